Background: an optimization exercise with open tools, aiming at small area, a short achievable clock period and few clock cycles per item. Do not read the settings as production practice. Where RTL was checked, it was by simulation tests only, not by an equivalence proof against the original. The runs stand in the order in which they began. Some may have run side by side, so a run need not build on the results above it, and the first need not be the original design. Some runs may be left out. An edit can pass the tests and still lose a function that they never use. The RTL of runs 2, 19 to 21, 24, 30 and 31 was laid out without a check of its function.

[flow/design.v]
`default_nettype none
module chacha20_quarter(input wire [31:0] ai, bi, ci, di,
                        output reg [31:0] a, b, c, d);
    always @(*) begin a=ai; b=bi; c=ci; d=di;
        a = a + b; d = d ^ a; d = {d[31-16:0], d[31:32-16]};
        c = c + d; b = b ^ c; b = {b[31-12:0], b[31:32-12]};
        a = a + b; d = d ^ a; d = {d[31-8:0], d[31:32-8]};
        c = c + d; b = b ^ c; b = {b[31-7:0], b[31:32-7]};
    end
endmodule
module chacha20(input wire clock,
                input wire reset,  
                input wire start,
                input  wire [255:0] key,
                input  wire [63:0] index,  
                input  wire [63:0] nonce,
                output reg done,
                output wire [511:0] out);
    function automatic [31:0] LE32(input [31:0] a);
        LE32 = {a[7:0], a[15:8], a[23:16], a[31:24]};
    endfunction
    localparam CONST = 128'h657870616e642033322d62797465206b;  
    wire [511:0] init ={CONST, key, LE32(index[31:0]), LE32(index[63:32]), nonce};
    parameter ROUNDS=20;
    reg [4:0] i;  
    reg [31:0] x [0:15];
    wire [31:0] x_init [0:15];
    wire [31:0] x_final [0:15];
    genvar j; generate for (j = 0; j < 16; j = j + 1) begin: gen
        assign x_init [j] =      LE32(init[511 - 32*j -: 32]        );
        assign x_final[j] = LE32(LE32(init[511 - 32*j -: 32]) + x[j]);
    end endgenerate
    wire v = i[0] == 0;  
    wire [31:0] a1, a2, a3, a4, b1, b2, b3, b4, c1, c2, c3, c4, d1, d2, d3, d4;
    chacha20_quarter q1(.ai(x[0]), .bi(x[v?4:5]), .ci(x[v?8:10]), .di(x[v?12:15]),
                        .a(a1),    .b(b1),        .c(c1),         .d(d1));
    chacha20_quarter q2(.ai(x[1]), .bi(x[v?5:6]), .ci(x[v?9:11]), .di(x[v?13:12]),
                        .a(a2),    .b(b2),        .c(c2),         .d(d2));
    chacha20_quarter q3(.ai(x[2]), .bi(x[v?6:7]), .ci(x[v?10:8]), .di(x[v?14:13]),
                        .a(a3),    .b(b3),        .c(c3),         .d(d3));
    chacha20_quarter q4(.ai(x[3]), .bi(x[v?7:4]), .ci(x[v?11:9]), .di(x[v?15:14]),
                        .a(a4),    .b(b4),        .c(c4),         .d(d4));
    always @(posedge clock) begin
        if (i < ROUNDS) begin
            {x[0], x[4], x[ 8], x[12]} <= {a1, v?b1:b4, v?c1:c3, v?d1:d2};
            {x[1], x[5], x[ 9], x[13]} <= {a2, v?b2:b1, v?c2:c4, v?d2:d3};
            {x[2], x[6], x[10], x[14]} <= {a3, v?b3:b2, v?c3:c1, v?d3:d4};
            {x[3], x[7], x[11], x[15]} <= {a4, v?b4:b3, v?c4:c2, v?d4:d1};
        end
        if (start) begin
            i <= 0;
            {x[0],x[1],x[2],x[3],x[4],x[5],x[6],x[7],x[8],x[9],x[10],x[11],x[12],x[13],x[14],x[15]} <= {x_init[0],x_init[1],x_init[2],x_init[3],x_init[4],x_init[5],x_init[6],x_init[7],x_init[8],x_init[9],x_init[10],x_init[11],x_init[12],x_init[13],x_init[14],x_init[15]};
        end
        if (i < ROUNDS+1) i <= i + 1;
        if (i == ROUNDS) begin
            done <= 1;
            {x[0],x[1],x[2],x[3],x[4],x[5],x[6],x[7],x[8],x[9],x[10],x[11],x[12],x[13],x[14],x[15]} <= {x_final[0],x_final[1],x_final[2],x_final[3],x_final[4],x_final[5],x_final[6],x_final[7],x_final[8],x_final[9],x_final[10],x_final[11],x_final[12],x_final[13],x_final[14],x_final[15]};
        end
        if (done) done <= 0;
        if (reset) begin
            i <= ROUNDS+1;
            done <= 0;
        end
    end
    assign out = {x[0],x[1],x[2],x[3],x[4],x[5],x[6],x[7],x[8],x[9],x[10],x[11],x[12],x[13],x[14],x[15]};
endmodule
[flow/config.mk]
export PLATFORM = sky130hd
export DESIGN_NAME = chacha20
export DESIGN_NICKNAME = chacha20
export VERILOG_FILES = /design/flow/design.v
export SDC_FILE = /design/flow/constraint.sdc
export NUM_CORES = 8
export LEC_CHECK = 0
export CAP_MARGIN = 30
export CORE_MARGIN = 2
export CORE_UTILIZATION = 35
export SETUP_SLACK_MARGIN = 0.5
export SLEW_MARGIN = 20
[flow/run.sh]
#!/bin/bash
# synth_recipe.tcl (not shown) runs the flow's synth.tcl, then flattens the netlist and writes it again
# the make line also repeats each setting of config.mk as NAME=value (left out here)
make -C /OpenROAD-flow-scripts/flow DESIGN_CONFIG=/design/flow/config.mk WORK_HOME=/design/flow/orfs CLKGATE_MAP_FILE= SYNTH_SCRIPT=/design/flow/synth_recipe.tcl finish
[flow/constraint.sdc]
create_clock -name core_clock -period 14.0 [get_ports {clock}]
set_input_delay 2.8000 -clock core_clock [delete_from_list [all_inputs] [get_ports {clock}]]
set_output_delay 2.8000 -clock core_clock [all_outputs]
set_load 0.01 [all_outputs]
==> results of run 1 <==
metal layers:
metal  track usage [%]  vias to the layer above  wire length, µm
li1                  -                    41900                -
met1              62.4                    48900           234000
met2              70.4                     8793           246000
met3              21.5                     2222            92700
met4              44.6                       63            69700
met5             0.347                        -              507
cell type report:
cell class                      instances  area [µm²]  area share (%)
Antenna cell                           91         228           0.200
Clock buffer                           91        1980            1.74
Clock inverter                         43         463           0.407
Inverter                              452        1710            1.50
Multi-Input combinational cell       8697       66100            58.2
Sequential cell                       518       15500            13.6
Tap cell                             3026        3790            3.33
Timing Repair Buffer                 2770       23800            21.0
state kept, by name (all words and copies together) (netlist names):
| register | count |
|---|---|
| i | 5 |
| x | 512 |
| done | 1 |
cell usage after synthesis, types with 29 or more instances:
cell,instances,area [µm²]
xnor3_1,37,833
nand4_1,63,394
xor2_1,562,4920
and3_1,97,607
o211ai_1,136,1020
o22ai_1,41,257
a31o_2,29,254
a21oi_1,886,4430
and2_1,56,350
a31oi_1,109,682
nor2_1,828,3110
ha_1,842,10500
o21a_1,83,623
xnor2_1,834,7300
nor2b_1,86,538
nor3_1,268,1340
mux2i_1,324,3240
a21o_1,215,1610
or2_2,60,375
buf_1,59,221
nand2_1,803,3010
o21bai_1,93,698
a21boi_0,52,390
mux2_2,204,2300
o31ai_1,72,541
a211oi_1,211,1580
edfxtp_1,512,15400
buf_2,40,200
nand3_1,220,1100
inv_1,449,1690
o21ai_0,706,3530
nand2b_1,126,788
clkbuf_1,265,995
or3_1,97,607
kinds of logic after synthesis:
logic type,after synthesis
buffers and inverters,820
adders and majority gates,879
DFF,518
xor gates and xnor gates,1449
muxes,528
AOI/OAI and AO/OA,3011
and+or+nand+nor,2830
repair_timing:
item	4_1_cts	5_1_grt
endpoints found under the setup margin	120	149
cloned	1	4
pin swaps	88	279
buffers inserted	43	113
gates resized for setup	199	425
through the flow:
stage          instances  hold WS, ps  area, µm²  util [%]
2_1_floorplan      10000          467      81500         -
3_5_place_dp       15300          430     106000      46.1
4_1_cts            15500          438     110000      47.8
6_report           15700          442     114000      49.3
5_1_grt            15600          444     113000      49.2
3_3_place_gp       15300          423     106000      46.1
path summary, 6_finish.rpt:
path | start | end | slack (ps) | cells after the start
worst max register to register | i[0] | x[9][30] | 290 | 68
worst min-delay path | done | done | 440 | 1
worst max-delay path | i[0] | x[9][30] | 290 | 68
worst min register to register | done | done | 440 | 1
==> flow_summary.yaml, run 1 <==
logic_synthesis:
  async_flop_share_pct: 0
  synth_compound_area_share_pct: 23.7
  synth.cell_area_um2: 81200
  synth_edf_count: 512
  synth_cell_types: 124
  synth_warnings: 4
  synth_fa_ha_area_share_pct: 13.8
  synthesis.nets: 11300
  yosys.area_share.simple_pct: 16.3
  syn_area_per_cell_um2: 8.10
  ys_seq_area_share_pct: 19.1
  synth_top_family_by_area: "compound AO/OA/AOI/OAI gates"
  muxShareOfSynthArea_pct: 6.82
  syn_inst: 10000
  synth_ff_type: "edfxtp_1"
  ys_ff_latch: 518
  synth_xor_area_share_pct: 16.5
detailed_routing:
  via_count: 102000
  drt-pass1-iter-count: 9
  ant_nets: 0
  wl_um: 643000
  first_iter_violations: 16900
  routedWlPerCell_um: 41.0
  via_per_inst: 6.49
  drc_errors: 0
clocking:
  cts_max_level: 3
  insertion_delay_ps: 820
  clock_sinks: 518
  tritoncts: "yes"
  path_clk_slew_ps: 60
  numCtsBuffers: 76
  clk_path_buf_depth: 3
  clockRootBuffer: "clkbuf_16"
  postCtsHoldBufs: 0
floorplanning:
  die_area_um2: 236000
  row_count: 176
  core_um2: 230000
  die_h_um: 486
  io_pins: 900
  die_x_um: 486
  start_util_pct: 35.3
critical_path:
  crit_family: "compound AO/OA/AOI/OAI gates"
  critical_path_arrival_ps: 14300
  crit_buf_inv: 13
  critical-path-max-stage-delay_ps: 640
  start_kind: "flop"
  critPathKind: "flop to flop"
  crit_required_ps: 14600
  slowest_stage: "o211ai_1"
  critPathMostFrequentCell: "buf_4"
  worst-path-max-fanout: 6
  end_kind: "flop"
timing:
  rsz0062_at_grt: "true"
  skew_ps: 66.0
  tns_ps: 0
  fmax_mhz: 73.0
  setup-violations-final: 0
  max-slew-margin-rel_pct: 15.6
  slew_violations: 0
  fin_crit_sh_pct: 97.9
  fin_crit_ps: 13710
  finalHoldViolations: 0
  worstMarginPinSlew_ps: 1230
  layout_setup_ws_ps: 295
global_route:
  antenna_found_initial: 137
  grt_max_degree: 152
  grtUsageTotal_pct: 51.8
  grt_pass1_wl_um: 827000
  gr-total-overflow: 0
  grt_pass1_vias: 91300
layout:
  final_common_cell: "buf_4"
  final_cell_mix: "buf_4, clkdlybuf4s50_1, nor2_1, a21oi_1, nand2_1"
  fin_nets: 13800
  num-fill-cells: 22300
  syn_to_final_growth_pct: 39.9
  drive_gt1_share_pct: 22.7
job:
  max-cap-violations: 0
place:
  place_ws_ps: -1120
  post-dp-hpwl_um: 544000
  place_congestion: 1.17
  port_buffers: 899
min_path:
  min-delay-path-class: "flop to flop"
run_status:
  status: "timing/DRC/antenna clean"
Testbench counts, summed over its fixed seeds: cycles 5,632, blocks 256.
Power of run 1 is not shown: default switching activity piles up to over one toggle a cycle in this logic, so the estimate is an artifact.
==> inputs of run 2 (changes only) <==
==> flow/design.v (replaced) <==
`default_nettype none
module chacha20(input wire clock,
                input wire reset,
                input wire start,
                input  wire [255:0] key,
                input  wire [63:0] index,
                input  wire [63:0] nonce,
                output reg done,
                output wire [511:0] out);
    function automatic [31:0] LE32(input [31:0] a);
        LE32 = {a[7:0], a[15:8], a[23:16], a[31:24]};
    endfunction
    function automatic [31:0] ROTL(input [31:0] w, input integer n);
        ROTL = (w << n) | (w >> (32 - n));
    endfunction
function automatic [31:0] ADD(input [31:0] a, input [31:0] b);
    reg [31:0] p, g, pp, gg, c;
    begin
    p = a ^ b; g = a & b; pp = p; gg = g;
    gg[31] = gg[31] | (pp[31] & gg[30]); pp[31] = pp[31] & pp[30];
    gg[29] = gg[29] | (pp[29] & gg[28]); pp[29] = pp[29] & pp[28];
    gg[27] = gg[27] | (pp[27] & gg[26]); pp[27] = pp[27] & pp[26];
    gg[25] = gg[25] | (pp[25] & gg[24]); pp[25] = pp[25] & pp[24];
    gg[23] = gg[23] | (pp[23] & gg[22]); pp[23] = pp[23] & pp[22];
    gg[21] = gg[21] | (pp[21] & gg[20]); pp[21] = pp[21] & pp[20];
    gg[19] = gg[19] | (pp[19] & gg[18]); pp[19] = pp[19] & pp[18];
    gg[17] = gg[17] | (pp[17] & gg[16]); pp[17] = pp[17] & pp[16];
    gg[15] = gg[15] | (pp[15] & gg[14]); pp[15] = pp[15] & pp[14];
    gg[13] = gg[13] | (pp[13] & gg[12]); pp[13] = pp[13] & pp[12];
    gg[11] = gg[11] | (pp[11] & gg[10]); pp[11] = pp[11] & pp[10];
    gg[9] = gg[9] | (pp[9] & gg[8]); pp[9] = pp[9] & pp[8];
    gg[7] = gg[7] | (pp[7] & gg[6]); pp[7] = pp[7] & pp[6];
    gg[5] = gg[5] | (pp[5] & gg[4]); pp[5] = pp[5] & pp[4];
    gg[3] = gg[3] | (pp[3] & gg[2]); pp[3] = pp[3] & pp[2];
    gg[1] = gg[1] | (pp[1] & gg[0]); pp[1] = pp[1] & pp[0];
    gg[31] = gg[31] | (pp[31] & gg[29]); pp[31] = pp[31] & pp[29];
    gg[30] = gg[30] | (pp[30] & gg[29]); pp[30] = pp[30] & pp[29];
    gg[27] = gg[27] | (pp[27] & gg[25]); pp[27] = pp[27] & pp[25];
    gg[26] = gg[26] | (pp[26] & gg[25]); pp[26] = pp[26] & pp[25];
    gg[23] = gg[23] | (pp[23] & gg[21]); pp[23] = pp[23] & pp[21];
    gg[22] = gg[22] | (pp[22] & gg[21]); pp[22] = pp[22] & pp[21];
    gg[19] = gg[19] | (pp[19] & gg[17]); pp[19] = pp[19] & pp[17];
    gg[18] = gg[18] | (pp[18] & gg[17]); pp[18] = pp[18] & pp[17];
    gg[15] = gg[15] | (pp[15] & gg[13]); pp[15] = pp[15] & pp[13];
    gg[14] = gg[14] | (pp[14] & gg[13]); pp[14] = pp[14] & pp[13];
    gg[11] = gg[11] | (pp[11] & gg[9]); pp[11] = pp[11] & pp[9];
    gg[10] = gg[10] | (pp[10] & gg[9]); pp[10] = pp[10] & pp[9];
    gg[7] = gg[7] | (pp[7] & gg[5]); pp[7] = pp[7] & pp[5];
    gg[6] = gg[6] | (pp[6] & gg[5]); pp[6] = pp[6] & pp[5];
    gg[3] = gg[3] | (pp[3] & gg[1]); pp[3] = pp[3] & pp[1];
    gg[2] = gg[2] | (pp[2] & gg[1]); pp[2] = pp[2] & pp[1];
    gg[31] = gg[31] | (pp[31] & gg[27]); pp[31] = pp[31] & pp[27];
    gg[30] = gg[30] | (pp[30] & gg[27]); pp[30] = pp[30] & pp[27];
    gg[29] = gg[29] | (pp[29] & gg[27]); pp[29] = pp[29] & pp[27];
    gg[28] = gg[28] | (pp[28] & gg[27]); pp[28] = pp[28] & pp[27];
    gg[23] = gg[23] | (pp[23] & gg[19]); pp[23] = pp[23] & pp[19];
    gg[22] = gg[22] | (pp[22] & gg[19]); pp[22] = pp[22] & pp[19];
    gg[21] = gg[21] | (pp[21] & gg[19]); pp[21] = pp[21] & pp[19];
    gg[20] = gg[20] | (pp[20] & gg[19]); pp[20] = pp[20] & pp[19];
    gg[15] = gg[15] | (pp[15] & gg[11]); pp[15] = pp[15] & pp[11];
    gg[14] = gg[14] | (pp[14] & gg[11]); pp[14] = pp[14] & pp[11];
    gg[13] = gg[13] | (pp[13] & gg[11]); pp[13] = pp[13] & pp[11];
    gg[12] = gg[12] | (pp[12] & gg[11]); pp[12] = pp[12] & pp[11];
    gg[7] = gg[7] | (pp[7] & gg[3]); pp[7] = pp[7] & pp[3];
    gg[6] = gg[6] | (pp[6] & gg[3]); pp[6] = pp[6] & pp[3];
    gg[5] = gg[5] | (pp[5] & gg[3]); pp[5] = pp[5] & pp[3];
    gg[4] = gg[4] | (pp[4] & gg[3]); pp[4] = pp[4] & pp[3];
    gg[31] = gg[31] | (pp[31] & gg[23]); pp[31] = pp[31] & pp[23];
    gg[30] = gg[30] | (pp[30] & gg[23]); pp[30] = pp[30] & pp[23];
    gg[29] = gg[29] | (pp[29] & gg[23]); pp[29] = pp[29] & pp[23];
    gg[28] = gg[28] | (pp[28] & gg[23]); pp[28] = pp[28] & pp[23];
    gg[27] = gg[27] | (pp[27] & gg[23]); pp[27] = pp[27] & pp[23];
    gg[26] = gg[26] | (pp[26] & gg[23]); pp[26] = pp[26] & pp[23];
    gg[25] = gg[25] | (pp[25] & gg[23]); pp[25] = pp[25] & pp[23];
    gg[24] = gg[24] | (pp[24] & gg[23]); pp[24] = pp[24] & pp[23];
    gg[15] = gg[15] | (pp[15] & gg[7]); pp[15] = pp[15] & pp[7];
    gg[14] = gg[14] | (pp[14] & gg[7]); pp[14] = pp[14] & pp[7];
    gg[13] = gg[13] | (pp[13] & gg[7]); pp[13] = pp[13] & pp[7];
    gg[12] = gg[12] | (pp[12] & gg[7]); pp[12] = pp[12] & pp[7];
    gg[11] = gg[11] | (pp[11] & gg[7]); pp[11] = pp[11] & pp[7];
    gg[10] = gg[10] | (pp[10] & gg[7]); pp[10] = pp[10] & pp[7];
    gg[9] = gg[9] | (pp[9] & gg[7]); pp[9] = pp[9] & pp[7];
    gg[8] = gg[8] | (pp[8] & gg[7]); pp[8] = pp[8] & pp[7];
    gg[31] = gg[31] | (pp[31] & gg[15]); pp[31] = pp[31] & pp[15];
    gg[30] = gg[30] | (pp[30] & gg[15]); pp[30] = pp[30] & pp[15];
    gg[29] = gg[29] | (pp[29] & gg[15]); pp[29] = pp[29] & pp[15];
    gg[28] = gg[28] | (pp[28] & gg[15]); pp[28] = pp[28] & pp[15];
    gg[27] = gg[27] | (pp[27] & gg[15]); pp[27] = pp[27] & pp[15];
    gg[26] = gg[26] | (pp[26] & gg[15]); pp[26] = pp[26] & pp[15];
    gg[25] = gg[25] | (pp[25] & gg[15]); pp[25] = pp[25] & pp[15];
    gg[24] = gg[24] | (pp[24] & gg[15]); pp[24] = pp[24] & pp[15];
    gg[23] = gg[23] | (pp[23] & gg[15]); pp[23] = pp[23] & pp[15];
    gg[22] = gg[22] | (pp[22] & gg[15]); pp[22] = pp[22] & pp[15];
    gg[21] = gg[21] | (pp[21] & gg[15]); pp[21] = pp[21] & pp[15];
    gg[20] = gg[20] | (pp[20] & gg[15]); pp[20] = pp[20] & pp[15];
    gg[19] = gg[19] | (pp[19] & gg[15]); pp[19] = pp[19] & pp[15];
    gg[18] = gg[18] | (pp[18] & gg[15]); pp[18] = pp[18] & pp[15];
    gg[17] = gg[17] | (pp[17] & gg[15]); pp[17] = pp[17] & pp[15];
    gg[16] = gg[16] | (pp[16] & gg[15]); pp[16] = pp[16] & pp[15];
    c = {gg[30:0], 1'b0};
    ADD = p ^ c;
    end
endfunction
    localparam CONST = 128'h657870616e642033322d62797465206b;
    wire [511:0] init = {CONST, key, LE32(index[31:0]), LE32(index[63:32]), nonce};
    reg [4:0] i;
    reg [31:0] x [0:15];
    wire [31:0] xi [0:15];
    wire [31:0] xn [0:15];
    genvar j;
    generate for (j = 0; j < 16; j = j + 1) begin: g_init
        assign xi[j] = LE32(init[511 - 32*j -: 32]);
    end endgenerate
    generate for (j = 0; j < 4; j = j + 1) begin: g_qr
        wire [31:0] a1 = ADD(x[j], x[4+j]);
        wire [31:0] d1 = ROTL(x[12+j] ^ a1, 16);
        wire [31:0] c1 = ADD(x[8+j], d1);
        wire [31:0] b1 = ROTL(x[4+j] ^ c1, 12);
        wire [31:0] a2 = ADD(a1, b1);
        wire [31:0] d2 = ROTL(d1 ^ a2, 8);
        wire [31:0] c2 = ADD(c1, d2);
        wire [31:0] b2 = ROTL(b1 ^ c2, 7);
        assign xn[     ((4 - j) % 4)] = a2;
        assign xn[4 +  ((5 - j) % 4)] = b2;
        assign xn[8 +  ((6 - j) % 4)] = c2;
        assign xn[12 + ((7 - j) % 4)] = d2;
    end endgenerate
    integer k;
    always @(posedge clock) begin
        for (k = 0; k < 16; k = k + 1)
            x[k] <= start ? xi[k] : (i == 20) ? x[k] + xi[k] : xn[k];
        if (i != 21) i <= i + 1;
        if (start) i <= 0;
        done <= (i == 20) && !start;
        if (reset) begin
            i <= 21;
            done <= 0;
        end
    end
    generate for (j = 0; j < 16; j = j + 1) begin: g_out
        assign out[511 - 32*j -: 32] = LE32(x[j]);
    end endgenerate
endmodule
==> run 2 against run 1 <==
Net effect: synthesized area shrank 24%; cell count shrank 28%; design area shrank 31%; still clean on timing, DRC and antenna; flip-flop and latch count is the same; critical path type unchanged; maximum frequency grew 4.0%.
==> flow_summary.yaml, run 2 <==
run_status:
  status: "timing/DRC/antenna clean"
timing:
  finalHoldViolations: 0
  fin_hold_ws_ps: 479
  fmax_mhz: 75.9
  rsz0062_at_grt: "false"
  slew_violations: 0
  fin_crit_ps: 13170
  setup-violations-final: 0
  layout_setup_ws_ps: 828
  max-slew-margin-rel_pct: 22.3
  skew_ps: 46.8
  fin_crit_sh_pct: 94.1
  worstMarginPinSlew_ps: 1160
  tns_ps: 0
layout:
  syn_to_final_growth_pct: 26.7
  multiInputGateArea_um2: 50000
  regArea_um2: 10400
  postLayoutCellArea_um2: 78700
  fin_nets: 10300
  final_cell_mix: "clkdlybuf4s50_1, ha_1, a21oi_1, nor2_1, xor2_1"
  largest_register_ffs: 512
  final_cells: 11400
  final_common_cell: "clkdlybuf4s50_1"
  utilization_pct: 44.7
  drive_gt1_share_pct: 6.65
  num-fill-cells: 17900
logic_synthesis:
  synth_warnings: 2
  synth_cell_types: 101
  syn_area_per_cell_um2: 7.91
  async_flop_share_pct: 0
  yosysTopAreaCell: "ha_1"
  synth_top_area_share_pct: 17.3
  synth_most_common_cell: "ha_1"
  synth_edf_count: 0
  syn_inst: 7852
  synth_top_cells_by_count: "ha_1, a21oi_1, xor2_1"
  synthesis.nets: 9190
  ys_ff_latch: 518
  ys_seq_area_share_pct: 16.7
  synthTopCellsByArea: "ha_1, dfxtp_1, xor2_1"
  synth_ff_type: "dfxtp_1"
  synth.cell_area_um2: 62100
critical_path:
  critical-path-max-stage-delay_ps: 520
  reg2reg_from: "x[5][0]"
  slowest_stage: "dfxtp_1"
  rr_worst_depth: 51
  crit_required_ps: 14480
  ff2ff_setup_slack_ps: 830
  critPathKind: "flop to flop"
  critical_path_arrival_ps: 13650
  cp-startpoint: "x[5][0]"
  crit_end: "x[4][6]"
  end_kind: "flop"
  worst-path-max-fanout: 5
  start_kind: "flop"
  rr_endpoint: "x[4][6]"
floorplanning:
  row_count: 154
  die_area_um2: 181000
  io_pins: 900
  core_um2: 176000
  die_x_um: 425
  start_util_pct: 35.2
  die_h_um: 425
place:
  dp.cells: 11200
  post-dp-hpwl_um: 344000
  dpl_cell_area_um2: 75500
  port_buffers: 899
  place_congestion: 1.08
  place_ws_ps: -144
detailed_routing:
  routedWlPerCell_um: 35.3
  wl_um: 401000
  ant_nets: 0
  drc_errors: 0
  drt-pass1-iter-count: 8
  first_iter_violations: 6978
  via_count: 67400
  via_per_inst: 5.93
clocking:
  tritoncts: "yes"
  clockRootBuffer: "clkbuf_16"
  cts_max_level: 3
  path_clk_slew_ps: 60
  clock_sinks: 518
  numCtsBuffers: 74
  clk_path_buf_depth: 3
  insertion_delay_ps: 750
min_path:
  min_path_cells: 2
  min-delay-path-class: "flop to flop"
  hp-start: "x[2][0]"
  hold_end: "x[2][0]"
global_route:
  grt_max_degree: 156
  gr-total-overflow: 0
  grt_pass1_vias: 62900
  grt_pass1_wl_um: 529000
  grtUsageTotal_pct: 42.6
  antenna_found_initial: 75
job:
  max-cap-violations: 0
run 2: cell count changes after synthesis, sizes merged, moves of 81 or more:
cell    previous run  this run
nand3            221       106
mux2             204        20
dfxtp              6       518
mux2i            324        28
nor3             270       155
nand2            803       611
inv              450       366
edfxtp           512         0
a21oi            889       767
clkbuf           266       185
xnor2            841       608
xor2             563       663
nor2             829       652
o21ai            722       514
run 2: critical path: cells and delay by family, from the launching register on:
family / cells / cell delay [ps]
adder cells (fa/ha/maj): 5 / 1600
flip-flops: 1 / 520
AO/OA/AOI/OAI: 23 / 5680
buffers and inverters: 5 / 770
AND/OR/NAND/NOR: 12 / 2100
XOR/XNOR: 6 / 2220
run 2: cells by family (layout without fill, tap and decap cells):
| group | Yosys count | in the layout | share of synthesized area (%) |
|---|---|---|---|
| AOI/OAI and AO/OA | 2458 | 2458 | 25.3 |
| and+or+nand+nor | 2010 | 2010 | 14.9 |
| xor gates and xnor gates | 1288 | 1288 | 18.6 |
| adders and majority gates | 951 | 951 | 20.3 |
| buffers and inverters | 579 | 1710 | 3.54 |
| DFF | 518 | 518 | 16.7 |
| muxes | 48 | 48 | 0.814 |
| other | 0 | 33 | 0 |
run 2: cell type report:
cell class / instances / share of cell area (%)
inverters: 366 / 1.75
clock inverters: 27 / 0.497
well taps: 2340 / 3.72
repair buffers: 1210 / 14.5
flip-flops and latches: 518 / 13.2
multi-input cells: 6755 / 63.5
diodes: 33 / 0.105
clock buffers: 107 / 2.78
run 2: layer usage:
layer | share of wire, % | vias to the layer above | wire, µm | track usage [%]
met1 | 41 | 32900 | 164000 | 54.2
met5 | 0.030 | - | 119 | 0
li1 | - | 30300 | - | -
met3 | 7.9 | 794 | 31500 | 7.85
met4 | 7.5 | 18 | 29900 | 27.1
met2 | 44 | 3369 | 175000 | 66.0
run 2: repair_timing:
action	in CTS	in global routing
setup endpoints to repair	19	92
resized for setup	18	47
hold buffers	0	0
pin swaps	0	16
hold endpoints to repair	0	0
setup buffers	1	13
Power of run 2 is left out for the same reason.
==> inputs of run 3 (changes only) <==
--- a/flow/design.v
+++ b/flow/design.v
@@ -1,8 +1,8 @@
 `default_nettype none
 module chacha20(input wire clock,
-                input wire reset,
+                input wire reset,  
                 input wire start,
                 input  wire [255:0] key,
-                input  wire [63:0] index,
+                input  wire [63:0] index,  
                 input  wire [63:0] nonce,
                 output reg done,
@@ -10,7 +10,4 @@
     function automatic [31:0] LE32(input [31:0] a);
         LE32 = {a[7:0], a[15:8], a[23:16], a[31:24]};
-    endfunction
-    function automatic [31:0] ROTL(input [31:0] w, input integer n);
-        ROTL = (w << n) | (w >> (32 - n));
     endfunction
 function automatic [31:0] ADD(input [31:0] a, input [31:0] b);
@@ -104,40 +101,57 @@
     localparam CONST = 128'h657870616e642033322d62797465206b;
     wire [511:0] init = {CONST, key, LE32(index[31:0]), LE32(index[63:32]), nonce};
-    reg [4:0] i;
-    reg [31:0] x [0:15];
+    reg [4:0] i;  
+    reg [31:0] y [0:15];  
     wire [31:0] xi [0:15];
-    wire [31:0] xn [0:15];
+    wire [31:0] h [0:15];
+    wire ld = start;
+    wire fa = i == 5'd19;
     genvar j;
     generate for (j = 0; j < 16; j = j + 1) begin: g_init
         assign xi[j] = LE32(init[511 - 32*j -: 32]);
     end endgenerate
-    generate for (j = 0; j < 4; j = j + 1) begin: g_qr
-        wire [31:0] a1 = ADD(x[j], x[4+j]);
-        wire [31:0] d1 = ROTL(x[12+j] ^ a1, 16);
-        wire [31:0] c1 = ADD(x[8+j], d1);
-        wire [31:0] b1 = ROTL(x[4+j] ^ c1, 12);
-        wire [31:0] a2 = ADD(a1, b1);
-        wire [31:0] d2 = ROTL(d1 ^ a2, 8);
-        wire [31:0] c2 = ADD(c1, d2);
-        wire [31:0] b2 = ROTL(b1 ^ c2, 7);
-        assign xn[     ((4 - j) % 4)] = a2;
-        assign xn[4 +  ((5 - j) % 4)] = b2;
-        assign xn[8 +  ((6 - j) % 4)] = c2;
-        assign xn[12 + ((7 - j) % 4)] = d2;
+    generate for (j = 0; j < 4; j = j + 1) begin: g_h2
+        wire [31:0] a2 = ADD(y[j], y[4+j]);
+        wire [31:0] t2 = y[12+j] ^ a2;
+        wire [31:0] d2 = {t2[23:0], t2[31:24]};
+        wire [31:0] c2 = ADD(y[8+j], d2);
+        wire [31:0] t3 = y[4+j] ^ c2;
+        wire [31:0] b2 = {t3[24:0], t3[31:25]};
+        assign h[     (4-j)%4] = a2;
+        assign h[4 +  (5-j)%4] = b2;
+        assign h[8 +  (6-j)%4] = c2;
+        assign h[12 + (7-j)%4] = d2;
     end endgenerate
-    integer k;
+    generate for (j = 0; j < 4; j = j + 1) begin: g_h1
+        wire [31:0] ai = ld ? xi[j]    : h[j];
+        wire [31:0] bi = ld ? xi[4+j]  : fa ? xi[j] : h[4+j];
+        wire [31:0] ci = ld ? xi[8+j]  : h[8+j];
+        wire [31:0] di = ld ? xi[12+j] : h[12+j];
+        wire [31:0] s1 = ADD(ai, bi);
+        wire [31:0] t0 = di ^ s1;
+        wire [31:0] d1 = {t0[15:0], t0[31:16]};
+        wire [31:0] s2 = ADD(ci, (fa ? xi[8+j] : d1));
+        wire [31:0] t1 = bi ^ s2;
+        wire [31:0] b1 = {t1[19:0], t1[31:20]};
+        wire [31:0] fb = h[4+j] + xi[4+j];
+        wire [31:0] fd = h[12+j] + xi[12+j];
+        always @(posedge clock) begin
+            y[j]    <= s1;
+            y[4+j]  <= fa ? fb : b1;
+            y[8+j]  <= s2;
+            y[12+j] <= fa ? fd : d1;
+        end
+    end endgenerate
     always @(posedge clock) begin
-        for (k = 0; k < 16; k = k + 1)
-            x[k] <= start ? xi[k] : (i == 20) ? x[k] + xi[k] : xn[k];
-        if (i != 21) i <= i + 1;
-        if (start) i <= 0;
-        done <= (i == 20) && !start;
+        if (i != 5'd20) i <= i + 5'd1;
+        if (start) i <= 5'd0;
+        done <= fa;
         if (reset) begin
-            i <= 21;
-            done <= 0;
+            i <= 5'd20;
+            done <= 1'b0;
         end
     end
     generate for (j = 0; j < 16; j = j + 1) begin: g_out
-        assign out[511 - 32*j -: 32] = LE32(x[j]);
+        assign out[511 - 32*j -: 32] = LE32(y[j]);
     end endgenerate
 endmodule
--- a/flow/config.mk
+++ b/flow/config.mk
@@ -6,4 +6,5 @@
 export NUM_CORES = 8
 export LEC_CHECK = 0
+export ABC_AREA = 1
 export CAP_MARGIN = 30
 export CORE_MARGIN = 2
==> run 3 against run 2 <==
Net effect: flip-flop and latch count unchanged; synthesized cell count increased by 20%; clock skew rose by 4.7 ps; largest cell class unchanged; routed wire length grew 9.9%; via count grew 8.8%; sequential share of layout area increased by 0.62 points; highest routed layer unchanged; register-to-register slack improved by 590 ps; still clean.
==> flow_summary.yaml, run 3 <==
logic_synthesis:
  syn_area_per_cell_um2: 6.42
  syn_inst: 9387
  yosysTopAreaCell: "dfxtp_1"
  synth_edf_count: 0
  synth_ff_type: "dfxtp_1"
  synth_cell_types: 69
  synth_most_common_cell: "nand2_1"
  ys_ff_latch: 518
  ys_seq_area_share_pct: 17.2
  async_flop_share_pct: 0
  synthesis.nets: 10600
  synth_top_cells_by_count: "nand2_1, inv_1, ha_1"
  synth_warnings: 2
  synth_top_area_share_pct: 17.2
  synth.cell_area_um2: 60300
  synthTopCellsByArea: "dfxtp_1, nand2_1, ha_1"
clocking:
  insertion_delay_ps: 750
  cts_max_level: 3
  path_clk_slew_ps: 60
  clock_sinks: 518
  clk_path_buf_depth: 3
  numCtsBuffers: 78
  tritoncts: "yes"
  postCtsHoldBufs: 0
  cts.repair.resized: 0
  clockRootBuffer: "clkbuf_16"
  post_cts_buffers: 0
layout:
  largest_register_ffs: 512
  postLayoutCellArea_um2: 75200
  final_common_cell: "nand2_1"
  num-fill-cells: 18100
  drive_gt1_share_pct: 4.80
  fin_nets: 11500
  regArea_um2: 10400
  syn_to_final_growth_pct: 24.7
  multiInputGateArea_um2: 44200
  final_cell_mix: "nand2_1, inv_1, clkdlybuf4s50_1, ha_1, a21oi_1"
floorplanning:
  die_x_um: 419
  core_um2: 171000
  die_h_um: 419
  row_count: 152
  start_util_pct: 35.2
  die_area_um2: 176000
  io_pins: 900
global_route:
  grt_util_met1_pct: 60.3
  grt_max_degree: 121
  grt_pass1_wl_um: 569000
  grtUsageTotal_pct: 48.2
  grt.busiest_layer: "met2"
  gr-total-overflow: 0
  grt_use_met2_pct: 67.6
  grt_util_met3_pct: 12.2
  grt_pass1_vias: 65600
  antenna_found_initial: 68
timing:
  rsz0062_at_grt: "false"
  fin_crit_ps: 12580
  worstMarginPinSlew_ps: 1170
  skew_ps: 51.5
  fmax_mhz: 79.5
  finalHoldViolations: 0
  tns_ps: 0
  setup-violations-final: 0
  max-slew-margin-rel_pct: 21.4
  slew_violations: 0
  fin_crit_sh_pct: 89.9
critical_path:
  crit_required_ps: 14570
  critical-path-max-stage-delay_ps: 910
  critical_path_arrival_ps: 13150
  crit_buf_inv: 7
  worst-path-max-fanout: 13
  critPathKind: "flop to flop"
  start_kind: "flop"
  slowest_stage: "xor2_1"
  end_kind: "flop"
  critPathMostFrequentCell: "nand2_1"
  crit_family: "simple AND/OR/NAND/NOR gates"
detailed_routing:
  via_count: 73300
  drc_errors: 0
  first_iter_violations: 10700
  routedWlPerCell_um: 34.6
  via_per_inst: 5.77
  drt-pass1-iter-count: 8
  wl_um: 440000
  ant_nets: 0
place:
  post-dp-hpwl_um: 385000
  place_congestion: 1.15
  dpl_cell_area_um2: 72200
  port_buffers: 899
min_path:
  min-delay-path-class: "flop to flop"
run_status:
  status: "timing/DRC/antenna clean"
job:
  max-cap-violations: 0
run 3: cells by family (layout without fill, tap and decap cells):
family | Yosys count | after routing | share of synthesized area (%)
buffers and inverters | 1521 | 2495 | 9.56
flip-flops | 518 | 518 | 17.2
adder cells (fa/ha/maj) | 818 | 818 | 18.1
XOR/XNOR | 598 | 598 | 9.08
multiplexers | 28 | 28 | 0.465
AND/OR/NAND/NOR | 4077 | 4077 | 28.5
other | 0 | 36 | 0
AO/OA/AOI/OAI | 1827 | 1827 | 17.1
run 3: tightest hold or removal path, cell delays in order (launching register included):
cell and delay (ps):
dfxtp_1 310, inv_1 90, a21oi_1 70
run 3: final timing paths:
| kind | from | to | slack, ps | cells past startpoint |
|---|---|---|---|---|
| worst min-delay path | i[1] | i[1] | 520 | 2 |
| worst max-delay path | y[4][0] | y[5][3] | 1420 | 58 |
| worst max register to register | y[4][0] | y[5][3] | 1420 | 58 |
| worst min register to register | i[1] | i[1] | 520 | 2 |
run 3: metal layers:
layer  wire length, µm  vias to the layer above
met5               150                        -
met1            170000                    34700
li1                  -                    32500
met3             49000                     1094
met4             46100                       22
met2            175000                     5054
run 3: cell type report:
type	instances	share of cell area, %
antenna	36	0.120
clock inverter	42	0.696
inverter	1349	6.75
timing repair buffer	1002	13.0
clock buffer	102	2.99
tap	2310	3.84
multi-input combinational	7348	58.8
sequential	518	13.8
run 3: stage by stage:
stage | util (%) | setup WS, ps | cells | hold WS, ps
global placement | 42.0 | 1640 | 12500 | 481
global route | 43.8 | 1040 | 12700 | 552
finish | 43.9 | 1420 | 12700 | 521
floorplan | - | 4880 | 9387 | 471
detailed placement | 42.2 | 1920 | 12500 | 515
CTS | 43.8 | 1880 | 12700 | 522
Testbench counts for the RTL of run 3, summed over its fixed seeds: cycles 5,376, blocks 256.
Power of run 3 is left out for the same reason.
==> inputs of run 4 (changes only) <==
--- a/flow/config.mk
+++ b/flow/config.mk
@@ -6,5 +6,4 @@
 export NUM_CORES = 8
 export LEC_CHECK = 0
-export ABC_AREA = 1
 export CAP_MARGIN = 30
 export CORE_MARGIN = 2
==> run 4 against run 3 <==
Net effect: clock skew is 6.4 ps lower; highest routed layer unchanged; design area is 7.4% lower; register-to-register slack lost 450 ps; die area decreased by 9.2%; routed wire length fell by 17%; flip-flop and latch count did not move; first-iteration DRC count shrank 27%; worst setup slack lost 450 ps; critical endpoint is now y[5][6]; cell count down 24%; global-route usage fell by 4.5 points; maximum frequency down 3.5%; critical path depth is 11 lower.
==> flow_summary.yaml, run 4 <==
floorplanning:
  row_count: 145
  die_area_um2: 159000
  die_x_um: 399
  core_um2: 156000
  start_util_pct: 35.1
  die_h_um: 399
  io_pins: 900
clocking:
  cts_max_level: 3
  tritoncts: "yes"
  clock_sinks: 518
  clk_path_buf_depth: 3
  insertion_delay_ps: 730
  numCtsBuffers: 72
  clockRootBuffer: "clkbuf_16"
  path_clk_slew_ps: 60
layout:
  drive_gt1_share_pct: 6.03
  multiInputGateArea_um2: 43100
  final_common_cell: "clkdlybuf4s50_1"
  largest_register_ffs: 512
  final_cell_mix: "clkdlybuf4s50_1, ha_1, nor2_1, xnor2_1, nand2_1"
  syn_to_final_growth_pct: 27.3
  fin_nets: 8795
  utilization_pct: 44.7
  num-fill-cells: 15600
  regArea_um2: 10400
logic_synthesis:
  async_flop_share_pct: 0
  synth_edf_count: 0
  ys_ff_latch: 518
  syn_area_per_cell_um2: 8.22
  synth_cell_types: 94
  synthesis.nets: 7858
  synth_top_area_share_pct: 19.0
  synth.cell_area_um2: 54700
  synth_ff_type: "dfxtp_1"
  synth_most_common_cell: "ha_1"
  ys_seq_area_share_pct: 19.0
  syn_inst: 6653
  synth_top_cells_by_count: "ha_1, xnor2_1, nor2_1"
  yosysTopAreaCell: "dfxtp_1"
  synth_warnings: 2
  synthTopCellsByArea: "dfxtp_1, ha_1, xnor2_1"
critical_path:
  critPathMostFrequentCell: "a21oi_1"
  slowest_stage: "xnor2_1"
  critPathKind: "flop to flop"
  critical_path_arrival_ps: 13600
  end_kind: "flop"
  critical-path-max-stage-delay_ps: 550
  start_kind: "flop"
  worst-path-max-fanout: 5
  crit_required_ps: 14570
run_status:
  status: "timing/DRC/antenna clean"
detailed_routing:
  drt-pass1-iter-count: 6
  wl_um: 365000
  routedWlPerCell_um: 37.6
  drc_errors: 0
  via_per_inst: 6.08
  ant_nets: 0
  via_count: 59000
  first_iter_violations: 7829
place:
  place_ws_ps: 199
  port_buffers: 899
  post-dp-hpwl_um: 319000
  place_congestion: 1.07
job:
  max-cap-violations: 0
min_path:
  min-delay-path-class: "flop to flop"
global_route:
  grt_pass1_wl_um: 469000
  grtUsageTotal_pct: 43.6
  grt_max_degree: 100
  antenna_found_initial: 27
  gr-total-overflow: 0
  grt_pass1_vias: 54300
timing:
  tns_ps: 0
  layout_setup_ws_ps: 970
  fmax_mhz: 76.7
  max-slew-margin-rel_pct: 19.0
  rsz0062_at_grt: "true"
  slew_violations: 0
  skew_ps: 45.2
  fin_crit_ps: 13030
  finalHoldViolations: 0
  worstMarginPinSlew_ps: 1210
  fin_hold_ws_ps: 579
  fin_crit_sh_pct: 93.1
  setup-violations-final: 0
run 4: cell count changes after synthesis, sizes merged, moves of 67 or more:
cell / before / now
o21a: 50 / 117
nand2b: 1 / 111
xor2: 350 / 448
nand3: 635 / 104
nand2: 2588 / 532
inv: 1349 / 281
a21o: 54 / 232
or2: 135 / 53
xnor2: 243 / 620
nor2: 508 / 610
a21oi: 746 / 532
o21ai: 703 / 402
mux2i: 28 / 159
run 4: layout make-up:
cell class | instances | share of cell area (%)
repair buffers | 1027 | 14.4
flip-flops and latches | 518 | 14.9
inverters | 282 | 1.53
clock buffers | 93 | 2.88
diodes | 7 | 0.0252
clock inverters | 34 | 0.678
multi-input cells | 5689 | 61.9
well taps | 2058 | 3.70
run 4: metal layers:
metal  share of wire (%)  GRT usage [%]
met1                  39           55.5
met2                  41           63.1
met3                  11           11.0
met4                 9.2           33.0
met5               0.035              0
run 4: logic make-up (layout without fill, tap and decap cells):
logic type	Yosys count	in the layout	share of synthesized area (%)
AO/OA/AOI/OAI	1803	1803	21.4
AND/OR/NAND/NOR	1777	1777	14.8
XOR/XNOR	1093	1093	18.2
adder cells (fa/ha/maj)	818	818	19.9
flip-flops	518	518	19.0
buffers and inverters	446	1436	3.06
multiplexers	198	198	3.71
other	0	7	0
run 4: timing repair:
item | in CTS | in global routing
endpoints found under the setup margin | 8 | 75
setup buffers | 0 | 5
gates resized for setup | 7 | 60
hold buffers | 0 | 0
pin swaps | 0 | 6
run 4: worst paths after layout:
| check | startpoint | end | slack [ps] | cells after the start |
|---|---|---|---|---|
| max | y[4][5] | y[5][6] | 970 | 47 |
| min | i[4] | i[4] | 580 | 2 |
| max reg2reg | y[4][5] | y[5][6] | 970 | 47 |
| min reg2reg | i[4] | i[4] | 580 | 2 |
run 4: critical path: cells and delay by family, from the launching register on:
kind / cells / cell delay [ps]
flops: 1 / 470
simple gates: 8 / 1650
fa+ha+maj: 4 / 1230
xor+xnor: 7 / 2460
compound gates: 28 / 7040
run 4: metrics by stage:
step / cells / cell area, µm²
floorplan: 6653 / 54700
global placement: 9548 / 66500
detailed placement: 9561 / 66600
CTS: 9688 / 69100
global route: 9701 / 69600
finish: 9708 / 69600
Power of run 4 is left out for the same reason.
==> inputs of run 5 (changes only) <==
==> flow/flow/run.sh (new file) <==
#!/bin/bash
# The standard layout, with the port buffers made from the smallest buffer cell.
set -euo pipefail
export BUFFER_PORTS_ARGS="-buffer_cell sky130_fd_sc_hd__buf_1"
bash standard.sh > standard_flow.log 2>&1
==> flow/standard.sh (new file) <==
#!/bin/bash
# synth_recipe.tcl (not shown) runs the flow's synth.tcl, then flattens the netlist and writes it again
# the make line also repeats each setting of config.mk as NAME=value (left out here)
make -C /OpenROAD-flow-scripts/flow DESIGN_CONFIG=/design/flow/config.mk WORK_HOME=/design/flow/orfs CLKGATE_MAP_FILE= SYNTH_SCRIPT=/design/flow/synth_recipe.tcl "${@:-finish}"
removed: flow/run.sh
==> run 5 against run 4 <==
Net effect: cell count increased by 0.43%; count of clock-buffer cells in the layout is 11 higher; first-iteration DRC count grew 1.1%; design area decreased by 7.5%; utilization is 3.4 points lower; routed wire length grew 1.1%; critical endpoint is now y[4][11]; largest cell class unchanged; highest routed layer unchanged.
==> flow_summary.yaml, run 5 <==
clocking:
  clock_sinks: 518
  clk_path_buf_depth: 3
  path_clk_slew_ps: 60
  tritoncts: "yes"
  clockRootBuffer: "clkbuf_16"
  cts_max_level: 3
  insertion_delay_ps: 720
  numCtsBuffers: 75
global_route:
  grt_max_degree: 130
  grtUsageTotal_pct: 44.2
  grt_util_met3_pct: 13.0
  gr-total-overflow: 0
  grt_use_met2_pct: 63.9
  grt_util_met1_pct: 55.4
  grt_pass1_wl_um: 474000
  grt.busiest_layer: "met2"
  antenna_found_initial: 37
  grt_pass1_vias: 54600
place:
  port_buffers: 899
  place_congestion: 1.10
  dpl_cell_area_um2: 61200
  post-dp-hpwl_um: 321000
logic_synthesis:
  ys_seq_area_share_pct: 19.0
  synth_warnings: 2
  syn_inst: 6653
  synth_ff_type: "dfxtp_1"
  async_flop_share_pct: 0
  synth_edf_count: 0
  yosysTopAreaCell: "dfxtp_1"
  synth.cell_area_um2: 54700
  synth_top_area_share_pct: 19.0
  syn_area_per_cell_um2: 8.22
  synthTopCellsByArea: "dfxtp_1, ha_1, xnor2_1"
  synth_cell_types: 94
  ys_ff_latch: 518
  synthesis.nets: 7858
  synth_most_common_cell: "ha_1"
  synth_top_cells_by_count: "ha_1, xnor2_1, nor2_1"
detailed_routing:
  drc_errors: 0
  via_count: 59600
  via_per_inst: 6.11
  drt-pass1-iter-count: 9
  routedWlPerCell_um: 37.8
  first_iter_violations: 7918
  ant_nets: 0
  wl_um: 369000
timing:
  slew_violations: 0
  tns_ps: 0
  fin_crit_sh_pct: 94.6
  skew_ps: 32.9
  setup-violations-final: 0
  fmax_mhz: 75.5
  finalHoldViolations: 0
  max-slew-margin-rel_pct: 23.2
  fin_crit_ps: 13250
  worstMarginPinSlew_ps: 1140
  rsz0062_at_grt: "true"
critical_path:
  critical-path-max-stage-delay_ps: 660
  critPathKind: "flop to flop"
  slowest_stage: "dfxtp_1"
  end_kind: "flop"
  critical_path_arrival_ps: 13890
  start_kind: "flop"
  crit_required_ps: 14640
  critPathMostFrequentCell: "a21o_1"
  worst-path-max-fanout: 5
layout:
  largest_register_ffs: 512
  drive_gt1_share_pct: 6.49
  utilization_pct: 41.3
  syn_to_final_growth_pct: 17.7
  postLayoutCellArea_um2: 64400
  num-fill-cells: 16300
  fin_nets: 8820
  final_common_cell: "buf_1"
  final_cell_mix: "buf_1, ha_1, nor2_1, xnor2_1, nand2_1"
job:
  max-cap-violations: 0
floorplanning:
  die_x_um: 399
  row_count: 145
  start_util_pct: 35.1
  core_um2: 156000
  die_area_um2: 159000
  die_h_um: 399
  io_pins: 900
min_path:
  min-delay-path-class: "flop to flop"
run_status:
  status: "timing/DRC/antenna clean"
run 5: cell counts after synthesis:
Identical to the previous run, type by type.
run 5: critical path: cells and delay by family, from the launching register on:
family | cells | cell delay, ps
xor+xnor | 5 | 1480
compound gates | 33 | 7950
flops | 1 | 660
simple gates | 6 | 1480
fa+ha+maj | 5 | 1580
run 5: area by class of cell:
type	count	area (µm²)	share of cell area, %
Multi-Input combinational cell	5689	43100	67.0
Inverter	282	1070	1.66
Antenna cell	21	52.6	0.0817
Timing Repair Buffer	1049	4580	7.12
Clock inverter	29	383	0.595
Sequential cell	518	10400	16.1
Clock buffer	104	2230	3.46
Tap cell	2058	2570	4.00
run 5: repair_timing:
item | CTS | global route
endpoints found under the setup margin | 31 | 74
pin swaps | 1 | 11
hold buffers | 0 | 0
buffers inserted | 1 | 6
gates resized for setup | 19 | 48
run 5: final timing paths:
check | start | end | slack, ps | cells after the start
max reg2reg | y[5][17] | y[4][11] | 750 | 49
min | i[4] | i[4] | 580 | 2
max | y[5][17] | y[4][11] | 750 | 49
min reg2reg | i[4] | i[4] | 580 | 2
run 5: metrics by stage:
| stage | worst slack, ps | cells | hold WS (ps) |
|---|---|---|---|
| 2_1_floorplan | 2760 | 6653 | 545 |
| 3_3_place_gp | -327 | 9553 | 564 |
| 3_5_place_dp | -301 | 9585 | 564 |
| 4_1_cts | 518 | 9719 | 583 |
| 5_1_grt | 469 | 9732 | 604 |
| 6_report | 750 | 9750 | 582 |
run 5: cells by family after synthesis:
group	after synthesis	synth area share, %
buffers and inverters	446	3.06
adders and majority gates	818	19.9
AOI/OAI and AO/OA	1803	21.4
and+or+nand+nor	1777	14.8
DFF	518	19.0
muxes	198	3.71
xor gates and xnor gates	1093	18.2
run 5: metal layers:
metal,part of all wire [%],vias up
li1,-,25500
met1,39,28900
met2,41,4094
met3,12,1003
met4,9.0,26
met5,0.086,-
Power of run 5 is left out for the same reason.
==> inputs of run 6 (changes only) <==
==> flow/run.sh (new file) <==
#!/bin/bash
# synth_recipe.tcl (not shown) runs the flow's synth.tcl, then flattens the netlist and writes it again
# the make line also repeats each setting of config.mk as NAME=value (left out here)
make -C /OpenROAD-flow-scripts/flow DESIGN_CONFIG=/design/flow/config.mk WORK_HOME=/design/flow/orfs CLKGATE_MAP_FILE= SYNTH_SCRIPT=/design/flow/synth_recipe.tcl finish
--- a/flow/config.mk
+++ b/flow/config.mk
@@ -9,4 +9,4 @@
 export CORE_MARGIN = 2
 export CORE_UTILIZATION = 35
-export SETUP_SLACK_MARGIN = 0.5
+export SETUP_SLACK_MARGIN = 2.5
 export SLEW_MARGIN = 20
removed: flow/flow/run.sh
removed: flow/standard.sh
==> run 6 against run 5 <==
Net effect: global-route usage decreased by 0.29 points; synthesized cell count unchanged; worst setup slack improved by 1800 ps; largest cell class unchanged; clock skew increased by 7.4 ps; critical path depth increased by 1.
==> flow_summary.yaml, run 6 <==
timing:
  tns_ps: 0
  slew_violations: 0
  worstMarginPinSlew_ps: 1120
  setup-violations-final: 0
  rsz0062_at_grt: "true"
  skew_ps: 40.3
  finalHoldViolations: 0
  fmax_mhz: 87.4
  fin_hold_ws_ps: 579
  fin_crit_sh_pct: 81.8
  max-slew-margin-rel_pct: 24.7
  fin_crit_ps: 11450
place:
  post-dp-hpwl_um: 319000
  dp.cells: 9561
  place_congestion: 1.07
  port_buffers: 899
logic_synthesis:
  synth.cell_area_um2: 54700
  synth_top_area_share_pct: 19.0
  synthTopCellsByArea: "dfxtp_1, ha_1, xnor2_1"
  synth_most_common_cell: "ha_1"
  ys_ff_latch: 518
  yosysTopAreaCell: "dfxtp_1"
  synth_warnings: 2
  synth_ff_type: "dfxtp_1"
  synth_cell_types: 94
  syn_area_per_cell_um2: 8.22
  syn_inst: 6653
  synthesis.nets: 7858
  synth_top_cells_by_count: "ha_1, xnor2_1, nor2_1"
  async_flop_share_pct: 0
  synth_edf_count: 0
  ys_seq_area_share_pct: 19.0
global_route:
  grt_pass1_wl_um: 472000
  grtUsageTotal_pct: 43.9
  grt_pass1_vias: 55200
  gr-total-overflow: 0
  antenna_found_initial: 41
  grt_max_degree: 100
layout:
  syn_to_final_growth_pct: 34.3
  utilization_pct: 47.2
  regArea_um2: 10400
  drive_gt1_share_pct: 12.5
  final_common_cell: "clkdlybuf4s50_1"
  multiInputGateArea_um2: 45600
  largest_register_ffs: 512
  final_cell_mix: "clkdlybuf4s50_1, ha_1, nor2_1, xnor2_1, nand2_1"
  fin_nets: 8962
  num-fill-cells: 15300
  final_cells: 9884
floorplanning:
  die_area_um2: 159000
  io_pins: 900
  row_count: 145
  core_um2: 156000
  start_util_pct: 35.1
  die_h_um: 399
  die_x_um: 399
critical_path:
  critPathMostFrequentCell: "buf_4"
  crit_required_ps: 14550
  worst-path-max-fanout: 5
  start_kind: "flop"
  critical-path-max-stage-delay_ps: 920
  critPathKind: "flop to flop"
  end_kind: "flop"
  critical_path_arrival_ps: 12000
  slowest_stage: "fa_1"
  rr_endpoint: "y[4][10]"
  reg2reg_from: "y[5][0]"
  rr_worst_depth: 50
  ff2ff_setup_slack_ps: 2550
clocking:
  cts_max_level: 3
  insertion_delay_ps: 730
  postCtsHoldBufs: 0
  path_clk_slew_ps: 60
  numCtsBuffers: 72
  clockRootBuffer: "clkbuf_16"
  tritoncts: "yes"
  clock_sinks: 518
  clk_path_buf_depth: 3
detailed_routing:
  via_per_inst: 6.08
  drc_errors: 0
  first_iter_violations: 7746
  ant_nets: 0
  routedWlPerCell_um: 37.2
  drt-pass1-iter-count: 6
  via_count: 60000
  wl_um: 368000
job:
  max-cap-violations: 0
min_path:
  min_path_cells: 2
  hp-start: "i[4]"
  hold_end: "i[4]"
  min-delay-path-class: "flop to flop"
run_status:
  status: "timing/DRC/antenna clean"
==> run 6: metrics by stage <==
step,instance area [µm²],setup slack [ps]
after global placement,66500,516
after floorplan,54700,2760
after CTS,71100,2500
after detailed placement,66600,199
final,73500,2550
after global routing,73400,2350
==> run 6: cell type report <==
| cell class | count | share of cell area (%) |
|---|---|---|
| multi-input cells | 5689 | 62.1 |
| clock buffers | 93 | 2.73 |
| well taps | 2058 | 3.51 |
| flip-flops and latches | 518 | 14.2 |
| repair buffers | 1194 | 15.4 |
| inverters | 282 | 1.45 |
| clock inverters | 34 | 0.642 |
| diodes | 16 | 0.0545 |
==> run 6: kinds of logic (layout without fill, tap and decap cells) <==
logic type / after synthesis / count (layout) / synth area share, %
buffers and inverters: 446 / 1603 / 3.06
XOR/XNOR: 1093 / 1093 / 18.2
other: 0 / 16 / 0
AO/OA/AOI/OAI: 1803 / 1803 / 21.4
multiplexers: 198 / 198 / 3.71
adder cells (fa/ha/maj): 818 / 818 / 19.9
flip-flops: 518 / 518 / 19.0
AND/OR/NAND/NOR: 1777 / 1777 / 14.8
==> run 6: critical path, delay by kind of cell (launching register included) <==
family	cells	cell delay [ps]
compound gates	25	4960
xor+xnor	7	1350
fa+ha+maj	6	2210
buf+inv	6	830
flops	1	350
simple gates	6	1550
==> run 6: layer usage <==
layer	global-route usage (%)	routed length (µm)	up-vias
met4	34.0	35300	22
met5	0	154	-
li1	-	-	25800
met2	63.3	149000	4165
met3	11.6	41000	1050
met1	55.4	142000	29000
==> run 6: timing repair <==
| item | in CTS | in global routing |
|---|---|---|
| pin swaps | 98 | 226 |
| gates resized for setup | 256 | 288 |
| endpoints found under the hold margin | 0 | 0 |
| gates cloned | 0 | 0 |
| buffers inserted | 69 | 103 |
| setup endpoints to repair | 213 | 138 |
==> run 6: how the worst max path moves through the flow <==
stage | from | endpoint | slack (ps)
2_1_floorplan | y[6][0] | y[7][11] | 2760
4_1_cts | y[4][5] | y[5][11] | 2500
3_5_place_dp | y[4][0] | y[5][6] | 200
3_3_place_gp | y[4][0] | y[5][6] | 520
6_report | y[5][0] | y[4][10] | 2550
5_1_grt | y[5][0] | y[4][10] | 2350
Power of run 6 is left out for the same reason.
==> inputs of run 7 (changes only) <==
--- a/flow/config.mk
+++ b/flow/config.mk
@@ -9,4 +9,4 @@
 export CORE_MARGIN = 2
 export CORE_UTILIZATION = 35
-export SETUP_SLACK_MARGIN = 2.5
+export SETUP_SLACK_MARGIN = 4
 export SLEW_MARGIN = 20
==> run 7 against run 6 <==
Net effect: still clean; count of clock-buffer cells in the layout down 1; critical path depth shrank 9; synthesized cell count unchanged; largest cell class unchanged.
==> flow_summary.yaml, run 7 <==
critical_path:
  critical-path-max-stage-delay_ps: 820
  crit_end: "y[4][11]"
  rr_endpoint: "y[4][11]"
  ff2ff_setup_slack_ps: 2160
  worst-path-max-fanout: 4
  slowest_stage: "fa_1"
  rr_worst_depth: 41
  cp-startpoint: "y[5][9]"
  reg2reg_from: "y[5][9]"
  end_kind: "flop"
  critical_path_arrival_ps: 12400
  crit_required_ps: 14560
  start_kind: "flop"
  critPathKind: "flop to flop"
timing:
  skew_ps: 30.9
  setup-violations-final: 0
  fin_crit_ps: 11840
  tns_ps: 0
  fmax_mhz: 84.5
  fin_crit_sh_pct: 84.6
  layout_setup_ws_ps: 2160
  rsz0062_at_grt: "true"
  max-slew-margin-rel_pct: 19.5
  worstMarginPinSlew_ps: 1200
  finalHoldViolations: 0
  slew_violations: 0
global_route:
  grtUsageTotal_pct: 45.4
  grt.busiest_layer: "met2"
  grt_util_met3_pct: 10.9
  gr-total-overflow: 0
  grt_use_met2_pct: 66.4
  antenna_found_initial: 55
  grt_util_met1_pct: 58.4
  grt_pass1_wl_um: 489000
  grt_pass1_vias: 57000
  grt_max_degree: 171
detailed_routing:
  drt-pass1-iter-count: 8
  wl_um: 380000
  ant_nets: 0
  via_count: 61800
  dr_wl_met3_um: 42200
  routedWlPerCell_um: 37.3
  drc_errors: 0
  top_layer_used: "met5"
  via_per_inst: 6.07
  first_iter_violations: 7607
  drt-met1-wl_um: 148000
  route.met2.wl_um: 156000
clocking:
  clockRootBuffer: "clkbuf_16"
  cts_max_level: 3
  numCtsBuffers: 72
  path_clk_slew_ps: 60
  clock_sinks: 518
  clk_path_buf_depth: 3
  tritoncts: "yes"
  postCtsHoldBufs: 0
  insertion_delay_ps: 700
floorplanning:
  row_count: 145
  die_x_um: 399
  core_um2: 156000
  die_area_um2: 159000
  io_pins: 900
  die_h_um: 399
  start_util_pct: 35.1
logic_synthesis:
  yosysTopAreaCell: "dfxtp_1"
  synth_most_common_cell: "ha_1"
  synth_warnings: 2
  ys_seq_area_share_pct: 19.0
  synth.cell_area_um2: 54700
  async_flop_share_pct: 0
  synth_cell_types: 94
  synth_ff_type: "dfxtp_1"
  synthTopCellsByArea: "dfxtp_1, ha_1, xnor2_1"
  ys_ff_latch: 518
  synthesis.nets: 7858
  syn_area_per_cell_um2: 8.22
  synth_edf_count: 0
  synth_top_area_share_pct: 19.0
  synth_top_cells_by_count: "ha_1, xnor2_1, nor2_1"
  syn_inst: 6653
place:
  dpl_cell_area_um2: 67400
  post-dp-hpwl_um: 322000
  port_buffers: 899
  place_ws_ps: 193
  place_congestion: 1.08
layout:
  final_common_cell: "clkdlybuf4s50_1"
  syn_to_final_growth_pct: 45.2
  postLayoutCellArea_um2: 79400
  fin_nets: 9238
  final_cell_mix: "clkdlybuf4s50_1, ha_1, nand2_1, nor2_1, dfxtp_1"
  largest_register_ffs: 512
  drive_gt1_share_pct: 20.9
run_status:
  status: "timing/DRC/antenna clean"
job:
  max-cap-violations: 0
min_path:
  min_path_cells: 2
  hp-start: "i[4]"
  min-delay-path-class: "flop to flop"
-- run 7: cell count changes in the layout (fill, tap and decap cells not counted), sizes merged --
cell / before / now
buf: 293 / 572
clkbuf: 96 / 92
clkinv: 17 / 19
clkinvlp: 5 / 9
diode: 16 / 26
inv: 285 / 286
-- run 7: cell type report --
type                            instances  area, µm²
Antenna cell                           26       65.1
Inverter                              282       1070
Sequential cell                       518      10400
Clock buffer                           92       2020
Fill cell                           14700      76200
Timing Repair Buffer                 1470      13800
Tap cell                             2058       2570
Clock inverter                         41        502
Multi-Input combinational cell       5689      48900
-- run 7: worst max-delay path: cells and delay by family, from the launching register on --
kind                       cells  cell delay [ps]
AOI/OAI and AO/OA             24             5630
xor gates and xnor gates       6             2030
adders and majority gates      5             2200
buffers and inverters          2              330
DFF                            1              480
and+or+nand+nor                4             1010
-- run 7: kinds of logic after synthesis --
| kind of cell | Yosys count | share of synthesized area, % |
|---|---|---|
| mux | 198 | 3.71 |
| compound gates | 1803 | 21.4 |
| fa+ha+maj | 818 | 19.9 |
| flops | 518 | 19.0 |
| simple gates | 1777 | 14.8 |
| xor+xnor | 1093 | 18.2 |
| buf+inv | 446 | 3.06 |
-- run 7: how the worst min path moves through the flow --
| stage | endpoint | slack (ps) |
|---|---|---|
| 6_report | i[4] | 590 |
| 5_1_grt | i[4] | 620 |
| 4_1_cts | i[0] | 590 |
| 3_5_place_dp | i[4] | 570 |
| 3_3_place_gp | i[4] | 550 |
| 2_1_floorplan | i[4] | 550 |
-- run 7: what timing repair did --
| item | CTS | global route |
|---|---|---|
| resized for setup | 783 | 379 |
| gates cloned | 0 | 0 |
| endpoints found under the setup margin | 276 | 225 |
| pin swaps | 386 | 413 |
| buffers inserted | 273 | 156 |
-- run 7: stage by stage --
| stage | util [%] | cells | hold slack [ps] |
|---|---|---|---|
| after detailed placement | 43.3 | 9580 | 568 |
| after floorplan | - | 6653 | 545 |
| after CTS | 48.9 | 9986 | 591 |
| after global placement | 43.2 | 9556 | 555 |
| after global routing | 51.0 | 10200 | 621 |
| final | 51.0 | 10200 | 592 |
Power of run 7 is left out for the same reason.
==> inputs of run 8 (changes only) <==
--- a/flow/config.mk
+++ b/flow/config.mk
@@ -9,4 +9,4 @@
 export CORE_MARGIN = 2
 export CORE_UTILIZATION = 35
-export SETUP_SLACK_MARGIN = 4
+export SETUP_SLACK_MARGIN = 5
 export SLEW_MARGIN = 20
==> run 8 against run 7 <==
Net effect: still clean; worst setup slack improved by 6.8 ps; global-route usage fell by 0.21 points; critical path depth rose by 7; synthesized cell count did not move; utilization rose by 1.0 points; non-clock buffer count rose by 80; count of clock-buffer cells in the layout rose by 8; sequential share of layout area fell by 0.25 points; maximum frequency barely moved; design area rose by 2.0%; register-to-register slack barely moved; critical path type unchanged; critical endpoint is now y[7][2]; highest routed layer unchanged.
==> flow_summary.yaml, run 8 <==
logic_synthesis:
  synth_warnings: 2
  synth_cell_types: 94
  synth_top_area_share_pct: 19.0
  yosysTopAreaCell: "dfxtp_1"
  synthesis.nets: 7858
  ys_ff_latch: 518
  synth_edf_count: 0
  synth.cell_area_um2: 54700
  synth_most_common_cell: "ha_1"
  synth_top_cells_by_count: "ha_1, xnor2_1, nor2_1"
  syn_area_per_cell_um2: 8.22
  ys_seq_area_share_pct: 19.0
  synth_ff_type: "dfxtp_1"
  async_flop_share_pct: 0
  synthTopCellsByArea: "dfxtp_1, ha_1, xnor2_1"
  syn_inst: 6653
layout:
  fin_nets: 9320
  final_cell_mix: "clkdlybuf4s50_1, ha_1, nor2_1, nand2_1, dfxtp_1"
  syn_to_final_growth_pct: 48.1
  multiInputGateArea_um2: 49500
  largest_register_ffs: 512
  final_common_cell: "clkdlybuf4s50_1"
  utilization_pct: 52.0
  num-fill-cells: 14300
  drive_gt1_share_pct: 22.0
  regArea_um2: 10400
detailed_routing:
  via_per_inst: 6.12
  wl_um: 380000
  first_iter_violations: 8551
  via_count: 62700
  ant_nets: 0
  drt-pass1-iter-count: 8
  routedWlPerCell_um: 37.1
  drc_errors: 0
global_route:
  grt_util_met1_pct: 54.7
  grt.busiest_layer: "met2"
  grt_pass1_wl_um: 490000
  grt_max_degree: 126
  grtUsageTotal_pct: 45.2
  gr-total-overflow: 0
  grt_util_met3_pct: 14.0
  antenna_found_initial: 36
  grt_use_met2_pct: 65.1
  grt_pass1_vias: 58500
clocking:
  clock_sinks: 518
  insertion_delay_ps: 710
  numCtsBuffers: 74
  clockRootBuffer: "clkbuf_16"
  path_clk_slew_ps: 60
  tritoncts: "yes"
  cts_max_level: 3
  clk_path_buf_depth: 3
min_path:
  min-delay-path-class: "flop to flop"
timing:
  worstMarginPinSlew_ps: 1190
  max-slew-margin-rel_pct: 20.3
  fin_crit_ps: 11830
  setup-violations-final: 0
  rsz0062_at_grt: "true"
  skew_ps: 35.4
  slew_violations: 0
  fmax_mhz: 84.5
  fin_crit_sh_pct: 84.5
  finalHoldViolations: 0
job:
  max-cap-violations: 0
floorplanning:
  core_um2: 156000
  die_area_um2: 159000
  io_pins: 900
  start_util_pct: 35.1
  die_x_um: 399
  die_h_um: 399
  row_count: 145
critical_path:
  worst-path-max-fanout: 4
  crit_required_ps: 14530
  critPathKind: "flop to flop"
  critical-path-max-stage-delay_ps: 920
  ff2ff_setup_slack_ps: 2170
  start_kind: "flop"
  end_kind: "flop"
  critical_path_arrival_ps: 12370
  slowest_stage: "xnor2_1"
place:
  place_congestion: 1.10
  port_buffers: 899
  post-dp-hpwl_um: 318000
run_status:
  status: "timing/DRC/antenna clean"
## run 8: cell families after synthesis
logic type / share of synthesized area (%)
and+or+nand+nor: 14.8
adders and majority gates: 19.9
DFF: 19.0
AOI/OAI and AO/OA: 21.4
xor gates and xnor gates: 18.2
muxes: 3.71
buffers and inverters: 3.06
## run 8: repair_timing
item	CTS	global route
setup endpoints to repair	374	284
hold buffers	0	0
buffers inserted	350	189
gates resized for setup	851	446
pin swaps	443	370
## run 8: worst max-delay path: cells and delay by family, from the launching register on
| kind | cells | cell delay (ps) |
|---|---|---|
| AOI/OAI and AO/OA | 22 | 4540 |
| xor gates and xnor gates | 8 | 2830 |
| adders and majority gates | 5 | 1930 |
| and+or+nand+nor | 9 | 1270 |
| buffers and inverters | 4 | 560 |
| DFF | 1 | 480 |
## run 8: worst paths after layout
check	start	endpoint	cells past startpoint
worst max register to register	y[6][3]	y[7][2]	48
worst max-delay path	y[6][3]	y[7][2]	48
worst min-delay path	i[0]	i[0]	2
worst min register to register	i[0]	i[0]	2
## run 8: layout make-up
cell class,instances,share of cell area [%]
multi-input combinational,5689,61.1
timing repair buffer,1550,18.4
sequential,518,12.9
tap,2058,3.18
clock buffer,100,2.53
inverter,282,1.33
clock inverter,35,0.499
antenna,15,0.0463
## run 8: layer usage
layer	routed length, µm	vias to the layer above
li1	-	26400
met1	139000	30300
met2	153000	4671
met3	47100	1341
met4	40400	24
met5	258	-
## run 8: through the flow
stage	std cells	hold WS [ps]	worst slack, ps	setup TNS [ps]	area (µm²)
after floorplan	6653	545	3980	0	55500
after global placement	9537	557	-2.41	-2.41	67300
after detailed placement	9549	571	387	0	67400
after CTS	10000	580	2480	0	77300
after global routing	10200	610	1980	0	81000
final	10200	580	2170	0	81000
Power of run 8 is left out for the same reason.
==> inputs of run 9 (changes only) <==
==> flow/flow/run.sh (new file) <==
#!/bin/bash
# The standard layout, with the port buffers made from the smallest buffer cell.
set -euo pipefail
export BUFFER_PORTS_ARGS="-buffer_cell sky130_fd_sc_hd__buf_1"
bash standard.sh > standard_flow.log 2>&1
==> flow/standard.sh (new file) <==
#!/bin/bash
# synth_recipe.tcl (not shown) runs the flow's synth.tcl, then flattens the netlist and writes it again
# the make line also repeats each setting of config.mk as NAME=value (left out here)
make -C /OpenROAD-flow-scripts/flow DESIGN_CONFIG=/design/flow/config.mk WORK_HOME=/design/flow/orfs CLKGATE_MAP_FILE= SYNTH_SCRIPT=/design/flow/synth_recipe.tcl "${@:-finish}"
--- a/flow/config.mk
+++ b/flow/config.mk
@@ -9,4 +9,4 @@
 export CORE_MARGIN = 2
 export CORE_UTILIZATION = 35
-export SETUP_SLACK_MARGIN = 5
+export SETUP_SLACK_MARGIN = 3
 export SLEW_MARGIN = 20
removed: flow/run.sh
==> run 9 against run 8 <==
Net effect: still clean on timing, DRC and antenna; synthesized area is the same; die area is the same; hold slack gained 7.9 ps; critical path type unchanged; highest routed layer unchanged.
==> flow_summary.yaml, run 9 <==
critical_path:
  slowest_stage: "or4_4"
  crit_required_ps: 14570
  critPathMostFrequentCell: "a31oi_4"
  critical_path_arrival_ps: 12020
  end_kind: "flop"
  worst-path-max-fanout: 5
  critical-path-max-stage-delay_ps: 580
  start_kind: "flop"
  critPathKind: "flop to flop"
timing:
  finalHoldViolations: 0
  rsz0062_at_grt: "true"
  tns_ps: 0
  fin_crit_ps: 11450
  skew_ps: 45.9
  setup-violations-final: 0
  layout_setup_ws_ps: 2550
  worstMarginPinSlew_ps: 1150
  fin_crit_sh_pct: 81.8
  fmax_mhz: 87.4
  max-slew-margin-rel_pct: 22.6
  slew_violations: 0
  fin_hold_ws_ps: 588
clocking:
  clock_sinks: 518
  numCtsBuffers: 73
  insertion_delay_ps: 710
  clk_path_buf_depth: 3
  clockRootBuffer: "clkbuf_16"
  tritoncts: "yes"
  cts_max_level: 3
  path_clk_slew_ps: 60
layout:
  final_cell_mix: "buf_1, ha_1, nor2_1, nand2_1, xnor2_1"
  syn_to_final_growth_pct: 27.8
  final_common_cell: "buf_1"
  fin_nets: 9062
  num-fill-cells: 15800
  largest_register_ffs: 512
  drive_gt1_share_pct: 15.6
detailed_routing:
  via_count: 61000
  drt-pass1-iter-count: 8
  wl_um: 381000
  first_iter_violations: 7876
  via_per_inst: 6.10
  drc_errors: 0
  ant_nets: 0
  routedWlPerCell_um: 38.1
floorplanning:
  die_h_um: 399
  core_um2: 156000
  start_util_pct: 35.1
  io_pins: 900
  row_count: 145
  die_x_um: 399
  die_area_um2: 159000
logic_synthesis:
  async_flop_share_pct: 0
  ys_seq_area_share_pct: 19.0
  synthTopCellsByArea: "dfxtp_1, ha_1, xnor2_1"
  synth_cell_types: 94
  synthesis.nets: 7858
  yosysTopAreaCell: "dfxtp_1"
  synth_top_area_share_pct: 19.0
  synth.cell_area_um2: 54700
  ys_ff_latch: 518
  synth_warnings: 2
  synth_edf_count: 0
  syn_inst: 6653
  synth_top_cells_by_count: "ha_1, xnor2_1, nor2_1"
  syn_area_per_cell_um2: 8.22
  synth_ff_type: "dfxtp_1"
  synth_most_common_cell: "ha_1"
global_route:
  grtUsageTotal_pct: 45.5
  grt_pass1_wl_um: 487000
  gr-total-overflow: 0
  grt_max_degree: 114
  grt_pass1_vias: 56100
  antenna_found_initial: 42
place:
  place_ws_ps: 265
  place_congestion: 1.09
  port_buffers: 899
  post-dp-hpwl_um: 329000
job:
  max-cap-violations: 0
min_path:
  min-delay-path-class: "flop to flop"
run_status:
  status: "timing/DRC/antenna clean"
==> run 9: kinds of logic after synthesis <==
logic type                 Yosys count  synth area share, %
xor gates and xnor gates          1093                 18.2
AOI/OAI and AO/OA                 1803                 21.4
buffers and inverters              446                 3.06
adders and majority gates          818                 19.9
DFF                                518                 19.0
and+or+nand+nor                   1777                 14.8
muxes                              198                 3.71
==> run 9: path summary, 6_finish.rpt <==
kind | from | endpoint | slack (ps) | cells after the start
setup / recovery | y[5][5] | y[4][10] | 2550 | 50
hold / removal | i[3] | i[3] | 590 | 2
setup reg to reg | y[5][5] | y[4][10] | 2550 | 50
hold reg to reg | i[3] | i[3] | 590 | 2
==> run 9: cell type report <==
| cell class | instances | area, µm² | share of cell area (%) |
|---|---|---|---|
| Sequential cell | 518 | 10400 | 14.9 |
| Clock inverter | 24 | 430 | 0.616 |
| Multi-Input combinational cell | 5689 | 46700 | 66.9 |
| Clock buffer | 103 | 2090 | 2.99 |
| Timing Repair Buffer | 1293 | 6500 | 9.30 |
| Tap cell | 2058 | 2570 | 3.68 |
| Inverter | 282 | 1070 | 1.53 |
| Antenna cell | 27 | 67.6 | 0.0967 |
==> run 9: worst max-delay path: cells and delay by family (launching register included) <==
family | cells | cell delay [ps]
xor+xnor | 8 | 1620
flops | 1 | 370
simple gates | 4 | 840
fa+ha+maj | 5 | 1690
compound gates | 30 | 6300
buf+inv | 3 | 480
==> run 9: stage by stage <==
stage                     instances  instance area [µm²]  utilization (%)
after detailed placement       9574                61100             39.3
after global placement         9555                60900             39.1
final                          9994                69900             44.9
after CTS                      9841                67000             43.0
after global routing           9968                69800             44.9
after floorplan                6653                54700                -
==> run 9: repair_timing <==
item	in CTS	in global routing
buffers inserted	140	115
gates resized for setup	417	371
hold endpoints to repair	0	0
hold buffers	0	0
pin swaps	218	298
setup endpoints to repair	225	156
==> run 9: layer usage <==
metal | vias up | global-route usage, % | part of all wire [%]
met5 | - | 0 | 0.038
met4 | 22 | 32.1 | 8.5
met3 | 1004 | 12.8 | 11
met2 | 4125 | 65.6 | 41
met1 | 29800 | 58.1 | 39
li1 | 26000 | - | -
Power of run 9 is left out for the same reason.
==> inputs of run 10 (changes only) <==
--- a/flow/config.mk
+++ b/flow/config.mk
@@ -9,4 +9,4 @@
 export CORE_MARGIN = 2
 export CORE_UTILIZATION = 35
-export SETUP_SLACK_MARGIN = 3
+export SETUP_SLACK_MARGIN = 2
 export SLEW_MARGIN = 20
==> run 10 against run 9 <==
Net effect: critical path depth up 6; flip-flop and latch count stayed put; count of clock-buffer cells in the layout grew 1; maximum frequency is 3.4% lower; still clean on timing, DRC and antenna; non-clock buffer count down 143.
==> flow_summary.yaml, run 10 <==
floorplanning:
  die_area_um2: 159000
  io_pins: 900
  die_x_um: 399
  start_util_pct: 35.1
  die_h_um: 399
  core_um2: 156000
  n_tap_cell: 2058
  row_count: 145
logic_synthesis:
  synthesis.nets: 7858
  synth.cell_area_um2: 54700
  ys_ff_latch: 518
  yosysTopAreaCell: "dfxtp_1"
  synthTopCellsByArea: "dfxtp_1, ha_1, xnor2_1"
  syn_inst: 6653
  ys_seq_area_share_pct: 19.0
  synth_top_cells_by_count: "ha_1, xnor2_1, nor2_1"
  async_flop_share_pct: 0
  synth_most_common_cell: "ha_1"
  synth_cell_types: 94
  syn_area_per_cell_um2: 8.22
  synth_ff_type: "dfxtp_1"
  synth_top_area_share_pct: 19.0
  synth_edf_count: 0
  synth_warnings: 2
global_route:
  grt_max_degree: 130
  gr-total-overflow: 0
  grt.busiest_layer: "met2"
  grt_util_met1_pct: 55.3
  grt_util_met3_pct: 13.3
  antenna_found_initial: 36
  grt_pass1_wl_um: 475000
  grtUsageTotal_pct: 44.3
  grt_pass1_vias: 54900
  grt_use_met2_pct: 63.8
clocking:
  clockRootBuffer: "clkbuf_16"
  numCtsBuffers: 75
  cts_max_level: 3
  clk_path_buf_depth: 3
  clock_sinks: 518
  path_clk_slew_ps: 60
  tritoncts: "yes"
  postCtsHoldBufs: 0
  insertion_delay_ps: 720
detailed_routing:
  wl_um: 371000
  ant_nets: 0
  via_count: 60100
  routedWlPerCell_um: 37.6
  first_iter_violations: 7824
  drt-pass1-iter-count: 6
  via_per_inst: 6.10
  drc_errors: 0
layout:
  clk_share_pct: 3.92
  final_cell_mix: "buf_1, ha_1, nor2_1, xnor2_1, nand2_1"
  syn_to_final_growth_pct: 21.9
  n_all_buffers: 1150
  largest_cell_class: "multi-input combinational cells"
  regArea_um2: 10400
  num-fill-cells: 16100
  nMultiInputCombCells: 5689
  final_cells: 9854
  nonClkBufAreaFrac_pct: 8.03
  nFlopsAndLatches: 518
  drive_gt1_share_pct: 10.2
  clkbuf_count: 104
  multi_input_area_share_pct: 66.9
  final_common_cell: "buf_1"
  fin_nets: 8921
  sh_seq_area_pct: 15.6
  diodes: 24
  inverters: 282
  multiInputGateArea_um2: 44600
  largest_register_ffs: 512
timing:
  fmax_mhz: 84.4
  rsz0062_at_grt: "true"
  slew_violations: 0
  max-slew-margin-rel_pct: 23.3
  fin_crit_ps: 11850
  tns_ps: 0
  fin_crit_sh_pct: 84.7
  setup-violations-final: 0
  skew_ps: 32.2
  finalHoldViolations: 0
  worstMarginPinSlew_ps: 1140
place:
  post-dp-hpwl_um: 321000
  port_buffers: 899
  dp.cells: 9585
  place_congestion: 1.10
critical_path:
  crit_required_ps: 14630
  critPathKind: "flop to flop"
  slowest_stage: "fa_1"
  end_kind: "flop"
  critical_path_arrival_ps: 12480
  critical-path-max-stage-delay_ps: 540
  start_kind: "flop"
  worst-path-max-fanout: 5
job:
  max-cap-violations: 0
min_path:
  min-delay-path-class: "flop to flop"
run_status:
  status: "timing/DRC/antenna clean"
## run 10: cell types whose count changed in the layout (fill, tap and decap cells not counted), sizes merged
cell / delta
clkinv: +7
clkinvlp: +1
bufinv: -3
clkbuf: -2
buf: -139
diode: -3
dlymetal6s2s: -1
## run 10: critical path, delay by kind of cell, from the launching register on
family / cells / cell delay [ps]
AO/OA/AOI/OAI: 27 / 5330
XOR/XNOR: 7 / 1390
adder cells (fa/ha/maj): 7 / 2150
buffers and inverters: 7 / 890
flip-flops: 1 / 390
AND/OR/NAND/NOR: 8 / 1570
## run 10: layer usage
metal | vias to the layer above | share of wire (%) | wire (µm)
met3 | 1038 | 12 | 44400
met4 | 14 | 9.4 | 34800
met5 | - | 0.065 | 241
met1 | 29100 | 38 | 141000
li1 | 25700 | - | -
met2 | 4274 | 40 | 150000
## run 10: path summary, 6_finish.rpt
kind	endpoint	slack, ps	depth (start not counted)	startpoint
worst max register to register	y[4][9]	2150	56	y[5][0]
worst min-delay path	i[4]	580	2	i[4]
worst max-delay path	y[4][9]	2150	56	y[5][0]
worst min register to register	i[4]	580	2	i[4]
## run 10: repair_timing
item / 4_1_cts / 5_1_grt
endpoints found under the setup margin: 159 / 128
gates resized for setup: 141 / 201
pin swaps: 48 / 119
buffers inserted: 40 / 69
## run 10: logic make-up after synthesis
| kind of cell | after synthesis | synth area share [%] |
|---|---|---|
| xor+xnor | 1093 | 18.2 |
| flops | 518 | 19.0 |
| simple gates | 1777 | 14.8 |
| buf+inv | 446 | 3.06 |
| fa+ha+maj | 818 | 19.9 |
| mux | 198 | 3.71 |
| compound gates | 1803 | 21.4 |
## run 10: stage by stage
stage / utilization [%] / setup WS [ps] / hold slack (ps) / cell area [µm²]
after floorplan: - / 2760 / 545 / 54700
after global routing: 42.8 / 1800 / 604 / 66600
after detailed placement: 39.3 / -301 / 564 / 61200
after global placement: 39.1 / -327 / 564 / 60900
final: 42.8 / 2150 / 583 / 66600
after CTS: 41.7 / 1980 / 583 / 64900
Power of run 10 is left out for the same reason.
==> inputs of run 11 (changes only) <==
--- a/flow/design.v
+++ b/flow/design.v
@@ -134,6 +134,6 @@
         wire [31:0] t1 = bi ^ s2;
         wire [31:0] b1 = {t1[19:0], t1[31:20]};
-        wire [31:0] fb = h[4+j] + xi[4+j];
-        wire [31:0] fd = h[12+j] + xi[12+j];
+        wire [31:0] fb = ADD(h[4+j], xi[4+j]);
+        wire [31:0] fd = ADD(h[12+j], xi[12+j]);
         always @(posedge clock) begin
             y[j]    <= s1;
==> run 11 against run 10 <==
Net effect: sequential share of layout area increased by 0.46 points; synthesized cell count decreased by 6.0%; global-route usage down 0.74 points; register-to-register slack gained 20 ps; non-clock buffer count is 32 lower; worst setup slack better by 17 ps; die area is 2.9% lower; critical path depth shrank 12; maximum frequency is 0.15% higher; clock skew up 12 ps; critical path type unchanged; largest cell class unchanged; highest routed layer unchanged.
==> flow_summary.yaml, run 11 <==
logic_synthesis:
  synthTopCellsByArea: "dfxtp_1, ha_1, xnor2_1"
  synth_edf_count: 0
  ys_seq_area_share_pct: 19.5
  synth_most_common_cell: "ha_1"
  synth_warnings: 2
  yosysTopAreaCell: "dfxtp_1"
  synthesis.nets: 7483
  async_flop_share_pct: 0
  synth_top_area_share_pct: 19.5
  synth.cell_area_um2: 53100
  synth_top_cells_by_count: "ha_1, xnor2_1, nor2_1"
  synth_cell_types: 101
  ys_ff_latch: 518
  synth_ff_type: "dfxtp_1"
  syn_area_per_cell_um2: 8.49
  syn_inst: 6254
clocking:
  clock_sinks: 518
  insertion_delay_ps: 720
  tritoncts: "yes"
  cts_max_level: 3
  path_clk_slew_ps: 60
  clk_path_buf_depth: 3
  numCtsBuffers: 74
  clockRootBuffer: "clkbuf_16"
run_status:
  status: "timing/DRC/antenna clean"
floorplanning:
  core_um2: 150000
  die_h_um: 393
  start_util_pct: 35.4
  die_x_um: 393
  io_pins: 900
  die_area_um2: 155000
  row_count: 142
layout:
  fin_nets: 8517
  regArea_um2: 10400
  final_cell_mix: "buf_1, ha_1, xnor2_1, dfxtp_1, nor2_1"
  largest_register_ffs: 512
  multiInputGateArea_um2: 42900
  syn_to_final_growth_pct: 21.8
  drive_gt1_share_pct: 11.0
  final_common_cell: "buf_1"
  utilization_pct: 43.1
  final_cells: 9389
  num-fill-cells: 15500
critical_path:
  worst-path-max-fanout: 6
  end_kind: "flop"
  crit_required_ps: 14570
  crit_family: "compound AO/OA/AOI/OAI gates"
  slowest_stage: "xor2_1"
  ff2ff_setup_slack_ps: 2170
  crit_buf_inv: 2
  start_kind: "flop"
  critical-path-max-stage-delay_ps: 940
  critPathKind: "flop to flop"
  critical_path_arrival_ps: 12410
timing:
  rsz0062_at_grt: "false"
  fmax_mhz: 84.5
  setup-violations-final: 0
  max-slew-margin-rel_pct: 21.5
  fin_crit_ps: 11830
  finalHoldViolations: 0
  skew_ps: 44.0
  fin_crit_sh_pct: 84.5
  worstMarginPinSlew_ps: 1170
  slew_violations: 0
  fin_hold_ws_ps: 578
detailed_routing:
  wl_um: 354000
  drc_errors: 0
  via_per_inst: 6.03
  drt-pass1-iter-count: 8
  via_count: 56600
  ant_nets: 0
  first_iter_violations: 7277
  routedWlPerCell_um: 37.7
place:
  port_buffers: 899
  dp.cells: 9138
  post-dp-hpwl_um: 308000
  place_congestion: 1.10
global_route:
  antenna_found_initial: 58
  grt_max_degree: 117
  grt_pass1_wl_um: 459000
  grtUsageTotal_pct: 43.6
  gr-total-overflow: 0
  grt_pass1_vias: 52900
min_path:
  min-delay-path-class: "flop to flop"
job:
  max-cap-violations: 0
## run 11: cell count changes in the layout (fill, tap and decap cells not counted), moves of 32 or more
cell / previous run / this run
a21oi_1: 494 / 385
nor2_1: 593 / 506
o21ai_0: 369 / 304
nand2b_1: 107 / 58
nand3_1: 104 / 60
xnor2_1: 554 / 513
fa_1: 78 / 113
nand2_1: 530 / 498
## run 11: path summary, 6_finish.rpt
check        startpoint  endpoint  cells after the start
max             y[5][0]  y[4][11]                     44
min                i[4]      i[4]                      2
max reg2reg     y[5][0]  y[4][11]                     44
min reg2reg        i[4]      i[4]                      2
## run 11: per-layer routing
metal  share of wire [%]  GRT usage (%)  routed length (µm)  up-vias
li1                    -              -                   -    24100
met2                  42           64.2              147000     3846
met3                  11           10.4               38100      995
met4                 9.2           33.5               32500       30
met1                  39           54.7              136000    27700
met5               0.049              0                 173        -
## run 11: cells by family (layout without fill, tap and decap cells)
kind of cell,Yosys count,count (layout),share of synthesized area [%]
AOI/OAI and AO/OA,1602,1602,20.1
xor gates and xnor gates,1078,1078,18.5
adders and majority gates,842,842,21.5
buffers and inverters,472,1561,3.34
DFF,518,518,19.5
muxes,199,199,3.86
other,0,30,0
and+or+nand+nor,1543,1543,13.2
## run 11: stage by stage
step	setup TNS (ps)	setup WS [ps]	instance area, µm²
after floorplan	0	3420	53100
after global placement	-3800	-591	59400
after detailed placement	-1680	-483	59500
after CTS	0	1990	63000
after global routing	0	1960	64600
final	0	2170	64700
## run 11: layout make-up
type / instances / area share, %
Inverter: 312 / 1.82
Tap cell: 2016 / 3.90
Sequential cell: 518 / 16.1
Multi-Input combinational cell: 5264 / 66.4
Clock buffer: 103 / 3.30
Timing Repair Buffer: 1118 / 7.93
Clock inverter: 28 / 0.451
Antenna cell: 30 / 0.116
## run 11: repair_timing
item | 4_1_cts | 5_1_grt
setup buffers | 32 | 52
endpoints found under the hold margin | 0 | 0
pin swaps | 35 | 101
setup endpoints to repair | 168 | 132
hold buffers | 0 | 0
resized for setup | 158 | 195
Testbench counts for the RTL of run 11, summed over its fixed seeds: cycles 5,376, blocks 256.
Power of run 11 is left out for the same reason.
==> inputs of run 12 (changes only) <==
--- a/flow/design.v
+++ b/flow/design.v
@@ -134,6 +134,6 @@
         wire [31:0] t1 = bi ^ s2;
         wire [31:0] b1 = {t1[19:0], t1[31:20]};
-        wire [31:0] fb = ADD(h[4+j], xi[4+j]);
-        wire [31:0] fd = ADD(h[12+j], xi[12+j]);
+        wire [31:0] fb = h[4+j] + xi[4+j];
+        wire [31:0] fd = h[12+j] + xi[12+j];
         always @(posedge clock) begin
             y[j]    <= s1;
--- a/flow/config.mk
+++ b/flow/config.mk
@@ -6,4 +6,5 @@
 export NUM_CORES = 8
 export LEC_CHECK = 0
+export ABC_AREA = 1
 export CAP_MARGIN = 30
 export CORE_MARGIN = 2
==> run 12 against run 11 <==
Net effect: maximum frequency up 0.33%; register-to-register slack better by 40 ps; first-iteration DRC count up 43%; critical path depth up 9; die area up 13%; routed wire length up 20%; design area up 7.5%; non-clock buffer count down 134; via count up 29%; largest cell class unchanged.
==> flow_summary.yaml, run 12 <==
run_status:
  status: "timing/DRC/antenna clean"
detailed_routing:
  route.met2.wl_um: 170000
  drt-met1-wl_um: 159000
  via_count: 73300
  drt-pass1-iter-count: 7
  drc_errors: 0
  via_per_inst: 5.77
  wl_um: 423000
  top_layer_used: "met5"
  dr_wl_met3_um: 47700
  ant_nets: 0
  routedWlPerCell_um: 33.3
  first_iter_violations: 10400
layout:
  largest_register_ffs: 512
  fin_nets: 11500
  final_common_cell: "nand2_1"
  syn_to_final_growth_pct: 15.3
  num-fill-cells: 18700
  drive_gt1_share_pct: 4.72
  final_cell_mix: "nand2_1, inv_1, buf_1, ha_1, a21oi_1"
timing:
  tns_ps: 0
  setup-violations-final: 0
  fin_crit_ps: 11800
  slew_violations: 0
  rsz0062_at_grt: "true"
  skew_ps: 33.2
  max-slew-margin-rel_pct: 18.6
  finalHoldViolations: 0
  fmax_mhz: 84.8
  worstMarginPinSlew_ps: 1210
  fin_crit_sh_pct: 84.3
global_route:
  grt_util_met1_pct: 56.9
  grtUsageTotal_pct: 46.2
  grt_util_met3_pct: 10.9
  gr-total-overflow: 0
  grt_use_met2_pct: 66.0
  grt.busiest_layer: "met2"
  antenna_found_initial: 63
  grt_max_degree: 149
  grt_pass1_vias: 65300
  grt_pass1_wl_um: 549000
job:
  max-cap-violations: 0
min_path:
  min-delay-path-class: "flop to flop"
  min_path_cells: 2
clocking:
  numCtsBuffers: 77
  insertion_delay_ps: 750
  postCtsHoldBufs: 0
  cts_max_level: 3
  clock_sinks: 518
  tritoncts: "yes"
  clockRootBuffer: "clkbuf_16"
  clk_path_buf_depth: 3
  path_clk_slew_ps: 60
logic_synthesis:
  syn_area_per_cell_um2: 6.42
  synthesis.nets: 10600
  ys_ff_latch: 518
  synth_warnings: 2
  async_flop_share_pct: 0
  synth_top_area_share_pct: 17.2
  synth_edf_count: 0
  synth_top_cells_by_count: "nand2_1, inv_1, ha_1"
  synthTopCellsByArea: "dfxtp_1, nand2_1, ha_1"
  yosysTopAreaCell: "dfxtp_1"
  synth.cell_area_um2: 60300
  syn_inst: 9387
  ys_seq_area_share_pct: 17.2
  synth_most_common_cell: "nand2_1"
  synth_cell_types: 69
  synth_ff_type: "dfxtp_1"
critical_path:
  start_kind: "flop"
  rr_worst_depth: 53
  ff2ff_setup_slack_ps: 2200
  critPathMostFrequentCell: "nand2_1"
  critPathKind: "flop to flop"
  slowest_stage: "xor2_1"
  worst-path-max-fanout: 13
  critical_path_arrival_ps: 12350
  crit_required_ps: 14560
  end_kind: "flop"
  critical-path-max-stage-delay_ps: 820
place:
  post-dp-hpwl_um: 368000
  place_congestion: 1.13
  port_buffers: 899
floorplanning:
  io_pins: 900
  die_area_um2: 176000
  core_um2: 171000
  die_x_um: 419
  start_util_pct: 35.2
  row_count: 152
  die_h_um: 419
==> run 12: changes by cell type after synthesis, moves of 139 or more <==
| cell | change |
|---|---|
| xor2_1 | -139 |
| a21o_1 | -193 |
| xnor2_1 | -337 |
| a21oi_1 | +309 |
| nand2_1 | +2033 |
| o21ai_0 | +255 |
| nand3_1 | +568 |
| inv_1 | +1029 |
==> run 12: path summary, 6_finish.rpt <==
path,startpoint,end
max,y[4][0],y[5][10]
min,i[1],i[1]
max reg2reg,y[4][0],y[5][10]
min reg2reg,i[1],i[1]
==> run 12: repair_timing <==
item / CTS / global route
setup endpoints to repair: 19 / 55
setup buffers: 0 / 1
gates resized for setup: 4 / 23
pin swaps: 0 / 3
==> run 12: area by class of cell <==
type                    count  area (µm²)  share of cell area, %
multi-input cells        7348       44300                   63.8
repair buffers            984        4040                   5.81
flip-flops and latches    518       10400                   14.9
clock inverters            32         394                  0.567
diodes                     45         113                  0.162
clock buffers             111        2280                   3.28
inverters                1349        5080                   7.31
well taps                2310        2890                   4.16
==> run 12: critical path: cells and delay by family, from the launching register on <==
kind / cells / cell delay (ps)
AOI/OAI and AO/OA: 12 / 3360
xor gates and xnor gates: 3 / 1370
adders and majority gates: 6 / 2180
buffers and inverters: 7 / 830
DFF: 1 / 480
and+or+nand+nor: 25 / 3360
==> run 12: per-stage QoR <==
step	instances	hold WS, ps	instance area, µm²	setup WS (ps)	utilization, %
after floorplan	9387	471	60300	4880	-
after global placement	12500	483	66300	1360	38.7
after detailed placement	12500	502	66500	1510	38.8
after CTS	12600	510	69200	2000	40.4
after global routing	12700	547	69400	1910	40.5
final	12700	508	69500	2200	40.6
==> run 12: cells by family after synthesis <==
| family | after synthesis | synth area share [%] |
|---|---|---|
| and+or+nand+nor | 4077 | 28.5 |
| AOI/OAI and AO/OA | 1827 | 17.1 |
| buffers and inverters | 1521 | 9.56 |
| adders and majority gates | 818 | 18.1 |
| xor gates and xnor gates | 598 | 9.08 |
| DFF | 518 | 17.2 |
| muxes | 28 | 0.465 |
Testbench counts for the RTL of run 12, summed over its fixed seeds: cycles 5,376, blocks 256.
Power of run 12 is left out for the same reason.
==> inputs of run 13 (changes only) <==
--- a/flow/design.v
+++ b/flow/design.v
@@ -134,6 +134,6 @@
         wire [31:0] t1 = bi ^ s2;
         wire [31:0] b1 = {t1[19:0], t1[31:20]};
-        wire [31:0] fb = h[4+j] + xi[4+j];
-        wire [31:0] fd = h[12+j] + xi[12+j];
+        wire [31:0] fb = ADD(h[4+j], xi[4+j]);
+        wire [31:0] fd = ADD(h[12+j], xi[12+j]);
         always @(posedge clock) begin
             y[j]    <= s1;
--- a/flow/config.mk
+++ b/flow/config.mk
@@ -6,8 +6,9 @@
 export NUM_CORES = 8
 export LEC_CHECK = 0
-export ABC_AREA = 1
 export CAP_MARGIN = 30
 export CORE_MARGIN = 2
 export CORE_UTILIZATION = 35
+export CTS_BUF_LIST = sky130_fd_sc_hd__clkbuf_8
+export CTS_CLUSTER_SIZE = 20
 export SETUP_SLACK_MARGIN = 2
 export SLEW_MARGIN = 20
==> run 13 against run 12 <==
Net effect: die area down 12%; global-route usage is 2.5 points lower; non-clock buffer count is 131 higher; register-to-register slack improved by 30 ps; hold slack better by 68 ps; utilization increased by 2.6 points; count of clock-buffer cells in the layout grew 35; synthesized area fell by 12%; critical path type unchanged; critical endpoint is now y[4][11].
==> flow_summary.yaml, run 13 <==
critical_path:
  crit_family: "compound AO/OA/AOI/OAI gates"
  cp_num_cells: 45
  critPathMostFrequentCell: "ha_1"
  slowest_stage: "xor2_1"
  critical-path-max-stage-delay_ps: 770
  start_kind: "flop"
  rr_worst_depth: 45
  worst-path-max-fanout: 6
  end_kind: "flop"
  crit_required_ps: 14750
  critical_path_arrival_ps: 12510
  critPathKind: "flop to flop"
  crit_buf_inv: 4
logic_synthesis:
  synth_top_area_share_pct: 19.5
  synth.cell_area_um2: 53100
  synth_top_cells_by_count: "ha_1, xnor2_1, nor2_1"
  synth_edf_count: 0
  ys_ff_latch: 518
  ys_seq_area_share_pct: 19.5
  synthesis.nets: 7483
  yosysTopAreaCell: "dfxtp_1"
  syn_inst: 6254
  synth_ff_type: "dfxtp_1"
  syn_area_per_cell_um2: 8.49
  synth_cell_types: 101
  synth_warnings: 2
  synthTopCellsByArea: "dfxtp_1, ha_1, xnor2_1"
  synth_most_common_cell: "ha_1"
  async_flop_share_pct: 0
detailed_routing:
  wl_um: 355000
  first_iter_violations: 7250
  via_per_inst: 6.02
  routedWlPerCell_um: 37.5
  drc_errors: 0
  via_count: 56900
  ant_nets: 0
  drt-pass1-iter-count: 6
floorplanning:
  io_pins: 900
  row_count: 142
  die_area_um2: 155000
  start_util_pct: 35.4
  die_x_um: 393
  die_h_um: 393
  core_um2: 150000
timing:
  fin_crit_sh_pct: 84.0
  slew_violations: 0
  finalHoldViolations: 0
  skew_ps: 68.6
  tns_ps: 0
  fmax_mhz: 85.0
  fin_crit_ps: 11770
  max-slew-margin-rel_pct: 21.0
  setup-violations-final: 0
  rsz0062_at_grt: "true"
  worstMarginPinSlew_ps: 1180
place:
  port_buffers: 899
  dpl_cell_area_um2: 59500
  place_congestion: 1.10
  dp.cells: 9138
  post-dp-hpwl_um: 308000
global_route:
  grt_pass1_vias: 53100
  grt_pass1_wl_um: 460000
  grtUsageTotal_pct: 43.6
  antenna_found_initial: 62
  gr-total-overflow: 0
  grt_max_degree: 117
layout:
  final_cell_mix: "buf_1, ha_1, dfxtp_1, xnor2_1, nor2_1"
  largest_register_ffs: 512
  postLayoutCellArea_um2: 64800
  final_common_cell: "buf_1"
  syn_to_final_growth_pct: 22.1
  final_cells: 9459
  drive_gt1_share_pct: 11.8
  fin_nets: 8550
clocking:
  clk_path_buf_depth: 3
  clock_sinks: 518
  path_clk_slew_ps: 70
  tritoncts: "yes"
  cts_max_level: 3
  numCtsBuffers: 110
  insertion_delay_ps: 910
  clockRootBuffer: "clkbuf_8"
run_status:
  status: "timing/DRC/antenna clean"
min_path:
  min-delay-path-class: "flop to flop"
  min_path_cells: 2
job:
  max-cap-violations: 0
[run 13: cell types whose count changed after synthesis, moves of 139 or more]
cell and delta:
nand2_1 -2033, inv_1 -1029, nand3_1 -568, xnor2_1 +337
a21oi_1 -309, o21ai_0 -255, a21o_1 +193, xor2_1 +139
[run 13: logic make-up (layout without fill, tap and decap cells)]
logic type | count (synthesis) | in the layout | share of synthesized area [%]
DFF | 518 | 518 | 19.5
other | 0 | 30 | 0
muxes | 199 | 199 | 3.86
and+or+nand+nor | 1543 | 1543 | 13.2
adders and majority gates | 842 | 842 | 21.5
buffers and inverters | 472 | 1631 | 3.34
xor gates and xnor gates | 1078 | 1078 | 18.5
AOI/OAI and AO/OA | 1602 | 1602 | 20.1
[run 13: cell type report]
class	instances	area, µm²
tap	2016	2520
multi-input combinational	5264	43100
sequential	518	10400
antenna	30	75.1
clock buffer	146	2010
inverter	312	1180
clock inverter	58	455
fill	15500	85300
timing repair buffer	1115	5110
[run 13: path summary, 6_finish.rpt]
check / startpoint / end / slack [ps]
setup / recovery: y[5][8] / y[4][11] / 2230
hold / removal: i[4] / i[4] / 580
setup reg to reg: y[5][8] / y[4][11] / 2230
hold reg to reg: i[4] / i[4] / 580
[run 13: stage by stage]
| stage | utilization, % | worst slack (ps) | hold slack, ps |
|---|---|---|---|
| after floorplan | - | 3420 | 545 |
| after global placement | 39.5 | -591 | 556 |
| after detailed placement | 39.6 | -483 | 557 |
| after CTS | 42.0 | 1950 | 578 |
| after global routing | 43.1 | 1900 | 621 |
| final | 43.2 | 2230 | 576 |
[run 13: per-layer routing]
metal	up-vias	share of wire [%]	GRT usage, %
met1	27800	39	55.1
met5	-	0.077	0
met3	1024	11	9.95
met2	3887	41	64.6
met4	42	9.2	32.8
li1	24100	-	-
[run 13: tightest hold or removal path: stages, from the launching register on]
cell,delay (ps)
dfxtp_1,330
xnor2_1,120
a21o_1,100
[run 13: what timing repair did]
item | in CTS | in global routing
pin swaps | 36 | 99
gates resized for setup | 153 | 214
endpoints found under the hold margin | 0 | 0
setup buffers | 32 | 51
hold buffers | 0 | 0
setup endpoints to repair | 169 | 140
Testbench counts for the RTL of run 13, summed over its fixed seeds: cycles 5,376, blocks 256.
Power of run 13 is left out for the same reason.
==> inputs of run 14 (changes only) <==
--- a/flow/config.mk
+++ b/flow/config.mk
@@ -8,7 +8,5 @@
 export CAP_MARGIN = 30
 export CORE_MARGIN = 2
-export CORE_UTILIZATION = 35
-export CTS_BUF_LIST = sky130_fd_sc_hd__clkbuf_8
-export CTS_CLUSTER_SIZE = 20
+export CORE_UTILIZATION = 45
 export SETUP_SLACK_MARGIN = 2
 export SLEW_MARGIN = 20
==> run 14 against run 13 <==
Net effect: global-route usage up 8.7 points; still clean on timing, DRC and antenna; design area down 0.91%; critical path depth down 2; largest cell class unchanged.
==> flow_summary.yaml, run 14 <==
logic_synthesis:
  synth_edf_count: 0
  synth_top_cells_by_count: "ha_1, xnor2_1, nor2_1"
  synthTopCellsByArea: "dfxtp_1, ha_1, xnor2_1"
  async_flop_share_pct: 0
  yosysTopAreaCell: "dfxtp_1"
  synth_top_family_by_area: "adder cells"
  synth_compound_area_share_pct: 20.1
  synthesis.nets: 7483
  synth_cell_types: 101
  synth_most_common_cell: "ha_1"
  syn_area_per_cell_um2: 8.49
  synth.cell_area_um2: 53100
  yosys.area_share.simple_pct: 13.2
  ys_seq_area_share_pct: 19.5
  muxShareOfSynthArea_pct: 3.86
  ys_ff_latch: 518
  synth_top_area_share_pct: 19.5
  synth_warnings: 2
  synth_fa_ha_area_share_pct: 21.5
  synth_xor_area_share_pct: 18.5
  syn_inst: 6254
  synth_ff_type: "dfxtp_1"
critical_path:
  rr_endpoint: "y[5][3]"
  crit_required_ps: 14540
  worst-path-max-fanout: 5
  critical-path-max-stage-delay_ps: 770
  reg2reg_from: "y[4][0]"
  critPathKind: "flop to flop"
  ff2ff_setup_slack_ps: 2150
  end_kind: "flop"
  slowest_stage: "xor2_1"
  crit_buf_inv: 2
  rr_worst_depth: 43
  critical_path_arrival_ps: 12390
  start_kind: "flop"
  critPathMostFrequentCell: "ha_1"
  crit_family: "compound AO/OA/AOI/OAI gates"
layout:
  fin_nets: 8530
  utilization_pct: 54.6
  num-fill-cells: 11400
  largest_register_ffs: 512
  drive_gt1_share_pct: 11.0
  final_cells: 8924
  final_cell_mix: "buf_1, ha_1, dfxtp_1, xnor2_1, nor2_1"
  final_common_cell: "buf_1"
  syn_to_final_growth_pct: 21.0
  multiInputGateArea_um2: 42900
  regArea_um2: 10400
clocking:
  numCtsBuffers: 73
  tritoncts: "yes"
  clk_path_buf_depth: 3
  insertion_delay_ps: 680
  cts_max_level: 3
  path_clk_slew_ps: 60
  clockRootBuffer: "clkbuf_16"
  clock_sinks: 518
  postCtsHoldBufs: 0
detailed_routing:
  drc_errors: 0
  ant_nets: 0
  wl_um: 332000
  via_count: 57500
  routedWlPerCell_um: 37.2
  drt-pass1-iter-count: 6
  via_per_inst: 6.44
  first_iter_violations: 8445
timing:
  slew_violations: 0
  finalHoldViolations: 0
  fin_hold_ws_ps: 591
  fmax_mhz: 84.4
  setup-violations-final: 0
  rsz0062_at_grt: "true"
  skew_ps: 40.5
  worstMarginPinSlew_ps: 1250
  max-slew-margin-rel_pct: 15.5
  fin_crit_sh_pct: 84.6
  fin_crit_ps: 11850
  tns_ps: 0
place:
  dp.cells: 8669
  port_buffers: 899
  post-dp-hpwl_um: 286000
  place_congestion: 1.11
global_route:
  gr-total-overflow: 0
  grt.busiest_layer: "met2"
  grt_pass1_wl_um: 433000
  grt_pass1_vias: 53000
  antenna_found_initial: 51
  grtUsageTotal_pct: 52.4
  grt_max_degree: 103
  grt_use_met2_pct: 75.5
  grt_util_met3_pct: 14.3
  grt_util_met1_pct: 65.2
run_status:
  status: "timing/DRC/antenna clean"
floorplanning:
  die_x_um: 347
  io_pins: 900
  die_h_um: 347
  die_area_um2: 121000
  core_um2: 118000
  start_util_pct: 45.1
  row_count: 126
job:
  max-cap-violations: 0
min_path:
  hp-start: "i[4]"
  min-delay-path-class: "flop to flop"
  min_path_cells: 2
  hold_end: "i[4]"
run 14: cell count changes in the layout (fill, tap and decap cells not counted), sizes merged:
cell      previous run  this run
buf               1114      1126
inv                344       313
clkinv              16        15
bufinv               7         9
clkinvlp             3         4
diode               30        31
clkbuf             147       108
run 14: per-stage QoR:
stage,area (µm²),worst slack (ps)
after detailed placement,58900,-277
final,64200,2150
after global placement,58800,-269
after floorplan,53100,3420
after CTS,62400,1960
after global routing,64200,1820
run 14: area by class of cell:
type / count / share of cell area [%]
antenna: 31 / 0.121
clock buffer: 102 / 3.38
clock inverter: 29 / 0.621
inverter: 312 / 1.84
multi-input combinational: 5264 / 66.8
sequential: 518 / 16.2
tap: 1536 / 2.99
timing repair buffer: 1132 / 8.09
run 14: worst max path at each step:
stage | startpoint | slack, ps | cells after the start | end
after global routing | y[2][0] | 1820 | 53 | y[7][11]
after detailed placement | y[4][0] | -280 | 54 | y[5][11]
after global placement | y[4][0] | -270 | 52 | y[5][11]
after CTS | y[4][0] | 1960 | 52 | y[5][11]
final | y[4][0] | 2150 | 43 | y[5][3]
after floorplan | y[4][5] | 3420 | 53 | y[5][11]
run 14: routing by layer:
layer	vias to the layer above	wire length, µm
met3	1216	41000
met4	30	33400
met5	-	175
met1	27700	124000
met2	4448	133000
li1	24100	-
run 14: worst reg2reg max path, delay by kind of cell (launching register included):
kind / cells / cell delay [ps]
simple gates: 10 / 2450
buf+inv: 2 / 210
flops: 1 / 440
compound gates: 18 / 3830
xor+xnor: 6 / 2480
fa+ha+maj: 7 / 2350
run 14: repair_timing:
| item | CTS | global route |
|---|---|---|
| gates resized for setup | 128 | 201 |
| endpoints found under the setup margin | 155 | 147 |
| pin swaps | 30 | 86 |
| cloned | 0 | 0 |
| buffers inserted | 29 | 56 |
run 14: logic make-up (layout without fill, tap and decap cells):
kind of cell / after synthesis / count (layout)
and+or+nand+nor: 1543 / 1543
AOI/OAI and AO/OA: 1602 / 1602
DFF: 518 / 518
muxes: 199 / 199
adders and majority gates: 842 / 842
xor gates and xnor gates: 1078 / 1078
other: 0 / 31
buffers and inverters: 472 / 1575
Power of run 14 is left out for the same reason.
==> inputs of run 15 (changes only) <==
--- a/flow/config.mk
+++ b/flow/config.mk
@@ -8,5 +8,7 @@
 export CAP_MARGIN = 30
 export CORE_MARGIN = 2
-export CORE_UTILIZATION = 45
+export CORE_UTILIZATION = 35
+export CTS_CLUSTER_DIAMETER = 80
+export CTS_CLUSTER_SIZE = 30
 export SETUP_SLACK_MARGIN = 2
 export SLEW_MARGIN = 20
==> run 15 against run 14 <==
Net effect: routed wire length rose by 6.6%; hold slack got worse by 14 ps; cell count rose by 5.1%; design area barely moved; non-clock buffer count fell by 11; synthesized cell count did not move; flip-flop and latch count did not move; maximum frequency fell by 0.11%; register-to-register slack barely moved; critical path type unchanged; largest cell class unchanged; highest routed layer unchanged.
==> flow_summary.yaml, run 15 <==
clocking:
  postCtsHoldBufs: 0
  clk_path_buf_depth: 3
  path_clk_slew_ps: 90
  cts_max_level: 2
  numCtsBuffers: 56
  insertion_delay_ps: 740
  tritoncts: "yes"
  clockRootBuffer: "clkbuf_16"
  clock_sinks: 518
critical_path:
  critical_path_arrival_ps: 12520
  start_kind: "flop"
  critPathMostFrequentCell: "xor2_2"
  critical-path-max-stage-delay_ps: 940
  critPathKind: "flop to flop"
  worst-path-max-fanout: 6
  slowest_stage: "xor2_1"
  crit_required_ps: 14650
  rr_worst_depth: 47
  end_kind: "flop"
logic_synthesis:
  synth_ff_type: "dfxtp_1"
  ys_seq_area_share_pct: 19.5
  async_flop_share_pct: 0
  synthTopCellsByArea: "dfxtp_1, ha_1, xnor2_1"
  synthesis.nets: 7483
  ys_ff_latch: 518
  synth_edf_count: 0
  synth_top_area_share_pct: 19.5
  syn_inst: 6254
  synth_warnings: 2
  syn_area_per_cell_um2: 8.49
  yosysTopAreaCell: "dfxtp_1"
  synth_cell_types: 101
  synth_top_cells_by_count: "ha_1, xnor2_1, nor2_1"
  synth_most_common_cell: "ha_1"
  synth.cell_area_um2: 53100
global_route:
  gr-total-overflow: 0
  grtUsageTotal_pct: 43.4
  antenna_found_initial: 67
  grt_max_degree: 117
  grt_pass1_wl_um: 458000
  grt_pass1_vias: 52400
layout:
  final_cell_mix: "buf_1, ha_1, xnor2_1, dfxtp_1, nor2_1"
  syn_to_final_growth_pct: 21.1
  postLayoutCellArea_um2: 64300
  drive_gt1_share_pct: 10.9
  final_cells: 9375
  largest_register_ffs: 512
  fin_nets: 8502
  num-fill-cells: 15500
  final_common_cell: "buf_1"
timing:
  slew_violations: 0
  fin_crit_ps: 11860
  fin_crit_sh_pct: 84.7
  rsz0062_at_grt: "true"
  tns_ps: 0
  fmax_mhz: 84.3
  layout_setup_ws_ps: 2140
  skew_ps: 62.1
  setup-violations-final: 0
  max-slew-margin-rel_pct: 18.4
  worstMarginPinSlew_ps: 1210
  finalHoldViolations: 0
floorplanning:
  die_area_um2: 155000
  io_pins: 900
  row_count: 142
  core_um2: 150000
  start_util_pct: 35.4
  die_h_um: 393
  die_x_um: 393
min_path:
  min_path_cells: 2
  min-delay-path-class: "flop to flop"
place:
  place_ws_ps: -483
  dpl_cell_area_um2: 59500
  post-dp-hpwl_um: 308000
  port_buffers: 899
  dp.cells: 9138
  place_congestion: 1.10
detailed_routing:
  first_iter_violations: 7597
  drt-pass1-iter-count: 8
  ant_nets: 0
  routedWlPerCell_um: 37.7
  drc_errors: 0
  via_count: 56700
  wl_um: 354000
  via_per_inst: 6.05
job:
  max-cap-violations: 0
run_status:
  status: "timing/DRC/antenna clean"
## run 15: changes by cell type in the layout (fill, tap and decap cells not counted), sizes merged
cell / previous run / this run
clkbuf: 108 / 63
clkinv: 15 / 16
inv: 313 / 331
buf: 1126 / 1120
clkinvlp: 4 / 2
diode: 31 / 42
bufinv: 9 / 3
## run 15: metrics by stage
step | utilization [%] | hold WS (ps)
detailed placement | 39.6 | 557
floorplan | - | 545
global route | 42.8 | 621
global placement | 39.5 | 556
CTS | 41.7 | 578
finish | 42.8 | 577
## run 15: repair_timing
item	CTS	global route
buffers inserted	32	56
resized for setup	158	195
setup endpoints to repair	168	136
pin swaps	36	102
cloned	0	0
## run 15: cells by family after synthesis
kind of cell             after synthesis  share of synthesized area, %
AO/OA/AOI/OAI                       1602                          20.1
XOR/XNOR                            1078                          18.5
adder cells (fa/ha/maj)              842                          21.5
buffers and inverters                472                          3.34
flip-flops                           518                          19.5
multiplexers                         199                          3.86
AND/OR/NAND/NOR                     1543                          13.2
## run 15: worst max-delay path, delay by kind of cell, from the launching register on
family                     cells  cell delay [ps]
adders and majority gates      6             2210
DFF                            1              430
xor gates and xnor gates       8             3310
buffers and inverters          3              390
AOI/OAI and AO/OA             23             4190
and+or+nand+nor                7             1210
## run 15: area by class of cell
type / instances / area, µm² / share of cell area, %
Tap cell: 2016 / 2520 / 3.92
Clock inverter: 40 / 526 / 0.818
Timing Repair Buffer: 1121 / 5150 / 8.01
Multi-Input combinational cell: 5264 / 42900 / 66.8
Inverter: 312 / 1180 / 1.83
Antenna cell: 42 / 105 / 0.164
Sequential cell: 518 / 10400 / 16.2
Clock buffer: 62 / 1470 / 2.28
## run 15: final timing paths
kind	start	endpoint	slack (ps)
hold / removal	i[4]	i[4]	580
setup / recovery	y[5][0]	y[4][10]	2140
hold reg to reg	i[4]	i[4]	580
setup reg to reg	y[5][0]	y[4][10]	2140
## run 15: routing by layer
metal / vias to the layer above / part of all wire (%) / GRT usage [%] / wire, µm
met2: 3781 / 42 / 64.4 / 147000
met1: 27800 / 39 / 54.6 / 136000
met5: - / 0.072 / 0 / 255
li1: 24100 / - / - / -
met4: 40 / 9.0 / 31.8 / 32000
met3: 1046 / 11 / 10.5 / 38400
Power of run 15 is left out for the same reason.
==> inputs of run 16 (changes only) <==
--- a/flow/config.mk
+++ b/flow/config.mk
@@ -6,5 +6,5 @@
 export NUM_CORES = 8
 export LEC_CHECK = 0
-export CAP_MARGIN = 30
+export CAP_MARGIN = 10
 export CORE_MARGIN = 2
 export CORE_UTILIZATION = 35
@@ -12,3 +12,3 @@
 export CTS_CLUSTER_SIZE = 30
 export SETUP_SLACK_MARGIN = 2
-export SLEW_MARGIN = 20
+export SLEW_MARGIN = 10
==> run 16 against run 15 <==
Net effect: still clean; register-to-register slack improved by 60 ps; first-iteration DRC count decreased by 5.4%; design area hardly changed; synthesized area stayed put; utilization barely moved; largest cell class unchanged.
==> flow_summary.yaml, run 16 <==
detailed_routing:
  drt-pass1-iter-count: 6
  via_count: 56600
  dr_wl_met3_um: 37900
  top_layer_used: "met5"
  drc_errors: 0
  ant_nets: 0
  drt-met1-wl_um: 136000
  via_per_inst: 6.06
  route.met2.wl_um: 147000
  wl_um: 353000
  routedWlPerCell_um: 37.8
  first_iter_violations: 7186
timing:
  max-slew-margin-rel_pct: 5.70
  fin_crit_ps: 11810
  fmax_mhz: 84.7
  tns_ps: 0
  worstMarginPinSlew_ps: 1400
  fin_crit_sh_pct: 84.3
  slew_violations: 0
  finalHoldViolations: 0
  layout_setup_ws_ps: 2190
  skew_ps: 56.5
  setup-violations-final: 0
  rsz0062_at_grt: "false"
logic_synthesis:
  yosys.area_share.simple_pct: 13.2
  yosysTopAreaCell: "dfxtp_1"
  syn_inst: 6254
  synth_most_common_cell: "ha_1"
  muxShareOfSynthArea_pct: 3.86
  syn_area_per_cell_um2: 8.49
  ys_seq_area_share_pct: 19.5
  synth_fa_ha_area_share_pct: 21.5
  synth_top_family_by_area: "adder cells"
  ys_ff_latch: 518
  async_flop_share_pct: 0
  synthTopCellsByArea: "dfxtp_1, ha_1, xnor2_1"
  synth_ff_type: "dfxtp_1"
  synth_top_cells_by_count: "ha_1, xnor2_1, nor2_1"
  synth_xor_area_share_pct: 18.5
  synth_warnings: 2
  synth_edf_count: 0
  synthesis.nets: 7483
  synth_cell_types: 101
  synth_top_area_share_pct: 19.5
  synth.cell_area_um2: 53100
  synth_compound_area_share_pct: 20.1
clocking:
  path_clk_slew_ps: 90
  clock_sinks: 518
  insertion_delay_ps: 740
  postCtsHoldBufs: 0
  clockRootBuffer: "clkbuf_16"
  tritoncts: "yes"
  numCtsBuffers: 59
  clk_path_buf_depth: 3
  cts_max_level: 2
floorplanning:
  io_pins: 900
  start_util_pct: 35.4
  die_h_um: 393
  die_x_um: 393
  die_area_um2: 155000
  core_um2: 150000
  row_count: 142
critical_path:
  critical-path-max-stage-delay_ps: 970
  critical_path_arrival_ps: 12420
  crit_required_ps: 14610
  ff2ff_setup_slack_ps: 2190
  crit_buf_inv: 3
  start_kind: "flop"
  rr_endpoint: "y[5][2]"
  rr_worst_depth: 43
  slowest_stage: "fa_1"
  worst-path-max-fanout: 5
  reg2reg_from: "y[4][0]"
  crit_family: "compound AO/OA/AOI/OAI gates"
  end_kind: "flop"
  critPathKind: "flop to flop"
global_route:
  grt_max_degree: 117
  grt_pass1_wl_um: 459000
  grt_pass1_vias: 52600
  gr-total-overflow: 0
  antenna_found_initial: 63
  grtUsageTotal_pct: 43.4
min_path:
  hold_end: "i[4]"
  min_path_cells: 2
  hp-start: "i[4]"
  min-delay-path-class: "flop to flop"
layout:
  postLayoutCellArea_um2: 64200
  largest_register_ffs: 512
  final_cell_mix: "buf_1, ha_1, dfxtp_1, xnor2_1, nor2_1"
  fin_nets: 8479
  syn_to_final_growth_pct: 21.0
  final_common_cell: "buf_1"
  drive_gt1_share_pct: 10.6
  utilization_pct: 42.8
place:
  dpl_cell_area_um2: 59400
  place_congestion: 1.10
  port_buffers: 899
  place_ws_ps: -448
  post-dp-hpwl_um: 308000
run_status:
  status: "timing/DRC/antenna clean"
job:
  max-cap-violations: 0
-- run 16: cell count changes in the layout (fill, tap and decap cells not counted), sizes merged --
| cell | change |
|---|---|
| inv | +1 |
| buf | -26 |
| clkinvlp | +4 |
| clkinv | +5 |
| diode | -9 |
-- run 16: worst max path at each step --
| stage | from | endpoint | depth (start not counted) | slack (ps) |
|---|---|---|---|---|
| 2_1_floorplan | y[4][5] | y[5][11] | 53 | 3420 |
| 3_3_place_gp | y[5][0] | y[4][11] | 51 | -590 |
| 3_5_place_dp | y[5][0] | y[4][11] | 51 | -450 |
| 4_1_cts | y[5][0] | y[4][11] | 51 | 1980 |
| 5_1_grt | y[7][0] | y[6][10] | 57 | 1900 |
| 6_report | y[4][0] | y[5][2] | 43 | 2190 |
-- run 16: cell type report --
type | instances | area, µm²
Fill cell | 15500 | 85900
Multi-Input combinational cell | 5264 | 43000
Sequential cell | 518 | 10400
Timing Repair Buffer | 1095 | 4940
Tap cell | 2016 | 2520
Clock buffer | 62 | 1510
Inverter | 312 | 1180
Clock inverter | 50 | 614
Antenna cell | 33 | 82.6
-- run 16: metal layers --
layer / up-vias / GRT usage, %
met4: 26 / 32.6
met3: 981 / 9.88
met1: 27700 / 54.9
met5: - / 0
met2: 3874 / 64.3
li1: 24000 / -
-- run 16: worst min-delay path, stage by stage (launching register included) --
cell and delay [ps]:
dfxtp_1 340, xnor2_1 120, a21o_1 100
-- run 16: metrics by stage --
stage,hold slack [ps],std cells
after CTS,579,9265
after global routing,622,9331
after detailed placement,557,9121
after global placement,556,9121
after floorplan,545,6254
final,579,9350
-- run 16: logic make-up after synthesis --
group,count (synthesis)
AND/OR/NAND/NOR,1543
XOR/XNOR,1078
adder cells (fa/ha/maj),842
buffers and inverters,472
flip-flops,518
AO/OA/AOI/OAI,1602
multiplexers,199
-- run 16: repair_timing --
item                                    CTS  global route
resized for setup                       159           202
pin swaps                                43           107
endpoints found under the setup margin  169           138
setup buffers                            32            52
Power of run 16 is left out for the same reason.
==> inputs of run 17 (changes only) <==
--- a/flow/config.mk
+++ b/flow/config.mk
@@ -6,9 +6,10 @@
 export NUM_CORES = 8
 export LEC_CHECK = 0
-export CAP_MARGIN = 10
+export CAP_MARGIN = 30
 export CORE_MARGIN = 2
 export CORE_UTILIZATION = 35
 export CTS_CLUSTER_DIAMETER = 80
 export CTS_CLUSTER_SIZE = 30
+export PLACE_DENSITY = 0.8
 export SETUP_SLACK_MARGIN = 2
-export SLEW_MARGIN = 10
+export SLEW_MARGIN = 20
==> run 17 against run 16 <==
Net effect: largest cell class unchanged; critical path depth is 2 higher; hold slack gained 25 ps; critical path type unchanged; global-route usage increased by 0.77 points; die area stayed put; non-clock buffer count is 32 higher; maximum frequency is 0.58% higher; routed wire length is 2.1% higher.
==> flow_summary.yaml, run 17 <==
run_status:
  status: "timing/DRC/antenna clean"
job:
  max-cap-violations: 0
place:
  place_congestion: 1.15
  port_buffers: 899
  post-dp-hpwl_um: 314000
critical_path:
  slowest_stage: "a2111oi_4"
  crit_required_ps: 14590
  critical-path-max-stage-delay_ps: 500
  critPathMostFrequentCell: "a21o_1"
  critical_path_arrival_ps: 12330
  worst-path-max-fanout: 5
  critPathKind: "flop to flop"
  start_kind: "flop"
  end_kind: "flop"
timing:
  max-slew-margin-rel_pct: 20.6
  setup-violations-final: 0
  skew_ps: 51.7
  rsz0062_at_grt: "true"
  slew_violations: 0
  fin_crit_ps: 11740
  tns_ps: 0
  fin_crit_sh_pct: 83.8
  worstMarginPinSlew_ps: 1180
  fmax_mhz: 85.2
  finalHoldViolations: 0
logic_synthesis:
  syn_area_per_cell_um2: 8.49
  synth_top_area_share_pct: 19.5
  synth_cell_types: 101
  synthesis.nets: 7483
  ys_ff_latch: 518
  syn_inst: 6254
  synth_edf_count: 0
  synth_top_cells_by_count: "ha_1, xnor2_1, nor2_1"
  synth_warnings: 2
  yosysTopAreaCell: "dfxtp_1"
  synthTopCellsByArea: "dfxtp_1, ha_1, xnor2_1"
  synth.cell_area_um2: 53100
  synth_ff_type: "dfxtp_1"
  async_flop_share_pct: 0
  synth_most_common_cell: "ha_1"
  ys_seq_area_share_pct: 19.5
global_route:
  grtUsageTotal_pct: 44.2
  grt_pass1_wl_um: 466000
  grt_max_degree: 143
  grt_pass1_vias: 53000
  gr-total-overflow: 0
  antenna_found_initial: 67
floorplanning:
  die_h_um: 393
  start_util_pct: 35.4
  io_pins: 900
  die_area_um2: 155000
  row_count: 142
  core_um2: 150000
  die_x_um: 393
clocking:
  insertion_delay_ps: 750
  path_clk_slew_ps: 100
  clockRootBuffer: "clkbuf_16"
  tritoncts: "yes"
  numCtsBuffers: 53
  clock_sinks: 518
  cts_max_level: 2
  clk_path_buf_depth: 3
min_path:
  min-delay-path-class: "flop to flop"
layout:
  drive_gt1_share_pct: 10.8
  syn_to_final_growth_pct: 21.1
  fin_nets: 8505
  num-fill-cells: 15200
  largest_register_ffs: 512
  final_cell_mix: "buf_1, ha_1, xnor2_1, nor2_1, dfxtp_1"
  final_common_cell: "buf_1"
detailed_routing:
  via_count: 57400
  routedWlPerCell_um: 38.4
  ant_nets: 0
  wl_um: 360000
  drc_errors: 0
  drt-pass1-iter-count: 6
  first_iter_violations: 7649
  via_per_inst: 6.12
-- run 17: worst max-delay path: cells and delay by family (launching register included) --
kind,cells,cell delay (ps)
buffers and inverters,1,90
DFF,1,440
and+or+nand+nor,9,1880
xor gates and xnor gates,7,1750
adders and majority gates,5,1790
AOI/OAI and AO/OA,23,5610
-- run 17: final timing paths --
check	cells after the start	slack [ps]	start	end
setup reg to reg	45	2260	y[6][1]	y[7][1]
hold / removal	2	600	i[4]	i[4]
setup / recovery	45	2260	y[6][1]	y[7][1]
hold reg to reg	2	600	i[4]	i[4]
-- run 17: cells by family (layout without fill, tap and decap cells) --
kind of cell	Yosys count	after routing	synth area share, %
muxes	199	199	3.86
AOI/OAI and AO/OA	1602	1602	20.1
and+or+nand+nor	1543	1543	13.2
other	0	41	0
DFF	518	518	19.5
buffers and inverters	472	1539	3.34
xor gates and xnor gates	1078	1078	18.5
adders and majority gates	842	842	21.5
-- run 17: layout make-up --
class	instances	area, µm²	area share [%]
multi-input combinational	5264	42900	66.7
sequential	518	10400	16.1
timing repair buffer	1127	5140	7.99
tap	2016	2520	3.92
clock buffer	56	1380	2.14
inverter	312	1180	1.83
clock inverter	44	681	1.06
antenna	41	103	0.160
-- run 17: timing repair --
action | in CTS | in global routing
setup buffers | 29 | 61
hold buffers | 0 | 0
resized for setup | 142 | 206
pin swaps | 30 | 91
endpoints found under the setup margin | 187 | 145
-- run 17: metrics by stage --
stage / setup slack [ps] / util (%) / hold WS [ps] / std cells / area (µm²)
final: 2260 / 42.8 / 604 / 9378 / 64300
after detailed placement: 17.7 / 39.6 / 574 / 9143 / 59500
after CTS: 1900 / 41.7 / 600 / 9272 / 62600
after global routing: 1880 / 42.8 / 627 / 9354 / 64200
after global placement: 31.2 / 39.6 / 560 / 9128 / 59400
after floorplan: 3420 / - / 545 / 6254 / 53100
-- run 17: per-layer routing --
metal	GRT usage, %	wire [µm]	vias up
met3	11.7	41500	1126
met2	64.5	148000	4216
li1	-	-	24100
met5	0	176	-
met4	34.4	34800	28
met1	55.0	136000	28000
Power of run 17 is left out for the same reason.
==> inputs of run 18 (changes only) <==
==> flow/flow/run.sh (replaced) <==
#!/bin/bash
# The standard layout, with the port buffers made from the smallest buffer cell,
# and power recovery (downsizing of gates off the critical paths) after global routing.
set -euo pipefail
export BUFFER_PORTS_ARGS="-buffer_cell sky130_fd_sc_hd__buf_1"
export RECOVER_POWER=100
bash standard.sh > standard_flow.log 2>&1
--- a/flow/config.mk
+++ b/flow/config.mk
@@ -6,10 +6,9 @@
 export NUM_CORES = 8
 export LEC_CHECK = 0
-export CAP_MARGIN = 30
+export CAP_MARGIN = 10
 export CORE_MARGIN = 2
 export CORE_UTILIZATION = 35
 export CTS_CLUSTER_DIAMETER = 80
 export CTS_CLUSTER_SIZE = 30
-export PLACE_DENSITY = 0.8
 export SETUP_SLACK_MARGIN = 2
-export SLEW_MARGIN = 20
+export SLEW_MARGIN = 10
==> run 18 against run 17 <==
Net effect: now fails the layout checks on max-capacitance violations, max-slew violations; critical path depth up 5; global-route usage down 0.77 points; register-to-register slack worse by 1000 ps; worst setup slack worse by 1000 ps; routed wire length down 2.0%; via count down 1.3%; cell count down 0.30%.
==> flow_summary.yaml, run 18 <==
detailed_routing:
  drt-pass1-iter-count: 5
  wl_um: 353000
  first_iter_violations: 7201
  drc_errors: 0
  routedWlPerCell_um: 37.8
  via_per_inst: 6.06
  via_count: 56700
  ant_nets: 0
logic_synthesis:
  ys_seq_area_share_pct: 19.5
  synth_edf_count: 0
  async_flop_share_pct: 0
  synthesis.nets: 7483
  synth_warnings: 2
  yosysTopAreaCell: "dfxtp_1"
  synth_top_cells_by_count: "ha_1, xnor2_1, nor2_1"
  syn_area_per_cell_um2: 8.49
  synth_ff_type: "dfxtp_1"
  synth_top_area_share_pct: 19.5
  synth_most_common_cell: "ha_1"
  synthTopCellsByArea: "dfxtp_1, ha_1, xnor2_1"
  ys_ff_latch: 518
  syn_inst: 6254
  synth.cell_area_um2: 53100
  synth_cell_types: 101
global_route:
  grt_pass1_wl_um: 459000
  grt_max_degree: 117
  grt_pass1_vias: 52600
  antenna_found_initial: 63
  grtUsageTotal_pct: 43.4
  gr-total-overflow: 0
run_status:
  status: "complete, but fails checks"
  check-failures: "max-capacitance violations, max-slew violations"
place:
  place_congestion: 1.10
  port_buffers: 899
  post-dp-hpwl_um: 308000
job:
  max-cap-violations: 1
critical_path:
  critical_path_arrival_ps: 13350
  critPathMostFrequentCell: "ha_1"
  slowest_stage: "xor2_1"
  crit_required_ps: 14580
  end_kind: "flop"
  start_kind: "flop"
  worst-path-max-fanout: 5
  critical-path-max-stage-delay_ps: 750
  critPathKind: "flop to flop"
timing:
  max-slew-margin-rel_pct: -123
  setup-violations-final: 0
  slew_violations: 64
  fmax_mhz: 78.3
  finalHoldViolations: 0
  fin_hold_ws_ps: 578
  skew_ps: 55.1
  rsz0062_at_grt: "false"
  fin_crit_sh_pct: 91.2
  tns_ps: 0
  fin_crit_ps: 12770
  worstMarginPinSlew_ps: 3340
floorplanning:
  row_count: 142
  io_pins: 900
  die_x_um: 393
  core_um2: 150000
  die_area_um2: 155000
  start_util_pct: 35.4
  die_h_um: 393
clocking:
  clock_sinks: 518
  clk_path_buf_depth: 3
  numCtsBuffers: 59
  clockRootBuffer: "clkbuf_16"
  insertion_delay_ps: 740
  path_clk_slew_ps: 90
  postCtsHoldBufs: 0
  tritoncts: "yes"
  cts_max_level: 2
min_path:
  min-delay-path-class: "flop to flop"
layout:
  final_common_cell: "buf_1"
  final_cell_mix: "buf_1, ha_1, dfxtp_1, xnor2_1, nor2_1"
  fin_nets: 8479
  drive_gt1_share_pct: 10.0
  syn_to_final_growth_pct: 20.6
  largest_register_ffs: 512
[run 18: cells by family after synthesis]
| logic type | Yosys count | share of synthesized area [%] |
|---|---|---|
| AOI/OAI and AO/OA | 1602 | 20.1 |
| adders and majority gates | 842 | 21.5 |
| and+or+nand+nor | 1543 | 13.2 |
| muxes | 199 | 3.86 |
| xor gates and xnor gates | 1078 | 18.5 |
| buffers and inverters | 472 | 3.34 |
| DFF | 518 | 19.5 |
[run 18: per-stage QoR]
stage,setup WS (ps),instances,instance area [µm²],util (%)
after floorplan,3420,6254,53100,-
after global placement,-591,9121,59400,39.5
after detailed placement,-448,9121,59400,39.5
after CTS,1980,9265,62600,41.7
after global routing,915,9332,63900,42.6
final,1230,9350,64000,42.6
[run 18: area by class of cell]
cell class	count	area (µm²)
Clock buffer	62	1510
Sequential cell	518	10400
Multi-Input combinational cell	5264	42800
Antenna cell	33	82.6
Tap cell	2016	2520
Inverter	312	1180
Fill cell	15500	86100
Clock inverter	50	614
Timing Repair Buffer	1095	4880
[run 18: path summary, 6_finish.rpt]
kind / cells after the start / startpoint / slack (ps) / to
setup / recovery: 50 / y[5][0] / 1230 / y[4][11]
hold / removal: 2 / i[4] / 580 / i[4]
setup reg to reg: 50 / y[5][0] / 1230 / y[4][11]
hold reg to reg: 2 / i[4] / 580 / i[4]
[run 18: what timing repair did]
item / in CTS / in global routing
buffers inserted: 32 / 52
gates resized for setup: 159 / 202
pin swaps: 43 / 107
setup endpoints to repair: 169 / 138
cloned: 0 / 0
[run 18: critical path, delay by kind of cell (launching register included)]
family / cells / cell delay (ps)
buf+inv: 4 / 840
simple gates: 5 / 730
compound gates: 27 / 6020
fa+ha+maj: 6 / 2110
xor+xnor: 8 / 2310
flops: 1 / 590
[run 18: per-layer routing]
metal	vias to the layer above	global-route usage, %	wire [µm]
li1	24000	-	-
met1	27700	54.9	136000
met2	3914	64.3	147000
met3	992	9.88	37900
met4	24	32.6	32000
met5	-	0	152
Power of run 18 is left out for the same reason.
==> inputs of run 19 (changes only) <==
==> flow/design.v (replaced) <==
`default_nettype none
module chacha20(input wire clock,
                input wire reset,  
                input wire start,
                input  wire [255:0] key,
                input  wire [63:0] index,  
                input  wire [63:0] nonce,
                output reg done,
                output wire [511:0] out);
    function automatic [31:0] LE32(input [31:0] a);
        LE32 = {a[7:0], a[15:8], a[23:16], a[31:24]};
    endfunction
function automatic [31:0] ADD(input [31:0] a, input [31:0] b);
    reg [31:0] p, g, pp, gg, c;
    begin
    p = a ^ b; g = a & b; pp = p; gg = g;
    gg[1] = gg[1] | (pp[1] & gg[0]); pp[1] = pp[1] & pp[0];
    gg[3] = gg[3] | (pp[3] & gg[2]); pp[3] = pp[3] & pp[2];
    gg[5] = gg[5] | (pp[5] & gg[4]); pp[5] = pp[5] & pp[4];
    gg[7] = gg[7] | (pp[7] & gg[6]); pp[7] = pp[7] & pp[6];
    gg[9] = gg[9] | (pp[9] & gg[8]); pp[9] = pp[9] & pp[8];
    gg[11] = gg[11] | (pp[11] & gg[10]); pp[11] = pp[11] & pp[10];
    gg[13] = gg[13] | (pp[13] & gg[12]); pp[13] = pp[13] & pp[12];
    gg[15] = gg[15] | (pp[15] & gg[14]); pp[15] = pp[15] & pp[14];
    gg[17] = gg[17] | (pp[17] & gg[16]); pp[17] = pp[17] & pp[16];
    gg[19] = gg[19] | (pp[19] & gg[18]); pp[19] = pp[19] & pp[18];
    gg[21] = gg[21] | (pp[21] & gg[20]); pp[21] = pp[21] & pp[20];
    gg[23] = gg[23] | (pp[23] & gg[22]); pp[23] = pp[23] & pp[22];
    gg[25] = gg[25] | (pp[25] & gg[24]); pp[25] = pp[25] & pp[24];
    gg[27] = gg[27] | (pp[27] & gg[26]); pp[27] = pp[27] & pp[26];
    gg[29] = gg[29] | (pp[29] & gg[28]); pp[29] = pp[29] & pp[28];
    gg[31] = gg[31] | (pp[31] & gg[30]); pp[31] = pp[31] & pp[30];
    gg[3] = gg[3] | (pp[3] & gg[1]); pp[3] = pp[3] & pp[1];
    gg[7] = gg[7] | (pp[7] & gg[5]); pp[7] = pp[7] & pp[5];
    gg[11] = gg[11] | (pp[11] & gg[9]); pp[11] = pp[11] & pp[9];
    gg[15] = gg[15] | (pp[15] & gg[13]); pp[15] = pp[15] & pp[13];
    gg[19] = gg[19] | (pp[19] & gg[17]); pp[19] = pp[19] & pp[17];
    gg[23] = gg[23] | (pp[23] & gg[21]); pp[23] = pp[23] & pp[21];
    gg[27] = gg[27] | (pp[27] & gg[25]); pp[27] = pp[27] & pp[25];
    gg[31] = gg[31] | (pp[31] & gg[29]); pp[31] = pp[31] & pp[29];
    gg[7] = gg[7] | (pp[7] & gg[3]); pp[7] = pp[7] & pp[3];
    gg[15] = gg[15] | (pp[15] & gg[11]); pp[15] = pp[15] & pp[11];
    gg[23] = gg[23] | (pp[23] & gg[19]); pp[23] = pp[23] & pp[19];
    gg[31] = gg[31] | (pp[31] & gg[27]); pp[31] = pp[31] & pp[27];
    gg[15] = gg[15] | (pp[15] & gg[7]); pp[15] = pp[15] & pp[7];
    gg[31] = gg[31] | (pp[31] & gg[23]); pp[31] = pp[31] & pp[23];
    gg[31] = gg[31] | (pp[31] & gg[15]); pp[31] = pp[31] & pp[15];
    gg[23] = gg[23] | (pp[23] & gg[15]); pp[23] = pp[23] & pp[15];
    gg[11] = gg[11] | (pp[11] & gg[7]); pp[11] = pp[11] & pp[7];
    gg[19] = gg[19] | (pp[19] & gg[15]); pp[19] = pp[19] & pp[15];
    gg[27] = gg[27] | (pp[27] & gg[23]); pp[27] = pp[27] & pp[23];
    gg[5] = gg[5] | (pp[5] & gg[3]); pp[5] = pp[5] & pp[3];
    gg[9] = gg[9] | (pp[9] & gg[7]); pp[9] = pp[9] & pp[7];
    gg[13] = gg[13] | (pp[13] & gg[11]); pp[13] = pp[13] & pp[11];
    gg[17] = gg[17] | (pp[17] & gg[15]); pp[17] = pp[17] & pp[15];
    gg[21] = gg[21] | (pp[21] & gg[19]); pp[21] = pp[21] & pp[19];
    gg[25] = gg[25] | (pp[25] & gg[23]); pp[25] = pp[25] & pp[23];
    gg[29] = gg[29] | (pp[29] & gg[27]); pp[29] = pp[29] & pp[27];
    gg[2] = gg[2] | (pp[2] & gg[1]); pp[2] = pp[2] & pp[1];
    gg[4] = gg[4] | (pp[4] & gg[3]); pp[4] = pp[4] & pp[3];
    gg[6] = gg[6] | (pp[6] & gg[5]); pp[6] = pp[6] & pp[5];
    gg[8] = gg[8] | (pp[8] & gg[7]); pp[8] = pp[8] & pp[7];
    gg[10] = gg[10] | (pp[10] & gg[9]); pp[10] = pp[10] & pp[9];
    gg[12] = gg[12] | (pp[12] & gg[11]); pp[12] = pp[12] & pp[11];
    gg[14] = gg[14] | (pp[14] & gg[13]); pp[14] = pp[14] & pp[13];
    gg[16] = gg[16] | (pp[16] & gg[15]); pp[16] = pp[16] & pp[15];
    gg[18] = gg[18] | (pp[18] & gg[17]); pp[18] = pp[18] & pp[17];
    gg[20] = gg[20] | (pp[20] & gg[19]); pp[20] = pp[20] & pp[19];
    gg[22] = gg[22] | (pp[22] & gg[21]); pp[22] = pp[22] & pp[21];
    gg[24] = gg[24] | (pp[24] & gg[23]); pp[24] = pp[24] & pp[23];
    gg[26] = gg[26] | (pp[26] & gg[25]); pp[26] = pp[26] & pp[25];
    gg[28] = gg[28] | (pp[28] & gg[27]); pp[28] = pp[28] & pp[27];
    gg[30] = gg[30] | (pp[30] & gg[29]); pp[30] = pp[30] & pp[29];
    c = {gg[30:0], 1'b0};
    ADD = p ^ c;
    end
endfunction
    localparam CONST = 128'h657870616e642033322d62797465206b;
    wire [511:0] init = {CONST, key, LE32(index[31:0]), LE32(index[63:32]), nonce};
    reg [4:0] i;  
    reg [31:0] y [0:15];  
    wire [31:0] xi [0:15];
    wire [31:0] h [0:15];
    wire ld = start;
    wire fa = i == 5'd19;
    genvar j;
    generate for (j = 0; j < 16; j = j + 1) begin: g_init
        assign xi[j] = LE32(init[511 - 32*j -: 32]);
    end endgenerate
    generate for (j = 0; j < 4; j = j + 1) begin: g_h2
        wire [31:0] a2 = ADD(y[j], y[4+j]);
        wire [31:0] t2 = y[12+j] ^ a2;
        wire [31:0] d2 = {t2[23:0], t2[31:24]};
        wire [31:0] c2 = ADD(y[8+j], d2);
        wire [31:0] t3 = y[4+j] ^ c2;
        wire [31:0] b2 = {t3[24:0], t3[31:25]};
        assign h[     (4-j)%4] = a2;
        assign h[4 +  (5-j)%4] = b2;
        assign h[8 +  (6-j)%4] = c2;
        assign h[12 + (7-j)%4] = d2;
    end endgenerate
    generate for (j = 0; j < 4; j = j + 1) begin: g_h1
        wire [31:0] ai = ld ? xi[j]    : h[j];
        wire [31:0] bi = ld ? xi[4+j]  : fa ? xi[j] : h[4+j];
        wire [31:0] ci = ld ? xi[8+j]  : h[8+j];
        wire [31:0] di = ld ? xi[12+j] : h[12+j];
        wire [31:0] s1 = ADD(ai, bi);
        wire [31:0] t0 = di ^ s1;
        wire [31:0] d1 = {t0[15:0], t0[31:16]};
        wire [31:0] s2 = ADD(ci, (fa ? xi[8+j] : d1));
        wire [31:0] t1 = bi ^ s2;
        wire [31:0] b1 = {t1[19:0], t1[31:20]};
        wire [31:0] fb = ADD(h[4+j], xi[4+j]);
        wire [31:0] fd = ADD(h[12+j], xi[12+j]);
        always @(posedge clock) begin
            y[j]    <= s1;
            y[4+j]  <= fa ? fb : b1;
            y[8+j]  <= s2;
            y[12+j] <= fa ? fd : d1;
        end
    end endgenerate
    always @(posedge clock) begin
        if (i != 5'd20) i <= i + 5'd1;
        if (start) i <= 5'd0;
        done <= fa;
        if (reset) begin
            i <= 5'd20;
            done <= 1'b0;
        end
    end
    generate for (j = 0; j < 16; j = j + 1) begin: g_out
        assign out[511 - 32*j -: 32] = LE32(y[j]);
    end endgenerate
endmodule
==> flow/flow/run.sh (replaced) <==
#!/bin/bash
# The standard layout, with the port buffers made from the smallest buffer cell.
set -euo pipefail
export BUFFER_PORTS_ARGS="-buffer_cell sky130_fd_sc_hd__buf_1"
bash standard.sh > standard_flow.log 2>&1
==> run 19 against run 18 <==
Net effect: the run now finishes clean; hold slack better by 33 ps; routed wire length is 4.8% higher; global-route usage is 1.4 points higher; cell count is 4.7% higher; critical path type unchanged; largest cell class unchanged; highest routed layer unchanged.
==> flow_summary.yaml, run 19 <==
floorplanning:
  die_area_um2: 158000
  row_count: 144
  die_h_um: 398
  io_pins: 900
  start_util_pct: 35.3
  core_um2: 154000
  die_x_um: 398
logic_synthesis:
  synth_warnings: 2
  synthesis.nets: 7711
  synth_top_cells_by_count: "inv_1, ha_1, nand2_1"
  synth_fa_ha_area_share_pct: 30.2
  muxShareOfSynthArea_pct: 3.90
  synthTopCellsByArea: "dfxtp_1, ha_1, fa_1"
  synth_top_family_by_area: "adder cells"
  synth_edf_count: 0
  syn_inst: 6242
  synth_most_common_cell: "inv_1"
  async_flop_share_pct: 0
  ys_seq_area_share_pct: 19.1
  synth_xor_area_share_pct: 14.8
  yosysTopAreaCell: "dfxtp_1"
  synth.cell_area_um2: 54300
  syn_area_per_cell_um2: 8.70
  synth_cell_types: 75
  synth_compound_area_share_pct: 15.5
  yosys.area_share.simple_pct: 10.4
  synth_top_area_share_pct: 19.1
  synth_ff_type: "dfxtp_1"
  ys_ff_latch: 518
place:
  place_ws_ps: -1450
  port_buffers: 899
  dpl_cell_area_um2: 63000
  post-dp-hpwl_um: 323000
  place_congestion: 1.11
clocking:
  numCtsBuffers: 53
  postCtsHoldBufs: 0
  clk_path_buf_depth: 3
  insertion_delay_ps: 720
  cts_max_level: 2
  clock_sinks: 518
  tritoncts: "yes"
  clockRootBuffer: "clkbuf_16"
  path_clk_slew_ps: 110
min_path:
  hold_end: "i[0]"
  min-delay-path-class: "flop to flop"
  min_path_cells: 2
  hp-start: "i[0]"
critical_path:
  worst-path-max-fanout: 3
  end_kind: "flop"
  crit_buf_inv: 8
  reg2reg_from: "y[7][0]"
  critPathKind: "flop to flop"
  rr_worst_depth: 61
  crit_family: "compound AO/OA/AOI/OAI gates"
  crit_required_ps: 14630
  slowest_stage: "a2111o_1"
  rr_endpoint: "y[6][11]"
  ff2ff_setup_slack_ps: 710
  critical-path-max-stage-delay_ps: 420
  critical_path_arrival_ps: 13920
  critPathMostFrequentCell: "xnor2_2"
  cp_num_cells: 61
  start_kind: "flop"
layout:
  largest_register_ffs: 512
  drive_gt1_share_pct: 19.3
  final_common_cell: "buf_1"
  final_cell_mix: "buf_1, inv_1, ha_1, nand2_1, buf_4"
  postLayoutCellArea_um2: 70900
  multiInputGateArea_um2: 44500
  regArea_um2: 10400
  syn_to_final_growth_pct: 30.5
  num-fill-cells: 15500
  fin_nets: 9148
global_route:
  gr-total-overflow: 0
  grt_max_degree: 127
  antenna_found_initial: 54
  grtUsageTotal_pct: 44.9
  grt_pass1_vias: 53700
  grt_pass1_wl_um: 475000
detailed_routing:
  via_count: 57200
  via_per_inst: 5.85
  drc_errors: 0
  first_iter_violations: 6745
  drt-pass1-iter-count: 12
  ant_nets: 0
  routedWlPerCell_um: 37.8
  wl_um: 370000
timing:
  layout_setup_ws_ps: 707
  fin_crit_sh_pct: 95.0
  slew_violations: 0
  skew_ps: 45.0
  fin_crit_ps: 13290
  fmax_mhz: 75.2
  finalHoldViolations: 0
  worstMarginPinSlew_ps: 1320
  rsz0062_at_grt: "true"
  max-slew-margin-rel_pct: 11.4
  setup-violations-final: 0
run_status:
  status: "timing/DRC/antenna clean"
job:
  max-cap-violations: 0
-- run 19: cell types whose count changed after synthesis, moves of 40 or more --
| cell | before | now |
|---|---|---|
| nor2_1 | 525 | 349 |
| nor3_1 | 93 | 53 |
| mux2_2 | 46 | 110 |
| xnor2_1 | 572 | 494 |
| inv_1 | 311 | 724 |
| xor2_1 | 475 | 401 |
| nand2_1 | 506 | 629 |
| o21a_1 | 118 | 66 |
| or2_2 | 55 | 9 |
| o22a_1 | 44 | 3 |
| a21o_1 | 247 | 136 |
| fa_1 | 120 | 384 |
| a22o_1 | 49 | 5 |
| mux2i_1 | 153 | 88 |
-- run 19: timing repair --
item / CTS / global route
gates resized for setup: 415 / 453
setup endpoints to repair: 219 / 210
setup buffers: 140 / 86
pin swaps: 247 / 231
endpoints found under the hold margin: 0 / 0
-- run 19: worst max-delay path by stage --
stage | start | to | slack, ps
floorplan | y[7][0] | y[6][11] | 1960
global placement | y[5][0] | y[4][11] | -1510
detailed placement | y[5][0] | y[4][11] | -1450
CTS | y[7][0] | y[6][11] | 780
global route | y[3][0] | y[6][26] | 490
finish | y[7][0] | y[6][11] | 710
-- run 19: metrics by stage --
step | hold WS [ps] | TNS (ps) | instances | util [%]
2_1_floorplan | 548 | 0 | 6242 | -
3_3_place_gp | 574 | -31880 | 9442 | 40.9
3_5_place_dp | 578 | -29360 | 9442 | 40.9
4_1_cts | 602 | 0 | 9681 | 44.2
5_1_grt | 635 | 0 | 9775 | 46.0
6_report | 611 | 0 | 9791 | 46.0
-- run 19: cell type report --
| type | instances | area share, % |
|---|---|---|
| antenna | 24 | 0.0847 |
| clock buffer | 56 | 1.91 |
| clock inverter | 43 | 0.905 |
| inverter | 725 | 3.87 |
| multi-input combinational | 4843 | 62.7 |
| sequential | 518 | 14.7 |
| tap | 2044 | 3.61 |
| timing repair buffer | 1538 | 12.2 |
-- run 19: layer usage --
metal  routed length [µm]  vias up  global-route usage (%)
met5                  241        -                       0
met4                37300       36                    36.3
met3                40400     1055                    11.5
met2               152000     3939                    65.1
met1               140000    28300                    56.1
li1                     -    23900                       -
Power of run 19 is left out for the same reason.
==> inputs of run 20 (changes only) <==
--- a/flow/design.v
+++ b/flow/design.v
@@ -31,30 +31,53 @@
     gg[29] = gg[29] | (pp[29] & gg[28]); pp[29] = pp[29] & pp[28];
     gg[31] = gg[31] | (pp[31] & gg[30]); pp[31] = pp[31] & pp[30];
+    gg[31] = gg[31] | (pp[31] & gg[29]); pp[31] = pp[31] & pp[29];
+    gg[29] = gg[29] | (pp[29] & gg[27]); pp[29] = pp[29] & pp[27];
+    gg[27] = gg[27] | (pp[27] & gg[25]); pp[27] = pp[27] & pp[25];
+    gg[25] = gg[25] | (pp[25] & gg[23]); pp[25] = pp[25] & pp[23];
+    gg[23] = gg[23] | (pp[23] & gg[21]); pp[23] = pp[23] & pp[21];
+    gg[21] = gg[21] | (pp[21] & gg[19]); pp[21] = pp[21] & pp[19];
+    gg[19] = gg[19] | (pp[19] & gg[17]); pp[19] = pp[19] & pp[17];
+    gg[17] = gg[17] | (pp[17] & gg[15]); pp[17] = pp[17] & pp[15];
+    gg[15] = gg[15] | (pp[15] & gg[13]); pp[15] = pp[15] & pp[13];
+    gg[13] = gg[13] | (pp[13] & gg[11]); pp[13] = pp[13] & pp[11];
+    gg[11] = gg[11] | (pp[11] & gg[9]); pp[11] = pp[11] & pp[9];
+    gg[9] = gg[9] | (pp[9] & gg[7]); pp[9] = pp[9] & pp[7];
+    gg[7] = gg[7] | (pp[7] & gg[5]); pp[7] = pp[7] & pp[5];
+    gg[5] = gg[5] | (pp[5] & gg[3]); pp[5] = pp[5] & pp[3];
     gg[3] = gg[3] | (pp[3] & gg[1]); pp[3] = pp[3] & pp[1];
-    gg[7] = gg[7] | (pp[7] & gg[5]); pp[7] = pp[7] & pp[5];
-    gg[11] = gg[11] | (pp[11] & gg[9]); pp[11] = pp[11] & pp[9];
-    gg[15] = gg[15] | (pp[15] & gg[13]); pp[15] = pp[15] & pp[13];
-    gg[19] = gg[19] | (pp[19] & gg[17]); pp[19] = pp[19] & pp[17];
-    gg[23] = gg[23] | (pp[23] & gg[21]); pp[23] = pp[23] & pp[21];
-    gg[27] = gg[27] | (pp[27] & gg[25]); pp[27] = pp[27] & pp[25];
-    gg[31] = gg[31] | (pp[31] & gg[29]); pp[31] = pp[31] & pp[29];
+    gg[31] = gg[31] | (pp[31] & gg[27]); pp[31] = pp[31] & pp[27];
+    gg[29] = gg[29] | (pp[29] & gg[25]); pp[29] = pp[29] & pp[25];
+    gg[27] = gg[27] | (pp[27] & gg[23]); pp[27] = pp[27] & pp[23];
+    gg[25] = gg[25] | (pp[25] & gg[21]); pp[25] = pp[25] & pp[21];
+    gg[23] = gg[23] | (pp[23] & gg[19]); pp[23] = pp[23] & pp[19];
+    gg[21] = gg[21] | (pp[21] & gg[17]); pp[21] = pp[21] & pp[17];
+    gg[19] = gg[19] | (pp[19] & gg[15]); pp[19] = pp[19] & pp[15];
+    gg[17] = gg[17] | (pp[17] & gg[13]); pp[17] = pp[17] & pp[13];
+    gg[15] = gg[15] | (pp[15] & gg[11]); pp[15] = pp[15] & pp[11];
+    gg[13] = gg[13] | (pp[13] & gg[9]); pp[13] = pp[13] & pp[9];
+    gg[11] = gg[11] | (pp[11] & gg[7]); pp[11] = pp[11] & pp[7];
+    gg[9] = gg[9] | (pp[9] & gg[5]); pp[9] = pp[9] & pp[5];
     gg[7] = gg[7] | (pp[7] & gg[3]); pp[7] = pp[7] & pp[3];
-    gg[15] = gg[15] | (pp[15] & gg[11]); pp[15] = pp[15] & pp[11];
-    gg[23] = gg[23] | (pp[23] & gg[19]); pp[23] = pp[23] & pp[19];
-    gg[31] = gg[31] | (pp[31] & gg[27]); pp[31] = pp[31] & pp[27];
+    gg[5] = gg[5] | (pp[5] & gg[1]); pp[5] = pp[5] & pp[1];
+    gg[31] = gg[31] | (pp[31] & gg[23]); pp[31] = pp[31] & pp[23];
+    gg[29] = gg[29] | (pp[29] & gg[21]); pp[29] = pp[29] & pp[21];
+    gg[27] = gg[27] | (pp[27] & gg[19]); pp[27] = pp[27] & pp[19];
+    gg[25] = gg[25] | (pp[25] & gg[17]); pp[25] = pp[25] & pp[17];
+    gg[23] = gg[23] | (pp[23] & gg[15]); pp[23] = pp[23] & pp[15];
+    gg[21] = gg[21] | (pp[21] & gg[13]); pp[21] = pp[21] & pp[13];
+    gg[19] = gg[19] | (pp[19] & gg[11]); pp[19] = pp[19] & pp[11];
+    gg[17] = gg[17] | (pp[17] & gg[9]); pp[17] = pp[17] & pp[9];
     gg[15] = gg[15] | (pp[15] & gg[7]); pp[15] = pp[15] & pp[7];
-    gg[31] = gg[31] | (pp[31] & gg[23]); pp[31] = pp[31] & pp[23];
+    gg[13] = gg[13] | (pp[13] & gg[5]); pp[13] = pp[13] & pp[5];
+    gg[11] = gg[11] | (pp[11] & gg[3]); pp[11] = pp[11] & pp[3];
+    gg[9] = gg[9] | (pp[9] & gg[1]); pp[9] = pp[9] & pp[1];
     gg[31] = gg[31] | (pp[31] & gg[15]); pp[31] = pp[31] & pp[15];
-    gg[23] = gg[23] | (pp[23] & gg[15]); pp[23] = pp[23] & pp[15];
-    gg[11] = gg[11] | (pp[11] & gg[7]); pp[11] = pp[11] & pp[7];
-    gg[19] = gg[19] | (pp[19] & gg[15]); pp[19] = pp[19] & pp[15];
-    gg[27] = gg[27] | (pp[27] & gg[23]); pp[27] = pp[27] & pp[23];
-    gg[5] = gg[5] | (pp[5] & gg[3]); pp[5] = pp[5] & pp[3];
-    gg[9] = gg[9] | (pp[9] & gg[7]); pp[9] = pp[9] & pp[7];
-    gg[13] = gg[13] | (pp[13] & gg[11]); pp[13] = pp[13] & pp[11];
-    gg[17] = gg[17] | (pp[17] & gg[15]); pp[17] = pp[17] & pp[15];
-    gg[21] = gg[21] | (pp[21] & gg[19]); pp[21] = pp[21] & pp[19];
-    gg[25] = gg[25] | (pp[25] & gg[23]); pp[25] = pp[25] & pp[23];
-    gg[29] = gg[29] | (pp[29] & gg[27]); pp[29] = pp[29] & pp[27];
+    gg[29] = gg[29] | (pp[29] & gg[13]); pp[29] = pp[29] & pp[13];
+    gg[27] = gg[27] | (pp[27] & gg[11]); pp[27] = pp[27] & pp[11];
+    gg[25] = gg[25] | (pp[25] & gg[9]); pp[25] = pp[25] & pp[9];
+    gg[23] = gg[23] | (pp[23] & gg[7]); pp[23] = pp[23] & pp[7];
+    gg[21] = gg[21] | (pp[21] & gg[5]); pp[21] = pp[21] & pp[5];
+    gg[19] = gg[19] | (pp[19] & gg[3]); pp[19] = pp[19] & pp[3];
+    gg[17] = gg[17] | (pp[17] & gg[1]); pp[17] = pp[17] & pp[1];
     gg[2] = gg[2] | (pp[2] & gg[1]); pp[2] = pp[2] & pp[1];
     gg[4] = gg[4] | (pp[4] & gg[3]); pp[4] = pp[4] & pp[3];
@@ -76,4 +99,92 @@
     end
 endfunction
+function automatic [31:0] FADD(input [31:0] a, input [31:0] b);
+    reg [31:0] p, g, pp, gg, c;
+    begin
+    p = a ^ b; g = a & b; pp = p; gg = g;
+    gg[31] = gg[31] | (pp[31] & gg[30]); pp[31] = pp[31] & pp[30];
+    gg[29] = gg[29] | (pp[29] & gg[28]); pp[29] = pp[29] & pp[28];
+    gg[27] = gg[27] | (pp[27] & gg[26]); pp[27] = pp[27] & pp[26];
+    gg[25] = gg[25] | (pp[25] & gg[24]); pp[25] = pp[25] & pp[24];
+    gg[23] = gg[23] | (pp[23] & gg[22]); pp[23] = pp[23] & pp[22];
+    gg[21] = gg[21] | (pp[21] & gg[20]); pp[21] = pp[21] & pp[20];
+    gg[19] = gg[19] | (pp[19] & gg[18]); pp[19] = pp[19] & pp[18];
+    gg[17] = gg[17] | (pp[17] & gg[16]); pp[17] = pp[17] & pp[16];
+    gg[15] = gg[15] | (pp[15] & gg[14]); pp[15] = pp[15] & pp[14];
+    gg[13] = gg[13] | (pp[13] & gg[12]); pp[13] = pp[13] & pp[12];
+    gg[11] = gg[11] | (pp[11] & gg[10]); pp[11] = pp[11] & pp[10];
+    gg[9] = gg[9] | (pp[9] & gg[8]); pp[9] = pp[9] & pp[8];
+    gg[7] = gg[7] | (pp[7] & gg[6]); pp[7] = pp[7] & pp[6];
+    gg[5] = gg[5] | (pp[5] & gg[4]); pp[5] = pp[5] & pp[4];
+    gg[3] = gg[3] | (pp[3] & gg[2]); pp[3] = pp[3] & pp[2];
+    gg[1] = gg[1] | (pp[1] & gg[0]); pp[1] = pp[1] & pp[0];
+    gg[31] = gg[31] | (pp[31] & gg[29]); pp[31] = pp[31] & pp[29];
+    gg[30] = gg[30] | (pp[30] & gg[29]); pp[30] = pp[30] & pp[29];
+    gg[27] = gg[27] | (pp[27] & gg[25]); pp[27] = pp[27] & pp[25];
+    gg[26] = gg[26] | (pp[26] & gg[25]); pp[26] = pp[26] & pp[25];
+    gg[23] = gg[23] | (pp[23] & gg[21]); pp[23] = pp[23] & pp[21];
+    gg[22] = gg[22] | (pp[22] & gg[21]); pp[22] = pp[22] & pp[21];
+    gg[19] = gg[19] | (pp[19] & gg[17]); pp[19] = pp[19] & pp[17];
+    gg[18] = gg[18] | (pp[18] & gg[17]); pp[18] = pp[18] & pp[17];
+    gg[15] = gg[15] | (pp[15] & gg[13]); pp[15] = pp[15] & pp[13];
+    gg[14] = gg[14] | (pp[14] & gg[13]); pp[14] = pp[14] & pp[13];
+    gg[11] = gg[11] | (pp[11] & gg[9]); pp[11] = pp[11] & pp[9];
+    gg[10] = gg[10] | (pp[10] & gg[9]); pp[10] = pp[10] & pp[9];
+    gg[7] = gg[7] | (pp[7] & gg[5]); pp[7] = pp[7] & pp[5];
+    gg[6] = gg[6] | (pp[6] & gg[5]); pp[6] = pp[6] & pp[5];
+    gg[3] = gg[3] | (pp[3] & gg[1]); pp[3] = pp[3] & pp[1];
+    gg[2] = gg[2] | (pp[2] & gg[1]); pp[2] = pp[2] & pp[1];
+    gg[31] = gg[31] | (pp[31] & gg[27]); pp[31] = pp[31] & pp[27];
+    gg[30] = gg[30] | (pp[30] & gg[27]); pp[30] = pp[30] & pp[27];
+    gg[29] = gg[29] | (pp[29] & gg[27]); pp[29] = pp[29] & pp[27];
+    gg[28] = gg[28] | (pp[28] & gg[27]); pp[28] = pp[28] & pp[27];
+    gg[23] = gg[23] | (pp[23] & gg[19]); pp[23] = pp[23] & pp[19];
+    gg[22] = gg[22] | (pp[22] & gg[19]); pp[22] = pp[22] & pp[19];
+    gg[21] = gg[21] | (pp[21] & gg[19]); pp[21] = pp[21] & pp[19];
+    gg[20] = gg[20] | (pp[20] & gg[19]); pp[20] = pp[20] & pp[19];
+    gg[15] = gg[15] | (pp[15] & gg[11]); pp[15] = pp[15] & pp[11];
+    gg[14] = gg[14] | (pp[14] & gg[11]); pp[14] = pp[14] & pp[11];
+    gg[13] = gg[13] | (pp[13] & gg[11]); pp[13] = pp[13] & pp[11];
+    gg[12] = gg[12] | (pp[12] & gg[11]); pp[12] = pp[12] & pp[11];
+    gg[7] = gg[7] | (pp[7] & gg[3]); pp[7] = pp[7] & pp[3];
+    gg[6] = gg[6] | (pp[6] & gg[3]); pp[6] = pp[6] & pp[3];
+    gg[5] = gg[5] | (pp[5] & gg[3]); pp[5] = pp[5] & pp[3];
+    gg[4] = gg[4] | (pp[4] & gg[3]); pp[4] = pp[4] & pp[3];
+    gg[31] = gg[31] | (pp[31] & gg[23]); pp[31] = pp[31] & pp[23];
+    gg[30] = gg[30] | (pp[30] & gg[23]); pp[30] = pp[30] & pp[23];
+    gg[29] = gg[29] | (pp[29] & gg[23]); pp[29] = pp[29] & pp[23];
+    gg[28] = gg[28] | (pp[28] & gg[23]); pp[28] = pp[28] & pp[23];
+    gg[27] = gg[27] | (pp[27] & gg[23]); pp[27] = pp[27] & pp[23];
+    gg[26] = gg[26] | (pp[26] & gg[23]); pp[26] = pp[26] & pp[23];
+    gg[25] = gg[25] | (pp[25] & gg[23]); pp[25] = pp[25] & pp[23];
+    gg[24] = gg[24] | (pp[24] & gg[23]); pp[24] = pp[24] & pp[23];
+    gg[15] = gg[15] | (pp[15] & gg[7]); pp[15] = pp[15] & pp[7];
+    gg[14] = gg[14] | (pp[14] & gg[7]); pp[14] = pp[14] & pp[7];
+    gg[13] = gg[13] | (pp[13] & gg[7]); pp[13] = pp[13] & pp[7];
+    gg[12] = gg[12] | (pp[12] & gg[7]); pp[12] = pp[12] & pp[7];
+    gg[11] = gg[11] | (pp[11] & gg[7]); pp[11] = pp[11] & pp[7];
+    gg[10] = gg[10] | (pp[10] & gg[7]); pp[10] = pp[10] & pp[7];
+    gg[9] = gg[9] | (pp[9] & gg[7]); pp[9] = pp[9] & pp[7];
+    gg[8] = gg[8] | (pp[8] & gg[7]); pp[8] = pp[8] & pp[7];
+    gg[31] = gg[31] | (pp[31] & gg[15]); pp[31] = pp[31] & pp[15];
+    gg[30] = gg[30] | (pp[30] & gg[15]); pp[30] = pp[30] & pp[15];
+    gg[29] = gg[29] | (pp[29] & gg[15]); pp[29] = pp[29] & pp[15];
+    gg[28] = gg[28] | (pp[28] & gg[15]); pp[28] = pp[28] & pp[15];
+    gg[27] = gg[27] | (pp[27] & gg[15]); pp[27] = pp[27] & pp[15];
+    gg[26] = gg[26] | (pp[26] & gg[15]); pp[26] = pp[26] & pp[15];
+    gg[25] = gg[25] | (pp[25] & gg[15]); pp[25] = pp[25] & pp[15];
+    gg[24] = gg[24] | (pp[24] & gg[15]); pp[24] = pp[24] & pp[15];
+    gg[23] = gg[23] | (pp[23] & gg[15]); pp[23] = pp[23] & pp[15];
+    gg[22] = gg[22] | (pp[22] & gg[15]); pp[22] = pp[22] & pp[15];
+    gg[21] = gg[21] | (pp[21] & gg[15]); pp[21] = pp[21] & pp[15];
+    gg[20] = gg[20] | (pp[20] & gg[15]); pp[20] = pp[20] & pp[15];
+    gg[19] = gg[19] | (pp[19] & gg[15]); pp[19] = pp[19] & pp[15];
+    gg[18] = gg[18] | (pp[18] & gg[15]); pp[18] = pp[18] & pp[15];
+    gg[17] = gg[17] | (pp[17] & gg[15]); pp[17] = pp[17] & pp[15];
+    gg[16] = gg[16] | (pp[16] & gg[15]); pp[16] = pp[16] & pp[15];
+    c = {gg[30:0], 1'b0};
+    FADD = p ^ c;
+    end
+endfunction
     localparam CONST = 128'h657870616e642033322d62797465206b;
     wire [511:0] init = {CONST, key, LE32(index[31:0]), LE32(index[63:32]), nonce};
@@ -111,6 +222,6 @@
         wire [31:0] t1 = bi ^ s2;
         wire [31:0] b1 = {t1[19:0], t1[31:20]};
-        wire [31:0] fb = ADD(h[4+j], xi[4+j]);
-        wire [31:0] fd = ADD(h[12+j], xi[12+j]);
+        wire [31:0] fb = FADD(h[4+j], xi[4+j]);
+        wire [31:0] fd = FADD(h[12+j], xi[12+j]);
         always @(posedge clock) begin
             y[j]    <= s1;
==> run 20 against run 19 <==
Net effect: still clean on timing, DRC and antenna; maximum frequency is 1.4% lower; routed wire length shrank 4.2%; worst setup slack got worse by 190 ps; largest cell class unchanged; highest routed layer unchanged.
==> flow_summary.yaml, run 20 <==
logic_synthesis:
  synth_ff_type: "dfxtp_1"
  yosysTopAreaCell: "dfxtp_1"
  synth_most_common_cell: "ha_1"
  async_flop_share_pct: 0
  synth_warnings: 2
  ys_seq_area_share_pct: 19.5
  synth_top_cells_by_count: "ha_1, nand2_1, inv_1"
  synth.cell_area_um2: 53100
  synth_top_area_share_pct: 19.5
  ys_ff_latch: 518
  syn_inst: 6076
  syn_area_per_cell_um2: 8.74
  synth_cell_types: 91
  synthTopCellsByArea: "dfxtp_1, ha_1, fa_1"
  synth_edf_count: 0
  synthesis.nets: 7465
clocking:
  path_clk_slew_ps: 100
  cts_max_level: 2
  clock_sinks: 518
  numCtsBuffers: 54
  postCtsHoldBufs: 0
  clockRootBuffer: "clkbuf_16"
  insertion_delay_ps: 740
  clk_path_buf_depth: 3
  tritoncts: "yes"
critical_path:
  worst-path-max-fanout: 2
  cp-startpoint: "y[3][0]"
  critical-path-max-stage-delay_ps: 560
  end_kind: "flop"
  cp_num_cells: 64
  crit_family: "compound AO/OA/AOI/OAI gates"
  crit_required_ps: 14560
  crit_end: "y[6][11]"
  slowest_stage: "fa_2"
  ff2ff_setup_slack_ps: 520
  critPathMostFrequentCell: "fa_2"
  reg2reg_from: "y[3][0]"
  rr_endpoint: "y[6][11]"
  critPathKind: "flop to flop"
  start_kind: "flop"
  critical_path_arrival_ps: 14050
  rr_worst_depth: 64
  crit_buf_inv: 6
detailed_routing:
  via_per_inst: 5.88
  drc_errors: 0
  first_iter_violations: 6599
  wl_um: 355000
  routedWlPerCell_um: 37.2
  drt-pass1-iter-count: 6
  via_count: 56000
  ant_nets: 0
layout:
  multiInputGateArea_um2: 43000
  final_common_cell: "buf_1"
  fin_nets: 8848
  final_cells: 9533
  num-fill-cells: 15200
  final_cell_mix: "buf_1, ha_1, nand2_1, buf_4, inv_1"
  largest_register_ffs: 512
  drive_gt1_share_pct: 17.2
  regArea_um2: 10400
  postLayoutCellArea_um2: 68100
  syn_to_final_growth_pct: 28.2
  utilization_pct: 45.3
timing:
  setup-violations-final: 0
  fin_crit_ps: 13480
  finalHoldViolations: 0
  fin_hold_ws_ps: 581
  slew_violations: 0
  fin_crit_sh_pct: 96.3
  worstMarginPinSlew_ps: 1330
  skew_ps: 58.7
  fmax_mhz: 74.2
  max-slew-margin-rel_pct: 10.3
  tns_ps: 0
  rsz0062_at_grt: "true"
  layout_setup_ws_ps: 515
floorplanning:
  row_count: 142
  core_um2: 150000
  start_util_pct: 35.3
  die_area_um2: 155000
  die_h_um: 393
  io_pins: 900
  die_x_um: 393
global_route:
  grt_pass1_vias: 53100
  grt_pass1_wl_um: 461000
  grtUsageTotal_pct: 43.8
  antenna_found_initial: 47
  grt_max_degree: 94
  gr-total-overflow: 0
run_status:
  status: "timing/DRC/antenna clean"
place:
  dpl_cell_area_um2: 61700
  post-dp-hpwl_um: 312000
  place_ws_ps: -514
  place_congestion: 1.08
  dp.cells: 9234
  port_buffers: 899
min_path:
  min-delay-path-class: "flop to flop"
job:
  max-cap-violations: 0
==> run 20: cell types whose count changed after synthesis, sizes merged, moves of 32 or more <==
cell   before  now
nor3       53   85
inv       725  547
o21ai     372  297
mux2i      88  131
a21oi     417  368
xor2      401  436
nand2     629  595
fa        384  296
a21o      136  252
==> run 20: worst min-delay path by stage <==
stage	from	endpoint	slack (ps)	depth (start not counted)
6_report	i[4]	i[4]	580	2
3_5_place_dp	i[4]	i[4]	560	2
5_1_grt	i[4]	i[4]	590	2
2_1_floorplan	i[4]	i[4]	550	2
3_3_place_gp	i[4]	i[4]	560	2
4_1_cts	i[4]	i[4]	580	2
==> run 20: worst register-to-register path: cells and delay by family (launching register included) <==
family / cells / cell delay [ps]
compound gates: 31 / 6440
flops: 1 / 370
buf+inv: 6 / 790
fa+ha+maj: 10 / 3090
simple gates: 9 / 950
xor+xnor: 8 / 1660
==> run 20: kinds of logic after synthesis <==
logic type,count (synthesis),synth area share [%]
buffers and inverters,704,4.99
flip-flops,518,19.5
adder cells (fa/ha/maj),1002,27.8
multiplexers,227,4.51
AND/OR/NAND/NOR,1321,11.0
XOR/XNOR,951,15.7
AO/OA/AOI/OAI,1353,16.5
==> run 20: repair_timing <==
item | 4_1_cts | 5_1_grt
cloned | 0 | 0
pin swaps | 294 | 141
setup endpoints to repair | 225 | 218
hold endpoints to repair | 0 | 0
resized for setup | 383 | 167
setup buffers | 136 | 49
==> run 20: cell type report <==
| cell class | count | area share [%] |
|---|---|---|
| timing repair buffer | 1483 | 11.7 |
| multi-input combinational | 4854 | 63.2 |
| clock buffer | 56 | 2.03 |
| inverter | 548 | 3.04 |
| sequential | 518 | 15.3 |
| clock inverter | 45 | 1.05 |
| tap | 2016 | 3.70 |
| antenna | 13 | 0.0478 |
==> run 20: per-layer routing <==
layer	up-vias	share of wire, %	GRT usage (%)	routed length, µm
met5	-	0.082	0	291
met4	42	9.3	31.4	32900
met3	1041	11	10.7	38300
met2	3770	41	64.6	146000
met1	27600	39	55.8	137000
li1	23500	-	-	-
Power of run 20 is left out for the same reason.
==> inputs of run 21 (changes only) <==
--- a/flow/design.v
+++ b/flow/design.v
@@ -15,84 +15,133 @@
     begin
     p = a ^ b; g = a & b; pp = p; gg = g;
+    gg[31] = gg[31] | (pp[31] & gg[30]); pp[31] = pp[31] & pp[30];
+    gg[30] = gg[30] | (pp[30] & gg[29]); pp[30] = pp[30] & pp[29];
+    gg[29] = gg[29] | (pp[29] & gg[28]); pp[29] = pp[29] & pp[28];
+    gg[28] = gg[28] | (pp[28] & gg[27]); pp[28] = pp[28] & pp[27];
+    gg[27] = gg[27] | (pp[27] & gg[26]); pp[27] = pp[27] & pp[26];
+    gg[26] = gg[26] | (pp[26] & gg[25]); pp[26] = pp[26] & pp[25];
+    gg[25] = gg[25] | (pp[25] & gg[24]); pp[25] = pp[25] & pp[24];
+    gg[24] = gg[24] | (pp[24] & gg[23]); pp[24] = pp[24] & pp[23];
+    gg[23] = gg[23] | (pp[23] & gg[22]); pp[23] = pp[23] & pp[22];
+    gg[22] = gg[22] | (pp[22] & gg[21]); pp[22] = pp[22] & pp[21];
+    gg[21] = gg[21] | (pp[21] & gg[20]); pp[21] = pp[21] & pp[20];
+    gg[20] = gg[20] | (pp[20] & gg[19]); pp[20] = pp[20] & pp[19];
+    gg[19] = gg[19] | (pp[19] & gg[18]); pp[19] = pp[19] & pp[18];
+    gg[18] = gg[18] | (pp[18] & gg[17]); pp[18] = pp[18] & pp[17];
+    gg[17] = gg[17] | (pp[17] & gg[16]); pp[17] = pp[17] & pp[16];
+    gg[16] = gg[16] | (pp[16] & gg[15]); pp[16] = pp[16] & pp[15];
+    gg[15] = gg[15] | (pp[15] & gg[14]); pp[15] = pp[15] & pp[14];
+    gg[14] = gg[14] | (pp[14] & gg[13]); pp[14] = pp[14] & pp[13];
+    gg[13] = gg[13] | (pp[13] & gg[12]); pp[13] = pp[13] & pp[12];
+    gg[12] = gg[12] | (pp[12] & gg[11]); pp[12] = pp[12] & pp[11];
+    gg[11] = gg[11] | (pp[11] & gg[10]); pp[11] = pp[11] & pp[10];
+    gg[10] = gg[10] | (pp[10] & gg[9]); pp[10] = pp[10] & pp[9];
+    gg[9] = gg[9] | (pp[9] & gg[8]); pp[9] = pp[9] & pp[8];
+    gg[8] = gg[8] | (pp[8] & gg[7]); pp[8] = pp[8] & pp[7];
+    gg[7] = gg[7] | (pp[7] & gg[6]); pp[7] = pp[7] & pp[6];
+    gg[6] = gg[6] | (pp[6] & gg[5]); pp[6] = pp[6] & pp[5];
+    gg[5] = gg[5] | (pp[5] & gg[4]); pp[5] = pp[5] & pp[4];
+    gg[4] = gg[4] | (pp[4] & gg[3]); pp[4] = pp[4] & pp[3];
+    gg[3] = gg[3] | (pp[3] & gg[2]); pp[3] = pp[3] & pp[2];
+    gg[2] = gg[2] | (pp[2] & gg[1]); pp[2] = pp[2] & pp[1];
     gg[1] = gg[1] | (pp[1] & gg[0]); pp[1] = pp[1] & pp[0];
-    gg[3] = gg[3] | (pp[3] & gg[2]); pp[3] = pp[3] & pp[2];
-    gg[5] = gg[5] | (pp[5] & gg[4]); pp[5] = pp[5] & pp[4];
-    gg[7] = gg[7] | (pp[7] & gg[6]); pp[7] = pp[7] & pp[6];
-    gg[9] = gg[9] | (pp[9] & gg[8]); pp[9] = pp[9] & pp[8];
-    gg[11] = gg[11] | (pp[11] & gg[10]); pp[11] = pp[11] & pp[10];
-    gg[13] = gg[13] | (pp[13] & gg[12]); pp[13] = pp[13] & pp[12];
-    gg[15] = gg[15] | (pp[15] & gg[14]); pp[15] = pp[15] & pp[14];
-    gg[17] = gg[17] | (pp[17] & gg[16]); pp[17] = pp[17] & pp[16];
-    gg[19] = gg[19] | (pp[19] & gg[18]); pp[19] = pp[19] & pp[18];
-    gg[21] = gg[21] | (pp[21] & gg[20]); pp[21] = pp[21] & pp[20];
-    gg[23] = gg[23] | (pp[23] & gg[22]); pp[23] = pp[23] & pp[22];
-    gg[25] = gg[25] | (pp[25] & gg[24]); pp[25] = pp[25] & pp[24];
-    gg[27] = gg[27] | (pp[27] & gg[26]); pp[27] = pp[27] & pp[26];
-    gg[29] = gg[29] | (pp[29] & gg[28]); pp[29] = pp[29] & pp[28];
-    gg[31] = gg[31] | (pp[31] & gg[30]); pp[31] = pp[31] & pp[30];
     gg[31] = gg[31] | (pp[31] & gg[29]); pp[31] = pp[31] & pp[29];
+    gg[30] = gg[30] | (pp[30] & gg[28]); pp[30] = pp[30] & pp[28];
     gg[29] = gg[29] | (pp[29] & gg[27]); pp[29] = pp[29] & pp[27];
+    gg[28] = gg[28] | (pp[28] & gg[26]); pp[28] = pp[28] & pp[26];
     gg[27] = gg[27] | (pp[27] & gg[25]); pp[27] = pp[27] & pp[25];
+    gg[26] = gg[26] | (pp[26] & gg[24]); pp[26] = pp[26] & pp[24];
     gg[25] = gg[25] | (pp[25] & gg[23]); pp[25] = pp[25] & pp[23];
+    gg[24] = gg[24] | (pp[24] & gg[22]); pp[24] = pp[24] & pp[22];
     gg[23] = gg[23] | (pp[23] & gg[21]); pp[23] = pp[23] & pp[21];
+    gg[22] = gg[22] | (pp[22] & gg[20]); pp[22] = pp[22] & pp[20];
     gg[21] = gg[21] | (pp[21] & gg[19]); pp[21] = pp[21] & pp[19];
+    gg[20] = gg[20] | (pp[20] & gg[18]); pp[20] = pp[20] & pp[18];
     gg[19] = gg[19] | (pp[19] & gg[17]); pp[19] = pp[19] & pp[17];
+    gg[18] = gg[18] | (pp[18] & gg[16]); pp[18] = pp[18] & pp[16];
     gg[17] = gg[17] | (pp[17] & gg[15]); pp[17] = pp[17] & pp[15];
+    gg[16] = gg[16] | (pp[16] & gg[14]); pp[16] = pp[16] & pp[14];
     gg[15] = gg[15] | (pp[15] & gg[13]); pp[15] = pp[15] & pp[13];
+    gg[14] = gg[14] | (pp[14] & gg[12]); pp[14] = pp[14] & pp[12];
     gg[13] = gg[13] | (pp[13] & gg[11]); pp[13] = pp[13] & pp[11];
+    gg[12] = gg[12] | (pp[12] & gg[10]); pp[12] = pp[12] & pp[10];
     gg[11] = gg[11] | (pp[11] & gg[9]); pp[11] = pp[11] & pp[9];
+    gg[10] = gg[10] | (pp[10] & gg[8]); pp[10] = pp[10] & pp[8];
     gg[9] = gg[9] | (pp[9] & gg[7]); pp[9] = pp[9] & pp[7];
+    gg[8] = gg[8] | (pp[8] & gg[6]); pp[8] = pp[8] & pp[6];
     gg[7] = gg[7] | (pp[7] & gg[5]); pp[7] = pp[7] & pp[5];
+    gg[6] = gg[6] | (pp[6] & gg[4]); pp[6] = pp[6] & pp[4];
     gg[5] = gg[5] | (pp[5] & gg[3]); pp[5] = pp[5] & pp[3];
+    gg[4] = gg[4] | (pp[4] & gg[2]); pp[4] = pp[4] & pp[2];
     gg[3] = gg[3] | (pp[3] & gg[1]); pp[3] = pp[3] & pp[1];
+    gg[2] = gg[2] | (pp[2] & gg[0]); pp[2] = pp[2] & pp[0];
     gg[31] = gg[31] | (pp[31] & gg[27]); pp[31] = pp[31] & pp[27];
+    gg[30] = gg[30] | (pp[30] & gg[26]); pp[30] = pp[30] & pp[26];
     gg[29] = gg[29] | (pp[29] & gg[25]); pp[29] = pp[29] & pp[25];
+    gg[28] = gg[28] | (pp[28] & gg[24]); pp[28] = pp[28] & pp[24];
     gg[27] = gg[27] | (pp[27] & gg[23]); pp[27] = pp[27] & pp[23];
+    gg[26] = gg[26] | (pp[26] & gg[22]); pp[26] = pp[26] & pp[22];
     gg[25] = gg[25] | (pp[25] & gg[21]); pp[25] = pp[25] & pp[21];
+    gg[24] = gg[24] | (pp[24] & gg[20]); pp[24] = pp[24] & pp[20];
     gg[23] = gg[23] | (pp[23] & gg[19]); pp[23] = pp[23] & pp[19];
+    gg[22] = gg[22] | (pp[22] & gg[18]); pp[22] = pp[22] & pp[18];
     gg[21] = gg[21] | (pp[21] & gg[17]); pp[21] = pp[21] & pp[17];
+    gg[20] = gg[20] | (pp[20] & gg[16]); pp[20] = pp[20] & pp[16];
     gg[19] = gg[19] | (pp[19] & gg[15]); pp[19] = pp[19] & pp[15];
+    gg[18] = gg[18] | (pp[18] & gg[14]); pp[18] = pp[18] & pp[14];
     gg[17] = gg[17] | (pp[17] & gg[13]); pp[17] = pp[17] & pp[13];
+    gg[16] = gg[16] | (pp[16] & gg[12]); pp[16] = pp[16] & pp[12];
     gg[15] = gg[15] | (pp[15] & gg[11]); pp[15] = pp[15] & pp[11];
+    gg[14] = gg[14] | (pp[14] & gg[10]); pp[14] = pp[14] & pp[10];
     gg[13] = gg[13] | (pp[13] & gg[9]); pp[13] = pp[13] & pp[9];
+    gg[12] = gg[12] | (pp[12] & gg[8]); pp[12] = pp[12] & pp[8];
     gg[11] = gg[11] | (pp[11] & gg[7]); pp[11] = pp[11] & pp[7];
+    gg[10] = gg[10] | (pp[10] & gg[6]); pp[10] = pp[10] & pp[6];
     gg[9] = gg[9] | (pp[9] & gg[5]); pp[9] = pp[9] & pp[5];
+    gg[8] = gg[8] | (pp[8] & gg[4]); pp[8] = pp[8] & pp[4];
     gg[7] = gg[7] | (pp[7] & gg[3]); pp[7] = pp[7] & pp[3];
+    gg[6] = gg[6] | (pp[6] & gg[2]); pp[6] = pp[6] & pp[2];
     gg[5] = gg[5] | (pp[5] & gg[1]); pp[5] = pp[5] & pp[1];
+    gg[4] = gg[4] | (pp[4] & gg[0]); pp[4] = pp[4] & pp[0];
     gg[31] = gg[31] | (pp[31] & gg[23]); pp[31] = pp[31] & pp[23];
+    gg[30] = gg[30] | (pp[30] & gg[22]); pp[30] = pp[30] & pp[22];
     gg[29] = gg[29] | (pp[29] & gg[21]); pp[29] = pp[29] & pp[21];
+    gg[28] = gg[28] | (pp[28] & gg[20]); pp[28] = pp[28] & pp[20];
     gg[27] = gg[27] | (pp[27] & gg[19]); pp[27] = pp[27] & pp[19];
+    gg[26] = gg[26] | (pp[26] & gg[18]); pp[26] = pp[26] & pp[18];
     gg[25] = gg[25] | (pp[25] & gg[17]); pp[25] = pp[25] & pp[17];
+    gg[24] = gg[24] | (pp[24] & gg[16]); pp[24] = pp[24] & pp[16];
     gg[23] = gg[23] | (pp[23] & gg[15]); pp[23] = pp[23] & pp[15];
+    gg[22] = gg[22] | (pp[22] & gg[14]); pp[22] = pp[22] & pp[14];
     gg[21] = gg[21] | (pp[21] & gg[13]); pp[21] = pp[21] & pp[13];
+    gg[20] = gg[20] | (pp[20] & gg[12]); pp[20] = pp[20] & pp[12];
     gg[19] = gg[19] | (pp[19] & gg[11]); pp[19] = pp[19] & pp[11];
+    gg[18] = gg[18] | (pp[18] & gg[10]); pp[18] = pp[18] & pp[10];
     gg[17] = gg[17] | (pp[17] & gg[9]); pp[17] = pp[17] & pp[9];
+    gg[16] = gg[16] | (pp[16] & gg[8]); pp[16] = pp[16] & pp[8];
     gg[15] = gg[15] | (pp[15] & gg[7]); pp[15] = pp[15] & pp[7];
+    gg[14] = gg[14] | (pp[14] & gg[6]); pp[14] = pp[14] & pp[6];
     gg[13] = gg[13] | (pp[13] & gg[5]); pp[13] = pp[13] & pp[5];
+    gg[12] = gg[12] | (pp[12] & gg[4]); pp[12] = pp[12] & pp[4];
     gg[11] = gg[11] | (pp[11] & gg[3]); pp[11] = pp[11] & pp[3];
+    gg[10] = gg[10] | (pp[10] & gg[2]); pp[10] = pp[10] & pp[2];
     gg[9] = gg[9] | (pp[9] & gg[1]); pp[9] = pp[9] & pp[1];
+    gg[8] = gg[8] | (pp[8] & gg[0]); pp[8] = pp[8] & pp[0];
     gg[31] = gg[31] | (pp[31] & gg[15]); pp[31] = pp[31] & pp[15];
+    gg[30] = gg[30] | (pp[30] & gg[14]); pp[30] = pp[30] & pp[14];
     gg[29] = gg[29] | (pp[29] & gg[13]); pp[29] = pp[29] & pp[13];
+    gg[28] = gg[28] | (pp[28] & gg[12]); pp[28] = pp[28] & pp[12];
     gg[27] = gg[27] | (pp[27] & gg[11]); pp[27] = pp[27] & pp[11];
+    gg[26] = gg[26] | (pp[26] & gg[10]); pp[26] = pp[26] & pp[10];
     gg[25] = gg[25] | (pp[25] & gg[9]); pp[25] = pp[25] & pp[9];
+    gg[24] = gg[24] | (pp[24] & gg[8]); pp[24] = pp[24] & pp[8];
     gg[23] = gg[23] | (pp[23] & gg[7]); pp[23] = pp[23] & pp[7];
+    gg[22] = gg[22] | (pp[22] & gg[6]); pp[22] = pp[22] & pp[6];
     gg[21] = gg[21] | (pp[21] & gg[5]); pp[21] = pp[21] & pp[5];
+    gg[20] = gg[20] | (pp[20] & gg[4]); pp[20] = pp[20] & pp[4];
     gg[19] = gg[19] | (pp[19] & gg[3]); pp[19] = pp[19] & pp[3];
+    gg[18] = gg[18] | (pp[18] & gg[2]); pp[18] = pp[18] & pp[2];
     gg[17] = gg[17] | (pp[17] & gg[1]); pp[17] = pp[17] & pp[1];
-    gg[2] = gg[2] | (pp[2] & gg[1]); pp[2] = pp[2] & pp[1];
-    gg[4] = gg[4] | (pp[4] & gg[3]); pp[4] = pp[4] & pp[3];
-    gg[6] = gg[6] | (pp[6] & gg[5]); pp[6] = pp[6] & pp[5];
-    gg[8] = gg[8] | (pp[8] & gg[7]); pp[8] = pp[8] & pp[7];
-    gg[10] = gg[10] | (pp[10] & gg[9]); pp[10] = pp[10] & pp[9];
-    gg[12] = gg[12] | (pp[12] & gg[11]); pp[12] = pp[12] & pp[11];
-    gg[14] = gg[14] | (pp[14] & gg[13]); pp[14] = pp[14] & pp[13];
-    gg[16] = gg[16] | (pp[16] & gg[15]); pp[16] = pp[16] & pp[15];
-    gg[18] = gg[18] | (pp[18] & gg[17]); pp[18] = pp[18] & pp[17];
-    gg[20] = gg[20] | (pp[20] & gg[19]); pp[20] = pp[20] & pp[19];
-    gg[22] = gg[22] | (pp[22] & gg[21]); pp[22] = pp[22] & pp[21];
-    gg[24] = gg[24] | (pp[24] & gg[23]); pp[24] = pp[24] & pp[23];
-    gg[26] = gg[26] | (pp[26] & gg[25]); pp[26] = pp[26] & pp[25];
-    gg[28] = gg[28] | (pp[28] & gg[27]); pp[28] = pp[28] & pp[27];
-    gg[30] = gg[30] | (pp[30] & gg[29]); pp[30] = pp[30] & pp[29];
+    gg[16] = gg[16] | (pp[16] & gg[0]); pp[16] = pp[16] & pp[0];
     c = {gg[30:0], 1'b0};
     ADD = p ^ c;
==> run 21 against run 20 <==
Net effect: still clean; synthesized area increased by 8.6%; die area increased by 8.6%; clock skew decreased by 12 ps; maximum frequency increased by 14%; via count increased by 14%; register-to-register slack improved by 1700 ps; global-route usage increased by 0.13 points; count of clock-buffer cells in the layout increased by 3; sequential share of layout area decreased by 0.19 points; critical path type unchanged; largest cell class unchanged.
==> flow_summary.yaml, run 21 <==
run_status:
  status: "timing/DRC/antenna clean"
detailed_routing:
  routedWlPerCell_um: 37.5
  wl_um: 389000
  via_count: 64200
  drc_errors: 0
  ant_nets: 0
  first_iter_violations: 7981
  via_per_inst: 6.18
  drt-pass1-iter-count: 6
logic_synthesis:
  synth_fa_ha_area_share_pct: 18.0
  synth_compound_area_share_pct: 24.4
  syn_area_per_cell_um2: 8.06
  synth_edf_count: 0
  yosys.area_share.simple_pct: 15.2
  synth_top_family_by_area: "compound AO/OA/AOI/OAI gates"
  synth_cell_types: 98
  muxShareOfSynthArea_pct: 3.06
  yosysTopAreaCell: "dfxtp_1"
  synth_top_cells_by_count: "ha_1, a21oi_1, xnor2_1"
  async_flop_share_pct: 0
  synth_most_common_cell: "ha_1"
  synth_ff_type: "dfxtp_1"
  synth_warnings: 2
  syn_inst: 7159
  synthTopCellsByArea: "dfxtp_1, ha_1, xnor2_1"
  synth.cell_area_um2: 57700
  synth_top_area_share_pct: 18.0
  synth_xor_area_share_pct: 18.5
  ys_seq_area_share_pct: 18.0
  synthesis.nets: 8341
  ys_ff_latch: 518
clocking:
  clockRootBuffer: "clkbuf_16"
  insertion_delay_ps: 730
  path_clk_slew_ps: 90
  tritoncts: "yes"
  clock_sinks: 518
  postCtsHoldBufs: 0
  clk_path_buf_depth: 3
  numCtsBuffers: 56
  cts_max_level: 2
global_route:
  grt_pass1_wl_um: 505000
  grt_max_degree: 94
  antenna_found_initial: 63
  grt_pass1_vias: 59000
  grtUsageTotal_pct: 44.0
  gr-total-overflow: 0
layout:
  largest_register_ffs: 512
  drive_gt1_share_pct: 9.59
  num-fill-cells: 16900
  final_cell_mix: "buf_1, ha_1, nor2_1, a21oi_1, xnor2_1"
  syn_to_final_growth_pct: 19.8
  fin_nets: 9331
  final_common_cell: "buf_1"
timing:
  worstMarginPinSlew_ps: 1430
  skew_ps: 46.4
  fin_crit_ps: 11780
  max-slew-margin-rel_pct: 4.21
  slew_violations: 0
  setup-violations-final: 0
  rsz0062_at_grt: "true"
  fmax_mhz: 84.9
  fin_crit_sh_pct: 84.2
  tns_ps: 0
  finalHoldViolations: 0
critical_path:
  critical-path-max-stage-delay_ps: 950
  worst-path-max-fanout: 6
  critPathMostFrequentCell: "buf_4"
  crit_family: "compound AO/OA/AOI/OAI gates"
  start_kind: "flop"
  slowest_stage: "xor2_1"
  end_kind: "flop"
  crit_buf_inv: 5
  critPathKind: "flop to flop"
  critical_path_arrival_ps: 12410
  crit_required_ps: 14630
place:
  port_buffers: 899
  place_congestion: 1.09
  post-dp-hpwl_um: 338000
floorplanning:
  row_count: 148
  start_util_pct: 35.4
  core_um2: 163000
  die_area_um2: 168000
  die_h_um: 410
  die_x_um: 410
  io_pins: 900
min_path:
  min-delay-path-class: "flop to flop"
job:
  max-cap-violations: 0
-- run 21: worst paths after layout --
path / from / end / slack [ps] / cells past startpoint
setup / recovery: y[4][5] / y[5][11] / 2220 / 43
hold / removal: i[0] / i[0] / 590 / 2
setup reg to reg: y[4][5] / y[5][11] / 2220 / 43
hold reg to reg: i[0] / i[0] / 590 / 2
-- run 21: per-layer routing --
layer	vias up	GRT usage [%]	part of all wire, %
met5	-	0	0.063
met4	36	29.7	8.3
met3	952	10.5	11
met2	4119	64.8	41
met1	31300	56.7	40
li1	27800	-	-
-- run 21: cells by family after synthesis --
logic type      count (synthesis)
compound gates               2179
xor+xnor                     1148
fa+ha+maj                     795
buf+inv                       435
flops                         518
mux                           174
simple gates                 1910
-- run 21: per-stage QoR --
stage	instance area (µm²)	worst slack [ps]	instances	hold slack (ps)	utilization [%]
global route	69100	1910	10400	613	42.3
finish	69100	2220	10400	595	42.3
floorplan	57700	3060	7159	545	-
global placement	64300	115	10200	563	39.4
CTS	67500	2000	10300	591	41.4
detailed placement	64300	146	10200	574	39.4
-- run 21: final cells by class --
cell class | count | area [µm²] | share of cell area, %
multi-input combinational | 6206 | 47700 | 69.1
timing repair buffer | 1137 | 5200 | 7.53
inverter | 230 | 871 | 1.26
clock buffer | 59 | 1440 | 2.09
antenna | 15 | 37.5 | 0.0543
tap | 2175 | 2720 | 3.94
clock inverter | 45 | 663 | 0.960
sequential | 518 | 10400 | 15.1
-- run 21: what timing repair did --
action / 4_1_cts / 5_1_grt
endpoints found under the setup margin: 135 / 134
resized for setup: 157 / 240
pin swaps: 27 / 86
buffers inserted: 27 / 48
-- run 21: worst reg2reg max path, delay by kind of cell (launching register included) --
family,cells,cell delay (ps)
flops,1,470
simple gates,5,1320
xor+xnor,5,1960
compound gates,23,5390
fa+ha+maj,5,1720
buf+inv,5,850
Power of run 21 is left out for the same reason.
==> inputs of run 22 (changes only) <==
==> flow/design.v: back to that of run 11 <==
--- a/flow/config.mk
+++ b/flow/config.mk
@@ -11,4 +11,4 @@
 export CTS_CLUSTER_DIAMETER = 80
 export CTS_CLUSTER_SIZE = 30
-export SETUP_SLACK_MARGIN = 2
+export SETUP_SLACK_MARGIN = 3
 export SLEW_MARGIN = 10
==> run 22 against run 21 <==
Net effect: first-iteration DRC count shrank 14%; hold slack worse by 16 ps; flip-flop and latch count did not move; synthesized area shrank 8.0%; largest cell class unchanged.
==> flow_summary.yaml, run 22 <==
run_status:
  status: "timing/DRC/antenna clean"
clocking:
  numCtsBuffers: 59
  clock_sinks: 518
  insertion_delay_ps: 740
  clockRootBuffer: "clkbuf_16"
  tritoncts: "yes"
  cts_max_level: 2
  path_clk_slew_ps: 90
  clk_path_buf_depth: 3
floorplanning:
  die_area_um2: 155000
  io_pins: 900
  row_count: 142
  die_x_um: 393
  die_h_um: 393
  core_um2: 150000
  start_util_pct: 35.4
global_route:
  gr-total-overflow: 0
  grt_pass1_vias: 53700
  grt_pass1_wl_um: 464000
  grtUsageTotal_pct: 43.8
  grt_max_degree: 117
  antenna_found_initial: 60
job:
  max-cap-violations: 0
layout:
  postLayoutCellArea_um2: 67900
  final_common_cell: "buf_1"
  syn_to_final_growth_pct: 28.0
  fin_nets: 8683
  final_cells: 9553
  largest_register_ffs: 512
  final_cell_mix: "buf_1, ha_1, nand2_1, dfxtp_1, nor2_1"
  drive_gt1_share_pct: 17.1
  num-fill-cells: 15200
detailed_routing:
  ant_nets: 0
  routedWlPerCell_um: 37.4
  drc_errors: 0
  via_count: 57600
  drt-pass1-iter-count: 6
  via_per_inst: 6.03
  wl_um: 357000
  first_iter_violations: 6895
logic_synthesis:
  synth_cell_types: 101
  yosys.area_share.simple_pct: 13.2
  synth_xor_area_share_pct: 18.5
  synth_top_family_by_area: "adder cells"
  ys_seq_area_share_pct: 19.5
  synth_warnings: 2
  syn_inst: 6254
  muxShareOfSynthArea_pct: 3.86
  synth.cell_area_um2: 53100
  synth_fa_ha_area_share_pct: 21.5
  synth_ff_type: "dfxtp_1"
  synth_most_common_cell: "ha_1"
  yosysTopAreaCell: "dfxtp_1"
  syn_area_per_cell_um2: 8.49
  synth_compound_area_share_pct: 20.1
  synth_edf_count: 0
  synth_top_area_share_pct: 19.5
  synthTopCellsByArea: "dfxtp_1, ha_1, xnor2_1"
  synth_top_cells_by_count: "ha_1, xnor2_1, nor2_1"
  synthesis.nets: 7483
  async_flop_share_pct: 0
  ys_ff_latch: 518
critical_path:
  critical-path-max-stage-delay_ps: 450
  start_kind: "flop"
  crit_required_ps: 14640
  worst-path-max-fanout: 5
  critPathMostFrequentCell: "buf_4"
  critical_path_arrival_ps: 12050
  end_kind: "flop"
  critPathKind: "flop to flop"
  slowest_stage: "xor2_2"
  crit_buf_inv: 8
  ff2ff_setup_slack_ps: 2590
  crit_family: "compound AO/OA/AOI/OAI gates"
place:
  place_congestion: 1.10
  port_buffers: 899
  dpl_cell_area_um2: 59400
  dp.cells: 9121
  post-dp-hpwl_um: 308000
timing:
  skew_ps: 51.5
  worstMarginPinSlew_ps: 1440
  fmax_mhz: 87.7
  max-slew-margin-rel_pct: 3.20
  setup-violations-final: 0
  fin_crit_ps: 11410
  finalHoldViolations: 0
  rsz0062_at_grt: "true"
  slew_violations: 0
  fin_crit_sh_pct: 81.5
min_path:
  min-delay-path-class: "flop to flop"
## run 22: per-stage QoR
| step | utilization, % | setup TNS [ps] | worst slack (ps) | hold slack (ps) |
|---|---|---|---|---|
| finish | 45.2 | 0 | 2590 | 579 |
| detailed placement | 39.5 | -1560 | -448 | 557 |
| global route | 45.2 | 0 | 2400 | 622 |
| floorplan | - | 0 | 3420 | 545 |
| CTS | 43.5 | 0 | 2830 | 579 |
| global placement | 39.5 | -3800 | -591 | 556 |
## run 22: logic make-up (layout without fill, tap and decap cells)
group,count (synthesis),in the layout
AND/OR/NAND/NOR,1543,1543
multiplexers,199,199
XOR/XNOR,1078,1078
adder cells (fa/ha/maj),842,842
flip-flops,518,518
AO/OA/AOI/OAI,1602,1602
buffers and inverters,472,1723
other,0,32
## run 22: what timing repair did
| action | in CTS | in global routing |
|---|---|---|
| hold buffers | 0 | 0 |
| buffers inserted | 181 | 107 |
| setup endpoints to repair | 242 | 155 |
| gates cloned | 0 | 0 |
| pin swaps | 208 | 214 |
| resized for setup | 466 | 312 |
## run 22: path summary, 6_finish.rpt
check	startpoint	endpoint	depth (start not counted)
hold reg to reg	i[4]	i[4]	2
setup / recovery	y[5][0]	y[4][10]	54
setup reg to reg	y[5][0]	y[4][10]	54
hold / removal	i[4]	i[4]	2
## run 22: final cells by class
cell class | count | area [µm²] | area share [%]
Multi-Input combinational cell | 5264 | 45000 | 66.3
Timing Repair Buffer | 1299 | 6590 | 9.70
Clock inverter | 50 | 614 | 0.904
Clock buffer | 62 | 1510 | 2.22
Sequential cell | 518 | 10400 | 15.3
Inverter | 312 | 1180 | 1.74
Antenna cell | 32 | 80.1 | 0.118
Tap cell | 2016 | 2520 | 3.71
## run 22: worst min-delay path, stage by stage, from the launching register on
cell,delay (ps)
dfxtp_1,340
xnor2_1,120
a21o_1,100
## run 22: layer usage
layer | track usage, % | share of wire [%]
met5 | 0 | 0.072
met4 | 33.4 | 9.4
met3 | 10.4 | 11
met2 | 64.8 | 41
met1 | 55.0 | 38
Testbench counts for the RTL of run 22, summed over its fixed seeds: cycles 5,376, blocks 256.
Power of run 22 is left out for the same reason.
==> inputs of run 23 (changes only) <==
--- a/flow/config.mk
+++ b/flow/config.mk
@@ -11,4 +11,5 @@
 export CTS_CLUSTER_DIAMETER = 80
 export CTS_CLUSTER_SIZE = 30
-export SETUP_SLACK_MARGIN = 3
+export GPL_TIMING_DRIVEN = 0
+export SETUP_SLACK_MARGIN = 2.5
 export SLEW_MARGIN = 10
==> run 23 against run 22 <==
Net effect: count of clock-buffer cells in the layout unchanged; design area increased by 3.6%; utilization increased by 1.6 points; the layout now fails its checks (max-capacitance violations, max-slew violations); flip-flop and latch count unchanged; synthesized cell count unchanged; non-clock buffer count increased by 99; register-to-register slack got worse by 380 ps; critical path depth decreased by 6; synthesized area unchanged.
==> flow_summary.yaml, run 23 <==
floorplanning:
  io_pins: 900
  start_util_pct: 35.4
  die_x_um: 393
  die_h_um: 393
  core_um2: 150000
  die_area_um2: 155000
  row_count: 142
layout:
  final_common_cell: "buf_1"
  num-fill-cells: 15000
  utilization_pct: 46.9
  fin_nets: 8781
  largest_register_ffs: 512
  final_cell_mix: "buf_1, ha_1, nand2_1, nor2_1, dfxtp_1"
  drive_gt1_share_pct: 18.7
  postLayoutCellArea_um2: 70400
  syn_to_final_growth_pct: 32.5
logic_synthesis:
  synth_warnings: 2
  syn_area_per_cell_um2: 8.49
  synthesis.nets: 7483
  synth_top_area_share_pct: 19.5
  synth_ff_type: "dfxtp_1"
  synth.cell_area_um2: 53100
  synthTopCellsByArea: "dfxtp_1, ha_1, xnor2_1"
  ys_ff_latch: 518
  synth_most_common_cell: "ha_1"
  synth_top_cells_by_count: "ha_1, xnor2_1, nor2_1"
  ys_seq_area_share_pct: 19.5
  syn_inst: 6254
  synth_cell_types: 101
  synth_edf_count: 0
  yosysTopAreaCell: "dfxtp_1"
  async_flop_share_pct: 0
timing:
  skew_ps: 39.0
  layout_setup_ws_ps: 2220
  tns_ps: 0
  fin_crit_ps: 11780
  fmax_mhz: 84.9
  worstMarginPinSlew_ps: 1530
  fin_crit_sh_pct: 84.2
  max-slew-margin-rel_pct: -1.98
  finalHoldViolations: 0
  rsz0062_at_grt: "true"
  setup-violations-final: 0
  slew_violations: 11
clocking:
  numCtsBuffers: 58
  insertion_delay_ps: 760
  tritoncts: "yes"
  clk_path_buf_depth: 3
  clockRootBuffer: "clkbuf_16"
  clock_sinks: 518
  cts_max_level: 2
  path_clk_slew_ps: 90
  postCtsHoldBufs: 0
critical_path:
  cp-startpoint: "y[7][5]"
  reg2reg_from: "y[7][5]"
  crit_required_ps: 14600
  slowest_stage: "xnor2_2"
  critPathKind: "flop to flop"
  crit_family: "compound AO/OA/AOI/OAI gates"
  critical_path_arrival_ps: 12380
  worst-path-max-fanout: 4
  end_kind: "flop"
  critical-path-max-stage-delay_ps: 780
  crit_buf_inv: 4
  start_kind: "flop"
detailed_routing:
  drt-pass1-iter-count: 5
  via_per_inst: 6.42
  via_count: 62100
  wl_um: 435000
  routedWlPerCell_um: 45.0
  ant_nets: 0
  drc_errors: 0
  first_iter_violations: 9235
place:
  dpl_cell_area_um2: 59700
  place_ws_ps: -2960
  place_congestion: 1.13
  port_buffers: 899
  post-dp-hpwl_um: 370000
run_status:
  status: "complete, but fails checks"
  check-failures: "max-capacitance violations, max-slew violations"
global_route:
  gr-total-overflow: 0
  grt_pass1_wl_um: 543000
  grtUsageTotal_pct: 53.2
  antenna_found_initial: 105
  grt_pass1_vias: 55500
  grt_max_degree: 21
job:
  max-cap-violations: 2
min_path:
  hp-start: "i[4]"
  min-delay-path-class: "flop to flop"
[run 23: cell count changes in the layout (fill, tap and decap cells not counted), moves of 26 or more]
| cell | change |
|---|---|
| clkbuf_2 | +65 |
| buf_2 | +26 |
| buf_4 | -87 |
| clkbuf_1 | +45 |
| xor2_1 | -30 |
| xnor2_4 | +26 |
| xnor2_1 | -26 |
| xor2_4 | +41 |
[run 23: layer usage]
metal | part of all wire (%) | global-route usage [%]
met1 | 38 | 67.8
met2 | 39 | 73.5
met3 | 13 | 16.4
met4 | 10 | 43.1
met5 | 0.075 | 0
[run 23: timing repair]
action / in CTS / in global routing
endpoints found under the hold margin: 0 / 0
gates resized for setup: 670 / 371
pin swaps: 218 / 265
setup buffers: 200 / 115
setup endpoints to repair: 323 / 137
[run 23: logic make-up (layout without fill, tap and decap cells)]
| group | after synthesis | count (layout) | share of synthesized area, % |
|---|---|---|---|
| buffers and inverters | 472 | 1818 | 3.34 |
| AND/OR/NAND/NOR | 1543 | 1543 | 13.2 |
| adder cells (fa/ha/maj) | 842 | 842 | 21.5 |
| XOR/XNOR | 1078 | 1078 | 18.5 |
| AO/OA/AOI/OAI | 1602 | 1602 | 20.1 |
| flip-flops | 518 | 518 | 19.5 |
| other | 0 | 55 | 0 |
| multiplexers | 199 | 199 | 3.86 |
[run 23: path summary, 6_finish.rpt]
kind	end	slack (ps)	depth (start not counted)
hold / removal	i[4]	600	2
hold reg to reg	i[4]	600	2
setup reg to reg	y[6][27]	2220	48
setup / recovery	y[6][27]	2220	48
[run 23: layout make-up]
class                           count  area [µm²]  area share [%]
Tap cell                         2016        2520            3.59
Buffer                            160         766            1.09
Antenna cell                       55         138           0.196
Multi-Input combinational cell   5264       46700            66.4
Timing Repair Buffer             1238        6480            9.20
Inverter                          312        1180            1.68
Sequential cell                   518       10500            14.9
Clock inverter                     46         608           0.864
Clock buffer                       62        1500            2.13
[run 23: through the flow]
stage                     cells  hold WS, ps
after global routing       9625          633
after global placement     9169          563
after CTS                  9500          585
after detailed placement   9192          565
after floorplan            6254          545
final                      9671          596
Power of run 23 is left out for the same reason.
==> inputs of run 24 (changes only) <==
--- a/flow/design.v
+++ b/flow/design.v
@@ -99,4 +99,69 @@
     end
 endfunction
+function automatic [31:0] FADD(input [31:0] a, input [31:0] b);
+    reg [31:0] p, g, pp, gg, c;
+    begin
+    p = a ^ b; g = a & b; pp = p; gg = g;
+    gg[1] = gg[1] | (pp[1] & gg[0]); pp[1] = pp[1] & pp[0];
+    gg[3] = gg[3] | (pp[3] & gg[2]); pp[3] = pp[3] & pp[2];
+    gg[5] = gg[5] | (pp[5] & gg[4]); pp[5] = pp[5] & pp[4];
+    gg[7] = gg[7] | (pp[7] & gg[6]); pp[7] = pp[7] & pp[6];
+    gg[9] = gg[9] | (pp[9] & gg[8]); pp[9] = pp[9] & pp[8];
+    gg[11] = gg[11] | (pp[11] & gg[10]); pp[11] = pp[11] & pp[10];
+    gg[13] = gg[13] | (pp[13] & gg[12]); pp[13] = pp[13] & pp[12];
+    gg[15] = gg[15] | (pp[15] & gg[14]); pp[15] = pp[15] & pp[14];
+    gg[17] = gg[17] | (pp[17] & gg[16]); pp[17] = pp[17] & pp[16];
+    gg[19] = gg[19] | (pp[19] & gg[18]); pp[19] = pp[19] & pp[18];
+    gg[21] = gg[21] | (pp[21] & gg[20]); pp[21] = pp[21] & pp[20];
+    gg[23] = gg[23] | (pp[23] & gg[22]); pp[23] = pp[23] & pp[22];
+    gg[25] = gg[25] | (pp[25] & gg[24]); pp[25] = pp[25] & pp[24];
+    gg[27] = gg[27] | (pp[27] & gg[26]); pp[27] = pp[27] & pp[26];
+    gg[29] = gg[29] | (pp[29] & gg[28]); pp[29] = pp[29] & pp[28];
+    gg[31] = gg[31] | (pp[31] & gg[30]); pp[31] = pp[31] & pp[30];
+    gg[3] = gg[3] | (pp[3] & gg[1]); pp[3] = pp[3] & pp[1];
+    gg[7] = gg[7] | (pp[7] & gg[5]); pp[7] = pp[7] & pp[5];
+    gg[11] = gg[11] | (pp[11] & gg[9]); pp[11] = pp[11] & pp[9];
+    gg[15] = gg[15] | (pp[15] & gg[13]); pp[15] = pp[15] & pp[13];
+    gg[19] = gg[19] | (pp[19] & gg[17]); pp[19] = pp[19] & pp[17];
+    gg[23] = gg[23] | (pp[23] & gg[21]); pp[23] = pp[23] & pp[21];
+    gg[27] = gg[27] | (pp[27] & gg[25]); pp[27] = pp[27] & pp[25];
+    gg[31] = gg[31] | (pp[31] & gg[29]); pp[31] = pp[31] & pp[29];
+    gg[7] = gg[7] | (pp[7] & gg[3]); pp[7] = pp[7] & pp[3];
+    gg[15] = gg[15] | (pp[15] & gg[11]); pp[15] = pp[15] & pp[11];
+    gg[23] = gg[23] | (pp[23] & gg[19]); pp[23] = pp[23] & pp[19];
+    gg[31] = gg[31] | (pp[31] & gg[27]); pp[31] = pp[31] & pp[27];
+    gg[15] = gg[15] | (pp[15] & gg[7]); pp[15] = pp[15] & pp[7];
+    gg[31] = gg[31] | (pp[31] & gg[23]); pp[31] = pp[31] & pp[23];
+    gg[31] = gg[31] | (pp[31] & gg[15]); pp[31] = pp[31] & pp[15];
+    gg[23] = gg[23] | (pp[23] & gg[15]); pp[23] = pp[23] & pp[15];
+    gg[11] = gg[11] | (pp[11] & gg[7]); pp[11] = pp[11] & pp[7];
+    gg[19] = gg[19] | (pp[19] & gg[15]); pp[19] = pp[19] & pp[15];
+    gg[27] = gg[27] | (pp[27] & gg[23]); pp[27] = pp[27] & pp[23];
+    gg[5] = gg[5] | (pp[5] & gg[3]); pp[5] = pp[5] & pp[3];
+    gg[9] = gg[9] | (pp[9] & gg[7]); pp[9] = pp[9] & pp[7];
+    gg[13] = gg[13] | (pp[13] & gg[11]); pp[13] = pp[13] & pp[11];
+    gg[17] = gg[17] | (pp[17] & gg[15]); pp[17] = pp[17] & pp[15];
+    gg[21] = gg[21] | (pp[21] & gg[19]); pp[21] = pp[21] & pp[19];
+    gg[25] = gg[25] | (pp[25] & gg[23]); pp[25] = pp[25] & pp[23];
+    gg[29] = gg[29] | (pp[29] & gg[27]); pp[29] = pp[29] & pp[27];
+    gg[2] = gg[2] | (pp[2] & gg[1]); pp[2] = pp[2] & pp[1];
+    gg[4] = gg[4] | (pp[4] & gg[3]); pp[4] = pp[4] & pp[3];
+    gg[6] = gg[6] | (pp[6] & gg[5]); pp[6] = pp[6] & pp[5];
+    gg[8] = gg[8] | (pp[8] & gg[7]); pp[8] = pp[8] & pp[7];
+    gg[10] = gg[10] | (pp[10] & gg[9]); pp[10] = pp[10] & pp[9];
+    gg[12] = gg[12] | (pp[12] & gg[11]); pp[12] = pp[12] & pp[11];
+    gg[14] = gg[14] | (pp[14] & gg[13]); pp[14] = pp[14] & pp[13];
+    gg[16] = gg[16] | (pp[16] & gg[15]); pp[16] = pp[16] & pp[15];
+    gg[18] = gg[18] | (pp[18] & gg[17]); pp[18] = pp[18] & pp[17];
+    gg[20] = gg[20] | (pp[20] & gg[19]); pp[20] = pp[20] & pp[19];
+    gg[22] = gg[22] | (pp[22] & gg[21]); pp[22] = pp[22] & pp[21];
+    gg[24] = gg[24] | (pp[24] & gg[23]); pp[24] = pp[24] & pp[23];
+    gg[26] = gg[26] | (pp[26] & gg[25]); pp[26] = pp[26] & pp[25];
+    gg[28] = gg[28] | (pp[28] & gg[27]); pp[28] = pp[28] & pp[27];
+    gg[30] = gg[30] | (pp[30] & gg[29]); pp[30] = pp[30] & pp[29];
+    c = {gg[30:0], 1'b0};
+    FADD = p ^ c;
+    end
+endfunction
     localparam CONST = 128'h657870616e642033322d62797465206b;
     wire [511:0] init = {CONST, key, LE32(index[31:0]), LE32(index[63:32]), nonce};
@@ -134,6 +199,6 @@
         wire [31:0] t1 = bi ^ s2;
         wire [31:0] b1 = {t1[19:0], t1[31:20]};
-        wire [31:0] fb = ADD(h[4+j], xi[4+j]);
-        wire [31:0] fd = ADD(h[12+j], xi[12+j]);
+        wire [31:0] fb = FADD(h[4+j], xi[4+j]);
+        wire [31:0] fd = FADD(h[12+j], xi[12+j]);
         always @(posedge clock) begin
             y[j]    <= s1;
--- a/flow/config.mk
+++ b/flow/config.mk
@@ -11,5 +11,4 @@
 export CTS_CLUSTER_DIAMETER = 80
 export CTS_CLUSTER_SIZE = 30
-export GPL_TIMING_DRIVEN = 0
 export SETUP_SLACK_MARGIN = 2.5
 export SLEW_MARGIN = 10
==> run 24 against run 23 <==
Net effect: clock skew rose by 27 ps; synthesized area rose by 1.7%; now clean on timing, DRC and antenna; design area fell by 5.4%; global-route usage fell by 9.0 points; first-iteration DRC count fell by 27%; register-to-register slack improved by 440 ps; maximum frequency rose by 3.9%.
==> flow_summary.yaml, run 24 <==
run_status:
  status: "timing/DRC/antenna clean"
job:
  max-cap-violations: 0
layout:
  num-fill-cells: 15700
  final_cell_mix: "buf_1, ha_1, nor2_1, nand2_1, dfxtp_1"
  postLayoutCellArea_um2: 66600
  largest_register_ffs: 512
  syn_to_final_growth_pct: 23.2
  fin_nets: 8800
  final_cells: 9620
  utilization_pct: 43.3
  final_common_cell: "buf_1"
  drive_gt1_share_pct: 12.4
critical_path:
  crit_required_ps: 14610
  start_kind: "flop"
  slowest_stage: "or4b_2"
  critPathKind: "flop to flop"
  worst-path-max-fanout: 5
  critical_path_arrival_ps: 11950
  end_kind: "flop"
  critical-path-max-stage-delay_ps: 610
clocking:
  postCtsHoldBufs: 0
  clk_path_buf_depth: 3
  numCtsBuffers: 57
  tritoncts: "yes"
  cts_max_level: 2
  clockRootBuffer: "clkbuf_16"
  path_clk_slew_ps: 80
  clock_sinks: 518
  insertion_delay_ps: 760
floorplanning:
  start_util_pct: 35.1
  row_count: 144
  die_x_um: 397
  die_area_um2: 157000
  core_um2: 154000
  io_pins: 900
  die_h_um: 397
timing:
  slew_violations: 0
  setup-violations-final: 0
  tns_ps: 0
  layout_setup_ws_ps: 2660
  fin_hold_ws_ps: 586
  worstMarginPinSlew_ps: 1420
  finalHoldViolations: 0
  max-slew-margin-rel_pct: 4.89
  fmax_mhz: 88.2
  fin_crit_sh_pct: 81.0
  fin_crit_ps: 11340
  rsz0062_at_grt: "true"
  skew_ps: 65.6
global_route:
  grtUsageTotal_pct: 44.3
  grt_max_degree: 113
  gr-total-overflow: 0
  grt_pass1_wl_um: 468000
  antenna_found_initial: 74
  grt_pass1_vias: 53600
detailed_routing:
  via_count: 57100
  drc_errors: 0
  routedWlPerCell_um: 37.9
  wl_um: 364000
  drt-pass1-iter-count: 6
  first_iter_violations: 6748
  via_per_inst: 5.93
  ant_nets: 0
logic_synthesis:
  syn_inst: 6387
  yosysTopAreaCell: "dfxtp_1"
  synth_ff_type: "dfxtp_1"
  synth_fa_ha_area_share_pct: 24.3
  synth_warnings: 2
  synth_most_common_cell: "ha_1"
  syn_area_per_cell_um2: 8.46
  synth_cell_types: 93
  synth_top_cells_by_count: "ha_1, nor2_1, xnor2_1"
  muxShareOfSynthArea_pct: 4.21
  synth.cell_area_um2: 54000
  synth_top_area_share_pct: 19.2
  synth_xor_area_share_pct: 17.4
  synthTopCellsByArea: "dfxtp_1, ha_1, xnor2_1"
  yosys.area_share.simple_pct: 13.2
  synth_edf_count: 0
  synth_compound_area_share_pct: 17.3
  ys_seq_area_share_pct: 19.2
  ys_ff_latch: 518
  synthesis.nets: 7696
  async_flop_share_pct: 0
  synth_top_family_by_area: "adder cells"
place:
  dp.cells: 9334
  post-dp-hpwl_um: 318000
  dpl_cell_area_um2: 60700
  place_ws_ps: 91.5
  port_buffers: 899
  place_congestion: 1.11
min_path:
  min-delay-path-class: "flop to flop"
[run 24: cell count changes in the layout (fill, tap and decap cells not counted), sizes merged, moves of 18 or more]
cell | previous run | this run
nor2 | 525 | 563
a21o | 247 | 149
o31ai | 36 | 18
inv | 331 | 502
clkbuf | 176 | 58
xnor2 | 580 | 546
buf | 1281 | 1207
a22o | 49 | 27
a21oi | 425 | 487
fa | 120 | 208
xor2 | 476 | 433
diode | 55 | 36
[run 24: what timing repair did]
action / CTS / global route
endpoints found under the setup margin: 222 / 172
resized for setup: 214 / 276
pin swaps: 66 / 136
buffers inserted: 54 / 88
[run 24: critical path: cells and delay by family, from the launching register on]
family,cells,cell delay [ps]
adders and majority gates,5,1580
buffers and inverters,6,1010
AOI/OAI and AO/OA,23,4770
muxes,1,160
DFF,1,530
xor gates and xnor gates,4,720
and+or+nand+nor,10,2410
[run 24: metal layers]
metal / routed length [µm] / global-route usage [%] / share of wire (%)
met2: 147000 / 63.9 / 40
met5: 203 / 0 / 0.056
met3: 39500 / 11.8 / 11
met1: 137000 / 53.6 / 37
met4: 40800 / 40.2 / 11
[run 24: final cells by class]
cell class / instances / area, µm² / area share (%)
diodes: 36 / 90.1 / 0.135
clock buffers: 57 / 1430 / 2.14
clock inverters: 51 / 731 / 1.10
inverters: 476 / 1800 / 2.70
multi-input cells: 5230 / 43700 / 65.7
flip-flops and latches: 518 / 10400 / 15.6
well taps: 2044 / 2560 / 3.84
repair buffers: 1208 / 5800 / 8.72
[run 24: kinds of logic after synthesis]
| family | after synthesis |
|---|---|
| flip-flops | 518 |
| XOR/XNOR | 1015 |
| AO/OA/AOI/OAI | 1483 |
| adder cells (fa/ha/maj) | 922 |
| multiplexers | 220 |
| buffers and inverters | 639 |
| AND/OR/NAND/NOR | 1590 |
[run 24: path summary, 6_finish.rpt]
path | startpoint | endpoint | slack, ps | depth (start not counted)
setup / recovery | y[5][15] | y[4][11] | 2660 | 49
setup reg to reg | y[5][15] | y[4][11] | 2660 | 49
hold / removal | i[0] | i[0] | 590 | 2
hold reg to reg | i[0] | i[0] | 590 | 2
Power of run 24 is left out for the same reason.
==> inputs of run 25 (changes only) <==
==> flow/design.v: back to that of run 11 <==
--- a/flow/config.mk
+++ b/flow/config.mk
@@ -9,6 +9,7 @@
 export CORE_MARGIN = 2
 export CORE_UTILIZATION = 35
-export CTS_CLUSTER_DIAMETER = 80
+export CTS_CLUSTER_DIAMETER = 60
 export CTS_CLUSTER_SIZE = 30
+export PLACE_DENSITY = 0.7
 export SETUP_SLACK_MARGIN = 2.5
 export SLEW_MARGIN = 10
==> run 25 against run 24 <==
Net effect: still clean; count of clock-buffer cells in the layout increased by 45; design area hardly changed; flip-flop and latch count did not move; critical path type unchanged.
==> flow_summary.yaml, run 25 <==
run_status:
  status: "timing/DRC/antenna clean"
floorplanning:
  die_area_um2: 155000
  core_um2: 150000
  start_util_pct: 35.4
  die_x_um: 393
  io_pins: 900
  die_h_um: 393
  row_count: 142
min_path:
  min-delay-path-class: "flop to flop"
clocking:
  cts_max_level: 3
  clock_sinks: 518
  path_clk_slew_ps: 70
  tritoncts: "yes"
  numCtsBuffers: 86
  clockRootBuffer: "clkbuf_16"
  insertion_delay_ps: 740
  clk_path_buf_depth: 3
  postCtsHoldBufs: 0
logic_synthesis:
  ys_ff_latch: 518
  synth_ff_type: "dfxtp_1"
  yosys.area_share.simple_pct: 13.2
  yosysTopAreaCell: "dfxtp_1"
  ys_seq_area_share_pct: 19.5
  synth_top_cells_by_count: "ha_1, xnor2_1, nor2_1"
  syn_area_per_cell_um2: 8.49
  async_flop_share_pct: 0
  synth_compound_area_share_pct: 20.1
  synth_cell_types: 101
  synthesis.nets: 7483
  synth_top_family_by_area: "adder cells"
  synthTopCellsByArea: "dfxtp_1, ha_1, xnor2_1"
  synth_fa_ha_area_share_pct: 21.5
  syn_inst: 6254
  synth_warnings: 2
  synth_top_area_share_pct: 19.5
  synth_most_common_cell: "ha_1"
  synth_xor_area_share_pct: 18.5
  synth.cell_area_um2: 53100
  synth_edf_count: 0
  muxShareOfSynthArea_pct: 3.86
detailed_routing:
  via_per_inst: 6.06
  wl_um: 356000
  drc_errors: 0
  routedWlPerCell_um: 37.8
  first_iter_violations: 8010
  via_count: 57100
  ant_nets: 0
  drt-pass1-iter-count: 6
timing:
  skew_ps: 32.9
  fmax_mhz: 87.9
  worstMarginPinSlew_ps: 1300
  max-slew-margin-rel_pct: 13.0
  layout_setup_ws_ps: 2620
  fin_crit_sh_pct: 81.3
  fin_hold_ws_ps: 584
  slew_violations: 0
  finalHoldViolations: 0
  rsz0062_at_grt: "true"
  setup-violations-final: 0
  fin_crit_ps: 11380
place:
  post-dp-hpwl_um: 308000
  place_ws_ps: -443
  place_congestion: 1.08
  port_buffers: 899
critical_path:
  start_kind: "flop"
  crit_required_ps: 14610
  end_kind: "flop"
  critical-path-max-stage-delay_ps: 570
  critical_path_arrival_ps: 11990
  slowest_stage: "nor2_1"
  critPathMostFrequentCell: "nor2_1"
  worst-path-max-fanout: 5
  critPathKind: "flop to flop"
layout:
  multiInputGateArea_um2: 44100
  drive_gt1_share_pct: 13.5
  largest_register_ffs: 512
  regArea_um2: 10400
  syn_to_final_growth_pct: 25.4
  fin_nets: 8537
  num-fill-cells: 15100
  final_common_cell: "buf_1"
  final_cell_mix: "buf_1, ha_1, nor2_1, dfxtp_1, nand2_1"
global_route:
  grtUsageTotal_pct: 43.6
  grt_pass1_vias: 52500
  gr-total-overflow: 0
  antenna_found_initial: 65
  grt_pass1_wl_um: 459000
  grt_max_degree: 130
job:
  max-cap-violations: 0
-- run 25: changes by cell type in the layout (fill, tap and decap cells not counted), sizes merged, moves of 43 or more --
cell,before,now
inv,502,340
a21o,149,247
buf,1207,1125
fa,208,120
xor2,433,476
clkbuf,58,103
a21oi,487,425
-- run 25: routing by layer --
metal  part of all wire, %  GRT usage (%)
met3                    11           11.0
met4                   9.4           32.8
met5                 0.035              0
met2                    41           63.8
met1                    38           55.1
-- run 25: final timing paths --
check / start / depth (start not counted) / slack [ps] / end
max: y[4][5] / 48 / 2620 / y[5][1]
min: i[3] / 2 / 580 / i[3]
min reg2reg: i[3] / 2 / 580 / i[3]
max reg2reg: y[4][5] / 48 / 2620 / y[5][1]
-- run 25: per-stage QoR --
stage               util, %  std cells  TNS [ps]  cell area, µm²
floorplan                 -       6254         0           53100
global placement       39.4       9088     -2080           59100
detailed placement     39.4       9088     -1200           59100
CTS                    42.8       9304         0           64200
global route           44.3       9413         0           66500
finish                 44.3       9429         0           66600
-- run 25: repair_timing --
action,in CTS,in global routing
setup endpoints to repair,222,150
buffers inserted,55,93
hold endpoints to repair,0,0
resized for setup,275,281
pin swaps,62,187
-- run 25: layout make-up --
type	count	area share (%)
clock buffer	102	3.57
tap	2016	3.79
sequential	518	15.6
multi-input combinational	5264	66.2
antenna	32	0.120
timing repair buffer	1126	7.74
clock inverter	59	1.13
inverter	312	1.77
-- run 25: critical path: cells and delay by family (launching register included) --
family,cells,cell delay (ps)
AOI/OAI and AO/OA,26,5490
adders and majority gates,4,1280
DFF,1,440
buffers and inverters,1,160
xor gates and xnor gates,6,1330
and+or+nand+nor,11,2510
-- run 25: logic make-up after synthesis --
group,after synthesis
AO/OA/AOI/OAI,1602
XOR/XNOR,1078
adder cells (fa/ha/maj),842
buffers and inverters,472
flip-flops,518
multiplexers,199
AND/OR/NAND/NOR,1543
Testbench counts for the RTL of run 25, summed over its fixed seeds: cycles 5,376, blocks 256.
Power of run 25 is left out for the same reason.
==> inputs of run 26 (changes only) <==
--- a/flow/config.mk
+++ b/flow/config.mk
@@ -9,7 +9,6 @@
 export CORE_MARGIN = 2
 export CORE_UTILIZATION = 35
-export CTS_CLUSTER_DIAMETER = 60
+export CTS_CLUSTER_DIAMETER = 80
 export CTS_CLUSTER_SIZE = 30
-export PLACE_DENSITY = 0.7
 export SETUP_SLACK_MARGIN = 2.5
 export SLEW_MARGIN = 10
==> run 26 against run 25 <==
Net effect: register-to-register slack got worse by 70 ps; sequential share of layout area increased by 0.13 points; clock skew is 21 ps higher; routed wire length down 0.30%; flip-flop and latch count did not move; critical path type unchanged; critical endpoint is now y[4][10]; highest routed layer unchanged.
==> flow_summary.yaml, run 26 <==
clocking:
  path_clk_slew_ps: 90
  postCtsHoldBufs: 0
  clk_path_buf_depth: 3
  insertion_delay_ps: 750
  numCtsBuffers: 59
  tritoncts: "yes"
  cts_max_level: 2
  clockRootBuffer: "clkbuf_16"
  clock_sinks: 518
timing:
  slew_violations: 0
  fin_crit_sh_pct: 81.7
  tns_ps: 0
  skew_ps: 54.4
  setup-violations-final: 0
  max-slew-margin-rel_pct: 4.11
  fin_crit_ps: 11440
  fmax_mhz: 87.4
  rsz0062_at_grt: "true"
  worstMarginPinSlew_ps: 1430
  finalHoldViolations: 0
layout:
  final_cells: 9440
  syn_to_final_growth_pct: 24.3
  fin_nets: 8565
  postLayoutCellArea_um2: 66000
  drive_gt1_share_pct: 13.8
  final_common_cell: "buf_1"
  final_cell_mix: "buf_1, ha_1, dfxtp_1, nor2_1, nand2_1"
  num-fill-cells: 15300
  largest_register_ffs: 512
place:
  place_congestion: 1.10
  dp.cells: 9121
  dpl_cell_area_um2: 59400
  post-dp-hpwl_um: 308000
  port_buffers: 899
global_route:
  grt_pass1_vias: 53000
  grtUsageTotal_pct: 43.6
  grt_max_degree: 117
  grt_pass1_wl_um: 460000
  antenna_found_initial: 60
  gr-total-overflow: 0
logic_synthesis:
  synth_top_cells_by_count: "ha_1, xnor2_1, nor2_1"
  synth_top_area_share_pct: 19.5
  synthesis.nets: 7483
  synth_warnings: 2
  synth.cell_area_um2: 53100
  async_flop_share_pct: 0
  yosysTopAreaCell: "dfxtp_1"
  ys_ff_latch: 518
  synth_most_common_cell: "ha_1"
  syn_area_per_cell_um2: 8.49
  ys_seq_area_share_pct: 19.5
  synth_ff_type: "dfxtp_1"
  synthTopCellsByArea: "dfxtp_1, ha_1, xnor2_1"
  synth_edf_count: 0
  syn_inst: 6254
  synth_cell_types: 101
min_path:
  min_path_cells: 2
  hold_end: "i[4]"
  hp-start: "i[4]"
  min-delay-path-class: "flop to flop"
critical_path:
  rr_endpoint: "y[4][10]"
  end_kind: "flop"
  worst-path-max-fanout: 5
  reg2reg_from: "y[5][3]"
  slowest_stage: "dfxtp_1"
  critical-path-max-stage-delay_ps: 530
  crit_required_ps: 14640
  start_kind: "flop"
  critPathKind: "flop to flop"
  ff2ff_setup_slack_ps: 2560
  critical_path_arrival_ps: 12090
  rr_worst_depth: 52
floorplanning:
  start_util_pct: 35.4
  die_area_um2: 155000
  die_x_um: 393
  io_pins: 900
  row_count: 142
  die_h_um: 393
  core_um2: 150000
run_status:
  status: "timing/DRC/antenna clean"
detailed_routing:
  first_iter_violations: 6796
  wl_um: 355000
  route.met2.wl_um: 147000
  via_count: 57100
  dr_wl_met3_um: 38500
  routedWlPerCell_um: 37.6
  drc_errors: 0
  drt-met1-wl_um: 136000
  drt-pass1-iter-count: 8
  via_per_inst: 6.05
  top_layer_used: "met5"
  ant_nets: 0
job:
  max-cap-violations: 0
## run 26: stage by stage
stage               utilization, %  setup slack (ps)  hold slack, ps
floorplan                        -              3420             545
global placement              39.5              -591             556
detailed placement            39.5              -448             557
CTS                           42.4              2510             579
global route                  43.9              2280             622
finish                        44.0              2560             578
## run 26: how the worst max path moves through the flow
stage                  from  endpoint  slack (ps)
global route        y[5][0]  y[4][10]        2280
global placement    y[5][0]  y[4][11]        -590
CTS                 y[7][0]  y[6][10]        2510
finish              y[5][3]  y[4][10]        2560
floorplan           y[4][5]  y[5][11]        3420
detailed placement  y[5][0]  y[4][11]        -450
## run 26: kinds of logic after synthesis
group	share of synthesized area [%]
compound gates	20.1
simple gates	13.2
xor+xnor	18.5
fa+ha+maj	21.5
flops	19.5
buf+inv	3.34
mux	3.86
## run 26: critical path: cells and delay by family (launching register included)
family	cells	cell delay (ps)
AO/OA/AOI/OAI	28	6090
XOR/XNOR	8	1370
adder cells (fa/ha/maj)	5	1510
buffers and inverters	4	690
flip-flops	1	530
AND/OR/NAND/NOR	7	1180
## run 26: metal layers
metal  vias up  track usage, %
met5         -               0
met4        40            33.0
met3      1052            10.0
met2      3887            64.4
met1     28000            55.0
li1      24100               -
## run 26: final cells by class
type | instances | area [µm²] | share of cell area [%]
well taps | 2016 | 2520 | 3.82
multi-input cells | 5264 | 44100 | 66.8
diodes | 37 | 92.6 | 0.140
flip-flops and latches | 518 | 10400 | 15.8
inverters | 312 | 1180 | 1.79
repair buffers | 1181 | 5620 | 8.51
clock inverters | 50 | 614 | 0.931
clock buffers | 62 | 1510 | 2.28
## run 26: repair_timing
item	4_1_cts	5_1_grt
resized for setup	283	281
buffers inserted	79	91
endpoints found under the setup margin	216	150
pin swaps	91	201
Power of run 26 is left out for the same reason.
==> inputs of run 27 (changes only) <==
--- a/flow/design.v
+++ b/flow/design.v
@@ -124,6 +124,6 @@
     end endgenerate
     generate for (j = 0; j < 4; j = j + 1) begin: g_h1
-        wire [31:0] ai = ld ? xi[j]    : h[j];
-        wire [31:0] bi = ld ? xi[4+j]  : fa ? xi[j] : h[4+j];
+        wire [31:0] ai = ld ? xi[j]    : fa ? xi[4+j] : h[j];
+        wire [31:0] bi = ld ? xi[4+j]  : h[4+j];
         wire [31:0] ci = ld ? xi[8+j]  : h[8+j];
         wire [31:0] di = ld ? xi[12+j] : h[12+j];
@@ -134,9 +134,9 @@
         wire [31:0] t1 = bi ^ s2;
         wire [31:0] b1 = {t1[19:0], t1[31:20]};
-        wire [31:0] fb = ADD(h[4+j], xi[4+j]);
+        wire [31:0] fa_ = ADD(h[j], xi[j]);
         wire [31:0] fd = ADD(h[12+j], xi[12+j]);
         always @(posedge clock) begin
             y[j]    <= s1;
-            y[4+j]  <= fa ? fb : b1;
+            y[4+j]  <= fa ? fa_ : b1;
             y[8+j]  <= s2;
             y[12+j] <= fa ? fd : d1;
@@ -152,6 +152,9 @@
         end
     end
-    generate for (j = 0; j < 16; j = j + 1) begin: g_out
-        assign out[511 - 32*j -: 32] = LE32(y[j]);
+    generate for (j = 0; j < 4; j = j + 1) begin: g_out
+        assign out[511 - 32*j      -: 32] = LE32(y[4+j]);
+        assign out[511 - 32*(4+j)  -: 32] = LE32(y[j]);
+        assign out[511 - 32*(8+j)  -: 32] = LE32(y[8+j]);
+        assign out[511 - 32*(12+j) -: 32] = LE32(y[12+j]);
     end endgenerate
 endmodule
--- a/flow/config.mk
+++ b/flow/config.mk
@@ -6,5 +6,5 @@
 export NUM_CORES = 8
 export LEC_CHECK = 0
-export CAP_MARGIN = 10
+export CAP_MARGIN = 20
 export CORE_MARGIN = 2
 export CORE_UTILIZATION = 35
@@ -12,3 +12,3 @@
 export CTS_CLUSTER_SIZE = 30
 export SETUP_SLACK_MARGIN = 2.5
-export SLEW_MARGIN = 10
+export SLEW_MARGIN = 20
==> run 27 against run 26 <==
Net effect: still clean on timing, DRC and antenna; non-clock buffer count rose by 159; via count down 0.76%; global-route usage increased by 3.1 points; critical path depth decreased by 3; utilization grew 0.92 points; design area shrank 2.3%; hold slack improved by 29 ps; count of clock-buffer cells in the layout down 7; die area shrank 4.4%; critical endpoint is now y[5][11]; highest routed layer unchanged.
==> flow_summary.yaml, run 27 <==
floorplanning:
  die_x_um: 385
  row_count: 139
  start_util_pct: 35.3
  core_um2: 144000
  die_area_um2: 148000
  io_pins: 900
  die_h_um: 385
logic_synthesis:
  synth_warnings: 2
  synth_fa_ha_area_share_pct: 19.2
  synth_xor_area_share_pct: 18.8
  synth_top_family_by_area: "adder cells"
  synth_top_cells_by_count: "nand2_1, xnor2_1, ha_1"
  synth_most_common_cell: "nand2_1"
  synthTopCellsByArea: "dfxtp_1, ha_1, xnor2_1"
  muxShareOfSynthArea_pct: 4.09
  ys_seq_area_share_pct: 20.4
  synth_edf_count: 0
  ys_ff_latch: 518
  synth_top_area_share_pct: 20.4
  yosys.area_share.simple_pct: 15.4
  synthesis.nets: 7351
  syn_area_per_cell_um2: 8.12
  synth_compound_area_share_pct: 18.7
  syn_inst: 6245
  synth_ff_type: "dfxtp_1"
  synth.cell_area_um2: 50700
  async_flop_share_pct: 0
  synth_cell_types: 89
  yosysTopAreaCell: "dfxtp_1"
run_status:
  status: "timing/DRC/antenna clean"
global_route:
  grt_max_degree: 177
  grt_pass1_wl_um: 461000
  grtUsageTotal_pct: 46.7
  grt_pass1_vias: 51500
  gr-total-overflow: 0
  antenna_found_initial: 76
critical_path:
  slowest_stage: "fa_1"
  critPathMostFrequentCell: "buf_4"
  crit_required_ps: 14590
  critPathKind: "flop to flop"
  reg2reg_from: "y[4][0]"
  ff2ff_setup_slack_ps: 2450
  start_kind: "flop"
  crit_family: "compound AO/OA/AOI/OAI gates"
  end_kind: "flop"
  rr_endpoint: "y[5][11]"
  critical_path_arrival_ps: 12140
  crit_buf_inv: 7
  rr_worst_depth: 49
  worst-path-max-fanout: 5
  critical-path-max-stage-delay_ps: 1010
min_path:
  min_path_cells: 2
  hold_end: "i[0]"
  min-delay-path-class: "flop to flop"
  hp-start: "i[0]"
detailed_routing:
  ant_nets: 0
  first_iter_violations: 7909
  via_count: 56700
  via_per_inst: 6.00
  wl_um: 362000
  drc_errors: 0
  drt-pass1-iter-count: 6
  routedWlPerCell_um: 38.4
timing:
  slew_violations: 0
  skew_ps: 67.6
  rsz0062_at_grt: "true"
  fin_crit_sh_pct: 82.5
  worstMarginPinSlew_ps: 1360
  fin_crit_ps: 11550
  max-slew-margin-rel_pct: 8.51
  finalHoldViolations: 0
  layout_setup_ws_ps: 2450
  setup-violations-final: 0
  fmax_mhz: 86.6
clocking:
  tritoncts: "yes"
  clk_path_buf_depth: 3
  postCtsHoldBufs: 0
  clockRootBuffer: "clkbuf_16"
  insertion_delay_ps: 750
  path_clk_slew_ps: 90
  clock_sinks: 518
  numCtsBuffers: 53
  cts_max_level: 2
layout:
  fin_nets: 8564
  largest_register_ffs: 512
  final_cell_mix: "buf_1, nand2_1, ha_1, xnor2_1, nor2_1"
  syn_to_final_growth_pct: 27.1
  num-fill-cells: 14800
  final_common_cell: "buf_1"
  drive_gt1_share_pct: 14.9
place:
  port_buffers: 899
  place_congestion: 1.11
  post-dp-hpwl_um: 313000
  place_ws_ps: -1220
job:
  max-cap-violations: 0
## run 27: changes by cell type after synthesis, moves of 24 or more
cell,before,now
a21o_1,247,210
a21oi_1,420,448
a22o_1,49,0
clkbuf_1,116,153
ha_1,722,619
inv_1,311,274
nand2_1,506,731
nand3_1,61,90
o211ai_1,24,48
o21ai_0,320,400
o22a_1,44,0
or2_2,55,19
xnor2_1,572,649
xor2_1,475,391
## run 27: cell type report
cell class              count  area [µm²]  share of cell area, %
inverters                 274        1040                   1.61
repair buffers           1340        6830                   10.6
clock inverters            44         578                  0.897
clock buffers              55        1370                   2.12
multi-input cells        5271       41800                   64.8
diodes                     37        92.6                  0.144
well taps                1903        2380                   3.69
flip-flops and latches    518       10400                   16.2
## run 27: kinds of logic (layout without fill, tap and decap cells)
family,after synthesis,count (layout)
AND/OR/NAND/NOR,1776,1776
AO/OA/AOI/OAI,1516,1516
other,0,37
XOR/XNOR,1060,1060
flip-flops,518,518
adder cells (fa/ha/maj),719,719
multiplexers,200,200
buffers and inverters,456,1713
## run 27: worst max-delay path by stage
stage / startpoint / endpoint / cells after the start / slack, ps
floorplan: y[5][0] / y[4][10] / 54 / 2900
global placement: y[6][0] / y[7][11] / 51 / -1130
detailed placement: y[6][0] / y[7][11] / 51 / -1220
CTS: y[6][0] / y[7][11] / 55 / 2470
global route: y[4][0] / y[5][11] / 60 / 2230
finish: y[4][0] / y[5][11] / 49 / 2450
## run 27: through the flow
stage                     instance area [µm²]  TNS [ps]  hold WS (ps)  std cells  util, %
after floorplan                         50700         0           545       6245        -
after global placement                  58100    -11520           563       9143     40.4
after detailed placement                58100    -13220           587       9143     40.4
after CTS                               61800         0           610       9301     43.0
after global routing                    64400         0           637       9423     44.8
final                                   64500         0           607       9442     44.9
## run 27: repair_timing
item	4_1_cts	5_1_grt
buffers inserted	59	104
cloned	0	0
endpoints found under the setup margin	235	152
resized for setup	271	344
pin swaps	88	219
hold endpoints to repair	0	0
## run 27: routing by layer
layer | part of all wire (%) | vias to the layer above | GRT usage [%]
met5 | 0.052 | - | 0
met4 | 11 | 24 | 40.0
met1 | 37 | 27400 | 57.8
met3 | 11 | 1098 | 11.2
li1 | - | 24100 | -
met2 | 41 | 4043 | 67.8
Testbench counts for the RTL of run 27, summed over its fixed seeds: cycles 5,376, blocks 256.
Power of run 27 is left out for the same reason.
==> inputs of run 28 (changes only) <==
--- a/flow/config.mk
+++ b/flow/config.mk
@@ -11,4 +11,4 @@
 export CTS_CLUSTER_DIAMETER = 80
 export CTS_CLUSTER_SIZE = 30
-export SETUP_SLACK_MARGIN = 2.5
+export SETUP_SLACK_MARGIN = 2
 export SLEW_MARGIN = 20
==> run 28 against run 27 <==
Net effect: utilization down 1.3 points; register-to-register slack worse by 260 ps; count of clock-buffer cells in the layout unchanged; design area down 2.8%; worst setup slack worse by 260 ps; critical endpoint unchanged; still clean; critical path type unchanged; hold slack better by 0.78 ps.
==> flow_summary.yaml, run 28 <==
logic_synthesis:
  synth_top_area_share_pct: 20.4
  synth_fa_ha_area_share_pct: 19.2
  async_flop_share_pct: 0
  synth_warnings: 2
  synth_edf_count: 0
  synth.cell_area_um2: 50700
  muxShareOfSynthArea_pct: 4.09
  syn_area_per_cell_um2: 8.12
  synth_top_cells_by_count: "nand2_1, xnor2_1, ha_1"
  synth_xor_area_share_pct: 18.8
  synthTopCellsByArea: "dfxtp_1, ha_1, xnor2_1"
  synth_top_family_by_area: "adder cells"
  synth_most_common_cell: "nand2_1"
  ys_ff_latch: 518
  synth_cell_types: 89
  yosysTopAreaCell: "dfxtp_1"
  synth_ff_type: "dfxtp_1"
  yosys.area_share.simple_pct: 15.4
  synthesis.nets: 7351
  syn_inst: 6245
  ys_seq_area_share_pct: 20.4
  synth_compound_area_share_pct: 18.7
timing:
  slew_violations: 0
  worstMarginPinSlew_ps: 1370
  finalHoldViolations: 0
  skew_ps: 49.0
  fmax_mhz: 84.7
  fin_crit_ps: 11810
  max-slew-margin-rel_pct: 8.33
  setup-violations-final: 0
  fin_hold_ws_ps: 608
  fin_crit_sh_pct: 84.3
  rsz0062_at_grt: "true"
detailed_routing:
  routedWlPerCell_um: 38.5
  drt-pass1-iter-count: 7
  drc_errors: 0
  ant_nets: 0
  via_count: 56300
  first_iter_violations: 7725
  via_per_inst: 6.01
  wl_um: 360000
critical_path:
  end_kind: "flop"
  worst-path-max-fanout: 5
  start_kind: "flop"
  crit_required_ps: 14600
  critical-path-max-stage-delay_ps: 810
  slowest_stage: "fa_1"
  critPathKind: "flop to flop"
  critical_path_arrival_ps: 12410
clocking:
  tritoncts: "yes"
  clk_path_buf_depth: 3
  cts_max_level: 2
  postCtsHoldBufs: 0
  clockRootBuffer: "clkbuf_16"
  path_clk_slew_ps: 90
  clock_sinks: 518
  numCtsBuffers: 53
  insertion_delay_ps: 740
floorplanning:
  die_x_um: 385
  start_util_pct: 35.3
  io_pins: 900
  die_area_um2: 148000
  core_um2: 144000
  row_count: 139
  die_h_um: 385
place:
  post-dp-hpwl_um: 313000
  port_buffers: 899
  place_congestion: 1.11
layout:
  fin_nets: 8480
  utilization_pct: 43.6
  drive_gt1_share_pct: 11.6
  num-fill-cells: 14900
  syn_to_final_growth_pct: 23.5
  final_common_cell: "buf_1"
  largest_register_ffs: 512
  final_cell_mix: "buf_1, nand2_1, ha_1, xnor2_1, nor2_1"
global_route:
  grt_max_degree: 177
  gr-total-overflow: 0
  antenna_found_initial: 70
  grt_pass1_vias: 51400
  grtUsageTotal_pct: 46.6
  grt_pass1_wl_um: 460000
min_path:
  min-delay-path-class: "flop to flop"
run_status:
  status: "timing/DRC/antenna clean"
job:
  max-cap-violations: 0
run 28: cell types whose count changed in the layout (fill, tap and decap cells not counted), sizes merged:
cell	change
buf	-84
diode	-6
run 28: final cells by class:
cell class	count	area, µm²	share of cell area (%)
multi-input combinational	5271	40600	64.9
inverter	274	1040	1.65
clock inverter	44	578	0.923
tap	1903	2380	3.80
antenna	31	77.6	0.124
clock buffer	55	1370	2.18
timing repair buffer	1256	6170	9.86
sequential	518	10400	16.6
run 28: repair_timing:
| action | 4_1_cts | 5_1_grt |
|---|---|---|
| endpoints found under the setup margin | 196 | 150 |
| buffers inserted | 32 | 46 |
| resized for setup | 168 | 197 |
| pin swaps | 29 | 96 |
run 28: stage by stage:
| step | setup TNS [ps] | cell area, µm² | setup WS [ps] | cells |
|---|---|---|---|---|
| finish | 0 | 62600 | 2190 | 9352 |
| global route | 0 | 62600 | 1900 | 9340 |
| CTS | 0 | 61100 | 1830 | 9274 |
| detailed placement | -13220 | 58100 | -1220 | 9143 |
| global placement | -11520 | 58100 | -1130 | 9143 |
| floorplan | 0 | 50700 | 2900 | 6245 |
run 28: worst paths after layout:
path | from | endpoint | slack, ps | depth (start not counted)
worst min-delay path | i[0] | i[0] | 610 | 2
worst min register to register | i[0] | i[0] | 610 | 2
worst max register to register | y[0][17] | y[5][11] | 2190 | 46
worst max-delay path | y[0][17] | y[5][11] | 2190 | 46
run 28: cells by family after synthesis:
group / count (synthesis)
mux: 200
buf+inv: 456
flops: 518
xor+xnor: 1060
simple gates: 1776
compound gates: 1516
fa+ha+maj: 719
run 28: critical path, delay by kind of cell (launching register included):
family,cells,cell delay [ps]
fa+ha+maj,5,2330
compound gates,23,5340
flops,1,360
buf+inv,4,700
mux,1,320
xor+xnor,7,1910
simple gates,6,670
run 28: routing by layer:
metal  part of all wire, %  wire (µm)  track usage (%)  vias to the layer above
met5                 0.036        130                0                        -
met4                    10      37800             39.7                       20
met3                    11      40000             11.3                      994
met2                    41     147000             67.7                     4039
met1                    38     135000             57.8                    27300
li1                      -          -                -                    23900
Power of run 28 is left out for the same reason.
==> inputs of run 29 (changes only) <==
--- a/flow/config.mk
+++ b/flow/config.mk
@@ -8,5 +8,5 @@
 export CAP_MARGIN = 20
 export CORE_MARGIN = 2
-export CORE_UTILIZATION = 35
+export CORE_UTILIZATION = 40
 export CTS_CLUSTER_DIAMETER = 80
 export CTS_CLUSTER_SIZE = 30
==> run 29 against run 28 <==
Net effect: critical path depth rose by 9; routed wire length is 0.73% lower; die area fell by 12%; flip-flop and latch count did not move; design area grew 0.90%; count of clock-buffer cells in the layout grew 4; register-to-register slack got worse by 150 ps; cell count fell by 1.6%; first-iteration DRC count is 8.5% higher; hold slack got worse by 33 ps; maximum frequency is 1.2% lower; clock skew up 13 ps; critical path type unchanged.
==> flow_summary.yaml, run 29 <==
run_status:
  status: "timing/DRC/antenna clean"
logic_synthesis:
  ys_seq_area_share_pct: 20.4
  synth_edf_count: 0
  synth_most_common_cell: "nand2_1"
  syn_inst: 6245
  yosysTopAreaCell: "dfxtp_1"
  synth_top_cells_by_count: "nand2_1, xnor2_1, ha_1"
  synth_warnings: 2
  synth_ff_type: "dfxtp_1"
  synth_cell_types: 89
  synth_top_area_share_pct: 20.4
  async_flop_share_pct: 0
  synthesis.nets: 7351
  synthTopCellsByArea: "dfxtp_1, ha_1, xnor2_1"
  syn_area_per_cell_um2: 8.12
  ys_ff_latch: 518
  synth.cell_area_um2: 50700
detailed_routing:
  wl_um: 358000
  routedWlPerCell_um: 38.9
  drt-pass1-iter-count: 6
  drc_errors: 0
  first_iter_violations: 8381
  ant_nets: 0
  via_count: 57600
  via_per_inst: 6.26
critical_path:
  worst-path-max-fanout: 5
  critPathMostFrequentCell: "buf_4"
  crit_buf_inv: 15
  slowest_stage: "xor2_1"
  crit_required_ps: 14590
  end_kind: "flop"
  critical-path-max-stage-delay_ps: 650
  critPathKind: "flop to flop"
  ff2ff_setup_slack_ps: 2050
  crit_family: "compound AO/OA/AOI/OAI gates"
  critical_path_arrival_ps: 12550
  start_kind: "flop"
timing:
  slew_violations: 0
  setup-violations-final: 0
  fin_crit_sh_pct: 85.4
  worstMarginPinSlew_ps: 1430
  max-slew-margin-rel_pct: 3.72
  skew_ps: 62.4
  rsz0062_at_grt: "true"
  layout_setup_ws_ps: 2050
  finalHoldViolations: 0
  fin_hold_ws_ps: 575
  fmax_mhz: 83.7
  fin_crit_ps: 11950
  tns_ps: 0
floorplanning:
  die_x_um: 360
  core_um2: 126000
  row_count: 130
  start_util_pct: 40.3
  die_area_um2: 130000
  io_pins: 900
  die_h_um: 360
layout:
  final_cells: 9200
  largest_register_ffs: 512
  num-fill-cells: 12700
  fin_nets: 8593
  drive_gt1_share_pct: 13.2
  final_cell_mix: "buf_1, nand2_1, ha_1, xnor2_1, nor2_1"
  multiInputGateArea_um2: 40700
  regArea_um2: 10400
  final_common_cell: "buf_1"
  syn_to_final_growth_pct: 24.6
clocking:
  path_clk_slew_ps: 110
  clk_path_buf_depth: 3
  tritoncts: "yes"
  postCtsHoldBufs: 0
  numCtsBuffers: 51
  clock_sinks: 518
  clockRootBuffer: "clkbuf_16"
  insertion_delay_ps: 750
  cts_max_level: 2
place:
  post-dp-hpwl_um: 310000
  dp.cells: 8956
  port_buffers: 899
  place_congestion: 1.13
  place_ws_ps: 239
global_route:
  grtUsageTotal_pct: 52.6
  antenna_found_initial: 59
  grt_pass1_wl_um: 459000
  gr-total-overflow: 0
  grt_max_degree: 145
  grt_pass1_vias: 52100
min_path:
  min-delay-path-class: "flop to flop"
job:
  max-cap-violations: 0
[run 29: changes by cell type in the layout (fill, tap and decap cells not counted), moves of 6 or more]
| cell | before | now |
|---|---|---|
| a21oi_1 | 418 | 408 |
| a21oi_2 | 27 | 33 |
| buf_4 | 345 | 462 |
| dfxtp_1 | 509 | 493 |
| dfxtp_2 | 7 | 22 |
| diode_2 | 31 | 23 |
| ha_1 | 609 | 600 |
| inv_8 | 14 | 2 |
| o21ai_0 | 365 | 359 |
[run 29: path summary, 6_finish.rpt]
| check | from | depth (start not counted) | endpoint |
|---|---|---|---|
| min | i[4] | 2 | i[4] |
| max | y[7][0] | 55 | y[6][5] |
| max reg2reg | y[7][0] | 55 | y[6][5] |
| min reg2reg | i[4] | 2 | i[4] |
[run 29: cells by family after synthesis]
group	after synthesis	share of synthesized area [%]
flip-flops	518	20.4
adder cells (fa/ha/maj)	719	19.2
AO/OA/AOI/OAI	1516	18.7
multiplexers	200	4.09
AND/OR/NAND/NOR	1776	15.4
XOR/XNOR	1060	18.8
buffers and inverters	456	3.37
[run 29: final cells by class]
class	count	area share [%]
multi-input combinational	5271	64.5
antenna	23	0.0911
sequential	518	16.5
clock buffer	59	2.13
tap	1650	3.27
timing repair buffer	1371	11.1
inverter	274	1.64
clock inverter	34	0.837
[run 29: metrics by stage]
step                      utilization (%)  instance area (µm²)
after floorplan                         -                50700
after global placement               46.3                58200
after detailed placement             46.3                58300
after CTS                            48.8                61400
after global routing                 50.2                63200
final                                50.3                63200
[run 29: routing by layer]
layer	vias up	track usage (%)	wire length, µm
li1	24100	-	-
met1	27700	64.0	130000
met2	4515	74.9	141000
met3	1238	12.8	42000
met4	22	51.3	44300
met5	-	0.0370	140
[run 29: repair_timing]
| action | 4_1_cts | 5_1_grt |
|---|---|---|
| pin swaps | 46 | 139 |
| buffers inserted | 63 | 65 |
| endpoints found under the setup margin | 189 | 150 |
| gates resized for setup | 156 | 249 |
[run 29: worst min-delay path, stage by stage, from the launching register on]
cell     delay (ps)
dfxtp_1         340
xnor2_1         110
a21o_1          100
Power of run 29 is left out for the same reason.
==> inputs of run 30 (changes only) <==
--- a/flow/design.v
+++ b/flow/design.v
@@ -112,9 +112,11 @@
     end endgenerate
     generate for (j = 0; j < 4; j = j + 1) begin: g_h2
-        wire [31:0] a2 = ADD(y[j], y[4+j]);
+        wire [31:0] t1 = y[4+j] ^ y[8+j];
+        wire [31:0] b1 = {t1[19:0], t1[31:20]};
+        wire [31:0] a2 = ADD(y[j], b1);
         wire [31:0] t2 = y[12+j] ^ a2;
         wire [31:0] d2 = {t2[23:0], t2[31:24]};
         wire [31:0] c2 = ADD(y[8+j], d2);
-        wire [31:0] t3 = y[4+j] ^ c2;
+        wire [31:0] t3 = b1 ^ c2;
         wire [31:0] b2 = {t3[24:0], t3[31:25]};
         assign h[     (4-j)%4] = a2;
@@ -132,11 +134,9 @@
         wire [31:0] d1 = {t0[15:0], t0[31:16]};
         wire [31:0] s2 = ADD(ci, (fa ? xi[8+j] : d1));
-        wire [31:0] t1 = bi ^ s2;
-        wire [31:0] b1 = {t1[19:0], t1[31:20]};
         wire [31:0] fa_ = ADD(h[j], xi[j]);
         wire [31:0] fd = ADD(h[12+j], xi[12+j]);
         always @(posedge clock) begin
             y[j]    <= s1;
-            y[4+j]  <= fa ? fa_ : b1;
+            y[4+j]  <= fa ? fa_ : bi;
             y[8+j]  <= s2;
             y[12+j] <= fa ? fd : d1;
--- a/flow/config.mk
+++ b/flow/config.mk
@@ -8,5 +8,5 @@
 export CAP_MARGIN = 20
 export CORE_MARGIN = 2
-export CORE_UTILIZATION = 40
+export CORE_UTILIZATION = 35
 export CTS_CLUSTER_DIAMETER = 80
 export CTS_CLUSTER_SIZE = 30
==> run 30 against run 29 <==
Net effect: cell count grew 2.3%; still clean; hold slack gained 17 ps; clock skew shrank 11 ps; worst setup slack lost 5.0 ps; synthesized cell count is essentially flat; maximum frequency is essentially flat; die area grew 15%; design area grew 0.60%; utilization shrank 6.1 points; sequential share of layout area shrank 0.073 points; routed wire length is essentially flat; critical path depth shrank 3.
==> flow_summary.yaml, run 30 <==
run_status:
  status: "timing/DRC/antenna clean"
place:
  place_congestion: 1.11
  post-dp-hpwl_um: 314000
  place_ws_ps: -170
  dpl_cell_area_um2: 58100
  port_buffers: 899
critical_path:
  start_kind: "flop"
  end_kind: "flop"
  crit_family: "compound AO/OA/AOI/OAI gates"
  crit_required_ps: 14640
  critical_path_arrival_ps: 12600
  critical-path-max-stage-delay_ps: 470
  crit_buf_inv: 3
  cp-startpoint: "y[10][29]"
  reg2reg_from: "y[10][29]"
  slowest_stage: "a2111o_1"
  critPathKind: "flop to flop"
  critPathMostFrequentCell: "a21o_1"
  worst-path-max-fanout: 4
layout:
  final_cell_mix: "buf_1, nand2_1, ha_1, nor2_1, dfxtp_1"
  largest_register_ffs: 512
  fin_nets: 8523
  utilization_pct: 44.1
  syn_to_final_growth_pct: 24.8
  postLayoutCellArea_um2: 63600
  drive_gt1_share_pct: 13.1
  final_common_cell: "buf_1"
timing:
  fin_crit_ps: 11960
  max-slew-margin-rel_pct: 7.80
  rsz0062_at_grt: "true"
  slew_violations: 0
  finalHoldViolations: 0
  layout_setup_ws_ps: 2040
  skew_ps: 51.2
  fin_hold_ws_ps: 592
  setup-violations-final: 0
  fin_crit_sh_pct: 85.4
  worstMarginPinSlew_ps: 1370
  fmax_mhz: 83.6
clocking:
  numCtsBuffers: 54
  tritoncts: "yes"
  cts_max_level: 2
  clk_path_buf_depth: 3
  clockRootBuffer: "clkbuf_16"
  insertion_delay_ps: 740
  clock_sinks: 518
  path_clk_slew_ps: 100
detailed_routing:
  via_per_inst: 5.99
  wl_um: 358000
  drt-pass1-iter-count: 6
  ant_nets: 0
  drc_errors: 0
  routedWlPerCell_um: 38.0
  via_count: 56400
  first_iter_violations: 7156
logic_synthesis:
  synth_edf_count: 0
  syn_inst: 6250
  synth.cell_area_um2: 50900
  async_flop_share_pct: 0
  synth_ff_type: "dfxtp_1"
  syn_area_per_cell_um2: 8.15
  synthesis.nets: 7356
  synth_most_common_cell: "nand2_1"
  yosysTopAreaCell: "dfxtp_1"
  ys_ff_latch: 518
  synth_top_cells_by_count: "nand2_1, ha_1, nor2_1"
  synth_cell_types: 101
  synth_top_area_share_pct: 20.4
  synthTopCellsByArea: "dfxtp_1, ha_1, xor2_1"
  ys_seq_area_share_pct: 20.4
  synth_warnings: 2
global_route:
  grt_pass1_vias: 51200
  gr-total-overflow: 0
  grt_pass1_wl_um: 457000
  antenna_found_initial: 89
  grt_max_degree: 134
  grtUsageTotal_pct: 46.0
floorplanning:
  row_count: 139
  die_h_um: 385
  io_pins: 900
  die_x_um: 385
  die_area_um2: 149000
  core_um2: 144000
  start_util_pct: 35.4
job:
  max-cap-violations: 0
min_path:
  min-delay-path-class: "flop to flop"
  hp-start: "i[0]"
## run 30: repair_timing
action / in CTS / in global routing
setup endpoints to repair: 99 / 53
pin swaps: 93 / 147
resized for setup: 222 / 226
hold buffers: 0 / 0
buffers inserted: 58 / 76
## run 30: path summary, 6_finish.rpt
path	endpoint	slack, ps	cells past startpoint
worst min register to register	i[0]	590	2
worst max-delay path	y[11][31]	2040	52
worst max register to register	y[11][31]	2040	52
worst min-delay path	i[0]	590	2
## run 30: kinds of logic after synthesis
group | share of synthesized area, %
and+or+nand+nor | 15.4
AOI/OAI and AO/OA | 18.8
adders and majority gates | 19.1
DFF | 20.4
muxes | 4.18
xor gates and xnor gates | 18.7
buffers and inverters | 3.35
## run 30: area by class of cell
type | count | area, µm²
Sequential cell | 518 | 10400
Tap cell | 1903 | 2380
Timing Repair Buffer | 1301 | 6460
Inverter | 260 | 986
Antenna cell | 47 | 118
Clock inverter | 45 | 708
Clock buffer | 56 | 1380
Fill cell | 14900 | 80400
Multi-Input combinational cell | 5282 | 41100
## run 30: per-layer routing
metal | track usage [%] | vias up | part of all wire, %
met4 | 41.3 | 50 | 11
li1 | - | 24000 | -
met1 | 56.2 | 27200 | 37
met5 | 0 | - | 0.084
met2 | 66.4 | 4030 | 40
met3 | 11.8 | 1092 | 11
## run 30: through the flow
step | TNS (ps) | std cells
2_1_floorplan | 0 | 6250
3_3_place_gp | -90.1 | 9130
3_5_place_dp | -175 | 9130
4_1_cts | 0 | 9289
5_1_grt | 0 | 9381
6_report | 0 | 9412
## run 30: tightest hold or removal path: cells and delay by family (launching register included)
family,cells,cell delay [ps]
flops,1,360
xor+xnor,1,160
simple gates,1,40
Power of run 30 is left out for the same reason.
==> inputs of run 31 (changes only) <==
--- a/flow/config.mk
+++ b/flow/config.mk
@@ -11,4 +11,4 @@
 export CTS_CLUSTER_DIAMETER = 80
 export CTS_CLUSTER_SIZE = 30
-export SETUP_SLACK_MARGIN = 2
+export SETUP_SLACK_MARGIN = 3
 export SLEW_MARGIN = 20
==> run 31 against run 30 <==
Net effect: flip-flop and latch count is the same; clock skew shrank 15 ps; highest routed layer unchanged; synthesized cell count is the same; hold slack gained 8.6 ps; maximum frequency shrank 2.6%; die area is the same; design area grew 3.3%; sequential share of layout area shrank 0.49 points; synthesized area is the same; register-to-register slack lost 320 ps; critical endpoint is now y[11][30]; cell count grew 1.4%; routed wire length grew 2.6%.
==> flow_summary.yaml, run 31 <==
logic_synthesis:
  synth.cell_area_um2: 50900
  synthTopCellsByArea: "dfxtp_1, ha_1, xor2_1"
  ys_ff_latch: 518
  syn_area_per_cell_um2: 8.15
  synthesis.nets: 7356
  synth_top_cells_by_count: "nand2_1, ha_1, nor2_1"
  synth_edf_count: 0
  ys_seq_area_share_pct: 20.4
  synth_top_area_share_pct: 20.4
  async_flop_share_pct: 0
  synth_most_common_cell: "nand2_1"
  yosysTopAreaCell: "dfxtp_1"
  synth_warnings: 2
  synth_cell_types: 101
  synth_ff_type: "dfxtp_1"
  syn_inst: 6250
timing:
  layout_setup_ws_ps: 1720
  max-slew-margin-rel_pct: 8.85
  rsz0062_at_grt: "true"
  fin_crit_ps: 12280
  worstMarginPinSlew_ps: 1360
  finalHoldViolations: 0
  fin_crit_sh_pct: 87.7
  fmax_mhz: 81.4
  skew_ps: 36.6
  slew_violations: 0
  setup-violations-final: 0
critical_path:
  worst-path-max-fanout: 6
  critical-path-max-stage-delay_ps: 490
  critPathMostFrequentCell: "o21ai_2"
  reg2reg_from: "y[10][20]"
  cp-startpoint: "y[10][20]"
  end_kind: "flop"
  start_kind: "flop"
  crit_required_ps: 14620
  rr_worst_depth: 55
  slowest_stage: "fa_1"
  critical_path_arrival_ps: 12900
  critPathKind: "flop to flop"
place:
  dp.cells: 9164
  post-dp-hpwl_um: 320000
  place_ws_ps: -749
  place_congestion: 1.12
  port_buffers: 899
clocking:
  numCtsBuffers: 60
  clock_sinks: 518
  insertion_delay_ps: 750
  clk_path_buf_depth: 3
  clockRootBuffer: "clkbuf_16"
  path_clk_slew_ps: 80
  cts_max_level: 2
  tritoncts: "yes"
layout:
  num-fill-cells: 14800
  fin_nets: 8655
  largest_register_ffs: 512
  final_cells: 9542
  syn_to_final_growth_pct: 29.0
  drive_gt1_share_pct: 16.4
  final_common_cell: "buf_1"
  final_cell_mix: "buf_1, nand2_1, ha_1, nor2_1, buf_4"
floorplanning:
  io_pins: 900
  die_h_um: 385
  core_um2: 144000
  die_x_um: 385
  row_count: 139
  start_util_pct: 35.4
  die_area_um2: 149000
detailed_routing:
  first_iter_violations: 7253
  routedWlPerCell_um: 38.5
  route.met2.wl_um: 148000
  drc_errors: 0
  ant_nets: 0
  via_count: 57500
  top_layer_used: "met5"
  drt-met1-wl_um: 137000
  dr_wl_met3_um: 42100
  wl_um: 367000
  via_per_inst: 6.03
  drt-pass1-iter-count: 8
global_route:
  gr-total-overflow: 0
  grt_pass1_vias: 52300
  antenna_found_initial: 67
  grt_pass1_wl_um: 469000
  grt_max_degree: 117
  grtUsageTotal_pct: 47.2
min_path:
  min_path_cells: 2
  min-delay-path-class: "flop to flop"
  hp-start: "i[0]"
job:
  max-cap-violations: 0
run_status:
  status: "timing/DRC/antenna clean"
## run 31: repair_timing
action,4_1_cts,5_1_grt
pin swaps,155,250
setup endpoints to repair,136,93
gates resized for setup,315,308
hold buffers,0,0
buffers inserted,106,120
## run 31: path summary, 6_finish.rpt
kind	endpoint	slack [ps]
max	y[11][30]	1720
min	i[0]	600
max reg2reg	y[11][30]	1720
min reg2reg	i[0]	600
## run 31: cell families after synthesis
kind of cell | after synthesis | share of synthesized area, %
AOI/OAI and AO/OA | 1496 | 18.8
xor gates and xnor gates | 1070 | 18.7
adders and majority gates | 719 | 19.1
buffers and inverters | 450 | 3.35
DFF | 518 | 20.4
muxes | 205 | 4.18
and+or+nand+nor | 1792 | 15.4
## run 31: area by class of cell
type | instances | area [µm²] | share of cell area [%]
diodes | 38 | 95.1 | 0.145
clock buffers | 63 | 1530 | 2.34
clock inverters | 51 | 693 | 1.06
inverters | 260 | 983 | 1.50
multi-input cells | 5282 | 42100 | 64.1
flip-flops and latches | 518 | 10400 | 15.9
well taps | 1903 | 2380 | 3.62
repair buffers | 1427 | 7480 | 11.4
## run 31: through the flow
step | utilization [%] | hold slack [ps] | setup TNS [ps] | instance area, µm²
finish | 45.6 | 601 | 0 | 65700
global route | 45.6 | 624 | 0 | 65600
CTS | 43.9 | 602 | 0 | 63200
detailed placement | 40.7 | 578 | -3370 | 58600
global placement | 40.7 | 559 | -2320 | 58600
floorplan | - | 545 | 0 | 51100
## run 31: worst max-delay path, delay by kind of cell (launching register included)
family,cells,cell delay (ps)
flops,1,340
compound gates,27,6230
xor+xnor,6,1030
fa+ha+maj,7,2150
buf+inv,6,750
simple gates,8,1280
mux,1,330
## run 31: metal layers
layer | vias up | GRT usage (%)
li1 | 24300 | -
met1 | 27900 | 57.6
met2 | 4206 | 68.0
met3 | 1102 | 12.8
met4 | 42 | 41.6
met5 | - | 0
Power of run 31 is left out for the same reason.
==> inputs of run 32 (changes only) <==
--- a/flow/design.v
+++ b/flow/design.v
@@ -112,11 +112,9 @@
     end endgenerate
     generate for (j = 0; j < 4; j = j + 1) begin: g_h2
-        wire [31:0] t1 = y[4+j] ^ y[8+j];
-        wire [31:0] b1 = {t1[19:0], t1[31:20]};
-        wire [31:0] a2 = ADD(y[j], b1);
+        wire [31:0] a2 = ADD(y[j], y[4+j]);
         wire [31:0] t2 = y[12+j] ^ a2;
         wire [31:0] d2 = {t2[23:0], t2[31:24]};
         wire [31:0] c2 = ADD(y[8+j], d2);
-        wire [31:0] t3 = b1 ^ c2;
+        wire [31:0] t3 = y[4+j] ^ c2;
         wire [31:0] b2 = {t3[24:0], t3[31:25]};
         assign h[     (4-j)%4] = a2;
@@ -134,9 +132,11 @@
         wire [31:0] d1 = {t0[15:0], t0[31:16]};
         wire [31:0] s2 = ADD(ci, (fa ? xi[8+j] : d1));
+        wire [31:0] t1 = bi ^ s2;
+        wire [31:0] b1 = {t1[19:0], t1[31:20]};
         wire [31:0] fa_ = ADD(h[j], xi[j]);
         wire [31:0] fd = ADD(h[12+j], xi[12+j]);
         always @(posedge clock) begin
             y[j]    <= s1;
-            y[4+j]  <= fa ? fa_ : bi;
+            y[4+j]  <= fa ? fa_ : b1;
             y[8+j]  <= s2;
             y[12+j] <= fa ? fd : d1;
--- a/flow/config.mk
+++ b/flow/config.mk
@@ -11,4 +11,5 @@
 export CTS_CLUSTER_DIAMETER = 80
 export CTS_CLUSTER_SIZE = 30
-export SETUP_SLACK_MARGIN = 3
+export SETUP_SLACK_MARGIN = 2
 export SLEW_MARGIN = 20
+export TNS_END_PERCENT = 10
==> run 32 against run 31 <==
Net effect: flip-flop and latch count unchanged; synthesized area is 0.40% lower; die area decreased by 0.40%; synthesized cell count about the same; count of clock-buffer cells in the layout down 8; global-route usage shrank 0.61 points; critical path type unchanged; largest cell class unchanged.
==> flow_summary.yaml, run 32 <==
critical_path:
  critical-path-max-stage-delay_ps: 810
  cp_num_cells: 48
  rr_worst_depth: 48
  worst-path-max-fanout: 4
  rr_endpoint: "y[5][11]"
  critical_path_arrival_ps: 12470
  crit_required_ps: 14590
  critPathKind: "flop to flop"
  start_kind: "flop"
  cp-startpoint: "y[0][5]"
  crit_buf_inv: 5
  reg2reg_from: "y[0][5]"
  ff2ff_setup_slack_ps: 2130
  slowest_stage: "fa_1"
  crit_family: "compound AO/OA/AOI/OAI gates"
  end_kind: "flop"
clocking:
  postCtsHoldBufs: 0
  clock_sinks: 518
  clk_path_buf_depth: 3
  clockRootBuffer: "clkbuf_16"
  insertion_delay_ps: 750
  cts_max_level: 2
  cts.repair.resized: 135
  tritoncts: "yes"
  path_clk_slew_ps: 80
  post_cts_buffers: 28
  numCtsBuffers: 53
timing:
  finalHoldViolations: 0
  slew_violations: 0
  setup-violations-final: 0
  skew_ps: 64.0
  fin_hold_ws_ps: 613
  fin_crit_sh_pct: 84.8
  fin_crit_ps: 11870
  fmax_mhz: 84.2
  worstMarginPinSlew_ps: 1320
  rsz0062_at_grt: "true"
  max-slew-margin-rel_pct: 11.5
place:
  port_buffers: 899
  post-dp-hpwl_um: 313000
  place_congestion: 1.11
floorplanning:
  row_count: 139
  core_um2: 144000
  die_x_um: 385
  io_pins: 900
  start_util_pct: 35.3
  die_area_um2: 148000
  die_h_um: 385
logic_synthesis:
  synth_edf_count: 0
  synthTopCellsByArea: "dfxtp_1, ha_1, xnor2_1"
  synth_warnings: 2
  synthesis.nets: 7351
  synth_top_cells_by_count: "nand2_1, xnor2_1, ha_1"
  synth_ff_type: "dfxtp_1"
  yosysTopAreaCell: "dfxtp_1"
  synth_cell_types: 89
  syn_inst: 6245
  async_flop_share_pct: 0
  ys_seq_area_share_pct: 20.4
  synth_most_common_cell: "nand2_1"
  ys_ff_latch: 518
  synth.cell_area_um2: 50700
  synth_top_area_share_pct: 20.4
  syn_area_per_cell_um2: 8.12
min_path:
  hp-start: "i[4]"
  min-delay-path-class: "flop to flop"
  hold_end: "i[4]"
  min_path_cells: 2
detailed_routing:
  first_iter_violations: 8006
  via_count: 56200
  wl_um: 360000
  drt-pass1-iter-count: 6
  routedWlPerCell_um: 38.5
  ant_nets: 0
  drc_errors: 0
  via_per_inst: 6.02
layout:
  largest_register_ffs: 512
  num-fill-cells: 14900
  final_cell_mix: "buf_1, nand2_1, ha_1, xnor2_1, nor2_1"
  syn_to_final_growth_pct: 23.3
  fin_nets: 8477
  final_common_cell: "buf_1"
  drive_gt1_share_pct: 11.4
global_route:
  gr-total-overflow: 0
  grtUsageTotal_pct: 46.6
  grt_pass1_wl_um: 460000
  grt_max_degree: 177
  grt_pass1_vias: 51300
  antenna_found_initial: 76
run_status:
  status: "timing/DRC/antenna clean"
job:
  max-cap-violations: 0
## run 32: changes by cell type after synthesis, moves of 10 or more
cell and change:
inv_1 +15, a41oi_1 +11, nor2_1 -14, clkbuf_1 +12, xor2_1 -146, a21o_1 -11
o21a_1 +21, nor4_1 -10, o21ai_0 +49, buf_1 -16, xnor2_1 +130, a211o_1 -15
nand2b_1 +16, o21bai_1 -17
## run 32: layout make-up
type                    count  area, µm²  area share [%]
diodes                     29       72.6           0.116
clock buffers              55       1370            2.18
clock inverters            44        578           0.924
inverters                 274       1040            1.66
multi-input cells        5271      40600            64.9
flip-flops and latches    518      10400            16.6
well taps                1903       2380            3.81
repair buffers           1253       6150            9.84
## run 32: routing by layer
| metal | vias up | global-route usage (%) | wire, µm |
|---|---|---|---|
| li1 | 23900 | - | - |
| met3 | 1015 | 11.3 | 40800 |
| met1 | 27200 | 57.7 | 135000 |
| met2 | 4118 | 67.5 | 147000 |
| met4 | 30 | 40.1 | 37200 |
| met5 | - | 0 | 220 |
## run 32: kinds of logic (layout without fill, tap and decap cells)
group | Yosys count | after routing | synth area share [%]
AND/OR/NAND/NOR | 1776 | 1776 | 15.4
AO/OA/AOI/OAI | 1516 | 1516 | 18.7
XOR/XNOR | 1060 | 1060 | 18.8
adder cells (fa/ha/maj) | 719 | 719 | 19.2
flip-flops | 518 | 518 | 20.4
buffers and inverters | 456 | 1626 | 3.37
multiplexers | 200 | 200 | 4.09
other | 0 | 29 | 0
## run 32: worst max-delay path by stage
stage,end,slack (ps)
floorplan,y[4][10],2900
detailed placement,y[7][11],-1220
global route,y[5][28],1850
CTS,y[5][11],1810
global placement,y[7][11],-1130
finish,y[5][11],2130
## run 32: metrics by stage
step | cells | utilization, % | area, µm² | worst slack, ps | TNS, ps
floorplan | 6245 | - | 50700 | 2900 | 0
global placement | 9143 | 40.4 | 58100 | -1130 | -11520
detailed placement | 9143 | 40.4 | 58100 | -1220 | -13220
CTS | 9270 | 42.4 | 61000 | 1810 | 0
global route | 9334 | 43.5 | 62500 | 1850 | 0
finish | 9347 | 43.5 | 62500 | 2130 | 0
Testbench counts for the RTL of run 32, summed over its fixed seeds: cycles 5,376, blocks 256.
Power of run 32 is left out for the same reason.
==> inputs of run 33 (changes only) <==
--- a/flow/config.mk
+++ b/flow/config.mk
@@ -11,5 +11,5 @@
 export CTS_CLUSTER_DIAMETER = 80
 export CTS_CLUSTER_SIZE = 30
-export SETUP_SLACK_MARGIN = 2
+export SETUP_SLACK_MARGIN = 2.5
 export SLEW_MARGIN = 20
 export TNS_END_PERCENT = 10
==> run 33 against run 32 <==
Net effect: still clean on timing, DRC and antenna; hold slack worse by 6.7 ps; synthesized area unchanged; non-clock buffer count up 69; critical path depth up 8; cell count up 0.81%; worst setup slack better by 280 ps; clock skew down 5.8 ps.
==> flow_summary.yaml, run 33 <==
detailed_routing:
  ant_nets: 0
  via_count: 56700
  drt-pass1-iter-count: 6
  via_per_inst: 6.02
  drc_errors: 0
  first_iter_violations: 8262
  routedWlPerCell_um: 38.4
  wl_um: 362000
clocking:
  insertion_delay_ps: 740
  path_clk_slew_ps: 90
  numCtsBuffers: 53
  postCtsHoldBufs: 0
  clockRootBuffer: "clkbuf_16"
  tritoncts: "yes"
  clk_path_buf_depth: 3
  clock_sinks: 518
  cts_max_level: 2
timing:
  rsz0062_at_grt: "true"
  worstMarginPinSlew_ps: 1240
  slew_violations: 0
  skew_ps: 58.2
  max-slew-margin-rel_pct: 16.6
  fin_crit_sh_pct: 82.8
  setup-violations-final: 0
  fmax_mhz: 86.3
  fin_crit_ps: 11590
  finalHoldViolations: 0
floorplanning:
  die_h_um: 385
  die_x_um: 385
  io_pins: 900
  start_util_pct: 35.3
  die_area_um2: 148000
  row_count: 139
  core_um2: 144000
layout:
  final_common_cell: "buf_1"
  regArea_um2: 10400
  fin_nets: 8546
  syn_to_final_growth_pct: 26.2
  final_cells: 9423
  final_cell_mix: "buf_1, nand2_1, ha_1, xnor2_1, nor2_1"
  num-fill-cells: 14800
  drive_gt1_share_pct: 14.2
  multiInputGateArea_um2: 41500
  largest_register_ffs: 512
logic_synthesis:
  syn_inst: 6245
  synthTopCellsByArea: "dfxtp_1, ha_1, xnor2_1"
  synth_cell_types: 89
  yosysTopAreaCell: "dfxtp_1"
  ys_seq_area_share_pct: 20.4
  syn_area_per_cell_um2: 8.12
  synth_ff_type: "dfxtp_1"
  ys_ff_latch: 518
  async_flop_share_pct: 0
  synth_top_cells_by_count: "nand2_1, xnor2_1, ha_1"
  synth_edf_count: 0
  synthesis.nets: 7351
  synth_most_common_cell: "nand2_1"
  synth_warnings: 2
  synth.cell_area_um2: 50700
  synth_top_area_share_pct: 20.4
global_route:
  grt_util_met3_pct: 11.1
  antenna_found_initial: 71
  grt_pass1_vias: 51500
  grtUsageTotal_pct: 46.7
  grt_pass1_wl_um: 461000
  grt.busiest_layer: "met2"
  gr-total-overflow: 0
  grt_util_met1_pct: 57.9
  grt_use_met2_pct: 67.7
  grt_max_degree: 177
min_path:
  min-delay-path-class: "flop to flop"
critical_path:
  end_kind: "flop"
  critical-path-max-stage-delay_ps: 750
  critical_path_arrival_ps: 12180
  crit_required_ps: 14590
  critPathKind: "flop to flop"
  slowest_stage: "xor2_1"
  worst-path-max-fanout: 5
  start_kind: "flop"
  critPathMostFrequentCell: "buf_4"
job:
  max-cap-violations: 0
place:
  port_buffers: 899
  post-dp-hpwl_um: 313000
  dp.cells: 9143
  place_congestion: 1.11
run_status:
  status: "timing/DRC/antenna clean"
[run 33: per-layer routing]
| metal | part of all wire [%] | wire length (µm) |
|---|---|---|
| met1 | 37 | 135000 |
| met2 | 41 | 147000 |
| met3 | 11 | 40600 |
| met4 | 11 | 38800 |
| met5 | 0.051 | 185 |
[run 33: through the flow]
| stage | area [µm²] | utilization [%] | setup slack, ps | hold WS [ps] | setup TNS [ps] |
|---|---|---|---|---|---|
| after floorplan | 50700 | - | 2900 | 545 | 0 |
| after global placement | 58100 | 40.4 | -1130 | 563 | -11520 |
| after detailed placement | 58100 | 40.4 | -1220 | 587 | -13220 |
| after CTS | 61800 | 43.0 | 2470 | 610 | 0 |
| after global routing | 64000 | 44.5 | 2140 | 637 | 0 |
| final | 64000 | 44.6 | 2410 | 606 | 0 |
[run 33: logic make-up after synthesis]
kind of cell	share of synthesized area, %
AOI/OAI and AO/OA	18.7
adders and majority gates	19.2
buffers and inverters	3.37
and+or+nand+nor	15.4
muxes	4.09
xor gates and xnor gates	18.8
DFF	20.4
[run 33: area by class of cell]
class | count | share of cell area (%)
Antenna cell | 36 | 0.141
Clock buffer | 55 | 2.13
Clock inverter | 44 | 0.903
Inverter | 274 | 1.62
Multi-Input combinational cell | 5271 | 64.8
Sequential cell | 518 | 16.3
Tap cell | 1903 | 3.72
Timing Repair Buffer | 1322 | 10.4
[run 33: worst max-delay path: cells and delay by family (launching register included)]
| kind | cells | cell delay, ps |
|---|---|---|
| AO/OA/AOI/OAI | 24 | 4290 |
| XOR/XNOR | 7 | 1520 |
| adder cells (fa/ha/maj) | 6 | 2080 |
| buffers and inverters | 10 | 1540 |
| flip-flops | 1 | 380 |
| multiplexers | 2 | 570 |
| AND/OR/NAND/NOR | 7 | 1040 |
[run 33: path summary, 6_finish.rpt]
path / slack, ps / endpoint / cells after the start / from
max: 2410 / y[5][11] / 56 / y[4][0]
min: 610 / i[0] / 2 / i[0]
max reg2reg: 2410 / y[5][11] / 56 / y[4][0]
min reg2reg: 610 / i[0] / 2 / i[0]
[run 33: timing repair]
| item | CTS | global route |
|---|---|---|
| pin swaps | 86 | 198 |
| resized for setup | 268 | 284 |
| buffers inserted | 57 | 87 |
| setup endpoints to repair | 235 | 157 |
Power of run 33 is left out for the same reason.
==> inputs of run 34 (changes only) <==
--- a/flow/config.mk
+++ b/flow/config.mk
@@ -11,5 +11,4 @@
 export CTS_CLUSTER_DIAMETER = 80
 export CTS_CLUSTER_SIZE = 30
-export SETUP_SLACK_MARGIN = 2.5
+export SETUP_SLACK_MARGIN = 2.25
 export SLEW_MARGIN = 20
-export TNS_END_PERCENT = 10
==> run 34 against run 33 <==
Net effect: still clean on timing, DRC and antenna; first-iteration DRC count shrank 5.7%; utilization fell by 0.52 points; clock skew is 8.2 ps higher; register-to-register slack got worse by 90 ps; routed wire length fell by 0.26%; maximum frequency shrank 0.77%; sequential share of layout area increased by 0.18 points; via count down 0.81%; global-route usage barely moved; non-clock buffer count is 34 lower; synthesized area is the same; critical path type unchanged.
==> flow_summary.yaml, run 34 <==
floorplanning:
  die_h_um: 385
  row_count: 139
  die_x_um: 385
  start_util_pct: 35.3
  core_um2: 144000
  die_area_um2: 148000
  io_pins: 900
detailed_routing:
  ant_nets: 0
  via_per_inst: 5.99
  drt-pass1-iter-count: 6
  via_count: 56300
  wl_um: 361000
  drc_errors: 0
  routedWlPerCell_um: 38.5
  first_iter_violations: 7794
layout:
  regArea_um2: 10400
  syn_to_final_growth_pct: 24.8
  final_cell_mix: "buf_1, nand2_1, ha_1, xnor2_1, nor2_1"
  num-fill-cells: 14900
  postLayoutCellArea_um2: 63300
  fin_nets: 8512
  drive_gt1_share_pct: 12.8
  multiInputGateArea_um2: 41000
  final_cells: 9385
  final_common_cell: "buf_1"
  largest_register_ffs: 512
timing:
  skew_ps: 66.5
  fin_hold_ws_ps: 615
  finalHoldViolations: 0
  worstMarginPinSlew_ps: 1330
  fin_crit_sh_pct: 83.4
  slew_violations: 0
  setup-violations-final: 0
  rsz0062_at_grt: "true"
  fmax_mhz: 85.6
  max-slew-margin-rel_pct: 10.9
  fin_crit_ps: 11680
min_path:
  hp-start: "i[0]"
  hold_end: "i[0]"
  min-delay-path-class: "flop to flop"
  min_path_cells: 2
critical_path:
  end_kind: "flop"
  reg2reg_from: "y[6][12]"
  critical_path_arrival_ps: 12270
  critical-path-max-stage-delay_ps: 640
  ff2ff_setup_slack_ps: 2320
  rr_worst_depth: 53
  slowest_stage: "xnor2_1"
  crit_buf_inv: 4
  crit_family: "compound AO/OA/AOI/OAI gates"
  start_kind: "flop"
  rr_endpoint: "y[7][11]"
  critPathMostFrequentCell: "a21oi_2"
  worst-path-max-fanout: 5
  crit_required_ps: 14590
  critPathKind: "flop to flop"
global_route:
  grt.busiest_layer: "met2"
  grt_pass1_vias: 51400
  grtUsageTotal_pct: 46.7
  grt_pass1_wl_um: 461000
  antenna_found_initial: 72
  grt_util_met1_pct: 57.6
  gr-total-overflow: 0
  grt_max_degree: 177
  grt_util_met3_pct: 11.7
  grt_use_met2_pct: 67.4
clocking:
  postCtsHoldBufs: 0
  clk_path_buf_depth: 3
  cts_max_level: 2
  path_clk_slew_ps: 100
  insertion_delay_ps: 750
  clock_sinks: 518
  tritoncts: "yes"
  clockRootBuffer: "clkbuf_16"
  numCtsBuffers: 53
logic_synthesis:
  synth_top_area_share_pct: 20.4
  synth_cell_types: 89
  yosysTopAreaCell: "dfxtp_1"
  async_flop_share_pct: 0
  synth.cell_area_um2: 50700
  synth_warnings: 2
  ys_seq_area_share_pct: 20.4
  syn_inst: 6245
  ys_ff_latch: 518
  synth_most_common_cell: "nand2_1"
  synth_ff_type: "dfxtp_1"
  synthTopCellsByArea: "dfxtp_1, ha_1, xnor2_1"
  syn_area_per_cell_um2: 8.12
  synth_top_cells_by_count: "nand2_1, xnor2_1, ha_1"
  synth_edf_count: 0
  synthesis.nets: 7351
place:
  port_buffers: 899
  dp.cells: 9143
  post-dp-hpwl_um: 313000
  dpl_cell_area_um2: 58100
  place_congestion: 1.11
job:
  max-cap-violations: 0
run_status:
  status: "timing/DRC/antenna clean"
[run 34: timing repair]
| item | 4_1_cts | 5_1_grt |
|---|---|---|
| gates resized for setup | 220 | 234 |
| endpoints found under the setup margin | 216 | 145 |
| pin swaps | 56 | 142 |
| setup buffers | 44 | 66 |
[run 34: final cells by class]
cell class / instances / share of cell area [%]
Antenna cell: 32 / 0.127
Clock buffer: 55 / 2.16
Clock inverter: 44 / 0.913
Inverter: 274 / 1.64
Multi-Input combinational cell: 5271 / 64.8
Sequential cell: 518 / 16.4
Tap cell: 1903 / 3.76
Timing Repair Buffer: 1288 / 10.1
[run 34: worst max-delay path by stage]
stage              from       end  slack, ps  cells past startpoint
5_1_grt         y[4][0]  y[5][11]       2120                     57
3_5_place_dp    y[6][0]  y[7][11]      -1220                     51
6_report       y[6][12]  y[7][11]       2320                     53
2_1_floorplan   y[5][0]  y[4][10]       2900                     54
3_3_place_gp    y[6][0]  y[7][11]      -1130                     51
4_1_cts        y[6][13]  y[7][11]       2230                     54
[run 34: metrics by stage]
| stage | setup TNS (ps) | utilization (%) | worst slack, ps |
|---|---|---|---|
| finish | 0 | 44.1 | 2320 |
| global route | 0 | 44.0 | 2120 |
| CTS | 0 | 42.8 | 2230 |
| detailed placement | -13220 | 40.4 | -1220 |
| global placement | -11520 | 40.4 | -1130 |
| floorplan | 0 | - | 2900 |
[run 34: kinds of logic (layout without fill, tap and decap cells)]
family	count (synthesis)	after routing	share of synthesized area [%]
simple gates	1776	1776	15.4
compound gates	1516	1516	18.7
xor+xnor	1060	1060	18.8
fa+ha+maj	719	719	19.2
flops	518	518	20.4
buf+inv	456	1661	3.37
mux	200	200	4.09
other cells	0	32	0
[run 34: tightest hold or removal path, delay by kind of cell (launching register included)]
family / cells / cell delay [ps]
and+or+nand+nor: 1 / 40
DFF: 1 / 360
xor gates and xnor gates: 1 / 180
[run 34: routing by layer]
layer  up-vias  wire length, µm
met3      1034            40100
met4        26            38900
li1      24000                -
met2      3979           147000
met5         -              177
met1     27200           135000
Power of run 34 is left out for the same reason.
==> inputs of run 35 (changes only) <==
--- a/flow/config.mk
+++ b/flow/config.mk
@@ -11,4 +11,5 @@
 export CTS_CLUSTER_DIAMETER = 80
 export CTS_CLUSTER_SIZE = 30
-export SETUP_SLACK_MARGIN = 2.25
+export PLACE_DENSITY = 0.65
+export SETUP_SLACK_MARGIN = 2
 export SLEW_MARGIN = 20
==> run 35 against run 34 <==
Net effect: still clean; maximum frequency decreased by 1.6%; worst setup slack got worse by 190 ps; hold slack got worse by 23 ps; die area unchanged; non-clock buffer count increased by 52; utilization about the same; critical path depth unchanged; register-to-register slack got worse by 190 ps; clock skew decreased by 32 ps; via count increased by 1.3%; first-iteration DRC count decreased by 6.1%; critical path type unchanged; critical endpoint is now y[7][10].
==> flow_summary.yaml, run 35 <==
logic_synthesis:
  async_flop_share_pct: 0
  synth_ff_type: "dfxtp_1"
  synthTopCellsByArea: "dfxtp_1, ha_1, xnor2_1"
  ys_seq_area_share_pct: 20.4
  synth_top_cells_by_count: "nand2_1, xnor2_1, ha_1"
  syn_inst: 6245
  synth_top_family_by_area: "adder cells"
  ys_ff_latch: 518
  muxShareOfSynthArea_pct: 4.09
  synth_compound_area_share_pct: 18.7
  synth_top_area_share_pct: 20.4
  yosys.area_share.simple_pct: 15.4
  synth_xor_area_share_pct: 18.8
  synth.cell_area_um2: 50700
  synth_warnings: 2
  syn_area_per_cell_um2: 8.12
  synth_edf_count: 0
  synth_fa_ha_area_share_pct: 19.2
  synth_cell_types: 89
  yosysTopAreaCell: "dfxtp_1"
  synthesis.nets: 7351
  synth_most_common_cell: "nand2_1"
critical_path:
  end_kind: "flop"
  critPathMostFrequentCell: "a21oi_2"
  worst-path-max-fanout: 4
  critPathKind: "flop to flop"
  critical_path_arrival_ps: 12450
  crit_required_ps: 14580
  critical-path-max-stage-delay_ps: 820
  start_kind: "flop"
  slowest_stage: "xnor2_1"
job:
  max-cap-violations: 0
timing:
  finalHoldViolations: 0
  setup-violations-final: 0
  max-slew-margin-rel_pct: 12.7
  worstMarginPinSlew_ps: 1300
  fmax_mhz: 84.3
  tns_ps: 0
  fin_crit_ps: 11870
  skew_ps: 34.8
  fin_crit_sh_pct: 84.8
  slew_violations: 0
  rsz0062_at_grt: "true"
clocking:
  cts_max_level: 2
  clk_path_buf_depth: 3
  path_clk_slew_ps: 80
  insertion_delay_ps: 730
  clockRootBuffer: "clkbuf_16"
  numCtsBuffers: 57
  tritoncts: "yes"
  postCtsHoldBufs: 0
  clock_sinks: 518
floorplanning:
  row_count: 139
  io_pins: 900
  core_um2: 144000
  die_x_um: 385
  die_area_um2: 148000
  start_util_pct: 35.3
  die_h_um: 385
detailed_routing:
  drc_errors: 0
  wl_um: 364000
  via_count: 57000
  via_per_inst: 6.03
  drt-pass1-iter-count: 7
  ant_nets: 0
  first_iter_violations: 7319
  routedWlPerCell_um: 38.5
global_route:
  grt_max_degree: 139
  grt_pass1_wl_um: 464000
  gr-total-overflow: 0
  antenna_found_initial: 72
  grt_pass1_vias: 51700
  grtUsageTotal_pct: 47.0
layout:
  fin_nets: 8568
  final_common_cell: "buf_1"
  largest_register_ffs: 512
  final_cell_mix: "buf_1, nand2_1, ha_1, xnor2_1, nor2_1"
  regArea_um2: 10400
  syn_to_final_growth_pct: 24.7
  multiInputGateArea_um2: 40400
  num-fill-cells: 14900
  drive_gt1_share_pct: 12.7
place:
  place_congestion: 1.12
  post-dp-hpwl_um: 316000
  port_buffers: 899
run_status:
  status: "timing/DRC/antenna clean"
min_path:
  min-delay-path-class: "flop to flop"
## run 35: metrics by stage
step | hold WS, ps | worst slack [ps] | area [µm²] | cells | util, %
5_1_grt | 625 | 1890 | 63200 | 9425 | 44.0
6_report | 592 | 2130 | 63200 | 9446 | 44.0
4_1_cts | 592 | 1910 | 61600 | 9348 | 42.9
3_5_place_dp | 569 | 420 | 58600 | 9216 | 40.8
2_1_floorplan | 545 | 2900 | 50700 | 6245 | -
3_3_place_gp | 564 | 581 | 58600 | 9216 | 40.8
## run 35: layer usage
metal,global-route usage (%),part of all wire (%),vias up
met5,0,0.066,-
met4,41.7,11,38
met3,12.9,11,1115
met2,67.9,41,4137
met1,56.8,37,27600
li1,-,-,24100
## run 35: repair_timing
action / in CTS / in global routing
pin swaps: 34 / 123
gates resized for setup: 136 / 223
setup buffers: 25 / 65
endpoints found under the setup margin: 173 / 166
## run 35: path summary, 6_finish.rpt
| kind | startpoint | endpoint | slack [ps] | depth (start not counted) |
|---|---|---|---|---|
| setup / recovery | y[2][0] | y[7][10] | 2130 | 53 |
| hold / removal | i[4] | i[4] | 590 | 2 |
| setup reg to reg | y[2][0] | y[7][10] | 2130 | 53 |
| hold reg to reg | i[4] | i[4] | 590 | 2 |
## run 35: kinds of logic (layout without fill, tap and decap cells)
group / Yosys count / after routing
adder cells (fa/ha/maj): 719 / 719
multiplexers: 200 / 200
other: 0 / 33
flip-flops: 518 / 518
buffers and inverters: 456 / 1721
AND/OR/NAND/NOR: 1776 / 1776
AO/OA/AOI/OAI: 1516 / 1516
XOR/XNOR: 1060 / 1060
## run 35: final cells by class
type / instances / area share (%)
well taps: 1903 / 3.77
diodes: 33 / 0.131
flip-flops and latches: 518 / 16.4
repair buffers: 1340 / 10.7
clock buffers: 60 / 2.36
multi-input cells: 5271 / 64.0
clock inverters: 47 / 0.989
inverters: 274 / 1.64
## run 35: worst max-delay path, delay by kind of cell (launching register included)
family	cells	cell delay, ps
compound gates	27	5030
fa+ha+maj	8	2840
xor+xnor	6	1690
simple gates	5	990
flops	1	360
buf+inv	7	750
Power of run 35 is left out for the same reason.
==> inputs of run 36 (changes only) <==
==> flow/flow/run.sh (replaced) <==
#!/bin/bash
# The standard layout, with the port buffers made from the smallest buffer cell
# and a clock tree built without dummy loads.
set -euo pipefail
export BUFFER_PORTS_ARGS="-buffer_cell sky130_fd_sc_hd__buf_1"
export CTS_ARGS="-sink_clustering_enable -repair_clock_nets -sink_clustering_size 30 -sink_clustering_max_diameter 80 -dont_use_dummy_load"
bash standard.sh > standard_flow.log 2>&1
--- a/flow/config.mk
+++ b/flow/config.mk
@@ -9,7 +9,4 @@
 export CORE_MARGIN = 2
 export CORE_UTILIZATION = 35
-export CTS_CLUSTER_DIAMETER = 80
-export CTS_CLUSTER_SIZE = 30
-export PLACE_DENSITY = 0.65
 export SETUP_SLACK_MARGIN = 2
 export SLEW_MARGIN = 20
==> run 36 against run 35 <==
Net effect: still clean; critical path depth fell by 4; routed wire length down 0.98%; utilization is 0.91 points lower; worst setup slack got worse by 9.7 ps; hold slack improved by 14 ps; synthesized area did not move; critical path type unchanged; largest cell class unchanged; highest routed layer unchanged.
==> flow_summary.yaml, run 36 <==
logic_synthesis:
  synth_top_area_share_pct: 20.4
  synth_most_common_cell: "nand2_1"
  ys_ff_latch: 518
  synth_warnings: 2
  yosysTopAreaCell: "dfxtp_1"
  synth_top_cells_by_count: "nand2_1, xnor2_1, ha_1"
  async_flop_share_pct: 0
  synth_cell_types: 89
  synthTopCellsByArea: "dfxtp_1, ha_1, xnor2_1"
  synth.cell_area_um2: 50700
  synthesis.nets: 7351
  synth_edf_count: 0
  syn_inst: 6245
  syn_area_per_cell_um2: 8.12
  ys_seq_area_share_pct: 20.4
  synth_ff_type: "dfxtp_1"
critical_path:
  rr_endpoint: "y[5][26]"
  critical_path_arrival_ps: 12440
  crit_required_ps: 14560
  critPathMostFrequentCell: "buf_4"
  ff2ff_setup_slack_ps: 2120
  reg2reg_from: "y[0][17]"
  slowest_stage: "fa_1"
  start_kind: "flop"
  worst-path-max-fanout: 5
  end_kind: "flop"
  crit_end: "y[5][26]"
  cp-startpoint: "y[0][17]"
  critical-path-max-stage-delay_ps: 790
  critPathKind: "flop to flop"
  rr_worst_depth: 49
layout:
  largest_register_ffs: 512
  final_cell_mix: "buf_1, nand2_1, ha_1, xnor2_1, nor2_1"
  final_cells: 9311
  utilization_pct: 43.1
  syn_to_final_growth_pct: 22.1
  fin_nets: 8482
  final_common_cell: "buf_1"
  drive_gt1_share_pct: 10.9
clocking:
  insertion_delay_ps: 730
  tritoncts: "yes"
  clockRootBuffer: "clkbuf_16"
  clk_path_buf_depth: 3
  cts_max_level: 2
  clock_sinks: 518
  path_clk_slew_ps: 90
  postCtsHoldBufs: 0
  numCtsBuffers: 53
detailed_routing:
  top_layer_used: "met5"
  first_iter_violations: 7745
  ant_nets: 0
  via_count: 56200
  drt-met1-wl_um: 135000
  drc_errors: 0
  routedWlPerCell_um: 38.7
  wl_um: 360000
  via_per_inst: 6.03
  dr_wl_met3_um: 41000
  route.met2.wl_um: 146000
  drt-pass1-iter-count: 6
global_route:
  grt_max_degree: 177
  grt_pass1_wl_um: 460000
  antenna_found_initial: 75
  gr-total-overflow: 0
  grt_pass1_vias: 51200
  grtUsageTotal_pct: 46.6
floorplanning:
  die_x_um: 385
  io_pins: 900
  die_h_um: 385
  core_um2: 144000
  die_area_um2: 148000
  row_count: 139
  start_util_pct: 35.3
place:
  place_congestion: 1.11
  dp.cells: 9143
  port_buffers: 899
  post-dp-hpwl_um: 313000
timing:
  fin_crit_ps: 11880
  rsz0062_at_grt: "true"
  max-slew-margin-rel_pct: 11.0
  worstMarginPinSlew_ps: 1330
  slew_violations: 0
  setup-violations-final: 0
  skew_ps: 89.2
  fmax_mhz: 84.2
  finalHoldViolations: 0
  fin_crit_sh_pct: 84.8
  tns_ps: 0
run_status:
  status: "timing/DRC/antenna clean"
min_path:
  min-delay-path-class: "flop to flop"
job:
  max-cap-violations: 0
run 36: worst min-delay path by stage:
stage,startpoint,to,slack [ps],cells past startpoint
6_report,i[0],i[0],610,2
3_3_place_gp,i[4],i[4],560,2
4_1_cts,i[0],i[0],610,2
3_5_place_dp,i[0],i[0],590,2
5_1_grt,i[4],i[4],630,2
2_1_floorplan,i[4],i[4],550,2
run 36: stage by stage:
step	instance area [µm²]	setup WS [ps]	hold slack [ps]
after global routing	61900	1940	633
after global placement	58100	-1130	563
after floorplan	50700	2900	545
after CTS	60500	1830	610
after detailed placement	58100	-1220	587
final	61900	2120	607
run 36: layer usage:
| layer | track usage [%] | vias to the layer above |
|---|---|---|
| met5 | 0 | - |
| met4 | 40.9 | 18 |
| li1 | - | 23900 |
| met3 | 11.3 | 1035 |
| met2 | 67.1 | 4200 |
| met1 | 57.8 | 27000 |
run 36: area by class of cell:
class / instances / area, µm²
fill: 15000 / 81700
antenna: 34 / 85.1
clock buffer: 53 / 1330
inverter: 274 / 1040
multi-input combinational: 5271 / 40500
timing repair buffer: 1258 / 6180
sequential: 518 / 10400
tap: 1903 / 2380
run 36: kinds of logic after synthesis:
family	share of synthesized area [%]
compound gates	18.7
xor+xnor	18.8
fa+ha+maj	19.2
buf+inv	3.37
flops	20.4
mux	4.09
simple gates	15.4
run 36: critical path, delay by kind of cell, from the launching register on:
kind	cells	cell delay (ps)
buffers and inverters	9	1350
DFF	1	350
AOI/OAI and AO/OA	18	4250
and+or+nand+nor	10	1250
xor gates and xnor gates	5	1370
adders and majority gates	7	3130
run 36: repair_timing:
item | in CTS | in global routing
setup buffers | 31 | 49
resized for setup | 165 | 182
pin swaps | 29 | 99
setup endpoints to repair | 195 | 151
Power of run 36 is left out for the same reason.
==> inputs of run 37 (changes only) <==
--- a/flow/config.mk
+++ b/flow/config.mk
@@ -9,4 +9,4 @@
 export CORE_MARGIN = 2
 export CORE_UTILIZATION = 35
-export SETUP_SLACK_MARGIN = 2
+export SETUP_SLACK_MARGIN = 2.25
 export SLEW_MARGIN = 20
==> run 37 against run 36 <==
Net effect: still clean; utilization grew 0.67 points; cell count grew 0.44%; synthesized cell count is the same; sequential share of layout area shrank 0.24 points; die area is the same; global-route usage is essentially flat; non-clock buffer count grew 38; maximum frequency grew 1.5%; critical path depth shrank 2; routed wire length grew 0.28%; via count grew 0.46%; critical path type unchanged.
==> flow_summary.yaml, run 37 <==
logic_synthesis:
  ys_ff_latch: 518
  synth_edf_count: 0
  synth.cell_area_um2: 50700
  yosysTopAreaCell: "dfxtp_1"
  syn_area_per_cell_um2: 8.12
  ys_seq_area_share_pct: 20.4
  synth_cell_types: 89
  synthesis.nets: 7351
  synth_top_family_by_area: "adder cells"
  synth_fa_ha_area_share_pct: 19.2
  yosys.area_share.simple_pct: 15.4
  synth_compound_area_share_pct: 18.7
  synth_warnings: 2
  async_flop_share_pct: 0
  synth_most_common_cell: "nand2_1"
  synth_top_area_share_pct: 20.4
  synth_ff_type: "dfxtp_1"
  synth_xor_area_share_pct: 18.8
  synthTopCellsByArea: "dfxtp_1, ha_1, xnor2_1"
  synth_top_cells_by_count: "nand2_1, xnor2_1, ha_1"
  muxShareOfSynthArea_pct: 4.09
  syn_inst: 6245
layout:
  fin_nets: 8520
  drive_gt1_share_pct: 12.6
  utilization_pct: 43.8
  largest_register_ffs: 512
  num-fill-cells: 14900
  syn_to_final_growth_pct: 24.0
  final_cell_mix: "buf_1, nand2_1, ha_1, xnor2_1, nor2_1"
  final_common_cell: "buf_1"
  regArea_um2: 10400
  multiInputGateArea_um2: 41200
clocking:
  clk_path_buf_depth: 3
  numCtsBuffers: 53
  cts_max_level: 2
  clock_sinks: 518
  tritoncts: "yes"
  path_clk_slew_ps: 80
  clockRootBuffer: "clkbuf_16"
  insertion_delay_ps: 730
critical_path:
  critical_path_arrival_ps: 12250
  critPathKind: "flop to flop"
  crit_required_ps: 14560
  slowest_stage: "xnor2_1"
  end_kind: "flop"
  crit_family: "compound AO/OA/AOI/OAI gates"
  worst-path-max-fanout: 6
  crit_buf_inv: 3
  start_kind: "flop"
  critical-path-max-stage-delay_ps: 710
detailed_routing:
  first_iter_violations: 7667
  ant_nets: 0
  wl_um: 361000
  routedWlPerCell_um: 38.6
  via_per_inst: 6.03
  drc_errors: 0
  via_count: 56400
  drt-pass1-iter-count: 6
timing:
  skew_ps: 84.0
  slew_violations: 0
  fin_hold_ws_ps: 608
  setup-violations-final: 0
  rsz0062_at_grt: "true"
  tns_ps: 0
  max-slew-margin-rel_pct: 14.5
  finalHoldViolations: 0
  fin_crit_sh_pct: 83.6
  fmax_mhz: 85.5
  fin_crit_ps: 11700
  worstMarginPinSlew_ps: 1280
floorplanning:
  start_util_pct: 35.3
  core_um2: 144000
  die_x_um: 385
  io_pins: 900
  die_h_um: 385
  die_area_um2: 148000
  row_count: 139
global_route:
  grt_max_degree: 177
  grt_pass1_vias: 51400
  gr-total-overflow: 0
  antenna_found_initial: 70
  grt_pass1_wl_um: 460000
  grtUsageTotal_pct: 46.6
min_path:
  min-delay-path-class: "flop to flop"
run_status:
  status: "timing/DRC/antenna clean"
place:
  port_buffers: 899
  place_congestion: 1.11
  post-dp-hpwl_um: 313000
job:
  max-cap-violations: 0
run 37: routing by layer:
layer  part of all wire [%]  vias up  GRT usage, %
met4                     11       32          41.2
met2                     40     4079          67.1
met5                  0.057        -             0
li1                       -    23900             -
met3                     11     1052          11.9
met1                     37    27300          57.3
run 37: kinds of logic (layout without fill, tap and decap cells):
logic type	Yosys count	in the layout
fa+ha+maj	719	719
flops	518	518
other cells	0	37
buf+inv	456	1623
compound gates	1516	1516
xor+xnor	1060	1060
simple gates	1776	1776
mux	200	200
run 37: area by class of cell:
| cell class | instances | share of cell area, % |
|---|---|---|
| inverters | 274 | 1.65 |
| repair buffers | 1296 | 10.3 |
| clock buffers | 53 | 2.11 |
| well taps | 1903 | 3.79 |
| multi-input cells | 5271 | 65.5 |
| flip-flops and latches | 518 | 16.5 |
| diodes | 37 | 0.147 |
run 37: repair_timing:
| item | CTS | global route |
|---|---|---|
| endpoints found under the setup margin | 216 | 149 |
| buffers inserted | 44 | 75 |
| pin swaps | 54 | 168 |
| gates cloned | 0 | 0 |
| resized for setup | 220 | 258 |
| hold buffers | 0 | 0 |
run 37: worst reg2reg max path: cells and delay by family, from the launching register on:
| family | cells | cell delay (ps) |
|---|---|---|
| AO/OA/AOI/OAI | 20 | 4540 |
| flip-flops | 1 | 360 |
| AND/OR/NAND/NOR | 11 | 1930 |
| XOR/XNOR | 8 | 2540 |
| adder cells (fa/ha/maj) | 5 | 1700 |
| buffers and inverters | 3 | 450 |
run 37: final timing paths:
kind / to / cells past startpoint / startpoint / slack (ps)
min reg2reg: i[0] / 2 / i[0] / 610
min: i[0] / 2 / i[0] / 610
max reg2reg: y[4][10] / 47 / y[5][0] / 2300
max: y[4][10] / 47 / y[5][0] / 2300
run 37: stage by stage:
stage,instance area (µm²),setup slack [ps],cells
floorplan,50700,2900,6245
global placement,58100,-1130,9143
detailed placement,58100,-1220,9143
CTS,60800,2180,9240
global route,62800,2030,9331
finish,62900,2300,9352
Power of run 37 is left out for the same reason.
==> inputs of run 38 (changes only) <==
--- a/flow/config.mk
+++ b/flow/config.mk
@@ -6,7 +6,7 @@
 export NUM_CORES = 8
 export LEC_CHECK = 0
-export CAP_MARGIN = 20
+export CAP_MARGIN = 15
 export CORE_MARGIN = 2
 export CORE_UTILIZATION = 35
-export SETUP_SLACK_MARGIN = 2.25
-export SLEW_MARGIN = 20
+export SETUP_SLACK_MARGIN = 2
+export SLEW_MARGIN = 15
==> run 38 against run 37 <==
Net effect: maximum frequency fell by 1.1%; design area decreased by 1.6%; count of clock-buffer cells in the layout unchanged; worst setup slack worse by 130 ps; critical endpoint is now y[5][29]; register-to-register slack lost 130 ps; global-route usage hardly changed; synthesized cell count stayed put; flip-flop and latch count is the same; critical path type unchanged; via count is 0.36% lower; utilization shrank 0.68 points; critical path depth is 1 higher.
==> flow_summary.yaml, run 38 <==
run_status:
  status: "timing/DRC/antenna clean"
critical_path:
  end_kind: "flop"
  reg2reg_from: "y[0][17]"
  start_kind: "flop"
  ff2ff_setup_slack_ps: 2170
  critPathMostFrequentCell: "buf_4"
  cp-startpoint: "y[0][17]"
  critPathKind: "flop to flop"
  critical_path_arrival_ps: 12400
  rr_endpoint: "y[5][29]"
  crit_end: "y[5][29]"
  critical-path-max-stage-delay_ps: 790
  worst-path-max-fanout: 5
  crit_required_ps: 14570
  slowest_stage: "fa_1"
  rr_worst_depth: 48
floorplanning:
  die_h_um: 385
  die_area_um2: 148000
  io_pins: 900
  start_util_pct: 35.3
  core_um2: 144000
  row_count: 139
  die_x_um: 385
layout:
  multiInputGateArea_um2: 40500
  regArea_um2: 10400
  postLayoutCellArea_um2: 61900
  largest_register_ffs: 512
  num-fill-cells: 15000
  final_cell_mix: "buf_1, nand2_1, ha_1, xnor2_1, nor2_1"
  syn_to_final_growth_pct: 22.0
  drive_gt1_share_pct: 10.9
  final_common_cell: "buf_1"
  fin_nets: 8482
timing:
  setup-violations-final: 0
  worstMarginPinSlew_ps: 1430
  tns_ps: 0
  rsz0062_at_grt: "true"
  fin_crit_ps: 11830
  fin_crit_sh_pct: 84.5
  fmax_mhz: 84.5
  finalHoldViolations: 0
  slew_violations: 0
  layout_setup_ws_ps: 2170
  max-slew-margin-rel_pct: 4.84
  skew_ps: 89.6
  fin_hold_ws_ps: 607
clocking:
  clk_path_buf_depth: 3
  tritoncts: "yes"
  clock_sinks: 518
  path_clk_slew_ps: 90
  postCtsHoldBufs: 0
  insertion_delay_ps: 730
  clockRootBuffer: "clkbuf_16"
  numCtsBuffers: 53
  cts_max_level: 2
global_route:
  gr-total-overflow: 0
  antenna_found_initial: 75
  grt_pass1_vias: 51200
  grt_pass1_wl_um: 460000
  grtUsageTotal_pct: 46.6
  grt_max_degree: 177
detailed_routing:
  via_count: 56200
  drc_errors: 0
  wl_um: 360000
  via_per_inst: 6.04
  drt-pass1-iter-count: 6
  routedWlPerCell_um: 38.7
  ant_nets: 0
  first_iter_violations: 7921
place:
  port_buffers: 899
  post-dp-hpwl_um: 313000
  place_congestion: 1.11
  dpl_cell_area_um2: 58100
  place_ws_ps: -1220
logic_synthesis:
  synth_top_cells_by_count: "nand2_1, xnor2_1, ha_1"
  synth_most_common_cell: "nand2_1"
  synth_warnings: 2
  synthesis.nets: 7351
  ys_ff_latch: 518
  syn_inst: 6245
  synth_edf_count: 0
  synth.cell_area_um2: 50700
  async_flop_share_pct: 0
  synth_cell_types: 89
  ys_seq_area_share_pct: 20.4
  synthTopCellsByArea: "dfxtp_1, ha_1, xnor2_1"
  yosysTopAreaCell: "dfxtp_1"
  synth_top_area_share_pct: 20.4
  synth_ff_type: "dfxtp_1"
  syn_area_per_cell_um2: 8.12
min_path:
  hp-start: "i[0]"
  min-delay-path-class: "flop to flop"
job:
  max-cap-violations: 0
run 38: cell counts after synthesis:
Identical to the previous run, type by type.
run 38: area by class of cell:
class | instances | area share [%]
Timing Repair Buffer | 1258 | 9.98
Sequential cell | 518 | 16.8
Inverter | 274 | 1.67
Tap cell | 1903 | 3.85
Clock buffer | 53 | 2.14
Antenna cell | 33 | 0.133
Multi-Input combinational cell | 5271 | 65.4
run 38: worst max-delay path: cells and delay by family, from the launching register on:
kind                       cells  cell delay (ps)
AOI/OAI and AO/OA             16             3840
adders and majority gates      8             3580
xor gates and xnor gates       6             1610
buffers and inverters          8             1130
and+or+nand+nor                9             1020
DFF                            1              350
muxes                          1              100
run 38: how the worst min path moves through the flow:
stage,to,depth (start not counted)
CTS,i[0],2
global route,i[4],2
finish,i[0],2
floorplan,i[4],2
detailed placement,i[0],2
global placement,i[4],2
run 38: stage by stage:
| stage | util [%] | std cells |
|---|---|---|
| floorplan | - | 6245 |
| global placement | 40.4 | 9143 |
| detailed placement | 40.4 | 9143 |
| CTS | 42.1 | 9227 |
| global route | 43.1 | 9295 |
| finish | 43.1 | 9310 |
run 38: kinds of logic (layout without fill, tap and decap cells):
logic type | Yosys count | after routing | share of synthesized area (%)
flops | 518 | 518 | 20.4
simple gates | 1776 | 1776 | 15.4
other cells | 0 | 33 | 0
buf+inv | 456 | 1585 | 3.37
compound gates | 1516 | 1516 | 18.7
mux | 200 | 200 | 4.09
xor+xnor | 1060 | 1060 | 18.8
fa+ha+maj | 719 | 719 | 19.2
run 38: routing by layer:
| metal | vias to the layer above | track usage [%] | wire, µm |
|---|---|---|---|
| met2 | 4072 | 67.1 | 146000 |
| met1 | 27200 | 57.8 | 135000 |
| li1 | 23900 | - | - |
| met4 | 18 | 40.9 | 38800 |
| met5 | - | 0 | 126 |
| met3 | 1052 | 11.3 | 40000 |
run 38: what timing repair did:
| item | in CTS | in global routing |
|---|---|---|
| pin swaps | 29 | 99 |
| setup endpoints to repair | 195 | 151 |
| gates cloned | 0 | 0 |
| buffers inserted | 31 | 50 |
| resized for setup | 165 | 181 |
Power of run 38 is left out for the same reason.
==> inputs of run 39 (changes only) <==
==> flow/design.v (replaced) <==
`default_nettype none
module chacha20(input wire clock,
                input wire reset,  
                input wire start,
                input  wire [255:0] key,
                input  wire [63:0] index,  
                input  wire [63:0] nonce,
                output reg done,
                output wire [511:0] out);
    function automatic [31:0] LE32(input [31:0] a);
        LE32 = {a[7:0], a[15:8], a[23:16], a[31:24]};
    endfunction
    function automatic [31:0] ADD(input [31:0] a, input [31:0] b);
        reg [31:0] p, g, pp, gg, c;
        begin
        p = a ^ b; g = a & b; pp = p; gg = g;
        gg[31] = gg[31] | (pp[31] & gg[30]); pp[31] = pp[31] & pp[30];
        gg[29] = gg[29] | (pp[29] & gg[28]); pp[29] = pp[29] & pp[28];
        gg[27] = gg[27] | (pp[27] & gg[26]); pp[27] = pp[27] & pp[26];
        gg[25] = gg[25] | (pp[25] & gg[24]); pp[25] = pp[25] & pp[24];
        gg[23] = gg[23] | (pp[23] & gg[22]); pp[23] = pp[23] & pp[22];
        gg[21] = gg[21] | (pp[21] & gg[20]); pp[21] = pp[21] & pp[20];
        gg[19] = gg[19] | (pp[19] & gg[18]); pp[19] = pp[19] & pp[18];
        gg[17] = gg[17] | (pp[17] & gg[16]); pp[17] = pp[17] & pp[16];
        gg[15] = gg[15] | (pp[15] & gg[14]); pp[15] = pp[15] & pp[14];
        gg[13] = gg[13] | (pp[13] & gg[12]); pp[13] = pp[13] & pp[12];
        gg[11] = gg[11] | (pp[11] & gg[10]); pp[11] = pp[11] & pp[10];
        gg[9] = gg[9] | (pp[9] & gg[8]); pp[9] = pp[9] & pp[8];
        gg[7] = gg[7] | (pp[7] & gg[6]); pp[7] = pp[7] & pp[6];
        gg[5] = gg[5] | (pp[5] & gg[4]); pp[5] = pp[5] & pp[4];
        gg[3] = gg[3] | (pp[3] & gg[2]); pp[3] = pp[3] & pp[2];
        gg[1] = gg[1] | (pp[1] & gg[0]); pp[1] = pp[1] & pp[0];
        gg[31] = gg[31] | (pp[31] & gg[29]); pp[31] = pp[31] & pp[29];
        gg[30] = gg[30] | (pp[30] & gg[29]); pp[30] = pp[30] & pp[29];
        gg[27] = gg[27] | (pp[27] & gg[25]); pp[27] = pp[27] & pp[25];
        gg[26] = gg[26] | (pp[26] & gg[25]); pp[26] = pp[26] & pp[25];
        gg[23] = gg[23] | (pp[23] & gg[21]); pp[23] = pp[23] & pp[21];
        gg[22] = gg[22] | (pp[22] & gg[21]); pp[22] = pp[22] & pp[21];
        gg[19] = gg[19] | (pp[19] & gg[17]); pp[19] = pp[19] & pp[17];
        gg[18] = gg[18] | (pp[18] & gg[17]); pp[18] = pp[18] & pp[17];
        gg[15] = gg[15] | (pp[15] & gg[13]); pp[15] = pp[15] & pp[13];
        gg[14] = gg[14] | (pp[14] & gg[13]); pp[14] = pp[14] & pp[13];
        gg[11] = gg[11] | (pp[11] & gg[9]); pp[11] = pp[11] & pp[9];
        gg[10] = gg[10] | (pp[10] & gg[9]); pp[10] = pp[10] & pp[9];
        gg[7] = gg[7] | (pp[7] & gg[5]); pp[7] = pp[7] & pp[5];
        gg[6] = gg[6] | (pp[6] & gg[5]); pp[6] = pp[6] & pp[5];
        gg[3] = gg[3] | (pp[3] & gg[1]); pp[3] = pp[3] & pp[1];
        gg[2] = gg[2] | (pp[2] & gg[1]); pp[2] = pp[2] & pp[1];
        gg[31] = gg[31] | (pp[31] & gg[27]); pp[31] = pp[31] & pp[27];
        gg[30] = gg[30] | (pp[30] & gg[27]); pp[30] = pp[30] & pp[27];
        gg[29] = gg[29] | (pp[29] & gg[27]); pp[29] = pp[29] & pp[27];
        gg[28] = gg[28] | (pp[28] & gg[27]); pp[28] = pp[28] & pp[27];
        gg[23] = gg[23] | (pp[23] & gg[19]); pp[23] = pp[23] & pp[19];
        gg[22] = gg[22] | (pp[22] & gg[19]); pp[22] = pp[22] & pp[19];
        gg[21] = gg[21] | (pp[21] & gg[19]); pp[21] = pp[21] & pp[19];
        gg[20] = gg[20] | (pp[20] & gg[19]); pp[20] = pp[20] & pp[19];
        gg[15] = gg[15] | (pp[15] & gg[11]); pp[15] = pp[15] & pp[11];
        gg[14] = gg[14] | (pp[14] & gg[11]); pp[14] = pp[14] & pp[11];
        gg[13] = gg[13] | (pp[13] & gg[11]); pp[13] = pp[13] & pp[11];
        gg[12] = gg[12] | (pp[12] & gg[11]); pp[12] = pp[12] & pp[11];
        gg[7] = gg[7] | (pp[7] & gg[3]); pp[7] = pp[7] & pp[3];
        gg[6] = gg[6] | (pp[6] & gg[3]); pp[6] = pp[6] & pp[3];
        gg[5] = gg[5] | (pp[5] & gg[3]); pp[5] = pp[5] & pp[3];
        gg[4] = gg[4] | (pp[4] & gg[3]); pp[4] = pp[4] & pp[3];
        gg[31] = gg[31] | (pp[31] & gg[23]); pp[31] = pp[31] & pp[23];
        gg[30] = gg[30] | (pp[30] & gg[23]); pp[30] = pp[30] & pp[23];
        gg[29] = gg[29] | (pp[29] & gg[23]); pp[29] = pp[29] & pp[23];
        gg[28] = gg[28] | (pp[28] & gg[23]); pp[28] = pp[28] & pp[23];
        gg[27] = gg[27] | (pp[27] & gg[23]); pp[27] = pp[27] & pp[23];
        gg[26] = gg[26] | (pp[26] & gg[23]); pp[26] = pp[26] & pp[23];
        gg[25] = gg[25] | (pp[25] & gg[23]); pp[25] = pp[25] & pp[23];
        gg[24] = gg[24] | (pp[24] & gg[23]); pp[24] = pp[24] & pp[23];
        gg[15] = gg[15] | (pp[15] & gg[7]); pp[15] = pp[15] & pp[7];
        gg[14] = gg[14] | (pp[14] & gg[7]); pp[14] = pp[14] & pp[7];
        gg[13] = gg[13] | (pp[13] & gg[7]); pp[13] = pp[13] & pp[7];
        gg[12] = gg[12] | (pp[12] & gg[7]); pp[12] = pp[12] & pp[7];
        gg[11] = gg[11] | (pp[11] & gg[7]); pp[11] = pp[11] & pp[7];
        gg[10] = gg[10] | (pp[10] & gg[7]); pp[10] = pp[10] & pp[7];
        gg[9] = gg[9] | (pp[9] & gg[7]); pp[9] = pp[9] & pp[7];
        gg[8] = gg[8] | (pp[8] & gg[7]); pp[8] = pp[8] & pp[7];
        gg[31] = gg[31] | (pp[31] & gg[15]); pp[31] = pp[31] & pp[15];
        gg[30] = gg[30] | (pp[30] & gg[15]); pp[30] = pp[30] & pp[15];
        gg[29] = gg[29] | (pp[29] & gg[15]); pp[29] = pp[29] & pp[15];
        gg[28] = gg[28] | (pp[28] & gg[15]); pp[28] = pp[28] & pp[15];
        gg[27] = gg[27] | (pp[27] & gg[15]); pp[27] = pp[27] & pp[15];
        gg[26] = gg[26] | (pp[26] & gg[15]); pp[26] = pp[26] & pp[15];
        gg[25] = gg[25] | (pp[25] & gg[15]); pp[25] = pp[25] & pp[15];
        gg[24] = gg[24] | (pp[24] & gg[15]); pp[24] = pp[24] & pp[15];
        gg[23] = gg[23] | (pp[23] & gg[15]); pp[23] = pp[23] & pp[15];
        gg[22] = gg[22] | (pp[22] & gg[15]); pp[22] = pp[22] & pp[15];
        gg[21] = gg[21] | (pp[21] & gg[15]); pp[21] = pp[21] & pp[15];
        gg[20] = gg[20] | (pp[20] & gg[15]); pp[20] = pp[20] & pp[15];
        gg[19] = gg[19] | (pp[19] & gg[15]); pp[19] = pp[19] & pp[15];
        gg[18] = gg[18] | (pp[18] & gg[15]); pp[18] = pp[18] & pp[15];
        gg[17] = gg[17] | (pp[17] & gg[15]); pp[17] = pp[17] & pp[15];
        gg[16] = gg[16] | (pp[16] & gg[15]); pp[16] = pp[16] & pp[15];
        c = {gg[30:0], 1'b0};
        ADD = p ^ c;
        end
    endfunction
    localparam CONST = 128'h657870616e642033322d62797465206b;
    wire [511:0] init = {CONST, key, LE32(index[31:0]), LE32(index[63:32]), nonce};
    reg [4:0] i;  
    reg [31:0] y [0:15];  
    wire [31:0] xi [0:15];
    wire [31:0] h [0:15];
    wire ld = start;
    wire fin = i == 5'd19;
    genvar j;
    generate for (j = 0; j < 16; j = j + 1) begin: g_init
        assign xi[j] = LE32(init[511 - 32*j -: 32]);
    end endgenerate
    generate for (j = 0; j < 4; j = j + 1) begin: g_h2
        wire [31:0] a2 = ADD(y[j], y[4+j]);
        wire [31:0] t2 = y[12+j] ^ a2;
        wire [31:0] d2 = {t2[23:0], t2[31:24]};
        wire [31:0] c2 = ADD(y[8+j], d2);
        wire [31:0] t3 = y[4+j] ^ c2;
        wire [31:0] b2 = {t3[24:0], t3[31:25]};
        assign h[     (4-j)%4] = a2;
        assign h[4 +  (5-j)%4] = b2;
        assign h[8 +  (6-j)%4] = c2;
        assign h[12 + (7-j)%4] = d2;
    end endgenerate
    generate for (j = 0; j < 4; j = j + 1) begin: g_h1
        wire [31:0] ai = ld ? xi[j]    : fin ? xi[4+j] : h[j];
        wire [31:0] bi = ld ? xi[4+j]  : h[4+j];
        wire [31:0] ci = ld ? xi[8+j]  : h[8+j];
        wire [31:0] di = ld ? xi[12+j] : h[12+j];
        wire [31:0] s1 = ADD(ai, bi);
        wire [31:0] t0 = di ^ s1;
        wire [31:0] d1 = {t0[15:0], t0[31:16]};
        wire [31:0] s2 = ADD(ci, (fin ? xi[8+j] : d1));
        wire [31:0] t1 = bi ^ s2;
        wire [31:0] b1 = {t1[19:0], t1[31:20]};
        wire [31:0] f0 = ADD(h[j], xi[j]);
        wire [31:0] f3 = ADD(h[12+j], xi[12+j]);
        always @(posedge clock) begin
            y[j]    <= s1;
            y[4+j]  <= fin ? f0 : b1;
            y[8+j]  <= s2;
            y[12+j] <= fin ? f3 : d1;
        end
    end endgenerate
    always @(posedge clock) begin
        if (i != 5'd20) i <= i + 5'd1;
        if (start) i <= 5'd0;
        done <= fin;
        if (reset) begin
            i <= 5'd20;
            done <= 1'b0;
        end
    end
    generate for (j = 0; j < 4; j = j + 1) begin: g_out
        assign out[511 - 32*j      -: 32] = LE32(y[4+j]);
        assign out[511 - 32*(4+j)  -: 32] = LE32(y[j]);
        assign out[511 - 32*(8+j)  -: 32] = LE32(y[8+j]);
        assign out[511 - 32*(12+j) -: 32] = LE32(y[12+j]);
    end endgenerate
endmodule
==> run 39 against run 38 <==
Net effect: largest cell class unchanged; first-iteration DRC count stayed put; critical path type unchanged; clock skew stayed put; design area stayed put.
==> flow_summary.yaml, run 39 <==
logic_synthesis:
  ys_ff_latch: 518
  syn_inst: 6245
  synth_top_cells_by_count: "nand2_1, xnor2_1, ha_1"
  synthTopCellsByArea: "dfxtp_1, ha_1, xnor2_1"
  synth_warnings: 2
  synth.cell_area_um2: 50700
  synth_cell_types: 89
  syn_area_per_cell_um2: 8.12
  synth_top_area_share_pct: 20.4
  yosysTopAreaCell: "dfxtp_1"
  synth_edf_count: 0
  ys_seq_area_share_pct: 20.4
  synth_most_common_cell: "nand2_1"
  synth_ff_type: "dfxtp_1"
  synthesis.nets: 7351
  async_flop_share_pct: 0
place:
  dpl_cell_area_um2: 58100
  place_congestion: 1.11
  port_buffers: 899
  post-dp-hpwl_um: 313000
floorplanning:
  row_count: 139
  die_area_um2: 148000
  io_pins: 900
  start_util_pct: 35.3
  core_um2: 144000
  die_h_um: 385
  die_x_um: 385
critical_path:
  end_kind: "flop"
  critPathKind: "flop to flop"
  rr_endpoint: "y[5][29]"
  worst-path-max-fanout: 5
  ff2ff_setup_slack_ps: 2170
  reg2reg_from: "y[0][17]"
  start_kind: "flop"
  critical_path_arrival_ps: 12400
  crit_required_ps: 14570
  cp-startpoint: "y[0][17]"
  slowest_stage: "fa_1"
  critPathMostFrequentCell: "buf_4"
  crit_end: "y[5][29]"
  critical-path-max-stage-delay_ps: 790
  rr_worst_depth: 48
clocking:
  postCtsHoldBufs: 0
  clockRootBuffer: "clkbuf_16"
  clock_sinks: 518
  tritoncts: "yes"
  numCtsBuffers: 53
  cts_max_level: 2
  clk_path_buf_depth: 3
  path_clk_slew_ps: 90
  insertion_delay_ps: 730
timing:
  fmax_mhz: 84.5
  finalHoldViolations: 0
  fin_crit_sh_pct: 84.5
  skew_ps: 89.6
  max-slew-margin-rel_pct: 4.84
  setup-violations-final: 0
  fin_hold_ws_ps: 607
  worstMarginPinSlew_ps: 1430
  rsz0062_at_grt: "true"
  tns_ps: 0
  fin_crit_ps: 11830
  slew_violations: 0
min_path:
  hp-start: "i[0]"
  min-delay-path-class: "flop to flop"
global_route:
  grt_pass1_vias: 51200
  grtUsageTotal_pct: 46.6
  gr-total-overflow: 0
  grt_max_degree: 177
  antenna_found_initial: 75
  grt_pass1_wl_um: 460000
detailed_routing:
  drc_errors: 0
  drt-met1-wl_um: 135000
  first_iter_violations: 7921
  routedWlPerCell_um: 38.7
  drt-pass1-iter-count: 6
  dr_wl_met3_um: 40000
  via_per_inst: 6.04
  ant_nets: 0
  top_layer_used: "met5"
  via_count: 56200
  wl_um: 360000
  route.met2.wl_um: 146000
layout:
  final_cell_mix: "buf_1, nand2_1, ha_1, xnor2_1, nor2_1"
  drive_gt1_share_pct: 10.9
  largest_register_ffs: 512
  fin_nets: 8482
  final_common_cell: "buf_1"
  postLayoutCellArea_um2: 61900
  syn_to_final_growth_pct: 22.0
  num-fill-cells: 15000
run_status:
  status: "timing/DRC/antenna clean"
job:
  max-cap-violations: 0
## run 39: cell counts in the layout (fill, tap and decap cells not counted)
Identical to the previous run, type by type.
## run 39: stage by stage
stage,worst slack [ps],instances,util [%]
4_1_cts,1830,9227,42.1
3_5_place_dp,-1220,9143,40.4
2_1_floorplan,2900,6245,-
6_report,2170,9310,43.1
5_1_grt,1920,9295,43.1
3_3_place_gp,-1130,9143,40.4
## run 39: cells by family (layout without fill, tap and decap cells)
kind of cell,Yosys count,in the layout,share of synthesized area (%)
simple gates,1776,1776,15.4
compound gates,1516,1516,18.7
xor+xnor,1060,1060,18.8
fa+ha+maj,719,719,19.2
flops,518,518,20.4
buf+inv,456,1585,3.37
mux,200,200,4.09
other cells,0,33,0
## run 39: how the worst min path moves through the flow
stage | to | slack (ps) | cells after the start
2_1_floorplan | i[4] | 550 | 2
3_3_place_gp | i[4] | 560 | 2
3_5_place_dp | i[0] | 590 | 2
4_1_cts | i[0] | 610 | 2
5_1_grt | i[4] | 630 | 2
6_report | i[0] | 610 | 2
## run 39: final cells by class
class / count / area, µm² / share of cell area (%)
flip-flops and latches: 518 / 10400 / 16.8
clock buffers: 53 / 1330 / 2.14
multi-input cells: 5271 / 40500 / 65.4
well taps: 1903 / 2380 / 3.85
repair buffers: 1258 / 6180 / 9.98
diodes: 33 / 82.6 / 0.133
inverters: 274 / 1040 / 1.67
## run 39: timing repair
item | in CTS | in global routing
setup endpoints to repair | 195 | 151
buffers inserted | 31 | 50
pin swaps | 29 | 99
gates resized for setup | 165 | 181
## run 39: critical path, delay by kind of cell, from the launching register on
kind	cells	cell delay, ps
AO/OA/AOI/OAI	16	3840
AND/OR/NAND/NOR	9	1020
XOR/XNOR	6	1610
buffers and inverters	8	1130
multiplexers	1	100
flip-flops	1	350
adder cells (fa/ha/maj)	8	3580
## run 39: metal layers
layer,GRT usage [%],vias up
met2,67.1,4072
met5,0,-
li1,-,23900
met3,11.3,1052
met4,40.9,18
met1,57.8,27200
Testbench counts for the RTL of run 39, summed over its fixed seeds: cycles 5,376, blocks 256.
Power of run 39 is left out for the same reason.
==> inputs of run 40 (changes only) <==
==> flow/flow/run.sh (replaced) <==
#!/bin/bash
# The standard layout, with the port buffers made from the smallest buffer cell
# and a clock tree built without dummy loads.
set -euo pipefail
export BUFFER_PORTS_ARGS="-buffer_cell sky130_fd_sc_hd__buf_1"
export CTS_ARGS="-sink_clustering_enable -repair_clock_nets -sink_clustering_size 20 -sink_clustering_max_diameter 60 -dont_use_dummy_load"
bash standard.sh > standard_flow.log 2>&1
==> run 40 against run 39 <==
Net effect: via count increased by 0.31%; synthesized cell count unchanged; sequential share of layout area decreased by 0.23 points; critical path depth increased by 1; clock skew decreased by 23 ps; routed wire length increased by 0.23%; first-iteration DRC count decreased by 2.7%; flip-flop and latch count unchanged; cell count increased by 0.32%; non-clock buffer count increased by 5; hold slack got worse by 4.1 ps.
==> flow_summary.yaml, run 40 <==
layout:
  syn_to_final_growth_pct: 23.7
  largest_register_ffs: 512
  fin_nets: 8517
  final_common_cell: "buf_1"
  drive_gt1_share_pct: 11.4
  postLayoutCellArea_um2: 62800
  final_cell_mix: "buf_1, nand2_1, ha_1, xnor2_1, nor2_1"
  num-fill-cells: 14900
timing:
  worstMarginPinSlew_ps: 1370
  fmax_mhz: 84.5
  finalHoldViolations: 0
  slew_violations: 0
  rsz0062_at_grt: "true"
  fin_crit_sh_pct: 84.5
  skew_ps: 66.5
  setup-violations-final: 0
  fin_crit_ps: 11830
  max-slew-margin-rel_pct: 8.16
global_route:
  antenna_found_initial: 68
  grt_pass1_wl_um: 460000
  grtUsageTotal_pct: 46.8
  grt_max_degree: 177
  gr-total-overflow: 0
  grt_pass1_vias: 51600
run_status:
  status: "timing/DRC/antenna clean"
logic_synthesis:
  synth_ff_type: "dfxtp_1"
  synth_cell_types: 89
  ys_seq_area_share_pct: 20.4
  yosysTopAreaCell: "dfxtp_1"
  syn_area_per_cell_um2: 8.12
  synthesis.nets: 7351
  ys_ff_latch: 518
  synth_top_area_share_pct: 20.4
  syn_inst: 6245
  synth_warnings: 2
  synthTopCellsByArea: "dfxtp_1, ha_1, xnor2_1"
  synth.cell_area_um2: 50700
  synth_top_cells_by_count: "nand2_1, xnor2_1, ha_1"
  synth_most_common_cell: "nand2_1"
  synth_edf_count: 0
  async_flop_share_pct: 0
place:
  dpl_cell_area_um2: 58100
  port_buffers: 899
  place_congestion: 1.11
  post-dp-hpwl_um: 313000
floorplanning:
  die_h_um: 385
  core_um2: 144000
  io_pins: 900
  die_x_um: 385
  die_area_um2: 148000
  row_count: 139
  start_util_pct: 35.3
detailed_routing:
  ant_nets: 0
  wl_um: 361000
  drt-pass1-iter-count: 6
  via_count: 56400
  routedWlPerCell_um: 38.7
  via_per_inst: 6.04
  drc_errors: 0
  first_iter_violations: 7709
clocking:
  insertion_delay_ps: 730
  clockRootBuffer: "clkbuf_16"
  clock_sinks: 518
  clk_path_buf_depth: 3
  cts_max_level: 3
  tritoncts: "yes"
  path_clk_slew_ps: 60
  numCtsBuffers: 83
job:
  max-cap-violations: 0
critical_path:
  critical-path-max-stage-delay_ps: 710
  crit_family: "compound AO/OA/AOI/OAI gates"
  start_kind: "flop"
  crit_required_ps: 14550
  end_kind: "flop"
  crit_buf_inv: 4
  slowest_stage: "dfxtp_1"
  critical_path_arrival_ps: 12380
  critPathMostFrequentCell: "a21oi_2"
  worst-path-max-fanout: 5
  critPathKind: "flop to flop"
min_path:
  min-delay-path-class: "flop to flop"
[run 40: logic make-up (layout without fill, tap and decap cells)]
group / count (synthesis) / in the layout / synth area share (%)
simple gates: 1776 / 1776 / 15.4
compound gates: 1516 / 1516 / 18.7
flops: 518 / 518 / 20.4
buf+inv: 456 / 1620 / 3.37
other cells: 0 / 28 / 0
mux: 200 / 200 / 4.09
xor+xnor: 1060 / 1060 / 18.8
fa+ha+maj: 719 / 719 / 19.2
[run 40: cell type report]
class                           count  area (µm²)  area share, %
Sequential cell                   518       10400           16.5
Timing Repair Buffer             1263        6220           9.91
Clock buffer                       83        2080           3.31
Tap cell                         1903        2380           3.79
Multi-Input combinational cell   5271       40600           64.7
Antenna cell                       28        70.1          0.112
Inverter                          274        1040           1.65
[run 40: tightest hold or removal path, stage by stage, from the launching register on]
cell and delay [ps]:
dfxtp_1 340, xnor2_1 170, nor3_1 40
[run 40: routing by layer]
layer	wire length [µm]	up-vias	track usage (%)	share of wire (%)
li1	-	23900	-	-
met1	135000	27300	57.5	37
met5	146	-	0	0.040
met3	41100	1034	11.7	11
met4	39100	22	42.4	11
met2	146000	4069	66.9	40
[run 40: what timing repair did]
action,CTS,global route
cloned,0,0
buffers inserted,31,54
setup endpoints to repair,197,151
hold buffers,0,0
pin swaps,31,107
gates resized for setup,158,201
endpoints found under the hold margin,0,0
[run 40: path summary, 6_finish.rpt]
check                from  slack, ps  cells after the start       end
setup / recovery  y[6][9]       2170                     49  y[7][11]
hold reg to reg      i[0]        600                      2      i[0]
setup reg to reg  y[6][9]       2170                     49  y[7][11]
hold / removal       i[0]        600                      2      i[0]
[run 40: per-stage QoR]
stage	instances	setup WS, ps	hold WS, ps	util, %	TNS, ps
finish	9340	2170	603	43.7	0
global route	9326	1820	630	43.7	0
CTS	9257	1840	607	42.6	0
detailed placement	9143	-1220	587	40.4	-13220
global placement	9143	-1130	563	40.4	-11520
floorplan	6245	2900	545	-	0
Power of run 40 is left out for the same reason.
==> inputs of run 41 (changes only) <==
==> flow/flow/run.sh (replaced) <==
#!/bin/bash
# The standard layout, with three changes: the port buffers are the smallest
# buffer cell; after global placement each output port's buffer is moved next
# to the flip-flop that drives it, so the long wire to the pin hangs on the
# buffer and not on the flip-flop; and the clock tree has no dummy loads.
set -euo pipefail
export BUFFER_PORTS_ARGS="-buffer_cell sky130_fd_sc_hd__buf_1"
export CTS_ARGS="-sink_clustering_enable -repair_clock_nets -sink_clustering_size 30 -sink_clustering_max_diameter 80 -dont_use_dummy_load"
R=orfs/results/$FLOW_PLATFORM/chacha20/base
bash standard.sh "$PWD/$R/3_3_place_gp.odb" > standard_flow_place.log 2>&1
openroad -no_init -exit flow/move_obufs.tcl > move_obufs.log 2>&1
bash standard.sh > standard_flow.log 2>&1
==> flow/flow/move_obufs.tcl (new file) <==
# Move each output port buffer onto the flip-flop that drives it; detailed
# placement legalizes the positions later.
set odb orfs/results/$::env(FLOW_PLATFORM)/chacha20/base/3_3_place_gp.odb
read_db $odb
set block [ord::get_db_block]
set moved 0
foreach inst [$block getInsts] {
  if {![string match "output*" [$inst getName]]} continue
  set a [$inst findITerm A]
  if {$a eq "NULL"} continue
  set net [$a getNet]
  set drv ""
  foreach it [$net getITerms] { if {[$it isOutputSignal]} { set drv [$it getInst] } }
  if {$drv eq ""} continue
  lassign [$drv getLocation] x y
  $inst setLocation $x $y
  incr moved
}
puts "moved $moved output buffers"
write_db $odb
==> run 41 against run 40 <==
Net effect: sequential share of layout area up 0.16 points; count of clock-buffer cells in the layout is 26 lower; global-route usage up 1.1 points; cell count shrank 0.22%; clock skew grew 42 ps; worst setup slack improved by 66 ps; largest cell class unchanged.
==> flow_summary.yaml, run 41 <==
floorplanning:
  start_util_pct: 35.3
  die_h_um: 385
  io_pins: 900
  die_x_um: 385
  core_um2: 144000
  die_area_um2: 148000
  row_count: 139
layout:
  fin_nets: 8499
  drive_gt1_share_pct: 11.5
  num-fill-cells: 14900
  multiInputGateArea_um2: 40600
  syn_to_final_growth_pct: 22.5
  largest_register_ffs: 512
  final_cell_mix: "buf_1, nand2_1, ha_1, xnor2_1, nor2_1"
  final_common_cell: "buf_1"
  regArea_um2: 10400
detailed_routing:
  ant_nets: 0
  via_per_inst: 6.03
  via_count: 56200
  first_iter_violations: 7690
  routedWlPerCell_um: 39.6
  wl_um: 369000
  drt-pass1-iter-count: 7
  drc_errors: 0
critical_path:
  reg2reg_from: "y[4][0]"
  critical_path_arrival_ps: 12320
  cp-startpoint: "y[4][0]"
  critical-path-max-stage-delay_ps: 790
  slowest_stage: "fa_1"
  critPathKind: "flop to flop"
  crit_buf_inv: 11
  start_kind: "flop"
  critPathMostFrequentCell: "buf_4"
  worst-path-max-fanout: 4
  crit_required_ps: 14560
  end_kind: "flop"
  crit_family: "compound AO/OA/AOI/OAI gates"
logic_synthesis:
  synth_warnings: 2
  syn_inst: 6245
  ys_ff_latch: 518
  synthTopCellsByArea: "dfxtp_1, ha_1, xnor2_1"
  async_flop_share_pct: 0
  synth_ff_type: "dfxtp_1"
  synth_top_cells_by_count: "nand2_1, xnor2_1, ha_1"
  synth_most_common_cell: "nand2_1"
  synth_edf_count: 0
  synth_top_area_share_pct: 20.4
  ys_seq_area_share_pct: 20.4
  synth.cell_area_um2: 50700
  synthesis.nets: 7351
  yosysTopAreaCell: "dfxtp_1"
  syn_area_per_cell_um2: 8.12
  synth_cell_types: 89
clocking:
  numCtsBuffers: 57
  tritoncts: "yes"
  cts_max_level: 2
  clockRootBuffer: "clkbuf_16"
  clock_sinks: 518
  clk_path_buf_depth: 3
  insertion_delay_ps: 770
  path_clk_slew_ps: 90
min_path:
  min-delay-path-class: "flop to flop"
  hp-start: "i[4]"
timing:
  setup-violations-final: 0
  skew_ps: 109
  rsz0062_at_grt: "false"
  worstMarginPinSlew_ps: 1320
  fin_crit_ps: 11760
  slew_violations: 0
  fin_crit_sh_pct: 84.0
  layout_setup_ws_ps: 2240
  max-slew-margin-rel_pct: 11.6
  fmax_mhz: 85.0
  finalHoldViolations: 0
global_route:
  grt_util_met3_pct: 15.8
  grt_use_met2_pct: 68.7
  grt_util_met1_pct: 56.4
  grt_pass1_vias: 51200
  grt_max_degree: 177
  grtUsageTotal_pct: 47.9
  grt_pass1_wl_um: 472000
  grt.busiest_layer: "met2"
  antenna_found_initial: 58
  gr-total-overflow: 0
place:
  post-dp-hpwl_um: 321000
  port_buffers: 899
  place_congestion: 1.11
  place_ws_ps: -1130
run_status:
  status: "timing/DRC/antenna clean"
job:
  max-cap-violations: 0
-- run 41: cell counts after synthesis --
No cell type changed its count.
-- run 41: path summary, 6_finish.rpt --
check                               end  slack (ps)  cells past startpoint
worst max-delay path            y[5][5]        2240                     50
worst min-delay path               i[4]         600                      2
worst max register to register  y[5][5]        2240                     50
worst min register to register     i[4]         600                      2
-- run 41: final cells by class --
type | instances | area share [%]
inverters | 274 | 1.67
flip-flops and latches | 518 | 16.7
repair buffers | 1271 | 10.1
well taps | 1903 | 3.83
multi-input cells | 5271 | 65.3
diodes | 25 | 0.101
clock buffers | 57 | 2.29
-- run 41: worst register-to-register path, delay by kind of cell, from the launching register on --
kind	cells	cell delay, ps
AO/OA/AOI/OAI	20	4970
adder cells (fa/ha/maj)	6	2470
buffers and inverters	11	1720
XOR/XNOR	7	1560
AND/OR/NAND/NOR	6	610
flip-flops	1	340
-- run 41: logic make-up (layout without fill, tap and decap cells) --
group | after synthesis | count (layout) | synth area share (%)
compound gates | 1516 | 1516 | 18.7
xor+xnor | 1060 | 1060 | 18.8
fa+ha+maj | 719 | 719 | 19.2
buf+inv | 456 | 1602 | 3.37
flops | 518 | 518 | 20.4
mux | 200 | 200 | 4.09
other cells | 0 | 25 | 0
simple gates | 1776 | 1776 | 15.4
-- run 41: metrics by stage --
step / setup TNS [ps] / utilization (%) / cells / area, µm² / hold WS (ps)
2_1_floorplan: 0 / - / 6245 / 50700 / 545
5_1_grt: 0 / 43.2 / 9306 / 62100 / 636
3_5_place_dp: -10510 / 40.4 / 9143 / 58100 / 576
4_1_cts: 0 / 42.2 / 9240 / 60600 / 600
6_report: 0 / 43.3 / 9319 / 62200 / 598
3_3_place_gp: -11520 / 40.4 / 9143 / 58100 / 563
-- run 41: routing by layer --
metal  wire length [µm]  share of wire [%]
met5                172              0.047
met4              42800                 12
met3              46100                 12
met2             147000                 40
met1             133000                 36
-- run 41: repair_timing --
action / in CTS / in global routing
setup endpoints to repair: 198 / 159
hold buffers: 0 / 0
resized for setup: 159 / 215
pin swaps: 32 / 117
setup buffers: 40 / 53
Power of run 41 is left out for the same reason.
==> inputs of run 42 (changes only) <==
--- a/flow/config.mk
+++ b/flow/config.mk
@@ -9,4 +9,4 @@
 export CORE_MARGIN = 2
 export CORE_UTILIZATION = 35
-export SETUP_SLACK_MARGIN = 2
+export SETUP_SLACK_MARGIN = 2.25
 export SLEW_MARGIN = 15
==> run 42 against run 41 <==
Net effect: still clean on timing, DRC and antenna; flip-flop and latch count did not move; cell count up 0.49%; clock skew rose by 6.8 ps; synthesized cell count did not move; count of clock-buffer cells in the layout unchanged; via count is 0.49% higher; critical endpoint is now y[7][11].
==> flow_summary.yaml, run 42 <==
detailed_routing:
  ant_nets: 0
  routedWlPerCell_um: 39.6
  first_iter_violations: 7996
  drt-pass1-iter-count: 9
  via_count: 56500
  wl_um: 371000
  via_per_inst: 6.03
  drc_errors: 0
timing:
  finalHoldViolations: 0
  slew_violations: 0
  skew_ps: 115
  fin_hold_ws_ps: 597
  setup-violations-final: 0
  fin_crit_sh_pct: 82.5
  fmax_mhz: 86.5
  max-slew-margin-rel_pct: 10.1
  fin_crit_ps: 11550
  rsz0062_at_grt: "true"
  worstMarginPinSlew_ps: 1340
floorplanning:
  die_area_um2: 148000
  start_util_pct: 35.3
  die_h_um: 385
  io_pins: 900
  die_x_um: 385
  core_um2: 144000
  row_count: 139
run_status:
  status: "timing/DRC/antenna clean"
clocking:
  tritoncts: "yes"
  insertion_delay_ps: 770
  cts_max_level: 2
  postCtsHoldBufs: 0
  clk_path_buf_depth: 3
  clock_sinks: 518
  numCtsBuffers: 57
  clockRootBuffer: "clkbuf_16"
  path_clk_slew_ps: 70
logic_synthesis:
  syn_area_per_cell_um2: 8.12
  syn_inst: 6245
  ys_seq_area_share_pct: 20.4
  synth_edf_count: 0
  synth_top_area_share_pct: 20.4
  synthesis.nets: 7351
  synthTopCellsByArea: "dfxtp_1, ha_1, xnor2_1"
  synth_most_common_cell: "nand2_1"
  async_flop_share_pct: 0
  ys_ff_latch: 518
  synth_warnings: 2
  synth.cell_area_um2: 50700
  synth_top_cells_by_count: "nand2_1, xnor2_1, ha_1"
  synth_ff_type: "dfxtp_1"
  yosysTopAreaCell: "dfxtp_1"
  synth_cell_types: 89
critical_path:
  critPathMostFrequentCell: "a21oi_2"
  crit_required_ps: 14560
  ff2ff_setup_slack_ps: 2450
  worst-path-max-fanout: 4
  end_kind: "flop"
  crit_family: "compound AO/OA/AOI/OAI gates"
  critPathKind: "flop to flop"
  start_kind: "flop"
  critical_path_arrival_ps: 12110
  rr_endpoint: "y[7][11]"
  rr_worst_depth: 52
  crit_buf_inv: 5
  slowest_stage: "xor2_1"
  reg2reg_from: "y[6][5]"
  critical-path-max-stage-delay_ps: 650
min_path:
  min-delay-path-class: "flop to flop"
  hp-start: "i[4]"
  min_path_cells: 2
  hold_end: "i[4]"
global_route:
  grt_pass1_vias: 51200
  antenna_found_initial: 57
  gr-total-overflow: 0
  grtUsageTotal_pct: 47.9
  grt_pass1_wl_um: 472000
  grt_max_degree: 177
place:
  port_buffers: 899
  place_congestion: 1.11
  post-dp-hpwl_um: 321000
layout:
  fin_nets: 8542
  regArea_um2: 10400
  syn_to_final_growth_pct: 24.5
  multiInputGateArea_um2: 41200
  final_common_cell: "buf_1"
  num-fill-cells: 14800
  largest_register_ffs: 512
  final_cell_mix: "buf_1, nand2_1, ha_1, xnor2_1, nor2_1"
  drive_gt1_share_pct: 13.0
job:
  max-cap-violations: 0
==> run 42: cell counts after synthesis <==
Identical to the previous run, type by type.
==> run 42: cell type report <==
type / count / share of cell area, %
Antenna cell: 28 / 0.111
Multi-Input combinational cell: 5271 / 65.3
Clock buffer: 57 / 2.26
Sequential cell: 518 / 16.5
Inverter: 274 / 1.64
Timing Repair Buffer: 1314 / 10.5
Tap cell: 1903 / 3.77
==> run 42: how the worst max path moves through the flow <==
stage,depth (start not counted),endpoint,from,slack [ps]
2_1_floorplan,54,y[4][10],y[5][0],2900
4_1_cts,54,y[7][11],y[6][0],2250
6_report,52,y[7][11],y[6][5],2450
5_1_grt,54,y[7][11],y[6][12],2100
3_3_place_gp,51,y[7][11],y[6][0],-1130
3_5_place_dp,51,y[7][11],y[6][0],-1130
==> run 42: per-stage QoR <==
stage,area (µm²),instances,util [%],setup TNS (ps),worst slack (ps)
floorplan,50700,6245,-,0,2900
CTS,61000,9256,42.5,0,2250
finish,63200,9365,44.0,0,2450
detailed placement,58100,9143,40.4,-10510,-1130
global route,63100,9351,43.9,0,2100
global placement,58100,9143,40.4,-11520,-1130
==> run 42: per-layer routing <==
layer / wire length [µm] / vias to the layer above / track usage, %
li1: - / 24000 / -
met1: 132000 / 27200 / 56.3
met5: 335 / - / 0
met3: 47700 / 1117 / 15.9
met4: 41800 / 24 / 42.7
met2: 149000 / 4219 / 69.3
==> run 42: cells by family after synthesis <==
group | count (synthesis) | synth area share, %
AOI/OAI and AO/OA | 1516 | 18.7
xor gates and xnor gates | 1060 | 18.8
adders and majority gates | 719 | 19.2
buffers and inverters | 456 | 3.37
DFF | 518 | 20.4
muxes | 200 | 4.09
and+or+nand+nor | 1776 | 15.4
==> run 42: worst min-delay path, delay by kind of cell, from the launching register on <==
family	cells	cell delay [ps]
compound gates	1	110
flops	1	340
xor+xnor	1	120
==> run 42: timing repair <==
item	in CTS	in global routing
resized for setup	213	280
pin swaps	65	164
hold endpoints to repair	0	0
cloned	0	0
setup buffers	56	81
setup endpoints to repair	217	159
Power of run 42 is left out for the same reason.
==> inputs of run 43 (changes only) <==
--- a/flow/config.mk
+++ b/flow/config.mk
@@ -9,4 +9,5 @@
 export CORE_MARGIN = 2
 export CORE_UTILIZATION = 35
-export SETUP_SLACK_MARGIN = 2.25
+export GPL_ROUTABILITY_DRIVEN = 0
+export SETUP_SLACK_MARGIN = 2
 export SLEW_MARGIN = 15
==> run 43 against run 42 <==
Net effect: critical path depth down 6; first-iteration DRC count is 16% higher; sequential share of layout area rose by 0.65 points; critical endpoint is now y[6][6].
==> flow_summary.yaml, run 43 <==
place:
  place_ws_ps: -1260
  port_buffers: 899
  post-dp-hpwl_um: 299000
  dpl_cell_area_um2: 56800
clocking:
  path_clk_slew_ps: 110
  numCtsBuffers: 45
  clk_path_buf_depth: 3
  clock_sinks: 518
  tritoncts: "yes"
  cts_max_level: 2
  insertion_delay_ps: 740
  clockRootBuffer: "clkbuf_16"
layout:
  drive_gt1_share_pct: 8.94
  num-fill-cells: 14700
  syn_to_final_growth_pct: 19.5
  largest_register_ffs: 512
  fin_nets: 8335
  final_common_cell: "buf_1"
  final_cell_mix: "buf_1, nand2_1, ha_1, xnor2_1, nor2_1"
  utilization_pct: 42.2
  postLayoutCellArea_um2: 60600
logic_synthesis:
  synth.cell_area_um2: 50700
  synth_edf_count: 0
  yosysTopAreaCell: "dfxtp_1"
  synth_fa_ha_area_share_pct: 19.2
  synth_xor_area_share_pct: 18.8
  synth_most_common_cell: "nand2_1"
  synth_top_family_by_area: "adder cells"
  muxShareOfSynthArea_pct: 4.09
  syn_area_per_cell_um2: 8.12
  ys_ff_latch: 518
  synthTopCellsByArea: "dfxtp_1, ha_1, xnor2_1"
  synth_top_area_share_pct: 20.4
  synth_top_cells_by_count: "nand2_1, xnor2_1, ha_1"
  ys_seq_area_share_pct: 20.4
  syn_inst: 6245
  synth_warnings: 2
  yosys.area_share.simple_pct: 15.4
  synth_compound_area_share_pct: 18.7
  synthesis.nets: 7351
  async_flop_share_pct: 0
  synth_ff_type: "dfxtp_1"
  synth_cell_types: 89
floorplanning:
  die_area_um2: 148000
  io_pins: 900
  core_um2: 144000
  start_util_pct: 35.3
  die_x_um: 385
  row_count: 139
  die_h_um: 385
timing:
  fin_crit_ps: 11930
  layout_setup_ws_ps: 2070
  setup-violations-final: 0
  slew_violations: 0
  fin_crit_sh_pct: 85.2
  fin_hold_ws_ps: 587
  skew_ps: 123
  fmax_mhz: 83.8
  finalHoldViolations: 0
  rsz0062_at_grt: "true"
  worstMarginPinSlew_ps: 1440
  max-slew-margin-rel_pct: 3.60
critical_path:
  critical-path-max-stage-delay_ps: 750
  worst-path-max-fanout: 6
  end_kind: "flop"
  critical_path_arrival_ps: 12460
  critPathMostFrequentCell: "a21o_1"
  start_kind: "flop"
  reg2reg_from: "y[7][17]"
  cp-startpoint: "y[7][17]"
  critPathKind: "flop to flop"
  slowest_stage: "o21ai_0"
  crit_required_ps: 14530
global_route:
  grt_pass1_wl_um: 449000
  grt_util_met1_pct: 47.8
  grt_util_met3_pct: 24.3
  grt_use_met2_pct: 61.9
  gr-total-overflow: 0
  grt_max_degree: 183
  grt_pass1_vias: 51200
  grtUsageTotal_pct: 45.1
  grt.busiest_layer: "met2"
  antenna_found_initial: 123
detailed_routing:
  via_count: 56600
  drc_errors: 0
  top_layer_used: "met5"
  drt-pass1-iter-count: 7
  wl_um: 349000
  drt-met1-wl_um: 110000
  dr_wl_met3_um: 59700
  via_per_inst: 6.15
  first_iter_violations: 9260
  ant_nets: 0
  routedWlPerCell_um: 38.0
  route.met2.wl_um: 133000
job:
  max-cap-violations: 0
min_path:
  hp-start: "i[0]"
  min-delay-path-class: "flop to flop"
run_status:
  status: "timing/DRC/antenna clean"
run 43: changes by cell type in the layout (fill, tap and decap cells not counted), moves of 11 or more:
cell       before  now
diode_2        28   63
o21ai_0       351  363
ha_1          593  609
xnor2_2        70   59
buf_4         400  212
nor2_1        520  532
xnor2_1       576  589
a21oi_1       403  419
dfxtp_1       502  514
clkbuf_16      57   45
a21oi_2        39   25
run 43: area by class of cell:
| type | instances | area [µm²] | area share (%) |
|---|---|---|---|
| flip-flops and latches | 518 | 10400 | 17.1 |
| well taps | 1903 | 2380 | 3.93 |
| clock buffers | 45 | 1130 | 1.86 |
| repair buffers | 1119 | 5100 | 8.41 |
| inverters | 274 | 1040 | 1.71 |
| diodes | 63 | 158 | 0.260 |
| multi-input cells | 5271 | 40500 | 66.7 |
run 43: metrics by stage:
step | instances | TNS (ps)
CTS | 9072 | 0
global placement | 8991 | -11460
floorplan | 6245 | 0
global route | 9171 | 0
detailed placement | 8991 | -14640
finish | 9193 | 0
run 43: kinds of logic (layout without fill, tap and decap cells):
| family | after synthesis | count (layout) |
|---|---|---|
| adders and majority gates | 719 | 719 |
| buffers and inverters | 456 | 1438 |
| and+or+nand+nor | 1776 | 1776 |
| DFF | 518 | 518 |
| xor gates and xnor gates | 1060 | 1060 |
| muxes | 200 | 200 |
| AOI/OAI and AO/OA | 1516 | 1516 |
| other | 0 | 63 |
run 43: timing repair:
| item | 4_1_cts | 5_1_grt |
|---|---|---|
| hold buffers | 0 | 0 |
| endpoints found under the hold margin | 0 | 0 |
| pin swaps | 43 | 101 |
| setup endpoints to repair | 203 | 160 |
| resized for setup | 162 | 166 |
| setup buffers | 36 | 56 |
run 43: critical path, delay by kind of cell, from the launching register on:
| kind | cells | cell delay, ps |
|---|---|---|
| DFF | 1 | 570 |
| AOI/OAI and AO/OA | 28 | 6200 |
| buffers and inverters | 2 | 170 |
| adders and majority gates | 4 | 1440 |
| xor gates and xnor gates | 7 | 2090 |
| and+or+nand+nor | 5 | 1200 |
run 43: worst paths after layout:
path                   to  slack (ps)  depth (start not counted)
setup / recovery  y[6][6]        2070                         46
hold / removal       i[0]         590                          2
setup reg to reg  y[6][6]        2070                         46
hold reg to reg      i[0]         590                          2
Power of run 43 is left out for the same reason.
==> inputs of run 44 (changes only) <==
--- a/flow/config.mk
+++ b/flow/config.mk
@@ -10,4 +10,4 @@
 export CORE_UTILIZATION = 35
 export GPL_ROUTABILITY_DRIVEN = 0
-export SETUP_SLACK_MARGIN = 2
+export SETUP_SLACK_MARGIN = 2.25
 export SLEW_MARGIN = 15
==> run 44 against run 43 <==
Net effect: still clean on timing, DRC and antenna; sequential share of layout area decreased by 0.19 points; critical path depth decreased by 3; utilization up 0.51 points; maximum frequency grew 2.0%; register-to-register slack better by 230 ps; die area stayed put; flip-flop and latch count unchanged; global-route usage is essentially flat; cell count increased by 0.29%; synthesized cell count is the same.
==> flow_summary.yaml, run 44 <==
run_status:
  status: "timing/DRC/antenna clean"
floorplanning:
  row_count: 139
  die_h_um: 385
  die_x_um: 385
  core_um2: 144000
  io_pins: 900
  start_util_pct: 35.3
  die_area_um2: 148000
place:
  dp.cells: 8991
  port_buffers: 899
  dpl_cell_area_um2: 56800
  post-dp-hpwl_um: 299000
timing:
  worstMarginPinSlew_ps: 1440
  fmax_mhz: 85.5
  fin_crit_ps: 11700
  slew_violations: 0
  max-slew-margin-rel_pct: 3.44
  skew_ps: 121
  finalHoldViolations: 0
  setup-violations-final: 0
  fin_crit_sh_pct: 83.6
  rsz0062_at_grt: "true"
  fin_hold_ws_ps: 589
detailed_routing:
  first_iter_violations: 9017
  wl_um: 351000
  drc_errors: 0
  route.met2.wl_um: 133000
  dr_wl_met3_um: 60200
  via_count: 56900
  top_layer_used: "met5"
  routedWlPerCell_um: 38.1
  drt-pass1-iter-count: 8
  via_per_inst: 6.17
  drt-met1-wl_um: 111000
  ant_nets: 0
clocking:
  clk_path_buf_depth: 3
  numCtsBuffers: 45
  cts_max_level: 2
  clockRootBuffer: "clkbuf_16"
  tritoncts: "yes"
  insertion_delay_ps: 720
  path_clk_slew_ps: 90
  clock_sinks: 518
logic_synthesis:
  syn_area_per_cell_um2: 8.12
  synth_top_area_share_pct: 20.4
  synthesis.nets: 7351
  synth_most_common_cell: "nand2_1"
  synth_edf_count: 0
  synthTopCellsByArea: "dfxtp_1, ha_1, xnor2_1"
  ys_seq_area_share_pct: 20.4
  synth_cell_types: 89
  synth_top_cells_by_count: "nand2_1, xnor2_1, ha_1"
  async_flop_share_pct: 0
  synth_warnings: 2
  syn_inst: 6245
  synth_ff_type: "dfxtp_1"
  yosysTopAreaCell: "dfxtp_1"
  ys_ff_latch: 518
  synth.cell_area_um2: 50700
critical_path:
  start_kind: "flop"
  cp-startpoint: "y[6][9]"
  critical-path-max-stage-delay_ps: 870
  worst-path-max-fanout: 5
  crit_required_ps: 14530
  slowest_stage: "xnor2_1"
  critPathKind: "flop to flop"
  end_kind: "flop"
  critical_path_arrival_ps: 12240
  reg2reg_from: "y[6][9]"
job:
  max-cap-violations: 0
layout:
  syn_to_final_growth_pct: 20.9
  num-fill-cells: 14700
  largest_register_ffs: 512
  final_common_cell: "buf_1"
  postLayoutCellArea_um2: 61400
  final_cells: 9220
  drive_gt1_share_pct: 10.1
  utilization_pct: 42.7
  final_cell_mix: "buf_1, nand2_1, ha_1, xnor2_1, nor2_1"
  fin_nets: 8359
global_route:
  grt_pass1_vias: 51400
  grt_max_degree: 183
  grtUsageTotal_pct: 45.2
  antenna_found_initial: 118
  grt_pass1_wl_um: 450000
  gr-total-overflow: 0
min_path:
  hp-start: "i[0]"
  min-delay-path-class: "flop to flop"
==> run 44: changes by cell type in the layout (fill, tap and decap cells not counted), moves of 5 or more <==
cell	delta
buf_4	+24
xor2_1	-14
xor2_2	+11
nor2_1	-8
o21ai_0	-8
nor2_2	+7
xnor2_1	-5
==> run 44: critical path: cells and delay by family (launching register included) <==
| family | cells | cell delay (ps) |
|---|---|---|
| compound gates | 22 | 4780 |
| xor+xnor | 8 | 3140 |
| fa+ha+maj | 6 | 2060 |
| flops | 1 | 640 |
| simple gates | 5 | 620 |
| buf+inv | 2 | 290 |
==> run 44: cell families after synthesis <==
| group | count (synthesis) | share of synthesized area (%) |
|---|---|---|
| and+or+nand+nor | 1776 | 15.4 |
| AOI/OAI and AO/OA | 1516 | 18.7 |
| xor gates and xnor gates | 1060 | 18.8 |
| adders and majority gates | 719 | 19.2 |
| DFF | 518 | 20.4 |
| buffers and inverters | 456 | 3.37 |
| muxes | 200 | 4.09 |
==> run 44: stage by stage <==
| step | TNS, ps | setup WS (ps) |
|---|---|---|
| 6_report | 0 | 2300 |
| 5_1_grt | 0 | 2090 |
| 4_1_cts | 0 | 2250 |
| 3_5_place_dp | -14640 | -1260 |
| 3_3_place_gp | -11460 | -1130 |
| 2_1_floorplan | 0 | 2900 |
==> run 44: layout make-up <==
type                            count  area, µm²  area share [%]
Multi-Input combinational cell   5271      41000            66.8
Sequential cell                   518      10400            16.9
Timing Repair Buffer             1143       5280            8.60
Tap cell                         1903       2380            3.88
Clock buffer                       45       1130            1.84
Inverter                          274       1040            1.69
Antenna cell                       66        165           0.269
==> run 44: layer usage <==
metal	vias up	GRT usage [%]
li1	23700	-
met1	26500	48.5
met2	5125	61.7
met3	1545	23.2
met4	42	46.7
met5	-	0.0975
==> run 44: path summary, 6_finish.rpt <==
path	end	slack, ps	cells past startpoint
min	i[0]	590	2
min reg2reg	i[0]	590	2
max reg2reg	y[7][2]	2300	43
max	y[7][2]	2300	43
==> run 44: what timing repair did <==
item                                    4_1_cts  5_1_grt
buffers inserted                             47       69
endpoints found under the setup margin      221      156
resized for setup                           205      219
endpoints found under the hold margin         0        0
hold buffers                                  0        0
pin swaps                                    56      131
Power of run 44 is left out for the same reason.
==> inputs of run 45 (changes only) <==
--- a/flow/config.mk
+++ b/flow/config.mk
@@ -10,4 +10,4 @@
 export CORE_UTILIZATION = 35
 export GPL_ROUTABILITY_DRIVEN = 0
-export SETUP_SLACK_MARGIN = 2.25
+export SETUP_SLACK_MARGIN = 3
 export SLEW_MARGIN = 15
==> run 45 against run 44 <==
Net effect: now fails the layout checks on max-capacitance violations, max-slew violations; critical path depth rose by 8; register-to-register slack lost 440 ps; count of clock-buffer cells in the layout increased by 1; critical path type unchanged; critical endpoint is now y[6][11].
==> flow_summary.yaml, run 45 <==
layout:
  syn_to_final_growth_pct: 28.9
  num-fill-cells: 14000
  final_cells: 9401
  final_cell_mix: "buf_1, nand2_1, ha_1, xnor2_1, dfxtp_1"
  drive_gt1_share_pct: 16.3
  multiInputGateArea_um2: 43400
  final_common_cell: "buf_1"
  fin_nets: 8548
  largest_register_ffs: 512
  regArea_um2: 10400
critical_path:
  critPathKind: "flop to flop"
  start_kind: "flop"
  ff2ff_setup_slack_ps: 1850
  worst-path-max-fanout: 6
  slowest_stage: "o21ai_0"
  end_kind: "flop"
  critical_path_arrival_ps: 12710
  crit_required_ps: 14570
  rr_worst_depth: 51
  critPathMostFrequentCell: "a21o_1"
  critical-path-max-stage-delay_ps: 1630
logic_synthesis:
  synth.cell_area_um2: 50700
  syn_area_per_cell_um2: 8.12
  synth_top_area_share_pct: 20.4
  synth_warnings: 2
  synth_most_common_cell: "nand2_1"
  synth_cell_types: 89
  ys_seq_area_share_pct: 20.4
  synthesis.nets: 7351
  synth_top_cells_by_count: "nand2_1, xnor2_1, ha_1"
  synthTopCellsByArea: "dfxtp_1, ha_1, xnor2_1"
  ys_ff_latch: 518
  synth_edf_count: 0
  synth_ff_type: "dfxtp_1"
  syn_inst: 6245
  async_flop_share_pct: 0
  yosysTopAreaCell: "dfxtp_1"
global_route:
  grtUsageTotal_pct: 45.5
  grt_pass1_vias: 52200
  gr-total-overflow: 0
  grt_max_degree: 138
  grt_pass1_wl_um: 453000
  antenna_found_initial: 114
timing:
  setup-violations-final: 0
  slew_violations: 6
  rsz0062_at_grt: "true"
  fmax_mhz: 82.3
  finalHoldViolations: 0
  layout_setup_ws_ps: 1850
  fin_crit_ps: 12150
  max-slew-margin-rel_pct: -47.5
  fin_crit_sh_pct: 86.8
  fin_hold_ws_ps: 586
  worstMarginPinSlew_ps: 2190
  skew_ps: 77.6
place:
  place_ws_ps: -288
  port_buffers: 899
  post-dp-hpwl_um: 300000
  dp.cells: 8971
detailed_routing:
  first_iter_violations: 10100
  wl_um: 360000
  via_per_inst: 6.26
  drt-pass1-iter-count: 12
  routedWlPerCell_um: 38.3
  via_count: 58900
  ant_nets: 0
  drc_errors: 0
floorplanning:
  start_util_pct: 35.3
  die_area_um2: 148000
  core_um2: 144000
  die_h_um: 385
  die_x_um: 385
  row_count: 139
  io_pins: 900
clocking:
  tritoncts: "yes"
  clock_sinks: 518
  insertion_delay_ps: 700
  numCtsBuffers: 46
  clockRootBuffer: "clkbuf_16"
  clk_path_buf_depth: 3
  cts_max_level: 2
  path_clk_slew_ps: 100
job:
  max-cap-violations: 2
run_status:
  status: "complete, but fails checks"
  check-failures: "max-capacitance violations, max-slew violations"
min_path:
  min-delay-path-class: "flop to flop"
  min_path_cells: 2
## run 45: cell families (layout without fill, tap and decap cells)
family | Yosys count | after routing | synth area share [%]
AO/OA/AOI/OAI | 1516 | 1516 | 18.7
XOR/XNOR | 1060 | 1060 | 18.8
adder cells (fa/ha/maj) | 719 | 719 | 19.2
buffers and inverters | 456 | 1651 | 3.37
flip-flops | 518 | 518 | 20.4
multiplexers | 200 | 200 | 4.09
other | 0 | 58 | 0
AND/OR/NAND/NOR | 1776 | 1776 | 15.4
## run 45: metrics by stage
step                      TNS (ps)  utilization (%)  area [µm²]
after floorplan                  0                -       50800
after global placement       -59.5             39.5       56700
after detailed placement     -1190             39.5       56700
after CTS                        0             42.8       61400
after global routing             0             45.5       65300
final                            0             45.5       65400
## run 45: what timing repair did
action / CTS / global route
cloned: 0 / 0
hold buffers: 0 / 0
setup endpoints to repair: 256 / 187
buffers inserted: 168 / 155
pin swaps: 198 / 315
resized for setup: 435 / 467
## run 45: layer usage
metal	GRT usage, %	vias to the layer above	part of all wire [%]
met5	0.0325	-	0.051
met4	49.2	30	14
met3	21.7	1802	17
met2	62.0	5568	38
met1	49.3	27500	31
li1	-	24000	-
## run 45: worst paths after layout
kind / startpoint / end
worst min register to register: i[4] / i[4]
worst min-delay path: i[4] / i[4]
worst max register to register: y[3][5] / y[6][11]
worst max-delay path: y[3][5] / y[6][11]
## run 45: critical path, delay by kind of cell, from the launching register on
kind / cells / cell delay, ps
fa+ha+maj: 4 / 1110
buf+inv: 4 / 670
flops: 1 / 350
mux: 1 / 140
simple gates: 10 / 1590
compound gates: 26 / 6370
xor+xnor: 6 / 1760
## run 45: cell type report
cell class	instances	area share [%]
multi-input cells	5271	66.3
flip-flops and latches	518	15.9
repair buffers	1331	10.5
well taps	1903	3.64
clock buffers	46	1.76
inverters	274	1.60
diodes	58	0.222
Power of run 45 is left out for the same reason.
==> inputs of run 46 (changes only) <==
--- a/flow/config.mk
+++ b/flow/config.mk
@@ -10,4 +10,4 @@
 export CORE_UTILIZATION = 35
 export GPL_ROUTABILITY_DRIVEN = 0
-export SETUP_SLACK_MARGIN = 3
+export SETUP_SLACK_MARGIN = 2.75
 export SLEW_MARGIN = 15
==> run 46 against run 45 <==
Net effect: global-route usage hardly changed; clock skew grew 48 ps; first-iteration DRC count fell by 6.4%; maximum frequency up 5.2%; hold slack better by 4.6 ps; design area decreased by 3.4%; non-clock buffer count down 102; critical endpoint is now y[4][10]; utilization down 1.5 points; critical path depth fell by 2; count of clock-buffer cells in the layout down 1; via count shrank 2.0%; fails the layout checks on max-capacitance violations.
==> flow_summary.yaml, run 46 <==
timing:
  fin_crit_ps: 11550
  fin_hold_ws_ps: 590
  slew_violations: 0
  worstMarginPinSlew_ps: 1480
  max-slew-margin-rel_pct: 0.893
  skew_ps: 126
  rsz0062_at_grt: "true"
  layout_setup_ws_ps: 2450
  fin_crit_sh_pct: 82.5
  setup-violations-final: 0
  tns_ps: 0
  finalHoldViolations: 0
  fmax_mhz: 86.6
logic_synthesis:
  synth.cell_area_um2: 50700
  synth_cell_types: 89
  synth_top_area_share_pct: 20.4
  syn_area_per_cell_um2: 8.12
  synth_ff_type: "dfxtp_1"
  yosysTopAreaCell: "dfxtp_1"
  syn_inst: 6245
  ys_ff_latch: 518
  synth_most_common_cell: "nand2_1"
  synthTopCellsByArea: "dfxtp_1, ha_1, xnor2_1"
  synth_edf_count: 0
  ys_seq_area_share_pct: 20.4
  synth_top_cells_by_count: "nand2_1, xnor2_1, ha_1"
  synth_warnings: 2
  synthesis.nets: 7351
  async_flop_share_pct: 0
layout:
  syn_to_final_growth_pct: 24.6
  largest_register_ffs: 512
  final_cell_mix: "buf_1, nand2_1, ha_1, xnor2_1, nor2_1"
  final_cells: 9315
  num-fill-cells: 14400
  utilization_pct: 44.0
  fin_nets: 8445
  final_common_cell: "buf_1"
  drive_gt1_share_pct: 13.3
  postLayoutCellArea_um2: 63200
floorplanning:
  die_area_um2: 148000
  row_count: 139
  io_pins: 900
  core_um2: 144000
  die_h_um: 385
  start_util_pct: 35.3
  die_x_um: 385
critical_path:
  slowest_stage: "xor2_1"
  end_kind: "flop"
  rr_worst_depth: 49
  cp-startpoint: "y[1][0]"
  rr_endpoint: "y[4][10]"
  ff2ff_setup_slack_ps: 2450
  critPathKind: "flop to flop"
  critPathMostFrequentCell: "o21ai_2"
  reg2reg_from: "y[1][0]"
  crit_end: "y[4][10]"
  crit_required_ps: 14560
  worst-path-max-fanout: 6
  start_kind: "flop"
  critical-path-max-stage-delay_ps: 610
  critical_path_arrival_ps: 12110
clocking:
  tritoncts: "yes"
  clock_sinks: 518
  clockRootBuffer: "clkbuf_16"
  path_clk_slew_ps: 90
  cts_max_level: 2
  clk_path_buf_depth: 3
  postCtsHoldBufs: 0
  numCtsBuffers: 45
  insertion_delay_ps: 740
global_route:
  grt_max_degree: 183
  grt_pass1_wl_um: 453000
  grtUsageTotal_pct: 45.5
  gr-total-overflow: 0
  antenna_found_initial: 112
  grt_pass1_vias: 52000
place:
  dp.cells: 8991
  port_buffers: 899
  place_ws_ps: -1260
  post-dp-hpwl_um: 299000
  dpl_cell_area_um2: 56800
detailed_routing:
  first_iter_violations: 9440
  drt-pass1-iter-count: 8
  ant_nets: 0
  via_per_inst: 6.19
  drc_errors: 0
  wl_um: 354000
  via_count: 57700
  routedWlPerCell_um: 38.0
job:
  max-cap-violations: 1
min_path:
  min-delay-path-class: "flop to flop"
run_status:
  status: "complete, but fails checks"
  check-failures: "max-capacitance violations"
[run 46: cell counts after synthesis]
Identical to the previous run, type by type.
[run 46: what timing repair did]
action	in CTS	in global routing
hold endpoints to repair	0	0
setup endpoints to repair	253	166
buffers inserted	86	116
pin swaps	106	223
resized for setup	301	353
[run 46: worst min path at each step]
| stage | startpoint | end | slack, ps | depth (start not counted) |
|---|---|---|---|---|
| CTS | i[4] | i[4] | 590 | 2 |
| floorplan | i[4] | i[4] | 550 | 2 |
| detailed placement | i[4] | i[4] | 570 | 2 |
| global route | i[4] | i[4] | 610 | 2 |
| global placement | i[4] | i[4] | 560 | 2 |
| finish | i[0] | i[0] | 590 | 2 |
[run 46: cell type report]
| type | instances | area [µm²] | share of cell area (%) |
|---|---|---|---|
| tap | 1903 | 2380 | 3.77 |
| sequential | 518 | 10400 | 16.5 |
| inverter | 274 | 1040 | 1.64 |
| antenna | 75 | 188 | 0.297 |
| timing repair buffer | 1229 | 5970 | 9.45 |
| multi-input combinational | 5271 | 42100 | 66.6 |
| clock buffer | 45 | 1130 | 1.78 |
[run 46: routing by layer]
metal  wire, µm  up-vias  global-route usage [%]
met2     135000     5212                    62.1
met5        434        -                   0.357
li1           -    23800                       -
met4      45900       34                    46.5
met3      61000     1652                    24.8
met1     112000    27000                    48.1
[run 46: worst max-delay path: cells and delay by family, from the launching register on]
kind	cells	cell delay (ps)
compound gates	21	4560
xor+xnor	7	1980
fa+ha+maj	7	2260
buf+inv	4	520
flops	1	370
simple gates	10	1680
[run 46: cells by family after synthesis]
| logic type | after synthesis | share of synthesized area [%] |
|---|---|---|
| xor+xnor | 1060 | 18.8 |
| flops | 518 | 20.4 |
| mux | 200 | 4.09 |
| buf+inv | 456 | 3.37 |
| fa+ha+maj | 719 | 19.2 |
| compound gates | 1516 | 18.7 |
| simple gates | 1776 | 15.4 |
Power of run 46 is left out for the same reason.
==> inputs of run 47 (changes only) <==
--- a/flow/config.mk
+++ b/flow/config.mk
@@ -10,4 +10,4 @@
 export CORE_UTILIZATION = 35
 export GPL_ROUTABILITY_DRIVEN = 0
-export SETUP_SLACK_MARGIN = 2.75
+export SETUP_SLACK_MARGIN = 2.5
 export SLEW_MARGIN = 15
==> run 47 against run 46 <==
Net effect: via count down 0.83%; the run now finishes clean; register-to-register slack better by 96 ps; critical endpoint is now y[5][11]; sequential share of layout area up 0.28 points; highest routed layer unchanged; global-route usage down 0.11 points; flip-flop and latch count unchanged; die area unchanged; largest cell class unchanged; maximum frequency up 0.84%.
==> flow_summary.yaml, run 47 <==
run_status:
  status: "timing/DRC/antenna clean"
logic_synthesis:
  syn_area_per_cell_um2: 8.12
  async_flop_share_pct: 0
  synth_warnings: 2
  ys_seq_area_share_pct: 20.4
  syn_inst: 6245
  synth_most_common_cell: "nand2_1"
  synth_ff_type: "dfxtp_1"
  synth_edf_count: 0
  synth.cell_area_um2: 50700
  synth_cell_types: 89
  synth_top_cells_by_count: "nand2_1, xnor2_1, ha_1"
  synthTopCellsByArea: "dfxtp_1, ha_1, xnor2_1"
  yosysTopAreaCell: "dfxtp_1"
  synth_top_area_share_pct: 20.4
  ys_ff_latch: 518
  synthesis.nets: 7351
layout:
  final_cell_mix: "buf_1, nand2_1, ha_1, xnor2_1, nor2_1"
  multiInputGateArea_um2: 41400
  drive_gt1_share_pct: 11.2
  num-fill-cells: 14600
  final_common_cell: "buf_1"
  syn_to_final_growth_pct: 22.2
  regArea_um2: 10400
  largest_register_ffs: 512
  postLayoutCellArea_um2: 62000
  fin_nets: 8389
place:
  post-dp-hpwl_um: 299000
  dpl_cell_area_um2: 56800
  place_ws_ps: -1260
  port_buffers: 899
floorplanning:
  core_um2: 144000
  die_h_um: 385
  start_util_pct: 35.3
  die_area_um2: 148000
  row_count: 139
  die_x_um: 385
  io_pins: 900
detailed_routing:
  via_per_inst: 6.18
  drc_errors: 0
  via_count: 57200
  drt-pass1-iter-count: 9
  routedWlPerCell_um: 38.1
  first_iter_violations: 9086
  wl_um: 352000
  ant_nets: 0
critical_path:
  slowest_stage: "fa_2"
  critPathKind: "flop to flop"
  rr_worst_depth: 48
  crit_required_ps: 14560
  critical-path-max-stage-delay_ps: 650
  critPathMostFrequentCell: "buf_4"
  worst-path-max-fanout: 5
  critical_path_arrival_ps: 12010
  start_kind: "flop"
  end_kind: "flop"
clocking:
  clk_path_buf_depth: 3
  cts_max_level: 2
  path_clk_slew_ps: 60
  numCtsBuffers: 45
  clock_sinks: 518
  tritoncts: "yes"
  insertion_delay_ps: 730
  clockRootBuffer: "clkbuf_16"
global_route:
  grt_pass1_wl_um: 452000
  gr-total-overflow: 0
  grtUsageTotal_pct: 45.4
  grt_pass1_vias: 51700
  grt_max_degree: 183
  antenna_found_initial: 114
timing:
  fin_crit_sh_pct: 81.8
  fmax_mhz: 87.3
  max-slew-margin-rel_pct: 3.74
  setup-violations-final: 0
  slew_violations: 0
  fin_crit_ps: 11450
  rsz0062_at_grt: "true"
  skew_ps: 124
  worstMarginPinSlew_ps: 1440
  finalHoldViolations: 0
  layout_setup_ws_ps: 2550
min_path:
  min-delay-path-class: "flop to flop"
  min_path_cells: 2
job:
  max-cap-violations: 0
[run 47: cell counts after synthesis]
No cell type changed its count.
[run 47: final timing paths]
path,slack (ps),startpoint,to
worst max-delay path,2550,y[4][0],y[5][11]
worst min-delay path,590,i[0],i[0]
worst max register to register,2550,y[4][0],y[5][11]
worst min register to register,590,i[0],i[0]
[run 47: logic make-up (layout without fill, tap and decap cells)]
group / Yosys count / after routing / share of synthesized area, %
simple gates: 1776 / 1776 / 15.4
compound gates: 1516 / 1516 / 18.7
xor+xnor: 1060 / 1060 / 18.8
fa+ha+maj: 719 / 719 / 19.2
flops: 518 / 518 / 20.4
buf+inv: 456 / 1492 / 3.37
mux: 200 / 200 / 4.09
other cells: 0 / 73 / 0
[run 47: critical path: cells and delay by family, from the launching register on]
| kind | cells | cell delay, ps |
|---|---|---|
| AO/OA/AOI/OAI | 22 | 4450 |
| adder cells (fa/ha/maj) | 6 | 2330 |
| XOR/XNOR | 7 | 1670 |
| AND/OR/NAND/NOR | 6 | 1360 |
| buffers and inverters | 6 | 840 |
| flip-flops | 1 | 350 |
| multiplexers | 1 | 290 |
[run 47: area by class of cell]
type,instances,area share [%]
multi-input combinational,5271,66.7
sequential,518,16.8
timing repair buffer,1173,8.91
tap,1903,3.84
clock buffer,45,1.82
inverter,274,1.68
antenna,73,0.295
[run 47: per-layer routing]
metal	up-vias	global-route usage (%)	routed length, µm
li1	23700	-	-
met4	36	46.1	45700
met2	5150	62.3	135000
met5	-	0.877	397
met1	26700	48.2	111000
met3	1552	24.0	60600
[run 47: per-stage QoR]
step,cells,utilization (%),hold slack (ps),TNS (ps)
final,9257,43.2,592,0
after global routing,9229,43.1,609,0
after CTS,9102,41.6,588,0
after detailed placement,8991,39.6,569,-14640
after global placement,8991,39.6,561,-11460
after floorplan,6245,-,545,0
[run 47: what timing repair did]
action	in CTS	in global routing
hold buffers	0	0
gates resized for setup	248	243
hold endpoints to repair	0	0
pin swaps	79	162
setup endpoints to repair	235	161
setup buffers	66	80
Power of run 47 is left out for the same reason.
==> inputs of run 48 (changes only) <==
--- a/flow/config.mk
+++ b/flow/config.mk
@@ -10,4 +10,5 @@
 export CORE_UTILIZATION = 35
 export GPL_ROUTABILITY_DRIVEN = 0
+export PLACE_DENSITY = 0.7
 export SETUP_SLACK_MARGIN = 2.5
 export SLEW_MARGIN = 15
==> run 48 against run 47 <==
Net effect: still clean on timing, DRC and antenna; die area is the same; clock skew shrank 30 ps; first-iteration DRC count grew 22%; hold slack lost 7.5 ps; maximum frequency shrank 4.9%.
==> flow_summary.yaml, run 48 <==
detailed_routing:
  drt-pass1-iter-count: 17
  first_iter_violations: 11100
  via_count: 59600
  drc_errors: 0
  ant_nets: 0
  via_per_inst: 6.45
  wl_um: 359000
  routedWlPerCell_um: 38.8
timing:
  fin_hold_ws_ps: 584
  rsz0062_at_grt: "true"
  fmax_mhz: 83.0
  fin_crit_sh_pct: 86.0
  fin_crit_ps: 12050
  skew_ps: 94.0
  setup-violations-final: 0
  finalHoldViolations: 0
  slew_violations: 0
  max-slew-margin-rel_pct: 6.63
  worstMarginPinSlew_ps: 1400
logic_synthesis:
  async_flop_share_pct: 0
  syn_inst: 6245
  synth_warnings: 2
  yosysTopAreaCell: "dfxtp_1"
  syn_area_per_cell_um2: 8.12
  synth_cell_types: 89
  synthTopCellsByArea: "dfxtp_1, ha_1, xnor2_1"
  ys_ff_latch: 518
  ys_seq_area_share_pct: 20.4
  synth.cell_area_um2: 50700
  synth_top_cells_by_count: "nand2_1, xnor2_1, ha_1"
  synth_edf_count: 0
  synth_ff_type: "dfxtp_1"
  synth_top_area_share_pct: 20.4
  synthesis.nets: 7351
  synth_most_common_cell: "nand2_1"
floorplanning:
  row_count: 139
  die_x_um: 385
  io_pins: 900
  core_um2: 144000
  die_area_um2: 148000
  die_h_um: 385
  start_util_pct: 35.3
critical_path:
  end_kind: "flop"
  start_kind: "flop"
  slowest_stage: "nor2_1"
  crit_required_ps: 14490
  critical-path-max-stage-delay_ps: 1000
  worst-path-max-fanout: 5
  critical_path_arrival_ps: 12540
  critPathKind: "flop to flop"
clocking:
  postCtsHoldBufs: 0
  tritoncts: "yes"
  clock_sinks: 518
  numCtsBuffers: 41
  clk_path_buf_depth: 3
  path_clk_slew_ps: 90
  cts_max_level: 2
  insertion_delay_ps: 710
  clockRootBuffer: "clkbuf_16"
global_route:
  grtUsageTotal_pct: 45.6
  gr-total-overflow: 0
  antenna_found_initial: 157
  grt_pass1_wl_um: 456000
  grt_pass1_vias: 53000
  grt_max_degree: 157
job:
  max-cap-violations: 0
layout:
  postLayoutCellArea_um2: 62300
  fin_nets: 8356
  syn_to_final_growth_pct: 22.8
  utilization_pct: 43.4
  final_cell_mix: "buf_1, nand2_1, ha_1, xnor2_1, nor2_1"
  final_common_cell: "buf_1"
  drive_gt1_share_pct: 11.7
  largest_register_ffs: 512
run_status:
  status: "timing/DRC/antenna clean"
place:
  dpl_cell_area_um2: 56500
  post-dp-hpwl_um: 298000
  port_buffers: 899
min_path:
  min-delay-path-class: "flop to flop"
==> run 48: cell counts after synthesis <==
Identical to the previous run, type by type.
==> run 48: kinds of logic after synthesis <==
kind of cell	count (synthesis)	synth area share (%)
and+or+nand+nor	1776	15.4
AOI/OAI and AO/OA	1516	18.7
xor gates and xnor gates	1060	18.8
adders and majority gates	719	19.2
DFF	518	20.4
buffers and inverters	456	3.37
muxes	200	4.09
==> run 48: cell type report <==
class	count	area, µm²
Antenna cell	101	253
Clock buffer	41	1030
Fill cell	14100	81400
Inverter	274	1040
Multi-Input combinational cell	5271	41900
Sequential cell	518	10400
Tap cell	1903	2380
Timing Repair Buffer	1144	5300
==> run 48: worst paths after layout <==
check,startpoint,to,cells past startpoint,slack (ps)
worst min register to register,i[4],i[4],2,580
worst min-delay path,i[4],i[4],2,580
worst max-delay path,y[6][5],y[7][26],49,1950
worst max register to register,y[6][5],y[7][26],49,1950
==> run 48: metal layers <==
metal | vias to the layer above | global-route usage [%] | share of wire (%)
li1 | 23700 | - | -
met1 | 27400 | 45.9 | 29
met2 | 6346 | 61.0 | 37
met3 | 2133 | 27.8 | 19
met4 | 56 | 50.4 | 15
met5 | - | 2.37 | 0.20
==> run 48: worst max-delay path, delay by kind of cell, from the launching register on <==
| kind | cells | cell delay (ps) |
|---|---|---|
| and+or+nand+nor | 12 | 3770 |
| xor gates and xnor gates | 6 | 1450 |
| buffers and inverters | 3 | 390 |
| DFF | 1 | 390 |
| AOI/OAI and AO/OA | 24 | 4610 |
| adders and majority gates | 4 | 1170 |
==> run 48: per-stage QoR <==
step,TNS [ps],worst slack [ps],instances
after floorplan,0,2900,6245
after global placement,0,114,8940
after detailed placement,-146,-99.3,8940
after CTS,0,2420,9056
after global routing,0,1850,9208
final,0,1950,9252
==> run 48: what timing repair did <==
action,CTS,global route
gates resized for setup,244,339
pin swaps,81,200
setup buffers,75,91
endpoints found under the setup margin,231,183
Power of run 48 is left out for the same reason.
==> inputs of run 49 (changes only) <==
--- a/flow/config.mk
+++ b/flow/config.mk
@@ -8,7 +8,6 @@
 export CAP_MARGIN = 15
 export CORE_MARGIN = 2
-export CORE_UTILIZATION = 35
+export CORE_UTILIZATION = 30
 export GPL_ROUTABILITY_DRIVEN = 0
-export PLACE_DENSITY = 0.7
 export SETUP_SLACK_MARGIN = 2.5
 export SLEW_MARGIN = 15
==> run 49 against run 48 <==
Net effect: still clean; count of clock-buffer cells in the layout up 4; sequential share of layout area down 0.37 points; synthesized cell count unchanged; critical path depth down 3; synthesized area unchanged; worst setup slack better by 270 ps; hold slack better by 9.5 ps; cell count up 4.3%; first-iteration DRC count down 10%; via count down 1.7%.
==> flow_summary.yaml, run 49 <==
place:
  post-dp-hpwl_um: 310000
  dp.cells: 9292
  port_buffers: 899
layout:
  fin_nets: 8460
  final_cells: 9650
  final_common_cell: "buf_1"
  drive_gt1_share_pct: 12.9
  syn_to_final_growth_pct: 25.4
  largest_register_ffs: 512
  utilization_pct: 38.0
  final_cell_mix: "buf_1, nand2_1, ha_1, xnor2_1, nor2_1"
detailed_routing:
  drc_errors: 0
  first_iter_violations: 9957
  routedWlPerCell_um: 38.5
  ant_nets: 0
  wl_um: 371000
  via_per_inst: 6.08
  drt-pass1-iter-count: 9
  via_count: 58600
critical_path:
  worst-path-max-fanout: 5
  crit_end: "y[4][9]"
  critical-path-max-stage-delay_ps: 500
  end_kind: "flop"
  cp-startpoint: "y[5][5]"
  start_kind: "flop"
  critPathKind: "flop to flop"
  ff2ff_setup_slack_ps: 2230
  rr_worst_depth: 46
  critical_path_arrival_ps: 12320
  reg2reg_from: "y[5][5]"
  rr_endpoint: "y[4][9]"
  slowest_stage: "xor2_4"
  crit_required_ps: 14540
logic_synthesis:
  synthTopCellsByArea: "dfxtp_1, ha_1, xnor2_1"
  synth_most_common_cell: "nand2_1"
  ys_seq_area_share_pct: 20.4
  synth_top_area_share_pct: 20.4
  muxShareOfSynthArea_pct: 4.09
  syn_area_per_cell_um2: 8.12
  synth_fa_ha_area_share_pct: 19.2
  syn_inst: 6245
  synth_top_family_by_area: "adder cells"
  yosysTopAreaCell: "dfxtp_1"
  synth_xor_area_share_pct: 18.8
  synth_top_cells_by_count: "nand2_1, xnor2_1, ha_1"
  async_flop_share_pct: 0
  synth_cell_types: 89
  synthesis.nets: 7351
  synth_ff_type: "dfxtp_1"
  synth_warnings: 2
  synth_edf_count: 0
  synth_compound_area_share_pct: 18.7
  ys_ff_latch: 518
  synth.cell_area_um2: 50700
  yosys.area_share.simple_pct: 15.4
clocking:
  insertion_delay_ps: 730
  clockRootBuffer: "clkbuf_16"
  clk_path_buf_depth: 3
  clock_sinks: 518
  numCtsBuffers: 45
  cts_max_level: 2
  path_clk_slew_ps: 80
  tritoncts: "yes"
min_path:
  min-delay-path-class: "flop to flop"
  hp-start: "i[0]"
floorplanning:
  row_count: 150
  start_util_pct: 30.3
  core_um2: 168000
  io_pins: 900
  die_x_um: 415
  die_area_um2: 172000
  die_h_um: 415
global_route:
  grt_pass1_vias: 52400
  grtUsageTotal_pct: 40.8
  antenna_found_initial: 175
  grt_pass1_wl_um: 473000
  gr-total-overflow: 0
  grt_max_degree: 139
job:
  max-cap-violations: 0
timing:
  finalHoldViolations: 0
  skew_ps: 106
  fin_crit_ps: 11770
  fin_crit_sh_pct: 84.1
  slew_violations: 0
  rsz0062_at_grt: "true"
  setup-violations-final: 0
  fmax_mhz: 85.0
  tns_ps: 0
  worstMarginPinSlew_ps: 1410
  max-slew-margin-rel_pct: 5.31
  fin_hold_ws_ps: 594
run_status:
  status: "timing/DRC/antenna clean"
-- run 49: cell count changes in the layout (fill, tap and decap cells not counted), sizes merged --
cell | previous run | this run
buf | 1142 | 1242
diode | 101 | 94
clkbuf | 43 | 47
-- run 49: worst min-delay path by stage --
stage / to / slack, ps / cells past startpoint
2_1_floorplan: i[4] / 550 / 2
3_3_place_gp: i[4] / 560 / 2
3_5_place_dp: i[4] / 570 / 2
4_1_cts: i[0] / 590 / 2
5_1_grt: i[0] / 630 / 2
6_report: i[0] / 590 / 2
-- run 49: stage by stage --
| step | instance area, µm² | setup slack [ps] |
|---|---|---|
| 6_report | 63600 | 2230 |
| 5_1_grt | 63500 | 1980 |
| 4_1_cts | 60700 | 2460 |
| 3_5_place_dp | 57300 | 151 |
| 3_3_place_gp | 57300 | 411 |
| 2_1_floorplan | 50700 | 2900 |
-- run 49: logic make-up after synthesis --
group                    count (synthesis)
flip-flops                             518
AND/OR/NAND/NOR                       1776
buffers and inverters                  456
adder cells (fa/ha/maj)                719
multiplexers                           200
AO/OA/AOI/OAI                         1516
XOR/XNOR                              1060
-- run 49: metal layers --
layer | vias up | part of all wire, % | global-route usage (%)
met5 | - | 0.11 | 0.667
met1 | 27400 | 31 | 42.0
met3 | 1820 | 16 | 20.8
met2 | 5507 | 39 | 57.1
li1 | 23900 | - | -
met4 | 60 | 14 | 44.5
-- run 49: final cells by class --
| class | instances | area [µm²] |
|---|---|---|
| antenna | 94 | 235 |
| tap | 2204 | 2760 |
| multi-input combinational | 5271 | 41900 |
| inverter | 274 | 1040 |
| fill | 17100 | 104000 |
| timing repair buffer | 1244 | 6120 |
| sequential | 518 | 10400 |
| clock buffer | 45 | 1130 |
-- run 49: worst max-delay path, delay by kind of cell (launching register included) --
kind                       cells  cell delay, ps
AOI/OAI and AO/OA             24            5170
xor gates and xnor gates       7            2190
adders and majority gates      5            1770
buffers and inverters          1             340
and+or+nand+nor                9            1660
DFF                            1             450
-- run 49: timing repair --
item | 4_1_cts | 5_1_grt
hold buffers | 0 | 0
setup buffers | 112 | 102
gates resized for setup | 257 | 331
endpoints found under the setup margin | 228 | 186
pin swaps | 97 | 242
Power of run 49 is left out for the same reason.
==> inputs of run 50 (changes only) <==
==> flow/design.v: back to that of run 11 <==
--- a/flow/config.mk
+++ b/flow/config.mk
@@ -8,5 +8,5 @@
 export CAP_MARGIN = 15
 export CORE_MARGIN = 2
-export CORE_UTILIZATION = 30
+export CORE_UTILIZATION = 35
 export GPL_ROUTABILITY_DRIVEN = 0
 export SETUP_SLACK_MARGIN = 2.5
==> run 50 against run 49 <==
Net effect: flip-flop and latch count is the same; critical path type unchanged; global-route usage grew 2.9 points; count of clock-buffer cells in the layout shrank 2; hold slack lost 13 ps; synthesized area grew 4.6%; critical path depth grew 8; non-clock buffer count shrank 120.
==> flow_summary.yaml, run 50 <==
floorplanning:
  die_area_um2: 155000
  die_x_um: 393
  die_h_um: 393
  start_util_pct: 35.4
  core_um2: 150000
  row_count: 142
  io_pins: 900
timing:
  fin_crit_sh_pct: 85.2
  tns_ps: 0
  worstMarginPinSlew_ps: 1340
  fmax_mhz: 83.9
  setup-violations-final: 0
  fin_crit_ps: 11920
  rsz0062_at_grt: "true"
  max-slew-margin-rel_pct: 9.92
  finalHoldViolations: 0
  skew_ps: 117
  slew_violations: 0
global_route:
  grtUsageTotal_pct: 43.7
  antenna_found_initial: 131
  grt_max_degree: 129
  gr-total-overflow: 0
  grt_pass1_vias: 52800
  grt_pass1_wl_um: 462000
critical_path:
  end_kind: "flop"
  critPathMostFrequentCell: "a21o_1"
  crit_end: "y[4][11]"
  reg2reg_from: "y[5][0]"
  ff2ff_setup_slack_ps: 2080
  critical_path_arrival_ps: 12450
  crit_buf_inv: 6
  crit_family: "compound AO/OA/AOI/OAI gates"
  critical-path-max-stage-delay_ps: 650
  cp-startpoint: "y[5][0]"
  start_kind: "flop"
  worst-path-max-fanout: 6
  crit_required_ps: 14520
  rr_worst_depth: 54
  slowest_stage: "xor2_1"
  rr_endpoint: "y[4][11]"
  cp_num_cells: 54
  critPathKind: "flop to flop"
layout:
  final_cell_mix: "buf_1, ha_1, dfxtp_1, nor2_1, nand2_1"
  utilization_pct: 43.0
  drive_gt1_share_pct: 11.9
  final_cells: 9356
  fin_nets: 8492
  regArea_um2: 10400
  largest_register_ffs: 512
  multiInputGateArea_um2: 44000
  final_common_cell: "buf_1"
  num-fill-cells: 14800
  syn_to_final_growth_pct: 21.6
clocking:
  cts_max_level: 2
  postCtsHoldBufs: 0
  tritoncts: "yes"
  clockRootBuffer: "clkbuf_16"
  numCtsBuffers: 43
  clk_path_buf_depth: 3
  clock_sinks: 518
  path_clk_slew_ps: 110
  insertion_delay_ps: 730
logic_synthesis:
  ys_ff_latch: 518
  synth_top_area_share_pct: 19.5
  synthesis.nets: 7483
  synth_top_cells_by_count: "ha_1, xnor2_1, nor2_1"
  yosysTopAreaCell: "dfxtp_1"
  syn_area_per_cell_um2: 8.49
  async_flop_share_pct: 0
  synth.cell_area_um2: 53100
  syn_inst: 6254
  ys_seq_area_share_pct: 19.5
  synth_ff_type: "dfxtp_1"
  synth_cell_types: 101
  synthTopCellsByArea: "dfxtp_1, ha_1, xnor2_1"
  synth_edf_count: 0
  synth_warnings: 2
  synth_most_common_cell: "ha_1"
min_path:
  hp-start: "i[4]"
  min-delay-path-class: "flop to flop"
place:
  port_buffers: 899
  post-dp-hpwl_um: 301000
  dp.cells: 9063
detailed_routing:
  first_iter_violations: 8804
  routedWlPerCell_um: 38.5
  wl_um: 360000
  via_per_inst: 6.28
  ant_nets: 0
  drt-pass1-iter-count: 7
  drc_errors: 0
  via_count: 58800
job:
  max-cap-violations: 0
run_status:
  status: "timing/DRC/antenna clean"
[run 50: changes by cell type after synthesis, moves of 24 or more]
cell      before  now
ha_1         619  722
or2_2         19   55
nand3_1       90   61
a21o_1       210  247
o21ai_0      400  320
o211ai_1      48   24
a22o_1         0   49
o22a_1         0   44
xor2_1       391  475
a21oi_1      448  420
clkbuf_1     153  116
inv_1        274  311
nand2_1      731  506
xnor2_1      649  572
[run 50: area by class of cell]
type | instances | share of cell area, %
multi-input cells | 5264 | 68.2
flip-flops and latches | 518 | 16.1
repair buffers | 1124 | 8.02
well taps | 2016 | 3.91
inverters | 312 | 1.83
clock buffers | 43 | 1.67
diodes | 79 | 0.306
[run 50: per-layer routing]
layer,up-vias,part of all wire (%),routed length [µm],global-route usage [%]
met3,1858,16,57100,22.3
met5,-,0.14,517,0.0308
met1,27500,33,117000,46.8
met2,5280,38,137000,60.7
li1,24000,-,-,-
met4,76,13,47400,43.9
[run 50: worst min-delay path by stage]
stage                       to  slack (ps)  depth (start not counted)
after floorplan           i[4]         550                          2
after global placement    i[4]         560                          2
after detailed placement  i[4]         560                          2
after CTS                 i[4]         580                          2
after global routing      i[3]         630                          2
final                     i[4]         580                          2
[run 50: logic make-up (layout without fill, tap and decap cells)]
group	after synthesis	in the layout	synth area share (%)
AO/OA/AOI/OAI	1602	1602	20.1
AND/OR/NAND/NOR	1543	1543	13.2
XOR/XNOR	1078	1078	18.5
adder cells (fa/ha/maj)	842	842	21.5
flip-flops	518	518	19.5
buffers and inverters	472	1479	3.34
multiplexers	199	199	3.86
other	0	79	0
[run 50: worst min-delay path, cell delays in order (launching register included)]
cell and delay [ps]:
dfxtp_1 330, xnor2_1 120, a21o_1 100
[run 50: through the flow]
stage | setup slack, ps | area (µm²) | hold WS (ps)
after floorplan | 3420 | 53100 | 545
after global placement | 164 | 58900 | 557
after detailed placement | 221 | 58900 | 557
after CTS | 2480 | 61600 | 575
after global routing | 1760 | 64400 | 629
final | 2080 | 64500 | 581
[run 50: repair_timing]
action                                 in CTS  in global routing
endpoints found under the hold margin       0                  0
gates cloned                                0                  0
setup endpoints to repair                 196                150
buffers inserted                           49                119
gates resized for setup                   222                304
pin swaps                                  49                202
Testbench counts for the RTL of run 50, summed over its fixed seeds: cycles 5,376, blocks 256.
Power of run 50 is left out for the same reason.
==> inputs of run 51 (changes only) <==
==> flow/design.v: back to that of run 39 <==
--- a/flow/config.mk
+++ b/flow/config.mk
@@ -8,5 +8,5 @@
 export CAP_MARGIN = 15
 export CORE_MARGIN = 2
-export CORE_UTILIZATION = 35
+export CORE_UTILIZATION = 40
 export GPL_ROUTABILITY_DRIVEN = 0
 export SETUP_SLACK_MARGIN = 2.5
==> run 51 against run 50 <==
Net effect: the layout now fails its checks (max-capacitance violations, max-slew violations); non-clock buffer count increased by 123; design area decreased by 3.1%; sequential share of layout area increased by 0.51 points; critical path type unchanged; highest routed layer unchanged.
==> flow_summary.yaml, run 51 <==
run_status:
  status: "complete, but fails checks"
  check-failures: "max-capacitance violations, max-slew violations"
logic_synthesis:
  ys_seq_area_share_pct: 20.4
  synthesis.nets: 7351
  syn_area_per_cell_um2: 8.12
  synth_fa_ha_area_share_pct: 19.2
  synth_top_area_share_pct: 20.4
  synthTopCellsByArea: "dfxtp_1, ha_1, xnor2_1"
  synth.cell_area_um2: 50700
  synth_most_common_cell: "nand2_1"
  async_flop_share_pct: 0
  synth_xor_area_share_pct: 18.8
  syn_inst: 6245
  synth_ff_type: "dfxtp_1"
  muxShareOfSynthArea_pct: 4.09
  synth_top_family_by_area: "adder cells"
  yosys.area_share.simple_pct: 15.4
  synth_compound_area_share_pct: 18.7
  synth_edf_count: 0
  yosysTopAreaCell: "dfxtp_1"
  synth_cell_types: 89
  synth_warnings: 2
  ys_ff_latch: 518
  synth_top_cells_by_count: "nand2_1, xnor2_1, ha_1"
timing:
  finalHoldViolations: 0
  skew_ps: 92.5
  fin_crit_sh_pct: 83.4
  rsz0062_at_grt: "true"
  setup-violations-final: 0
  max-slew-margin-rel_pct: -33.9
  fin_crit_ps: 11670
  fin_hold_ws_ps: 585
  slew_violations: 4
  worstMarginPinSlew_ps: 1990
  fmax_mhz: 85.7
detailed_routing:
  wl_um: 345000
  via_count: 58200
  first_iter_violations: 9178
  ant_nets: 0
  routedWlPerCell_um: 38.1
  drt-pass1-iter-count: 10
  via_per_inst: 6.43
  drc_errors: 0
floorplanning:
  start_util_pct: 40.3
  die_area_um2: 130000
  io_pins: 900
  row_count: 130
  die_h_um: 360
  die_x_um: 360
  core_um2: 126000
global_route:
  grt_pass1_vias: 52400
  grt_max_degree: 148
  grt_pass1_wl_um: 444000
  antenna_found_initial: 83
  grtUsageTotal_pct: 50.2
  gr-total-overflow: 0
clocking:
  numCtsBuffers: 47
  cts_max_level: 2
  insertion_delay_ps: 740
  clockRootBuffer: "clkbuf_16"
  path_clk_slew_ps: 90
  tritoncts: "yes"
  clock_sinks: 518
  clk_path_buf_depth: 3
critical_path:
  crit_required_ps: 14510
  critPathMostFrequentCell: "buf_4"
  slowest_stage: "xnor2_1"
  end_kind: "flop"
  start_kind: "flop"
  critPathKind: "flop to flop"
  critical_path_arrival_ps: 12180
  critical-path-max-stage-delay_ps: 1640
  worst-path-max-fanout: 5
layout:
  drive_gt1_share_pct: 12.6
  fin_nets: 8465
  utilization_pct: 49.8
  final_cells: 9057
  postLayoutCellArea_um2: 62600
  final_cell_mix: "buf_1, nand2_1, ha_1, xnor2_1, nor2_1"
  largest_register_ffs: 512
  final_common_cell: "buf_1"
  syn_to_final_growth_pct: 23.3
place:
  dpl_cell_area_um2: 56800
  port_buffers: 899
  post-dp-hpwl_um: 289000
  dp.cells: 8778
job:
  max-cap-violations: 1
min_path:
  min-delay-path-class: "flop to flop"
## run 51: cell types whose count changed in the layout (fill, tap and decap cells not counted), sizes merged, moves of 38 or more
| cell | previous run | this run |
|---|---|---|
| nand2 | 506 | 731 |
| buf | 1123 | 1245 |
| ha | 722 | 619 |
| xor2 | 476 | 393 |
| o21ai | 352 | 431 |
| xnor2 | 580 | 652 |
| a22o | 49 | 0 |
| o22a | 44 | 0 |
| inv | 312 | 274 |
## run 51: worst max-delay path, delay by kind of cell (launching register included)
family	cells	cell delay, ps
flops	1	410
simple gates	8	1630
fa+ha+maj	4	1380
compound gates	23	4130
xor+xnor	7	3030
buf+inv	5	840
## run 51: worst paths after layout
path | start | endpoint | slack, ps | cells after the start
setup / recovery | y[3][5] | y[6][6] | 2330 | 47
hold / removal | i[4] | i[4] | 590 | 2
setup reg to reg | y[3][5] | y[6][6] | 2330 | 47
hold reg to reg | i[4] | i[4] | 590 | 2
## run 51: cell type report
type | instances | area (µm²)
Antenna cell | 50 | 125
Clock buffer | 47 | 1180
Fill cell | 12200 | 63200
Inverter | 274 | 1040
Multi-Input combinational cell | 5271 | 41700
Sequential cell | 518 | 10400
Tap cell | 1650 | 2060
Timing Repair Buffer | 1247 | 6090
## run 51: stage by stage
stage                     TNS (ps)  worst slack, ps
after global placement       -1430             -515
after floorplan                  0             2900
final                            0             2330
after CTS                        0             2470
after detailed placement     -2410             -604
after global routing             0             2120
## run 51: cell families after synthesis
logic type	count (synthesis)
DFF	518
AOI/OAI and AO/OA	1516
buffers and inverters	456
xor gates and xnor gates	1060
and+or+nand+nor	1776
muxes	200
adders and majority gates	719
## run 51: routing by layer
metal / share of wire (%) / wire length (µm) / vias up / global-route usage, %
li1: - / - / 23800 / -
met4: 14 / 47800 / 30 / 53.5
met5: 0.23 / 776 / - / 2.48
met3: 17 / 58600 / 1792 / 27.0
met1: 31 / 108000 / 27100 / 52.6
met2: 37 / 129000 / 5476 / 68.3
## run 51: repair_timing
item,in CTS,in global routing
pin swaps,88,226
resized for setup,226,322
hold buffers,0,0
setup buffers,64,116
setup endpoints to repair,210,171
Testbench counts for the RTL of run 51, summed over its fixed seeds: cycles 5,376, blocks 256.
Power of run 51 is left out for the same reason.
==> inputs of run 52 (changes only) <==
--- a/flow/config.mk
+++ b/flow/config.mk
@@ -6,8 +6,8 @@
 export NUM_CORES = 8
 export LEC_CHECK = 0
-export CAP_MARGIN = 15
+export CAP_MARGIN = 20
 export CORE_MARGIN = 2
-export CORE_UTILIZATION = 40
+export CORE_UTILIZATION = 35
 export GPL_ROUTABILITY_DRIVEN = 0
 export SETUP_SLACK_MARGIN = 2.5
-export SLEW_MARGIN = 15
+export SLEW_MARGIN = 20
==> run 52 against run 51 <==
Net effect: now clean on timing, DRC and antenna; maximum frequency rose by 0.53%; utilization fell by 6.4 points; die area rose by 14%; first-iteration DRC count fell by 1.7%; hold slack improved by 2.1 ps; global-route usage fell by 5.1 points; cell count rose by 2.2%; non-clock buffer count fell by 75; critical path depth fell by 2; synthesized cell count did not move; clock skew rose by 6.3 ps; synthesized area did not move; largest cell class unchanged.
==> flow_summary.yaml, run 52 <==
run_status:
  status: "timing/DRC/antenna clean"
clocking:
  tritoncts: "yes"
  path_clk_slew_ps: 90
  cts_max_level: 2
  clockRootBuffer: "clkbuf_16"
  numCtsBuffers: 46
  clock_sinks: 518
  clk_path_buf_depth: 3
  postCtsHoldBufs: 0
  insertion_delay_ps: 740
critical_path:
  slowest_stage: "xor2_1"
  rr_worst_depth: 45
  crit_family: "compound AO/OA/AOI/OAI gates"
  cp_num_cells: 45
  start_kind: "flop"
  critical_path_arrival_ps: 12160
  end_kind: "flop"
  critical-path-max-stage-delay_ps: 1040
  critPathMostFrequentCell: "o21ai_2"
  critPathKind: "flop to flop"
  worst-path-max-fanout: 7
  crit_buf_inv: 2
  crit_required_ps: 14550
min_path:
  min-delay-path-class: "flop to flop"
  min_path_cells: 2
floorplanning:
  die_area_um2: 148000
  start_util_pct: 35.3
  io_pins: 900
  die_h_um: 385
  core_um2: 144000
  row_count: 139
  die_x_um: 385
logic_synthesis:
  synth_xor_area_share_pct: 18.8
  synthTopCellsByArea: "dfxtp_1, ha_1, xnor2_1"
  async_flop_share_pct: 0
  synth_top_cells_by_count: "nand2_1, xnor2_1, ha_1"
  synth_compound_area_share_pct: 18.7
  synth_ff_type: "dfxtp_1"
  synth_edf_count: 0
  synth.cell_area_um2: 50700
  synth_most_common_cell: "nand2_1"
  synth_top_family_by_area: "adder cells"
  synthesis.nets: 7351
  synth_fa_ha_area_share_pct: 19.2
  synth_warnings: 2
  ys_ff_latch: 518
  synth_cell_types: 89
  syn_inst: 6245
  muxShareOfSynthArea_pct: 4.09
  yosysTopAreaCell: "dfxtp_1"
  synth_top_area_share_pct: 20.4
  ys_seq_area_share_pct: 20.4
  yosys.area_share.simple_pct: 15.4
  syn_area_per_cell_um2: 8.12
place:
  port_buffers: 899
  dpl_cell_area_um2: 56900
  dp.cells: 8991
  post-dp-hpwl_um: 299000
timing:
  max-slew-margin-rel_pct: 3.40
  fin_crit_sh_pct: 82.9
  slew_violations: 0
  fin_hold_ws_ps: 587
  worstMarginPinSlew_ps: 1440
  finalHoldViolations: 0
  setup-violations-final: 0
  fin_crit_ps: 11610
  fmax_mhz: 86.1
  skew_ps: 98.8
  rsz0062_at_grt: "true"
detailed_routing:
  first_iter_violations: 9022
  routedWlPerCell_um: 38.0
  drc_errors: 0
  drt-pass1-iter-count: 8
  ant_nets: 0
  via_count: 57200
  wl_um: 351000
  via_per_inst: 6.18
layout:
  syn_to_final_growth_pct: 22.6
  final_cell_mix: "buf_1, nand2_1, ha_1, xnor2_1, nor2_1"
  largest_register_ffs: 512
  num-fill-cells: 14600
  fin_nets: 8389
  final_common_cell: "buf_1"
  drive_gt1_share_pct: 11.4
  utilization_pct: 43.3
  final_cells: 9254
  postLayoutCellArea_um2: 62200
global_route:
  antenna_found_initial: 127
  grt_pass1_vias: 51400
  grt_max_degree: 183
  grt_pass1_wl_um: 450000
  gr-total-overflow: 0
  grtUsageTotal_pct: 45.1
job:
  max-cap-violations: 0
run 52: layout make-up:
type | instances | area, µm² | area share (%)
repair buffers | 1172 | 5510 | 8.86
well taps | 1903 | 2380 | 3.83
flip-flops and latches | 518 | 10400 | 16.7
inverters | 274 | 1040 | 1.67
diodes | 70 | 175 | 0.282
clock buffers | 46 | 1150 | 1.85
multi-input cells | 5271 | 41600 | 66.8
run 52: cells by family (layout without fill, tap and decap cells):
| group | after synthesis | after routing |
|---|---|---|
| adder cells (fa/ha/maj) | 719 | 719 |
| XOR/XNOR | 1060 | 1060 |
| AND/OR/NAND/NOR | 1776 | 1776 |
| multiplexers | 200 | 200 |
| AO/OA/AOI/OAI | 1516 | 1516 |
| buffers and inverters | 456 | 1492 |
| flip-flops | 518 | 518 |
| other | 0 | 70 |
run 52: worst register-to-register path: cells and delay by family (launching register included):
kind / cells / cell delay [ps]
buffers and inverters: 2 / 180
AOI/OAI and AO/OA: 18 / 3660
DFF: 1 / 380
and+or+nand+nor: 11 / 2040
adders and majority gates: 7 / 2410
xor gates and xnor gates: 7 / 2810
run 52: repair_timing:
action                                  CTS  global route
endpoints found under the setup margin  237           158
buffers inserted                         60            87
gates resized for setup                 251           273
hold endpoints to repair                  0             0
pin swaps                                77           174
run 52: path summary, 6_finish.rpt:
check,end,start,slack [ps]
max,y[4][10],y[5][11],2390
min,i[0],i[0],590
max reg2reg,y[4][10],y[5][11],2390
min reg2reg,i[0],i[0],590
run 52: per-stage QoR:
stage	TNS, ps	worst slack [ps]
floorplan	0	2900
global placement	-11460	-1130
detailed placement	-12720	-1160
CTS	0	2470
global route	0	2110
finish	0	2390
run 52: routing by layer:
layer / share of wire, % / track usage [%] / routed length (µm)
met3: 17 / 23.9 / 59500
met2: 38 / 62.4 / 135000
met1: 31 / 47.7 / 110000
met5: 0.075 / 0.0650 / 262
met4: 13 / 45.8 / 45900
Power of run 52 is left out for the same reason.
==> inputs of run 53 (changes only) <==
--- a/flow/config.mk
+++ b/flow/config.mk
@@ -6,5 +6,5 @@
 export NUM_CORES = 8
 export LEC_CHECK = 0
-export CAP_MARGIN = 20
+export CAP_MARGIN = 15
 export CORE_MARGIN = 2
 export CORE_UTILIZATION = 35
==> run 53 against run 52 <==
Net effect: count of clock-buffer cells in the layout stayed put; utilization stayed put; flip-flop and latch count stayed put; non-clock buffer count stayed put; synthesized area stayed put; die area stayed put; maximum frequency stayed put; clock skew stayed put; highest routed layer unchanged.
==> flow_summary.yaml, run 53 <==
run_status:
  status: "timing/DRC/antenna clean"
logic_synthesis:
  synth.cell_area_um2: 50700
  async_flop_share_pct: 0
  synth_edf_count: 0
  synth_top_cells_by_count: "nand2_1, xnor2_1, ha_1"
  syn_inst: 6245
  synthesis.nets: 7351
  synth_cell_types: 89
  ys_ff_latch: 518
  syn_area_per_cell_um2: 8.12
  yosysTopAreaCell: "dfxtp_1"
  synthTopCellsByArea: "dfxtp_1, ha_1, xnor2_1"
  synth_ff_type: "dfxtp_1"
  synth_top_area_share_pct: 20.4
  synth_most_common_cell: "nand2_1"
  synth_warnings: 2
  ys_seq_area_share_pct: 20.4
global_route:
  antenna_found_initial: 127
  gr-total-overflow: 0
  grt_max_degree: 183
  grt_pass1_vias: 51400
  grt_pass1_wl_um: 450000
  grtUsageTotal_pct: 45.1
timing:
  setup-violations-final: 0
  finalHoldViolations: 0
  fin_crit_sh_pct: 82.9
  max-slew-margin-rel_pct: 3.40
  rsz0062_at_grt: "true"
  fmax_mhz: 86.1
  skew_ps: 98.8
  slew_violations: 0
  fin_hold_ws_ps: 587
  worstMarginPinSlew_ps: 1440
  fin_crit_ps: 11610
  tns_ps: 0
clocking:
  tritoncts: "yes"
  numCtsBuffers: 46
  clock_sinks: 518
  clockRootBuffer: "clkbuf_16"
  cts_max_level: 2
  postCtsHoldBufs: 0
  path_clk_slew_ps: 90
  clk_path_buf_depth: 3
  insertion_delay_ps: 740
layout:
  final_cell_mix: "buf_1, nand2_1, ha_1, xnor2_1, nor2_1"
  largest_register_ffs: 512
  fin_nets: 8389
  syn_to_final_growth_pct: 22.6
  drive_gt1_share_pct: 11.4
  final_cells: 9254
  final_common_cell: "buf_1"
  postLayoutCellArea_um2: 62200
place:
  dp.cells: 8991
  post-dp-hpwl_um: 299000
  port_buffers: 899
  dpl_cell_area_um2: 56900
critical_path:
  crit_required_ps: 14550
  slowest_stage: "xor2_1"
  start_kind: "flop"
  ff2ff_setup_slack_ps: 2390
  reg2reg_from: "y[5][11]"
  rr_endpoint: "y[4][10]"
  critical-path-max-stage-delay_ps: 1040
  critPathKind: "flop to flop"
  rr_worst_depth: 45
  end_kind: "flop"
  critPathMostFrequentCell: "o21ai_2"
  critical_path_arrival_ps: 12160
  worst-path-max-fanout: 7
detailed_routing:
  drt-pass1-iter-count: 8
  via_per_inst: 6.18
  first_iter_violations: 9022
  routedWlPerCell_um: 38.0
  drc_errors: 0
  via_count: 57200
  wl_um: 351000
  ant_nets: 0
floorplanning:
  die_area_um2: 148000
  die_x_um: 385
  io_pins: 900
  row_count: 139
  start_util_pct: 35.3
  die_h_um: 385
  core_um2: 144000
min_path:
  hp-start: "i[0]"
  hold_end: "i[0]"
  min_path_cells: 2
  min-delay-path-class: "flop to flop"
job:
  max-cap-violations: 0
run 53: cell counts in the layout (fill, tap and decap cells not counted):
Identical to the previous run, type by type.
run 53: layer usage:
| metal | vias up | wire length (µm) | track usage, % |
|---|---|---|---|
| met5 | - | 262 | 0.0650 |
| met3 | 1608 | 59500 | 23.9 |
| met2 | 5166 | 135000 | 62.4 |
| met4 | 38 | 45900 | 45.8 |
| li1 | 23700 | - | - |
| met1 | 26600 | 110000 | 47.7 |
run 53: critical path, delay by kind of cell, from the launching register on:
kind,cells,cell delay [ps]
simple gates,11,2040
xor+xnor,7,2790
flops,1,380
fa+ha+maj,7,2400
compound gates,18,3630
buf+inv,2,180
run 53: layout make-up:
class	count	area, µm²
inverters	274	1040
multi-input cells	5271	41600
well taps	1903	2380
diodes	70	175
clock buffers	46	1150
repair buffers	1172	5510
fillers	14600	81400
flip-flops and latches	518	10400
run 53: worst max-delay path by stage:
stage / startpoint / to / depth (start not counted)
after CTS: y[6][5] / y[7][11] / 54
after floorplan: y[5][0] / y[4][10] / 54
final: y[5][11] / y[4][10] / 45
after global routing: y[5][11] / y[4][10] / 51
after detailed placement: y[6][0] / y[7][11] / 49
after global placement: y[6][0] / y[7][11] / 49
run 53: cell families (layout without fill, tap and decap cells):
family | Yosys count | in the layout | synth area share [%]
other | 0 | 70 | 0
AND/OR/NAND/NOR | 1776 | 1776 | 15.4
XOR/XNOR | 1060 | 1060 | 18.8
flip-flops | 518 | 518 | 20.4
buffers and inverters | 456 | 1492 | 3.37
adder cells (fa/ha/maj) | 719 | 719 | 19.2
AO/OA/AOI/OAI | 1516 | 1516 | 18.7
multiplexers | 200 | 200 | 4.09
run 53: stage by stage:
| stage | setup WS [ps] | utilization, % |
|---|---|---|
| after floorplan | 2900 | - |
| after global placement | -1130 | 39.6 |
| after detailed placement | -1160 | 39.6 |
| after CTS | 2470 | 41.7 |
| after global routing | 2110 | 43.3 |
| final | 2390 | 43.3 |
run 53: timing repair:
action | CTS | global route
buffers inserted | 60 | 87
resized for setup | 251 | 273
pin swaps | 77 | 174
gates cloned | 0 | 0
setup endpoints to repair | 237 | 158
Power of run 53 is left out for the same reason.
==> inputs of run 54 (changes only) <==
--- a/flow/config.mk
+++ b/flow/config.mk
@@ -10,4 +10,5 @@
 export CORE_UTILIZATION = 35
 export GPL_ROUTABILITY_DRIVEN = 0
+export MIN_ROUTING_LAYER = met2
 export SETUP_SLACK_MARGIN = 2.5
-export SLEW_MARGIN = 20
+export SLEW_MARGIN = 15
==> run 54 against run 53 <==
Net effect: the flow now stops in global routing; synthesized cell count unchanged; synthesized area unchanged.
==> flow_summary.yaml, run 54 <==
logic_synthesis:
  synth_most_common_cell: "nand2_1"
  yosysTopAreaCell: "dfxtp_1"
  synth_ff_type: "dfxtp_1"
  synthTopCellsByArea: "dfxtp_1, ha_1, xnor2_1"
  synth_cell_types: 89
  synth_top_cells_by_count: "nand2_1, xnor2_1, ha_1"
  ys_seq_area_share_pct: 20.4
  synth_top_area_share_pct: 20.4
  synth_warnings: 2
  syn_inst: 6245
  syn_area_per_cell_um2: 8.12
  ys_ff_latch: 518
  synthesis.nets: 7351
  async_flop_share_pct: 0
  synth_edf_count: 0
  synth.cell_area_um2: 50700
global_route:
  grt_max_degree: 183
  gr-total-overflow: 879
  grt_pass1_vias: 87200
  grt_pass1_wl_um: 573000
  grtUsageTotal_pct: 83.3
floorplanning:
  row_count: 139
  die_h_um: 385
  die_x_um: 385
  io_pins: 900
  start_util_pct: 35.3
place:
  post-dp-hpwl_um: 299000
  port_buffers: 899
  place_ws_ps: -1260
  dpl_cell_area_um2: 56800
  dp.cells: 8991
clocking:
  clockRootBuffer: "clkbuf_16"
  clk_path_buf_depth: 3
  cts_max_level: 2
  numCtsBuffers: 45
  clock_sinks: 518
run_status:
  haltStage: "global routing"
  status: "aborted with a tool error"
  error_line: "[ERROR GRT-0116] Global routing finished with congestion. Check the congestion regions in the DRC Viewer."
==> run 54: cell counts after synthesis <==
No cell type changed its count.
==> run 54: per-layer routing <==
layer | GRT overflow | track usage, %
met1 | - | -
met5 | 82 | 77.4
met4 | 107 | 74.9
met2 | 177 | 82.8
met3 | 513 | 89.8
==> run 54: worst min path at each step <==
stage | slack [ps] | endpoint | start
after global placement | 560 | i[4] | i[4]
after CTS | 590 | i[4] | i[4]
after floorplan | 550 | i[4] | i[4]
after detailed placement | 570 | i[4] | i[4]
==> run 54: logic make-up after synthesis <==
group                      Yosys count  synth area share [%]
and+or+nand+nor                   1776                  15.4
AOI/OAI and AO/OA                 1516                  18.7
xor gates and xnor gates          1060                  18.8
adders and majority gates          719                  19.2
DFF                                518                  20.4
buffers and inverters              456                  3.37
muxes                              200                  4.09
==> run 54: through the flow <==
step	hold slack (ps)	setup TNS (ps)
after CTS	588	0
after global placement	561	-11460
after detailed placement	569	-14640
after floorplan	545	0
==> run 54: timing repair <==
| action | 4_1_cts |
|---|---|
| buffers inserted | 66 |
| pin swaps | 79 |
| hold buffers | 0 |
| gates resized for setup | 248 |
| gates cloned | 0 |
| endpoints found under the setup margin | 235 |
==> inputs of run 55 (changes only) <==
--- a/flow/config.mk
+++ b/flow/config.mk
@@ -10,5 +10,4 @@
 export CORE_UTILIZATION = 35
 export GPL_ROUTABILITY_DRIVEN = 0
-export MIN_ROUTING_LAYER = met2
-export SETUP_SLACK_MARGIN = 2.5
+export SETUP_SLACK_MARGIN = 2.4
 export SLEW_MARGIN = 15
==> run 55 against run 54 <==
Net effect: now clean on timing, DRC and antenna; synthesized cell count stayed put; synthesized area stayed put.
==> flow_summary.yaml, run 55 <==
logic_synthesis:
  syn_inst: 6245
  synthTopCellsByArea: "dfxtp_1, ha_1, xnor2_1"
  synth_warnings: 2
  synth_top_area_share_pct: 20.4
  synth_top_cells_by_count: "nand2_1, xnor2_1, ha_1"
  syn_area_per_cell_um2: 8.12
  ys_seq_area_share_pct: 20.4
  synth_edf_count: 0
  synth.cell_area_um2: 50700
  synth_cell_types: 89
  ys_ff_latch: 518
  synth_most_common_cell: "nand2_1"
  yosysTopAreaCell: "dfxtp_1"
  synthesis.nets: 7351
  synth_ff_type: "dfxtp_1"
  async_flop_share_pct: 0
global_route:
  grt_max_degree: 183
  gr-total-overflow: 0
  grt_pass1_vias: 51500
  antenna_found_initial: 124
  grt_pass1_wl_um: 452000
  grtUsageTotal_pct: 45.4
critical_path:
  critical_path_arrival_ps: 12120
  critical-path-max-stage-delay_ps: 980
  start_kind: "flop"
  reg2reg_from: "y[5][11]"
  crit_required_ps: 14540
  critPathKind: "flop to flop"
  slowest_stage: "xor2_1"
  critPathMostFrequentCell: "nor2_1"
  rr_endpoint: "y[4][10]"
  ff2ff_setup_slack_ps: 2430
  end_kind: "flop"
  rr_worst_depth: 44
  worst-path-max-fanout: 7
timing:
  skew_ps: 115
  fin_crit_sh_pct: 82.7
  max-slew-margin-rel_pct: 3.54
  fmax_mhz: 86.4
  finalHoldViolations: 0
  tns_ps: 0
  setup-violations-final: 0
  rsz0062_at_grt: "true"
  slew_violations: 0
  fin_crit_ps: 11570
  worstMarginPinSlew_ps: 1440
layout:
  final_cells: 9251
  drive_gt1_share_pct: 10.7
  utilization_pct: 42.9
  syn_to_final_growth_pct: 21.6
  final_cell_mix: "buf_1, nand2_1, ha_1, xnor2_1, nor2_1"
  largest_register_ffs: 512
  fin_nets: 8374
  final_common_cell: "buf_1"
  num-fill-cells: 14600
detailed_routing:
  drc_errors: 0
  via_per_inst: 6.21
  routedWlPerCell_um: 38.1
  wl_um: 352000
  route.met2.wl_um: 134000
  drt-pass1-iter-count: 10
  ant_nets: 0
  top_layer_used: "met5"
  dr_wl_met3_um: 60700
  drt-met1-wl_um: 111000
  first_iter_violations: 9105
  via_count: 57400
min_path:
  hp-start: "i[0]"
  min_path_cells: 2
  min-delay-path-class: "flop to flop"
  hold_end: "i[0]"
floorplanning:
  die_h_um: 385
  start_util_pct: 35.3
  row_count: 139
  die_area_um2: 148000
  core_um2: 144000
  io_pins: 900
  die_x_um: 385
clocking:
  numCtsBuffers: 45
  clk_path_buf_depth: 3
  clock_sinks: 518
  cts_max_level: 2
  clockRootBuffer: "clkbuf_16"
  tritoncts: "yes"
  insertion_delay_ps: 730
  path_clk_slew_ps: 80
place:
  post-dp-hpwl_um: 299000
  dp.cells: 8991
  port_buffers: 899
job:
  max-cap-violations: 0
run_status:
  status: "timing/DRC/antenna clean"
==> run 55: routing by layer <==
metal,track usage (%),up-vias
met5,0,-
met4,45.5,44
met3,24.6,1599
met2,62.3,5257
met1,48.2,26800
li1,-,23700
==> run 55: logic make-up (layout without fill, tap and decap cells) <==
| kind of cell | after synthesis | count (layout) | share of synthesized area, % |
|---|---|---|---|
| xor+xnor | 1060 | 1060 | 18.8 |
| other cells | 0 | 82 | 0 |
| buf+inv | 456 | 1477 | 3.37 |
| flops | 518 | 518 | 20.4 |
| compound gates | 1516 | 1516 | 18.7 |
| simple gates | 1776 | 1776 | 15.4 |
| mux | 200 | 200 | 4.09 |
| fa+ha+maj | 719 | 719 | 19.2 |
==> run 55: area by class of cell <==
class                   instances  area (µm²)  area share, %
diodes                         82         205          0.333
clock buffers                  45        1130           1.83
inverters                     274        1040           1.68
multi-input cells            5271       41200           66.7
flip-flops and latches        518       10400           16.8
well taps                    1903        2380           3.86
repair buffers               1158        5410           8.77
==> run 55: worst max-delay path by stage <==
stage	from	to	slack, ps
floorplan	y[5][0]	y[4][10]	2900
global placement	y[6][0]	y[7][11]	-1130
detailed placement	y[6][13]	y[7][11]	-1260
CTS	y[6][0]	y[7][11]	2370
global route	y[5][0]	y[4][10]	2190
finish	y[5][11]	y[4][10]	2430
==> run 55: per-stage QoR <==
step / hold slack [ps] / setup slack, ps / instance area, µm²
after detailed placement: 569 / -1260 / 56800
after global placement: 561 / -1130 / 56800
after global routing: 609 / 2190 / 61600
final: 589 / 2430 / 61700
after CTS: 588 / 2370 / 59600
after floorplan: 545 / 2900 / 50700
==> run 55: what timing repair did <==
action,4_1_cts,5_1_grt
hold endpoints to repair,0,0
setup endpoints to repair,231,156
hold buffers,0,0
buffers inserted,56,74
resized for setup,228,234
pin swaps,67,151
==> run 55: critical path, delay by kind of cell, from the launching register on <==
kind            cells  cell delay (ps)
xor+xnor            7             2660
flops               1              460
compound gates     20             4040
buf+inv             1              200
simple gates       11             2240
fa+ha+maj           5             1830
Power of run 55 is left out for the same reason.
==> inputs of run 56 (changes only) <==
--- a/flow/config.mk
+++ b/flow/config.mk
@@ -10,4 +10,5 @@
 export CORE_UTILIZATION = 35
 export GPL_ROUTABILITY_DRIVEN = 0
-export SETUP_SLACK_MARGIN = 2.4
+export SETUP_SLACK_MARGIN = 2.5
 export SLEW_MARGIN = 15
+export TNS_END_PERCENT = 50
==> run 56 against run 55 <==
Net effect: still clean on timing, DRC and antenna; global-route usage hardly changed; flip-flop and latch count is the same; maximum frequency grew 1.1%; hold slack improved by 3.1 ps; design area is 0.48% higher; clock skew rose by 9.4 ps; die area unchanged; via count shrank 0.35%; utilization grew 0.21 points; count of clock-buffer cells in the layout unchanged; critical endpoint is now y[5][11].
==> flow_summary.yaml, run 56 <==
detailed_routing:
  via_count: 57200
  routedWlPerCell_um: 38.1
  first_iter_violations: 9086
  wl_um: 352000
  ant_nets: 0
  drt-pass1-iter-count: 9
  via_per_inst: 6.18
  drc_errors: 0
clocking:
  insertion_delay_ps: 730
  tritoncts: "yes"
  clock_sinks: 518
  path_clk_slew_ps: 60
  clockRootBuffer: "clkbuf_16"
  clk_path_buf_depth: 3
  numCtsBuffers: 45
  postCtsHoldBufs: 0
  cts_max_level: 2
critical_path:
  slowest_stage: "fa_2"
  crit_required_ps: 14560
  critPathKind: "flop to flop"
  critPathMostFrequentCell: "buf_4"
  end_kind: "flop"
  critical-path-max-stage-delay_ps: 650
  start_kind: "flop"
  worst-path-max-fanout: 5
  critical_path_arrival_ps: 12010
timing:
  fin_crit_sh_pct: 81.8
  skew_ps: 124
  finalHoldViolations: 0
  slew_violations: 0
  rsz0062_at_grt: "true"
  layout_setup_ws_ps: 2550
  fmax_mhz: 87.3
  max-slew-margin-rel_pct: 3.74
  fin_crit_ps: 11450
  fin_hold_ws_ps: 592
  worstMarginPinSlew_ps: 1440
  tns_ps: 0
  setup-violations-final: 0
layout:
  postLayoutCellArea_um2: 62000
  utilization_pct: 43.2
  syn_to_final_growth_pct: 22.2
  final_common_cell: "buf_1"
  final_cells: 9257
  final_cell_mix: "buf_1, nand2_1, ha_1, xnor2_1, nor2_1"
  drive_gt1_share_pct: 11.2
  largest_register_ffs: 512
  fin_nets: 8389
job:
  max-cap-violations: 0
global_route:
  grtUsageTotal_pct: 45.4
  grt_pass1_vias: 51700
  grt_pass1_wl_um: 452000
  grt_max_degree: 183
  antenna_found_initial: 114
  gr-total-overflow: 0
floorplanning:
  die_h_um: 385
  row_count: 139
  die_x_um: 385
  core_um2: 144000
  io_pins: 900
  start_util_pct: 35.3
  die_area_um2: 148000
logic_synthesis:
  synthesis.nets: 7351
  synthTopCellsByArea: "dfxtp_1, ha_1, xnor2_1"
  yosysTopAreaCell: "dfxtp_1"
  async_flop_share_pct: 0
  synth_cell_types: 89
  synth.cell_area_um2: 50700
  ys_ff_latch: 518
  synth_warnings: 2
  ys_seq_area_share_pct: 20.4
  syn_area_per_cell_um2: 8.12
  synth_top_cells_by_count: "nand2_1, xnor2_1, ha_1"
  synth_edf_count: 0
  syn_inst: 6245
  synth_most_common_cell: "nand2_1"
  synth_top_area_share_pct: 20.4
  synth_ff_type: "dfxtp_1"
place:
  post-dp-hpwl_um: 299000
  place_ws_ps: -1260
  dp.cells: 8991
  port_buffers: 899
  dpl_cell_area_um2: 56800
run_status:
  status: "timing/DRC/antenna clean"
min_path:
  min-delay-path-class: "flop to flop"
run 56: kinds of logic (layout without fill, tap and decap cells):
logic type / count (synthesis) / in the layout / share of synthesized area [%]
buffers and inverters: 456 / 1492 / 3.37
adders and majority gates: 719 / 719 / 19.2
xor gates and xnor gates: 1060 / 1060 / 18.8
DFF: 518 / 518 / 20.4
other: 0 / 73 / 0
and+or+nand+nor: 1776 / 1776 / 15.4
AOI/OAI and AO/OA: 1516 / 1516 / 18.7
muxes: 200 / 200 / 4.09
run 56: critical path: cells and delay by family (launching register included):
family	cells	cell delay (ps)
flip-flops	1	350
XOR/XNOR	7	1670
buffers and inverters	6	840
adder cells (fa/ha/maj)	6	2330
AO/OA/AOI/OAI	22	4450
AND/OR/NAND/NOR	6	1360
multiplexers	1	290
run 56: area by class of cell:
class / count / area [µm²]
Antenna cell: 73 / 183
Clock buffer: 45 / 1130
Fill cell: 14600 / 81700
Inverter: 274 / 1040
Multi-Input combinational cell: 5271 / 41400
Sequential cell: 518 / 10400
Tap cell: 1903 / 2380
Timing Repair Buffer: 1173 / 5530
run 56: final timing paths:
| check | to | slack, ps | start | cells after the start |
|---|---|---|---|---|
| hold reg to reg | i[0] | 590 | i[0] | 2 |
| hold / removal | i[0] | 590 | i[0] | 2 |
| setup reg to reg | y[5][11] | 2550 | y[4][0] | 48 |
| setup / recovery | y[5][11] | 2550 | y[4][0] | 48 |
run 56: repair_timing:
| action | 4_1_cts | 5_1_grt |
|---|---|---|
| gates resized for setup | 248 | 243 |
| buffers inserted | 66 | 80 |
| setup endpoints to repair | 235 | 161 |
| pin swaps | 79 | 162 |
run 56: per-layer routing:
metal  GRT usage [%]  vias to the layer above  wire length (µm)
met5           0.877                        -               397
met2            62.3                     5150            135000
met3            24.0                     1552             60600
met4            46.1                       36             45700
li1                -                    23700                 -
met1            48.2                    26700            111000
Power of run 56 is left out for the same reason.
==> inputs of run 57 (changes only) <==
--- a/flow/config.mk
+++ b/flow/config.mk
@@ -10,5 +10,4 @@
 export CORE_UTILIZATION = 35
 export GPL_ROUTABILITY_DRIVEN = 0
-export SETUP_SLACK_MARGIN = 2.5
+export SETUP_SLACK_MARGIN = 2.6
 export SLEW_MARGIN = 15
-export TNS_END_PERCENT = 50
==> run 57 against run 56 <==
Net effect: synthesized cell count stayed put; flip-flop and latch count stayed put; cell count hardly changed; global-route usage hardly changed; critical path type unchanged; still clean; utilization is 0.31 points higher; register-to-register slack worse by 230 ps; worst setup slack worse by 230 ps; sequential share of layout area is 0.10 points lower; clock skew is 6.8 ps lower; maximum frequency is 2.0% lower.
==> flow_summary.yaml, run 57 <==
detailed_routing:
  wl_um: 353000
  via_per_inst: 6.20
  drt-pass1-iter-count: 9
  drc_errors: 0
  first_iter_violations: 9086
  routedWlPerCell_um: 38.1
  ant_nets: 0
  via_count: 57400
critical_path:
  reg2reg_from: "y[6][5]"
  critical_path_arrival_ps: 12240
  critical-path-max-stage-delay_ps: 720
  end_kind: "flop"
  worst-path-max-fanout: 5
  critPathKind: "flop to flop"
  start_kind: "flop"
  crit_family: "compound AO/OA/AOI/OAI gates"
  rr_endpoint: "y[7][11]"
  crit_required_ps: 14560
  slowest_stage: "o21ai_0"
  rr_worst_depth: 47
  crit_buf_inv: 2
  ff2ff_setup_slack_ps: 2320
global_route:
  grt_util_met1_pct: 48.5
  grt.busiest_layer: "met2"
  grt_pass1_vias: 51800
  grt_pass1_wl_um: 452000
  grt_max_degree: 183
  grt_util_met3_pct: 23.4
  antenna_found_initial: 114
  grtUsageTotal_pct: 45.4
  gr-total-overflow: 0
  grt_use_met2_pct: 62.3
clocking:
  postCtsHoldBufs: 0
  tritoncts: "yes"
  insertion_delay_ps: 720
  clk_path_buf_depth: 3
  clockRootBuffer: "clkbuf_16"
  numCtsBuffers: 45
  path_clk_slew_ps: 100
  cts_max_level: 2
  clock_sinks: 518
run_status:
  status: "timing/DRC/antenna clean"
logic_synthesis:
  synth_top_area_share_pct: 20.4
  ys_seq_area_share_pct: 20.4
  ys_ff_latch: 518
  synth.cell_area_um2: 50700
  yosysTopAreaCell: "dfxtp_1"
  synth_edf_count: 0
  syn_inst: 6245
  synth_warnings: 2
  synth_cell_types: 89
  syn_area_per_cell_um2: 8.12
  async_flop_share_pct: 0
  synth_most_common_cell: "nand2_1"
  synth_ff_type: "dfxtp_1"
  synthTopCellsByArea: "dfxtp_1, ha_1, xnor2_1"
  synth_top_cells_by_count: "nand2_1, xnor2_1, ha_1"
  synthesis.nets: 7351
min_path:
  min-delay-path-class: "flop to flop"
  hp-start: "i[0]"
  min_path_cells: 2
  hold_end: "i[0]"
floorplanning:
  io_pins: 900
  die_x_um: 385
  die_area_um2: 148000
  die_h_um: 385
  core_um2: 144000
  start_util_pct: 35.3
  row_count: 139
layout:
  fin_nets: 8403
  final_common_cell: "buf_1"
  drive_gt1_share_pct: 12.1
  postLayoutCellArea_um2: 62400
  final_cell_mix: "buf_1, nand2_1, ha_1, xnor2_1, nor2_1"
  largest_register_ffs: 512
  syn_to_final_growth_pct: 23.1
  utilization_pct: 43.5
timing:
  finalHoldViolations: 0
  fin_crit_sh_pct: 83.4
  fin_hold_ws_ps: 588
  setup-violations-final: 0
  max-slew-margin-rel_pct: 2.79
  slew_violations: 0
  worstMarginPinSlew_ps: 1450
  fin_crit_ps: 11680
  rsz0062_at_grt: "true"
  fmax_mhz: 85.6
  skew_ps: 117
place:
  dpl_cell_area_um2: 56800
  post-dp-hpwl_um: 299000
  port_buffers: 899
job:
  max-cap-violations: 0
==> run 57: cell counts after synthesis <==
No cell type changed its count.
==> run 57: layout make-up <==
type / count / area, µm²
Fill cell: 14500 / 81200
Multi-Input combinational cell: 5271 / 41700
Sequential cell: 518 / 10400
Timing Repair Buffer: 1187 / 5620
Tap cell: 1903 / 2380
Clock buffer: 45 / 1130
Inverter: 274 / 1040
Antenna cell: 67 / 168
==> run 57: logic make-up after synthesis <==
group	after synthesis	share of synthesized area (%)
buffers and inverters	456	3.37
multiplexers	200	4.09
AO/OA/AOI/OAI	1516	18.7
AND/OR/NAND/NOR	1776	15.4
adder cells (fa/ha/maj)	719	19.2
XOR/XNOR	1060	18.8
flip-flops	518	20.4
==> run 57: stage by stage <==
| step | TNS (ps) | cells | setup slack [ps] |
|---|---|---|---|
| 6_report | 0 | 9265 | 2320 |
| 5_1_grt | 0 | 9239 | 2230 |
| 4_1_cts | 0 | 9109 | 2580 |
| 3_5_place_dp | -14640 | 8991 | -1260 |
| 3_3_place_gp | -11460 | 8991 | -1130 |
| 2_1_floorplan | 0 | 6245 | 2900 |
==> run 57: how the worst max path moves through the flow <==
stage / to / slack [ps] / cells after the start / from
after floorplan: y[4][10] / 2900 / 54 / y[5][0]
after global placement: y[7][11] / -1130 / 49 / y[6][0]
after CTS: y[7][11] / 2580 / 54 / y[6][5]
after global routing: y[5][11] / 2230 / 53 / y[4][6]
after detailed placement: y[7][11] / -1260 / 47 / y[6][13]
final: y[7][11] / 2320 / 47 / y[6][5]
==> run 57: timing repair <==
item / in CTS / in global routing
setup endpoints to repair: 246 / 164
gates resized for setup: 274 / 291
buffers inserted: 73 / 86
pin swaps: 87 / 188
==> run 57: per-layer routing <==
layer	share of wire, %	routed length, µm
met3	17	60800
met1	31	111000
met2	38	134000
met4	13	46400
met5	0.097	343
==> run 57: worst register-to-register path: cells and delay by family, from the launching register on <==
kind	cells	cell delay (ps)
XOR/XNOR	8	2240
buffers and inverters	2	350
multiplexers	1	110
AND/OR/NAND/NOR	8	1240
flip-flops	1	440
AO/OA/AOI/OAI	23	5440
adder cells (fa/ha/maj)	5	1750
Power of run 57 is left out for the same reason.
==> inputs of run 58 (changes only) <==
--- a/flow/config.mk
+++ b/flow/config.mk
@@ -10,4 +10,4 @@
 export CORE_UTILIZATION = 35
 export GPL_ROUTABILITY_DRIVEN = 0
-export SETUP_SLACK_MARGIN = 2.6
+export SETUP_SLACK_MARGIN = 2.45
 export SLEW_MARGIN = 15
==> run 58 against run 57 <==
Net effect: count of clock-buffer cells in the layout stayed put; maximum frequency is 0.99% higher; synthesized area stayed put; global-route usage is 0.12 points lower; sequential share of layout area is 0.14 points higher; critical path depth is 3 higher; still clean; largest cell class unchanged; cell count hardly changed; first-iteration DRC count is 4.2% higher; register-to-register slack better by 110 ps; worst setup slack better by 110 ps.
==> flow_summary.yaml, run 58 <==
clocking:
  path_clk_slew_ps: 90
  cts_max_level: 2
  insertion_delay_ps: 730
  clock_sinks: 518
  tritoncts: "yes"
  numCtsBuffers: 45
  clk_path_buf_depth: 3
  clockRootBuffer: "clkbuf_16"
  postCtsHoldBufs: 0
detailed_routing:
  drt-pass1-iter-count: 9
  wl_um: 352000
  first_iter_violations: 9469
  drc_errors: 0
  routedWlPerCell_um: 38.1
  via_count: 57100
  via_per_inst: 6.16
  ant_nets: 0
timing:
  slew_violations: 0
  finalHoldViolations: 0
  skew_ps: 123
  tns_ps: 0
  fin_crit_ps: 11560
  fin_hold_ws_ps: 589
  worstMarginPinSlew_ps: 1460
  rsz0062_at_grt: "true"
  fmax_mhz: 86.5
  setup-violations-final: 0
  fin_crit_sh_pct: 82.6
  max-slew-margin-rel_pct: 2.11
critical_path:
  critical-path-max-stage-delay_ps: 740
  worst-path-max-fanout: 4
  slowest_stage: "o21ai_0"
  critical_path_arrival_ps: 12100
  end_kind: "flop"
  start_kind: "flop"
  crit_buf_inv: 5
  ff2ff_setup_slack_ps: 2440
  rr_endpoint: "y[4][10]"
  reg2reg_from: "y[5][0]"
  critPathKind: "flop to flop"
  crit_required_ps: 14540
  crit_family: "compound AO/OA/AOI/OAI gates"
  rr_worst_depth: 50
  critPathMostFrequentCell: "o21a_1"
place:
  post-dp-hpwl_um: 299000
  dpl_cell_area_um2: 56800
  port_buffers: 899
  dp.cells: 8991
global_route:
  grt_pass1_vias: 51600
  gr-total-overflow: 0
  antenna_found_initial: 118
  grtUsageTotal_pct: 45.2
  grt_pass1_wl_um: 451000
  grt_max_degree: 183
min_path:
  hp-start: "i[0]"
  min_path_cells: 2
  hold_end: "i[0]"
  min-delay-path-class: "flop to flop"
logic_synthesis:
  synthesis.nets: 7351
  synth_top_cells_by_count: "nand2_1, xnor2_1, ha_1"
  synth.cell_area_um2: 50700
  synth_warnings: 2
  async_flop_share_pct: 0
  synth_most_common_cell: "nand2_1"
  yosysTopAreaCell: "dfxtp_1"
  synth_cell_types: 89
  syn_area_per_cell_um2: 8.12
  synthTopCellsByArea: "dfxtp_1, ha_1, xnor2_1"
  ys_ff_latch: 518
  synth_edf_count: 0
  synth_ff_type: "dfxtp_1"
  ys_seq_area_share_pct: 20.4
  synth_top_area_share_pct: 20.4
  syn_inst: 6245
layout:
  largest_register_ffs: 512
  final_cell_mix: "buf_1, nand2_1, ha_1, xnor2_1, nor2_1"
  final_cells: 9257
  drive_gt1_share_pct: 11.1
  final_common_cell: "buf_1"
  postLayoutCellArea_um2: 61900
  syn_to_final_growth_pct: 22.0
  fin_nets: 8389
floorplanning:
  die_area_um2: 148000
  core_um2: 144000
  start_util_pct: 35.3
  row_count: 139
  die_h_um: 385
  io_pins: 900
  die_x_um: 385
run_status:
  status: "timing/DRC/antenna clean"
job:
  max-cap-violations: 0
-- run 58: cell counts after synthesis --
No cell type changed its count.
-- run 58: cell type report --
class	instances	area (µm²)
fill	14600	81700
multi-input combinational	5271	41300
sequential	518	10400
timing repair buffer	1173	5520
tap	1903	2380
clock buffer	45	1130
inverter	274	1040
antenna	73	183
-- run 58: logic make-up (layout without fill, tap and decap cells) --
| kind of cell | after synthesis | in the layout | synth area share (%) |
|---|---|---|---|
| other | 0 | 73 | 0 |
| DFF | 518 | 518 | 20.4 |
| xor gates and xnor gates | 1060 | 1060 | 18.8 |
| muxes | 200 | 200 | 4.09 |
| AOI/OAI and AO/OA | 1516 | 1516 | 18.7 |
| and+or+nand+nor | 1776 | 1776 | 15.4 |
| adders and majority gates | 719 | 719 | 19.2 |
| buffers and inverters | 456 | 1492 | 3.37 |
-- run 58: what timing repair did --
item | 4_1_cts | 5_1_grt
buffers inserted | 59 | 86
endpoints found under the setup margin | 234 | 155
pin swaps | 72 | 164
gates resized for setup | 238 | 249
-- run 58: per-layer routing --
metal,GRT usage (%),part of all wire [%],wire length (µm),vias up
met5,0.130,0.066,232,-
met4,46.6,13,45800,34
met3,24.2,17,60700,1553
met2,62.0,38,135000,5108
met1,47.8,31,111000,26600
li1,-,-,-,23700
-- run 58: metrics by stage --
stage	setup slack (ps)	utilization (%)
after floorplan	2900	-
after global placement	-1130	39.6
after detailed placement	-1260	39.6
after CTS	2450	41.5
after global routing	2230	43.0
final	2440	43.1
-- run 58: worst max path at each step --
stage / to / from / cells after the start
finish: y[4][10] / y[5][0] / 50
floorplan: y[4][10] / y[5][0] / 54
CTS: y[4][10] / y[5][11] / 53
global route: y[4][10] / y[5][0] / 53
detailed placement: y[7][11] / y[6][13] / 47
global placement: y[7][11] / y[6][0] / 49
-- run 58: worst min-delay path: stages (launching register included) --
cell and delay, ps:
dfxtp_1 340, xnor2_1 170, nor3_1 40
Power of run 58 is left out for the same reason.

## static timing again, ports no longer ideal
How much do the figures lean on ideal ports? The routed layouts below were timed once more, with nothing changed but the port constraints. Step 1: set_driving_cell puts a clkbuf_16 on clock and a buf_2 on each other input, an assumption about the parent block. Step 2 adds t to the input delays and takes it off the output delays; t is the mean of the earliest and latest rising clock arrival at the registers after step 1. Input paths then give back, and output paths get back, about the clock's delay inside the block. a / b / c = ideal / step 1 / step 2; a / b = the first two.
run | t, ns | slack for setup (ns) | latest minus earliest clock arrival (ns) | worst register clock-pin slew, ns | worst slew at a driven data input, ns
run 1 | 0.898 | 0.295 / 0.295 / 0.295 | 0.068 / 0.068 | 0.08 / 0.08 | 0.27
run 2 | 0.820 | 0.828 / 0.828 / 0.828 | 0.047 / 0.047 | 0.07 / 0.07 | 0.24
run 3 | 0.819 | 1.420 / 1.420 / 1.420 | 0.052 / 0.052 | 0.07 / 0.07 | 0.24
run 4 | 0.796 | 0.970 / 0.970 / 0.970 | 0.045 / 0.045 | 0.07 / 0.07 | 0.29
run 5 | 0.792 | 0.750 / 0.750 / 0.750 | 0.033 / 0.033 | 0.07 / 0.07 | 0.21
run 6 | 0.793 | 2.552 / 2.552 / 2.552 | 0.040 / 0.040 | 0.07 / 0.07 | 0.30
run 7 | 0.776 | 2.160 / 2.160 / 2.160 | 0.031 / 0.031 | 0.07 / 0.07 | 0.28
run 8 | 0.780 | 2.167 / 2.167 / 2.167 | 0.036 / 0.035 | 0.07 / 0.07 | 0.27
run 9 | 0.786 | 2.554 / 2.554 / 2.554 | 0.046 / 0.045 | 0.07 / 0.07 | 0.29
run 10 | 0.796 | 2.148 / 2.148 / 2.148 | 0.032 / 0.033 | 0.07 / 0.07 | 0.23
run 11 | 0.782 | 2.165 / 2.165 / 2.165 | 0.044 / 0.044 | 0.07 / 0.07 | 0.28
run 12 | 0.820 | 2.204 / 2.204 / 2.204 | 0.034 / 0.034 | 0.07 / 0.07 | 0.24
run 13 | 0.960 | 2.233 / 2.233 / 2.233 | 0.069 / 0.069 | 0.07 / 0.07 | 0.23
run 14 | 0.748 | 2.152 / 2.152 / 2.152 | 0.041 / 0.041 | 0.07 / 0.07 | 0.19
run 15 | 0.799 | 2.138 / 2.138 / 2.138 | 0.062 / 0.062 | 0.09 / 0.09 | 0.23
run 16 | 0.803 | 2.194 / 2.194 / 2.194 | 0.057 / 0.058 | 0.09 / 0.09 | 0.25
run 17 | 0.806 | 2.262 / 2.262 / 2.262 | 0.052 / 0.052 | 0.12 / 0.12 | 0.23
run 18 | 0.800 | 1.226 / 1.226 / 1.001 | 0.055 / 0.056 | 0.09 / 0.09 | 0.26
run 19 | 0.791 | 0.707 / 0.707 / 0.707 | 0.045 / 0.045 | 0.11 / 0.11 | 0.30
run 20 | 0.802 | 0.515 / 0.515 / 0.515 | 0.059 / 0.059 | 0.11 / 0.11 | 0.23
run 21 | 0.787 | 2.219 / 2.219 / 2.219 | 0.046 / 0.046 | 0.10 / 0.10 | 0.29
run 22 | 0.806 | 2.594 / 2.594 / 2.594 | 0.052 / 0.051 | 0.09 / 0.09 | 0.25
run 23 | 0.835 | 2.217 / 2.217 / 1.451 | 0.039 / 0.039 | 0.09 / 0.09 | 0.20
run 24 | 0.810 | 2.661 / 2.661 / 2.661 | 0.066 / 0.066 | 0.11 / 0.11 | 0.37
run 25 | 0.809 | 2.622 / 2.622 / 2.622 | 0.033 / 0.033 | 0.08 / 0.08 | 0.21
run 26 | 0.811 | 2.556 / 2.556 / 2.556 | 0.054 / 0.055 | 0.09 / 0.09 | 0.26
run 27 | 0.812 | 2.452 / 2.452 / 2.452 | 0.067 / 0.068 | 0.11 / 0.11 | 0.26
run 28 | 0.806 | 2.193 / 2.193 / 2.193 | 0.049 / 0.049 | 0.10 / 0.10 | 0.27
run 29 | 0.805 | 2.046 / 2.046 / 2.046 | 0.062 / 0.062 | 0.11 / 0.11 | 0.20
run 30 | 0.803 | 2.041 / 2.041 / 2.041 | 0.051 / 0.052 | 0.11 / 0.11 | 0.21
run 31 | 0.822 | 1.717 / 1.717 / 1.717 | 0.037 / 0.037 | 0.10 / 0.10 | 0.19
run 32 | 0.807 | 2.130 / 2.130 / 2.130 | 0.064 / 0.064 | 0.11 / 0.11 | 0.28
run 33 | 0.806 | 2.408 / 2.408 / 2.408 | 0.058 / 0.058 | 0.11 / 0.11 | 0.28
run 34 | 0.810 | 2.317 / 2.317 / 2.317 | 0.067 / 0.066 | 0.11 / 0.11 | 0.30
run 35 | 0.813 | 2.132 / 2.132 / 2.132 | 0.035 / 0.034 | 0.10 / 0.10 | 0.28
run 36 | 0.775 | 2.122 / 2.122 / 2.122 | 0.089 / 0.090 | 0.11 / 0.11 | 0.26
run 37 | 0.777 | 2.303 / 2.303 / 2.303 | 0.084 / 0.084 | 0.10 / 0.10 | 0.29
run 38 | 0.779 | 2.170 / 2.170 / 2.170 | 0.089 / 0.089 | 0.10 / 0.10 | 0.29
run 39 | 0.779 | 2.170 / 2.170 / 2.170 | 0.089 / 0.089 | 0.10 / 0.10 | 0.29
run 40 | 0.787 | 2.171 / 2.172 / 2.172 | 0.066 / 0.067 | 0.09 / 0.09 | 0.27
run 41 | 0.810 | 2.238 / 2.238 / 2.238 | 0.109 / 0.108 | 0.10 / 0.10 | 0.27
run 42 | 0.800 | 2.446 / 2.446 / 2.446 | 0.115 / 0.115 | 0.10 / 0.10 | 0.27
run 43 | 0.765 | 2.068 / 2.068 / 2.068 | 0.123 / 0.123 | 0.11 / 0.11 | 0.26
run 44 | 0.750 | 2.299 / 2.299 / 2.299 | 0.121 / 0.120 | 0.11 / 0.11 | 0.24
run 45 | 0.749 | 1.855 / 1.855 / 1.855 | 0.078 / 0.078 | 0.10 / 0.10 | 0.29
run 46 | 0.756 | 2.454 / 2.454 / 2.454 | 0.125 / 0.126 | 0.12 / 0.12 | 0.25
run 47 | 0.759 | 2.549 / 2.549 / 2.549 | 0.124 / 0.124 | 0.11 / 0.11 | 0.27
run 48 | 0.761 | 1.955 / 1.955 / 1.955 | 0.094 / 0.094 | 0.12 / 0.12 | 0.29
run 49 | 0.770 | 2.229 / 2.229 / 2.229 | 0.105 / 0.106 | 0.11 / 0.11 | 0.42
run 50 | 0.753 | 2.076 / 2.076 / 2.076 | 0.117 / 0.118 | 0.12 / 0.12 | 0.25
run 51 | 0.780 | 2.329 / 2.329 / 2.329 | 0.093 / 0.092 | 0.10 / 0.10 | 0.24
run 52 | 0.779 | 2.391 / 2.391 / 2.391 | 0.099 / 0.098 | 0.11 / 0.11 | 0.26
run 53 | 0.779 | 2.391 / 2.391 / 2.391 | 0.099 / 0.098 | 0.11 / 0.11 | 0.26
run 55 | 0.761 | 2.427 / 2.427 / 2.427 | 0.115 / 0.115 | 0.11 / 0.11 | 0.26
run 56 | 0.759 | 2.549 / 2.549 / 2.549 | 0.124 / 0.124 | 0.11 / 0.11 | 0.27
run 57 | 0.754 | 2.320 / 2.320 / 2.320 | 0.118 / 0.117 | 0.11 / 0.11 | 0.26
run 58 | 0.754 | 2.435 / 2.435 / 2.435 | 0.123 / 0.124 | 0.11 / 0.11 | 0.24
The setup slack of run 23, which loses most, moves by 0.000 ns with the drivers and by -0.766 ns with both steps.
